This is an optimization exercise on Yosys and OpenROAD, whose aim is small area and a short achievable clock period, not a production implementation.
Where RTL was checked, it was by simulation tests only, not by an equivalence proof against the original.
Order is by start time. A run may have started before the one above it ended, and the first run may already hold edits.
Not every run is shown, and edits may drop behaviour that the tests do not exercise.
The RTL of runs 2 to 5, 17, 18, 22 and 23 was laid out without a check of its function.
No activity file was given, so power comes from the tool's default toggle rates.

<file path="config.mk">
export PLATFORM = sky130hd
export DESIGN_NAME = PE_Array
export DESIGN_NICKNAME = PE_Array
export VERILOG_FILES = /design/flow/design.v
export SDC_FILE = /design/flow/constraint.sdc
export NUM_CORES = 4
export LEC_CHECK = 0
export CAP_MARGIN = 20
export CORE_MARGIN = 2
export CORE_UTILIZATION = 40
export SETUP_SLACK_MARGIN = 0.2
export SLEW_MARGIN = 20
</file>
<file path="constraint.sdc">
create_clock -name core_clock -period 7.0 [get_ports {clk}]
set_input_delay 1.4000 -clock core_clock [delete_from_list [all_inputs] [get_ports {clk}]]
set_output_delay 1.4000 -clock core_clock [all_outputs]
set_load 0.01 [all_outputs]
</file>
<file path="design.v">
(*use_dsp="yes"*)module PE#(
    parameter DATA_WIDTH = 8,
    parameter SUM_WIDTH = 32
)(
    input [DATA_WIDTH-1:0] ifm_in,
    input [DATA_WIDTH-1:0] w_in,
    input clk,
    input rst_n,
    input done,
    output [DATA_WIDTH-1:0] ifm_pass,
    output [DATA_WIDTH-1:0] w_pass,
    output [SUM_WIDTH-1:0] psum_out
);
    reg [DATA_WIDTH-1:0] ifm_pass_r;
    reg [DATA_WIDTH-1:0] w_pass_r;
    wire [SUM_WIDTH-1:0] mul;
    reg [SUM_WIDTH-1:0] psum_out_r;
    assign ifm_pass = ifm_pass_r;
    assign w_pass = w_pass_r;
    assign psum_out = psum_out_r;
    assign mul =  w_in * ifm_in;
    always @(posedge clk or negedge rst_n) begin
        if(!rst_n) begin
            ifm_pass_r <= 0;
            w_pass_r <= 0;
            psum_out_r <= 0;
        end
        else begin
            ifm_pass_r <= ifm_in;
            w_pass_r <= w_in;
            case(done)
                1'b0 : psum_out_r <= psum_out_r + mul;
                1'b1 : psum_out_r <= mul;
                default : psum_out_r <= 0;
            endcase
        end
    end
endmodule
module PE_Array #(
    parameter DATA_WIDTH = 8,
    parameter ARRAY_SIZE = 4,
    parameter DIAG_NUM = 2 * ARRAY_SIZE - 1,
    parameter SUM_WIDTH = 32
)(
    input [ARRAY_SIZE*DATA_WIDTH-1:0] ifm_in,
    input [ARRAY_SIZE*DATA_WIDTH-1:0] w_in,
    input clk,
    input rst_n,
    input [DIAG_NUM-1:0] done,
    output [ARRAY_SIZE*DATA_WIDTH-1:0] ifm_pass,
    output [ARRAY_SIZE*DATA_WIDTH-1:0] w_pass,
    output [ARRAY_SIZE*ARRAY_SIZE*SUM_WIDTH-1:0] psum_out
);
    wire [DATA_WIDTH-1:0] ifm_wire [0:ARRAY_SIZE-1][0:ARRAY_SIZE];
    wire [DATA_WIDTH-1:0] w_wire [0:ARRAY_SIZE][0:ARRAY_SIZE-1];
    generate
        for(genvar i=0; i<ARRAY_SIZE; i=i+1) begin : input_connections
            assign ifm_wire[i][0] = ifm_in[DATA_WIDTH*i +: DATA_WIDTH];
            assign w_wire[0][i] = w_in[DATA_WIDTH*i +: DATA_WIDTH];
        end
    endgenerate
    generate
        for(genvar i=0; i<ARRAY_SIZE; i=i+1) begin : output_connections
            assign ifm_pass[DATA_WIDTH*i +: DATA_WIDTH] = ifm_wire[i][ARRAY_SIZE];
            assign w_pass[DATA_WIDTH*i +: DATA_WIDTH] = w_wire[ARRAY_SIZE][i];
        end
    endgenerate
    generate
        for(genvar i=0;i<ARRAY_SIZE;i=i+1) begin : row_gen
            for(genvar j=0;j<ARRAY_SIZE;j=j+1) begin : col_gen
                PE #(
                .DATA_WIDTH(DATA_WIDTH),
                .SUM_WIDTH(SUM_WIDTH)
                )Processing_Element(
                .ifm_in(ifm_wire[i][j]),
                .w_in(w_wire[i][j]),
                .clk(clk),
                .rst_n(rst_n),
                .done(done[i+j]),
                .ifm_pass(ifm_wire[i][j+1]),
                .w_pass(w_wire[i+1][j]),
                .psum_out(psum_out[SUM_WIDTH*(i*ARRAY_SIZE+j) +: SUM_WIDTH])
                );
            end
        end
    endgenerate
endmodule
</file>
<file path="run.sh">
#!/bin/bash
# synth_recipe.tcl (not shown) runs the flow's synth.tcl, then flattens the netlist and writes it again
# the make line also repeats each setting of config.mk as NAME=value (left out here)
make -C /OpenROAD-flow-scripts/flow DESIGN_CONFIG=/design/flow/config.mk WORK_HOME=/design/flow/orfs CLKGATE_MAP_FILE= SYNTH_SCRIPT=/design/flow/synth_recipe.tcl finish
</file>
==> reports/metrics.cfg, run 1 <==
[logic_synthesis]
ys_types=97
synth_nets=9250
synth_most_common_cell=and2_1
yosys_warnings=2
synth_top_cell_by_area=dfrtp_1
ys_seq_area_share_pct=26.3
synth_area_leaders=dfrtp_1 26%, fa_1 16%, ha_1 15%
synthCells=7721
synth_ff_type=dfrtp_1
syn_avg_cell_area_um2=9.46
synth_top_area_share_pct=26.3
async_flop_share_pct=100
ys_ff_latch=768
synth-edff-count=0
synth_common_cells=909 x and2_1, 886 x inv_1, 864 x ha_1
synth_area_um2=73100

[place]
dp_hpwl_um=162000
portBuffers=648
detailedPlace.worstSlack_ns=-0.537
routabilityCongestion=0.899
place_inst=11100

[finish]
multi_input_area_um2=50200
final_cells=11300
finalNetCount=10300
fillers=16800
syn2layout_area_growth_pct=22.1
seqCellArea_um2=19200
drive_above_1_share_pct=8.73

[routing]
via_per_inst=5.17
m1WireLength_um=87900
drt_first_iter_violations=2683
antenna_left=0
vias=58300
drt_pass1_iterations=5
top_layer_used=met5
route.detailed.drc=0
routed_wl_um=204000
met3_length_um=10100
route.met2.wl_um=99400
wl_per_cell_um=18.1

[worst_setup_path]
ff2ff_setup_slack_ns=0.54
endpoint_kind=flip-flop
cp_max_fo=5
crit_type=input port to flip-flop
rr_worst_depth=24
worstSetupStartpointType=input port
critPathRequiredTime_ns=7.59
arrival_ns=7.15

[sta]
whs_ns=0.536
finalWorstSetupSlack_ns=0.435
fin_skew_ns=0.0224
finalCritPeriodShare_pct=93.8
worst_slew_margin_rel_pct=28.5
setup_viol=0
worst-slew-pin-transition_ns=1.07
rsz0062_at_grt=true
max_freq_mhz=152
slew_violations=0
fin_crit_ns=6.56
finalHoldViolCount=0

[die]
dieWidth_um=431
initial_utilization_pct=40.3
io-pin-count=649
die-area_um2=186000
rows=156
coreArea_um2=181000
die_y_um=431

[grt]
grt-ovfl-total=0
grt_max_degree=144
first_global_vias=60700
grt.total_usage_pct=22.0
grt_pass1_wl_um=331000
antenna_found_initial=24

[power]
power-per-cell-area_nw_per_um2=478
leakage_uw=0.0434
worst_ir_drop_vdd_mv=0.329
power_uw=42700

[clock_network]
clockBufferDepth=3
cts_made_buffers=101
cts_root_buf=clkbuf_16
cts_tree=done
cts.sinks=768
clk_latency_ns=0.74
clkTransAtPathRegs_ns=0.06
htreeDepth=3

[status]
status=timing/DRC/antenna clean

[min_path]
hp-class=flip-flop to flip-flop
holdPathStages=2

[flow_run]
drv_cap=0

==> power breakdown <==
| group | switching [µW] | internal, µW |
|---|---|---|
| sequential | 912 | 5410 |
| combinational | 16200 | 14500 |
| clock | 2230 | 3400 |
==> critical path, cell delays in order <==
cell	delay (ns)
clkdlybuf4s50_1	0.57
nand2_1	0.10
fa_1	0.49
fa_1	0.49
inv_1	0.05
fa_1	0.48
inv_1	0.05
fa_1	0.48
inv_1	0.04
ha_1	0.30
a21oi_1	0.17
o22ai_1	0.13
nor3_2	0.17
o21bai_2	0.12
a311oi_2	0.26
o21bai_1	0.12
xnor2_1	0.15
ha_1	0.34
nand2_1	0.08
o21ai_2	0.16
o21bai_1	0.13
o41a_1	0.22
or4b_1	0.46
xor2_1	0.14
nor2_1	0.05
==> metrics by stage <==
step / util, % / TNS (ns) / cell area [µm²]
finish: 49.3 / 0 / 89200
global route: 49.3 / 0 / 89200
CTS: 49.2 / 0 / 89100
detailed placement: 47.2 / -32.75 / 85500
global placement: 47.2 / -26.57 / 85500
floorplan: - / 0 / 73100
==> area by class of cell <==
| class | instances | area share, % |
|---|---|---|
| antenna | 8 | 0.0224 |
| clock buffer | 142 | 3.38 |
| clock inverter | 46 | 0.655 |
| inverter | 888 | 3.74 |
| multi-input combinational | 5956 | 56.2 |
| sequential | 768 | 21.5 |
| tap | 2370 | 3.32 |
| timing repair buffer | 1088 | 11.1 |
==> cell families (layout without fill, tap and decap cells) <==
| family | count (synthesis) | count (layout) | synth area share, % |
|---|---|---|---|
| AOI/OAI and AO/OA | 1405 | 1405 | 12.1 |
| xor gates and xnor gates | 576 | 576 | 6.91 |
| adders and majority gates | 1456 | 1456 | 31.0 |
| buffers and inverters | 997 | 2164 | 5.13 |
| DFF | 768 | 768 | 26.3 |
| muxes | 79 | 79 | 1.21 |
| other | 0 | 8 | 0 |
| and+or+nand+nor | 2440 | 2440 | 17.4 |
==> worst max path at each step <==
| stage | start | endpoint | slack (ns) | cells past startpoint |
|---|---|---|---|---|
| 6_report | w_in[25] | flip-flop | 0.44 | 25 |
| 5_1_grt | w_in[25] | flip-flop | 0.14 | 25 |
| 4_1_cts | w_in[27] | flip-flop | 0.26 | 25 |
| 3_5_place_dp | w_in[27] | flip-flop | -0.54 | 25 |
| 3_3_place_gp | w_in[28] | flip-flop | -0.50 | 25 |
| 2_1_floorplan | w_in[29] | flip-flop | 0.41 | 24 |
==> registers in the layout (all words and copies together) (netlist names) <==
signal and count:
row_gen.col_gen.Processing_Element.w_pass_r 128, row_gen.col_gen.Processing_Element.ifm_pass_r 128, row_gen.col_gen.Processing_Element.psum_out_r 512
==> per-layer routing <==
layer,global-route usage [%],vias up
met2,38.0,1163
met5,0,-
li1,-,28000
met3,3.62,303
met4,7.31,26
met1,27.9,28800
==> timing repair <==
action / 4_1_cts / 5_1_grt
resized for setup: 0 / 45
hold buffers: 0 / 0
endpoints found under the hold margin: 0 / 0
setup endpoints to repair: 0 / 113
buffers inserted: 0 / 2
==> cells in the final DEF, fill, tap and decap left out, types with 49 or more instances in the layout <==
master / count
or3_1: 49
ha_1: 864
nand4_1: 70
o21bai_1: 63
nand3_1: 148
o21ai_0: 343
xnor2_1: 302
clkbuf_16: 105
a21o_1: 188
mux2_2: 74
a21oi_1: 430
xor2_1: 272
nand2_1: 542
dfrtp_1: 763
o21a_1: 58
fa_1: 592
clkdlybuf4s50_1: 627
and3_1: 66
buf_4: 436
nor3_1: 62
and2_1: 909
inv_1: 886
nor2_1: 433
==> inputs of run 2 (changes only) <==
--- a/design.v
+++ b/design.v
@@ -1,38 +1,210 @@
-(*use_dsp="yes"*)module PE#(
-    parameter DATA_WIDTH = 8,
-    parameter SUM_WIDTH = 32
-)(
-    input [DATA_WIDTH-1:0] ifm_in,
-    input [DATA_WIDTH-1:0] w_in,
-    input clk,
-    input rst_n,
-    input done,
-    output [DATA_WIDTH-1:0] ifm_pass,
-    output [DATA_WIDTH-1:0] w_pass,
-    output [SUM_WIDTH-1:0] psum_out
+module PE (
+    input  [7:0]  ifm_in,
+    input  [7:0]  w_in,
+    input         clk,
+    input         rst_n,
+    input         done,
+    output [7:0]  ifm_pass,
+    output [7:0]  w_pass,
+    output [31:0] psum_out
 );
-    reg [DATA_WIDTH-1:0] ifm_pass_r;
-    reg [DATA_WIDTH-1:0] w_pass_r;
-    wire [SUM_WIDTH-1:0] mul;
-    reg [SUM_WIDTH-1:0] psum_out_r;
+    reg [7:0]  ifm_pass_r;
+    reg [7:0]  w_pass_r;
+    reg [31:0] psum_out_r;
     assign ifm_pass = ifm_pass_r;
     assign w_pass = w_pass_r;
     assign psum_out = psum_out_r;
-    assign mul =  w_in * ifm_in;
+    wire [15:0] acc = psum_out_r[15:0] & {16{~done}};
+    wire pp0_0 = w_in[0] & ifm_in[0];
+    wire pp0_1 = w_in[0] & ifm_in[1];
+    wire pp0_2 = w_in[0] & ifm_in[2];
+    wire pp0_3 = w_in[0] & ifm_in[3];
+    wire pp0_4 = w_in[0] & ifm_in[4];
+    wire pp0_5 = w_in[0] & ifm_in[5];
+    wire pp0_6 = w_in[0] & ifm_in[6];
+    wire pp0_7 = w_in[0] & ifm_in[7];
+    wire pp1_0 = w_in[1] & ifm_in[0];
+    wire pp1_1 = w_in[1] & ifm_in[1];
+    wire pp1_2 = w_in[1] & ifm_in[2];
+    wire pp1_3 = w_in[1] & ifm_in[3];
+    wire pp1_4 = w_in[1] & ifm_in[4];
+    wire pp1_5 = w_in[1] & ifm_in[5];
+    wire pp1_6 = w_in[1] & ifm_in[6];
+    wire pp1_7 = w_in[1] & ifm_in[7];
+    wire pp2_0 = w_in[2] & ifm_in[0];
+    wire pp2_1 = w_in[2] & ifm_in[1];
+    wire pp2_2 = w_in[2] & ifm_in[2];
+    wire pp2_3 = w_in[2] & ifm_in[3];
+    wire pp2_4 = w_in[2] & ifm_in[4];
+    wire pp2_5 = w_in[2] & ifm_in[5];
+    wire pp2_6 = w_in[2] & ifm_in[6];
+    wire pp2_7 = w_in[2] & ifm_in[7];
+    wire pp3_0 = w_in[3] & ifm_in[0];
+    wire pp3_1 = w_in[3] & ifm_in[1];
+    wire pp3_2 = w_in[3] & ifm_in[2];
+    wire pp3_3 = w_in[3] & ifm_in[3];
+    wire pp3_4 = w_in[3] & ifm_in[4];
+    wire pp3_5 = w_in[3] & ifm_in[5];
+    wire pp3_6 = w_in[3] & ifm_in[6];
+    wire pp3_7 = w_in[3] & ifm_in[7];
+    wire pp4_0 = w_in[4] & ifm_in[0];
+    wire pp4_1 = w_in[4] & ifm_in[1];
+    wire pp4_2 = w_in[4] & ifm_in[2];
+    wire pp4_3 = w_in[4] & ifm_in[3];
+    wire pp4_4 = w_in[4] & ifm_in[4];
+    wire pp4_5 = w_in[4] & ifm_in[5];
+    wire pp4_6 = w_in[4] & ifm_in[6];
+    wire pp4_7 = w_in[4] & ifm_in[7];
+    wire pp5_0 = w_in[5] & ifm_in[0];
+    wire pp5_1 = w_in[5] & ifm_in[1];
+    wire pp5_2 = w_in[5] & ifm_in[2];
+    wire pp5_3 = w_in[5] & ifm_in[3];
+    wire pp5_4 = w_in[5] & ifm_in[4];
+    wire pp5_5 = w_in[5] & ifm_in[5];
+    wire pp5_6 = w_in[5] & ifm_in[6];
+    wire pp5_7 = w_in[5] & ifm_in[7];
+    wire pp6_0 = w_in[6] & ifm_in[0];
+    wire pp6_1 = w_in[6] & ifm_in[1];
+    wire pp6_2 = w_in[6] & ifm_in[2];
+    wire pp6_3 = w_in[6] & ifm_in[3];
+    wire pp6_4 = w_in[6] & ifm_in[4];
+    wire pp6_5 = w_in[6] & ifm_in[5];
+    wire pp6_6 = w_in[6] & ifm_in[6];
+    wire pp6_7 = w_in[6] & ifm_in[7];
+    wire pp7_0 = w_in[7] & ifm_in[0];
+    wire pp7_1 = w_in[7] & ifm_in[1];
+    wire pp7_2 = w_in[7] & ifm_in[2];
+    wire pp7_3 = w_in[7] & ifm_in[3];
+    wire pp7_4 = w_in[7] & ifm_in[4];
+    wire pp7_5 = w_in[7] & ifm_in[5];
+    wire pp7_6 = w_in[7] & ifm_in[6];
+    wire pp7_7 = w_in[7] & ifm_in[7];
+    wire ts0 = pp0_5 ^ pp1_4;
+    wire tc0 = pp0_5 & pp1_4;
+    wire ts1 = pp0_6 ^ pp1_5 ^ pp2_4;
+    wire tc1 = (pp0_6 & pp1_5) | (pp0_6 & pp2_4) | (pp1_5 & pp2_4);
+    wire ts2 = pp3_3 ^ pp4_2;
+    wire tc2 = pp3_3 & pp4_2;
+    wire ts3 = pp0_7 ^ pp1_6 ^ pp2_5;
+    wire tc3 = (pp0_7 & pp1_6) | (pp0_7 & pp2_5) | (pp1_6 & pp2_5);
+    wire ts4 = pp3_4 ^ pp4_3 ^ pp5_2;
+    wire tc4 = (pp3_4 & pp4_3) | (pp3_4 & pp5_2) | (pp4_3 & pp5_2);
+    wire ts5 = pp6_1 ^ pp7_0;
+    wire tc5 = pp6_1 & pp7_0;
+    wire ts6 = pp1_7 ^ pp2_6 ^ pp3_5;
+    wire tc6 = (pp1_7 & pp2_6) | (pp1_7 & pp3_5) | (pp2_6 & pp3_5);
+    wire ts7 = pp4_4 ^ pp5_3 ^ pp6_2;
+    wire tc7 = (pp4_4 & pp5_3) | (pp4_4 & pp6_2) | (pp5_3 & pp6_2);
+    wire ts8 = pp7_1 ^ acc[8];
+    wire tc8 = pp7_1 & acc[8];
+    wire ts9 = pp2_7 ^ pp3_6 ^ pp4_5;
+    wire tc9 = (pp2_7 & pp3_6) | (pp2_7 & pp4_5) | (pp3_6 & pp4_5);
+    wire ts10 = pp5_4 ^ pp6_3 ^ pp7_2;
+    wire tc10 = (pp5_4 & pp6_3) | (pp5_4 & pp7_2) | (pp6_3 & pp7_2);
+    wire ts11 = pp3_7 ^ pp4_6 ^ pp5_5;
+    wire tc11 = (pp3_7 & pp4_6) | (pp3_7 & pp5_5) | (pp4_6 & pp5_5);
+    wire ts12 = pp0_3 ^ pp1_2;
+    wire tc12 = pp0_3 & pp1_2;
+    wire ts13 = pp0_4 ^ pp1_3 ^ pp2_2;
+    wire tc13 = (pp0_4 & pp1_3) | (pp0_4 & pp2_2) | (pp1_3 & pp2_2);
+    wire ts14 = pp3_1 ^ pp4_0;
+    wire tc14 = pp3_1 & pp4_0;
+    wire ts15 = ts0 ^ pp2_3 ^ pp3_2;
+    wire tc15 = (ts0 & pp2_3) | (ts0 & pp3_2) | (pp2_3 & pp3_2);
+    wire ts16 = pp4_1 ^ pp5_0 ^ acc[5];
+    wire tc16 = (pp4_1 & pp5_0) | (pp4_1 & acc[5]) | (pp5_0 & acc[5]);
+    wire ts17 = tc0 ^ ts1 ^ ts2;
+    wire tc17 = (tc0 & ts1) | (tc0 & ts2) | (ts1 & ts2);
+    wire ts18 = pp5_1 ^ pp6_0 ^ acc[6];
+    wire tc18 = (pp5_1 & pp6_0) | (pp5_1 & acc[6]) | (pp6_0 & acc[6]);
+    wire ts19 = tc1 ^ tc2 ^ ts3;
+    wire tc19 = (tc1 & tc2) | (tc1 & ts3) | (tc2 & ts3);
+    wire ts20 = ts4 ^ ts5 ^ acc[7];
+    wire tc20 = (ts4 & ts5) | (ts4 & acc[7]) | (ts5 & acc[7]);
+    wire ts21 = tc3 ^ tc4 ^ tc5;
+    wire tc21 = (tc3 & tc4) | (tc3 & tc5) | (tc4 & tc5);
+    wire ts22 = ts6 ^ ts7 ^ ts8;
+    wire tc22 = (ts6 & ts7) | (ts6 & ts8) | (ts7 & ts8);
+    wire ts23 = tc6 ^ tc7 ^ tc8;
+    wire tc23 = (tc6 & tc7) | (tc6 & tc8) | (tc7 & tc8);
+    wire ts24 = ts9 ^ ts10 ^ acc[9];
+    wire tc24 = (ts9 & ts10) | (ts9 & acc[9]) | (ts10 & acc[9]);
+    wire ts25 = tc9 ^ tc10 ^ ts11;
+    wire tc25 = (tc9 & tc10) | (tc9 & ts11) | (tc10 & ts11);
+    wire ts26 = pp6_4 ^ pp7_3 ^ acc[10];
+    wire tc26 = (pp6_4 & pp7_3) | (pp6_4 & acc[10]) | (pp7_3 & acc[10]);
+    wire ts27 = tc11 ^ pp4_7 ^ pp5_6;
+    wire tc27 = (tc11 & pp4_7) | (tc11 & pp5_6) | (pp4_7 & pp5_6);
+    wire ts28 = pp6_5 ^ pp7_4 ^ acc[11];
+    wire tc28 = (pp6_5 & pp7_4) | (pp6_5 & acc[11]) | (pp7_4 & acc[11]);
+    wire ts29 = pp5_7 ^ pp6_6 ^ pp7_5;
+    wire tc29 = (pp5_7 & pp6_6) | (pp5_7 & pp7_5) | (pp6_6 & pp7_5);
+    wire ts30 = pp0_2 ^ pp1_1;
+    wire tc30 = pp0_2 & pp1_1;
+    wire ts31 = ts12 ^ pp2_1 ^ pp3_0;
+    wire tc31 = (ts12 & pp2_1) | (ts12 & pp3_0) | (pp2_1 & pp3_0);
+    wire ts32 = tc12 ^ ts13 ^ ts14;
+    wire tc32 = (tc12 & ts13) | (tc12 & ts14) | (ts13 & ts14);
+    wire ts33 = tc13 ^ tc14 ^ ts15;
+    wire tc33 = (tc13 & tc14) | (tc13 & ts15) | (tc14 & ts15);
+    wire ts34 = tc15 ^ tc16 ^ ts17;
+    wire tc34 = (tc15 & tc16) | (tc15 & ts17) | (tc16 & ts17);
+    wire ts35 = tc17 ^ tc18 ^ ts19;
+    wire tc35 = (tc17 & tc18) | (tc17 & ts19) | (tc18 & ts19);
+    wire ts36 = tc19 ^ tc20 ^ ts21;
+    wire tc36 = (tc19 & tc20) | (tc19 & ts21) | (tc20 & ts21);
+    wire ts37 = tc21 ^ tc22 ^ ts23;
+    wire tc37 = (tc21 & tc22) | (tc21 & ts23) | (tc22 & ts23);
+    wire ts38 = tc23 ^ tc24 ^ ts25;
+    wire tc38 = (tc23 & tc24) | (tc23 & ts25) | (tc24 & ts25);
+    wire ts39 = tc25 ^ tc26 ^ ts27;
+    wire tc39 = (tc25 & tc26) | (tc25 & ts27) | (tc26 & ts27);
+    wire ts40 = tc27 ^ tc28 ^ ts29;
+    wire tc40 = (tc27 & tc28) | (tc27 & ts29) | (tc28 & ts29);
+    wire ts41 = tc29 ^ pp6_7 ^ pp7_6;
+    wire tc41 = (tc29 & pp6_7) | (tc29 & pp7_6) | (pp6_7 & pp7_6);
+    wire ts42 = pp0_1 ^ pp1_0;
+    wire tc42 = pp0_1 & pp1_0;
+    wire ts43 = ts30 ^ pp2_0 ^ acc[2];
+    wire tc43 = (ts30 & pp2_0) | (ts30 & acc[2]) | (pp2_0 & acc[2]);
+    wire ts44 = tc30 ^ ts31 ^ acc[3];
+    wire tc44 = (tc30 & ts31) | (tc30 & acc[3]) | (ts31 & acc[3]);
+    wire ts45 = tc31 ^ ts32 ^ acc[4];
+    wire tc45 = (tc31 & ts32) | (tc31 & acc[4]) | (ts32 & acc[4]);
+    wire ts46 = tc32 ^ ts33 ^ ts16;
+    wire tc46 = (tc32 & ts33) | (tc32 & ts16) | (ts33 & ts16);
+    wire ts47 = tc33 ^ ts34 ^ ts18;
+    wire tc47 = (tc33 & ts34) | (tc33 & ts18) | (ts34 & ts18);
+    wire ts48 = tc34 ^ ts35 ^ ts20;
+    wire tc48 = (tc34 & ts35) | (tc34 & ts20) | (ts35 & ts20);
+    wire ts49 = tc35 ^ ts36 ^ ts22;
+    wire tc49 = (tc35 & ts36) | (tc35 & ts22) | (ts36 & ts22);
+    wire ts50 = tc36 ^ ts37 ^ ts24;
+    wire tc50 = (tc36 & ts37) | (tc36 & ts24) | (ts37 & ts24);
+    wire ts51 = tc37 ^ ts38 ^ ts26;
+    wire tc51 = (tc37 & ts38) | (tc37 & ts26) | (ts38 & ts26);
+    wire ts52 = tc38 ^ ts39 ^ ts28;
+    wire tc52 = (tc38 & ts39) | (tc38 & ts28) | (ts39 & ts28);
+    wire ts53 = tc39 ^ ts40 ^ acc[12];
+    wire tc53 = (tc39 & ts40) | (tc39 & acc[12]) | (ts40 & acc[12]);
+    wire ts54 = tc40 ^ ts41 ^ acc[13];
+    wire tc54 = (tc40 & ts41) | (tc40 & acc[13]) | (ts41 & acc[13]);
+    wire ts55 = tc41 ^ pp7_7 ^ acc[14];
+    wire tc55 = (tc41 & pp7_7) | (tc41 & acc[14]) | (pp7_7 & acc[14]);
+    wire [15:0] ra = {tc55, tc54, tc53, tc52, tc51, tc50, tc49, tc48, tc47, tc46, tc45, tc44, tc43, tc42, ts42, pp0_0};
+    wire [15:0] rb = {acc[15], ts55, ts54, ts53, ts52, ts51, ts50, ts49, ts48, ts47, ts46, ts45, ts44, ts43, acc[1], acc[0]};
+    wire [16:0] lo = {1'b0, ra} + {1'b0, rb};
+    wire [15:0] hi_inc = psum_out_r[31:16] + 16'd1;
+    wire [15:0] hi = done ? 16'd0 : (lo[16] ? hi_inc : psum_out_r[31:16]);
     always @(posedge clk or negedge rst_n) begin
-        if(!rst_n) begin
-            ifm_pass_r <= 0;
-            w_pass_r <= 0;
-            psum_out_r <= 0;
-        end
-        else begin
+        if (!rst_n) begin
+            ifm_pass_r <= 8'd0;
+            w_pass_r <= 8'd0;
+            psum_out_r <= 32'd0;
+        end else begin
             ifm_pass_r <= ifm_in;
             w_pass_r <= w_in;
-            case(done)
-                1'b0 : psum_out_r <= psum_out_r + mul;
-                1'b1 : psum_out_r <= mul;
-                default : psum_out_r <= 0;
-            endcase
+            psum_out_r <= {hi, lo[15:0]};
         end
     end
 endmodule
@@ -68,10 +240,7 @@
     generate
         for(genvar i=0;i<ARRAY_SIZE;i=i+1) begin : row_gen
             for(genvar j=0;j<ARRAY_SIZE;j=j+1) begin : col_gen
-                PE #(
-                .DATA_WIDTH(DATA_WIDTH),
-                .SUM_WIDTH(SUM_WIDTH)
-                )Processing_Element(
+                PE Processing_Element(
                 .ifm_in(ifm_wire[i][j]),
                 .w_in(w_wire[i][j]),
                 .clk(clk),
==> reports/metrics.cfg, run 2 <==
[status]
status=timing/DRC/antenna clean  ; unchanged

[logic_synthesis]
synth_top_area_share_pct=30.1  ; was 26.3%
synth_ff_type=dfrtp_1  ; unchanged
syn_avg_cell_area_um2=9.97  ; was 9.46 µm²
synth_top_cell_by_area=dfrtp_1  ; unchanged
ys_seq_area_share_pct=30.1  ; was 26.3%
ys_ff_latch=768  ; unchanged
ys_types=90  ; was 97
synth_common_cells=906 x inv_1, 784 x fa_1, 768 x dfrtp_1  ; was 909 x and2_1, 886 x inv_1, 864 x ha_1
synth_area_leaders=dfrtp_1 30%, fa_1 25%, ha_1 7.8%  ; was dfrtp_1 26%, fa_1 16%, ha_1 15%
async_flop_share_pct=100  ; unchanged
synth_most_common_cell=inv_1  ; was and2_1
yosys_warnings=2  ; unchanged
synth-edff-count=0  ; unchanged
synth_nets=7655  ; was 9,250
synthCells=6398  ; was 7,721
synth_area_um2=63800  ; was 73,100 µm²

[routing]
via_per_inst=5.08  ; was 5.17
route.detailed.drc=0  ; unchanged
drt_pass1_iterations=7  ; was 5
vias=47100  ; was 58,300
drt_first_iter_violations=2487  ; was 2,683
wl_per_cell_um=19.4  ; was 18.1 µm
antenna_left=0  ; unchanged
routed_wl_um=180000  ; was 204,000 µm

[finish]
fillers=14700  ; was 16,800
drive_above_1_share_pct=4.50  ; was 8.73%
final_common_cell=inv_1  ; was and2_1
layout_common_cells=906 x inv_1, 784 x fa_1, 768 x dfrtp_1  ; was 909 x and2_1, 886 x inv_1, 864 x ha_1
largest_register_ffs=512  ; unchanged
finalNetCount=8370  ; was 10,300
regMostFlops=row_gen.col_gen.Processing_Element.psum_out_r  ; unchanged
syn2layout_area_growth_pct=19.8  ; was 22.1%
reg_top3=row_gen.col_gen.Processing_Element.psum_out_r: 512 flops, row_gen.col_gen.Processing_Element.ifm_pass_r: 128 flops, row_gen.col_gen.Processing_Element.w_pass_r: 128 flops  ; unchanged
final_cells=9270  ; was 11,300

[worst_setup_path]
crit_type=input port to flip-flop  ; unchanged
endpoint_kind=flip-flop  ; unchanged
critPathRequiredTime_ns=7.58  ; was 7.59 ns
arrival_ns=6.75  ; was 7.15 ns
worstSetupStartpointType=input port  ; unchanged
cp_max_fo=16  ; was 5

[grt]
antenna_found_initial=11  ; was 24
grt-ovfl-total=0  ; unchanged
grt.total_usage_pct=22.6  ; was 22.0%
grt_pass1_wl_um=290000  ; was 331,000 µm
grt_max_degree=162  ; was 144
first_global_vias=50400  ; was 60,700

[sta]
setup_viol=0  ; unchanged
slew_violations=0  ; unchanged
finalHoldViolCount=0  ; unchanged
fin_crit_ns=6.17  ; was 6.56 ns
setup_tns_ns=0  ; unchanged
fin_skew_ns=0.0321  ; was 0.0224 ns
rsz0062_at_grt=false  ; was true
worst_slew_margin_rel_pct=33.1  ; was 28.5%
worst-slew-pin-transition_ns=1.00  ; was 1.07 ns
finalCritPeriodShare_pct=88.2  ; was 93.8%
max_freq_mhz=162  ; was 152 MHz

[clock_network]
clockBufferDepth=3  ; unchanged
cts.sinks=768  ; unchanged
cts_tree=done  ; unchanged
cts_resized=0  ; unchanged
cts_made_buffers=98  ; was 101
cts_root_buf=clkbuf_16  ; unchanged
hold_buffers=0  ; unchanged
clk_latency_ns=0.72  ; was 0.74 ns
clkTransAtPathRegs_ns=0.06  ; about the same
htreeDepth=3  ; unchanged
cts_setup_buffers=0  ; unchanged

[power]
worst_ir_drop_vdd_mv=0.254  ; was 0.329 mV
power_uw=28600  ; was 42,700 µW
power-per-cell-area_nw_per_um2=374  ; was 478 nW/µm²
leakage_uw=0.0353  ; was 0.0434 µW

[place]
portBuffers=648  ; unchanged
place_inst=9085  ; was 11,100
dp_hpwl_um=140000  ; was 162,000 µm
routabilityCongestion=0.886  ; was 0.899

[flow_run]
drv_cap=0  ; unchanged

[die]
die-area_um2=163000  ; was 186,000 µm²
initial_utilization_pct=40.3  ; about the same
io-pin-count=649  ; unchanged
dieWidth_um=403  ; was 431 µm
die_y_um=403  ; was 431 µm
rows=146  ; was 156
coreArea_um2=158000  ; was 181,000 µm²

[min_path]
hp-class=flip-flop to flip-flop  ; unchanged

run 2: changes by cell type after synthesis, sizes merged, moves of 192 or more:
cell,change
fa,+192
and2,-323
nand2,+195
a21oi,-210
o21ai,-229
ha,-464
run 2: worst max-delay path: stages:
cell and delay (ns):
clkdlybuf4s50_1 0.60, and2_1 0.28, fa_1 0.50, inv_1 0.05
fa_1 0.48, fa_1 0.54, inv_1 0.05, fa_1 0.44
ha_1 0.23, nor3_1 0.32, o21ai_0 0.24, a311oi_1 0.54
o31ai_1 0.22, a31o_2 0.42, nand4_1 0.18, xor2_1 0.17
nor2_1 0.05
run 2: final cells by class:
type / count / area [µm²] / share of cell area [%]
Inverter: 907 / 3400 / 4.45
Clock buffer: 131 / 2770 / 3.62
Clock inverter: 50 / 576 / 0.753
Multi-Input combinational cell: 4619 / 40700 / 53.3
Sequential cell: 768 / 19200 / 25.1
Timing Repair Buffer: 719 / 7130 / 9.33
Tap cell: 2072 / 2590 / 3.39
Antenna cell: 4 / 10.0 / 0.0131
run 2: cell families after synthesis:
group	synth area share (%)
flops	30.1
mux	0.449
simple gates	18.7
fa+ha+maj	32.5
xor+xnor	4.67
buf+inv	6.06
compound gates	7.56
run 2: worst paths after layout:
path / startpoint / to / slack [ns] / cells past startpoint
hold / removal: flip-flop / flip-flop / 0.54 / 2
min in group asynchronous: rst_n / asynchronous set/reset pin / 0.74 / 1
max in group asynchronous: rst_n / asynchronous set/reset pin / 4.75 / 2
setup / recovery: ifm_in[13] / flip-flop / 0.83 / 17
hold reg to reg: flip-flop / flip-flop / 0.54 / 2
setup reg to reg: flip-flop / flip-flop / 1.43 / 17
run 2: stage by stage:
step / hold WS (ns) / util, % / setup WS [ns] / area, µm²
floorplan: 0.352 / - / 1.16 / 63800
global placement: 0.505 / 46.1 / 0.176 / 73100
detailed placement: 0.529 / 46.1 / 0.104 / 73100
CTS: 0.546 / 48.2 / 0.850 / 76400
global route: 0.568 / 48.2 / 0.513 / 76400
finish: 0.541 / 48.3 / 0.829 / 76400
run 2: routing by layer:
layer | vias up | part of all wire, % | global-route usage, %
met4 | 10 | 2.5 | 6.24
met1 | 24000 | 42 | 29.4
met5 | - | 0.037 | 0
met2 | 1078 | 48 | 37.5
met3 | 226 | 7.1 | 5.56
li1 | 21800 | - | -
run 2: power breakdown:
group          internal [µW]  switching, µW  total (µW)
sequential              5560            947        6510
clock                   3150           2150        5300
combinational           7640           9150       16800
==> inputs of run 3 (changes only) <==
--- a/design.v
+++ b/design.v
@@ -10,11 +10,8 @@
 );
     reg [7:0]  ifm_pass_r;
     reg [7:0]  w_pass_r;
-    reg [31:0] psum_out_r;
     assign ifm_pass = ifm_pass_r;
     assign w_pass = w_pass_r;
-    assign psum_out = psum_out_r;
-    wire [15:0] acc = psum_out_r[15:0] & {16{~done}};
     wire pp0_0 = w_in[0] & ifm_in[0];
     wire pp0_1 = w_in[0] & ifm_in[1];
     wire pp0_2 = w_in[0] & ifm_in[2];
@@ -79,6 +76,15 @@
     wire pp7_5 = w_in[7] & ifm_in[5];
     wire pp7_6 = w_in[7] & ifm_in[6];
     wire pp7_7 = w_in[7] & ifm_in[7];
+    reg [15:0] lo_a;
+    reg [15:0] lo_b;
+    reg [15:0] hi;
+    wire [16:0] lo = {1'b0, lo_a} + {1'b0, lo_b};
+    wire [15:0] hi_inc = hi + 16'd1;
+    wire [15:0] p_hi = lo[16] ? hi_inc : hi;
+    assign psum_out = {p_hi, lo[15:0]};
+    wire [15:0] acc = lo[15:0] & {16{~done}};
+    wire [15:0] acc_hi = p_hi & {16{~done}};
     wire ts0 = pp0_5 ^ pp1_4;
     wire tc0 = pp0_5 & pp1_4;
     wire ts1 = pp0_6 ^ pp1_5 ^ pp2_4;
@@ -109,102 +115,103 @@
     wire tc13 = (pp0_4 & pp1_3) | (pp0_4 & pp2_2) | (pp1_3 & pp2_2);
     wire ts14 = pp3_1 ^ pp4_0;
     wire tc14 = pp3_1 & pp4_0;
-    wire ts15 = ts0 ^ pp2_3 ^ pp3_2;
-    wire tc15 = (ts0 & pp2_3) | (ts0 & pp3_2) | (pp2_3 & pp3_2);
-    wire ts16 = pp4_1 ^ pp5_0 ^ acc[5];
-    wire tc16 = (pp4_1 & pp5_0) | (pp4_1 & acc[5]) | (pp5_0 & acc[5]);
-    wire ts17 = tc0 ^ ts1 ^ ts2;
-    wire tc17 = (tc0 & ts1) | (tc0 & ts2) | (ts1 & ts2);
-    wire ts18 = pp5_1 ^ pp6_0 ^ acc[6];
-    wire tc18 = (pp5_1 & pp6_0) | (pp5_1 & acc[6]) | (pp6_0 & acc[6]);
-    wire ts19 = tc1 ^ tc2 ^ ts3;
-    wire tc19 = (tc1 & tc2) | (tc1 & ts3) | (tc2 & ts3);
-    wire ts20 = ts4 ^ ts5 ^ acc[7];
-    wire tc20 = (ts4 & ts5) | (ts4 & acc[7]) | (ts5 & acc[7]);
-    wire ts21 = tc3 ^ tc4 ^ tc5;
-    wire tc21 = (tc3 & tc4) | (tc3 & tc5) | (tc4 & tc5);
+    wire ts15 = pp2_3 ^ pp3_2 ^ pp4_1;
+    wire tc15 = (pp2_3 & pp3_2) | (pp2_3 & pp4_1) | (pp3_2 & pp4_1);
+    wire ts16 = pp5_0 ^ ts0 ^ acc[5];
+    wire tc16 = (pp5_0 & ts0) | (pp5_0 & acc[5]) | (ts0 & acc[5]);
+    wire ts17 = pp5_1 ^ pp6_0 ^ tc0;
+    wire tc17 = (pp5_1 & pp6_0) | (pp5_1 & tc0) | (pp6_0 & tc0);
+    wire ts18 = ts2 ^ ts1 ^ acc[6];
+    wire tc18 = (ts2 & ts1) | (ts2 & acc[6]) | (ts1 & acc[6]);
+    wire ts19 = tc2 ^ ts5 ^ tc1;
+    wire tc19 = (tc2 & ts5) | (tc2 & tc1) | (ts5 & tc1);
+    wire ts20 = ts3 ^ ts4 ^ acc[7];
+    wire tc20 = (ts3 & ts4) | (ts3 & acc[7]) | (ts4 & acc[7]);
+    wire ts21 = tc5 ^ tc3 ^ tc4;
+    wire tc21 = (tc5 & tc3) | (tc5 & tc4) | (tc3 & tc4);
     wire ts22 = ts6 ^ ts7 ^ ts8;
     wire tc22 = (ts6 & ts7) | (ts6 & ts8) | (ts7 & ts8);
-    wire ts23 = tc6 ^ tc7 ^ tc8;
-    wire tc23 = (tc6 & tc7) | (tc6 & tc8) | (tc7 & tc8);
-    wire ts24 = ts9 ^ ts10 ^ acc[9];
-    wire tc24 = (ts9 & ts10) | (ts9 & acc[9]) | (ts10 & acc[9]);
-    wire ts25 = tc9 ^ tc10 ^ ts11;
-    wire tc25 = (tc9 & tc10) | (tc9 & ts11) | (tc10 & ts11);
-    wire ts26 = pp6_4 ^ pp7_3 ^ acc[10];
-    wire tc26 = (pp6_4 & pp7_3) | (pp6_4 & acc[10]) | (pp7_3 & acc[10]);
-    wire ts27 = tc11 ^ pp4_7 ^ pp5_6;
-    wire tc27 = (tc11 & pp4_7) | (tc11 & pp5_6) | (pp4_7 & pp5_6);
-    wire ts28 = pp6_5 ^ pp7_4 ^ acc[11];
-    wire tc28 = (pp6_5 & pp7_4) | (pp6_5 & acc[11]) | (pp7_4 & acc[11]);
+    wire ts23 = tc6 ^ tc7 ^ ts10;
+    wire tc23 = (tc6 & tc7) | (tc6 & ts10) | (tc7 & ts10);
+    wire ts24 = ts9 ^ acc[9] ^ tc8;
+    wire tc24 = (ts9 & acc[9]) | (ts9 & tc8) | (acc[9] & tc8);
+    wire ts25 = pp6_4 ^ pp7_3 ^ tc10;
+    wire tc25 = (pp6_4 & pp7_3) | (pp6_4 & tc10) | (pp7_3 & tc10);
+    wire ts26 = tc9 ^ ts11 ^ acc[10];
+    wire tc26 = (tc9 & ts11) | (tc9 & acc[10]) | (ts11 & acc[10]);
+    wire ts27 = pp4_7 ^ pp5_6 ^ pp6_5;
+    wire tc27 = (pp4_7 & pp5_6) | (pp4_7 & pp6_5) | (pp5_6 & pp6_5);
+    wire ts28 = pp7_4 ^ tc11 ^ acc[11];
+    wire tc28 = (pp7_4 & tc11) | (pp7_4 & acc[11]) | (tc11 & acc[11]);
     wire ts29 = pp5_7 ^ pp6_6 ^ pp7_5;
     wire tc29 = (pp5_7 & pp6_6) | (pp5_7 & pp7_5) | (pp6_6 & pp7_5);
     wire ts30 = pp0_2 ^ pp1_1;
     wire tc30 = pp0_2 & pp1_1;
-    wire ts31 = ts12 ^ pp2_1 ^ pp3_0;
-    wire tc31 = (ts12 & pp2_1) | (ts12 & pp3_0) | (pp2_1 & pp3_0);
-    wire ts32 = tc12 ^ ts13 ^ ts14;
-    wire tc32 = (tc12 & ts13) | (tc12 & ts14) | (ts13 & ts14);
-    wire ts33 = tc13 ^ tc14 ^ ts15;
-    wire tc33 = (tc13 & tc14) | (tc13 & ts15) | (tc14 & ts15);
-    wire ts34 = tc15 ^ tc16 ^ ts17;
-    wire tc34 = (tc15 & tc16) | (tc15 & ts17) | (tc16 & ts17);
-    wire ts35 = tc17 ^ tc18 ^ ts19;
-    wire tc35 = (tc17 & tc18) | (tc17 & ts19) | (tc18 & ts19);
-    wire ts36 = tc19 ^ tc20 ^ ts21;
-    wire tc36 = (tc19 & tc20) | (tc19 & ts21) | (tc20 & ts21);
-    wire ts37 = tc21 ^ tc22 ^ ts23;
-    wire tc37 = (tc21 & tc22) | (tc21 & ts23) | (tc22 & ts23);
-    wire ts38 = tc23 ^ tc24 ^ ts25;
-    wire tc38 = (tc23 & tc24) | (tc23 & ts25) | (tc24 & ts25);
-    wire ts39 = tc25 ^ tc26 ^ ts27;
-    wire tc39 = (tc25 & tc26) | (tc25 & ts27) | (tc26 & ts27);
-    wire ts40 = tc27 ^ tc28 ^ ts29;
-    wire tc40 = (tc27 & tc28) | (tc27 & ts29) | (tc28 & ts29);
-    wire ts41 = tc29 ^ pp6_7 ^ pp7_6;
-    wire tc41 = (tc29 & pp6_7) | (tc29 & pp7_6) | (pp6_7 & pp7_6);
+    wire ts31 = pp2_1 ^ pp3_0 ^ ts12;
+    wire tc31 = (pp2_1 & pp3_0) | (pp2_1 & ts12) | (pp3_0 & ts12);
+    wire ts32 = tc12 ^ ts14 ^ ts13;
+    wire tc32 = (tc12 & ts14) | (tc12 & ts13) | (ts14 & ts13);
+    wire ts33 = tc14 ^ tc13 ^ ts15;
+    wire tc33 = (tc14 & tc13) | (tc14 & ts15) | (tc13 & ts15);
+    wire ts34 = tc15 ^ ts17 ^ tc16;
+    wire tc34 = (tc15 & ts17) | (tc15 & tc16) | (ts17 & tc16);
+    wire ts35 = tc17 ^ ts19 ^ tc18;
+    wire tc35 = (tc17 & ts19) | (tc17 & tc18) | (ts19 & tc18);
+    wire ts36 = tc19 ^ ts21 ^ tc20;
+    wire tc36 = (tc19 & ts21) | (tc19 & tc20) | (ts21 & tc20);
+    wire ts37 = tc21 ^ ts23 ^ ts24;
+    wire tc37 = (tc21 & ts23) | (tc21 & ts24) | (ts23 & ts24);
+    wire ts38 = tc23 ^ ts25 ^ ts26;
+    wire tc38 = (tc23 & ts25) | (tc23 & ts26) | (ts25 & ts26);
+    wire ts39 = ts27 ^ tc25 ^ tc26;
+    wire tc39 = (ts27 & tc25) | (ts27 & tc26) | (tc25 & tc26);
+    wire ts40 = tc27 ^ ts29 ^ acc[12];
+    wire tc40 = (tc27 & ts29) | (tc27 & acc[12]) | (ts29 & acc[12]);
+    wire ts41 = pp6_7 ^ pp7_6 ^ tc29;
+    wire tc41 = (pp6_7 & pp7_6) | (pp6_7 & tc29) | (pp7_6 & tc29);
     wire ts42 = pp0_1 ^ pp1_0;
     wire tc42 = pp0_1 & pp1_0;
-    wire ts43 = ts30 ^ pp2_0 ^ acc[2];
-    wire tc43 = (ts30 & pp2_0) | (ts30 & acc[2]) | (pp2_0 & acc[2]);
-    wire ts44 = tc30 ^ ts31 ^ acc[3];
-    wire tc44 = (tc30 & ts31) | (tc30 & acc[3]) | (ts31 & acc[3]);
-    wire ts45 = tc31 ^ ts32 ^ acc[4];
-    wire tc45 = (tc31 & ts32) | (tc31 & acc[4]) | (ts32 & acc[4]);
+    wire ts43 = pp2_0 ^ ts30 ^ acc[2];
+    wire tc43 = (pp2_0 & ts30) | (pp2_0 & acc[2]) | (ts30 & acc[2]);
+    wire ts44 = tc30 ^ acc[3] ^ ts31;
+    wire tc44 = (tc30 & acc[3]) | (tc30 & ts31) | (acc[3] & ts31);
+    wire ts45 = acc[4] ^ tc31 ^ ts32;
+    wire tc45 = (acc[4] & tc31) | (acc[4] & ts32) | (tc31 & ts32);
     wire ts46 = tc32 ^ ts33 ^ ts16;
     wire tc46 = (tc32 & ts33) | (tc32 & ts16) | (ts33 & ts16);
-    wire ts47 = tc33 ^ ts34 ^ ts18;
-    wire tc47 = (tc33 & ts34) | (tc33 & ts18) | (ts34 & ts18);
-    wire ts48 = tc34 ^ ts35 ^ ts20;
-    wire tc48 = (tc34 & ts35) | (tc34 & ts20) | (ts35 & ts20);
-    wire ts49 = tc35 ^ ts36 ^ ts22;
-    wire tc49 = (tc35 & ts36) | (tc35 & ts22) | (ts36 & ts22);
-    wire ts50 = tc36 ^ ts37 ^ ts24;
-    wire tc50 = (tc36 & ts37) | (tc36 & ts24) | (ts37 & ts24);
-    wire ts51 = tc37 ^ ts38 ^ ts26;
-    wire tc51 = (tc37 & ts38) | (tc37 & ts26) | (ts38 & ts26);
-    wire ts52 = tc38 ^ ts39 ^ ts28;
-    wire tc52 = (tc38 & ts39) | (tc38 & ts28) | (ts39 & ts28);
-    wire ts53 = tc39 ^ ts40 ^ acc[12];
-    wire tc53 = (tc39 & ts40) | (tc39 & acc[12]) | (ts40 & acc[12]);
-    wire ts54 = tc40 ^ ts41 ^ acc[13];
-    wire tc54 = (tc40 & ts41) | (tc40 & acc[13]) | (ts41 & acc[13]);
-    wire ts55 = tc41 ^ pp7_7 ^ acc[14];
-    wire tc55 = (tc41 & pp7_7) | (tc41 & acc[14]) | (pp7_7 & acc[14]);
-    wire [15:0] ra = {tc55, tc54, tc53, tc52, tc51, tc50, tc49, tc48, tc47, tc46, tc45, tc44, tc43, tc42, ts42, pp0_0};
-    wire [15:0] rb = {acc[15], ts55, ts54, ts53, ts52, ts51, ts50, ts49, ts48, ts47, ts46, ts45, ts44, ts43, acc[1], acc[0]};
-    wire [16:0] lo = {1'b0, ra} + {1'b0, rb};
-    wire [15:0] hi_inc = psum_out_r[31:16] + 16'd1;
-    wire [15:0] hi = done ? 16'd0 : (lo[16] ? hi_inc : psum_out_r[31:16]);
+    wire ts47 = tc33 ^ ts18 ^ ts34;
+    wire tc47 = (tc33 & ts18) | (tc33 & ts34) | (ts18 & ts34);
+    wire ts48 = ts20 ^ tc34 ^ ts35;
+    wire tc48 = (ts20 & tc34) | (ts20 & ts35) | (tc34 & ts35);
+    wire ts49 = ts22 ^ tc35 ^ ts36;
+    wire tc49 = (ts22 & tc35) | (ts22 & ts36) | (tc35 & ts36);
+    wire ts50 = tc22 ^ tc36 ^ ts37;
+    wire tc50 = (tc22 & tc36) | (tc22 & ts37) | (tc36 & ts37);
+    wire ts51 = tc24 ^ ts38 ^ tc37;
+    wire tc51 = (tc24 & ts38) | (tc24 & tc37) | (ts38 & tc37);
+    wire ts52 = ts28 ^ ts39 ^ tc38;
+    wire tc52 = (ts28 & ts39) | (ts28 & tc38) | (ts39 & tc38);
+    wire ts53 = tc28 ^ ts40 ^ tc39;
+    wire tc53 = (tc28 & ts40) | (tc28 & tc39) | (ts40 & tc39);
+    wire ts54 = acc[13] ^ ts41 ^ tc40;
+    wire tc54 = (acc[13] & ts41) | (acc[13] & tc40) | (ts41 & tc40);
+    wire ts55 = pp7_7 ^ acc[14] ^ tc41;
+    wire tc55 = (pp7_7 & acc[14]) | (pp7_7 & tc41) | (acc[14] & tc41);
+    wire [15:0] ta = {acc[15], ts55, ts54, ts53, ts52, ts51, ts50, ts49, ts48, ts47, ts46, ts45, ts44, ts43, acc[1], pp0_0};
+    wire [15:0] tb = {tc55, tc54, tc53, tc52, tc51, tc50, tc49, tc48, tc47, tc46, tc45, tc44, tc43, tc42, ts42, acc[0]};
     always @(posedge clk or negedge rst_n) begin
         if (!rst_n) begin
             ifm_pass_r <= 8'd0;
             w_pass_r <= 8'd0;
-            psum_out_r <= 32'd0;
+            lo_a <= 16'd0;
+            lo_b <= 16'd0;
+            hi <= 16'd0;
         end else begin
             ifm_pass_r <= ifm_in;
             w_pass_r <= w_in;
-            psum_out_r <= {hi, lo[15:0]};
+            lo_a <= ta;
+            lo_b <= tb;
+            hi <= acc_hi;
         end
     end
 endmodule
==> reports/metrics.cfg, run 3 <==
[status]
status=timing/DRC/antenna clean  ; unchanged

[logic_synthesis]
ys_seq_area_share_pct=35.9  ; was 30.1%
syn_avg_cell_area_um2=10.9  ; was 9.97 µm²
ys_ff_latch=1024  ; was 768
synth-edff-count=0  ; unchanged
synth_area_leaders=dfrtp_1 36%, fa_1 22%, and2_1 7.7%  ; was dfrtp_1 30%, fa_1 25%, ha_1 7.8%
async_flop_share_pct=100  ; unchanged
yosys_warnings=2  ; unchanged
synth_ff_type=dfrtp_1  ; unchanged
ys_types=91  ; was 90
synth_most_common_cell=dfrtp_1  ; was inv_1
synth_nets=7826  ; was 7,655
synth_area_um2=71400  ; was 63,800 µm²
synth_top_area_share_pct=35.9  ; was 30.1%
synth_top_cell_by_area=dfrtp_1  ; unchanged
synth_common_cells=1,024 x dfrtp_1, 883 x and2_1, 879 x inv_1  ; was 906 x inv_1, 784 x fa_1, 768 x dfrtp_1
synthCells=6569  ; was 6,398

[finish]
syn2layout_area_growth_pct=19.1  ; was 19.8%
layout_common_cells=1,024 x dfrtp_1, 883 x and2_1, 879 x inv_1  ; was 906 x inv_1, 784 x fa_1, 768 x dfrtp_1
drive_above_1_share_pct=4.54  ; was 4.50%
fillers=16300  ; was 14,700
final_common_cell=dfrtp_1  ; was inv_1
final_util_pct=47.8  ; was 48.3%
finalNetCount=8551  ; was 8,370
reg_top3=row_gen.col_gen.Processing_Element.hi: 256 flops, row_gen.col_gen.Processing_Element.lo_a: 256 flops, row_gen.col_gen.Processing_Element.lo_b: 256 flops  ; was row_gen.col_gen.Processing_Element.psum_out_r: 512 flops, row_gen.col_gen.Processing_Element.ifm_pass_r: 128 flops, row_gen.col_gen.Processing_Element.w_pass_r: 128 flops

[die]
dieWidth_um=426  ; was 403 µm
die-area_um2=182000  ; was 163,000 µm²
rows=155  ; was 146
initial_utilization_pct=40.1  ; was 40.3%
io-pin-count=649  ; unchanged
coreArea_um2=178000  ; was 158,000 µm²
die_y_um=426  ; was 403 µm

[sta]
worst_slew_margin_rel_pct=26.4  ; was 33.1%
whs_ns=0.533  ; was 0.541 ns
setup_tns_ns=0  ; unchanged
finalHoldViolCount=0  ; unchanged
fin_skew_ns=0.0340  ; was 0.0321 ns
fin_crit_ns=6.36  ; was 6.17 ns
max_freq_mhz=157  ; was 162 MHz
setup_viol=0  ; unchanged
slew_violations=0  ; unchanged
rsz0062_at_grt=false  ; unchanged
finalCritPeriodShare_pct=90.9  ; was 88.2%
worst-slew-pin-transition_ns=1.10  ; was 1.00 ns

[routing]
via_per_inst=4.94  ; was 5.08
routed_wl_um=185000  ; was 180,000 µm
drt_first_iter_violations=2280  ; was 2,487
route.detailed.drc=0  ; unchanged
antenna_left=0  ; unchanged
vias=48200  ; was 47,100
wl_per_cell_um=18.9  ; was 19.4 µm
drt_pass1_iterations=5  ; was 7

[worst_setup_path]
rr_endpoint=row_gen[2].col_gen[1].Processing_Element.lo_a[9]
rr_worst_depth=17  ; unchanged
arrival_ns=4.96  ; was 6.75 ns
timing.rr.start=row_gen[2].col_gen[1].Processing_Element.lo_b[0]
crit_type=flip-flop to output pin  ; was input port to flip-flop
critPathRequiredTime_ns=5.60  ; was 7.58 ns
endpoint_kind=output pin  ; was flip-flop
worstSetupStartpointType=flip-flop  ; was input port
cp_max_fo=9  ; was 16
ff2ff_setup_slack_ns=2.49  ; was 1.43 ns

[place]
portBuffers=648  ; unchanged
dp_hpwl_um=141000  ; was 140,000 µm
routabilityCongestion=0.861  ; was 0.886

[flow_run]
drv_cap=0  ; unchanged

[clock_network]
cts.sinks=1024  ; was 768
clkTransAtPathRegs_ns=0.06  ; about the same
clk_latency_ns=0.78  ; was 0.72 ns
cts_root_buf=clkbuf_16  ; unchanged
cts_made_buffers=130  ; was 98
htreeDepth=4  ; was 3
cts_tree=done  ; unchanged
clockBufferDepth=3  ; unchanged

[power]
worst_ir_drop_vdd_mv=0.429  ; was 0.254 mV
leakage_uw=0.0405  ; was 0.0353 µW
power-per-cell-area_nw_per_um2=409  ; was 374 nW/µm²

[grt]
grt_pass1_wl_um=297000  ; was 290,000 µm
first_global_vias=52800  ; was 50,400
grt_max_degree=143  ; was 162
grt-ovfl-total=0  ; unchanged
antenna_found_initial=7  ; was 11
grt.total_usage_pct=20.9  ; was 22.6%

[min_path]
holdPathStages=0  ; was 2
hp-class=flip-flop to flip-flop  ; unchanged

-- run 3: cell types whose count changed after synthesis, sizes merged, moves of 17 or more --
cell,before,now
a21o,63,82
a21oi,226,165
and2,586,883
buf,27,10
dfrtp,768,1024
inv,907,879
mux2,13,39
nand2,737,329
nand2b,154,72
nor2,324,185
nor2b,140,459
nor3,79,98
o21ai,147,85
xnor2,179,282
-- run 3: cell type report --
type                    count  area (µm²)  share of cell area (%)
multi-input cells        4579       42100                    49.6
flip-flops and latches   1024       25600                    30.1
repair buffers            680        6780                    7.97
clock buffers             184        3820                    4.50
inverters                 879        3300                    3.88
well taps                2355        2950                    3.47
clock inverters            47         415                   0.489
diodes                      3        7.51                 0.00883
-- run 3: worst max path at each step --
stage | from | endpoint | slack [ns] | cells after the start
2_1_floorplan | row_gen[0].col_gen[0].Processing_Element.lo_b[0] | psum_out[17] | 2.68 | 11
3_3_place_gp | row_gen[2].col_gen[1].Processing_Element.lo_b[0] | psum_out[316] | 1.14 | 13
3_5_place_dp | row_gen[2].col_gen[1].Processing_Element.lo_a[0] | psum_out[316] | 1.06 | 13
4_1_cts | row_gen[2].col_gen[1].Processing_Element.lo_a[0] | psum_out[316] | 0.46 | 13
5_1_grt | row_gen[2].col_gen[1].Processing_Element.lo_a[0] | psum_out[316] | 0.40 | 13
6_report | row_gen[2].col_gen[1].Processing_Element.lo_b[0] | psum_out[316] | 0.64 | 13
-- run 3: through the flow --
step	power, µW	cell area, µm²	setup slack [ns]	std cells
after floorplan	19800	71400	2.68	6569
after global placement	28200	80800	1.14	9517
after detailed placement	28500	80800	1.06	9517
after CTS	35400	85000	0.460	9748
after global routing	37800	85000	0.401	9749
final	34800	85000	0.638	9751
-- run 3: cells by family after synthesis --
| kind of cell | count (synthesis) | synth area share [%] |
|---|---|---|
| compound gates | 559 | 5.25 |
| fa+ha+maj | 1184 | 29.0 |
| mux | 44 | 0.685 |
| buf+inv | 966 | 5.10 |
| flops | 1024 | 35.9 |
| simple gates | 2360 | 18.8 |
| xor+xnor | 432 | 5.30 |
-- run 3: timing repair --
item,4_1_cts,5_1_grt
hold buffers,0,0
resized for setup,1,0
setup buffers,0,0
setup endpoints to repair,1,0
-- run 3: routing by layer --
| metal | part of all wire (%) | GRT usage [%] | vias to the layer above | wire [µm] |
|---|---|---|---|---|
| li1 | - | - | 22200 | - |
| met5 | 0.0070 | 0 | - | 13 |
| met2 | 49 | 35.7 | 936 | 90800 |
| met3 | 4.7 | 3.81 | 301 | 8750 |
| met4 | 4.0 | 8.00 | 2 | 7460 |
| met1 | 42 | 26.3 | 24700 | 77600 |
-- run 3: critical path: stages, from the launching register on --
cell and delay (ns):
dfrtp_1 0.32, ha_1 0.16, inv_1 0.06, fa_1 0.40, nor2b_1 0.12, o21ai_0 0.10, a21boi_0 0.37, o211ai_1 0.16
a21boi_0 0.32, o211ai_2 0.43, a21boi_4 0.64, nand3_1 0.23, xnor2_1 0.28, clkdlybuf4s50_1 0.59
-- run 3: power by group --
group | switching [µW] | internal, µW | leakage (µW) | total (µW)
Sequential | 608 | 7320 | 0.0130 | 7920
Combinational | 11100 | 9200 | 0.0255 | 20300
Clock | 2710 | 3920 | 0.00209 | 6630
==> inputs of run 4 (changes only) <==
==> design.v (replaced) <==
module PE (
    input  [7:0]  ifm_in,
    input  [7:0]  w_in,
    input         clk,
    input         rst_n,
    input         done,
    output [7:0]  ifm_pass,
    output [7:0]  w_pass,
    output [31:0] psum_out
);
    reg [7:0]  ifm_pass_r;
    reg [7:0]  w_pass_r;
    assign ifm_pass = ifm_pass_r;
    assign w_pass = w_pass_r;
    wire pp0_0 = w_in[0] & ifm_in[0];
    wire pp0_1 = w_in[0] & ifm_in[1];
    wire pp0_2 = w_in[0] & ifm_in[2];
    wire pp0_3 = w_in[0] & ifm_in[3];
    wire pp0_4 = w_in[0] & ifm_in[4];
    wire pp0_5 = w_in[0] & ifm_in[5];
    wire pp0_6 = w_in[0] & ifm_in[6];
    wire pp0_7 = w_in[0] & ifm_in[7];
    wire pp1_0 = w_in[1] & ifm_in[0];
    wire pp1_1 = w_in[1] & ifm_in[1];
    wire pp1_2 = w_in[1] & ifm_in[2];
    wire pp1_3 = w_in[1] & ifm_in[3];
    wire pp1_4 = w_in[1] & ifm_in[4];
    wire pp1_5 = w_in[1] & ifm_in[5];
    wire pp1_6 = w_in[1] & ifm_in[6];
    wire pp1_7 = w_in[1] & ifm_in[7];
    wire pp2_0 = w_in[2] & ifm_in[0];
    wire pp2_1 = w_in[2] & ifm_in[1];
    wire pp2_2 = w_in[2] & ifm_in[2];
    wire pp2_3 = w_in[2] & ifm_in[3];
    wire pp2_4 = w_in[2] & ifm_in[4];
    wire pp2_5 = w_in[2] & ifm_in[5];
    wire pp2_6 = w_in[2] & ifm_in[6];
    wire pp2_7 = w_in[2] & ifm_in[7];
    wire pp3_0 = w_in[3] & ifm_in[0];
    wire pp3_1 = w_in[3] & ifm_in[1];
    wire pp3_2 = w_in[3] & ifm_in[2];
    wire pp3_3 = w_in[3] & ifm_in[3];
    wire pp3_4 = w_in[3] & ifm_in[4];
    wire pp3_5 = w_in[3] & ifm_in[5];
    wire pp3_6 = w_in[3] & ifm_in[6];
    wire pp3_7 = w_in[3] & ifm_in[7];
    wire pp4_0 = w_in[4] & ifm_in[0];
    wire pp4_1 = w_in[4] & ifm_in[1];
    wire pp4_2 = w_in[4] & ifm_in[2];
    wire pp4_3 = w_in[4] & ifm_in[3];
    wire pp4_4 = w_in[4] & ifm_in[4];
    wire pp4_5 = w_in[4] & ifm_in[5];
    wire pp4_6 = w_in[4] & ifm_in[6];
    wire pp4_7 = w_in[4] & ifm_in[7];
    wire pp5_0 = w_in[5] & ifm_in[0];
    wire pp5_1 = w_in[5] & ifm_in[1];
    wire pp5_2 = w_in[5] & ifm_in[2];
    wire pp5_3 = w_in[5] & ifm_in[3];
    wire pp5_4 = w_in[5] & ifm_in[4];
    wire pp5_5 = w_in[5] & ifm_in[5];
    wire pp5_6 = w_in[5] & ifm_in[6];
    wire pp5_7 = w_in[5] & ifm_in[7];
    wire pp6_0 = w_in[6] & ifm_in[0];
    wire pp6_1 = w_in[6] & ifm_in[1];
    wire pp6_2 = w_in[6] & ifm_in[2];
    wire pp6_3 = w_in[6] & ifm_in[3];
    wire pp6_4 = w_in[6] & ifm_in[4];
    wire pp6_5 = w_in[6] & ifm_in[5];
    wire pp6_6 = w_in[6] & ifm_in[6];
    wire pp6_7 = w_in[6] & ifm_in[7];
    wire pp7_0 = w_in[7] & ifm_in[0];
    wire pp7_1 = w_in[7] & ifm_in[1];
    wire pp7_2 = w_in[7] & ifm_in[2];
    wire pp7_3 = w_in[7] & ifm_in[3];
    wire pp7_4 = w_in[7] & ifm_in[4];
    wire pp7_5 = w_in[7] & ifm_in[5];
    wire pp7_6 = w_in[7] & ifm_in[6];
    wire pp7_7 = w_in[7] & ifm_in[7];
    reg [15:0] lo_a;    
    reg [8:0] lo_b;    
    reg        lo_c;
    reg [15:0] hi;
    wire [15:0] ra = {lo_a[15], lo_a[14], lo_a[13], lo_a[12], lo_a[11], lo_a[10], lo_a[9], lo_a[8], lo_a[7], lo_a[6], lo_a[5], lo_a[4], lo_a[3], lo_a[2], lo_a[1], lo_a[0]};
    wire [15:0] rb = {1'b0, lo_b[8], lo_b[7], 1'b0, lo_b[6], lo_b[5], lo_b[4], lo_b[3], lo_b[2], 1'b0, lo_b[1], lo_b[0], 1'b0, 1'b0, 1'b0, 1'b0};
    wire [16:0] lo = {1'b0, ra} + {1'b0, rb};
    wire [15:0] hi_inc = hi + 16'd1;
    wire [15:0] p_hi = (lo[16] | lo_c) ? hi_inc : hi;
    assign psum_out = {p_hi, lo[15:0]};
    wire [15:0] acc = lo[15:0] & {16{~done}};
    wire [15:0] acc_hi = p_hi & {16{~done}};
    wire hs0 = pp0_0 ^ acc[0];
    wire hc0 = pp0_0 & acc[0];
    wire ts0 = pp0_1 ^ pp1_0 ^ acc[1];
    wire tc0 = (pp0_1 & pp1_0) | (pp0_1 & acc[1]) | (pp1_0 & acc[1]);
    wire hs1 = hc0 ^ ts0;
    wire hc1 = hc0 & ts0;
    wire ts1 = pp0_2 ^ pp1_1 ^ pp2_0;
    wire tc1 = (pp0_2 & pp1_1) | (pp0_2 & pp2_0) | (pp1_1 & pp2_0);
    wire ts2 = ts1 ^ acc[2] ^ tc0;
    wire tc2 = (ts1 & acc[2]) | (ts1 & tc0) | (acc[2] & tc0);
    wire hs2 = hc1 ^ ts2;
    wire hc2 = hc1 & ts2;
    wire ts3 = pp0_3 ^ pp1_2 ^ pp2_1;
    wire tc3 = (pp0_3 & pp1_2) | (pp0_3 & pp2_1) | (pp1_2 & pp2_1);
    wire ts4 = pp3_0 ^ tc1 ^ ts3;
    wire tc4 = (pp3_0 & tc1) | (pp3_0 & ts3) | (tc1 & ts3);
    wire ts5 = acc[3] ^ ts4 ^ tc2;
    wire tc5 = (acc[3] & ts4) | (acc[3] & tc2) | (ts4 & tc2);
    wire hs3 = hc2 ^ ts5;
    wire hc3 = hc2 & ts5;
    wire ts6 = pp0_4 ^ pp1_3 ^ pp2_2;
    wire tc6 = (pp0_4 & pp1_3) | (pp0_4 & pp2_2) | (pp1_3 & pp2_2);
    wire ts7 = pp3_1 ^ pp4_0 ^ tc3;
    wire tc7 = (pp3_1 & pp4_0) | (pp3_1 & tc3) | (pp4_0 & tc3);
    wire ts8 = ts6 ^ acc[4] ^ tc4;
    wire tc8 = (ts6 & acc[4]) | (ts6 & tc4) | (acc[4] & tc4);
    wire ts9 = ts7 ^ ts8 ^ tc5;
    wire tc9 = (ts7 & ts8) | (ts7 & tc5) | (ts8 & tc5);
    wire ts10 = pp0_5 ^ pp1_4 ^ pp2_3;
    wire tc10 = (pp0_5 & pp1_4) | (pp0_5 & pp2_3) | (pp1_4 & pp2_3);
    wire ts11 = pp3_2 ^ pp4_1 ^ pp5_0;
    wire tc11 = (pp3_2 & pp4_1) | (pp3_2 & pp5_0) | (pp4_1 & pp5_0);
    wire ts12 = tc6 ^ ts10 ^ ts11;
    wire tc12 = (tc6 & ts10) | (tc6 & ts11) | (ts10 & ts11);
    wire ts13 = acc[5] ^ tc7 ^ ts12;
    wire tc13 = (acc[5] & tc7) | (acc[5] & ts12) | (tc7 & ts12);
    wire hs4 = tc8 ^ ts13;
    wire hc4 = tc8 & ts13;
    wire ts14 = pp0_6 ^ pp1_5 ^ pp2_4;
    wire tc14 = (pp0_6 & pp1_5) | (pp0_6 & pp2_4) | (pp1_5 & pp2_4);
    wire ts15 = pp3_3 ^ pp4_2 ^ pp5_1;
    wire tc15 = (pp3_3 & pp4_2) | (pp3_3 & pp5_1) | (pp4_2 & pp5_1);
    wire ts16 = pp6_0 ^ tc10 ^ tc11;
    wire tc16 = (pp6_0 & tc10) | (pp6_0 & tc11) | (tc10 & tc11);
    wire ts17 = ts14 ^ ts15 ^ acc[6];
    wire tc17 = (ts14 & ts15) | (ts14 & acc[6]) | (ts15 & acc[6]);
    wire ts18 = tc12 ^ ts16 ^ ts17;
    wire tc18 = (tc12 & ts16) | (tc12 & ts17) | (ts16 & ts17);
    wire ts19 = tc13 ^ ts18 ^ hc4;
    wire tc19 = (tc13 & ts18) | (tc13 & hc4) | (ts18 & hc4);
    wire ts20 = pp0_7 ^ pp1_6 ^ pp2_5;
    wire tc20 = (pp0_7 & pp1_6) | (pp0_7 & pp2_5) | (pp1_6 & pp2_5);
    wire ts21 = pp3_4 ^ pp4_3 ^ pp5_2;
    wire tc21 = (pp3_4 & pp4_3) | (pp3_4 & pp5_2) | (pp4_3 & pp5_2);
    wire ts22 = pp6_1 ^ pp7_0 ^ tc14;
    wire tc22 = (pp6_1 & pp7_0) | (pp6_1 & tc14) | (pp7_0 & tc14);
    wire ts23 = tc15 ^ ts20 ^ ts21;
    wire tc23 = (tc15 & ts20) | (tc15 & ts21) | (ts20 & ts21);
    wire ts24 = acc[7] ^ tc16 ^ ts22;
    wire tc24 = (acc[7] & tc16) | (acc[7] & ts22) | (tc16 & ts22);
    wire ts25 = tc17 ^ ts23 ^ ts24;
    wire tc25 = (tc17 & ts23) | (tc17 & ts24) | (ts23 & ts24);
    wire hs5 = tc18 ^ ts25;
    wire hc5 = tc18 & ts25;
    wire ts26 = pp1_7 ^ pp2_6 ^ pp3_5;
    wire tc26 = (pp1_7 & pp2_6) | (pp1_7 & pp3_5) | (pp2_6 & pp3_5);
    wire ts27 = pp4_4 ^ pp5_3 ^ pp6_2;
    wire tc27 = (pp4_4 & pp5_3) | (pp4_4 & pp6_2) | (pp5_3 & pp6_2);
    wire ts28 = pp7_1 ^ tc20 ^ tc21;
    wire tc28 = (pp7_1 & tc20) | (pp7_1 & tc21) | (tc20 & tc21);
    wire ts29 = ts26 ^ ts27 ^ acc[8];
    wire tc29 = (ts26 & ts27) | (ts26 & acc[8]) | (ts27 & acc[8]);
    wire ts30 = tc22 ^ tc23 ^ ts28;
    wire tc30 = (tc22 & tc23) | (tc22 & ts28) | (tc23 & ts28);
    wire ts31 = ts29 ^ tc24 ^ ts30;
    wire tc31 = (ts29 & tc24) | (ts29 & ts30) | (tc24 & ts30);
    wire hs6 = tc25 ^ ts31;
    wire hc6 = tc25 & ts31;
    wire ts32 = pp2_7 ^ pp3_6 ^ pp4_5;
    wire tc32 = (pp2_7 & pp3_6) | (pp2_7 & pp4_5) | (pp3_6 & pp4_5);
    wire ts33 = pp5_4 ^ pp6_3 ^ pp7_2;
    wire tc33 = (pp5_4 & pp6_3) | (pp5_4 & pp7_2) | (pp6_3 & pp7_2);
    wire ts34 = tc26 ^ tc27 ^ ts32;
    wire tc34 = (tc26 & tc27) | (tc26 & ts32) | (tc27 & ts32);
    wire ts35 = ts33 ^ acc[9] ^ tc28;
    wire tc35 = (ts33 & acc[9]) | (ts33 & tc28) | (acc[9] & tc28);
    wire ts36 = tc29 ^ ts34 ^ tc30;
    wire tc36 = (tc29 & ts34) | (tc29 & tc30) | (ts34 & tc30);
    wire ts37 = ts35 ^ ts36 ^ tc31;
    wire tc37 = (ts35 & ts36) | (ts35 & tc31) | (ts36 & tc31);
    wire ts38 = pp3_7 ^ pp4_6 ^ pp5_5;
    wire tc38 = (pp3_7 & pp4_6) | (pp3_7 & pp5_5) | (pp4_6 & pp5_5);
    wire ts39 = pp6_4 ^ pp7_3 ^ tc32;
    wire tc39 = (pp6_4 & pp7_3) | (pp6_4 & tc32) | (pp7_3 & tc32);
    wire ts40 = tc33 ^ ts38 ^ acc[10];
    wire tc40 = (tc33 & ts38) | (tc33 & acc[10]) | (ts38 & acc[10]);
    wire ts41 = tc34 ^ ts39 ^ ts40;
    wire tc41 = (tc34 & ts39) | (tc34 & ts40) | (ts39 & ts40);
    wire ts42 = tc35 ^ ts41 ^ tc36;
    wire tc42 = (tc35 & ts41) | (tc35 & tc36) | (ts41 & tc36);
    wire ts43 = pp4_7 ^ pp5_6 ^ pp6_5;
    wire tc43 = (pp4_7 & pp5_6) | (pp4_7 & pp6_5) | (pp5_6 & pp6_5);
    wire ts44 = pp7_4 ^ tc38 ^ ts43;
    wire tc44 = (pp7_4 & tc38) | (pp7_4 & ts43) | (tc38 & ts43);
    wire ts45 = acc[11] ^ tc39 ^ tc40;
    wire tc45 = (acc[11] & tc39) | (acc[11] & tc40) | (tc39 & tc40);
    wire ts46 = ts44 ^ tc41 ^ ts45;
    wire tc46 = (ts44 & tc41) | (ts44 & ts45) | (tc41 & ts45);
    wire ts47 = pp5_7 ^ pp6_6 ^ pp7_5;
    wire tc47 = (pp5_7 & pp6_6) | (pp5_7 & pp7_5) | (pp6_6 & pp7_5);
    wire ts48 = tc43 ^ ts47 ^ acc[12];
    wire tc48 = (tc43 & ts47) | (tc43 & acc[12]) | (ts47 & acc[12]);
    wire ts49 = tc44 ^ ts48 ^ tc45;
    wire tc49 = (tc44 & ts48) | (tc44 & tc45) | (ts48 & tc45);
    wire hs7 = tc46 ^ ts49;
    wire hc7 = tc46 & ts49;
    wire ts50 = pp6_7 ^ pp7_6 ^ tc47;
    wire tc50 = (pp6_7 & pp7_6) | (pp6_7 & tc47) | (pp7_6 & tc47);
    wire ts51 = acc[13] ^ ts50 ^ tc48;
    wire tc51 = (acc[13] & ts50) | (acc[13] & tc48) | (ts50 & tc48);
    wire hs8 = ts51 ^ tc49;
    wire hc8 = ts51 & tc49;
    wire ts52 = pp7_7 ^ acc[14] ^ tc50;
    wire tc52 = (pp7_7 & acc[14]) | (pp7_7 & tc50) | (acc[14] & tc50);
    wire hs9 = ts52 ^ tc51;
    wire hc9 = ts52 & tc51;
    wire ts53 = acc[15] ^ tc52 ^ hc9;
    wire tc53 = (acc[15] & tc52) | (acc[15] & hc9) | (tc52 & hc9);
    always @(posedge clk or negedge rst_n) begin
        if (!rst_n) begin
            ifm_pass_r <= 8'd0;
            w_pass_r <= 8'd0;
            lo_a <= 0;
            lo_b <= 0;
            lo_c <= 1'b0;
            hi <= 16'd0;
        end else begin
            ifm_pass_r <= ifm_in;
            w_pass_r <= w_in;
            lo_a <= {ts53, hs9, hc7, hs7, ts46, tc37, hc6, hc5, tc19, ts19, hs4, hc3, hs3, hs2, hs1, hs0};
            lo_b <= {hc8, hs8, tc42, ts42, ts37, hs6, hs5, tc9, ts9};
            lo_c <= tc53;
            hi <= acc_hi;
        end
    end
endmodule
module PE_Array #(
    parameter DATA_WIDTH = 8,
    parameter ARRAY_SIZE = 4,
    parameter DIAG_NUM = 2 * ARRAY_SIZE - 1,
    parameter SUM_WIDTH = 32
)(
    input [ARRAY_SIZE*DATA_WIDTH-1:0] ifm_in,
    input [ARRAY_SIZE*DATA_WIDTH-1:0] w_in,
    input clk,
    input rst_n,
    input [DIAG_NUM-1:0] done,
    output [ARRAY_SIZE*DATA_WIDTH-1:0] ifm_pass,
    output [ARRAY_SIZE*DATA_WIDTH-1:0] w_pass,
    output [ARRAY_SIZE*ARRAY_SIZE*SUM_WIDTH-1:0] psum_out
);
    wire [DATA_WIDTH-1:0] ifm_wire [0:ARRAY_SIZE-1][0:ARRAY_SIZE];
    wire [DATA_WIDTH-1:0] w_wire [0:ARRAY_SIZE][0:ARRAY_SIZE-1];
    generate
        for(genvar i=0; i<ARRAY_SIZE; i=i+1) begin : input_connections
            assign ifm_wire[i][0] = ifm_in[DATA_WIDTH*i +: DATA_WIDTH];
            assign w_wire[0][i] = w_in[DATA_WIDTH*i +: DATA_WIDTH];
        end
    endgenerate
    generate
        for(genvar i=0; i<ARRAY_SIZE; i=i+1) begin : output_connections
            assign ifm_pass[DATA_WIDTH*i +: DATA_WIDTH] = ifm_wire[i][ARRAY_SIZE];
            assign w_pass[DATA_WIDTH*i +: DATA_WIDTH] = w_wire[ARRAY_SIZE][i];
        end
    endgenerate
    generate
        for(genvar i=0;i<ARRAY_SIZE;i=i+1) begin : row_gen
            for(genvar j=0;j<ARRAY_SIZE;j=j+1) begin : col_gen
                PE Processing_Element(
                .ifm_in(ifm_wire[i][j]),
                .w_in(w_wire[i][j]),
                .clk(clk),
                .rst_n(rst_n),
                .done(done[i+j]),
                .ifm_pass(ifm_wire[i][j+1]),
                .w_pass(w_wire[i+1][j]),
                .psum_out(psum_out[SUM_WIDTH*(i*ARRAY_SIZE+j) +: SUM_WIDTH])
                );
            end
        end
    endgenerate
endmodule
==> flow/run.sh (new file) <==
#!/bin/bash
# Own layout flow: the standard synthesis unchanged, then the standard
# ORFS layout with the port buffers made from the smallest plain buffer
# (buffer_ports would otherwise pick the 10 um2 clkdlybuf4s50_1 delay cell).
set -euo pipefail
bash standard.sh synth > synth.log 2>&1
bash standard.sh "BUFFER_PORTS_ARGS=-buffer_cell sky130_fd_sc_hd__buf_1" finish > layout.log 2>&1
==> standard.sh (new file) <==
#!/bin/bash
# synth_recipe.tcl (not shown) runs the flow's synth.tcl, then flattens the netlist and writes it again
# the make line also repeats each setting of config.mk as NAME=value (left out here)
make -C /OpenROAD-flow-scripts/flow DESIGN_CONFIG=/design/flow/config.mk WORK_HOME=/design/flow/orfs CLKGATE_MAP_FILE= SYNTH_SCRIPT=/design/flow/synth_recipe.tcl "${@:-finish}"
--- a/config.mk
+++ b/config.mk
@@ -8,5 +8,6 @@
 export CAP_MARGIN = 20
 export CORE_MARGIN = 2
 export CORE_UTILIZATION = 40
+export CTS_BUF_LIST = sky130_fd_sc_hd__clkbuf_4 sky130_fd_sc_hd__clkbuf_8
 export SETUP_SLACK_MARGIN = 0.2
 export SLEW_MARGIN = 20
removed: run.sh
==> reports/metrics.cfg, run 4 <==
[worst_setup_path]
critPathRequiredTime_ns=5.60  ; about the same
slowest_delay_ns=0.79  ; was 0.64 ns
arrival_ns=4.04  ; was 4.96 ns
crit_family=compound AO/OA/AOI/OAI gates  ; unchanged
cp_max_fo=13  ; was 9
slowest_stage=a2111oi_4  ; was a21boi_4
path_cells=ha_1 -> fa_1 -> a31oi_1 -> a22oi_2 -> a2111oi_4 -> nor2_1 -> nor3b_1 -> xor2_1 -> buf_1  ; was ha_1 -> inv_1 -> fa_1 -> nor2b_1 -> o21ai_0 -> a21boi_0 -> o211ai_1 -> a21boi_0 -> o211ai_2 -> a21boi_4 -> nand3_1 -> xnor2_1 -> clkdlybuf4s50_1
timing.rr.start=row_gen[2].col_gen[1].Processing_Element.lo_b[0]  ; unchanged
rr_worst_depth=13  ; was 17
worstSetupStartpointType=flip-flop  ; unchanged
critPathCapture=psum_out[124]  ; was psum_out[316]
cp-startpoint=row_gen[0].col_gen[3].Processing_Element.lo_b[0]  ; was row_gen[2].col_gen[1].Processing_Element.lo_b[0]
endpoint_kind=output pin  ; unchanged
ff2ff_setup_slack_ns=2.92  ; was 2.49 ns
rr_endpoint=row_gen[2].col_gen[1].Processing_Element.lo_a[15]  ; was row_gen[2].col_gen[1].Processing_Element.lo_a[9]
critPathBufInv=1  ; was 2
cp_num_cells=9  ; was 13
crit_type=flip-flop to output pin  ; unchanged

[die]
rows=151  ; was 155
die-area_um2=173000  ; was 182,000 µm²
initial_utilization_pct=40.2  ; was 40.1%
io-pin-count=649  ; unchanged
die_y_um=416  ; was 426 µm
dieWidth_um=416  ; was 426 µm
coreArea_um2=169000  ; was 178,000 µm²

[routing]
via_per_inst=4.96  ; was 4.94
wl_per_cell_um=19.7  ; was 18.9 µm
vias=45800  ; was 48,200
m1WireLength_um=73200  ; was 77,600 µm
top_layer_used=met5  ; unchanged
routed_wl_um=182000  ; was 185,000 µm
route.met2.wl_um=91300  ; was 90,800 µm
drt_pass1_iterations=5  ; unchanged
drt_first_iter_violations=2229  ; was 2,280
antenna_left=0  ; unchanged
route.detailed.drc=0  ; unchanged
met3_length_um=9080  ; was 8750 µm

[sta]
fin_crit_ns=5.44  ; was 6.36 ns
slew_violations=0  ; unchanged
worst-slew-pin-transition_ns=1.18  ; was 1.10 ns
finalHoldViolCount=0  ; unchanged
setup_viol=0  ; unchanged
setup_tns_ns=0  ; unchanged
finalCritPeriodShare_pct=77.7  ; was 90.9%
fin_skew_ns=0.0520  ; was 0.0340 ns
worst_slew_margin_rel_pct=21.6  ; was 26.4%
rsz0062_at_grt=false  ; unchanged
max_freq_mhz=184  ; was 157 MHz

[clock_network]
cts_made_buffers=178  ; was 130
cts_resized=0  ; was 1
hold_buffers=0  ; unchanged
cts_root_buf=clkbuf_8  ; was clkbuf_16
clk_latency_ns=0.94  ; was 0.78 ns
htreeDepth=4  ; unchanged
cts.sinks=928  ; was 1,024
clkTransAtPathRegs_ns=0.06  ; about the same
cts_tree=done  ; unchanged
clockBufferDepth=3  ; unchanged
cts_setup_buffers=0  ; unchanged

[grt]
grt_max_degree=142  ; was 143
first_global_vias=49600  ; was 52,800
grt_pass1_wl_um=289000  ; was 297,000 µm
grt-ovfl-total=0  ; unchanged
grt.total_usage_pct=21.6  ; was 20.9%
antenna_found_initial=7  ; unchanged

[finish]
syn2layout_area_growth_pct=13.0  ; was 19.1%
drive_above_1_share_pct=6.96  ; was 4.54%
final_area_um2=76900  ; was 85,000 µm²
fillers=15900  ; was 16,300
reg_top3=row_gen.col_gen.Processing_Element.hi: 256 flops, row_gen.col_gen.Processing_Element.lo_a: 256 flops, row_gen.col_gen.Processing_Element.lo_b: 144 flops  ; was row_gen.col_gen.Processing_Element.hi: 256 flops, row_gen.col_gen.Processing_Element.lo_a: 256 flops, row_gen.col_gen.Processing_Element.lo_b: 256 flops
final_common_cell=and2_1  ; was dfrtp_1
layout_common_cells=937 x and2_1, 928 x dfrtp_1, 880 x fa_1  ; was 1,024 x dfrtp_1, 883 x and2_1, 879 x inv_1
multi_input_area_um2=40900  ; was 42,100 µm²
seqCellArea_um2=23200  ; was 25,600 µm²
finalNetCount=8137  ; was 8,551

[power]
power-per-cell-area_nw_per_um2=360  ; was 409 nW/µm²
worst_ir_drop_vdd_mv=0.322  ; was 0.429 mV
leakage_uw=0.0369  ; was 0.0405 µW

[logic_synthesis]
yosys.area_share.simple_pct=18.5  ; was 18.8%
synth_adder_area_share_pct=31.8  ; was 29.0%
synth_top_area_share_pct=34.1  ; was 35.9%
synth_nets=7414  ; was 7,826
synth-edff-count=0  ; unchanged
synth_most_common_cell=and2_1  ; was dfrtp_1
synth_compound_area_share_pct=4.15  ; was 5.25%
synth_area_leaders=dfrtp_1 34%, fa_1 26%, and2_1 8.6%  ; was dfrtp_1 36%, fa_1 22%, and2_1 7.7%
ys_ff_latch=928  ; was 1,024
yosys_warnings=2  ; unchanged
async_flop_share_pct=100  ; unchanged
syn_avg_cell_area_um2=11.1  ; was 10.9 µm²
synthMuxAreaShare_pct=0.977  ; was 0.685%
ys_types=91  ; unchanged
ys_seq_area_share_pct=34.1  ; was 35.9%
synth_common_cells=937 x and2_1, 928 x dfrtp_1, 880 x fa_1  ; was 1,024 x dfrtp_1, 883 x and2_1, 879 x inv_1
synth_xor_xnor_area_share_pct=4.75  ; was 5.30%
synth_top_family_by_area=adder cells  ; unchanged
synth_area_um2=68000  ; was 71,400 µm²
synthCells=6141  ; was 6,569
synth_top_cell_by_area=dfrtp_1  ; unchanged
synth_ff_type=dfrtp_1  ; unchanged

[place]
dp_hpwl_um=142000  ; was 141,000 µm
portBuffers=648  ; unchanged
placed_area_um2=72800  ; was 80,800 µm²
routabilityCongestion=0.886  ; was 0.861

[status]
status=timing/DRC/antenna clean  ; unchanged

[flow_run]
drv_cap=0  ; unchanged

[min_path]
holdPathStages=0  ; unchanged
hp-class=flip-flop to flip-flop  ; unchanged

## run 4: cell count changes after synthesis, sizes merged, moves of 47 or more
cell | previous run | this run
nor2b | 459 | 281
nand2 | 329 | 460
xnor2 | 282 | 177
dfrtp | 1024 | 928
fa | 784 | 880
ha | 400 | 320
buf | 10 | 82
inv | 879 | 819
and2 | 883 | 938
nor2 | 185 | 131
nor3 | 98 | 51
## run 4: layout make-up
type / count / share of cell area (%)
inverters: 819 / 4.00
multi-input cells: 4253 / 53.3
clock buffers: 290 / 4.75
repair buffers: 684 / 3.64
flip-flops and latches: 928 / 30.2
diodes: 7 / 0.0228
well taps: 2218 / 3.61
clock inverters: 37 / 0.501
## run 4: routing by layer
| metal | vias up | track usage, % |
|---|---|---|
| li1 | 20700 | - |
| met1 | 23600 | 26.4 |
| met2 | 1122 | 37.1 |
| met3 | 339 | 4.04 |
| met4 | 4 | 9.42 |
| met5 | - | 0 |
## run 4: cell families after synthesis
| group | Yosys count |
|---|---|
| AOI/OAI and AO/OA | 399 |
| xor gates and xnor gates | 369 |
| adders and majority gates | 1200 |
| buffers and inverters | 960 |
| DFF | 928 |
| muxes | 59 |
| and+or+nand+nor | 2226 |
## run 4: stage by stage
| stage | power, µW | setup WS [ns] | util, % | hold WS [ns] | instances |
|---|---|---|---|---|---|
| after floorplan | 17000 | 2.75 | - | 0.438 | 6141 |
| after global placement | 21500 | 2.32 | 43.0 | 0.547 | 8901 |
| after detailed placement | 21900 | 2.45 | 43.1 | 0.541 | 8902 |
| after CTS | 28200 | 1.45 | 45.4 | 0.537 | 9229 |
| after global routing | 30400 | 1.25 | 45.5 | 0.562 | 9234 |
| final | 27700 | 1.56 | 45.5 | 0.544 | 9236 |
## run 4: report_power, final
part	switching [µW]	total (µW)	internal [µW]
logic	8830	14200	5380
clock network	2520	6040	3520
registers	773	7410	6640
## run 4: worst min path at each step
stage	slack (ns)	end
final	0.54	flip-flop
after global routing	0.56	flip-flop
after CTS	0.54	flip-flop
after detailed placement	0.54	flip-flop
after global placement	0.55	flip-flop
after floorplan	0.44	flip-flop
==> inputs of run 5 (changes only) <==
--- a/config.mk
+++ b/config.mk
@@ -9,5 +9,5 @@
 export CORE_MARGIN = 2
 export CORE_UTILIZATION = 40
 export CTS_BUF_LIST = sky130_fd_sc_hd__clkbuf_4 sky130_fd_sc_hd__clkbuf_8
-export SETUP_SLACK_MARGIN = 0.2
+export SETUP_SLACK_MARGIN = 2.5
 export SLEW_MARGIN = 20
==> reports/metrics.cfg, run 5 <==
[sta]
slew_violations=0  ; unchanged
finalCritPeriodShare_pct=70.8  ; was 77.7%
fin_skew_ns=0.0523  ; was 0.0520 ns
setup_tns_ns=0  ; unchanged
setup_viol=0  ; unchanged
finalHoldViolCount=0  ; unchanged
worst_slew_margin_rel_pct=10.3  ; was 21.6%
worst-slew-pin-transition_ns=1.34  ; was 1.18 ns
max_freq_mhz=202  ; was 184 MHz
rsz0062_at_grt=true  ; was false
fin_crit_ns=4.96  ; was 5.44 ns

[finish]
finalNetCount=8502  ; was 8,137
reg_top3=row_gen.col_gen.Processing_Element.hi: 256 flops, row_gen.col_gen.Processing_Element.lo_a: 256 flops, row_gen.col_gen.Processing_Element.lo_b: 144 flops  ; unchanged
final_cells=9599  ; was 9,236
final_util_pct=50.2  ; was 45.5%
multi_input_area_um2=45100  ; was 40,900 µm²
final_common_cell=and2_1  ; unchanged
fillers=15000  ; was 15,900
layout_common_cells=933 x and2_1, 928 x dfrtp_1, 864 x fa_1  ; was 937 x and2_1, 928 x dfrtp_1, 880 x fa_1
syn2layout_area_growth_pct=24.8  ; was 13.0%
drive_above_1_share_pct=22.2  ; was 6.96%
seqCellArea_um2=23200  ; unchanged

[die]
coreArea_um2=169000  ; unchanged
io-pin-count=649  ; unchanged
die_y_um=416  ; unchanged
initial_utilization_pct=40.2  ; unchanged
rows=151  ; unchanged
die-area_um2=173000  ; unchanged
dieWidth_um=416  ; unchanged

[worst_setup_path]
crit_family=simple AND/OR/NAND/NOR gates  ; was compound AO/OA/AOI/OAI gates
endpoint_kind=output pin  ; unchanged
crit_type=flip-flop to output pin  ; unchanged
timing.rr.start=row_gen[2].col_gen[1].Processing_Element.lo_b[0]  ; unchanged
cp_max_fo=5  ; was 13
arrival_ns=3.56  ; was 4.04 ns
cp-startpoint=row_gen[3].col_gen[0].Processing_Element.lo_b[0]  ; was row_gen[0].col_gen[3].Processing_Element.lo_b[0]
path_cells=ha_4 -> inv_2 -> fa_2 -> nand4b_1 -> a211oi_4 -> nor2_4 -> buf_4 -> a21oi_4 -> nand4_1 -> xnor2_1 -> clkbuf_2  ; was ha_1 -> fa_1 -> a31oi_1 -> a22oi_2 -> a2111oi_4 -> nor2_1 -> nor3b_1 -> xor2_1 -> buf_1
slowest_stage=dfrtp_1  ; was a2111oi_4
critPathBufInv=3  ; was 1
critPathRequiredTime_ns=5.60  ; about the same
slowest_delay_ns=0.37  ; was 0.79 ns
worstSetupStartpointType=flip-flop  ; unchanged

[logic_synthesis]
synth_area_leaders=dfrtp_1 34%, fa_1 26%, and2_1 8.6%  ; unchanged
ys_ff_latch=928  ; unchanged
synth_area_um2=68000  ; unchanged
synth_top_cell_by_area=dfrtp_1  ; unchanged
synthCells=6141  ; unchanged
ys_seq_area_share_pct=34.1  ; unchanged
synth_most_common_cell=and2_1  ; unchanged
yosys_warnings=2  ; unchanged
ys_types=91  ; unchanged
synth_top_area_share_pct=34.1  ; unchanged
synth_nets=7414  ; unchanged
synth_ff_type=dfrtp_1  ; unchanged
synth_common_cells=937 x and2_1, 928 x dfrtp_1, 880 x fa_1  ; unchanged
async_flop_share_pct=100  ; unchanged
synth-edff-count=0  ; unchanged
syn_avg_cell_area_um2=11.1  ; unchanged

[routing]
top_layer_used=met5  ; unchanged
met3_length_um=9360  ; was 9080 µm
route.detailed.drc=0  ; unchanged
vias=47900  ; was 45,800
drt_first_iter_violations=2279  ; was 2,229
m1WireLength_um=76100  ; was 73,200 µm
via_per_inst=4.99  ; was 4.96
drt_pass1_iterations=5  ; unchanged
routed_wl_um=195000  ; was 182,000 µm
wl_per_cell_um=20.3  ; was 19.7 µm
route.met2.wl_um=98700  ; was 91,300 µm
antenna_left=0  ; unchanged

[min_path]
hp-class=flip-flop to flip-flop  ; unchanged

[clock_network]
clkTransAtPathRegs_ns=0.06  ; about the same
clk_latency_ns=0.93  ; was 0.94 ns
cts.sinks=928  ; unchanged
htreeDepth=4  ; unchanged
cts_root_buf=clkbuf_8  ; unchanged
cts_made_buffers=178  ; unchanged
cts_tree=done  ; unchanged
clockBufferDepth=3  ; unchanged

[place]
place_inst=8902  ; unchanged
routabilityCongestion=0.886  ; unchanged
portBuffers=648  ; unchanged
dp_hpwl_um=142000  ; unchanged

[grt]
grt_max_degree=142  ; unchanged
first_global_vias=52000  ; was 49,600
antenna_found_initial=7  ; unchanged
grt_pass1_wl_um=303000  ; was 289,000 µm
grt.total_usage_pct=22.6  ; was 21.6%
grt-ovfl-total=0  ; unchanged

[flow_run]
drv_cap=0  ; unchanged

[power]
worst_ir_drop_vdd_mv=0.324  ; was 0.322 mV
power-per-cell-area_nw_per_um2=359  ; was 360 nW/µm²
leakage_uw=0.0418  ; was 0.0369 µW

[status]
status=timing/DRC/antenna clean  ; unchanged

-- run 5: changes by cell type in the layout (fill, tap and decap cells not counted), sizes merged --
cell     change
buf        +342
and2         +1
nor2         +1
o2111ai      +1
clkbuf      +17
diode        -2
o2111a       +2
and3         +1
-- run 5: worst reg2reg max path, stage by stage, from the launching register on --
cell and delay (ns):
dfrtp_1 0.37, ha_2 0.20, inv_2 0.05, fa_2 0.19, and3b_1 0.19, or4_4 0.47, a31o_4 0.26, a21o_1 0.20
xor2_2 0.17, buf_4 0.15, nor2b_1 0.14, fa_1 0.47, fa_1 0.45, ha_1 0.23, fa_1 0.53
-- run 5: metrics by stage --
step	hold WS, ns	instance area (µm²)	total power (µW)	worst slack, ns
finish	0.547	84900	30500	2.04
global route	0.561	84900	33200	1.88
CTS	0.537	81800	29900	1.87
detailed placement	0.541	72800	21900	2.45
global placement	0.547	72800	21500	2.32
floorplan	0.438	68000	17000	2.75
-- run 5: final timing paths --
| kind | to | slack [ns] | cells past startpoint |
|---|---|---|---|
| setup / recovery | psum_out[412] | 2.04 | 11 |
| hold / removal | flip-flop | 0.55 | 0 |
| setup reg to reg | row_gen[2].col_gen[1].Processing_Element.lo_a[15] | 2.86 | 14 |
| hold reg to reg | flip-flop | 0.55 | 0 |
| max in group asynchronous | asynchronous set/reset pin | 4.96 | 2 |
| min in group asynchronous | row_gen[3].col_gen[2].Processing_Element.hi[7] | 0.66 | 1 |
-- run 5: where the power goes --
group          switching [µW]  leakage [µW]  total [µW]  internal (µW)
Clock                    2530       0.00212        6050           3520
Sequential                862        0.0117        7500           6640
Combinational            9960        0.0280       16900           6980
Total                   13400        0.0418       30500          17100
-- run 5: metal layers --
metal | up-vias | track usage (%)
met3 | 386 | 4.17
met2 | 1183 | 39.0
met4 | 4 | 10.9
met1 | 24900 | 27.2
met5 | - | 0
li1 | 21400 | -
-- run 5: layout make-up --
cell class | count | area share (%)
Inverter | 819 | 3.62
Tap cell | 2218 | 3.27
Multi-Input combinational cell | 4259 | 53.1
Antenna cell | 5 | 0.0147
Clock buffer | 290 | 4.30
Sequential cell | 928 | 27.3
Clock inverter | 37 | 0.454
Timing Repair Buffer | 1043 | 7.90
-- run 5: cells by family (layout without fill, tap and decap cells) --
family	Yosys count	count (layout)	synth area share (%)
buffers and inverters	960	2189	5.70
xor gates and xnor gates	369	369	4.75
muxes	59	59	0.977
AOI/OAI and AO/OA	399	402	4.15
DFF	928	928	34.1
other	0	5	0
and+or+nand+nor	2226	2229	18.5
adders and majority gates	1200	1200	31.8
-- run 5: timing repair --
action	in CTS	in global routing
hold buffers	0	0
buffers inserted	205	151
hold endpoints to repair	0	0
endpoints found under the setup margin	311	320
resized for setup	876	376
cloned	8	0
pin swaps	377	283
==> inputs of run 6 (changes only) <==
==> design.v (replaced) <==
module PE (
    input  [7:0]  ifm_in,
    input  [7:0]  w_in,
    input         clk,
    input         rst_n,
    input         done,
    output [7:0]  ifm_pass,
    output [7:0]  w_pass,
    output [31:0] psum_out
);
    reg [7:0]  ifm_pass_r;
    reg [7:0]  w_pass_r;
    assign ifm_pass = ifm_pass_r;
    assign w_pass = w_pass_r;
    reg [15:0] lo_a;    
    reg [9:0] lo_b;    
    reg [0:0] cy;    
    reg [15:0] hi;
    wire [15:0] ra = {lo_a[15], lo_a[14], lo_a[13], lo_a[12], lo_a[11], lo_a[10], lo_a[9], lo_a[8], lo_a[7], lo_a[6], lo_a[5], lo_a[4], lo_a[3], lo_a[2], lo_a[1], lo_a[0]};
    wire [15:0] rb = {lo_b[9], 1'b0, 1'b0, lo_b[8], lo_b[7], lo_b[6], lo_b[5], lo_b[4], lo_b[3], lo_b[2], 1'b0, lo_b[1], lo_b[0], 1'b0, 1'b0, 1'b0};
    wire [15:0] lo0 = ra[15:0] + rb[15:0];
    wire [15:0] lo = {lo0};
    wire [15:0] hi_inc = hi + 16'd1;
    wire [15:0] p_hi = cy[0] ? hi_inc : hi;
    assign psum_out = {p_hi, lo};
    wire [15:0] acc = lo & {16{~done}};
    wire [15:0] acc_hi = p_hi & {16{~done}};
    wire pp0_0 = w_in[0] & ifm_in[0];
    wire pp0_1 = w_in[0] & ifm_in[1];
    wire pp0_2 = w_in[0] & ifm_in[2];
    wire pp0_3 = w_in[0] & ifm_in[3];
    wire pp0_4 = w_in[0] & ifm_in[4];
    wire pp0_5 = w_in[0] & ifm_in[5];
    wire pp0_6 = w_in[0] & ifm_in[6];
    wire pp0_7 = w_in[0] & ifm_in[7];
    wire pp1_0 = w_in[1] & ifm_in[0];
    wire pp1_1 = w_in[1] & ifm_in[1];
    wire pp1_2 = w_in[1] & ifm_in[2];
    wire pp1_3 = w_in[1] & ifm_in[3];
    wire pp1_4 = w_in[1] & ifm_in[4];
    wire pp1_5 = w_in[1] & ifm_in[5];
    wire pp1_6 = w_in[1] & ifm_in[6];
    wire pp1_7 = w_in[1] & ifm_in[7];
    wire pp2_0 = w_in[2] & ifm_in[0];
    wire pp2_1 = w_in[2] & ifm_in[1];
    wire pp2_2 = w_in[2] & ifm_in[2];
    wire pp2_3 = w_in[2] & ifm_in[3];
    wire pp2_4 = w_in[2] & ifm_in[4];
    wire pp2_5 = w_in[2] & ifm_in[5];
    wire pp2_6 = w_in[2] & ifm_in[6];
    wire pp2_7 = w_in[2] & ifm_in[7];
    wire pp3_0 = w_in[3] & ifm_in[0];
    wire pp3_1 = w_in[3] & ifm_in[1];
    wire pp3_2 = w_in[3] & ifm_in[2];
    wire pp3_3 = w_in[3] & ifm_in[3];
    wire pp3_4 = w_in[3] & ifm_in[4];
    wire pp3_5 = w_in[3] & ifm_in[5];
    wire pp3_6 = w_in[3] & ifm_in[6];
    wire pp3_7 = w_in[3] & ifm_in[7];
    wire pp4_0 = w_in[4] & ifm_in[0];
    wire pp4_1 = w_in[4] & ifm_in[1];
    wire pp4_2 = w_in[4] & ifm_in[2];
    wire pp4_3 = w_in[4] & ifm_in[3];
    wire pp4_4 = w_in[4] & ifm_in[4];
    wire pp4_5 = w_in[4] & ifm_in[5];
    wire pp4_6 = w_in[4] & ifm_in[6];
    wire pp4_7 = w_in[4] & ifm_in[7];
    wire pp5_0 = w_in[5] & ifm_in[0];
    wire pp5_1 = w_in[5] & ifm_in[1];
    wire pp5_2 = w_in[5] & ifm_in[2];
    wire pp5_3 = w_in[5] & ifm_in[3];
    wire pp5_4 = w_in[5] & ifm_in[4];
    wire pp5_5 = w_in[5] & ifm_in[5];
    wire pp5_6 = w_in[5] & ifm_in[6];
    wire pp5_7 = w_in[5] & ifm_in[7];
    wire pp6_0 = w_in[6] & ifm_in[0];
    wire pp6_1 = w_in[6] & ifm_in[1];
    wire pp6_2 = w_in[6] & ifm_in[2];
    wire pp6_3 = w_in[6] & ifm_in[3];
    wire pp6_4 = w_in[6] & ifm_in[4];
    wire pp6_5 = w_in[6] & ifm_in[5];
    wire pp6_6 = w_in[6] & ifm_in[6];
    wire pp6_7 = w_in[6] & ifm_in[7];
    wire pp7_0 = w_in[7] & ifm_in[0];
    wire pp7_1 = w_in[7] & ifm_in[1];
    wire pp7_2 = w_in[7] & ifm_in[2];
    wire pp7_3 = w_in[7] & ifm_in[3];
    wire pp7_4 = w_in[7] & ifm_in[4];
    wire pp7_5 = w_in[7] & ifm_in[5];
    wire pp7_6 = w_in[7] & ifm_in[6];
    wire pp7_7 = w_in[7] & ifm_in[7];
    wire hs0 = pp0_0 ^ acc[0];
    wire hc0 = pp0_0 & acc[0];
    wire ts0 = pp0_1 ^ pp1_0 ^ acc[1];
    wire tc0 = (pp0_1 & pp1_0) | (pp0_1 & acc[1]) | (pp1_0 & acc[1]);
    wire hs1 = hc0 ^ ts0;
    wire hc1 = hc0 & ts0;
    wire ts1 = pp0_2 ^ pp1_1 ^ pp2_0;
    wire tc1 = (pp0_2 & pp1_1) | (pp0_2 & pp2_0) | (pp1_1 & pp2_0);
    wire ts2 = ts1 ^ acc[2] ^ tc0;
    wire tc2 = (ts1 & acc[2]) | (ts1 & tc0) | (acc[2] & tc0);
    wire hs2 = hc1 ^ ts2;
    wire hc2 = hc1 & ts2;
    wire ts3 = pp0_3 ^ pp1_2 ^ pp2_1;
    wire tc3 = (pp0_3 & pp1_2) | (pp0_3 & pp2_1) | (pp1_2 & pp2_1);
    wire ts4 = pp3_0 ^ tc1 ^ ts3;
    wire tc4 = (pp3_0 & tc1) | (pp3_0 & ts3) | (tc1 & ts3);
    wire ts5 = ts4 ^ acc[3] ^ tc2;
    wire tc5 = (ts4 & acc[3]) | (ts4 & tc2) | (acc[3] & tc2);
    wire ts6 = pp0_4 ^ pp1_3 ^ pp2_2;
    wire tc6 = (pp0_4 & pp1_3) | (pp0_4 & pp2_2) | (pp1_3 & pp2_2);
    wire ts7 = pp3_1 ^ pp4_0 ^ tc3;
    wire tc7 = (pp3_1 & pp4_0) | (pp3_1 & tc3) | (pp4_0 & tc3);
    wire ts8 = ts6 ^ tc4 ^ ts7;
    wire tc8 = (ts6 & tc4) | (ts6 & ts7) | (tc4 & ts7);
    wire hs3 = acc[4] ^ ts8;
    wire hc3 = acc[4] & ts8;
    wire ts9 = pp0_5 ^ pp1_4 ^ pp2_3;
    wire tc9 = (pp0_5 & pp1_4) | (pp0_5 & pp2_3) | (pp1_4 & pp2_3);
    wire ts10 = pp3_2 ^ pp4_1 ^ pp5_0;
    wire tc10 = (pp3_2 & pp4_1) | (pp3_2 & pp5_0) | (pp4_1 & pp5_0);
    wire ts11 = tc6 ^ ts10 ^ ts9;
    wire tc11 = (tc6 & ts10) | (tc6 & ts9) | (ts10 & ts9);
    wire ts12 = tc7 ^ ts11 ^ acc[5];
    wire tc12 = (tc7 & ts11) | (tc7 & acc[5]) | (ts11 & acc[5]);
    wire ts13 = tc8 ^ ts12 ^ hc3;
    wire tc13 = (tc8 & ts12) | (tc8 & hc3) | (ts12 & hc3);
    wire ts14 = pp0_6 ^ pp1_5 ^ pp2_4;
    wire tc14 = (pp0_6 & pp1_5) | (pp0_6 & pp2_4) | (pp1_5 & pp2_4);
    wire ts15 = pp3_3 ^ pp4_2 ^ pp5_1;
    wire tc15 = (pp3_3 & pp4_2) | (pp3_3 & pp5_1) | (pp4_2 & pp5_1);
    wire ts16 = pp6_0 ^ tc10 ^ tc9;
    wire tc16 = (pp6_0 & tc10) | (pp6_0 & tc9) | (tc10 & tc9);
    wire ts17 = ts14 ^ ts15 ^ tc11;
    wire tc17 = (ts14 & ts15) | (ts14 & tc11) | (ts15 & tc11);
    wire ts18 = ts16 ^ acc[6] ^ ts17;
    wire tc18 = (ts16 & acc[6]) | (ts16 & ts17) | (acc[6] & ts17);
    wire hs4 = tc12 ^ ts18;
    wire hc4 = tc12 & ts18;
    wire ts19 = pp0_7 ^ pp1_6 ^ pp2_5;
    wire tc19 = (pp0_7 & pp1_6) | (pp0_7 & pp2_5) | (pp1_6 & pp2_5);
    wire ts20 = pp3_4 ^ pp4_3 ^ pp5_2;
    wire tc20 = (pp3_4 & pp4_3) | (pp3_4 & pp5_2) | (pp4_3 & pp5_2);
    wire ts21 = pp6_1 ^ pp7_0 ^ tc14;
    wire tc21 = (pp6_1 & pp7_0) | (pp6_1 & tc14) | (pp7_0 & tc14);
    wire ts22 = tc15 ^ ts19 ^ ts20;
    wire tc22 = (tc15 & ts19) | (tc15 & ts20) | (ts19 & ts20);
    wire ts23 = tc16 ^ ts21 ^ ts22;
    wire tc23 = (tc16 & ts21) | (tc16 & ts22) | (ts21 & ts22);
    wire ts24 = acc[7] ^ tc17 ^ ts23;
    wire tc24 = (acc[7] & tc17) | (acc[7] & ts23) | (tc17 & ts23);
    wire hs5 = tc18 ^ ts24;
    wire hc5 = tc18 & ts24;
    wire ts25 = pp1_7 ^ pp2_6 ^ pp3_5;
    wire tc25 = (pp1_7 & pp2_6) | (pp1_7 & pp3_5) | (pp2_6 & pp3_5);
    wire ts26 = pp4_4 ^ pp5_3 ^ pp6_2;
    wire tc26 = (pp4_4 & pp5_3) | (pp4_4 & pp6_2) | (pp5_3 & pp6_2);
    wire ts27 = pp7_1 ^ tc19 ^ tc20;
    wire tc27 = (pp7_1 & tc19) | (pp7_1 & tc20) | (tc19 & tc20);
    wire ts28 = ts25 ^ ts26 ^ tc21;
    wire tc28 = (ts25 & ts26) | (ts25 & tc21) | (ts26 & tc21);
    wire ts29 = tc22 ^ ts27 ^ acc[8];
    wire tc29 = (tc22 & ts27) | (tc22 & acc[8]) | (ts27 & acc[8]);
    wire ts30 = ts28 ^ tc23 ^ ts29;
    wire tc30 = (ts28 & tc23) | (ts28 & ts29) | (tc23 & ts29);
    wire hs6 = tc24 ^ ts30;
    wire hc6 = tc24 & ts30;
    wire ts31 = pp2_7 ^ pp3_6 ^ pp4_5;
    wire tc31 = (pp2_7 & pp3_6) | (pp2_7 & pp4_5) | (pp3_6 & pp4_5);
    wire ts32 = pp5_4 ^ pp6_3 ^ pp7_2;
    wire tc32 = (pp5_4 & pp6_3) | (pp5_4 & pp7_2) | (pp6_3 & pp7_2);
    wire ts33 = tc25 ^ tc26 ^ ts31;
    wire tc33 = (tc25 & tc26) | (tc25 & ts31) | (tc26 & ts31);
    wire ts34 = ts32 ^ tc27 ^ ts33;
    wire tc34 = (ts32 & tc27) | (ts32 & ts33) | (tc27 & ts33);
    wire ts35 = acc[9] ^ tc28 ^ ts34;
    wire tc35 = (acc[9] & tc28) | (acc[9] & ts34) | (tc28 & ts34);
    wire ts36 = tc29 ^ ts35 ^ tc30;
    wire tc36 = (tc29 & ts35) | (tc29 & tc30) | (ts35 & tc30);
    wire ts37 = pp3_7 ^ pp4_6 ^ pp5_5;
    wire tc37 = (pp3_7 & pp4_6) | (pp3_7 & pp5_5) | (pp4_6 & pp5_5);
    wire ts38 = pp6_4 ^ pp7_3 ^ tc31;
    wire tc38 = (pp6_4 & pp7_3) | (pp6_4 & tc31) | (pp7_3 & tc31);
    wire ts39 = tc32 ^ ts37 ^ tc33;
    wire tc39 = (tc32 & ts37) | (tc32 & tc33) | (ts37 & tc33);
    wire ts40 = ts38 ^ acc[10] ^ tc34;
    wire tc40 = (ts38 & acc[10]) | (ts38 & tc34) | (acc[10] & tc34);
    wire ts41 = ts39 ^ tc35 ^ ts40;
    wire tc41 = (ts39 & tc35) | (ts39 & ts40) | (tc35 & ts40);
    wire ts42 = pp4_7 ^ pp5_6 ^ pp6_5;
    wire tc42 = (pp4_7 & pp5_6) | (pp4_7 & pp6_5) | (pp5_6 & pp6_5);
    wire ts43 = pp7_4 ^ tc37 ^ ts42;
    wire tc43 = (pp7_4 & tc37) | (pp7_4 & ts42) | (tc37 & ts42);
    wire ts44 = tc38 ^ ts43 ^ acc[11];
    wire tc44 = (tc38 & ts43) | (tc38 & acc[11]) | (ts43 & acc[11]);
    wire ts45 = tc39 ^ ts44 ^ tc40;
    wire tc45 = (tc39 & ts44) | (tc39 & tc40) | (ts44 & tc40);
    wire ts46 = pp5_7 ^ pp6_6 ^ pp7_5;
    wire tc46 = (pp5_7 & pp6_6) | (pp5_7 & pp7_5) | (pp6_6 & pp7_5);
    wire ts47 = tc42 ^ ts46 ^ tc43;
    wire tc47 = (tc42 & ts46) | (tc42 & tc43) | (ts46 & tc43);
    wire ts48 = acc[12] ^ ts47 ^ tc44;
    wire tc48 = (acc[12] & ts47) | (acc[12] & tc44) | (ts47 & tc44);
    wire ts49 = pp6_7 ^ pp7_6 ^ tc46;
    wire tc49 = (pp6_7 & pp7_6) | (pp6_7 & tc46) | (pp7_6 & tc46);
    wire ts50 = ts49 ^ acc[13] ^ tc47;
    wire tc50 = (ts49 & acc[13]) | (ts49 & tc47) | (acc[13] & tc47);
    wire hs7 = ts50 ^ tc48;
    wire hc7 = ts50 & tc48;
    wire ts51 = pp7_7 ^ tc49 ^ acc[14];
    wire tc51 = (pp7_7 & tc49) | (pp7_7 & acc[14]) | (tc49 & acc[14]);
    wire hs8 = ts51 ^ tc50;
    wire hc8 = ts51 & tc50;
    wire hs9 = hs8 ^ hc7;
    wire hc9 = hs8 & hc7;
    wire ts52 = acc[15] ^ tc51 ^ hc8;
    wire tc52 = (acc[15] & tc51) | (acc[15] & hc8) | (tc51 & hc8);
    wire [15:0] ta = {hc9, hs9, hs7, ts48, tc41, ts41, hc6, hc5, hc4, tc13, ts13, hs3, hc2, hs2, hs1, hs0};
    wire [15:0] tb = {ts52, 1'b0, 1'b0, tc45, ts45, tc36, ts36, hs6, hs5, hs4, 1'b0, tc5, ts5, 1'b0, 1'b0, 1'b0};
    wire [16:0] tsum16 = {1'b0, ta[15:0]} + {1'b0, tb[15:0]};
    always @(posedge clk or negedge rst_n) begin
        if (!rst_n) begin
            ifm_pass_r <= 8'd0;
            w_pass_r <= 8'd0;
            lo_a <= 0;
            lo_b <= 0;
            cy <= 0;
            hi <= 16'd0;
        end else begin
            ifm_pass_r <= ifm_in;
            w_pass_r <= w_in;
            lo_a <= {hc9, hs9, hs7, ts48, tc41, ts41, hc6, hc5, hc4, tc13, ts13, hs3, hc2, hs2, hs1, hs0};
            lo_b <= {ts52, tc45, ts45, tc36, ts36, hs6, hs5, hs4, tc5, ts5};
            cy <= {(tsum16[16] | tc52)};
            hi <= acc_hi;
        end
    end
endmodule
module PE_Array #(
    parameter DATA_WIDTH = 8,
    parameter ARRAY_SIZE = 4,
    parameter DIAG_NUM = 2 * ARRAY_SIZE - 1,
    parameter SUM_WIDTH = 32
)(
    input [ARRAY_SIZE*DATA_WIDTH-1:0] ifm_in,
    input [ARRAY_SIZE*DATA_WIDTH-1:0] w_in,
    input clk,
    input rst_n,
    input [DIAG_NUM-1:0] done,
    output [ARRAY_SIZE*DATA_WIDTH-1:0] ifm_pass,
    output [ARRAY_SIZE*DATA_WIDTH-1:0] w_pass,
    output [ARRAY_SIZE*ARRAY_SIZE*SUM_WIDTH-1:0] psum_out
);
    wire [DATA_WIDTH-1:0] ifm_wire [0:ARRAY_SIZE-1][0:ARRAY_SIZE];
    wire [DATA_WIDTH-1:0] w_wire [0:ARRAY_SIZE][0:ARRAY_SIZE-1];
    generate
        for(genvar i=0; i<ARRAY_SIZE; i=i+1) begin : input_connections
            assign ifm_wire[i][0] = ifm_in[DATA_WIDTH*i +: DATA_WIDTH];
            assign w_wire[0][i] = w_in[DATA_WIDTH*i +: DATA_WIDTH];
        end
    endgenerate
    generate
        for(genvar i=0; i<ARRAY_SIZE; i=i+1) begin : output_connections
            assign ifm_pass[DATA_WIDTH*i +: DATA_WIDTH] = ifm_wire[i][ARRAY_SIZE];
            assign w_pass[DATA_WIDTH*i +: DATA_WIDTH] = w_wire[ARRAY_SIZE][i];
        end
    endgenerate
    generate
        for(genvar i=0;i<ARRAY_SIZE;i=i+1) begin : row_gen
            for(genvar j=0;j<ARRAY_SIZE;j=j+1) begin : col_gen
                PE Processing_Element(
                .ifm_in(ifm_wire[i][j]),
                .w_in(w_wire[i][j]),
                .clk(clk),
                .rst_n(rst_n),
                .done(done[i+j]),
                .ifm_pass(ifm_wire[i][j+1]),
                .w_pass(w_wire[i+1][j]),
                .psum_out(psum_out[SUM_WIDTH*(i*ARRAY_SIZE+j) +: SUM_WIDTH])
                );
            end
        end
    endgenerate
endmodule
--- a/config.mk
+++ b/config.mk
@@ -9,5 +9,5 @@
 export CORE_MARGIN = 2
 export CORE_UTILIZATION = 40
 export CTS_BUF_LIST = sky130_fd_sc_hd__clkbuf_4 sky130_fd_sc_hd__clkbuf_8
-export SETUP_SLACK_MARGIN = 2.5
+export SETUP_SLACK_MARGIN = 0.2
 export SLEW_MARGIN = 20
==> reports/metrics.cfg, run 6 <==
[power]
leakage_uw=0.0378  ; was 0.0418 µW
power-per-cell-area_nw_per_um2=391  ; was 359 nW/µm²
intPower_uw=17000  ; was 17,100 µW
clkPwrFrac_pct=20.0  ; was 19.8%
worst_ir_drop_vdd_mv=0.305  ; was 0.324 mV
p_sw_uw=13600  ; was 13,400 µW
seqPwrFrac_pct=24.2  ; was 24.6%
switching_share_pct=44.4  ; was 43.8%
pwr-share-comb_pct=55.8  ; was 55.6%

[logic_synthesis]
syn_avg_cell_area_um2=11.1  ; about the same
synth-edff-count=0  ; unchanged
synth_area_leaders=dfrtp_1 34%, fa_1 25%, ha_1 8.4%  ; was dfrtp_1 34%, fa_1 26%, and2_1 8.6%
synth_ff_type=dfrtp_1  ; unchanged
synth_common_cells=944 x dfrtp_1, 864 x fa_1, 834 x inv_1  ; was 937 x and2_1, 928 x dfrtp_1, 880 x fa_1
ys_types=79  ; was 91
synth_most_common_cell=dfrtp_1  ; was and2_1
yosys_warnings=2  ; unchanged
synth_area_um2=69200  ; was 68,000 µm²
async_flop_share_pct=100  ; unchanged
synth_top_area_share_pct=34.1  ; about the same
synth_top_cell_by_area=dfrtp_1  ; unchanged
ys_ff_latch=944  ; was 928
synth_nets=7639  ; was 7,414
ys_seq_area_share_pct=34.1  ; about the same
synthCells=6238  ; was 6,141

[clock_network]
clkTransAtPathRegs_ns=0.06  ; about the same
cts_root_buf=clkbuf_8  ; unchanged
clockBufferDepth=3  ; unchanged
cts_setup_buffers=0  ; was 205
hold_buffers=0  ; unchanged
cts_resized=0  ; was 876
clk_latency_ns=0.95  ; was 0.93 ns
htreeDepth=4  ; unchanged
cts.sinks=944  ; was 928
cts_made_buffers=180  ; was 178
cts_tree=done  ; unchanged

[finish]
fillers=16200  ; was 15,000
reg_top3=row_gen.col_gen.Processing_Element.hi: 256 flops, row_gen.col_gen.Processing_Element.lo_a: 256 flops, row_gen.col_gen.Processing_Element.lo_b: 160 flops  ; was row_gen.col_gen.Processing_Element.hi: 256 flops, row_gen.col_gen.Processing_Element.lo_a: 256 flops, row_gen.col_gen.Processing_Element.lo_b: 144 flops
multi_input_area_um2=41900  ; was 45,100 µm²
finalNetCount=8392  ; was 8,502
final_common_cell=dfrtp_1  ; was and2_1
drive_above_1_share_pct=6.06  ; was 22.2%
layout_common_cells=944 x dfrtp_1, 864 x fa_1, 834 x inv_1  ; was 933 x and2_1, 928 x dfrtp_1, 864 x fa_1
syn2layout_area_growth_pct=13.2  ; was 24.8%
seqCellArea_um2=23600  ; was 23,200 µm²
final_cells=9449  ; was 9,599

[grt]
grt-ovfl-total=0  ; unchanged
antenna_found_initial=3  ; was 7
grt.total_usage_pct=20.4  ; was 22.6%
grt_pass1_wl_um=282000  ; was 303,000 µm
grt_max_degree=162  ; was 142
first_global_vias=50600  ; was 52,000

[sta]
finalCritPeriodShare_pct=71.7  ; was 70.8%
max_freq_mhz=199  ; was 202 MHz
slew_violations=0  ; unchanged
finalWorstSetupSlack_ns=1.98  ; was 2.04 ns
setup_viol=0  ; unchanged
fin_crit_ns=5.02  ; was 4.96 ns
rsz0062_at_grt=false  ; was true
finalHoldViolCount=0  ; unchanged
worst_slew_margin_rel_pct=36.4  ; was 10.3%
fin_skew_ns=0.0542  ; was 0.0523 ns
worst-slew-pin-transition_ns=0.954  ; was 1.34 ns
setup_tns_ns=0  ; unchanged

[die]
die-area_um2=176000  ; was 173,000 µm²
initial_utilization_pct=40.3  ; was 40.2%
io-pin-count=649  ; unchanged
dieWidth_um=420  ; was 416 µm
die_y_um=420  ; was 416 µm
coreArea_um2=172000  ; was 169,000 µm²
rows=152  ; was 151

[worst_setup_path]
worstSetupStartpointType=flip-flop  ; unchanged
arrival_ns=5.73  ; was 3.56 ns
critPathRequiredTime_ns=7.70  ; was 5.60 ns
cp_max_fo=3  ; was 5
cp-startpoint=row_gen[1].col_gen[2].Processing_Element.lo_b[0]  ; was row_gen[3].col_gen[0].Processing_Element.lo_b[0]
endpoint_kind=flip-flop  ; was output pin
crit_type=flip-flop to flip-flop  ; was flip-flop to output pin
timing.rr.start=row_gen[1].col_gen[2].Processing_Element.lo_b[0]  ; was row_gen[2].col_gen[1].Processing_Element.lo_b[0]

[place]
dp_hpwl_um=139000  ; was 142,000 µm
portBuffers=648  ; unchanged
place_inst=9119  ; was 8,902
detailedPlace.worstSlack_ns=1.31  ; was 2.45 ns
routabilityCongestion=0.871  ; was 0.886

[routing]
drt_first_iter_violations=2312  ; was 2,279
vias=45800  ; was 47,900
antenna_left=0  ; unchanged
routed_wl_um=175000  ; was 195,000 µm
wl_per_cell_um=18.5  ; was 20.3 µm
route.detailed.drc=0  ; unchanged
via_per_inst=4.84  ; was 4.99
drt_pass1_iterations=5  ; unchanged

[min_path]
hp-class=flip-flop to flip-flop  ; unchanged

[status]
status=timing/DRC/antenna clean  ; unchanged

[flow_run]
drv_cap=0  ; unchanged

[run 6: cell type report]
type | count | share of cell area (%)
sequential | 944 | 30.1
timing repair buffer | 672 | 3.44
inverter | 834 | 4.00
antenna | 5 | 0.0160
multi-input combinational | 4359 | 53.5
clock buffer | 274 | 4.44
tap | 2310 | 3.69
clock inverter | 51 | 0.789
[run 6: metal layers]
| layer | track usage, % | up-vias | part of all wire, % |
|---|---|---|---|
| li1 | - | 21000 | - |
| met1 | 24.8 | 23600 | 41 |
| met2 | 35.5 | 886 | 50 |
| met3 | 4.54 | 284 | 5.3 |
| met4 | 7.41 | 2 | 3.5 |
| met5 | 0 | - | 0.0074 |
[run 6: path summary, 6_finish.rpt]
path	endpoint	slack (ns)	depth (start not counted)
max	row_gen[1].col_gen[2].Processing_Element.cy	1.98	15
min	flip-flop	0.54	0
max reg2reg	row_gen[1].col_gen[2].Processing_Element.cy	1.98	15
min reg2reg	flip-flop	0.54	0
max in group asynchronous	row_gen[2].col_gen[2].Processing_Element.hi[9]	4.82	2
min in group asynchronous	asynchronous set/reset pin	0.61	1
[run 6: cell families after synthesis]
kind of cell / synth area share (%)
muxes: 0.338
adders and majority gates: 33.4
DFF: 34.1
buffers and inverters: 5.33
xor gates and xnor gates: 5.39
AOI/OAI and AO/OA: 3.86
and+or+nand+nor: 17.6
[run 6: stage by stage]
stage / instance area (µm²) / hold WS (ns) / util (%) / power [µW]
after floorplan: 69200 / 0.432 / - / 19100
after global placement: 74200 / 0.541 / 43.2 / 24400
after detailed placement: 74200 / 0.535 / 43.2 / 24800
after CTS: 78300 / 0.497 / 45.6 / 31200
after global routing: 78400 / 0.553 / 45.6 / 33800
final: 78400 / 0.538 / 45.6 / 30600
[run 6: worst max-delay path, stage by stage, from the launching register on]
cell and delay (ns):
dfrtp_1 0.36, ha_1 0.23, fa_1 0.44, a311o_1 0.36
a21oi_2 0.18, o21ai_1 0.15, xor2_1 0.19, nor2b_1 0.20
fa_1 0.49, fa_1 0.45, ha_1 0.21, ha_1 0.22
ha_1 0.30, and4_1 0.19, a2111oi_0 0.50, o21ai_0 0.32
[run 6: power groups by stage]
stage / Sequential (µW) / Clock (µW) / Combinational [µW]
after floorplan: 7280 / 0 / 11800
after detailed placement: 7520 / 0 / 17300
after global routing: 7550 / 6620 / 19700
final: 7420 / 6130 / 17100
after CTS: 7430 / 6350 / 17400
after global placement: 7500 / 0 / 16900
==> inputs of run 7 (changes only) <==
==> flow/run.sh (replaced) <==
#!/bin/bash
# Own layout flow: the standard synthesis unchanged, then the standard
# ORFS layout with two changes: the port buffers are the smallest plain
# buffer (buffer_ports would otherwise pick the 10 um2 clkdlybuf4s50_1 delay
# cell), and clock tree synthesis uses larger sink clusters and no dummy loads.
set -euo pipefail
bash standard.sh synth > synth.log 2>&1
bash standard.sh "BUFFER_PORTS_ARGS=-buffer_cell sky130_fd_sc_hd__buf_1" \
  "CTS_ARGS=-sink_clustering_enable -repair_clock_nets -sink_clustering_size 30 -sink_clustering_max_diameter 80 -buf_list {sky130_fd_sc_hd__clkbuf_8 sky130_fd_sc_hd__clkbuf_16} -dont_use_dummy_load" \
  finish > layout.log 2>&1
==> reports/metrics.cfg, run 7 <==
[routing]
antenna_left=0  ; unchanged
via_per_inst=4.88  ; was 4.84
vias=44900  ; was 45,800
drt_pass1_iterations=5  ; unchanged
routed_wl_um=172000  ; was 175,000 µm
wl_per_cell_um=18.7  ; was 18.5 µm
route.detailed.drc=0  ; unchanged
drt_first_iter_violations=2138  ; was 2,312

[logic_synthesis]
synth-edff-count=0  ; unchanged
synth_ff_type=dfrtp_1  ; unchanged
ys_ff_latch=944  ; unchanged
synth_nets=7639  ; unchanged
syn_avg_cell_area_um2=11.1  ; unchanged
synth_common_cells=944 x dfrtp_1, 864 x fa_1, 834 x inv_1  ; unchanged
synth_most_common_cell=dfrtp_1  ; unchanged
synthCells=6238  ; unchanged
async_flop_share_pct=100  ; unchanged
synth_top_cell_by_area=dfrtp_1  ; unchanged
ys_types=79  ; unchanged
ys_seq_area_share_pct=34.1  ; unchanged
yosys_warnings=2  ; unchanged
synth_area_leaders=dfrtp_1 34%, fa_1 25%, ha_1 8.4%  ; unchanged
synth_top_area_share_pct=34.1  ; unchanged
synth_area_um2=69200  ; unchanged

[flow_run]
drv_cap=0  ; unchanged

[worst_setup_path]
critPathRequiredTime_ns=7.45  ; was 7.70 ns
crit_family=adder cells  ; unchanged
endpoint_kind=flip-flop  ; unchanged
crit_top_cell=ha_1  ; unchanged
critPathBufInv=0  ; unchanged
crit_type=flip-flop to flip-flop  ; unchanged
cp_max_fo=3  ; unchanged
slowest_delay_ns=0.50  ; about the same
path_cells=ha_1 -> fa_1 -> a311o_1 -> a21oi_2 -> o21ai_1 -> xor2_1 -> nor2b_1 -> fa_1 -> fa_1 -> ha_1 -> ha_1 -> ha_1 -> and4_1 -> a2111oi_0 -> o21ai_0  ; unchanged
ff2ff_setup_slack_ns=1.97  ; was 1.98 ns
worstSetupStartpointType=flip-flop  ; unchanged
slowest_stage=a2111oi_0  ; unchanged
arrival_ns=5.47  ; was 5.73 ns

[finish]
final_common_cell=dfrtp_1  ; unchanged
final_area_um2=76200  ; was 78,400 µm²
reg_top3=row_gen.col_gen.Processing_Element.hi: 256 flops, row_gen.col_gen.Processing_Element.lo_a: 256 flops, row_gen.col_gen.Processing_Element.lo_b: 160 flops  ; unchanged
syn2layout_area_growth_pct=10.1  ; was 13.2%
final_util_pct=44.4  ; was 45.6%
drive_above_1_share_pct=2.70  ; was 6.06%
layout_common_cells=944 x dfrtp_1, 864 x fa_1, 834 x inv_1  ; unchanged
final_cells=9199  ; was 9,449
finalNetCount=8291  ; was 8,392
fillers=16300  ; was 16,200

[clock_network]
cts_setup_buffers=0  ; unchanged
clkTransAtPathRegs_ns=0.08  ; was 0.06 ns
clk_latency_ns=0.74  ; was 0.95 ns
cts_made_buffers=79  ; was 180
htreeDepth=3  ; was 4
hold_buffers=0  ; unchanged
clockBufferDepth=3  ; unchanged
cts.sinks=944  ; unchanged
cts_resized=0  ; unchanged
cts_root_buf=clkbuf_16  ; was clkbuf_8
cts_tree=done  ; unchanged

[min_path]
hp-class=flip-flop to flip-flop  ; unchanged

[grt]
grt_max_degree=162  ; unchanged
grt_pass1_wl_um=279000  ; was 282,000 µm
first_global_vias=49500  ; was 50,600
grt-ovfl-total=0  ; unchanged
antenna_found_initial=2  ; was 3
grt.total_usage_pct=20.1  ; was 20.4%

[power]
worst_ir_drop_vdd_mv=0.215  ; was 0.305 mV
power_uw=28500  ; was 30,600 µW
leakage_uw=0.0366  ; was 0.0378 µW
power-per-cell-area_nw_per_um2=373  ; was 391 nW/µm²

[status]
status=timing/DRC/antenna clean  ; unchanged

[sta]
rsz0062_at_grt=false  ; unchanged
worst-slew-pin-transition_ns=0.998  ; was 0.954 ns
worst_slew_margin_rel_pct=33.5  ; was 36.4%
setup_viol=0  ; unchanged
max_freq_mhz=199  ; about the same
finalCritPeriodShare_pct=71.8  ; was 71.7%
fin_crit_ns=5.03  ; was 5.02 ns
slew_violations=0  ; unchanged
fin_skew_ns=0.0790  ; was 0.0542 ns
finalHoldViolCount=0  ; unchanged
setup_tns_ns=0  ; unchanged

[die]
coreArea_um2=172000  ; unchanged
dieWidth_um=420  ; unchanged
io-pin-count=649  ; unchanged
rows=152  ; unchanged
die-area_um2=176000  ; unchanged
die_y_um=420  ; unchanged
initial_utilization_pct=40.3  ; unchanged

[place]
placed_area_um2=74200  ; unchanged
portBuffers=648  ; unchanged
place_inst=9119  ; unchanged
routabilityCongestion=0.871  ; unchanged
dp_hpwl_um=139000  ; unchanged

==> run 7: cell counts after synthesis <==
Identical to the previous run, type by type.
==> run 7: layout make-up <==
type / instances / area, µm² / share of cell area (%)
multi-input cells: 4359 / 41900 / 55.0
flip-flops and latches: 944 / 23600 / 31.0
inverters: 834 / 3130 / 4.11
well taps: 2310 / 2890 / 3.79
repair buffers: 672 / 2690 / 3.53
clock buffers: 79 / 1980 / 2.59
diodes: 1 / 2.50 / 0.00328
==> run 7: stage by stage <==
step                      hold WS, ns  setup WS (ns)
after floorplan                 0.432           1.90
after global placement          0.541           1.37
after detailed placement        0.535           1.31
after CTS                       0.507           1.84
after global routing            0.541           1.64
final                           0.499           1.97
==> run 7: kinds of logic (layout without fill, tap and decap cells) <==
kind of cell	Yosys count	after routing	synth area share, %
mux	21	21	0.338
other cells	0	1	0
compound gates	408	408	3.86
buf+inv	935	1585	5.33
flops	944	944	34.1
fa+ha+maj	1328	1328	33.4
simple gates	2181	2181	17.6
xor+xnor	421	421	5.39
==> run 7: where the power goes <==
part | switching, µW | internal (µW) | leakage, µW
clock network | 2000 | 1980 | 0.000974
registers | 695 | 6710 | 0.0119
logic | 10300 | 6760 | 0.0237
==> run 7: per-layer routing <==
layer | vias to the layer above | global-route usage [%] | part of all wire (%)
li1 | 20700 | - | -
met1 | 23200 | 24.8 | 41
met2 | 774 | 35.4 | 51
met3 | 221 | 3.75 | 4.8
met4 | 2 | 6.66 | 3.5
met5 | - | 0 | 0.0075
==> run 7: worst register-to-register path, stage by stage (launching register included) <==
cell       delay [ns]
dfrtp_1          0.37
ha_1             0.23
fa_1             0.44
a311o_1          0.36
a21oi_2          0.18
o21ai_1          0.14
xor2_1           0.19
nor2b_1          0.19
fa_1             0.49
fa_1             0.44
ha_1             0.21
ha_1             0.22
ha_1             0.30
and4_1           0.19
a2111oi_0        0.50
o21ai_0          0.32
==> run 7: final timing paths <==
| check | start | end | depth (start not counted) |
|---|---|---|---|
| min in group asynchronous | rst_n | asynchronous set/reset pin | 1 |
| worst min register to register | flip-flop | flip-flop | 0 |
| worst min-delay path | flip-flop | flip-flop | 0 |
| worst max-delay path | row_gen[1].col_gen[2].Processing_Element.lo_b[0] | row_gen[1].col_gen[2].Processing_Element.cy | 15 |
| worst max register to register | row_gen[1].col_gen[2].Processing_Element.lo_b[0] | row_gen[1].col_gen[2].Processing_Element.cy | 15 |
| max in group asynchronous | rst_n | row_gen[3].col_gen[0].Processing_Element.cy | 3 |
==> inputs of run 8 (changes only) <==
--- a/config.mk
+++ b/config.mk
@@ -9,5 +9,5 @@
 export CORE_MARGIN = 2
 export CORE_UTILIZATION = 40
 export CTS_BUF_LIST = sky130_fd_sc_hd__clkbuf_4 sky130_fd_sc_hd__clkbuf_8
-export SETUP_SLACK_MARGIN = 0.2
+export SETUP_SLACK_MARGIN = 2.5
 export SLEW_MARGIN = 20
==> reports/metrics.cfg, run 8 <==
[status]
status=timing/DRC/antenna clean  ; unchanged

[grt]
grt_max_degree=168  ; was 162
use_met3_pct=4.06  ; was 3.75%
grt.busiest_layer=met2  ; unchanged
first_global_vias=49600  ; was 49,500
grt_pass1_wl_um=279000  ; about the same
met1_usage_pct=24.8  ; about the same
antenna_found_initial=5  ; was 2
grt.total_usage_pct=20.2  ; was 20.1%
grt-ovfl-total=0  ; unchanged
met2_usage_pct=34.9  ; was 35.4%

[clock_network]
clockBufferDepth=3  ; unchanged
cts_tree=done  ; unchanged
htreeDepth=3  ; unchanged
cts_root_buf=clkbuf_16  ; unchanged
clkTransAtPathRegs_ns=0.07  ; was 0.08 ns
cts_made_buffers=83  ; was 79
hold_buffers=0  ; unchanged
clk_latency_ns=0.72  ; was 0.74 ns
cts.sinks=944  ; unchanged

[routing]
drt_first_iter_violations=2016  ; was 2,138
wl_per_cell_um=18.9  ; was 18.7 µm
route.detailed.drc=0  ; unchanged
drt_pass1_iterations=5  ; unchanged
routed_wl_um=176000  ; was 172,000 µm
vias=45400  ; was 44,900
antenna_left=0  ; unchanged
via_per_inst=4.89  ; was 4.88

[sta]
whs_ns=0.440  ; was 0.499 ns
worst_slew_margin_rel_pct=28.5  ; was 33.5%
finalCritPeriodShare_pct=65.6  ; was 71.8%
finalHoldViolCount=0  ; unchanged
worst-slew-pin-transition_ns=1.07  ; was 0.998 ns
max_freq_mhz=218  ; was 199 MHz
rsz0062_at_grt=true  ; was false
slew_violations=0  ; unchanged
setup_tns_ns=0  ; unchanged
fin_crit_ns=4.59  ; was 5.03 ns
setup_viol=0  ; unchanged
fin_skew_ns=0.0858  ; was 0.0790 ns

[logic_synthesis]
syn_avg_cell_area_um2=11.1  ; unchanged
synth_ff_type=dfrtp_1  ; unchanged
async_flop_share_pct=100  ; unchanged
ys_seq_area_share_pct=34.1  ; unchanged
ys_ff_latch=944  ; unchanged
ys_types=79  ; unchanged
synth_top_area_share_pct=34.1  ; unchanged
synth_most_common_cell=dfrtp_1  ; unchanged
synthCells=6238  ; unchanged
yosys_warnings=2  ; unchanged
synth_area_leaders=dfrtp_1 34%, fa_1 25%, ha_1 8.4%  ; unchanged
synth_nets=7639  ; unchanged
synth_top_cell_by_area=dfrtp_1  ; unchanged
synth-edff-count=0  ; unchanged
synth_common_cells=944 x dfrtp_1, 864 x fa_1, 834 x inv_1  ; unchanged
synth_area_um2=69200  ; unchanged

[power]
worst_ir_drop_vdd_mv=0.275  ; was 0.215 mV
clkPwrFrac_pct=14.0  ; about the same
leakage_uw=0.0374  ; was 0.0366 µW
power-per-cell-area_nw_per_um2=378  ; was 373 nW/µm²
seqPwrFrac_pct=25.1  ; was 26.0%
p_sw_uw=13500  ; was 13,000 µW
switching_share_pct=45.5  ; was 45.7%
intPower_uw=16100  ; was 15,500 µW
pwr-share-comb_pct=60.9  ; was 60.0%

[finish]
syn2layout_area_growth_pct=13.2  ; was 10.1%
reg_top3=row_gen.col_gen.Processing_Element.hi: 256 flops, row_gen.col_gen.Processing_Element.lo_a: 256 flops, row_gen.col_gen.Processing_Element.lo_b: 160 flops  ; unchanged
layout_common_cells=848 x dfrtp_1, 823 x inv_1, 812 x fa_1  ; was 944 x dfrtp_1, 864 x fa_1, 834 x inv_1
drive_above_1_share_pct=8.96  ; was 2.70%
finalNetCount=8393  ; was 8,291
final_common_cell=dfrtp_1  ; unchanged

[die]
die_y_um=420  ; unchanged
dieWidth_um=420  ; unchanged
io-pin-count=649  ; unchanged
initial_utilization_pct=40.3  ; unchanged
die-area_um2=176000  ; unchanged
rows=152  ; unchanged
coreArea_um2=172000  ; unchanged

[worst_setup_path]
critPathRequiredTime_ns=7.52  ; was 7.45 ns
arrival_ns=5.11  ; was 5.47 ns
worstSetupStartpointType=input port  ; was flip-flop
crit_type=input port to flip-flop  ; was flip-flop to flip-flop
cp_max_fo=8  ; was 3
endpoint_kind=flip-flop  ; unchanged

[flow_run]
drv_cap=0  ; unchanged

[place]
portBuffers=648  ; unchanged
routabilityCongestion=0.869  ; was 0.871
dp_hpwl_um=139000  ; about the same

[min_path]
hp-class=flip-flop to flip-flop  ; unchanged

[run 8: final cells by class]
type	instances	area [µm²]
fillers	16200	93400
flip-flops and latches	944	23700
diodes	2	5.00
well taps	2310	2890
inverters	834	3130
multi-input cells	4359	42700
repair buffers	770	3760
clock buffers	83	2080
[run 8: per-stage QoR]
stage | cell area, µm² | utilization (%) | total power (µW) | setup WS [ns] | std cells
floorplan | 69300 | - | 19100 | 2.09 | 6238
global placement | 74300 | 43.3 | 24400 | 1.42 | 9117
detailed placement | 74300 | 43.3 | 24800 | 1.42 | 9117
CTS | 76900 | 44.8 | 29300 | 2.41 | 9233
global route | 78300 | 45.6 | 32600 | 2.32 | 9301
finish | 78300 | 45.6 | 29600 | 2.41 | 9302
[run 8: power by group through the flow]
| stage | sequential (µW) | clock [µW] | combinational [µW] |
|---|---|---|---|
| after floorplan | 7280 | 0 | 11900 |
| after global placement | 7510 | 0 | 16900 |
| after detailed placement | 7530 | 0 | 17200 |
| after CTS | 7440 | 4300 | 17500 |
| after global routing | 7560 | 4480 | 20600 |
| final | 7430 | 4130 | 18000 |
[run 8: cells by family after synthesis]
group | Yosys count | synth area share [%]
adders and majority gates | 1328 | 33.4
AOI/OAI and AO/OA | 408 | 3.86
xor gates and xnor gates | 421 | 5.39
muxes | 21 | 0.338
and+or+nand+nor | 2181 | 17.6
DFF | 944 | 34.1
buffers and inverters | 935 | 5.33
[run 8: path summary, 6_finish.rpt]
path	startpoint	slack, ns	endpoint	depth (start not counted)
hold reg to reg	flip-flop	0.44	flip-flop	0
max in group asynchronous	rst_n	4.62	row_gen[0].col_gen[0].Processing_Element.lo_b[9]	3
setup reg to reg	flip-flop	2.54	row_gen[1].col_gen[3].Processing_Element.cy	12
min in group asynchronous	rst_n	0.69	row_gen[2].col_gen[3].Processing_Element.lo_a[1]	1
hold / removal	flip-flop	0.44	flip-flop	0
setup / recovery	w_in[18]	2.41	row_gen[0].col_gen[2].Processing_Element.cy	13
[run 8: critical path, cell delays in order]
cell     delay, ns
buf_12        0.09
nand2_4       0.04
fa_1          0.56
inv_2         0.04
fa_1          0.52
fa_1          0.52
fa_1          0.52
fa_2          0.61
ha_4          0.22
a21o_1        0.18
a21oi_2       0.13
a21oi_2       0.06
a211o_1       0.22
[run 8: routing by layer]
layer	part of all wire, %	routed length, µm
met1	41	71500
met2	50	88000
met3	4.9	8600
met4	4.4	7690
met5	0.022	39
[run 8: what timing repair did]
| action | 4_1_cts | 5_1_grt |
|---|---|---|
| resized for setup | 142 | 273 |
| buffers inserted | 33 | 67 |
| pin swaps | 22 | 100 |
| endpoints found under the setup margin | 27 | 42 |
==> inputs of run 9 (changes only) <==
==> flow/run.sh (replaced) <==
#!/bin/bash
# Own layout flow:
#  1. the standard synthesis, unchanged;
#  2. flow/polarity.py removes inverters from the synthesised netlist by
#     flipping full adders (self-dual) and swapping gates for their
#     complementary twins; registers and ports are untouched;
#  3. the standard ORFS layout, with the port buffers made from the smallest
#     plain buffer (buffer_ports would otherwise pick the 10 um2
#     clkdlybuf4s50_1 delay cell) and clock tree synthesis with larger sink
#     clusters and no dummy loads.
set -euo pipefail
bash standard.sh synth > synth.log 2>&1
R=orfs/results/sky130hd/PE_Array/base
cp $R/1_2_yosys.v $R/1_2_yosys_standard.v
python3 flow/polarity.py $R/1_2_yosys_standard.v $R/1_2_yosys.v > polarity.log 2>&1
rm -f $R/1_synth.odb $R/1_synth.sdc
bash standard.sh "BUFFER_PORTS_ARGS=-buffer_cell sky130_fd_sc_hd__buf_1" \
  "CTS_ARGS=-sink_clustering_enable -repair_clock_nets -sink_clustering_size 30 -sink_clustering_max_diameter 80 -buf_list {sky130_fd_sc_hd__clkbuf_8 sky130_fd_sc_hd__clkbuf_16} -dont_use_dummy_load" \
  finish > layout.log 2>&1
==> flow/polarity.py (new file) <==
#!/usr/bin/env python3
"""Remove inverters from a flat Yosys netlist by choosing output polarities.

Usage: polarity.py IN.v OUT.v

A full adder is self-dual: complementing its three inputs complements its sum
and carry.  So each full adder may be "flipped" (same cell, inputs and
outputs read complemented), and each and2/nand2 (or2/nor2, xor2/xnor2) may be
swapped for its complement.  Given the inverters of the netlist, this picks
the flips that need the fewest inverters (by area) with a local search, then
rewrites the netlist: every driver feeds its loads directly or through one
new inverter.  Registers, ports and every other cell are left as they are;
a driver whose inverter chain reaches a port keeps its chain untouched.
"""
import re, sys, os, json, math, collections, random

src = open(sys.argv[1]).read()
mod_start = src.index("module ")
first = re.search(r"^\s*sky130_fd_sc_hd__\w+\s+\S+\s*\(", src, re.M)
header = src[:first.start()]
end = src.rindex("endmodule")
body = src[first.start():end]

inst = []
for m in re.finditer(r"^\s*(sky130_fd_sc_hd__\w+)\s+(\S+)\s*\((.*?)\);", body, re.S | re.M):
    pins = [(p, n.strip()) for p, n in re.findall(r"\.(\w+)\(([^()]*)\)", m.group(3))]
    inst.append([m.group(1), m.group(2), pins])

ports = set()
for m in re.finditer(r"^\s*(input|output)\s+(\[[^\]]*\]\s*)?(\S+);", header, re.M):
    ports.add(m.group(3))
def is_port(net):
    return re.sub(r"\s*\[\d+\]$", "", net) in ports

OUTP = {"X", "Y", "Q", "Q_N", "SUM", "COUT", "HI", "LO"}
drv = {}
loads = collections.defaultdict(list)
for i, (c, nm, pins) in enumerate(inst):
    for p, n in pins:
        if p in OUTP:
            drv[n] = (i, p)
        else:
            loads[n].append((i, p))

def isinv(i):
    return re.match(r"sky130_fd_sc_hd__(inv|clkinv)_\d+$", inst[i][0]) is not None
def isfa(i):
    return re.match(r"sky130_fd_sc_hd__fa_\d+$", inst[i][0]) is not None
# complementary cell pairs (same inputs, complemented output): cell -> [twin, out pin, twin's out pin, area change]
SWAP = json.load(open(os.path.join(os.path.dirname(os.path.abspath(__file__)), "swap.json")))
INV = 3.7536

# roots: nets driven by a non-inverter cell, or input ports feeding cells
roots = {}
for n, (i, p) in drv.items():
    if not isinv(i):
        roots[n] = (i, p)
for n in loads:
    if n not in drv:
        roots[n] = (None, None)      # input port or constant

sinks = {}        # root net -> [(inst, pin, parity)]
chain_to_port = set()
used_inv = set()
def walk(net, par, out, invs):
    if is_port(net) and par is not None and net not in roots:
        out.append(("PORT", net, par))
    for (j, p) in loads.get(net, []):
        if isinv(j):
            invs.append(j)
            ynet = dict(inst[j][2])["Y"]
            walk(ynet, par ^ 1, out, invs)
        else:
            out.append((j, p, par))
for n in roots:
    out, invs = [], []
    walk(n, 0, out, invs)
    if any(s[0] == "PORT" for s in out) or is_port(n):
        chain_to_port.add(n)
        continue
    sinks[n] = out
    used_inv.update(invs)

fixed_cells = set()
for n in chain_to_port:
    i, p = roots[n]
    if i is not None:
        fixed_cells.add(i)
cand = [i for i in range(len(inst))
        if i not in fixed_cells and (isfa(i) or inst[i][0] in SWAP)]
flip = collections.defaultdict(int)

def fin(j):
    """inversion a flipped cell applies to its inputs (full adders only)"""
    return flip[j] if (j != "PORT" and isfa(j)) else 0

def root_cost(n):
    i, p = roots[n]
    fd = flip[i] if i is not None else 0
    return INV if any((par ^ fd ^ fin(j)) for j, q, par in sinks[n]) else 0.0
def cell_cost(i):
    return SWAP[inst[i][0]][3] if (flip[i] and inst[i][0] in SWAP) else 0.0

touch = collections.defaultdict(set)
for n, lst in sinks.items():
    i, p = roots[n]
    if i is not None:
        touch[i].add(n)
    for j, q, par in lst:
        touch[j].add(n)

before = sum(root_cost(n) for n in sinks)
random.seed(1)
for rnd in range(20):
    changed = False
    order = cand[:]
    random.shuffle(order)
    for i in order:
        b = sum(root_cost(n) for n in touch[i]) + cell_cost(i)
        flip[i] ^= 1
        a = sum(root_cost(n) for n in touch[i]) + cell_cost(i)
        if a < b - 1e-9:
            changed = True
        else:
            flip[i] ^= 1
    if not changed:
        break
cur = sum(root_cost(n) for n in sinks) + sum(cell_cost(i) for i in cand)
best, best_flip = cur, dict(flip)
steps = int(os.environ.get("POL_STEPS", "400000"))
for k in range(steps):
    T = 3.0 * (0.01 / 3.0) ** (k / steps)
    i = cand[random.randrange(len(cand))]
    b = sum(root_cost(n) for n in touch[i]) + cell_cost(i)
    flip[i] ^= 1
    a = sum(root_cost(n) for n in touch[i]) + cell_cost(i)
    d = a - b
    if d <= 0 or random.random() < math.exp(-d / T):
        cur += d
        if cur < best - 1e-9:
            best, best_flip = cur, dict(flip)
    else:
        flip[i] ^= 1
flip = collections.defaultdict(int, best_flip)
after = sum(root_cost(n) for n in sinks) + sum(cell_cost(i) for i in cand)
ninv_before = len(used_inv)

# rewrite
drop = set(used_inv)
newwires = []
conn = {}          # (inst, pin) -> net
ninv_after = 0
newinst = []
for n, lst in sinks.items():
    i, p = roots[n]
    fd = flip[i] if i is not None else 0
    inv_net = None
    for j, q, par in lst:
        need = par ^ fd ^ fin(j)
        if need:
            if inv_net is None:
                inv_net = f"_pol{len(newwires)}_"
                newwires.append(inv_net)
                newinst.append(["sky130_fd_sc_hd__inv_1", f"_polinv{len(newwires)}_",
                                [("A", n), ("Y", inv_net)]])
                ninv_after += 1
            conn[(j, q)] = inv_net
        else:
            conn[(j, q)] = n

def fmt(n):
    return n + " " if n.startswith("\\") else n

out = [header]
for w in newwires:
    out.append(f"  wire {w};\n")
for i, (c, nm, pins) in enumerate(inst):
    if i in drop:
        continue
    if flip[i] and c in SWAP:
        nc, po, pn, _ = SWAP[c]
        pins = [(pn if p == po else p, n) for p, n in pins]
        c = nc
    pins = [(p, conn.get((i, p), n)) for p, n in pins]
    out.append(f"  {c} {nm} (\n" + ",\n".join(f"    .{p}({fmt(n)})" for p, n in pins) + "\n  );\n")
for c, nm, pins in newinst:
    out.append(f"  {c} {nm} (\n" + ",\n".join(f"    .{p}({fmt(n)})" for p, n in pins) + "\n  );\n")
out.append(src[end:])
open(sys.argv[2], "w").write("".join(out))
nfl = sum(1 for i in cand if flip[i])
print(f"polarity: inverters {ninv_before} -> {ninv_after}, flipped {nfl} of {len(cand)} cells, "
      f"model cost {before:.1f} -> {after:.1f} um2")
==> flow/swap.json (new file) <==
{
"sky130_fd_sc_hd__a2111o_1": [
"sky130_fd_sc_hd__a2111oi_1",
"X",
"Y",
-1.2512
],
"sky130_fd_sc_hd__a2111o_2": [
"sky130_fd_sc_hd__a2111oi_2",
"X",
"Y",
2.5024
],
"sky130_fd_sc_hd__a2111o_4": [
"sky130_fd_sc_hd__a2111oi_4",
"X",
"Y",
6.256
],
"sky130_fd_sc_hd__a2111oi_0": [
"sky130_fd_sc_hd__a2111o_1",
"Y",
"X",
2.5024
],
"sky130_fd_sc_hd__a2111oi_1": [
"sky130_fd_sc_hd__a2111o_1",
"Y",
"X",
1.2512
],
"sky130_fd_sc_hd__a2111oi_2": [
"sky130_fd_sc_hd__a2111o_2",
"Y",
"X",
-2.5024
],
"sky130_fd_sc_hd__a2111oi_4": [
"sky130_fd_sc_hd__a2111o_4",
"Y",
"X",
-6.256
],
"sky130_fd_sc_hd__a211o_1": [
"sky130_fd_sc_hd__a211oi_1",
"X",
"Y",
-1.2512
],
"sky130_fd_sc_hd__a211o_2": [
"sky130_fd_sc_hd__a211oi_2",
"X",
"Y",
2.5024
],
"sky130_fd_sc_hd__a211o_4": [
"sky130_fd_sc_hd__a211oi_4",
"X",
"Y",
2.5024
],
"sky130_fd_sc_hd__a211oi_1": [
"sky130_fd_sc_hd__a211o_1",
"Y",
"X",
1.2512
],
"sky130_fd_sc_hd__a211oi_2": [
"sky130_fd_sc_hd__a211o_2",
"Y",
"X",
-2.5024
],
"sky130_fd_sc_hd__a211oi_4": [
"sky130_fd_sc_hd__a211o_4",
"Y",
"X",
-2.5024
],
"sky130_fd_sc_hd__a21bo_1": [
"sky130_fd_sc_hd__a21boi_1",
"X",
"Y",
-2.5024
],
"sky130_fd_sc_hd__a21bo_2": [
"sky130_fd_sc_hd__a21boi_2",
"X",
"Y",
1.2512
],
"sky130_fd_sc_hd__a21bo_4": [
"sky130_fd_sc_hd__a21boi_4",
"X",
"Y",
2.5024
],
"sky130_fd_sc_hd__a21boi_0": [
"sky130_fd_sc_hd__a21bo_1",
"Y",
"X",
2.5024
],
"sky130_fd_sc_hd__a21boi_1": [
"sky130_fd_sc_hd__a21bo_1",
"Y",
"X",
2.5024
],
"sky130_fd_sc_hd__a21boi_2": [
"sky130_fd_sc_hd__a21bo_2",
"Y",
"X",
-1.2512
],
"sky130_fd_sc_hd__a21boi_4": [
"sky130_fd_sc_hd__a21bo_4",
"Y",
"X",
-2.5024
],
"sky130_fd_sc_hd__a21o_1": [
"sky130_fd_sc_hd__a21oi_1",
"X",
"Y",
-2.5024
],
"sky130_fd_sc_hd__a21o_2": [
"sky130_fd_sc_hd__a21oi_2",
"X",
"Y",
0.0
],
"sky130_fd_sc_hd__a21o_4": [
"sky130_fd_sc_hd__a21oi_4",
"X",
"Y",
1.2512
],
"sky130_fd_sc_hd__a21oi_1": [
"sky130_fd_sc_hd__a21o_1",
"Y",
"X",
2.5024
],
"sky130_fd_sc_hd__a21oi_2": [
"sky130_fd_sc_hd__a21o_2",
"Y",
"X",
0.0
],
"sky130_fd_sc_hd__a21oi_4": [
"sky130_fd_sc_hd__a21o_4",
"Y",
"X",
-1.2512
],
"sky130_fd_sc_hd__a221o_1": [
"sky130_fd_sc_hd__a221oi_1",
"X",
"Y",
-1.2512
],
"sky130_fd_sc_hd__a221o_2": [
"sky130_fd_sc_hd__a221oi_2",
"X",
"Y",
3.7536
],
"sky130_fd_sc_hd__a221o_4": [
"sky130_fd_sc_hd__a221oi_4",
"X",
"Y",
5.0048
],
"sky130_fd_sc_hd__a221oi_1": [
"sky130_fd_sc_hd__a221o_1",
"Y",
"X",
1.2512
],
"sky130_fd_sc_hd__a221oi_2": [
"sky130_fd_sc_hd__a221o_2",
"Y",
"X",
-3.7536
],
"sky130_fd_sc_hd__a221oi_4": [
"sky130_fd_sc_hd__a221o_4",
"Y",
"X",
-5.0048
],
"sky130_fd_sc_hd__a22o_1": [
"sky130_fd_sc_hd__a22oi_1",
"X",
"Y",
-1.2512
],
"sky130_fd_sc_hd__a22o_2": [
"sky130_fd_sc_hd__a22oi_2",
"X",
"Y",
2.5024
],
"sky130_fd_sc_hd__a22o_4": [
"sky130_fd_sc_hd__a22oi_4",
"X",
"Y",
3.7536
],
"sky130_fd_sc_hd__a22oi_1": [
"sky130_fd_sc_hd__a22o_1",
"Y",
"X",
1.2512
],
"sky130_fd_sc_hd__a22oi_2": [
"sky130_fd_sc_hd__a22o_2",
"Y",
"X",
-2.5024
],
"sky130_fd_sc_hd__a22oi_4": [
"sky130_fd_sc_hd__a22o_4",
"Y",
"X",
-3.7536
],
"sky130_fd_sc_hd__a2bb2o_1": [
"sky130_fd_sc_hd__a2bb2oi_1",
"X",
"Y",
-1.2512
],
"sky130_fd_sc_hd__a2bb2o_2": [
"sky130_fd_sc_hd__a2bb2oi_2",
"X",
"Y",
3.7536
],
"sky130_fd_sc_hd__a2bb2o_4": [
"sky130_fd_sc_hd__a2bb2oi_4",
"X",
"Y",
6.256
],
"sky130_fd_sc_hd__a2bb2oi_1": [
"sky130_fd_sc_hd__a2bb2o_1",
"Y",
"X",
1.2512
],
"sky130_fd_sc_hd__a2bb2oi_2": [
"sky130_fd_sc_hd__a2bb2o_2",
"Y",
"X",
-3.7536
],
"sky130_fd_sc_hd__a2bb2oi_4": [
"sky130_fd_sc_hd__a2bb2o_4",
"Y",
"X",
-6.256
],
"sky130_fd_sc_hd__a311o_1": [
"sky130_fd_sc_hd__a311oi_1",
"X",
"Y",
-1.2512
],
"sky130_fd_sc_hd__a311o_2": [
"sky130_fd_sc_hd__a311oi_2",
"X",
"Y",
3.7536
],
"sky130_fd_sc_hd__a311o_4": [
"sky130_fd_sc_hd__a311oi_4",
"X",
"Y",
6.256
],
"sky130_fd_sc_hd__a311oi_1": [
"sky130_fd_sc_hd__a311o_1",
"Y",
"X",
1.2512
],
"sky130_fd_sc_hd__a311oi_2": [
"sky130_fd_sc_hd__a311o_2",
"Y",
"X",
-3.7536
],
"sky130_fd_sc_hd__a311oi_4": [
"sky130_fd_sc_hd__a311o_4",
"Y",
"X",
-6.256
],
"sky130_fd_sc_hd__a31o_1": [
"sky130_fd_sc_hd__a31oi_1",
"X",
"Y",
-2.5024
],
"sky130_fd_sc_hd__a31o_2": [
"sky130_fd_sc_hd__a31oi_2",
"X",
"Y",
3.7536
],
"sky130_fd_sc_hd__a31o_4": [
"sky130_fd_sc_hd__a31oi_4",
"X",
"Y",
3.7536
],
"sky130_fd_sc_hd__a31oi_1": [
"sky130_fd_sc_hd__a31o_1",
"Y",
"X",
2.5024
],
"sky130_fd_sc_hd__a31oi_2": [
"sky130_fd_sc_hd__a31o_2",
"Y",
"X",
-3.7536
],
"sky130_fd_sc_hd__a31oi_4": [
"sky130_fd_sc_hd__a31o_4",
"Y",
"X",
-3.7536
],
"sky130_fd_sc_hd__a32o_1": [
"sky130_fd_sc_hd__a32oi_1",
"X",
"Y",
-1.2512
],
"sky130_fd_sc_hd__a32o_2": [
"sky130_fd_sc_hd__a32oi_2",
"X",
"Y",
5.0048
],
"sky130_fd_sc_hd__a32o_4": [
"sky130_fd_sc_hd__a32oi_4",
"X",
"Y",
6.256
],
"sky130_fd_sc_hd__a32oi_1": [
"sky130_fd_sc_hd__a32o_1",
"Y",
"X",
1.2512
],
"sky130_fd_sc_hd__a32oi_2": [
"sky130_fd_sc_hd__a32o_2",
"Y",
"X",
-5.0048
],
"sky130_fd_sc_hd__a32oi_4": [
"sky130_fd_sc_hd__a32o_4",
"Y",
"X",
-6.256
],
"sky130_fd_sc_hd__a41o_1": [
"sky130_fd_sc_hd__a41oi_1",
"X",
"Y",
-1.2512
],
"sky130_fd_sc_hd__a41o_2": [
"sky130_fd_sc_hd__a41oi_2",
"X",
"Y",
5.0048
],
"sky130_fd_sc_hd__a41o_4": [
"sky130_fd_sc_hd__a41oi_4",
"X",
"Y",
6.256
],
"sky130_fd_sc_hd__a41oi_1": [
"sky130_fd_sc_hd__a41o_1",
"Y",
"X",
1.2512
],
"sky130_fd_sc_hd__a41oi_2": [
"sky130_fd_sc_hd__a41o_2",
"Y",
"X",
-5.0048
],
"sky130_fd_sc_hd__a41oi_4": [
"sky130_fd_sc_hd__a41o_4",
"Y",
"X",
-6.256
],
"sky130_fd_sc_hd__and2_0": [
"sky130_fd_sc_hd__nand2_1",
"X",
"Y",
-2.5024
],
"sky130_fd_sc_hd__and2_1": [
"sky130_fd_sc_hd__nand2_1",
"X",
"Y",
-2.5024
],
"sky130_fd_sc_hd__and2_2": [
"sky130_fd_sc_hd__nand2_2",
"X",
"Y",
-1.2512
],
"sky130_fd_sc_hd__and2_4": [
"sky130_fd_sc_hd__nand2_4",
"X",
"Y",
2.5024
],
"sky130_fd_sc_hd__and2b_1": [
"sky130_fd_sc_hd__nand2b_1",
"X",
"Y",
-1.2512
],
"sky130_fd_sc_hd__and2b_2": [
"sky130_fd_sc_hd__nand2b_2",
"X",
"Y",
0.0
],
"sky130_fd_sc_hd__and2b_4": [
"sky130_fd_sc_hd__nand2b_4",
"X",
"Y",
3.7536
],
"sky130_fd_sc_hd__and3_1": [
"sky130_fd_sc_hd__nand3_1",
"X",
"Y",
-1.2512
],
"sky130_fd_sc_hd__and3_2": [
"sky130_fd_sc_hd__nand3_2",
"X",
"Y",
2.5024
],
"sky130_fd_sc_hd__and3_4": [
"sky130_fd_sc_hd__nand3_4",
"X",
"Y",
6.256
],
"sky130_fd_sc_hd__and3b_1": [
"sky130_fd_sc_hd__nand3b_1",
"X",
"Y",
-1.2512
],
"sky130_fd_sc_hd__and3b_2": [
"sky130_fd_sc_hd__nand3b_2",
"X",
"Y",
1.2512
],
"sky130_fd_sc_hd__and3b_4": [
"sky130_fd_sc_hd__nand3b_4",
"X",
"Y",
7.5072
],
"sky130_fd_sc_hd__and4_1": [
"sky130_fd_sc_hd__nand4_1",
"X",
"Y",
-2.5024
],
"sky130_fd_sc_hd__and4_2": [
"sky130_fd_sc_hd__nand4_2",
"X",
"Y",
2.5024
],
"sky130_fd_sc_hd__and4_4": [
"sky130_fd_sc_hd__nand4_4",
"X",
"Y",
10.0096
],
"sky130_fd_sc_hd__and4b_1": [
"sky130_fd_sc_hd__nand4b_1",
"X",
"Y",
-1.2512
],
"sky130_fd_sc_hd__and4b_2": [
"sky130_fd_sc_hd__nand4b_2",
"X",
"Y",
3.7536
],
"sky130_fd_sc_hd__and4b_4": [
"sky130_fd_sc_hd__nand4b_4",
"X",
"Y",
10.0096
],
"sky130_fd_sc_hd__and4bb_1": [
"sky130_fd_sc_hd__nand4bb_1",
"X",
"Y",
-1.2512
],
"sky130_fd_sc_hd__and4bb_2": [
"sky130_fd_sc_hd__nand4bb_2",
"X",
"Y",
3.7536
],
"sky130_fd_sc_hd__and4bb_4": [
"sky130_fd_sc_hd__nand4bb_4",
"X",
"Y",
11.2608
],
"sky130_fd_sc_hd__ebufn_1": [
"sky130_fd_sc_hd__einvn_1",
"Z",
"Z",
-3.7536
],
"sky130_fd_sc_hd__ebufn_2": [
"sky130_fd_sc_hd__einvn_2",
"Z",
"Z",
-2.5024
],
"sky130_fd_sc_hd__ebufn_4": [
"sky130_fd_sc_hd__einvn_4",
"Z",
"Z",
-2.5024
],
"sky130_fd_sc_hd__ebufn_8": [
"sky130_fd_sc_hd__einvn_8",
"Z",
"Z",
-3.7536
],
"sky130_fd_sc_hd__einvn_0": [
"sky130_fd_sc_hd__ebufn_1",
"Z",
"Z",
5.0048
],
"sky130_fd_sc_hd__einvn_1": [
"sky130_fd_sc_hd__ebufn_1",
"Z",
"Z",
3.7536
],
"sky130_fd_sc_hd__einvn_2": [
"sky130_fd_sc_hd__ebufn_2",
"Z",
"Z",
2.5024
],
"sky130_fd_sc_hd__einvn_4": [
"sky130_fd_sc_hd__ebufn_4",
"Z",
"Z",
2.5024
],
"sky130_fd_sc_hd__einvn_8": [
"sky130_fd_sc_hd__ebufn_8",
"Z",
"Z",
3.7536
],
"sky130_fd_sc_hd__mux2_1": [
"sky130_fd_sc_hd__mux2i_1",
"X",
"Y",
-1.2512
],
"sky130_fd_sc_hd__mux2_2": [
"sky130_fd_sc_hd__mux2i_2",
"X",
"Y",
2.5024
],
"sky130_fd_sc_hd__mux2_4": [
"sky130_fd_sc_hd__mux2i_4",
"X",
"Y",
7.5072
],
"sky130_fd_sc_hd__mux2_8": [
"sky130_fd_sc_hd__mux2i_1",
"X",
"Y",
-16.2656
],
"sky130_fd_sc_hd__mux2i_1": [
"sky130_fd_sc_hd__mux2_1",
"Y",
"X",
1.2512
],
"sky130_fd_sc_hd__mux2i_2": [
"sky130_fd_sc_hd__mux2_2",
"Y",
"X",
-2.5024
],
"sky130_fd_sc_hd__mux2i_4": [
"sky130_fd_sc_hd__mux2_4",
"Y",
"X",
-7.5072
],
"sky130_fd_sc_hd__nand2_1": [
"sky130_fd_sc_hd__and2_1",
"Y",
"X",
2.5024
],
"sky130_fd_sc_hd__nand2_2": [
"sky130_fd_sc_hd__and2_2",
"Y",
"X",
1.2512
],
"sky130_fd_sc_hd__nand2_4": [
"sky130_fd_sc_hd__and2_4",
"Y",
"X",
-2.5024
],
"sky130_fd_sc_hd__nand2_8": [
"sky130_fd_sc_hd__and2_0",
"Y",
"X",
-13.7632
],
"sky130_fd_sc_hd__nand2b_1": [
"sky130_fd_sc_hd__and2b_1",
"Y",
"X",
1.2512
],
"sky130_fd_sc_hd__nand2b_2": [
"sky130_fd_sc_hd__and2b_2",
"Y",
"X",
0.0
],
"sky130_fd_sc_hd__nand2b_4": [
"sky130_fd_sc_hd__and2b_4",
"Y",
"X",
-3.7536
],
"sky130_fd_sc_hd__nand3_1": [
"sky130_fd_sc_hd__and3_1",
"Y",
"X",
1.2512
],
"sky130_fd_sc_hd__nand3_2": [
"sky130_fd_sc_hd__and3_2",
"Y",
"X",
-2.5024
],
"sky130_fd_sc_hd__nand3_4": [
"sky130_fd_sc_hd__and3_4",
"Y",
"X",
-6.256
],
"sky130_fd_sc_hd__nand3b_1": [
"sky130_fd_sc_hd__and3b_1",
"Y",
"X",
1.2512
],
"sky130_fd_sc_hd__nand3b_2": [
"sky130_fd_sc_hd__and3b_2",
"Y",
"X",
-1.2512
],
"sky130_fd_sc_hd__nand3b_4": [
"sky130_fd_sc_hd__and3b_4",
"Y",
"X",
-7.5072
],
"sky130_fd_sc_hd__nand4_1": [
"sky130_fd_sc_hd__and4_1",
"Y",
"X",
2.5024
],
"sky130_fd_sc_hd__nand4_2": [
"sky130_fd_sc_hd__and4_2",
"Y",
"X",
-2.5024
],
"sky130_fd_sc_hd__nand4_4": [
"sky130_fd_sc_hd__and4_4",
"Y",
"X",
-10.0096
],
"sky130_fd_sc_hd__nand4b_1": [
"sky130_fd_sc_hd__and4b_1",
"Y",
"X",
1.2512
],
"sky130_fd_sc_hd__nand4b_2": [
"sky130_fd_sc_hd__and4b_2",
"Y",
"X",
-3.7536
],
"sky130_fd_sc_hd__nand4b_4": [
"sky130_fd_sc_hd__and4b_4",
"Y",
"X",
-10.0096
],
"sky130_fd_sc_hd__nand4bb_1": [
"sky130_fd_sc_hd__and4bb_1",
"Y",
"X",
1.2512
],
"sky130_fd_sc_hd__nand4bb_2": [
"sky130_fd_sc_hd__and4bb_2",
"Y",
"X",
-3.7536
],
"sky130_fd_sc_hd__nand4bb_4": [
"sky130_fd_sc_hd__and4bb_4",
"Y",
"X",
-11.2608
],
"sky130_fd_sc_hd__nor2_1": [
"sky130_fd_sc_hd__or2_1",
"Y",
"X",
2.5024
],
"sky130_fd_sc_hd__nor2_2": [
"sky130_fd_sc_hd__or2_2",
"Y",
"X",
0.0
],
"sky130_fd_sc_hd__nor2_4": [
"sky130_fd_sc_hd__or2_4",
"Y",
"X",
-2.5024
],
"sky130_fd_sc_hd__nor2_8": [
"sky130_fd_sc_hd__or2_0",
"Y",
"X",
-13.7632
],
"sky130_fd_sc_hd__nor2b_1": [
"sky130_fd_sc_hd__or2b_1",
"Y",
"X",
1.2512
],
"sky130_fd_sc_hd__nor2b_2": [
"sky130_fd_sc_hd__or2b_2",
"Y",
"X",
0.0
],
"sky130_fd_sc_hd__nor2b_4": [
"sky130_fd_sc_hd__or2b_4",
"Y",
"X",
-2.5024
],
"sky130_fd_sc_hd__nor3_1": [
"sky130_fd_sc_hd__or3_1",
"Y",
"X",
1.2512
],
"sky130_fd_sc_hd__nor3_2": [
"sky130_fd_sc_hd__or3_2",
"Y",
"X",
-2.5024
],
"sky130_fd_sc_hd__nor3_4": [
"sky130_fd_sc_hd__or3_4",
"Y",
"X",
-5.0048
],
"sky130_fd_sc_hd__nor3b_1": [
"sky130_fd_sc_hd__or3b_1",
"Y",
"X",
1.2512
],
"sky130_fd_sc_hd__nor3b_2": [
"sky130_fd_sc_hd__or3b_2",
"Y",
"X",
-3.7536
],
"sky130_fd_sc_hd__nor3b_4": [
"sky130_fd_sc_hd__or3b_4",
"Y",
"X",
-7.5072
],
"sky130_fd_sc_hd__nor4_1": [
"sky130_fd_sc_hd__or4_1",
"Y",
"X",
1.2512
],
"sky130_fd_sc_hd__nor4_2": [
"sky130_fd_sc_hd__or4_2",
"Y",
"X",
-3.7536
],
"sky130_fd_sc_hd__nor4_4": [
"sky130_fd_sc_hd__or4_4",
"Y",
"X",
-10.0096
],
"sky130_fd_sc_hd__nor4b_1": [
"sky130_fd_sc_hd__or4b_1",
"Y",
"X",
1.2512
],
"sky130_fd_sc_hd__nor4b_2": [
"sky130_fd_sc_hd__or4b_2",
"Y",
"X",
-5.0048
],
"sky130_fd_sc_hd__nor4b_4": [
"sky130_fd_sc_hd__or4b_4",
"Y",
"X",
-10.0096
],
"sky130_fd_sc_hd__nor4bb_1": [
"sky130_fd_sc_hd__or4bb_1",
"Y",
"X",
1.2512
],
"sky130_fd_sc_hd__nor4bb_2": [
"sky130_fd_sc_hd__or4bb_2",
"Y",
"X",
-3.7536
],
"sky130_fd_sc_hd__nor4bb_4": [
"sky130_fd_sc_hd__or4bb_4",
"Y",
"X",
-10.0096
],
"sky130_fd_sc_hd__o2111a_1": [
"sky130_fd_sc_hd__o2111ai_1",
"X",
"Y",
-2.5024
],
"sky130_fd_sc_hd__o2111a_2": [
"sky130_fd_sc_hd__o2111ai_2",
"X",
"Y",
2.5024
],
"sky130_fd_sc_hd__o2111a_4": [
"sky130_fd_sc_hd__o2111ai_4",
"X",
"Y",
6.256
],
"sky130_fd_sc_hd__o2111ai_1": [
"sky130_fd_sc_hd__o2111a_1",
"Y",
"X",
2.5024
],
"sky130_fd_sc_hd__o2111ai_2": [
"sky130_fd_sc_hd__o2111a_2",
"Y",
"X",
-2.5024
],
"sky130_fd_sc_hd__o2111ai_4": [
"sky130_fd_sc_hd__o2111a_4",
"Y",
"X",
-6.256
],
"sky130_fd_sc_hd__o211a_1": [
"sky130_fd_sc_hd__o211ai_1",
"X",
"Y",
-2.5024
],
"sky130_fd_sc_hd__o211a_2": [
"sky130_fd_sc_hd__o211ai_2",
"X",
"Y",
2.5024
],
"sky130_fd_sc_hd__o211a_4": [
"sky130_fd_sc_hd__o211ai_4",
"X",
"Y",
3.7536
],
"sky130_fd_sc_hd__o211ai_1": [
"sky130_fd_sc_hd__o211a_1",
"Y",
"X",
2.5024
],
"sky130_fd_sc_hd__o211ai_2": [
"sky130_fd_sc_hd__o211a_2",
"Y",
"X",
-2.5024
],
"sky130_fd_sc_hd__o211ai_4": [
"sky130_fd_sc_hd__o211a_4",
"Y",
"X",
-3.7536
],
"sky130_fd_sc_hd__o21a_1": [
"sky130_fd_sc_hd__o21ai_1",
"X",
"Y",
-2.5024
],
"sky130_fd_sc_hd__o21a_2": [
"sky130_fd_sc_hd__o21ai_2",
"X",
"Y",
0.0
],
"sky130_fd_sc_hd__o21a_4": [
"sky130_fd_sc_hd__o21ai_4",
"X",
"Y",
1.2512
],
"sky130_fd_sc_hd__o21ai_0": [
"sky130_fd_sc_hd__o21a_1",
"Y",
"X",
2.5024
],
"sky130_fd_sc_hd__o21ai_1": [
"sky130_fd_sc_hd__o21a_1",
"Y",
"X",
2.5024
],
"sky130_fd_sc_hd__o21ai_2": [
"sky130_fd_sc_hd__o21a_2",
"Y",
"X",
0.0
],
"sky130_fd_sc_hd__o21ai_4": [
"sky130_fd_sc_hd__o21a_4",
"Y",
"X",
-1.2512
],
"sky130_fd_sc_hd__o21ba_1": [
"sky130_fd_sc_hd__o21bai_1",
"X",
"Y",
-2.5024
],
"sky130_fd_sc_hd__o21ba_2": [
"sky130_fd_sc_hd__o21bai_2",
"X",
"Y",
1.2512
],
"sky130_fd_sc_hd__o21ba_4": [
"sky130_fd_sc_hd__o21bai_4",
"X",
"Y",
2.5024
],
"sky130_fd_sc_hd__o21bai_1": [
"sky130_fd_sc_hd__o21ba_1",
"Y",
"X",
2.5024
],
"sky130_fd_sc_hd__o21bai_2": [
"sky130_fd_sc_hd__o21ba_2",
"Y",
"X",
-1.2512
],
"sky130_fd_sc_hd__o21bai_4": [
"sky130_fd_sc_hd__o21ba_4",
"Y",
"X",
-2.5024
],
"sky130_fd_sc_hd__o221a_1": [
"sky130_fd_sc_hd__o221ai_1",
"X",
"Y",
-2.5024
],
"sky130_fd_sc_hd__o221a_2": [
"sky130_fd_sc_hd__o221ai_2",
"X",
"Y",
3.7536
],
"sky130_fd_sc_hd__o221a_4": [
"sky130_fd_sc_hd__o221ai_4",
"X",
"Y",
6.256
],
"sky130_fd_sc_hd__o221ai_1": [
"sky130_fd_sc_hd__o221a_1",
"Y",
"X",
2.5024
],
"sky130_fd_sc_hd__o221ai_2": [
"sky130_fd_sc_hd__o221a_2",
"Y",
"X",
-3.7536
],
"sky130_fd_sc_hd__o221ai_4": [
"sky130_fd_sc_hd__o221a_4",
"Y",
"X",
-6.256
],
"sky130_fd_sc_hd__o22a_1": [
"sky130_fd_sc_hd__o22ai_1",
"X",
"Y",
-2.5024
],
"sky130_fd_sc_hd__o22a_2": [
"sky130_fd_sc_hd__o22ai_2",
"X",
"Y",
2.5024
],
"sky130_fd_sc_hd__o22a_4": [
"sky130_fd_sc_hd__o22ai_4",
"X",
"Y",
2.5024
],
"sky130_fd_sc_hd__o22ai_1": [
"sky130_fd_sc_hd__o22a_1",
"Y",
"X",
2.5024
],
"sky130_fd_sc_hd__o22ai_2": [
"sky130_fd_sc_hd__o22a_2",
"Y",
"X",
-2.5024
],
"sky130_fd_sc_hd__o22ai_4": [
"sky130_fd_sc_hd__o22a_4",
"Y",
"X",
-2.5024
],
"sky130_fd_sc_hd__o2bb2a_1": [
"sky130_fd_sc_hd__o2bb2ai_1",
"X",
"Y",
-1.2512
],
"sky130_fd_sc_hd__o2bb2a_2": [
"sky130_fd_sc_hd__o2bb2ai_2",
"X",
"Y",
3.7536
],
"sky130_fd_sc_hd__o2bb2a_4": [
"sky130_fd_sc_hd__o2bb2ai_4",
"X",
"Y",
7.5072
],
"sky130_fd_sc_hd__o2bb2ai_1": [
"sky130_fd_sc_hd__o2bb2a_1",
"Y",
"X",
1.2512
],
"sky130_fd_sc_hd__o2bb2ai_2": [
"sky130_fd_sc_hd__o2bb2a_2",
"Y",
"X",
-3.7536
],
"sky130_fd_sc_hd__o2bb2ai_4": [
"sky130_fd_sc_hd__o2bb2a_4",
"Y",
"X",
-7.5072
],
"sky130_fd_sc_hd__o311a_1": [
"sky130_fd_sc_hd__o311ai_1",
"X",
"Y",
-1.2512
],
"sky130_fd_sc_hd__o311a_2": [
"sky130_fd_sc_hd__o311ai_2",
"X",
"Y",
5.0048
],
"sky130_fd_sc_hd__o311a_4": [
"sky130_fd_sc_hd__o311ai_4",
"X",
"Y",
5.0048
],
"sky130_fd_sc_hd__o311ai_0": [
"sky130_fd_sc_hd__o311a_1",
"Y",
"X",
1.2512
],
"sky130_fd_sc_hd__o311ai_1": [
"sky130_fd_sc_hd__o311a_1",
"Y",
"X",
1.2512
],
"sky130_fd_sc_hd__o311ai_2": [
"sky130_fd_sc_hd__o311a_2",
"Y",
"X",
-5.0048
],
"sky130_fd_sc_hd__o311ai_4": [
"sky130_fd_sc_hd__o311a_4",
"Y",
"X",
-5.0048
],
"sky130_fd_sc_hd__o31a_1": [
"sky130_fd_sc_hd__o31ai_1",
"X",
"Y",
-1.2512
],
"sky130_fd_sc_hd__o31a_2": [
"sky130_fd_sc_hd__o31ai_2",
"X",
"Y",
2.5024
],
"sky130_fd_sc_hd__o31a_4": [
"sky130_fd_sc_hd__o31ai_4",
"X",
"Y",
3.7536
],
"sky130_fd_sc_hd__o31ai_1": [
"sky130_fd_sc_hd__o31a_1",
"Y",
"X",
1.2512
],
"sky130_fd_sc_hd__o31ai_2": [
"sky130_fd_sc_hd__o31a_2",
"Y",
"X",
-2.5024
],
"sky130_fd_sc_hd__o31ai_4": [
"sky130_fd_sc_hd__o31a_4",
"Y",
"X",
-3.7536
],
"sky130_fd_sc_hd__o32a_1": [
"sky130_fd_sc_hd__o32ai_1",
"X",
"Y",
-1.2512
],
"sky130_fd_sc_hd__o32a_2": [
"sky130_fd_sc_hd__o32ai_2",
"X",
"Y",
5.0048
],
"sky130_fd_sc_hd__o32a_4": [
"sky130_fd_sc_hd__o32ai_4",
"X",
"Y",
5.0048
],
"sky130_fd_sc_hd__o32ai_1": [
"sky130_fd_sc_hd__o32a_1",
"Y",
"X",
1.2512
],
"sky130_fd_sc_hd__o32ai_2": [
"sky130_fd_sc_hd__o32a_2",
"Y",
"X",
-5.0048
],
"sky130_fd_sc_hd__o32ai_4": [
"sky130_fd_sc_hd__o32a_4",
"Y",
"X",
-5.0048
],
"sky130_fd_sc_hd__o41a_1": [
"sky130_fd_sc_hd__o41ai_1",
"X",
"Y",
-2.5024
],
"sky130_fd_sc_hd__o41a_2": [
"sky130_fd_sc_hd__o41ai_2",
"X",
"Y",
3.7536
],
"sky130_fd_sc_hd__o41a_4": [
"sky130_fd_sc_hd__o41ai_4",
"X",
"Y",
6.256
],
"sky130_fd_sc_hd__o41ai_1": [
"sky130_fd_sc_hd__o41a_1",
"Y",
"X",
2.5024
],
"sky130_fd_sc_hd__o41ai_2": [
"sky130_fd_sc_hd__o41a_2",
"Y",
"X",
-3.7536
],
"sky130_fd_sc_hd__o41ai_4": [
"sky130_fd_sc_hd__o41a_4",
"Y",
"X",
-6.256
],
"sky130_fd_sc_hd__or2_0": [
"sky130_fd_sc_hd__nor2_1",
"X",
"Y",
-2.5024
],
"sky130_fd_sc_hd__or2_1": [
"sky130_fd_sc_hd__nor2_1",
"X",
"Y",
-2.5024
],
"sky130_fd_sc_hd__or2_2": [
"sky130_fd_sc_hd__nor2_2",
"X",
"Y",
0.0
],
"sky130_fd_sc_hd__or2_4": [
"sky130_fd_sc_hd__nor2_4",
"X",
"Y",
2.5024
],
"sky130_fd_sc_hd__or2b_1": [
"sky130_fd_sc_hd__nor2b_1",
"X",
"Y",
-1.2512
],
"sky130_fd_sc_hd__or2b_2": [
"sky130_fd_sc_hd__nor2b_2",
"X",
"Y",
0.0
],
"sky130_fd_sc_hd__or2b_4": [
"sky130_fd_sc_hd__nor2b_4",
"X",
"Y",
2.5024
],
"sky130_fd_sc_hd__or3_1": [
"sky130_fd_sc_hd__nor3_1",
"X",
"Y",
-1.2512
],
"sky130_fd_sc_hd__or3_2": [
"sky130_fd_sc_hd__nor3_2",
"X",
"Y",
2.5024
],
"sky130_fd_sc_hd__or3_4": [
"sky130_fd_sc_hd__nor3_4",
"X",
"Y",
5.0048
],
"sky130_fd_sc_hd__or3b_1": [
"sky130_fd_sc_hd__nor3b_1",
"X",
"Y",
-1.2512
],
"sky130_fd_sc_hd__or3b_2": [
"sky130_fd_sc_hd__nor3b_2",
"X",
"Y",
3.7536
],
"sky130_fd_sc_hd__or3b_4": [
"sky130_fd_sc_hd__nor3b_4",
"X",
"Y",
7.5072
],
"sky130_fd_sc_hd__or4_1": [
"sky130_fd_sc_hd__nor4_1",
"X",
"Y",
-1.2512
],
"sky130_fd_sc_hd__or4_2": [
"sky130_fd_sc_hd__nor4_2",
"X",
"Y",
3.7536
],
"sky130_fd_sc_hd__or4_4": [
"sky130_fd_sc_hd__nor4_4",
"X",
"Y",
10.0096
],
"sky130_fd_sc_hd__or4b_1": [
"sky130_fd_sc_hd__nor4b_1",
"X",
"Y",
-1.2512
],
"sky130_fd_sc_hd__or4b_2": [
"sky130_fd_sc_hd__nor4b_2",
"X",
"Y",
5.0048
],
"sky130_fd_sc_hd__or4b_4": [
"sky130_fd_sc_hd__nor4b_4",
"X",
"Y",
10.0096
],
"sky130_fd_sc_hd__or4bb_1": [
"sky130_fd_sc_hd__nor4bb_1",
"X",
"Y",
-1.2512
],
"sky130_fd_sc_hd__or4bb_2": [
"sky130_fd_sc_hd__nor4bb_2",
"X",
"Y",
3.7536
],
"sky130_fd_sc_hd__or4bb_4": [
"sky130_fd_sc_hd__nor4bb_4",
"X",
"Y",
10.0096
],
"sky130_fd_sc_hd__xnor2_1": [
"sky130_fd_sc_hd__xor2_1",
"Y",
"X",
0.0
],
"sky130_fd_sc_hd__xnor2_2": [
"sky130_fd_sc_hd__xor2_2",
"Y",
"X",
0.0
],
"sky130_fd_sc_hd__xnor2_4": [
"sky130_fd_sc_hd__xor2_4",
"Y",
"X",
0.0
],
"sky130_fd_sc_hd__xnor3_1": [
"sky130_fd_sc_hd__xor3_1",
"X",
"X",
1.2512
],
"sky130_fd_sc_hd__xnor3_2": [
"sky130_fd_sc_hd__xor3_2",
"X",
"X",
1.2512
],
"sky130_fd_sc_hd__xnor3_4": [
"sky130_fd_sc_hd__xor3_4",
"X",
"X",
1.2512
],
"sky130_fd_sc_hd__xor2_1": [
"sky130_fd_sc_hd__xnor2_1",
"X",
"Y",
0.0
],
"sky130_fd_sc_hd__xor2_2": [
"sky130_fd_sc_hd__xnor2_2",
"X",
"Y",
0.0
],
"sky130_fd_sc_hd__xor2_4": [
"sky130_fd_sc_hd__xnor2_4",
"X",
"Y",
0.0
],
"sky130_fd_sc_hd__xor3_1": [
"sky130_fd_sc_hd__xnor3_1",
"X",
"X",
-1.2512
],
"sky130_fd_sc_hd__xor3_2": [
"sky130_fd_sc_hd__xnor3_2",
"X",
"X",
-1.2512
],
"sky130_fd_sc_hd__xor3_4": [
"sky130_fd_sc_hd__xnor3_4",
"X",
"X",
-1.2512
]
}
--- a/config.mk
+++ b/config.mk
@@ -9,5 +9,5 @@
 export CORE_MARGIN = 2
 export CORE_UTILIZATION = 40
 export CTS_BUF_LIST = sky130_fd_sc_hd__clkbuf_4 sky130_fd_sc_hd__clkbuf_8
-export SETUP_SLACK_MARGIN = 2.5
+export SETUP_SLACK_MARGIN = 0.2
 export SLEW_MARGIN = 20
==> reports/metrics.cfg, run 9 <==
[worst_setup_path]
worstSetupStartpointType=input port  ; unchanged
slowest_delay_ns=0.58  ; was 0.61 ns
cp_max_fo=9  ; was 8
arrival_ns=5.51  ; was 5.11 ns
critPathRequiredTime_ns=7.54  ; was 7.52 ns
slowest_stage=fa_1  ; was fa_2
crit_type=input port to flip-flop  ; unchanged
endpoint_kind=flip-flop  ; unchanged
crit_top_cell=fa_1  ; unchanged
path_cells=buf_1 -> nand2_1 -> fa_1 -> inv_1 -> fa_1 -> fa_1 -> fa_1 -> fa_1 -> ha_1 -> a21o_1 -> a21oi_1 -> a21oi_1 -> a211o_1  ; was buf_12 -> nand2_4 -> fa_1 -> inv_2 -> fa_1 -> fa_1 -> fa_1 -> fa_2 -> ha_4 -> a21o_1 -> a21oi_2 -> a21oi_2 -> a211o_1

[power]
clkPwrFrac_pct=13.9  ; was 14.0%
pwr-share-comb_pct=59.8  ; was 60.9%
switching_share_pct=45.1  ; was 45.5%
power-per-cell-area_nw_per_um2=383  ; was 378 nW/µm²
worst_ir_drop_vdd_mv=0.340  ; was 0.275 mV
p_sw_uw=12800  ; was 13,500 µW
power_uw=28300  ; was 29,600 µW
intPower_uw=15500  ; was 16,100 µW
seqPwrFrac_pct=26.3  ; was 25.1%
leakage_uw=0.0345  ; was 0.0374 µW

[die]
io-pin-count=649  ; unchanged
initial_utilization_pct=40.2  ; was 40.3%
coreArea_um2=167000  ; was 172,000 µm²
dieWidth_um=413  ; was 420 µm
rows=150  ; was 152
die_y_um=413  ; was 420 µm
die-area_um2=171000  ; was 176,000 µm²

[sta]
worst-slew-pin-transition_ns=1.13  ; was 1.07 ns
fin_crit_ns=4.98  ; was 4.59 ns
slew_violations=0  ; unchanged
finalCritPeriodShare_pct=71.1  ; was 65.6%
setup_tns_ns=0  ; unchanged
worst_slew_margin_rel_pct=23.9  ; was 28.5%
finalHoldViolCount=0  ; unchanged
rsz0062_at_grt=false  ; was true
setup_viol=0  ; unchanged
max_freq_mhz=201  ; was 218 MHz
fin_skew_ns=0.0695  ; was 0.0858 ns

[clock_network]
cts_resized=0  ; was 142
cts.sinks=944  ; unchanged
cts_made_buffers=78  ; was 83
cts_setup_buffers=0  ; was 33
clk_latency_ns=0.69  ; was 0.72 ns
clkTransAtPathRegs_ns=0.09  ; was 0.07 ns
cts_tree=done  ; unchanged
htreeDepth=3  ; unchanged
hold_buffers=0  ; unchanged
clockBufferDepth=3  ; unchanged
cts_root_buf=clkbuf_16  ; unchanged

[grt]
first_global_vias=47100  ; was 49,600
grt_pass1_wl_um=272000  ; was 279,000 µm
grt-ovfl-total=0  ; unchanged
antenna_found_initial=4  ; was 5
grt_max_degree=162  ; was 168
grt.total_usage_pct=20.5  ; was 20.2%

[finish]
finalNetCount=7748  ; was 8,393
reg_top3=row_gen.col_gen.Processing_Element.hi: 256 flops, row_gen.col_gen.Processing_Element.lo_a: 256 flops, row_gen.col_gen.Processing_Element.lo_b: 160 flops  ; unchanged
final_common_cell=dfrtp_1  ; unchanged
layout_common_cells=944 x dfrtp_1, 864 x fa_1, 684 x and2_1  ; was 848 x dfrtp_1, 823 x inv_1, 812 x fa_1
antenna_cells=0  ; was 2
drive_above_1_share_pct=2.99  ; was 8.96%
syn2layout_area_growth_pct=10.3  ; was 13.2%

[logic_synthesis]
yosys_warnings=2  ; unchanged
synthCells=5690  ; was 6,238
synth_nets=7091  ; was 7,639
syn_avg_cell_area_um2=11.8  ; was 11.1 µm²
synth_area_um2=67000  ; was 69,200 µm²

[routing]
via_per_inst=5.03  ; was 4.89
wl_per_cell_um=20.0  ; was 18.9 µm
route.detailed.drc=0  ; unchanged
drt_pass1_iterations=8  ; was 5
drt_first_iter_violations=2154  ; was 2,016
routed_wl_um=171000  ; was 176,000 µm
antenna_left=0  ; unchanged
vias=43000  ; was 45,400

[place]
portBuffers=648  ; unchanged
dp_hpwl_um=137000  ; was 139,000 µm
routabilityCongestion=0.863  ; was 0.869

[status]
status=timing/DRC/antenna clean  ; unchanged

[flow_run]
drv_cap=0  ; unchanged

[min_path]
hp-class=flip-flop to flip-flop  ; unchanged

## run 9: area by class of cell
class | count | area (µm²)
flip-flops and latches | 944 | 23600
well taps | 2204 | 2760
clock buffers | 78 | 1950
repair buffers | 678 | 2740
multi-input cells | 4359 | 41800
inverters | 286 | 1070
fillers | 15600 | 92900
## run 9: metrics by stage
step	util, %	setup slack (ns)	hold slack (ns)	std cells	cell area (µm²)
global placement	43.1	1.37	0.546	8471	72000
global route	44.3	1.74	0.536	8549	73900
CTS	44.3	2.03	0.528	8549	73900
detailed placement	43.1	1.32	0.553	8471	72000
floorplan	-	1.90	0.431	5690	67000
finish	44.3	2.02	0.528	8549	73900
## run 9: worst paths after layout
kind	startpoint	end	slack (ns)	cells past startpoint
max	w_in[20]	row_gen[0].col_gen[2].Processing_Element.cy	2.02	13
min	flip-flop	flip-flop	0.53	0
max reg2reg	row_gen[1].col_gen[2].Processing_Element.lo_b[0]	row_gen[1].col_gen[2].Processing_Element.cy	2.08	15
min reg2reg	flip-flop	flip-flop	0.53	0
max in group asynchronous	rst_n	row_gen[2].col_gen[1].Processing_Element.hi[13]	4.49	3
min in group asynchronous	rst_n	row_gen[3].col_gen[3].Processing_Element.lo_b[2]	0.81	1
## run 9: critical path, delay by kind of cell
family                     cells  cell delay, ns
adders and majority gates      6            2.95
AOI/OAI and AO/OA              4            0.67
and+or+nand+nor                1            0.14
buffers and inverters          2            0.37
## run 9: layer usage
metal  part of all wire [%]  track usage [%]  wire (µm)
met5                  0.015                0         25
met4                    3.3             6.21       5700
met3                    6.4             5.14      11000
met2                     48             34.1      82400
met1                     42             26.2      71800
## run 9: power groups by stage
stage / clock, µW / sequential [µW] / combinational, µW
2_1_floorplan: 0 / 7280 / 11600
3_3_place_gp: 0 / 7520 / 16700
6_report: 3930 / 7440 / 16900
4_1_cts: 4110 / 7450 / 17200
3_5_place_dp: 0 / 7540 / 17100
5_1_grt: 4300 / 7570 / 19400
==> inputs of run 10 (changes only) <==
==> flow/run.sh (replaced) <==
#!/bin/bash
# Own layout flow: the standard synthesis unchanged, then the standard
# ORFS layout with two changes: the port buffers are the smallest plain
# buffer (buffer_ports would otherwise pick the 10 um2 clkdlybuf4s50_1 delay
# cell), and clock tree synthesis uses larger sink clusters and no dummy loads.
set -euo pipefail
bash standard.sh synth > synth.log 2>&1
bash standard.sh "BUFFER_PORTS_ARGS=-buffer_cell sky130_fd_sc_hd__buf_1" \
  "CTS_ARGS=-sink_clustering_enable -repair_clock_nets -sink_clustering_size 30 -sink_clustering_max_diameter 80 -buf_list {sky130_fd_sc_hd__clkbuf_8 sky130_fd_sc_hd__clkbuf_16} -dont_use_dummy_load" \
  finish > layout.log 2>&1
--- a/config.mk
+++ b/config.mk
@@ -9,5 +9,5 @@
 export CORE_MARGIN = 2
 export CORE_UTILIZATION = 40
 export CTS_BUF_LIST = sky130_fd_sc_hd__clkbuf_4 sky130_fd_sc_hd__clkbuf_8
-export SETUP_SLACK_MARGIN = 0.2
+export SETUP_SLACK_MARGIN = 3.2
 export SLEW_MARGIN = 20
removed: flow/polarity.py
removed: flow/swap.json
==> reports/metrics.cfg, run 10 <==
[sta]
slew_violations=0  ; unchanged
fin_crit_ns=4.43  ; was 4.98 ns
whs_ns=0.456  ; was 0.528 ns
fin_skew_ns=0.0752  ; was 0.0695 ns
max_freq_mhz=226  ; was 201 MHz
rsz0062_at_grt=true  ; was false
worst_slew_margin_rel_pct=35.6  ; was 23.9%
finalHoldViolCount=0  ; unchanged
worst-slew-pin-transition_ns=0.966  ; was 1.13 ns
finalCritPeriodShare_pct=63.3  ; was 71.1%
setup_tns_ns=0  ; unchanged
setup_viol=0  ; unchanged

[routing]
route.detailed.drc=0  ; unchanged
routed_wl_um=184000  ; was 171,000 µm
antenna_left=0  ; unchanged
wl_per_cell_um=19.1  ; was 20.0 µm
via_per_inst=4.89  ; was 5.03
drt_pass1_iterations=7  ; was 8
drt_first_iter_violations=1851  ; was 2,154
vias=47100  ; was 43,000

[finish]
final_area_um2=86200  ; was 73,900 µm²
reg_top3=row_gen.col_gen.Processing_Element.hi: 256 flops, row_gen.col_gen.Processing_Element.lo_a: 256 flops, row_gen.col_gen.Processing_Element.lo_b: 160 flops  ; unchanged
syn2layout_area_growth_pct=24.6  ; was 10.3%
layout_common_cells=817 x dfrtp_1, 793 x inv_1, 697 x and2_1  ; was 944 x dfrtp_1, 864 x fa_1, 684 x and2_1
fillers=15300  ; was 15,600
final_common_cell=dfrtp_1  ; unchanged
finalNetCount=8725  ; was 7,748
drive_above_1_share_pct=25.3  ; was 2.99%

[place]
placed_area_um2=74900  ; was 72,000 µm²
routabilityCongestion=0.873  ; was 0.863
dp_hpwl_um=138000  ; was 137,000 µm
portBuffers=648  ; unchanged

[die]
initial_utilization_pct=40.3  ; was 40.2%
io-pin-count=649  ; unchanged
die-area_um2=176000  ; was 171,000 µm²
dieWidth_um=420  ; was 413 µm
rows=152  ; was 150
die_y_um=420  ; was 413 µm
coreArea_um2=172000  ; was 167,000 µm²

[logic_synthesis]
ys_ff_latch=944
ys_seq_area_share_pct=34.1
synth_common_cells=944 x dfrtp_1, 864 x fa_1, 834 x inv_1
synth_top_cell_by_area=dfrtp_1
synth_most_common_cell=dfrtp_1
synth_adder_area_share_pct=33.4
ys_types=79
synth_area_leaders=dfrtp_1 34%, fa_1 25%, ha_1 8.4%
synth_area_um2=69200  ; was 67,000 µm²
yosys.area_share.simple_pct=17.6
syn_avg_cell_area_um2=11.1  ; was 11.8 µm²
synth_xor_xnor_area_share_pct=5.39
async_flop_share_pct=100
yosys_warnings=2  ; unchanged
synth_compound_area_share_pct=3.86
synth-edff-count=0
synth_nets=7639  ; was 7,091
synth_ff_type=dfrtp_1
synth_top_area_share_pct=34.1
synthMuxAreaShare_pct=0.338
synthCells=6238  ; was 5,690
synth_top_family_by_area=adder cells

[clock_network]
clockBufferDepth=3  ; unchanged
clk_latency_ns=0.71  ; was 0.69 ns
cts_made_buffers=85  ; was 78
htreeDepth=3  ; unchanged
clkTransAtPathRegs_ns=0.10  ; was 0.09 ns
hold_buffers=0  ; unchanged
cts_tree=done  ; unchanged
cts_root_buf=clkbuf_16  ; unchanged
cts.sinks=944  ; unchanged

[worst_setup_path]
slowest_stage=fa_2  ; was fa_1
slowest_delay_ns=0.59  ; was 0.58 ns
path_cells=buf_12 -> and2_4 -> fa_1 -> inv_1 -> fa_1 -> fa_1 -> inv_1 -> fa_1 -> fa_2 -> ha_4 -> and3_1 -> a221oi_2 -> o21ai_1  ; was buf_1 -> nand2_1 -> fa_1 -> inv_1 -> fa_1 -> fa_1 -> fa_1 -> fa_1 -> ha_1 -> a21o_1 -> a21oi_1 -> a21oi_1 -> a211o_1
critPathBufInv=3  ; was 2
endpoint_kind=flip-flop  ; unchanged
crit_top_cell=fa_1  ; unchanged
cp_max_fo=7  ; was 9
crit_type=input port to flip-flop  ; unchanged
arrival_ns=5.02  ; was 5.51 ns
worstSetupStartpointType=input port  ; unchanged
critPathRequiredTime_ns=7.59  ; was 7.54 ns
crit_family=adder cells  ; unchanged

[grt]
grt.total_usage_pct=20.9  ; was 20.5%
grt_pass1_wl_um=288000  ; was 272,000 µm
grt-ovfl-total=0  ; unchanged
grt_max_degree=163  ; was 162
first_global_vias=51600  ; was 47,100
antenna_found_initial=5  ; was 4

[power]
power-per-cell-area_nw_per_um2=408  ; was 383 nW/µm²
leakage_uw=0.0407  ; was 0.0345 µW
worst_ir_drop_vdd_mv=0.335  ; was 0.340 mV
power_uw=35200  ; was 28,300 µW

[status]
status=timing/DRC/antenna clean  ; unchanged

[min_path]
hp-class=flip-flop to flip-flop  ; unchanged

[flow_run]
drv_cap=0  ; unchanged

## run 10: kinds of logic after synthesis
group / count (synthesis)
buf+inv: 935
xor+xnor: 421
simple gates: 2181
flops: 944
fa+ha+maj: 1328
compound gates: 408
mux: 21
## run 10: worst paths after layout
kind	from	to	slack, ns	cells after the start
setup / recovery	ifm_in[21]	row_gen[2].col_gen[0].Processing_Element.cy	2.57	13
hold / removal	flip-flop	flip-flop	0.46	0
setup reg to reg	flip-flop	row_gen[2].col_gen[1].Processing_Element.cy	2.72	13
hold reg to reg	flip-flop	flip-flop	0.46	0
max in group asynchronous	rst_n	asynchronous set/reset pin	4.79	2
min in group asynchronous	rst_n	row_gen[3].col_gen[3].Processing_Element.hi[7]	0.70	1
## run 10: power breakdown
part,switching (µW),internal (µW),leakage (µW),total (µW)
Sequential,880,6730,0.0118,7610
Clock,2040,2130,0.00105,4160
Combinational,12500,10900,0.0278,23400
Total,15400,19800,0.0407,35200
## run 10: routing by layer
metal	GRT usage, %	vias to the layer above	routed length [µm]
met5	0	-	11
met4	6.65	2	6190
met3	3.86	263	8450
met2	37.0	801	94600
met1	25.5	24500	75300
li1	-	21600	-
## run 10: layout make-up
type	count	area (µm²)	share of cell area, %
Multi-Input combinational cell	4359	47200	54.7
Tap cell	2310	2890	3.35
Inverter	834	3130	3.63
Clock buffer	85	2130	2.47
Antenna cell	3	7.51	0.00871
Timing Repair Buffer	1100	7110	8.24
Sequential cell	944	23800	27.6
## run 10: what timing repair did
item,in CTS,in global routing
pin swaps,453,333
setup buffers,274,150
gates resized for setup,1032,460
endpoints found under the setup margin,267,267
## run 10: stage by stage
step	instances	setup WS (ns)	util (%)
global route	9635	2.51	50.2
CTS	9482	2.55	48.3
floorplan	6238	2.11	-
global placement	9123	1.57	43.6
finish	9635	2.57	50.2
detailed placement	9123	1.49	43.6
## run 10: worst reg2reg max path, cell delays in order (launching register included)
cell and delay [ns]:
dfrtp_2 0.48, and2_4 0.17, fa_1 0.53, inv_1 0.05
fa_1 0.45, fa_1 0.50, inv_1 0.05, fa_1 0.46
fa_1 0.56, ha_4 0.23, a21oi_4 0.16, nor3_1 0.08
nor4_2 0.30, o41ai_2 0.13
==> inputs of run 11 (changes only) <==
==> flow/run.sh (replaced) <==
#!/bin/bash
# Own layout flow:
#  1. the standard synthesis, unchanged;
#  2. flow/polarity.py removes inverters from the synthesised netlist by
#     flipping full adders (self-dual) and swapping gates for their
#     complementary twins; registers and ports are untouched;
#  3. the standard ORFS layout, with the port buffers made from the smallest
#     plain buffer (buffer_ports would otherwise pick the 10 um2
#     clkdlybuf4s50_1 delay cell) and clock tree synthesis with larger sink
#     clusters and no dummy loads.
set -euo pipefail
bash standard.sh synth > synth.log 2>&1
R=orfs/results/sky130hd/PE_Array/base
cp $R/1_2_yosys.v $R/1_2_yosys_standard.v
python3 flow/polarity.py $R/1_2_yosys_standard.v $R/1_2_yosys.v > polarity.log 2>&1
rm -f $R/1_synth.odb $R/1_synth.sdc
bash standard.sh "BUFFER_PORTS_ARGS=-buffer_cell sky130_fd_sc_hd__buf_1" \
  "CTS_ARGS=-sink_clustering_enable -repair_clock_nets -sink_clustering_size 30 -sink_clustering_max_diameter 80 -buf_list {sky130_fd_sc_hd__clkbuf_8 sky130_fd_sc_hd__clkbuf_16} -dont_use_dummy_load" \
  finish > layout.log 2>&1
==> flow/polarity.py: back to that of run 9 <==
==> flow/swap.json: back to that of run 9 <==
--- a/config.mk
+++ b/config.mk
@@ -9,5 +9,5 @@
 export CORE_MARGIN = 2
 export CORE_UTILIZATION = 40
 export CTS_BUF_LIST = sky130_fd_sc_hd__clkbuf_4 sky130_fd_sc_hd__clkbuf_8
-export SETUP_SLACK_MARGIN = 3.2
+export SETUP_SLACK_MARGIN = 2.5
 export SLEW_MARGIN = 20
==> reports/metrics.cfg, run 11 <==
[routing]
route.detailed.drc=0  ; unchanged
antenna_left=0  ; unchanged
wl_per_cell_um=20.0  ; was 19.1 µm
drt_first_iter_violations=2186  ; was 1,851
via_per_inst=5.01  ; was 4.89
drt_pass1_iterations=5  ; was 7
routed_wl_um=172000  ; was 184,000 µm
vias=43200  ; was 47,100

[power]
leakage_uw=0.0350  ; was 0.0407 µW
switching_share_pct=44.9  ; was 43.8%
p_sw_uw=13000  ; was 15,400 µW
clkPwrFrac_pct=13.4  ; was 11.8%
power_uw=28900  ; was 35,200 µW
worst_ir_drop_vdd_mv=0.243  ; was 0.335 mV
pwr-share-comb_pct=60.9  ; was 66.6%
power-per-cell-area_nw_per_um2=383  ; was 408 nW/µm²
seqPwrFrac_pct=25.7  ; was 21.6%
intPower_uw=15900  ; was 19,800 µW

[die]
die-area_um2=171000  ; was 176,000 µm²
io-pin-count=649  ; unchanged
die_y_um=413  ; was 420 µm
initial_utilization_pct=40.2  ; was 40.3%
rows=150  ; was 152
dieWidth_um=413  ; was 420 µm
coreArea_um2=167000  ; was 172,000 µm²

[sta]
fin_skew_ns=0.0707  ; was 0.0752 ns
max_freq_mhz=221  ; was 226 MHz
fin_crit_ns=4.53  ; was 4.43 ns
worst-slew-pin-transition_ns=0.989  ; was 0.966 ns
finalCritPeriodShare_pct=64.8  ; was 63.3%
setup_tns_ns=0  ; unchanged
finalHoldViolCount=0  ; unchanged
setup_viol=0  ; unchanged
rsz0062_at_grt=true  ; unchanged
slew_violations=0  ; unchanged
worst_slew_margin_rel_pct=34.1  ; was 35.6%

[clock_network]
clockBufferDepth=3  ; unchanged
hold_buffers=0  ; unchanged
cts_root_buf=clkbuf_16  ; unchanged
cts.sinks=944  ; unchanged
cts_tree=done  ; unchanged
clk_latency_ns=0.71  ; about the same
clkTransAtPathRegs_ns=0.07  ; was 0.10 ns
htreeDepth=3  ; unchanged
cts_made_buffers=75  ; was 85

[logic_synthesis]
synth_area_um2=67000  ; was 69,200 µm²
synthCells=5690  ; was 6,238
synth_nets=7091  ; was 7,639
syn_avg_cell_area_um2=11.8  ; was 11.1 µm²
yosys_warnings=2  ; unchanged

[finish]
multi_input_area_um2=42400  ; was 47,200 µm²
seqCellArea_um2=23700  ; was 23,800 µm²
reg_top3=row_gen.col_gen.Processing_Element.hi: 256 flops, row_gen.col_gen.Processing_Element.lo_a: 256 flops, row_gen.col_gen.Processing_Element.lo_b: 160 flops  ; unchanged
syn2layout_area_growth_pct=12.5  ; was 24.6%
final_util_pct=45.2  ; was 50.2%
fillers=15500  ; was 15,300
layout_common_cells=851 x dfrtp_1, 811 x fa_1, 679 x and2_1  ; was 817 x dfrtp_1, 793 x inv_1, 697 x and2_1
drive_above_1_share_pct=8.87  ; was 25.3%
final_common_cell=dfrtp_1  ; unchanged
finalNetCount=7819  ; was 8,725

[place]
dp_hpwl_um=137000  ; was 138,000 µm
routabilityCongestion=0.858  ; was 0.873
portBuffers=648  ; unchanged

[grt]
grt_max_degree=171  ; was 163
antenna_found_initial=10  ; was 5
grt_pass1_wl_um=273000  ; was 288,000 µm
first_global_vias=47200  ; was 51,600
grt.total_usage_pct=20.5  ; was 20.9%
grt-ovfl-total=0  ; unchanged

[worst_setup_path]
slowest_delay_ns=0.61  ; was 0.59 ns
crit_top_cell=fa_1  ; unchanged
slowest_stage=fa_1  ; was fa_2
path_cells=buf_12 -> and2_4 -> fa_1 -> fa_1 -> fa_1 -> fa_1 -> fa_1 -> ha_1 -> a21o_1 -> a221oi_2 -> o21ai_1  ; was buf_12 -> and2_4 -> fa_1 -> inv_1 -> fa_1 -> fa_1 -> inv_1 -> fa_1 -> fa_2 -> ha_4 -> and3_1 -> a221oi_2 -> o21ai_1
endpoint_kind=flip-flop  ; unchanged
crit_type=input port to flip-flop  ; unchanged
arrival_ns=5.06  ; was 5.02 ns
cp_max_fo=5  ; was 7
critPathRequiredTime_ns=7.53  ; was 7.59 ns
worstSetupStartpointType=input port  ; unchanged

[flow_run]
drv_cap=0  ; unchanged

[min_path]
hp-class=flip-flop to flip-flop  ; unchanged

[status]
status=timing/DRC/antenna clean  ; unchanged

-- run 11: changes by cell type in the layout (fill, tap and decap cells not counted), moves of 90 or more --
cell / delta
nand2_1: +90
ha_1: +125
xnor2_1: +93
buf_1: +175
fa_1: +115
buf_6: -109
fa_2: -115
inv_1: -507
buf_4: -337
-- run 11: metal layers --
metal	vias up	GRT usage (%)	wire [µm]
met1	22400	26.7	73600
met3	206	4.79	9710
met2	793	34.6	84500
met4	12	4.85	4360
li1	19800	-	-
met5	-	0	86
-- run 11: final cells by class --
class / count / share of cell area [%]
tap: 2204 / 3.66
multi-input combinational: 4359 / 56.3
timing repair buffer: 752 / 4.68
clock buffer: 75 / 2.49
sequential: 944 / 31.5
antenna: 1 / 0.00332
inverter: 286 / 1.42
-- run 11: path summary, 6_finish.rpt --
path | from | endpoint | slack [ns] | cells past startpoint
hold reg to reg | flip-flop | flip-flop | 0.47 | 0
max in group asynchronous | rst_n | row_gen[2].col_gen[0].Processing_Element.lo_b[5] | 4.59 | 2
hold / removal | flip-flop | flip-flop | 0.47 | 0
min in group asynchronous | rst_n | row_gen[3].col_gen[3].Processing_Element.hi[5] | 0.84 | 1
setup reg to reg | flip-flop | row_gen[2].col_gen[2].Processing_Element.cy | 2.59 | 12
setup / recovery | ifm_in[23] | row_gen[2].col_gen[0].Processing_Element.cy | 2.47 | 11
-- run 11: through the flow --
step	std cells	instance area (µm²)	hold slack [ns]	worst slack, ns
after CTS	8557	74400	0.516	2.44
after global placement	8470	72200	0.552	1.56
after detailed placement	8470	72200	0.550	1.53
after global routing	8621	75400	0.479	2.35
after floorplan	5690	67200	0.431	2.14
final	8621	75400	0.472	2.47
-- run 11: critical path, delay by kind of cell --
family,cells,cell delay [ns]
AOI/OAI and AO/OA,3,0.54
and+or+nand+nor,1,0.13
buffers and inverters,1,0.11
adders and majority gates,6,2.88
-- run 11: repair_timing --
| action | CTS | global route |
|---|---|---|
| gates resized for setup | 107 | 215 |
| pin swaps | 6 | 79 |
| setup buffers | 12 | 63 |
| setup endpoints to repair | 28 | 45 |
-- run 11: power groups by stage --
stage | clock (µW) | sequential (µW) | combinational, µW
after floorplan | 0 | 7280 | 11700
after global placement | 0 | 7520 | 16700
after detailed placement | 0 | 7550 | 17100
after CTS | 4030 | 7450 | 17400
after global routing | 4210 | 7570 | 20200
final | 3860 | 7450 | 17600
==> inputs of run 12 (changes only) <==
--- a/design.v
+++ b/design.v
@@ -13,15 +13,25 @@
     assign ifm_pass = ifm_pass_r;
     assign w_pass = w_pass_r;
     reg [15:0] lo_a;    
-    reg [9:0] lo_b;    
-    reg [0:0] cy;    
+    reg [10:0] lo_b;    
+    reg [3:0] g;
+    reg [3:0] p;
     reg [15:0] hi;
     wire [15:0] ra = {lo_a[15], lo_a[14], lo_a[13], lo_a[12], lo_a[11], lo_a[10], lo_a[9], lo_a[8], lo_a[7], lo_a[6], lo_a[5], lo_a[4], lo_a[3], lo_a[2], lo_a[1], lo_a[0]};
-    wire [15:0] rb = {lo_b[9], 1'b0, 1'b0, lo_b[8], lo_b[7], lo_b[6], lo_b[5], lo_b[4], lo_b[3], lo_b[2], 1'b0, lo_b[1], lo_b[0], 1'b0, 1'b0, 1'b0};
-    wire [15:0] lo0 = ra[15:0] + rb[15:0];
-    wire [15:0] lo = {lo0};
+    wire [15:0] rb = {lo_b[10], lo_b[9], 1'b0, lo_b[8], lo_b[7], lo_b[6], lo_b[5], lo_b[4], lo_b[3], lo_b[2], 1'b0, lo_b[1], lo_b[0], 1'b0, 1'b0, 1'b0};
+    wire [4:0] c;
+    assign c[0] = 1'b0;
+    assign c[1] = g[0] | (p[0] & c[0]);
+    assign c[2] = g[1] | (p[1] & c[1]);
+    assign c[3] = g[2] | (p[2] & c[2]);
+    assign c[4] = g[3] | (p[3] & c[3]);
+    wire [3:0] lo0 = ra[3:0] + rb[3:0];
+    wire [3:0] lo1 = ra[7:4] + rb[7:4] + {3'd0, c[1]};
+    wire [3:0] lo2 = ra[11:8] + rb[11:8] + {3'd0, c[2]};
+    wire [3:0] lo3 = ra[15:12] + rb[15:12] + {3'd0, c[3]};
+    wire [15:0] lo = {lo3, lo2, lo1, lo0};
     wire [15:0] hi_inc = hi + 16'd1;
-    wire [15:0] p_hi = cy[0] ? hi_inc : hi;
+    wire [15:0] p_hi = c[4] ? hi_inc : hi;
     assign psum_out = {p_hi, lo};
     wire [15:0] acc = lo & {16{~done}};
     wire [15:0] acc_hi = p_hi & {16{~done}};
@@ -105,8 +115,8 @@
     wire tc3 = (pp0_3 & pp1_2) | (pp0_3 & pp2_1) | (pp1_2 & pp2_1);
     wire ts4 = pp3_0 ^ tc1 ^ ts3;
     wire tc4 = (pp3_0 & tc1) | (pp3_0 & ts3) | (tc1 & ts3);
-    wire ts5 = ts4 ^ acc[3] ^ tc2;
-    wire tc5 = (ts4 & acc[3]) | (ts4 & tc2) | (acc[3] & tc2);
+    wire ts5 = acc[3] ^ ts4 ^ tc2;
+    wire tc5 = (acc[3] & ts4) | (acc[3] & tc2) | (ts4 & tc2);
     wire ts6 = pp0_4 ^ pp1_3 ^ pp2_2;
     wire tc6 = (pp0_4 & pp1_3) | (pp0_4 & pp2_2) | (pp1_3 & pp2_2);
     wire ts7 = pp3_1 ^ pp4_0 ^ tc3;
@@ -121,8 +131,8 @@
     wire tc10 = (pp3_2 & pp4_1) | (pp3_2 & pp5_0) | (pp4_1 & pp5_0);
     wire ts11 = tc6 ^ ts10 ^ ts9;
     wire tc11 = (tc6 & ts10) | (tc6 & ts9) | (ts10 & ts9);
-    wire ts12 = tc7 ^ ts11 ^ acc[5];
-    wire tc12 = (tc7 & ts11) | (tc7 & acc[5]) | (ts11 & acc[5]);
+    wire ts12 = tc7 ^ acc[5] ^ ts11;
+    wire tc12 = (tc7 & acc[5]) | (tc7 & ts11) | (acc[5] & ts11);
     wire ts13 = tc8 ^ ts12 ^ hc3;
     wire tc13 = (tc8 & ts12) | (tc8 & hc3) | (ts12 & hc3);
     wire ts14 = pp0_6 ^ pp1_5 ^ pp2_4;
@@ -133,10 +143,10 @@
     wire tc16 = (pp6_0 & tc10) | (pp6_0 & tc9) | (tc10 & tc9);
     wire ts17 = ts14 ^ ts15 ^ tc11;
     wire tc17 = (ts14 & ts15) | (ts14 & tc11) | (ts15 & tc11);
-    wire ts18 = ts16 ^ acc[6] ^ ts17;
-    wire tc18 = (ts16 & acc[6]) | (ts16 & ts17) | (acc[6] & ts17);
-    wire hs4 = tc12 ^ ts18;
-    wire hc4 = tc12 & ts18;
+    wire ts18 = ts16 ^ acc[6] ^ tc12;
+    wire tc18 = (ts16 & acc[6]) | (ts16 & tc12) | (acc[6] & tc12);
+    wire hs4 = ts17 ^ ts18;
+    wire hc4 = ts17 & ts18;
     wire ts19 = pp0_7 ^ pp1_6 ^ pp2_5;
     wire tc19 = (pp0_7 & pp1_6) | (pp0_7 & pp2_5) | (pp1_6 & pp2_5);
     wire ts20 = pp3_4 ^ pp4_3 ^ pp5_2;
@@ -145,10 +155,10 @@
     wire tc21 = (pp6_1 & pp7_0) | (pp6_1 & tc14) | (pp7_0 & tc14);
     wire ts22 = tc15 ^ ts19 ^ ts20;
     wire tc22 = (tc15 & ts19) | (tc15 & ts20) | (ts19 & ts20);
-    wire ts23 = tc16 ^ ts21 ^ ts22;
-    wire tc23 = (tc16 & ts21) | (tc16 & ts22) | (ts21 & ts22);
-    wire ts24 = acc[7] ^ tc17 ^ ts23;
-    wire tc24 = (acc[7] & tc17) | (acc[7] & ts23) | (tc17 & ts23);
+    wire ts23 = tc16 ^ ts21 ^ acc[7];
+    wire tc23 = (tc16 & ts21) | (tc16 & acc[7]) | (ts21 & acc[7]);
+    wire ts24 = ts22 ^ tc17 ^ ts23;
+    wire tc24 = (ts22 & tc17) | (ts22 & ts23) | (tc17 & ts23);
     wire hs5 = tc18 ^ ts24;
     wire hc5 = tc18 & ts24;
     wire ts25 = pp1_7 ^ pp2_6 ^ pp3_5;
@@ -171,12 +181,12 @@
     wire tc32 = (pp5_4 & pp6_3) | (pp5_4 & pp7_2) | (pp6_3 & pp7_2);
     wire ts33 = tc25 ^ tc26 ^ ts31;
     wire tc33 = (tc25 & tc26) | (tc25 & ts31) | (tc26 & ts31);
-    wire ts34 = ts32 ^ tc27 ^ ts33;
-    wire tc34 = (ts32 & tc27) | (ts32 & ts33) | (tc27 & ts33);
-    wire ts35 = acc[9] ^ tc28 ^ ts34;
-    wire tc35 = (acc[9] & tc28) | (acc[9] & ts34) | (tc28 & ts34);
-    wire ts36 = tc29 ^ ts35 ^ tc30;
-    wire tc36 = (tc29 & ts35) | (tc29 & tc30) | (ts35 & tc30);
+    wire ts34 = ts32 ^ tc27 ^ acc[9];
+    wire tc34 = (ts32 & tc27) | (ts32 & acc[9]) | (tc27 & acc[9]);
+    wire ts35 = ts33 ^ tc28 ^ tc29;
+    wire tc35 = (ts33 & tc28) | (ts33 & tc29) | (tc28 & tc29);
+    wire ts36 = ts34 ^ tc30 ^ ts35;
+    wire tc36 = (ts34 & tc30) | (ts34 & ts35) | (tc30 & ts35);
     wire ts37 = pp3_7 ^ pp4_6 ^ pp5_5;
     wire tc37 = (pp3_7 & pp4_6) | (pp3_7 & pp5_5) | (pp4_6 & pp5_5);
     wire ts38 = pp6_4 ^ pp7_3 ^ tc31;
@@ -191,47 +201,50 @@
     wire tc42 = (pp4_7 & pp5_6) | (pp4_7 & pp6_5) | (pp5_6 & pp6_5);
     wire ts43 = pp7_4 ^ tc37 ^ ts42;
     wire tc43 = (pp7_4 & tc37) | (pp7_4 & ts42) | (tc37 & ts42);
-    wire ts44 = tc38 ^ ts43 ^ acc[11];
-    wire tc44 = (tc38 & ts43) | (tc38 & acc[11]) | (ts43 & acc[11]);
+    wire ts44 = tc38 ^ acc[11] ^ ts43;
+    wire tc44 = (tc38 & acc[11]) | (tc38 & ts43) | (acc[11] & ts43);
     wire ts45 = tc39 ^ ts44 ^ tc40;
     wire tc45 = (tc39 & ts44) | (tc39 & tc40) | (ts44 & tc40);
     wire ts46 = pp5_7 ^ pp6_6 ^ pp7_5;
     wire tc46 = (pp5_7 & pp6_6) | (pp5_7 & pp7_5) | (pp6_6 & pp7_5);
     wire ts47 = tc42 ^ ts46 ^ tc43;
     wire tc47 = (tc42 & ts46) | (tc42 & tc43) | (ts46 & tc43);
-    wire ts48 = acc[12] ^ ts47 ^ tc44;
-    wire tc48 = (acc[12] & ts47) | (acc[12] & tc44) | (ts47 & tc44);
+    wire ts48 = acc[12] ^ tc44 ^ ts47;
+    wire tc48 = (acc[12] & tc44) | (acc[12] & ts47) | (tc44 & ts47);
     wire ts49 = pp6_7 ^ pp7_6 ^ tc46;
     wire tc49 = (pp6_7 & pp7_6) | (pp6_7 & tc46) | (pp7_6 & tc46);
     wire ts50 = ts49 ^ acc[13] ^ tc47;
     wire tc50 = (ts49 & acc[13]) | (ts49 & tc47) | (acc[13] & tc47);
-    wire hs7 = ts50 ^ tc48;
-    wire hc7 = ts50 & tc48;
+    wire hs7 = tc48 ^ ts50;
+    wire hc7 = tc48 & ts50;
     wire ts51 = pp7_7 ^ tc49 ^ acc[14];
     wire tc51 = (pp7_7 & tc49) | (pp7_7 & acc[14]) | (tc49 & acc[14]);
     wire hs8 = ts51 ^ tc50;
     wire hc8 = ts51 & tc50;
-    wire hs9 = hs8 ^ hc7;
-    wire hc9 = hs8 & hc7;
-    wire ts52 = acc[15] ^ tc51 ^ hc8;
-    wire tc52 = (acc[15] & tc51) | (acc[15] & hc8) | (tc51 & hc8);
-    wire [15:0] ta = {hc9, hs9, hs7, ts48, tc41, ts41, hc6, hc5, hc4, tc13, ts13, hs3, hc2, hs2, hs1, hs0};
-    wire [15:0] tb = {ts52, 1'b0, 1'b0, tc45, ts45, tc36, ts36, hs6, hs5, hs4, 1'b0, tc5, ts5, 1'b0, 1'b0, 1'b0};
-    wire [16:0] tsum16 = {1'b0, ta[15:0]} + {1'b0, tb[15:0]};
+    wire hs9 = acc[15] ^ tc51;
+    wire hc9 = acc[15] & tc51;
+    wire [15:0] ta = {hs9, hs8, hs7, ts48, ts45, tc36, hc6, hc5, hc4, tc13, ts13, hs3, hc2, hs2, hs1, hs0};
+    wire [15:0] tb = {hc8, hc7, 1'b0, tc45, tc41, ts41, ts36, hs6, hs5, hs4, 1'b0, tc5, ts5, 1'b0, 1'b0, 1'b0};
+    wire [4:0] gsum0 = {1'b0, ta[3:0]} + {1'b0, tb[3:0]};
+    wire [4:0] gsum1 = {1'b0, ta[7:4]} + {1'b0, tb[7:4]};
+    wire [4:0] gsum2 = {1'b0, ta[11:8]} + {1'b0, tb[11:8]};
+    wire [4:0] gsum3 = {1'b0, ta[15:12]} + {1'b0, tb[15:12]};
     always @(posedge clk or negedge rst_n) begin
         if (!rst_n) begin
             ifm_pass_r <= 8'd0;
             w_pass_r <= 8'd0;
             lo_a <= 0;
             lo_b <= 0;
-            cy <= 0;
+            g <= 0;
+            p <= 0;
             hi <= 16'd0;
         end else begin
             ifm_pass_r <= ifm_in;
             w_pass_r <= w_in;
-            lo_a <= {hc9, hs9, hs7, ts48, tc41, ts41, hc6, hc5, hc4, tc13, ts13, hs3, hc2, hs2, hs1, hs0};
-            lo_b <= {ts52, tc45, ts45, tc36, ts36, hs6, hs5, hs4, tc5, ts5};
-            cy <= {(tsum16[16] | tc52)};
+            lo_a <= {hs9, hs8, hs7, ts48, ts45, tc36, hc6, hc5, hc4, tc13, ts13, hs3, hc2, hs2, hs1, hs0};
+            lo_b <= {hc8, hc7, tc45, tc41, ts41, ts36, hs6, hs5, hs4, tc5, ts5};
+            g <= {(gsum3[4] | hc9), gsum2[4], gsum1[4], gsum0[4]};
+            p <= {(&(ta[15:12] ^ tb[15:12])), (&(ta[11:8] ^ tb[11:8])), (&(ta[7:4] ^ tb[7:4])), (&(ta[3:0] ^ tb[3:0]))};
             hi <= acc_hi;
         end
     end
--- a/config.mk
+++ b/config.mk
@@ -9,5 +9,5 @@
 export CORE_MARGIN = 2
 export CORE_UTILIZATION = 40
 export CTS_BUF_LIST = sky130_fd_sc_hd__clkbuf_4 sky130_fd_sc_hd__clkbuf_8
-export SETUP_SLACK_MARGIN = 2.5
+export SETUP_SLACK_MARGIN = 2.9
 export SLEW_MARGIN = 20
==> reports/metrics.cfg, run 12 <==
[logic_synthesis]
synthCells=5711  ; was 5,690
synth_area_um2=69300  ; was 67,000 µm²
synth_nets=7112  ; was 7,091
yosys_warnings=2  ; unchanged
syn_avg_cell_area_um2=12.1  ; was 11.8 µm²

[finish]
seqCellArea_um2=26500  ; was 23,700 µm²
drive_above_1_share_pct=13.9  ; was 8.87%
layout_common_cells=972 x dfrtp_1, 770 x fa_1, 556 x and2_1  ; was 851 x dfrtp_1, 811 x fa_1, 679 x and2_1
syn2layout_area_growth_pct=14.9  ; was 12.5%
fillers=15800  ; was 15,500
final_common_cell=dfrtp_1  ; unchanged
multi_input_area_um2=42100  ; was 42,400 µm²
reg_top3=row_gen.col_gen.Processing_Element.hi: 256 flops, row_gen.col_gen.Processing_Element.lo_a: 256 flops, row_gen.col_gen.Processing_Element.lo_b: 176 flops  ; was row_gen.col_gen.Processing_Element.hi: 256 flops, row_gen.col_gen.Processing_Element.lo_a: 256 flops, row_gen.col_gen.Processing_Element.lo_b: 160 flops
finalNetCount=7897  ; was 7,819

[sta]
fin_crit_ns=4.07  ; was 4.53 ns
whs_ns=0.440  ; was 0.472 ns
rsz0062_at_grt=true  ; unchanged
finalCritPeriodShare_pct=58.1  ; was 64.8%
worst_slew_margin_rel_pct=35.6  ; was 34.1%
slew_violations=0  ; unchanged
worst-slew-pin-transition_ns=0.966  ; was 0.989 ns
setup_tns_ns=0  ; unchanged
setup_viol=0  ; unchanged
fin_skew_ns=0.117  ; was 0.0707 ns
finalHoldViolCount=0  ; unchanged
max_freq_mhz=246  ; was 221 MHz

[power]
power-per-cell-area_nw_per_um2=385  ; was 383 nW/µm²
leakage_uw=0.0380  ; was 0.0350 µW
worst_ir_drop_vdd_mv=0.387  ; was 0.243 mV

[grt]
grt.total_usage_pct=20.6  ; was 20.5%
first_global_vias=48000  ; was 47,200
grt-ovfl-total=0  ; unchanged
antenna_found_initial=9  ; was 10
grt_pass1_wl_um=280000  ; was 273,000 µm
grt_max_degree=174  ; was 171

[worst_setup_path]
path_cells=buf_2 -> and2_4 -> fa_2 -> fa_2 -> fa_2 -> fa_2 -> fa_1 -> ha_4 -> a21oi_2 -> nor2b_1 -> o21ai_1 -> nand2b_1  ; was buf_12 -> and2_4 -> fa_1 -> fa_1 -> fa_1 -> fa_1 -> fa_1 -> ha_1 -> a21o_1 -> a221oi_2 -> o21ai_1
endpoint_kind=flip-flop  ; unchanged
crit_top_cell=fa_2  ; was fa_1
ff2ff_setup_slack_ns=3.02  ; was 2.59 ns
crit_family=adder cells  ; unchanged
critPathBufInv=1  ; unchanged
cp_num_cells=12  ; was 11
critPathRequiredTime_ns=7.54  ; was 7.53 ns
rr_endpoint=row_gen[3].col_gen[1].Processing_Element.g[2]  ; was row_gen[2].col_gen[2].Processing_Element.cy
cp_max_fo=9  ; was 5
slowest_delay_ns=0.57  ; was 0.61 ns
worstSetupStartpointType=input port  ; unchanged
rr_worst_depth=11  ; was 12
arrival_ns=4.61  ; was 5.06 ns
slowest_stage=fa_2  ; was fa_1
crit_type=input port to flip-flop  ; unchanged

[routing]
top_layer_used=met5  ; unchanged
drt_pass1_iterations=7  ; was 5
m1WireLength_um=71700  ; was 73,600 µm
met3_length_um=8350  ; was 9710 µm
drt_first_iter_violations=1955  ; was 2,186
wl_per_cell_um=20.3  ; was 20.0 µm
via_per_inst=4.95  ; was 5.01
routed_wl_um=178000  ; was 172,000 µm
route.detailed.drc=0  ; unchanged
route.met2.wl_um=91700  ; was 84,500 µm
antenna_left=0  ; unchanged
vias=43600  ; was 43,200

[die]
die-area_um2=177000  ; was 171,000 µm²
die_y_um=420  ; was 413 µm
rows=152  ; was 150
io-pin-count=649  ; unchanged
coreArea_um2=172000  ; was 167,000 µm²
initial_utilization_pct=40.3  ; was 40.2%
dieWidth_um=420  ; was 413 µm

[clock_network]
cts_root_buf=clkbuf_16  ; unchanged
cts_made_buffers=90  ; was 75
cts.sinks=1056  ; was 944
clkTransAtPathRegs_ns=0.10  ; was 0.07 ns
clk_latency_ns=0.75  ; was 0.71 ns
cts_tree=done  ; unchanged
htreeDepth=3  ; unchanged
clockBufferDepth=3  ; unchanged
hold_buffers=0  ; unchanged

[status]
status=timing/DRC/antenna clean  ; unchanged

[flow_run]
drv_cap=0  ; unchanged

[min_path]
holdPathStages=0  ; unchanged
hp-class=flip-flop to flip-flop  ; unchanged

[place]
dp_hpwl_um=138000  ; was 137,000 µm
portBuffers=648  ; unchanged
routabilityCongestion=0.846  ; was 0.858

-- run 12: power by group --
part           internal (µW)  switching, µW  total, µW
logic                   7680          10000      17700
clock network           2250           2220       4470
registers               7670            844       8510
total                  17600          13100      30700
-- run 12: timing repair --
action	4_1_cts	5_1_grt
pin swaps	47	64
endpoints found under the setup margin	196	126
setup buffers	64	67
hold endpoints to repair	0	0
resized for setup	259	214
-- run 12: worst max-delay path by stage --
stage                                                  start                                             to  slack (ns)
4_1_cts        row_gen[0].col_gen[3].Processing_Element.g[0]                                  psum_out[125]        2.80
3_5_place_dp                                      ifm_in[17]  row_gen[2].col_gen[0].Processing_Element.g[2]        1.73
3_3_place_gp                                      ifm_in[17]  row_gen[2].col_gen[0].Processing_Element.g[2]        1.80
6_report                                          ifm_in[31]  row_gen[3].col_gen[0].Processing_Element.g[2]        2.93
5_1_grt        row_gen[0].col_gen[3].Processing_Element.g[0]                                  psum_out[125]        2.80
2_1_floorplan                                       w_in[21]  row_gen[0].col_gen[2].Processing_Element.g[2]        2.53
-- run 12: area by class of cell --
cell class / instances / share of cell area (%)
Clock buffer: 90 / 2.83
Inverter: 467 / 2.23
Multi-Input combinational cell: 4069 / 52.8
Timing Repair Buffer: 812 / 5.15
Tap cell: 2310 / 3.63
Sequential cell: 1056 / 33.3
Antenna cell: 3 / 0.00942
-- run 12: worst register-to-register path, delay by kind of cell, from the launching register on --
kind / cells / cell delay [ns]
DFF: 1 / 0.50
AOI/OAI and AO/OA: 2 / 0.30
adders and majority gates: 6 / 2.63
and+or+nand+nor: 3 / 0.37
-- run 12: per-stage QoR --
stage          power [µW]  utilization [%]  std cells  worst slack, ns  instance area, µm²
2_1_floorplan       19900                -       5711             2.53               70100
3_3_place_gp        25400             43.7       8582             1.80               75100
3_5_place_dp        25800             43.7       8582             1.73               75100
4_1_cts             30900             45.7       8736             2.80               78500
5_1_grt             33800             46.3       8807             2.80               79700
6_report            30700             46.3       8807             2.93               79700
-- run 12: metal layers --
layer  global-route usage, %  vias up
met5                       0        -
met4                    7.07        8
met3                    3.93      244
met2                    36.2      822
met1                    25.2    22900
li1                        -    19600
==> inputs of run 13 (changes only) <==
--- a/config.mk
+++ b/config.mk
@@ -9,5 +9,5 @@
 export CORE_MARGIN = 2
 export CORE_UTILIZATION = 40
 export CTS_BUF_LIST = sky130_fd_sc_hd__clkbuf_4 sky130_fd_sc_hd__clkbuf_8
-export SETUP_SLACK_MARGIN = 2.9
+export SETUP_SLACK_MARGIN = 3.3
 export SLEW_MARGIN = 20
==> reports/metrics.cfg, run 13 <==
[status]
status=timing/DRC/antenna clean  ; unchanged

[finish]
final_common_cell=dfrtp_1  ; unchanged
drive_above_1_share_pct=38.3  ; was 13.9%
finalNetCount=8374  ; was 7,897
final_area_um2=91300  ; was 79,700 µm²
final_util_pct=53.1  ; was 46.3%
antenna_cells=0  ; was 3
layout_common_cells=900 x dfrtp_1, 524 x fa_1, 520 x and2_1  ; was 972 x dfrtp_1, 770 x fa_1, 556 x and2_1
reg_top3=row_gen.col_gen.Processing_Element.hi: 256 flops, row_gen.col_gen.Processing_Element.lo_a: 256 flops, row_gen.col_gen.Processing_Element.lo_b: 176 flops  ; unchanged
fillers=14400  ; was 15,800
syn2layout_area_growth_pct=31.7  ; was 14.9%

[die]
die-area_um2=177000  ; unchanged
rows=152  ; unchanged
io-pin-count=649  ; unchanged
dieWidth_um=420  ; unchanged
die_y_um=420  ; unchanged
coreArea_um2=172000  ; unchanged
initial_utilization_pct=40.3  ; unchanged

[sta]
rsz0062_at_grt=true  ; unchanged
fin_skew_ns=0.0948  ; was 0.117 ns
worst_slew_margin_rel_pct=37.6  ; was 35.6%
fin_crit_ns=4.05  ; was 4.07 ns
finalCritPeriodShare_pct=57.8  ; was 58.1%
finalHoldViolCount=0  ; unchanged
setup_tns_ns=0  ; unchanged
whs_ns=0.455  ; was 0.440 ns
setup_viol=0  ; unchanged
max_freq_mhz=247  ; was 246 MHz
slew_violations=0  ; unchanged
finalWorstSetupSlack_ns=2.95  ; was 2.93 ns
worst-slew-pin-transition_ns=0.937  ; was 0.966 ns

[routing]
via_per_inst=4.99  ; was 4.95
drt_pass1_iterations=5  ; was 7
drt_first_iter_violations=1933  ; was 1,955
routed_wl_um=194000  ; was 178,000 µm
antenna_left=0  ; unchanged
route.detailed.drc=0  ; unchanged
wl_per_cell_um=20.9  ; was 20.3 µm
vias=46300  ; was 43,600

[worst_setup_path]
slowest_delay_ns=0.52  ; was 0.57 ns
crit_type=flip-flop to output pin  ; was input port to flip-flop
crit_family=simple AND/OR/NAND/NOR gates  ; was adder cells
worstSetupStartpointType=flip-flop  ; was input port
slowest_stage=or4_4  ; was fa_2
crit_top_cell=and4_4  ; was fa_2
critPathBufInv=3  ; was 1
critPathRequiredTime_ns=5.60  ; was 7.54 ns
endpoint_kind=output pin  ; was flip-flop
arrival_ns=2.65  ; was 4.61 ns
cp_max_fo=5  ; was 9
cp-startpoint=row_gen[3].col_gen[0].Processing_Element.hi[4]  ; was ifm_in[31]
path_cells=and4_4 -> and4_4 -> clkinvlp_4 -> or4_4 -> inv_2 -> xor2_2 -> buf_4  ; was buf_2 -> and2_4 -> fa_2 -> fa_2 -> fa_2 -> fa_2 -> fa_1 -> ha_4 -> a21oi_2 -> nor2b_1 -> o21ai_1 -> nand2b_1

[power]
power-per-cell-area_nw_per_um2=404  ; was 385 nW/µm²
intPower_uw=21700  ; was 17,600 µW
leakage_uw=0.0439  ; was 0.0380 µW
switching_share_pct=41.1  ; was 42.7%
seqPwrFrac_pct=23.4  ; was 27.7%
p_sw_uw=15100  ; was 13,100 µW
clkPwrFrac_pct=11.7  ; was 14.6%
worst_ir_drop_vdd_mv=0.408  ; was 0.387 mV
pwr-share-comb_pct=64.9  ; was 57.7%

[place]
detailedPlace.worstSlack_ns=1.85  ; was 1.73 ns
placed_area_um2=75400  ; was 75,100 µm²
routabilityCongestion=0.846  ; about the same
portBuffers=648  ; unchanged
dp_hpwl_um=139000  ; was 138,000 µm

[logic_synthesis]
synth_area_um2=69300  ; unchanged
yosys_warnings=2  ; unchanged
syn_avg_cell_area_um2=12.1  ; unchanged
synth_nets=7112  ; unchanged
synthCells=5711  ; unchanged

[grt]
grt_max_degree=162  ; was 174
grt-ovfl-total=0  ; unchanged
first_global_vias=50200  ; was 48,000
grt.total_usage_pct=21.7  ; was 20.6%
grt_pass1_wl_um=295000  ; was 280,000 µm
antenna_found_initial=1  ; was 9

[clock_network]
cts_tree=done  ; unchanged
cts_root_buf=clkbuf_16  ; unchanged
htreeDepth=3  ; unchanged
cts_made_buffers=84  ; was 90
cts.sinks=1056  ; unchanged
clockBufferDepth=3  ; unchanged
clkTransAtPathRegs_ns=0.08  ; was 0.10 ns
hold_buffers=0  ; unchanged
clk_latency_ns=0.75  ; about the same

[min_path]
hp-class=flip-flop to flip-flop  ; unchanged

[flow_run]
drv_cap=0  ; unchanged

-- run 13: cell count changes in the layout (fill, tap and decap cells not counted), sizes merged --
cell | before | now
a31o | 40 | 41
buf | 762 | 1273
clkbuf | 140 | 105
clkinvlp | 5 | 8
diode | 3 | 0
inv | 462 | 459
-- run 13: worst paths after layout --
path / cells past startpoint / end / slack [ns]
min in group asynchronous: 1 / row_gen[3].col_gen[3].Processing_Element.lo_b[0] / 0.79
max: 7 / psum_out[413] / 2.95
max reg2reg: 12 / row_gen[1].col_gen[0].Processing_Element.g[2] / 3.15
max in group asynchronous: 3 / asynchronous set/reset pin / 4.61
min reg2reg: 0 / flip-flop / 0.45
min: 0 / flip-flop / 0.45
-- run 13: what timing repair did --
item	in CTS	in global routing
setup buffers	425	181
setup endpoints to repair	477	437
gates resized for setup	1633	811
pin swaps	579	501
gates cloned	4	1
-- run 13: layout make-up --
class / instances / area [µm²] / share of cell area, %
Multi-Input combinational cell: 4070 / 47900 / 52.4
Tap cell: 2310 / 2890 / 3.17
Inverter: 467 / 1840 / 2.02
Sequential cell: 1056 / 26600 / 29.2
Clock buffer: 84 / 2100 / 2.30
Timing Repair Buffer: 1294 / 9970 / 10.9
-- run 13: metrics by stage --
stage	cells	power, µW
2_1_floorplan	5711	20200
3_3_place_gp	8586	25800
3_5_place_dp	8586	26100
4_1_cts	9099	34700
5_1_grt	9281	40000
6_report	9281	36800
-- run 13: power groups by stage --
stage          Combinational, µW  Clock (µW)  Sequential [µW]
4_1_cts                    21600        4470             8570
6_report                   23900        4300             8620
3_3_place_gp               17200           0             8550
3_5_place_dp               17500           0             8610
2_1_floorplan              11900           0             8320
5_1_grt                    26500        4700             8760
-- run 13: layer usage --
layer,up-vias,routed length (µm),global-route usage [%],share of wire [%]
li1,20600,-,-,-
met1,24500,75200,26.1,39
met2,933,102000,38.8,52
met3,301,7770,3.22,4.0
met4,2,9240,8.80,4.8
met5,-,13,0,0.0067
==> inputs of run 14 (changes only) <==
--- a/flow/polarity.py
+++ b/flow/polarity.py
@@ -127,7 +127,7 @@
         break
 cur = sum(root_cost(n) for n in sinks) + sum(cell_cost(i) for i in cand)
 best, best_flip = cur, dict(flip)
-steps = int(os.environ.get("POL_STEPS", "400000"))
+steps = int(os.environ.get("POL_STEPS", "2000000"))
 for k in range(steps):
     T = 3.0 * (0.01 / 3.0) ** (k / steps)
     i = cand[random.randrange(len(cand))]
--- a/config.mk
+++ b/config.mk
@@ -7,7 +7,7 @@
 export LEC_CHECK = 0
 export CAP_MARGIN = 20
 export CORE_MARGIN = 2
-export CORE_UTILIZATION = 40
+export CORE_UTILIZATION = 75
 export CTS_BUF_LIST = sky130_fd_sc_hd__clkbuf_4 sky130_fd_sc_hd__clkbuf_8
-export SETUP_SLACK_MARGIN = 3.3
+export SETUP_SLACK_MARGIN = 2.9
 export SLEW_MARGIN = 20
==> reports/metrics.cfg, run 14 <==
[routing]
top_layer_used=met5  ; unchanged
wl_per_cell_um=21.8  ; was 20.9 µm
m1WireLength_um=61500  ; was 75,200 µm
met3_length_um=12600  ; was 7770 µm
drt_first_iter_violations=3756  ; was 1,933
antenna_left=0  ; unchanged
route.detailed.drc=0  ; unchanged
route.met2.wl_um=83600  ; was 102,000 µm
drt_pass1_iterations=8  ; was 5
vias=45400  ; was 46,300
routed_wl_um=168000  ; was 194,000 µm
via_per_inst=5.90  ; was 4.99

[worst_setup_path]
endpoint_kind=output pin  ; unchanged
crit_type=flip-flop to output pin  ; unchanged
critPathRequiredTime_ns=5.60  ; about the same
slowest_stage=o21ai_1  ; was or4_4
slowest_delay_ns=0.56  ; was 0.52 ns
cp_max_fo=11  ; was 5
critPathBufInv=1  ; was 3
crit_top_cell=nand2_1  ; was and4_4
crit_family=simple AND/OR/NAND/NOR gates  ; unchanged
path_cells=a21oi_4 -> o21ai_1 -> nand2_1 -> or4_1 -> nand2_1 -> buf_1  ; was and4_4 -> and4_4 -> clkinvlp_4 -> or4_4 -> inv_2 -> xor2_2 -> buf_4
worstSetupStartpointType=flip-flop  ; unchanged
ff2ff_setup_slack_ns=2.98  ; was 3.15 ns
arrival_ns=2.74  ; was 2.65 ns

[place]
dp_hpwl_um=129000  ; was 139,000 µm
place_inst=7542  ; was 8,586
portBuffers=648  ; unchanged
routabilityCongestion=0.902  ; was 0.846

[die]
dieWidth_um=307  ; was 420 µm
die-area_um2=94400  ; was 177,000 µm²
rows=111  ; was 152
io-pin-count=649  ; unchanged
coreArea_um2=91400  ; was 172,000 µm²
initial_utilization_pct=75.5  ; was 40.3%
die_y_um=307  ; was 420 µm

[sta]
max_freq_mhz=241  ; was 247 MHz
setup_tns_ns=0  ; unchanged
worst_slew_margin_rel_pct=37.1  ; was 37.6%
fin_crit_ns=4.14  ; was 4.05 ns
fin_skew_ns=0.0639  ; was 0.0948 ns
worst-slew-pin-transition_ns=0.943  ; was 0.937 ns
setup_viol=0  ; unchanged
finalCritPeriodShare_pct=59.2  ; was 57.8%
rsz0062_at_grt=true  ; unchanged
slew_violations=0  ; unchanged
finalHoldViolCount=0  ; unchanged

[logic_synthesis]
yosys_warnings=2  ; unchanged
syn_avg_cell_area_um2=11.9  ; was 12.1 µm²
synth_nets=7200  ; was 7,112
synthCells=5799  ; was 5,711
synth_area_um2=69000  ; was 69,300 µm²

[grt]
grt_max_degree=170  ; was 162
grt-ovfl-total=0  ; unchanged
first_global_vias=49200  ; was 50,200
grt_pass1_wl_um=264000  ; was 295,000 µm
antenna_found_initial=5  ; was 1
grt.total_usage_pct=36.4  ; was 21.7%

[power]
leakage_uw=0.0368  ; was 0.0439 µW
worst_ir_drop_vdd_mv=0.353  ; was 0.408 mV
power-per-cell-area_nw_per_um2=391  ; was 404 nW/µm²

[clock_network]
htreeDepth=2  ; was 3
cts_root_buf=clkbuf_16  ; unchanged
clockBufferDepth=3  ; unchanged
cts_made_buffers=51  ; was 84
cts.sinks=1056  ; unchanged
hold_buffers=0  ; unchanged
clk_latency_ns=0.72  ; was 0.75 ns
clkTransAtPathRegs_ns=0.10  ; was 0.08 ns
cts_tree=done  ; unchanged

[status]
status=timing/DRC/antenna clean  ; unchanged

[finish]
finalNetCount=7909  ; was 8,374
fillers=5025  ; was 14,400
final_cells=7696  ; was 9,281
drive_above_1_share_pct=12.0  ; was 38.3%
final_common_cell=dfrtp_1  ; unchanged
reg_top3=row_gen.col_gen.Processing_Element.hi: 256 flops, row_gen.col_gen.Processing_Element.lo_a: 256 flops, row_gen.col_gen.Processing_Element.lo_b: 176 flops  ; unchanged
layout_common_cells=952 x dfrtp_1, 770 x fa_1, 765 x nand2_1  ; was 900 x dfrtp_1, 524 x fa_1, 520 x and2_1
syn2layout_area_growth_pct=10.9  ; was 31.7%

[flow_run]
drv_cap=0  ; unchanged

[min_path]
hp-class=flip-flop to flip-flop  ; unchanged

==> run 14: final timing paths <==
path | start | to | cells after the start
setup / recovery | row_gen[1].col_gen[1].Processing_Element.p[1] | psum_out[188] | 6
hold / removal | flip-flop | flip-flop | 0
setup reg to reg | row_gen[3].col_gen[0].Processing_Element.g[0] | row_gen[3].col_gen[0].Processing_Element.g[2] | 13
hold reg to reg | flip-flop | flip-flop | 0
max in group asynchronous | rst_n | row_gen[1].col_gen[2].Processing_Element.g[0] | 3
min in group asynchronous | rst_n | row_gen[3].col_gen[2].Processing_Element.hi[0] | 1
==> run 14: layer usage <==
metal | track usage, % | up-vias
li1 | - | 19700
met1 | 46.7 | 23600
met2 | 60.0 | 1684
met3 | 7.16 | 464
met4 | 18.8 | 6
met5 | 0 | -
==> run 14: report_power, final <==
part / switching (µW) / internal (µW)
logic: 10500 / 7600
clock network: 1940 / 1300
registers: 880 / 7660
==> run 14: area by class of cell <==
class | count | area, µm² | share of cell area [%]
Tap cell | 1186 | 1480 | 1.94
Multi-Input combinational cell | 4069 | 41200 | 53.8
Clock buffer | 51 | 1280 | 1.67
Inverter | 555 | 2090 | 2.74
Sequential cell | 1056 | 26600 | 34.7
Timing Repair Buffer | 775 | 3910 | 5.11
Antenna cell | 4 | 10.0 | 0.0131
==> run 14: metrics by stage <==
step / area, µm² / setup WS (ns) / utilization (%) / hold WS [ns] / power [µW]
after floorplan: 69800 / 2.58 / - / 0.442 / 19900
after global routing: 76500 / 2.70 / 83.7 / 0.527 / 32400
after global placement: 73300 / 2.02 / 80.2 / 0.536 / 24900
after CTS: 75100 / 2.79 / 82.2 / 0.523 / 29400
after detailed placement: 73300 / 1.83 / 80.2 / 0.543 / 25800
final: 76500 / 2.86 / 83.7 / 0.509 / 29900
==> run 14: repair_timing <==
| item | CTS | global route |
|---|---|---|
| gates resized for setup | 146 | 343 |
| setup endpoints to repair | 133 | 100 |
| buffers inserted | 22 | 77 |
| pin swaps | 10 | 80 |
==> inputs of run 15 (changes only) <==
--- a/config.mk
+++ b/config.mk
@@ -7,7 +7,7 @@
 export LEC_CHECK = 0
 export CAP_MARGIN = 20
 export CORE_MARGIN = 2
-export CORE_UTILIZATION = 75
+export CORE_UTILIZATION = 60
 export CTS_BUF_LIST = sky130_fd_sc_hd__clkbuf_4 sky130_fd_sc_hd__clkbuf_8
-export SETUP_SLACK_MARGIN = 2.9
+export SETUP_SLACK_MARGIN = 2.7
 export SLEW_MARGIN = 20
==> reports/metrics.cfg, run 15 <==
[worst_setup_path]
rr_worst_depth=13  ; unchanged
arrival_ns=4.78  ; was 2.74 ns
cp_max_fo=9  ; was 11
endpoint_kind=flip-flop  ; was output pin
worstSetupStartpointType=input port  ; was flip-flop
crit_type=input port to flip-flop  ; was flip-flop to output pin
critPathRequiredTime_ns=7.59  ; was 5.60 ns

[routing]
drt_pass1_iterations=5  ; was 8
top_layer_used=met5  ; unchanged
routed_wl_um=162000  ; was 168,000 µm
route.met2.wl_um=78200  ; was 83,600 µm
wl_per_cell_um=20.4  ; was 21.8 µm
antenna_left=0  ; unchanged
met3_length_um=11300  ; was 12,600 µm
drt_first_iter_violations=2223  ; was 3,756
route.detailed.drc=0  ; unchanged
via_per_inst=5.48  ; was 5.90
vias=43500  ; was 45,400
m1WireLength_um=66200  ; was 61,500 µm

[logic_synthesis]
yosys_warnings=2  ; unchanged
synth_area_um2=69000  ; unchanged
syn_avg_cell_area_um2=11.9  ; unchanged
synth_nets=7200  ; unchanged
synthCells=5799  ; unchanged

[grt]
grt-ovfl-total=0  ; unchanged
grt.total_usage_pct=28.7  ; was 36.4%
antenna_found_initial=17  ; was 5
grt_max_degree=147  ; was 170
grt_pass1_wl_um=262000  ; was 264,000 µm
first_global_vias=47000  ; was 49,200

[die]
io-pin-count=649  ; unchanged
die-area_um2=118000  ; was 94,400 µm²
rows=124  ; was 111
coreArea_um2=114000  ; was 91,400 µm²
initial_utilization_pct=60.4  ; was 75.5%
dieWidth_um=343  ; was 307 µm
die_y_um=343  ; was 307 µm

[clock_network]
hold_buffers=0  ; unchanged
clk_latency_ns=0.72  ; about the same
cts_root_buf=clkbuf_16  ; unchanged
cts_tree=done  ; unchanged
htreeDepth=2  ; unchanged
clkTransAtPathRegs_ns=0.10  ; about the same
cts_made_buffers=58  ; was 51
cts.sinks=1056  ; unchanged
clockBufferDepth=3  ; unchanged

[power]
pwr-share-comb_pct=58.4  ; was 60.6%
seqPwrFrac_pct=29.6  ; was 28.6%
clkPwrFrac_pct=12.0  ; was 10.9%
switching_share_pct=44.0  ; was 44.6%
intPower_uw=16100  ; was 16,600 µW
power-per-cell-area_nw_per_um2=382  ; was 391 nW/µm²
worst_ir_drop_vdd_mv=0.338  ; was 0.353 mV
p_sw_uw=12600  ; was 13,300 µW
leakage_uw=0.0362  ; was 0.0368 µW

[finish]
reg_top3=row_gen.col_gen.Processing_Element.hi: 256 flops, row_gen.col_gen.Processing_Element.lo_a: 256 flops, row_gen.col_gen.Processing_Element.lo_b: 176 flops  ; unchanged
finalNetCount=7827  ; was 7,909
drive_above_1_share_pct=6.15  ; was 12.0%
syn2layout_area_growth_pct=8.73  ; was 10.9%
final_common_cell=dfrtp_1  ; unchanged
layout_common_cells=1,042 x dfrtp_1, 822 x fa_1, 809 x nand2_1  ; was 952 x dfrtp_1, 770 x fa_1, 765 x nand2_1
fillers=9272  ; was 5,025

[sta]
finalHoldViolCount=0  ; unchanged
finalCritPeriodShare_pct=59.9  ; was 59.2%
worst_slew_margin_rel_pct=42.5  ; was 37.1%
setup_viol=0  ; unchanged
slew_violations=0  ; unchanged
max_freq_mhz=238  ; was 241 MHz
fin_skew_ns=0.0585  ; was 0.0639 ns
whs_ns=0.537  ; was 0.509 ns
rsz0062_at_grt=true  ; unchanged
setup_tns_ns=0  ; unchanged
finalWorstSetupSlack_ns=2.81  ; was 2.86 ns
fin_crit_ns=4.19  ; was 4.14 ns
worst-slew-pin-transition_ns=0.863  ; was 0.943 ns

[place]
detailedPlace.worstSlack_ns=1.86  ; was 1.83 ns
dp_hpwl_um=129000  ; about the same
routabilityCongestion=0.891  ; was 0.902
portBuffers=648  ; unchanged

[flow_run]
drv_cap=0  ; unchanged

[min_path]
hp-class=flip-flop to flip-flop  ; unchanged
holdPathStages=0  ; unchanged

[status]
status=timing/DRC/antenna clean  ; unchanged

[run 15: cell types whose count changed in the layout (fill, tap and decap cells not counted), moves of 21 or more]
cell      before   now
dfrtp_1      952  1042
nand2_2       30     5
nand2_1      765   809
buf_1        546   585
clkbuf_2      24    50
fa_1         770   822
dfrtp_2      104    14
inv_1        532   553
fa_2         126    74
buf_4        140    33
[run 15: power groups by stage]
stage	Combinational, µW	Clock [µW]	Sequential [µW]
global route	19200	3770	8640
finish	16700	3440	8490
detailed placement	16800	0	8600
CTS	17000	3580	8490
global placement	16400	0	8550
floorplan	11400	0	8330
[run 15: through the flow]
step / power (µW) / cell area [µm²] / cells / utilization [%]
finish: 28700 / 75000 / 7944 / 65.7
CTS: 29100 / 74800 / 7927 / 65.5
global route: 31600 / 75000 / 7940 / 65.7
detailed placement: 25400 / 73300 / 7868 / 64.2
floorplan: 19700 / 69300 / 5799 / -
global placement: 25000 / 73300 / 7868 / 64.2
[run 15: routing by layer]
layer | vias up | global-route usage (%)
li1 | 19500 | -
met1 | 22600 | 38.7
met2 | 1168 | 46.6
met3 | 255 | 5.82
met4 | 14 | 10.5
met5 | - | 0
[run 15: worst paths after layout]
kind,start,to,slack [ns]
hold / removal,flip-flop,flip-flop,0.54
min in group asynchronous,rst_n,asynchronous set/reset pin,0.71
setup / recovery,w_in[6],row_gen[0].col_gen[0].Processing_Element.g[3],2.81
setup reg to reg,row_gen[3].col_gen[0].Processing_Element.g[0],row_gen[3].col_gen[0].Processing_Element.g[2],2.83
max in group asynchronous,rst_n,row_gen[1].col_gen[1].Processing_Element.lo_b[3],4.65
hold reg to reg,flip-flop,flip-flop,0.54
[run 15: final cells by class]
cell class	count	area, µm²	share of cell area (%)
repair buffers	686	2890	3.85
multi-input cells	4069	40200	53.6
clock buffers	58	1450	1.93
well taps	1512	1890	2.52
diodes	8	20.0	0.0267
inverters	555	2090	2.78
flip-flops and latches	1056	26400	35.2
[run 15: timing repair]
action / 4_1_cts / 5_1_grt
resized for setup: 16 / 85
pin swaps: 1 / 6
setup endpoints to repair: 28 / 57
buffers inserted: 1 / 9
[run 15: critical path, stage by stage]
cell and delay (ns):
buf_1 0.43, nand2_1 0.14, fa_1 0.48, fa_2 0.36
fa_1 0.50, inv_1 0.05, fa_1 0.36, ha_1 0.22
ha_1 0.30, a31o_2 0.24, a211o_1 0.29
==> inputs of run 16 (changes only) <==
==> flow/run.sh (replaced) <==
#!/bin/bash
# Own layout flow:
#  1. the standard synthesis, unchanged;
#  2. flow/polarity.py removes inverters from the synthesised netlist by
#     flipping full adders (self-dual) and swapping gates for their
#     complementary twins; registers and ports are untouched;
#  3. flow/fa_split.py replaces each full-adder cell by two xor2 cells and a
#     maj3 cell, which are faster;
#  4. the standard ORFS layout, with the port buffers made from the smallest
#     plain buffer (buffer_ports would otherwise pick the 10 um2
#     clkdlybuf4s50_1 delay cell) and clock tree synthesis with larger sink
#     clusters and no dummy loads.
set -euo pipefail
bash standard.sh synth > synth.log 2>&1
R=orfs/results/sky130hd/PE_Array/base
cp $R/1_2_yosys.v $R/1_2_yosys_standard.v
python3 flow/polarity.py $R/1_2_yosys_standard.v $R/1_2_yosys_polarity.v > polarity.log 2>&1
python3 flow/fa_split.py $R/1_2_yosys_polarity.v $R/1_2_yosys.v > fa_split.log 2>&1
rm -f $R/1_synth.odb $R/1_synth.sdc
bash standard.sh "BUFFER_PORTS_ARGS=-buffer_cell sky130_fd_sc_hd__buf_1" \
  "CTS_ARGS=-sink_clustering_enable -repair_clock_nets -sink_clustering_size 30 -sink_clustering_max_diameter 80 -buf_list {sky130_fd_sc_hd__clkbuf_8 sky130_fd_sc_hd__clkbuf_16} -dont_use_dummy_load" \
  finish > layout.log 2>&1
==> flow/fa_split.py (new file) <==
#!/usr/bin/env python3
"""Replace each full-adder cell of a flat netlist by two xor2 cells (sum) and
a maj3 cell (carry), which are faster than the fa cell.

Usage: fa_split.py IN.v OUT.v
"""
import re, sys
src = open(sys.argv[1]).read()
first = re.search(r"^\s*sky130_fd_sc_hd__\w+\s+\S+\s*\(", src, re.M)
header, end = src[:first.start()], src.rindex("endmodule")
body = src[first.start():end]
out, wires, n = [], [], 0
def fmt(x):
    return x + " " if x.startswith("\\") else x
for m in re.finditer(r"^\s*(sky130_fd_sc_hd__\w+)\s+(\S+)\s*\((.*?)\);", body, re.S | re.M):
    cell, name, conns = m.group(1), m.group(2), m.group(3)
    pins = {p: x.strip() for p, x in re.findall(r"\.(\w+)\(([^()]*)\)", conns)}
    if re.match(r"sky130_fd_sc_hd__fa_\d+$", cell):
        w = f"_fasplit{n}_"; n += 1; wires.append(w)
        a, b, c = fmt(pins["A"]), fmt(pins["B"]), fmt(pins["CIN"])
        if "SUM" in pins:
            out.append(f"  sky130_fd_sc_hd__xor2_1 {name}_x1 (\n    .A({a}),\n    .B({b}),\n    .X({w})\n  );\n")
            out.append(f"  sky130_fd_sc_hd__xor2_1 {name}_x2 (\n    .A({w}),\n    .B({c}),\n    .X({fmt(pins['SUM'])})\n  );\n")
        if "COUT" in pins:
            out.append(f"  sky130_fd_sc_hd__maj3_1 {name}_m (\n    .A({a}),\n    .B({b}),\n    .C({c}),\n    .X({fmt(pins['COUT'])})\n  );\n")
        continue
    out.append(m.group(0).lstrip("\n") + "\n")
open(sys.argv[2], "w").write(header + "".join(f"  wire {w};\n" for w in wires) + "".join(out) + src[end:])
print(f"fa_split: {n} full adders split")
--- a/config.mk
+++ b/config.mk
@@ -9,5 +9,5 @@
 export CORE_MARGIN = 2
 export CORE_UTILIZATION = 60
 export CTS_BUF_LIST = sky130_fd_sc_hd__clkbuf_4 sky130_fd_sc_hd__clkbuf_8
-export SETUP_SLACK_MARGIN = 2.7
+export SETUP_SLACK_MARGIN = 3.3
 export SLEW_MARGIN = 20
==> reports/metrics.cfg, run 16 <==
[sta]
worst-slew-pin-transition_ns=0.904  ; was 0.863 ns
rsz0062_at_grt=true  ; unchanged
finalHoldViolCount=0  ; unchanged
worst_slew_margin_rel_pct=39.7  ; was 42.5%
fin_skew_ns=0.0819  ; was 0.0585 ns
max_freq_mhz=250  ; was 238 MHz
slew_violations=0  ; unchanged
setup_viol=0  ; unchanged
finalCritPeriodShare_pct=57.2  ; was 59.9%
setup_tns_ns=0  ; unchanged
fin_crit_ns=4.00  ; was 4.19 ns

[routing]
antenna_left=0  ; unchanged
via_per_inst=5.41  ; was 5.48
drt_pass1_iterations=5  ; unchanged
vias=56200  ; was 43,500
routed_wl_um=195000  ; was 162,000 µm
wl_per_cell_um=18.8  ; was 20.4 µm
route.detailed.drc=0  ; unchanged
drt_first_iter_violations=3015  ; was 2,223

[die]
die-area_um2=129000  ; was 118,000 µm²
dieWidth_um=359  ; was 343 µm
die_y_um=359  ; was 343 µm
coreArea_um2=125000  ; was 114,000 µm²
rows=130  ; was 124
initial_utilization_pct=60.4  ; about the same
io-pin-count=649  ; unchanged

[worst_setup_path]
slowest_delay_ns=0.39  ; was 0.50 ns
crit_type=flip-flop to output pin  ; was input port to flip-flop
arrival_ns=2.60  ; was 4.78 ns
critPathRequiredTime_ns=5.60  ; was 7.59 ns
cp_max_fo=2  ; was 9
worstSetupStartpointType=flip-flop  ; was input port
crit_top_cell=and4_4  ; was fa_1
path_cells=and4_4 -> and4_4 -> clkinvlp_4 -> nor3_4 -> nand4_1 -> xnor2_2 -> buf_4  ; was buf_1 -> nand2_1 -> fa_1 -> fa_2 -> fa_1 -> inv_1 -> fa_1 -> ha_1 -> ha_1 -> a31o_2 -> a211o_1
slowest_stage=dfrtp_1  ; was fa_1
endpoint_kind=output pin  ; was flip-flop

[logic_synthesis]
yosys_warnings=2  ; unchanged
synth_area_um2=75700  ; was 69,000 µm²
synth_nets=8096  ; was 7,200
synthCells=7591  ; was 5,799
syn_avg_cell_area_um2=9.98  ; was 11.9 µm²

[grt]
use_met3_pct=4.85  ; was 5.82%
grt_pass1_wl_um=299000  ; was 262,000 µm
grt.busiest_layer=met2  ; unchanged
first_global_vias=56600  ; was 47,000
antenna_found_initial=7  ; was 17
grt.total_usage_pct=28.6  ; was 28.7%
met1_usage_pct=35.9  ; was 38.7%
met2_usage_pct=49.9  ; was 46.6%
grt-ovfl-total=0  ; unchanged
grt_max_degree=154  ; was 147

[clock_network]
clk_latency_ns=0.70  ; was 0.72 ns
cts_made_buffers=66  ; was 58
cts_root_buf=clkbuf_16  ; unchanged
htreeDepth=3  ; was 2
cts_tree=done  ; unchanged
clockBufferDepth=3  ; unchanged
cts.sinks=1056  ; unchanged
clkTransAtPathRegs_ns=0.09  ; was 0.10 ns

[place]
place_inst=9800  ; was 7,868
portBuffers=648  ; unchanged
routabilityCongestion=0.871  ; was 0.891
dp_hpwl_um=140000  ; was 129,000 µm

[power]
intPower_uw=20400  ; was 16,100 µW
power-per-cell-area_nw_per_um2=390  ; was 382 nW/µm²
pwr-share-comb_pct=65.8  ; was 58.4%
worst_ir_drop_vdd_mv=0.347  ; was 0.338 mV
switching_share_pct=43.9  ; was 44.0%
clkPwrFrac_pct=10.3  ; was 12.0%
p_sw_uw=15900  ; was 12,600 µW
leakage_uw=0.0462  ; was 0.0362 µW
seqPwrFrac_pct=23.9  ; was 29.6%

[finish]
reg_top3=row_gen.col_gen.Processing_Element.hi: 256 flops, row_gen.col_gen.Processing_Element.lo_a: 256 flops, row_gen.col_gen.Processing_Element.lo_b: 176 flops  ; unchanged
layout_common_cells=1,879 x xor2_1, 928 x dfrtp_1, 717 x nand2_1  ; was 1,042 x dfrtp_1, 822 x fa_1, 809 x nand2_1
finalNetCount=9238  ; was 7,827
syn2layout_area_growth_pct=22.9  ; was 8.73%
final_cells=10400  ; was 7,944
final_common_cell=xor2_1  ; was dfrtp_1
drive_above_1_share_pct=25.3  ; was 6.15%

[flow_run]
drv_cap=0  ; unchanged

[status]
status=timing/DRC/antenna clean  ; unchanged

[min_path]
hp-class=flip-flop to flip-flop  ; unchanged

==> run 16: layout make-up <==
type | count | area, µm²
fill | 8859 | 32400
sequential | 1056 | 26600
tap | 1650 | 2060
timing repair buffer | 1191 | 8290
inverter | 555 | 2150
multi-input combinational | 5863 | 52300
antenna | 6 | 15.0
clock buffer | 66 | 1650
==> run 16: worst max-delay path, delay by kind of cell, from the launching register on <==
| family | cells | cell delay, ns |
|---|---|---|
| and+or+nand+nor | 4 | 0.87 |
| DFF | 1 | 0.39 |
| buffers and inverters | 2 | 0.33 |
| xor gates and xnor gates | 1 | 0.35 |
==> run 16: per-stage QoR <==
step	total power [µW]	util (%)	worst slack, ns	hold slack (ns)	cell area (µm²)
after floorplan	22300	-	3.09	0.442	76900
after global placement	27300	64.6	2.26	0.553	81000
after detailed placement	27700	64.6	2.24	0.556	81000
after CTS	34100	70.0	3.03	0.538	87700
after global routing	39100	74.2	2.90	0.511	93000
final	36300	74.2	3.00	0.507	93000
==> run 16: final timing paths <==
kind	from	end	slack (ns)	cells after the start
worst min-delay path	flip-flop	flip-flop	0.51	0
worst max-delay path	row_gen[3].col_gen[0].Processing_Element.hi[2]	psum_out[415]	3.00	7
worst max register to register	row_gen[0].col_gen[1].Processing_Element.hi[3]	row_gen[0].col_gen[1].Processing_Element.hi[15]	3.03	24
max in group asynchronous	rst_n	asynchronous set/reset pin	4.57	3
worst min register to register	flip-flop	flip-flop	0.51	0
min in group asynchronous	rst_n	row_gen[2].col_gen[1].Processing_Element.hi[7]	0.81	1
==> run 16: power by group through the flow <==
stage / Clock, µW / Sequential (µW) / Combinational, µW
after floorplan: 0 / 8360 / 13900
after global placement: 0 / 8590 / 18700
after detailed placement: 0 / 8640 / 19100
after CTS: 3840 / 8590 / 21700
after global routing: 4050 / 8810 / 26200
final: 3740 / 8670 / 23900
==> run 16: routing by layer <==
metal / wire length [µm] / up-vias / share of wire, %
met3: 9240 / 321 / 4.7
met2: 97500 / 1082 / 50
met4: 6730 / 0 / 3.4
li1: - / 26900 / -
met1: 81700 / 27800 / 42
met5: 0 / - / 0
==> run 16: timing repair <==
item	CTS	global route
hold buffers	0	0
cloned	1	3
buffers inserted	274	237
pin swaps	312	420
setup endpoints to repair	406	388
gates resized for setup	857	967
==> inputs of run 17 (changes only) <==
--- a/design.v
+++ b/design.v
@@ -15,10 +15,14 @@
     reg [15:0] lo_a;    
     reg [10:0] lo_b;    
     reg [3:0] g;
-    reg [3:0] p;
     reg [15:0] hi;
     wire [15:0] ra = {lo_a[15], lo_a[14], lo_a[13], lo_a[12], lo_a[11], lo_a[10], lo_a[9], lo_a[8], lo_a[7], lo_a[6], lo_a[5], lo_a[4], lo_a[3], lo_a[2], lo_a[1], lo_a[0]};
     wire [15:0] rb = {lo_b[10], lo_b[9], 1'b0, lo_b[8], lo_b[7], lo_b[6], lo_b[5], lo_b[4], lo_b[3], lo_b[2], 1'b0, lo_b[1], lo_b[0], 1'b0, 1'b0, 1'b0};
+    wire [3:0] p;    
+    assign p[0] = &(ra[3:0] ^ rb[3:0]);
+    assign p[1] = &(ra[7:4] ^ rb[7:4]);
+    assign p[2] = &(ra[11:8] ^ rb[11:8]);
+    assign p[3] = &(ra[15:12] ^ rb[15:12]);
     wire [4:0] c;
     assign c[0] = 1'b0;
     assign c[1] = g[0] | (p[0] & c[0]);
@@ -236,7 +240,6 @@
             lo_a <= 0;
             lo_b <= 0;
             g <= 0;
-            p <= 0;
             hi <= 16'd0;
         end else begin
             ifm_pass_r <= ifm_in;
@@ -244,7 +247,6 @@
             lo_a <= {hs9, hs8, hs7, ts48, ts45, tc36, hc6, hc5, hc4, tc13, ts13, hs3, hc2, hs2, hs1, hs0};
             lo_b <= {hc8, hc7, tc45, tc41, ts41, ts36, hs6, hs5, hs4, tc5, ts5};
             g <= {(gsum3[4] | hc9), gsum2[4], gsum1[4], gsum0[4]};
-            p <= {(&(ta[15:12] ^ tb[15:12])), (&(ta[11:8] ^ tb[11:8])), (&(ta[7:4] ^ tb[7:4])), (&(ta[3:0] ^ tb[3:0]))};
             hi <= acc_hi;
         end
     end
==> flow/run.sh (replaced) <==
#!/bin/bash
# Own layout flow:
#  1. the standard synthesis, unchanged;
#  2. flow/polarity.py removes inverters from the synthesised netlist by
#     flipping full adders (self-dual) and swapping gates for their
#     complementary twins; registers and ports are untouched;
#  3. the standard ORFS layout, with the port buffers made from the smallest
#     plain buffer (buffer_ports would otherwise pick the 10 um2
#     clkdlybuf4s50_1 delay cell) and clock tree synthesis with larger sink
#     clusters and no dummy loads.
set -euo pipefail
bash standard.sh synth > synth.log 2>&1
R=orfs/results/sky130hd/PE_Array/base
cp $R/1_2_yosys.v $R/1_2_yosys_standard.v
python3 flow/polarity.py $R/1_2_yosys_standard.v $R/1_2_yosys.v > polarity.log 2>&1
rm -f $R/1_synth.odb $R/1_synth.sdc
bash standard.sh "BUFFER_PORTS_ARGS=-buffer_cell sky130_fd_sc_hd__buf_1" \
  "CTS_ARGS=-sink_clustering_enable -repair_clock_nets -sink_clustering_size 30 -sink_clustering_max_diameter 80 -buf_list {sky130_fd_sc_hd__clkbuf_8 sky130_fd_sc_hd__clkbuf_16} -dont_use_dummy_load" \
  finish > layout.log 2>&1
--- a/config.mk
+++ b/config.mk
@@ -9,5 +9,5 @@
 export CORE_MARGIN = 2
 export CORE_UTILIZATION = 60
 export CTS_BUF_LIST = sky130_fd_sc_hd__clkbuf_4 sky130_fd_sc_hd__clkbuf_8
-export SETUP_SLACK_MARGIN = 3.3
+export SETUP_SLACK_MARGIN = 2.9
 export SLEW_MARGIN = 20
removed: flow/fa_split.py
==> reports/metrics.cfg, run 17 <==
[status]
status=timing/DRC/antenna clean  ; unchanged

[min_path]
hp-class=flip-flop to flip-flop  ; unchanged
holdPathStages=0  ; unchanged

[routing]
route.detailed.drc=0  ; unchanged
wl_per_cell_um=21.7  ; was 18.8 µm
drt_first_iter_violations=3053  ; was 3,015
via_per_inst=5.66  ; was 5.41
vias=50000  ; was 56,200
antenna_left=0  ; unchanged
routed_wl_um=192000  ; was 195,000 µm
drt_pass1_iterations=6  ; was 5

[grt]
grt-ovfl-total=0  ; unchanged
antenna_found_initial=7  ; unchanged
grt_max_degree=140  ; was 154
grt_pass1_wl_um=296000  ; was 299,000 µm
grt.total_usage_pct=31.6  ; was 28.6%
first_global_vias=53200  ; was 56,600

[worst_setup_path]
slowest_delay_ns=0.52  ; was 0.39 ns
timing.rr.start=row_gen[2].col_gen[3].Processing_Element.lo_a[6]  ; was row_gen[0].col_gen[1].Processing_Element.hi[3]
arrival_ns=3.11  ; was 2.60 ns
rr_endpoint=row_gen[2].col_gen[3].Processing_Element.g[2]  ; was row_gen[0].col_gen[1].Processing_Element.hi[15]
worstSetupStartpointType=flip-flop  ; unchanged
critPathRequiredTime_ns=5.60  ; about the same
endpoint_kind=output pin  ; unchanged
rr_worst_depth=16  ; was 24
crit_type=flip-flop to output pin  ; unchanged
cp_max_fo=5  ; was 2
ff2ff_setup_slack_ns=2.59  ; was 3.03 ns
slowest_stage=or4b_4  ; was dfrtp_1
path_cells=ha_4 -> and2_4 -> a41o_4 -> inv_4 -> o31a_1 -> buf_6 -> or4b_4 -> inv_2 -> xor2_1 -> buf_2  ; was and4_4 -> and4_4 -> clkinvlp_4 -> nor3_4 -> nand4_1 -> xnor2_2 -> buf_4

[sta]
fin_skew_ns=0.0739  ; was 0.0819 ns
worst-slew-pin-transition_ns=0.955  ; was 0.904 ns
setup_tns_ns=0  ; unchanged
finalCritPeriodShare_pct=64.4  ; was 57.2%
finalHoldViolCount=0  ; unchanged
slew_violations=0  ; unchanged
fin_crit_ns=4.51  ; was 4.00 ns
max_freq_mhz=222  ; was 250 MHz
worst_slew_margin_rel_pct=36.3  ; was 39.7%
setup_viol=0  ; unchanged
whs_ns=0.517  ; was 0.507 ns
rsz0062_at_grt=true  ; unchanged

[die]
io-pin-count=649  ; unchanged
coreArea_um2=116000  ; was 125,000 µm²
rows=125  ; was 130
die-area_um2=120000  ; was 129,000 µm²
initial_utilization_pct=60.5  ; was 60.4%
dieWidth_um=346  ; was 359 µm
die_y_um=346  ; was 359 µm

[finish]
fillers=7440  ; was 8,859
final_common_cell=dfrtp_1  ; was xor2_1
finalNetCount=8709  ; was 9,238
drive_above_1_share_pct=31.2  ; was 25.3%
layout_common_cells=993 x dfrtp_1, 855 x nand2_1, 715 x fa_1  ; was 1,879 x xor2_1, 928 x dfrtp_1, 717 x nand2_1
multi_input_area_um2=49200  ; was 52,300 µm²
syn2layout_area_growth_pct=26.8  ; was 22.9%
reg_top3=row_gen.col_gen.Processing_Element.hi: 256 flops, row_gen.col_gen.Processing_Element.lo_a: 256 flops, row_gen.col_gen.Processing_Element.lo_b: 176 flops  ; unchanged
seqCellArea_um2=25200  ; was 26,600 µm²

[clock_network]
cts.sinks=1008  ; was 1,056
cts_root_buf=clkbuf_16  ; unchanged
htreeDepth=2  ; was 3
clk_latency_ns=0.73  ; was 0.70 ns
clkTransAtPathRegs_ns=0.10  ; was 0.09 ns
cts_tree=done  ; unchanged
cts_made_buffers=58  ; was 66
clockBufferDepth=3  ; unchanged

[place]
portBuffers=648  ; unchanged
dp_hpwl_um=132000  ; was 140,000 µm
routabilityCongestion=0.876  ; was 0.871

[power]
leakage_uw=0.0432  ; was 0.0462 µW
power-per-cell-area_nw_per_um2=401  ; was 390 nW/µm²
worst_ir_drop_vdd_mv=0.320  ; was 0.347 mV

[flow_run]
drv_cap=0  ; unchanged

[logic_synthesis]
synth_nets=7621  ; was 8,096
synth_area_um2=70200  ; was 75,700 µm²
yosys_warnings=2  ; unchanged
synthCells=6220  ; was 7,591
syn_avg_cell_area_um2=11.3  ; was 9.98 µm²

-- run 17: power by group --
group | switching (µW) | total, µW | internal [µW]
Clock | 1960 | 3430 | 1460
Sequential | 1160 | 8450 | 7300
Combinational | 12300 | 23800 | 11500
-- run 17: area by class of cell --
cell class / count / share of cell area, %
repair buffers: 1165 / 10.1
multi-input cells: 4508 / 55.3
flip-flops and latches: 1008 / 28.4
clock buffers: 58 / 1.63
repair inverters: 2 / 0.0169
inverters: 565 / 2.44
well taps: 1524 / 2.14
diodes: 3 / 0.00844
-- run 17: per-layer routing --
layer | share of wire [%] | GRT usage, % | vias to the layer above
met3 | 5.7 | 5.60 | 392
met5 | 0.029 | 0 | -
li1 | - | - | 22000
met1 | 39 | 40.1 | 26200
met2 | 51 | 54.2 | 1408
met4 | 4.5 | 12.2 | 8
-- run 17: worst max-delay path by stage --
| stage | cells after the start | startpoint | to |
|---|---|---|---|
| 4_1_cts | 9 | row_gen[0].col_gen[1].Processing_Element.lo_a[6] | psum_out[63] |
| 6_report | 10 | row_gen[2].col_gen[3].Processing_Element.lo_a[6] | psum_out[379] |
| 2_1_floorplan | 10 | ifm_in[10] | row_gen[1].col_gen[0].Processing_Element.g[2] |
| 3_3_place_gp | 12 | w_in[13] | row_gen[0].col_gen[1].Processing_Element.g[2] |
| 3_5_place_dp | 12 | w_in[12] | row_gen[0].col_gen[1].Processing_Element.g[2] |
| 5_1_grt | 10 | row_gen[0].col_gen[1].Processing_Element.lo_b[2] | psum_out[59] |
-- run 17: what timing repair did --
item                                    4_1_cts  5_1_grt
endpoints found under the hold margin         0        0
pin swaps                                   433      366
resized for setup                          1463      667
setup buffers                               304      171
gates cloned                                 20        4
endpoints found under the setup margin      420      402
hold buffers                                  0        0
-- run 17: worst max-delay path: cells and delay by family, from the launching register on --
kind | cells | cell delay, ns
DFF | 1 | 0.41
and+or+nand+nor | 2 | 0.66
adders and majority gates | 1 | 0.28
AOI/OAI and AO/OA | 2 | 0.45
buffers and inverters | 4 | 0.46
xor gates and xnor gates | 1 | 0.15
-- run 17: metrics by stage --
step	instance area, µm²	instances	total power [µW]	util [%]	worst slack, ns
after floorplan	71000	6220	19400	-	2.38
after global placement	74700	8273	24600	64.4	1.86
after detailed placement	74700	8273	25100	64.4	1.81
after CTS	84700	8655	33300	73.0	2.54
after global routing	89000	8833	38500	76.7	2.43
final	89000	8833	35700	76.7	2.49
==> inputs of run 18 (changes only) <==
--- a/design.v
+++ b/design.v
@@ -14,21 +14,10 @@
     assign w_pass = w_pass_r;
     reg [15:0] lo_a;    
     reg [10:0] lo_b;    
-    reg [3:0] g;
+    reg [4:1] c;    
     reg [15:0] hi;
     wire [15:0] ra = {lo_a[15], lo_a[14], lo_a[13], lo_a[12], lo_a[11], lo_a[10], lo_a[9], lo_a[8], lo_a[7], lo_a[6], lo_a[5], lo_a[4], lo_a[3], lo_a[2], lo_a[1], lo_a[0]};
     wire [15:0] rb = {lo_b[10], lo_b[9], 1'b0, lo_b[8], lo_b[7], lo_b[6], lo_b[5], lo_b[4], lo_b[3], lo_b[2], 1'b0, lo_b[1], lo_b[0], 1'b0, 1'b0, 1'b0};
-    wire [3:0] p;    
-    assign p[0] = &(ra[3:0] ^ rb[3:0]);
-    assign p[1] = &(ra[7:4] ^ rb[7:4]);
-    assign p[2] = &(ra[11:8] ^ rb[11:8]);
-    assign p[3] = &(ra[15:12] ^ rb[15:12]);
-    wire [4:0] c;
-    assign c[0] = 1'b0;
-    assign c[1] = g[0] | (p[0] & c[0]);
-    assign c[2] = g[1] | (p[1] & c[1]);
-    assign c[3] = g[2] | (p[2] & c[2]);
-    assign c[4] = g[3] | (p[3] & c[3]);
     wire [3:0] lo0 = ra[3:0] + rb[3:0];
     wire [3:0] lo1 = ra[7:4] + rb[7:4] + {3'd0, c[1]};
     wire [3:0] lo2 = ra[11:8] + rb[11:8] + {3'd0, c[2]};
@@ -233,20 +222,26 @@
     wire [4:0] gsum1 = {1'b0, ta[7:4]} + {1'b0, tb[7:4]};
     wire [4:0] gsum2 = {1'b0, ta[11:8]} + {1'b0, tb[11:8]};
     wire [4:0] gsum3 = {1'b0, ta[15:12]} + {1'b0, tb[15:12]};
+    wire [4:0] tc;
+    assign tc[0] = 1'b0;
+    assign tc[1] = gsum0[4] | ((&(ta[3:0] ^ tb[3:0])) & tc[0]);
+    assign tc[2] = gsum1[4] | ((&(ta[7:4] ^ tb[7:4])) & tc[1]);
+    assign tc[3] = gsum2[4] | ((&(ta[11:8] ^ tb[11:8])) & tc[2]);
+    assign tc[4] = (gsum3[4] | hc9) | ((&(ta[15:12] ^ tb[15:12])) & tc[3]);
     always @(posedge clk or negedge rst_n) begin
         if (!rst_n) begin
             ifm_pass_r <= 8'd0;
             w_pass_r <= 8'd0;
             lo_a <= 0;
             lo_b <= 0;
-            g <= 0;
+            c <= 0;
             hi <= 16'd0;
         end else begin
             ifm_pass_r <= ifm_in;
             w_pass_r <= w_in;
             lo_a <= {hs9, hs8, hs7, ts48, ts45, tc36, hc6, hc5, hc4, tc13, ts13, hs3, hc2, hs2, hs1, hs0};
             lo_b <= {hc8, hc7, tc45, tc41, ts41, ts36, hs6, hs5, hs4, tc5, ts5};
-            g <= {(gsum3[4] | hc9), gsum2[4], gsum1[4], gsum0[4]};
+            c <= tc[4:1];
             hi <= acc_hi;
         end
     end
==> reports/metrics.cfg, run 18 <==
[status]
status=timing/DRC/antenna clean  ; unchanged

[worst_setup_path]
crit_top_cell=fa_1
cp-startpoint=row_gen[1].col_gen[3].Processing_Element.c[2]  ; was row_gen[2].col_gen[3].Processing_Element.lo_a[6]
slowest_stage=o211ai_1  ; was or4b_4
critPathRequiredTime_ns=7.52  ; was 5.60 ns
critPathBufInv=2  ; was 4
slowest_delay_ns=0.67  ; was 0.52 ns
arrival_ns=4.78  ; was 3.11 ns
worstSetupStartpointType=flip-flop  ; unchanged
path_cells=fa_2 -> inv_2 -> fa_1 -> or2_4 -> fa_2 -> inv_2 -> fa_1 -> fa_1 -> ha_1 -> nand2_1 -> nor2_2 -> a211oi_2 -> o211ai_1  ; was ha_4 -> and2_4 -> a41o_4 -> inv_4 -> o31a_1 -> buf_6 -> or4b_4 -> inv_2 -> xor2_1 -> buf_2
crit_family=adder cells  ; was simple AND/OR/NAND/NOR gates
endpoint_kind=flip-flop  ; was output pin
ff2ff_setup_slack_ns=2.74  ; was 2.59 ns
timing.rr.start=row_gen[1].col_gen[3].Processing_Element.c[2]  ; was row_gen[2].col_gen[3].Processing_Element.lo_a[6]
crit_type=flip-flop to flip-flop  ; was flip-flop to output pin
cp_max_fo=2  ; was 5

[sta]
worst_slew_margin_rel_pct=38.8  ; was 36.3%
slew_violations=0  ; unchanged
setup_tns_ns=0  ; unchanged
rsz0062_at_grt=true  ; unchanged
worst-slew-pin-transition_ns=0.919  ; was 0.955 ns
setup_viol=0  ; unchanged
finalHoldViolCount=0  ; unchanged
fin_crit_ns=4.26  ; was 4.51 ns
max_freq_mhz=235  ; was 222 MHz
finalCritPeriodShare_pct=60.8  ; was 64.4%
fin_skew_ns=0.0733  ; was 0.0739 ns
whs_ns=0.410  ; was 0.517 ns

[die]
rows=122  ; was 125
initial_utilization_pct=60.6  ; was 60.5%
io-pin-count=649  ; unchanged
die_y_um=339  ; was 346 µm
die-area_um2=115000  ; was 120,000 µm²
coreArea_um2=111000  ; was 116,000 µm²
dieWidth_um=339  ; was 346 µm

[clock_network]
cts_root_buf=clkbuf_16  ; unchanged
cts_tree=done  ; unchanged
clkTransAtPathRegs_ns=0.10  ; about the same
htreeDepth=2  ; unchanged
cts_made_buffers=52  ; was 58
clockBufferDepth=3  ; unchanged
cts.sinks=1008  ; unchanged
hold_buffers=0  ; unchanged
clk_latency_ns=0.70  ; was 0.73 ns

[routing]
drt_first_iter_violations=2445  ; was 3,053
wl_per_cell_um=20.2  ; was 21.7 µm
drt_pass1_iterations=6  ; unchanged
routed_wl_um=162000  ; was 192,000 µm
via_per_inst=5.44  ; was 5.66
vias=43800  ; was 50,000
antenna_left=0  ; unchanged
route.detailed.drc=0  ; unchanged

[finish]
final_util_pct=69.0  ; was 76.7%
reg_top3=row_gen.col_gen.Processing_Element.hi: 256 flops, row_gen.col_gen.Processing_Element.lo_a: 256 flops, row_gen.col_gen.Processing_Element.lo_b: 176 flops  ; unchanged
finalNetCount=7950  ; was 8,709
layout_common_cells=880 x nand2_1, 878 x dfrtp_1, 747 x fa_1  ; was 993 x dfrtp_1, 855 x nand2_1, 715 x fa_1
syn2layout_area_growth_pct=14.0  ; was 26.8%
drive_above_1_share_pct=14.5  ; was 31.2%
final_common_cell=nand2_1  ; was dfrtp_1
final_cells=8037  ; was 8,833

[grt]
grt-ovfl-total=0  ; unchanged
grt_max_degree=157  ; was 140
grt.total_usage_pct=28.9  ; was 31.6%
first_global_vias=47300  ; was 53,200
grt_pass1_wl_um=260000  ; was 296,000 µm
antenna_found_initial=1  ; was 7

[power]
worst_ir_drop_vdd_mv=0.421  ; was 0.320 mV
leakage_uw=0.0362  ; was 0.0432 µW
power-per-cell-area_nw_per_um2=389  ; was 401 nW/µm²

[logic_synthesis]
synth_nets=7108  ; was 7,621
yosys_warnings=2  ; unchanged
synthCells=5707  ; was 6,220
syn_avg_cell_area_um2=11.8  ; was 11.3 µm²
synth_area_um2=67200  ; was 70,200 µm²

[place]
routabilityCongestion=0.867  ; was 0.876
dp_hpwl_um=124000  ; was 132,000 µm
place_inst=7761  ; was 8,273
portBuffers=648  ; unchanged

[min_path]
hp-class=flip-flop to flip-flop  ; unchanged

[flow_run]
drv_cap=0  ; unchanged

-- run 18: cell types whose count changed in the layout (fill, tap and decap cells not counted), sizes merged, moves of 44 or more --
cell   change
nor2b     +85
mux2     -100
buf      -250
inv       -79
nor2     -127
a21oi     -63
or3       -44
o21ai     -60
-- run 18: area by class of cell --
class / count / area [µm²]
multi-input combinational: 4107 / 41200
tap: 1488 / 1860
fill: 8492 / 34300
antenna: 2 / 5.00
inverter: 483 / 1810
sequential: 1008 / 25400
timing repair buffer: 897 / 5070
clock buffer: 52 / 1300
-- run 18: layer usage --
metal | up-vias | global-route usage (%) | share of wire, %
met4 | 0 | 11.1 | 4.1
met3 | 263 | 5.10 | 6.0
met1 | 22600 | 37.5 | 40
met2 | 1138 | 48.7 | 50
met5 | - | 0 | 0
li1 | 19700 | - | -
-- run 18: final timing paths --
| kind | to | cells past startpoint |
|---|---|---|
| min in group asynchronous | row_gen[3].col_gen[3].Processing_Element.hi[0] | 1 |
| setup reg to reg | row_gen[1].col_gen[3].Processing_Element.c[4] | 13 |
| setup / recovery | row_gen[1].col_gen[3].Processing_Element.c[4] | 13 |
| hold / removal | flip-flop | 0 |
| max in group asynchronous | asynchronous set/reset pin | 3 |
| hold reg to reg | flip-flop | 0 |
-- run 18: repair_timing --
| item | in CTS | in global routing |
|---|---|---|
| cloned | 0 | 3 |
| buffers inserted | 116 | 103 |
| hold endpoints to repair | 0 | 0 |
| setup endpoints to repair | 46 | 40 |
| pin swaps | 78 | 139 |
| gates resized for setup | 323 | 275 |
-- run 18: power by group --
| part | total, µW | leakage (µW) | internal (µW) | switching, µW |
|---|---|---|---|---|
| combinational | 18600 | 0.0229 | 7940 | 10700 |
| sequential | 7960 | 0.0126 | 7240 | 717 |
| clock | 3210 | 0.000641 | 1320 | 1880 |
| total | 29800 | 0.0362 | 16500 | 13300 |
-- run 18: stage by stage --
stage	instance area (µm²)	setup slack, ns	total power [µW]
after floorplan	68000	2.42	19800
after global placement	71800	1.79	24800
after detailed placement	71800	1.71	25300
after CTS	74700	2.65	29100
after global routing	76600	2.64	32700
final	76600	2.74	29800
==> inputs of run 19 (changes only) <==
--- a/design.v
+++ b/design.v
@@ -14,10 +14,17 @@
     assign w_pass = w_pass_r;
     reg [15:0] lo_a;    
     reg [10:0] lo_b;    
-    reg [4:1] c;    
+    reg [3:0] g;
+    reg [3:0] p;
     reg [15:0] hi;
     wire [15:0] ra = {lo_a[15], lo_a[14], lo_a[13], lo_a[12], lo_a[11], lo_a[10], lo_a[9], lo_a[8], lo_a[7], lo_a[6], lo_a[5], lo_a[4], lo_a[3], lo_a[2], lo_a[1], lo_a[0]};
     wire [15:0] rb = {lo_b[10], lo_b[9], 1'b0, lo_b[8], lo_b[7], lo_b[6], lo_b[5], lo_b[4], lo_b[3], lo_b[2], 1'b0, lo_b[1], lo_b[0], 1'b0, 1'b0, 1'b0};
+    wire [4:0] c;
+    assign c[0] = 1'b0;
+    assign c[1] = g[0] | (p[0] & c[0]);
+    assign c[2] = g[1] | (p[1] & c[1]);
+    assign c[3] = g[2] | (p[2] & c[2]);
+    assign c[4] = g[3] | (p[3] & c[3]);
     wire [3:0] lo0 = ra[3:0] + rb[3:0];
     wire [3:0] lo1 = ra[7:4] + rb[7:4] + {3'd0, c[1]};
     wire [3:0] lo2 = ra[11:8] + rb[11:8] + {3'd0, c[2]};
@@ -222,26 +229,22 @@
     wire [4:0] gsum1 = {1'b0, ta[7:4]} + {1'b0, tb[7:4]};
     wire [4:0] gsum2 = {1'b0, ta[11:8]} + {1'b0, tb[11:8]};
     wire [4:0] gsum3 = {1'b0, ta[15:12]} + {1'b0, tb[15:12]};
-    wire [4:0] tc;
-    assign tc[0] = 1'b0;
-    assign tc[1] = gsum0[4] | ((&(ta[3:0] ^ tb[3:0])) & tc[0]);
-    assign tc[2] = gsum1[4] | ((&(ta[7:4] ^ tb[7:4])) & tc[1]);
-    assign tc[3] = gsum2[4] | ((&(ta[11:8] ^ tb[11:8])) & tc[2]);
-    assign tc[4] = (gsum3[4] | hc9) | ((&(ta[15:12] ^ tb[15:12])) & tc[3]);
     always @(posedge clk or negedge rst_n) begin
         if (!rst_n) begin
             ifm_pass_r <= 8'd0;
             w_pass_r <= 8'd0;
             lo_a <= 0;
             lo_b <= 0;
-            c <= 0;
+            g <= 0;
+            p <= 0;
             hi <= 16'd0;
         end else begin
             ifm_pass_r <= ifm_in;
             w_pass_r <= w_in;
             lo_a <= {hs9, hs8, hs7, ts48, ts45, tc36, hc6, hc5, hc4, tc13, ts13, hs3, hc2, hs2, hs1, hs0};
             lo_b <= {hc8, hc7, tc45, tc41, ts41, ts36, hs6, hs5, hs4, tc5, ts5};
-            c <= tc[4:1];
+            g <= {(gsum3[4] | hc9), gsum2[4], gsum1[4], gsum0[4]};
+            p <= {(&(ta[15:12] ^ tb[15:12])), (&(ta[11:8] ^ tb[11:8])), (&(ta[7:4] ^ tb[7:4])), (&(ta[3:0] ^ tb[3:0]))};
             hi <= acc_hi;
         end
     end
--- a/config.mk
+++ b/config.mk
@@ -7,7 +7,7 @@
 export LEC_CHECK = 0
 export CAP_MARGIN = 20
 export CORE_MARGIN = 2
-export CORE_UTILIZATION = 60
+export CORE_UTILIZATION = 50
 export CTS_BUF_LIST = sky130_fd_sc_hd__clkbuf_4 sky130_fd_sc_hd__clkbuf_8
 export SETUP_SLACK_MARGIN = 2.9
 export SLEW_MARGIN = 20
==> reports/metrics.cfg, run 19 <==
[status]
status=timing/DRC/antenna clean  ; unchanged

[clock_network]
cts_root_buf=clkbuf_16  ; unchanged
cts.sinks=1056  ; was 1,008
clkTransAtPathRegs_ns=0.11  ; was 0.10 ns
cts_tree=done  ; unchanged
clk_latency_ns=0.70  ; about the same
cts_made_buffers=74  ; was 52
clockBufferDepth=3  ; unchanged
htreeDepth=3  ; was 2

[sta]
max_freq_mhz=245  ; was 235 MHz
setup_viol=0  ; unchanged
finalCritPeriodShare_pct=58.2  ; was 60.8%
fin_crit_ns=4.08  ; was 4.26 ns
slew_violations=0  ; unchanged
worst-slew-pin-transition_ns=0.925  ; was 0.919 ns
finalWorstSetupSlack_ns=2.92  ; was 2.74 ns
worst_slew_margin_rel_pct=38.4  ; was 38.8%
finalHoldViolCount=0  ; unchanged
fin_skew_ns=0.0661  ; was 0.0733 ns
setup_tns_ns=0  ; unchanged
whs_ns=0.480  ; was 0.410 ns
rsz0062_at_grt=true  ; unchanged

[power]
power-per-cell-area_nw_per_um2=386  ; was 389 nW/µm²
leakage_uw=0.0372  ; was 0.0362 µW
worst_ir_drop_vdd_mv=0.293  ; was 0.421 mV

[grt]
grt_max_degree=143  ; was 157
grt_pass1_wl_um=269000  ; was 260,000 µm
first_global_vias=47200  ; was 47,300
grt.total_usage_pct=24.5  ; was 28.9%
antenna_found_initial=10  ; was 1
grt-ovfl-total=0  ; unchanged

[routing]
route.detailed.drc=0  ; unchanged
met3_length_um=10800  ; was 9810 µm
top_layer_used=met5  ; was met4
drt_first_iter_violations=2047  ; was 2,445
drt_pass1_iterations=6  ; unchanged
via_per_inst=5.23  ; was 5.44
route.met2.wl_um=80400  ; was 80,500 µm
vias=43600  ; was 43,800
m1WireLength_um=71700  ; was 65,200 µm
routed_wl_um=168000  ; was 162,000 µm
antenna_left=0  ; unchanged
wl_per_cell_um=20.1  ; was 20.2 µm

[finish]
final_util_pct=56.8  ; was 69.0%
final_cells=8349  ; was 8,037
multi_input_area_um2=41200  ; about the same
syn2layout_area_growth_pct=12.9  ; was 14.0%
layout_common_cells=958 x dfrtp_1, 776 x fa_1, 774 x nand2_1  ; was 880 x nand2_1, 878 x dfrtp_1, 747 x fa_1
finalNetCount=7955  ; was 7,950
seqCellArea_um2=26500  ; was 25,400 µm²
final_common_cell=dfrtp_1  ; was nand2_1
drive_above_1_share_pct=12.3  ; was 14.5%
reg_top3=row_gen.col_gen.Processing_Element.hi: 256 flops, row_gen.col_gen.Processing_Element.lo_a: 256 flops, row_gen.col_gen.Processing_Element.lo_b: 176 flops  ; unchanged
fillers=11700  ; was 8,492

[die]
die_y_um=375  ; was 339 µm
coreArea_um2=137000  ; was 111,000 µm²
initial_utilization_pct=50.3  ; was 60.6%
io-pin-count=649  ; unchanged
die-area_um2=141000  ; was 115,000 µm²
rows=136  ; was 122
dieWidth_um=375  ; was 339 µm

[min_path]
hp-class=flip-flop to flip-flop  ; unchanged
holdPathStages=0  ; unchanged

[worst_setup_path]
critPathRequiredTime_ns=5.60  ; was 7.52 ns
rr_worst_depth=13  ; unchanged
endpoint_kind=output pin  ; was flip-flop
arrival_ns=2.68  ; was 4.78 ns
crit_type=flip-flop to output pin  ; was flip-flop to flip-flop
rr_endpoint=row_gen[0].col_gen[0].Processing_Element.g[2]  ; was row_gen[1].col_gen[3].Processing_Element.c[4]
cp_max_fo=6  ; was 2
worstSetupStartpointType=flip-flop  ; unchanged
timing.rr.start=row_gen[0].col_gen[0].Processing_Element.g[0]  ; was row_gen[1].col_gen[3].Processing_Element.c[2]
ff2ff_setup_slack_ns=3.02  ; was 2.74 ns

[logic_synthesis]
synth_area_um2=69000  ; was 67,200 µm²
syn_avg_cell_area_um2=11.9  ; was 11.8 µm²
synthCells=5799  ; was 5,707
synth_nets=7200  ; was 7,108
yosys_warnings=2  ; unchanged

[place]
detailedPlace.worstSlack_ns=1.88  ; was 1.71 ns
routabilityCongestion=0.859  ; was 0.867
place_inst=8156  ; was 7,761
dp_hpwl_um=132000  ; was 124,000 µm
portBuffers=648  ; unchanged

[flow_run]
drv_cap=0  ; unchanged

==> run 19: cell types whose count changed in the layout (fill, tap and decap cells not counted), sizes merged, moves of 50 or more <==
cell / previous run / this run
and4: 11 / 71
nand2: 935 / 816
buf: 883 / 755
and2: 225 / 302
inv: 483 / 553
clkbuf: 66 / 116
==> run 19: layout make-up <==
type                            count  share of cell area (%)
Timing Repair Buffer              797                    5.13
Multi-Input combinational cell   4070                    52.8
Clock buffer                       74                    2.38
Tap cell                         1794                    2.88
Antenna cell                        3                 0.00964
Sequential cell                  1056                    34.1
Inverter                          555                    2.69
==> run 19: power breakdown <==
| part | internal, µW | switching (µW) | leakage [µW] |
|---|---|---|---|
| sequential | 7660 | 847 | 0.0133 |
| combinational | 7500 | 10100 | 0.0229 |
| clock | 1870 | 2100 | 0.000912 |
| total | 17000 | 13100 | 0.0372 |
==> run 19: per-stage QoR <==
step / cell area [µm²] / total power, µW
6_report: 77900 / 30100
5_1_grt: 77900 / 33200
4_1_cts: 76600 / 30200
3_5_place_dp: 74100 / 25800
3_3_place_gp: 74100 / 25400
2_1_floorplan: 69800 / 19900
==> run 19: worst max-delay path: stages (launching register included) <==
cell     delay, ns
dfrtp_1       0.42
and4_1        0.28
and4_4        0.23
inv_1         0.10
nor3_2        0.19
nand4_1       0.11
buf_4         0.19
xnor2_4       0.26
buf_1         0.20
==> run 19: per-layer routing <==
| layer | up-vias | GRT usage, % |
|---|---|---|
| met3 | 207 | 5.67 |
| met2 | 965 | 40.1 |
| met4 | 10 | 6.59 |
| li1 | 19700 | - |
| met1 | 22700 | 33.0 |
| met5 | - | 0 |
==> run 19: how the worst max path moves through the flow <==
| stage | from | end | slack (ns) | cells after the start |
|---|---|---|---|---|
| final | row_gen[3].col_gen[0].Processing_Element.hi[2] | psum_out[415] | 2.92 | 8 |
| after global routing | row_gen[3].col_gen[0].Processing_Element.hi[2] | psum_out[415] | 2.72 | 8 |
| after CTS | row_gen[3].col_gen[0].Processing_Element.hi[2] | psum_out[415] | 2.83 | 8 |
| after detailed placement | ifm_in[10] | row_gen[1].col_gen[0].Processing_Element.g[2] | 1.88 | 13 |
| after global placement | w_in[0] | row_gen[0].col_gen[0].Processing_Element.g[2] | 1.95 | 13 |
| after floorplan | w_in[11] | row_gen[0].col_gen[1].Processing_Element.g[2] | 2.58 | 11 |
==> run 19: timing repair <==
item / in CTS / in global routing
buffers inserted: 38 / 77
endpoints found under the setup margin: 152 / 111
endpoints found under the hold margin: 0 / 0
gates resized for setup: 150 / 285
gates cloned: 0 / 1
hold buffers: 0 / 0
pin swaps: 24 / 55
==> inputs of run 20 (changes only) <==
--- a/config.mk
+++ b/config.mk
@@ -7,7 +7,7 @@
 export LEC_CHECK = 0
 export CAP_MARGIN = 20
 export CORE_MARGIN = 2
-export CORE_UTILIZATION = 50
+export CORE_UTILIZATION = 40
 export CTS_BUF_LIST = sky130_fd_sc_hd__clkbuf_4 sky130_fd_sc_hd__clkbuf_8
 export SETUP_SLACK_MARGIN = 2.9
 export SLEW_MARGIN = 20
==> reports/metrics.cfg, run 20 <==
[die]
initial_utilization_pct=40.2  ; was 50.3%
die_y_um=419  ; was 375 µm
io-pin-count=649  ; unchanged
coreArea_um2=172000  ; was 137,000 µm²
dieWidth_um=419  ; was 375 µm
rows=152  ; was 136
die-area_um2=176000  ; was 141,000 µm²

[routing]
drt_pass1_iterations=5  ; was 6
wl_per_cell_um=19.5  ; was 20.1 µm
routed_wl_um=172000  ; was 168,000 µm
m1WireLength_um=70300  ; was 71,700 µm
route.met2.wl_um=87500  ; was 80,400 µm
vias=43700  ; was 43,600
top_layer_used=met5  ; unchanged
route.detailed.drc=0  ; unchanged
antenna_left=0  ; unchanged
drt_first_iter_violations=1871  ; was 2,047
met3_length_um=8580  ; was 10,800 µm
via_per_inst=4.94  ; was 5.23

[finish]
finalNetCount=7936  ; was 7,955
syn2layout_area_growth_pct=14.0  ; was 12.9%
final_common_cell=dfrtp_1  ; unchanged
final_area_um2=78700  ; was 77,900 µm²
reg_top3=row_gen.col_gen.Processing_Element.hi: 256 flops, row_gen.col_gen.Processing_Element.lo_a: 256 flops, row_gen.col_gen.Processing_Element.lo_b: 176 flops  ; unchanged
drive_above_1_share_pct=12.7  ; was 12.3%
fillers=15900  ; was 11,700
layout_common_cells=949 x dfrtp_1, 770 x fa_1, 768 x nand2_1  ; was 958 x dfrtp_1, 776 x fa_1, 774 x nand2_1

[worst_setup_path]
crit_type=input port to flip-flop  ; was flip-flop to output pin
slowest_stage=fa_2  ; was dfrtp_1
path_cells=buf_6 -> nand2_2 -> fa_2 -> fa_2 -> fa_2 -> fa_1 -> inv_1 -> fa_2 -> ha_4 -> a21oi_2 -> nor2b_1 -> o21ai_1 -> nand2b_1  ; was and4_1 -> and4_4 -> inv_1 -> nor3_2 -> nand4_1 -> buf_4 -> xnor2_4 -> buf_1
cp_max_fo=9  ; was 6
slowest_delay_ns=0.57  ; was 0.42 ns
endpoint_kind=flip-flop  ; was output pin
critPathBufInv=2  ; was 3
crit_family=adder cells  ; was simple AND/OR/NAND/NOR gates
crit_top_cell=fa_2
arrival_ns=4.58  ; was 2.68 ns
critPathRequiredTime_ns=7.54  ; was 5.60 ns
worstSetupStartpointType=input port  ; was flip-flop

[power]
switching_share_pct=43.2  ; was 43.4%
clkPwrFrac_pct=14.1  ; was 13.2%
power-per-cell-area_nw_per_um2=386  ; about the same
seqPwrFrac_pct=28.0  ; was 28.3%
p_sw_uw=13100  ; about the same
intPower_uw=17300  ; was 17,000 µW
leakage_uw=0.0372  ; about the same
worst_ir_drop_vdd_mv=0.251  ; was 0.293 mV
pwr-share-comb_pct=57.9  ; was 58.5%

[sta]
whs_ns=0.471  ; was 0.480 ns
rsz0062_at_grt=true  ; unchanged
slew_violations=0  ; unchanged
finalHoldViolCount=0  ; unchanged
max_freq_mhz=248  ; was 245 MHz
setup_viol=0  ; unchanged
worst_slew_margin_rel_pct=37.9  ; was 38.4%
fin_skew_ns=0.0870  ; was 0.0661 ns
fin_crit_ns=4.04  ; was 4.08 ns
finalCritPeriodShare_pct=57.7  ; was 58.2%
setup_tns_ns=0  ; unchanged
worst-slew-pin-transition_ns=0.932  ; was 0.925 ns

[clock_network]
clkTransAtPathRegs_ns=0.10  ; was 0.11 ns
htreeDepth=3  ; unchanged
cts_tree=done  ; unchanged
cts.sinks=1056  ; unchanged
cts_root_buf=clkbuf_16  ; unchanged
clockBufferDepth=3  ; unchanged
clk_latency_ns=0.72  ; was 0.70 ns
cts_made_buffers=84  ; was 74

[logic_synthesis]
synthCells=5799  ; unchanged
yosys_warnings=2  ; unchanged
synth_nets=7200  ; unchanged
synth_area_um2=69000  ; unchanged
syn_avg_cell_area_um2=11.9  ; unchanged

[grt]
grt_pass1_wl_um=275000  ; was 269,000 µm
first_global_vias=48400  ; was 47,200
grt-ovfl-total=0  ; unchanged
grt.total_usage_pct=20.1  ; was 24.5%
antenna_found_initial=12  ; was 10
grt_max_degree=144  ; was 143

[min_path]
hp-class=flip-flop to flip-flop  ; unchanged

[place]
placed_area_um2=74700  ; was 74,100 µm²
portBuffers=648  ; unchanged
routabilityCongestion=0.845  ; was 0.859
dp_hpwl_um=135000  ; was 132,000 µm

[flow_run]
drv_cap=0  ; unchanged

[status]
status=timing/DRC/antenna clean  ; unchanged

[run 20: final cells by class]
type	instances	area, µm²	share of cell area, %
inverter	555	2090	2.66
multi-input combinational	4069	41200	52.4
sequential	1056	26600	33.8
clock buffer	84	2100	2.67
antenna	1	2.50	0.00318
tap	2310	2890	3.67
timing repair buffer	769	3820	4.86
[run 20: power by group through the flow]
stage / clock (µW) / combinational [µW] / sequential [µW]
final: 4270 / 17600 / 8520
after global routing: 4700 / 20200 / 8690
after detailed placement: 0 / 17200 / 8620
after CTS: 4480 / 17700 / 8520
after floorplan: 0 / 11600 / 8330
after global placement: 0 / 16900 / 8560
[run 20: per-stage QoR]
step / cells / total power [µW] / util (%) / worst slack, ns
2_1_floorplan: 5799 / 19900 / - / 2.58
3_3_place_gp: 8667 / 25500 / 43.6 / 1.81
3_5_place_dp: 8667 / 25800 / 43.6 / 1.77
4_1_cts: 8798 / 30700 / 45.3 / 2.77
5_1_grt: 8844 / 33600 / 45.9 / 2.78
6_report: 8844 / 30400 / 45.9 / 2.96
[run 20: routing by layer]
layer	track usage, %	up-vias
met2	34.9	844
met1	25.2	22900
li1	-	19700
met3	3.57	225
met5	0	-
met4	6.85	14
[run 20: timing repair]
action                     4_1_cts  5_1_grt
setup endpoints to repair      186       90
hold buffers                     0        0
buffers inserted                47       45
pin swaps                       26       62
gates resized for setup        180      313
gates cloned                     0        0
[run 20: worst paths after layout]
check                                                                   end  cells after the start  slack, ns  startpoint
min reg2reg                                                       flip-flop                      0       0.47   flip-flop
min                                                               flip-flop                      0       0.47   flip-flop
max in group asynchronous  row_gen[1].col_gen[0].Processing_Element.lo_b[4]                      3       4.53       rst_n
max reg2reg                   row_gen[2].col_gen[3].Processing_Element.g[2]                     11       3.04   flip-flop
min in group asynchronous   row_gen[3].col_gen[3].Processing_Element.hi[13]                      1       0.78       rst_n
max                           row_gen[2].col_gen[0].Processing_Element.g[2]                     13       2.96  ifm_in[20]
==> inputs of run 21 (changes only) <==
--- a/config.mk
+++ b/config.mk
@@ -9,5 +9,5 @@
 export CORE_MARGIN = 2
 export CORE_UTILIZATION = 40
 export CTS_BUF_LIST = sky130_fd_sc_hd__clkbuf_4 sky130_fd_sc_hd__clkbuf_8
-export SETUP_SLACK_MARGIN = 2.9
+export SETUP_SLACK_MARGIN = 3.05
 export SLEW_MARGIN = 20
==> reports/metrics.cfg, run 21 <==
[worst_setup_path]
timing.rr.start=row_gen[0].col_gen[0].Processing_Element.g[0]
path_cells=a21o_1 -> buf_12 -> a31o_4 -> clkinvlp_4 -> buf_6 -> or4_4 -> inv_2 -> xor2_1 -> buf_2  ; was buf_6 -> nand2_2 -> fa_2 -> fa_2 -> fa_2 -> fa_1 -> inv_1 -> fa_2 -> ha_4 -> a21oi_2 -> nor2b_1 -> o21ai_1 -> nand2b_1
critPathBufInv=5  ; was 2
cp_max_fo=2  ; was 9
rr_endpoint=row_gen[0].col_gen[0].Processing_Element.g[2]  ; was row_gen[2].col_gen[3].Processing_Element.g[2]
crit_type=flip-flop to output pin  ; was input port to flip-flop
crit_family=buffers and inverters  ; was adder cells
endpoint_kind=output pin  ; was flip-flop
worstSetupStartpointType=flip-flop  ; was input port
ff2ff_setup_slack_ns=3.03  ; was 3.04 ns
slowest_stage=or4_4  ; was fa_2
slowest_delay_ns=0.41  ; was 0.57 ns
arrival_ns=2.63  ; was 4.58 ns
critPathRequiredTime_ns=5.60  ; was 7.54 ns
cp_num_cells=9  ; was 13
rr_worst_depth=14  ; was 11

[sta]
finalWorstSetupSlack_ns=2.97  ; was 2.96 ns
setup_tns_ns=0  ; unchanged
whs_ns=0.476  ; was 0.471 ns
max_freq_mhz=248  ; about the same
worst-slew-pin-transition_ns=1.04  ; was 0.932 ns
worst_slew_margin_rel_pct=30.5  ; was 37.9%
finalHoldViolCount=0  ; unchanged
slew_violations=0  ; unchanged
setup_viol=0  ; unchanged
fin_skew_ns=0.0764  ; was 0.0870 ns
fin_crit_ns=4.03  ; was 4.04 ns
rsz0062_at_grt=true  ; unchanged
finalCritPeriodShare_pct=57.6  ; was 57.7%

[clock_network]
cts_root_buf=clkbuf_16  ; unchanged
clk_latency_ns=0.75  ; was 0.72 ns
clockBufferDepth=3  ; unchanged
cts.sinks=1056  ; unchanged
cts_tree=done  ; unchanged
clkTransAtPathRegs_ns=0.07  ; was 0.10 ns
cts_made_buffers=85  ; was 84
htreeDepth=3  ; unchanged

[finish]
layout_common_cells=918 x dfrtp_1, 753 x nand2_1, 711 x fa_1  ; was 949 x dfrtp_1, 770 x fa_1, 768 x nand2_1
fillers=15500  ; was 15,900
drive_above_1_share_pct=21.5  ; was 12.7%
final_common_cell=dfrtp_1  ; unchanged
reg_top3=row_gen.col_gen.Processing_Element.hi: 256 flops, row_gen.col_gen.Processing_Element.lo_a: 256 flops, row_gen.col_gen.Processing_Element.lo_b: 176 flops  ; unchanged
syn2layout_area_growth_pct=20.1  ; was 14.0%
final_util_pct=48.3  ; was 45.9%
finalNetCount=8142  ; was 7,936

[die]
rows=152  ; unchanged
dieWidth_um=419  ; unchanged
initial_utilization_pct=40.2  ; unchanged
die-area_um2=176000  ; unchanged
die_y_um=419  ; unchanged
coreArea_um2=172000  ; unchanged
io-pin-count=649  ; unchanged

[flow_run]
drv_cap=0  ; unchanged

[power]
power_uw=32300  ; was 30,400 µW
worst_ir_drop_vdd_mv=0.325  ; was 0.251 mV
power-per-cell-area_nw_per_um2=390  ; was 386 nW/µm²
leakage_uw=0.0394  ; was 0.0372 µW

[status]
status=timing/DRC/antenna clean  ; unchanged

[logic_synthesis]
yosys_warnings=2  ; unchanged
synth_nets=7200  ; unchanged
synth_area_um2=69000  ; unchanged
synthCells=5799  ; unchanged
syn_avg_cell_area_um2=11.9  ; unchanged

[grt]
antenna_found_initial=7  ; was 12
grt_max_degree=157  ; was 144
grt_pass1_wl_um=280000  ; was 275,000 µm
first_global_vias=48800  ; was 48,400
grt-ovfl-total=0  ; unchanged
grt.total_usage_pct=20.4  ; was 20.1%

[routing]
route.detailed.drc=0  ; unchanged
wl_per_cell_um=19.7  ; was 19.5 µm
via_per_inst=4.95  ; was 4.94
drt_first_iter_violations=2339  ; was 1,871
vias=44800  ; was 43,700
antenna_left=0  ; unchanged
routed_wl_um=179000  ; was 172,000 µm
drt_pass1_iterations=5  ; unchanged

[place]
portBuffers=648  ; unchanged
detailedPlace.worstSlack_ns=1.81  ; was 1.77 ns
dp_hpwl_um=137000  ; was 135,000 µm
routabilityCongestion=0.861  ; was 0.845

[min_path]
hp-class=flip-flop to flip-flop  ; unchanged
holdPathStages=0  ; unchanged

==> run 21: changes by cell type in the layout (fill, tap and decap cells not counted), moves of 26 or more <==
cell     delta
buf_6      +63
buf_1      -97
dfrtp_1    -31
dfrtp_2    +26
inv_2      +32
buf_4     +170
buf_2      +55
inv_1      -45
xnor2_2    +37
fa_1       -59
xnor2_1    -44
fa_2       +59
==> run 21: worst max path at each step <==
stage | startpoint | end | slack (ns)
global placement | w_in[29] | row_gen[0].col_gen[3].Processing_Element.g[1] | 1.90
global route | row_gen[2].col_gen[0].Processing_Element.hi[3] | psum_out[285] | 2.82
finish | row_gen[0].col_gen[0].Processing_Element.g[0] | psum_out[31] | 2.97
detailed placement | w_in[29] | row_gen[0].col_gen[3].Processing_Element.g[2] | 1.81
floorplan | w_in[11] | row_gen[0].col_gen[1].Processing_Element.g[2] | 2.58
CTS | row_gen[2].col_gen[0].Processing_Element.g[0] | psum_out[266] | 2.84
==> run 21: area by class of cell <==
type	instances	area, µm²	area share (%)
Clock buffer	85	2130	2.57
Sequential cell	1056	26600	32.1
Tap cell	2310	2890	3.49
Timing Repair Buffer	974	6160	7.44
Inverter	555	2130	2.57
Multi-Input combinational cell	4069	42900	51.8
Antenna cell	4	10.0	0.0121
==> run 21: routing by layer <==
metal  GRT usage (%)  vias to the layer above  routed length (µm)
li1                -                    20100                   -
met1            25.5                    23500               71600
met2            35.7                      942               91500
met3            3.52                      243                8610
met4            7.16                        2                6760
met5               0                        -                  13
==> run 21: power by group <==
group / switching (µW) / internal, µW
Combinational: 10700 / 8730
Clock: 2210 / 2130
Sequential: 864 / 7670
==> run 21: worst reg2reg max path, stage by stage (launching register included) <==
cell and delay, ns:
dfrtp_1 0.41, a21o_1 0.24, buf_6 0.13, fa_2 0.34, inv_2 0.07, fa_2 0.45, or2_4 0.25, fa_2 0.33
fa_1 0.45, fa_1 0.49, inv_1 0.06, ha_1 0.30, nor2b_1 0.14, o21ai_1 0.12, nand2b_1 0.07
==> run 21: timing repair <==
action / CTS / global route
gates cloned: 2 / 1
resized for setup: 596 / 550
hold buffers: 0 / 0
pin swaps: 147 / 219
setup endpoints to repair: 317 / 210
setup buffers: 131 / 158
==> run 21: per-stage QoR <==
stage               std cells  cell area [µm²]
floorplan                5799            69900
global placement         8672            74800
detailed placement       8672            74800
CTS                      8890            79600
global route             9050            82900
finish                   9053            82900
==> inputs of run 22 (changes only) <==
--- a/design.v
+++ b/design.v
@@ -14,17 +14,10 @@
     assign w_pass = w_pass_r;
     reg [15:0] lo_a;    
     reg [10:0] lo_b;    
-    reg [3:0] g;
-    reg [3:0] p;
+    reg [4:1] c;    
     reg [15:0] hi;
     wire [15:0] ra = {lo_a[15], lo_a[14], lo_a[13], lo_a[12], lo_a[11], lo_a[10], lo_a[9], lo_a[8], lo_a[7], lo_a[6], lo_a[5], lo_a[4], lo_a[3], lo_a[2], lo_a[1], lo_a[0]};
     wire [15:0] rb = {lo_b[10], lo_b[9], 1'b0, lo_b[8], lo_b[7], lo_b[6], lo_b[5], lo_b[4], lo_b[3], lo_b[2], 1'b0, lo_b[1], lo_b[0], 1'b0, 1'b0, 1'b0};
-    wire [4:0] c;
-    assign c[0] = 1'b0;
-    assign c[1] = g[0] | (p[0] & c[0]);
-    assign c[2] = g[1] | (p[1] & c[1]);
-    assign c[3] = g[2] | (p[2] & c[2]);
-    assign c[4] = g[3] | (p[3] & c[3]);
     wire [3:0] lo0 = ra[3:0] + rb[3:0];
     wire [3:0] lo1 = ra[7:4] + rb[7:4] + {3'd0, c[1]};
     wire [3:0] lo2 = ra[11:8] + rb[11:8] + {3'd0, c[2]};
@@ -229,22 +222,26 @@
     wire [4:0] gsum1 = {1'b0, ta[7:4]} + {1'b0, tb[7:4]};
     wire [4:0] gsum2 = {1'b0, ta[11:8]} + {1'b0, tb[11:8]};
     wire [4:0] gsum3 = {1'b0, ta[15:12]} + {1'b0, tb[15:12]};
+    wire [4:0] tc;
+    assign tc[0] = 1'b0;
+    assign tc[1] = gsum0[4] | ((&(ta[3:0] ^ tb[3:0])) & tc[0]);
+    assign tc[2] = gsum1[4] | ((&(ta[7:4] ^ tb[7:4])) & tc[1]);
+    assign tc[3] = gsum2[4] | ((&(ta[11:8] ^ tb[11:8])) & tc[2]);
+    assign tc[4] = (gsum3[4] | hc9) | ((&(ta[15:12] ^ tb[15:12])) & tc[3]);
     always @(posedge clk or negedge rst_n) begin
         if (!rst_n) begin
             ifm_pass_r <= 8'd0;
             w_pass_r <= 8'd0;
             lo_a <= 0;
             lo_b <= 0;
-            g <= 0;
-            p <= 0;
+            c <= 0;
             hi <= 16'd0;
         end else begin
             ifm_pass_r <= ifm_in;
             w_pass_r <= w_in;
             lo_a <= {hs9, hs8, hs7, ts48, ts45, tc36, hc6, hc5, hc4, tc13, ts13, hs3, hc2, hs2, hs1, hs0};
             lo_b <= {hc8, hc7, tc45, tc41, ts41, ts36, hs6, hs5, hs4, tc5, ts5};
-            g <= {(gsum3[4] | hc9), gsum2[4], gsum1[4], gsum0[4]};
-            p <= {(&(ta[15:12] ^ tb[15:12])), (&(ta[11:8] ^ tb[11:8])), (&(ta[7:4] ^ tb[7:4])), (&(ta[3:0] ^ tb[3:0]))};
+            c <= tc[4:1];
             hi <= acc_hi;
         end
     end
--- a/config.mk
+++ b/config.mk
@@ -9,5 +9,5 @@
 export CORE_MARGIN = 2
 export CORE_UTILIZATION = 40
 export CTS_BUF_LIST = sky130_fd_sc_hd__clkbuf_4 sky130_fd_sc_hd__clkbuf_8
-export SETUP_SLACK_MARGIN = 3.05
+export SETUP_SLACK_MARGIN = 2.8
 export SLEW_MARGIN = 20
==> reports/metrics.cfg, run 22 <==
[status]
status=timing/DRC/antenna clean  ; unchanged

[clock_network]
clk_latency_ns=0.71  ; was 0.75 ns
htreeDepth=3  ; unchanged
clkTransAtPathRegs_ns=0.09  ; was 0.07 ns
cts_tree=done  ; unchanged
cts_made_buffers=77  ; was 85
clockBufferDepth=3  ; unchanged
cts_root_buf=clkbuf_16  ; unchanged
cts.sinks=1008  ; was 1,056
hold_buffers=0  ; unchanged

[worst_setup_path]
cp_max_fo=9  ; was 2
crit_type=input port to flip-flop  ; was flip-flop to output pin
crit_family=adder cells  ; was buffers and inverters
critPathBufInv=1  ; was 5
slowest_stage=fa_1  ; was or4_4
arrival_ns=4.79  ; was 2.63 ns
worstSetupStartpointType=input port  ; was flip-flop
cp-startpoint=w_in[21]  ; was row_gen[0].col_gen[0].Processing_Element.g[0]
ff2ff_setup_slack_ns=2.79  ; was 3.03 ns
critPathCapture=row_gen[0].col_gen[2].Processing_Element.c[4]  ; was psum_out[31]
slowest_delay_ns=0.59  ; was 0.41 ns
rr_endpoint=row_gen[1].col_gen[2].Processing_Element.c[4]  ; was row_gen[0].col_gen[0].Processing_Element.g[2]
rr_worst_depth=12  ; was 14
cp_num_cells=11  ; was 9
endpoint_kind=flip-flop  ; was output pin
critPathRequiredTime_ns=7.54  ; was 5.60 ns
crit_top_cell=fa_1
path_cells=buf_12 -> and2_4 -> fa_1 -> fa_1 -> fa_2 -> fa_1 -> ha_4 -> ha_4 -> a2111o_1 -> a31oi_4 -> o21ai_1  ; was a21o_1 -> buf_12 -> a31o_4 -> clkinvlp_4 -> buf_6 -> or4_4 -> inv_2 -> xor2_1 -> buf_2

[die]
initial_utilization_pct=40.3  ; was 40.2%
coreArea_um2=167000  ; was 172,000 µm²
rows=150  ; was 152
die-area_um2=171000  ; was 176,000 µm²
dieWidth_um=414  ; was 419 µm
io-pin-count=649  ; unchanged
die_y_um=414  ; was 419 µm

[sta]
finalCritPeriodShare_pct=60.7  ; was 57.6%
fin_crit_ns=4.25  ; was 4.03 ns
fin_skew_ns=0.0757  ; was 0.0764 ns
finalHoldViolCount=0  ; unchanged
setup_tns_ns=0  ; unchanged
worst-slew-pin-transition_ns=0.803  ; was 1.04 ns
slew_violations=0  ; unchanged
max_freq_mhz=235  ; was 248 MHz
setup_viol=0  ; unchanged
rsz0062_at_grt=true  ; unchanged
finalWorstSetupSlack_ns=2.75  ; was 2.97 ns
worst_slew_margin_rel_pct=46.5  ; was 30.5%

[power]
switching_share_pct=44.4  ; was 42.7%
power_uw=30300  ; was 32,300 µW
p_sw_uw=13400  ; was 13,800 µW
intPower_uw=16800  ; was 18,500 µW
clkPwrFrac_pct=13.3  ; was 13.4%
leakage_uw=0.0361  ; was 0.0394 µW
pwr-share-comb_pct=60.4  ; was 60.2%
worst_ir_drop_vdd_mv=0.302  ; was 0.325 mV
seqPwrFrac_pct=26.4  ; about the same
power-per-cell-area_nw_per_um2=392  ; was 390 nW/µm²

[routing]
via_per_inst=5.01  ; was 4.95
m1WireLength_um=69100  ; was 71,600 µm
route.detailed.drc=0  ; unchanged
drt_first_iter_violations=2229  ; was 2,339
routed_wl_um=172000  ; was 179,000 µm
wl_per_cell_um=19.7  ; about the same
drt_pass1_iterations=5  ; unchanged
vias=43700  ; was 44,800
antenna_left=0  ; unchanged
top_layer_used=met5  ; unchanged
met3_length_um=8060  ; was 8610 µm
route.met2.wl_um=87900  ; was 91,500 µm

[grt]
antenna_found_initial=3  ; was 7
grt.total_usage_pct=20.3  ; was 20.4%
grt_pass1_wl_um=271000  ; was 280,000 µm
grt_max_degree=130  ; was 157
first_global_vias=47700  ; was 48,800
grt-ovfl-total=0  ; unchanged

[finish]
final_util_pct=46.3  ; was 48.3%
layout_common_cells=901 x nand2_1, 874 x dfrtp_1, 775 x fa_1  ; was 918 x dfrtp_1, 753 x nand2_1, 711 x fa_1
antenna_cells=0  ; was 4
seqCellArea_um2=25400  ; was 26,600 µm²
final_common_cell=nand2_1  ; was dfrtp_1
reg_top3=row_gen.col_gen.Processing_Element.hi: 256 flops, row_gen.col_gen.Processing_Element.lo_a: 256 flops, row_gen.col_gen.Processing_Element.lo_b: 176 flops  ; unchanged
drive_above_1_share_pct=13.2  ; was 21.5%
fillers=15400  ; was 15,500
multi_input_area_um2=40900  ; was 42,900 µm²
syn2layout_area_growth_pct=14.9  ; was 20.1%
finalNetCount=7931  ; was 8,142

[logic_synthesis]
syn_avg_cell_area_um2=11.8  ; was 11.9 µm²
synth_area_um2=67200  ; was 69,000 µm²
yosys_warnings=2  ; unchanged
synth_nets=7108  ; was 7,200
synthCells=5707  ; was 5,799

[flow_run]
drv_cap=0  ; unchanged

[min_path]
hp-class=flip-flop to flip-flop  ; unchanged

[place]
portBuffers=648  ; unchanged
dp_hpwl_um=134000  ; was 137,000 µm
detailedPlace.worstSlack_ns=1.67  ; was 1.81 ns
routabilityCongestion=0.862  ; was 0.861

[run 22: through the flow]
step | hold WS (ns) | cells | area [µm²]
floorplan | 0.434 | 5707 | 67800
global placement | 0.529 | 8479 | 72700
detailed placement | 0.541 | 8479 | 72700
CTS | 0.444 | 8613 | 75400
global route | 0.419 | 8732 | 77300
finish | 0.418 | 8732 | 77300
[run 22: layout make-up]
cell class	instances	area share (%)
Multi-Input combinational cell	4107	52.9
Sequential cell	1008	32.9
Timing Repair Buffer	853	5.84
Tap cell	2204	3.57
Clock buffer	77	2.49
Inverter	483	2.35
[run 22: worst min path at each step]
| stage | depth (start not counted) | from | slack [ns] | endpoint |
|---|---|---|---|---|
| 6_report | 0 | flip-flop | 0.42 | flip-flop |
| 4_1_cts | 0 | flip-flop | 0.44 | flip-flop |
| 3_3_place_gp | 0 | flip-flop | 0.53 | flip-flop |
| 5_1_grt | 0 | flip-flop | 0.42 | flip-flop |
| 2_1_floorplan | 0 | flip-flop | 0.43 | flip-flop |
| 3_5_place_dp | 0 | flip-flop | 0.54 | flip-flop |
[run 22: per-layer routing]
layer / global-route usage, % / up-vias
li1: - / 19700
met1: 25.5 / 22800
met2: 35.5 / 1020
met3: 3.36 / 245
met4: 6.89 / 4
met5: 0 / -
[run 22: power by group through the flow]
stage | Clock (µW) | Sequential (µW) | Combinational (µW)
detailed placement | 0 | 8130 | 17200
global route | 4390 | 8120 | 20800
floorplan | 0 | 7870 | 11800
global placement | 0 | 8080 | 16800
CTS | 4200 | 8000 | 17600
finish | 4010 | 7980 | 18300
[run 22: what timing repair did]
item                                    in CTS  in global routing
endpoints found under the setup margin      46                 38
pin swaps                                   18                128
gates cloned                                 0                  0
setup buffers                               57                119
gates resized for setup                    222                285
[run 22: worst register-to-register path: stages (launching register included)]
cell	delay [ns]
dfrtp_2	0.51
nand2_2	0.11
fa_2	0.40
fa_1	0.51
fa_1	0.44
fa_1	0.54
inv_2	0.05
ha_4	0.22
ha_4	0.26
nor2b_4	0.14
nand4_1	0.22
a211o_1	0.35
o211ai_1	0.30
==> inputs of run 23 (changes only) <==
==> design.v (replaced) <==
module PE (
    input  [7:0]  ifm_in,
    input  [7:0]  w_in,
    input         clk,
    input         rst_n,
    input         done,
    output [7:0]  ifm_pass,
    output [7:0]  w_pass,
    output [31:0] psum_out
);
    reg [7:0]  ifm_pass_r;
    reg [7:0]  w_pass_r;
    assign ifm_pass = ifm_pass_r;
    assign w_pass = w_pass_r;
    reg [15:0] lo_a;    
    reg [11:0] lo_b;    
    reg [3:0] g;
    reg [3:0] p;
    reg [15:0] hi;
    wire [15:0] ra = {lo_a[15], lo_a[14], lo_a[13], lo_a[12], lo_a[11], lo_a[10], lo_a[9], lo_a[8], lo_a[7], lo_a[6], lo_a[5], lo_a[4], lo_a[3], lo_a[2], lo_a[1], lo_a[0]};
    wire [15:0] rb = {lo_b[11], 1'b0, lo_b[10], lo_b[9], lo_b[8], lo_b[7], lo_b[6], lo_b[5], lo_b[4], lo_b[3], lo_b[2], lo_b[1], lo_b[0], 1'b0, 1'b0, 1'b0};
    wire [4:0] c;
    assign c[0] = 1'b0;
    assign c[1] = g[0] | (p[0] & c[0]);
    assign c[2] = g[1] | (p[1] & c[1]);
    assign c[3] = g[2] | (p[2] & c[2]);
    assign c[4] = g[3] | (p[3] & c[3]);
    wire [3:0] lo0 = ra[3:0] + rb[3:0];
    wire [3:0] lo1 = ra[7:4] + rb[7:4] + {3'd0, c[1]};
    wire [3:0] lo2 = ra[11:8] + rb[11:8] + {3'd0, c[2]};
    wire [3:0] lo3 = ra[15:12] + rb[15:12] + {3'd0, c[3]};
    wire [15:0] lo = {lo3, lo2, lo1, lo0};
    wire [15:0] hi_inc = hi + 16'd1;
    wire [15:0] p_hi = c[4] ? hi_inc : hi;
    assign psum_out = {p_hi, lo};
    wire [15:0] acc = lo & {16{~done}};
    wire [15:0] acc_hi = p_hi & {16{~done}};
    wire pp0_0 = w_in[0] & ifm_in[0];
    wire pp0_1 = w_in[0] & ifm_in[1];
    wire pp0_2 = w_in[0] & ifm_in[2];
    wire pp0_3 = w_in[0] & ifm_in[3];
    wire pp0_4 = w_in[0] & ifm_in[4];
    wire pp0_5 = w_in[0] & ifm_in[5];
    wire pp0_6 = w_in[0] & ifm_in[6];
    wire pp0_7 = w_in[0] & ifm_in[7];
    wire pp1_0 = w_in[1] & ifm_in[0];
    wire pp1_1 = w_in[1] & ifm_in[1];
    wire pp1_2 = w_in[1] & ifm_in[2];
    wire pp1_3 = w_in[1] & ifm_in[3];
    wire pp1_4 = w_in[1] & ifm_in[4];
    wire pp1_5 = w_in[1] & ifm_in[5];
    wire pp1_6 = w_in[1] & ifm_in[6];
    wire pp1_7 = w_in[1] & ifm_in[7];
    wire pp2_0 = w_in[2] & ifm_in[0];
    wire pp2_1 = w_in[2] & ifm_in[1];
    wire pp2_2 = w_in[2] & ifm_in[2];
    wire pp2_3 = w_in[2] & ifm_in[3];
    wire pp2_4 = w_in[2] & ifm_in[4];
    wire pp2_5 = w_in[2] & ifm_in[5];
    wire pp2_6 = w_in[2] & ifm_in[6];
    wire pp2_7 = w_in[2] & ifm_in[7];
    wire pp3_0 = w_in[3] & ifm_in[0];
    wire pp3_1 = w_in[3] & ifm_in[1];
    wire pp3_2 = w_in[3] & ifm_in[2];
    wire pp3_3 = w_in[3] & ifm_in[3];
    wire pp3_4 = w_in[3] & ifm_in[4];
    wire pp3_5 = w_in[3] & ifm_in[5];
    wire pp3_6 = w_in[3] & ifm_in[6];
    wire pp3_7 = w_in[3] & ifm_in[7];
    wire pp4_0 = w_in[4] & ifm_in[0];
    wire pp4_1 = w_in[4] & ifm_in[1];
    wire pp4_2 = w_in[4] & ifm_in[2];
    wire pp4_3 = w_in[4] & ifm_in[3];
    wire pp4_4 = w_in[4] & ifm_in[4];
    wire pp4_5 = w_in[4] & ifm_in[5];
    wire pp4_6 = w_in[4] & ifm_in[6];
    wire pp4_7 = w_in[4] & ifm_in[7];
    wire pp5_0 = w_in[5] & ifm_in[0];
    wire pp5_1 = w_in[5] & ifm_in[1];
    wire pp5_2 = w_in[5] & ifm_in[2];
    wire pp5_3 = w_in[5] & ifm_in[3];
    wire pp5_4 = w_in[5] & ifm_in[4];
    wire pp5_5 = w_in[5] & ifm_in[5];
    wire pp5_6 = w_in[5] & ifm_in[6];
    wire pp5_7 = w_in[5] & ifm_in[7];
    wire pp6_0 = w_in[6] & ifm_in[0];
    wire pp6_1 = w_in[6] & ifm_in[1];
    wire pp6_2 = w_in[6] & ifm_in[2];
    wire pp6_3 = w_in[6] & ifm_in[3];
    wire pp6_4 = w_in[6] & ifm_in[4];
    wire pp6_5 = w_in[6] & ifm_in[5];
    wire pp6_6 = w_in[6] & ifm_in[6];
    wire pp6_7 = w_in[6] & ifm_in[7];
    wire pp7_0 = w_in[7] & ifm_in[0];
    wire pp7_1 = w_in[7] & ifm_in[1];
    wire pp7_2 = w_in[7] & ifm_in[2];
    wire pp7_3 = w_in[7] & ifm_in[3];
    wire pp7_4 = w_in[7] & ifm_in[4];
    wire pp7_5 = w_in[7] & ifm_in[5];
    wire pp7_6 = w_in[7] & ifm_in[6];
    wire pp7_7 = w_in[7] & ifm_in[7];
    wire hs0 = pp0_0 ^ acc[0];
    wire hc0 = pp0_0 & acc[0];
    wire ts0 = pp0_1 ^ pp1_0 ^ acc[1];
    wire tc0 = (pp0_1 & pp1_0) | (pp0_1 & acc[1]) | (pp1_0 & acc[1]);
    wire hs1 = hc0 ^ ts0;
    wire hc1 = hc0 & ts0;
    wire ts1 = pp0_2 ^ pp1_1 ^ pp2_0;
    wire tc1 = (pp0_2 & pp1_1) | (pp0_2 & pp2_0) | (pp1_1 & pp2_0);
    wire ts2 = ts1 ^ acc[2] ^ tc0;
    wire tc2 = (ts1 & acc[2]) | (ts1 & tc0) | (acc[2] & tc0);
    wire hs2 = hc1 ^ ts2;
    wire hc2 = hc1 & ts2;
    wire ts3 = pp0_3 ^ pp1_2 ^ pp2_1;
    wire tc3 = (pp0_3 & pp1_2) | (pp0_3 & pp2_1) | (pp1_2 & pp2_1);
    wire ts4 = pp3_0 ^ tc1 ^ ts3;
    wire tc4 = (pp3_0 & tc1) | (pp3_0 & ts3) | (tc1 & ts3);
    wire ts5 = acc[3] ^ ts4 ^ tc2;
    wire tc5 = (acc[3] & ts4) | (acc[3] & tc2) | (ts4 & tc2);
    wire ts6 = pp0_4 ^ pp1_3 ^ pp2_2;
    wire tc6 = (pp0_4 & pp1_3) | (pp0_4 & pp2_2) | (pp1_3 & pp2_2);
    wire ts7 = pp3_1 ^ pp4_0 ^ tc3;
    wire tc7 = (pp3_1 & pp4_0) | (pp3_1 & tc3) | (pp4_0 & tc3);
    wire ts8 = ts6 ^ acc[4] ^ tc4;
    wire tc8 = (ts6 & acc[4]) | (ts6 & tc4) | (acc[4] & tc4);
    wire hs3 = ts7 ^ ts8;
    wire hc3 = ts7 & ts8;
    wire ts9 = pp0_5 ^ pp1_4 ^ pp2_3;
    wire tc9 = (pp0_5 & pp1_4) | (pp0_5 & pp2_3) | (pp1_4 & pp2_3);
    wire ts10 = pp3_2 ^ pp4_1 ^ pp5_0;
    wire tc10 = (pp3_2 & pp4_1) | (pp3_2 & pp5_0) | (pp4_1 & pp5_0);
    wire ts11 = tc6 ^ ts10 ^ ts9;
    wire tc11 = (tc6 & ts10) | (tc6 & ts9) | (ts10 & ts9);
    wire ts12 = tc7 ^ acc[5] ^ ts11;
    wire tc12 = (tc7 & acc[5]) | (tc7 & ts11) | (acc[5] & ts11);
    wire hs4 = tc8 ^ ts12;
    wire hc4 = tc8 & ts12;
    wire ts13 = pp0_6 ^ pp1_5 ^ pp2_4;
    wire tc13 = (pp0_6 & pp1_5) | (pp0_6 & pp2_4) | (pp1_5 & pp2_4);
    wire ts14 = pp3_3 ^ pp4_2 ^ pp5_1;
    wire tc14 = (pp3_3 & pp4_2) | (pp3_3 & pp5_1) | (pp4_2 & pp5_1);
    wire ts15 = pp6_0 ^ tc10 ^ tc9;
    wire tc15 = (pp6_0 & tc10) | (pp6_0 & tc9) | (tc10 & tc9);
    wire ts16 = ts13 ^ ts14 ^ acc[6];
    wire tc16 = (ts13 & ts14) | (ts13 & acc[6]) | (ts14 & acc[6]);
    wire ts17 = tc11 ^ ts15 ^ ts16;
    wire tc17 = (tc11 & ts15) | (tc11 & ts16) | (ts15 & ts16);
    wire hs5 = tc12 ^ hc4;
    wire hc5 = tc12 & hc4;
    wire ts18 = pp0_7 ^ pp1_6 ^ pp2_5;
    wire tc18 = (pp0_7 & pp1_6) | (pp0_7 & pp2_5) | (pp1_6 & pp2_5);
    wire ts19 = pp3_4 ^ pp4_3 ^ pp5_2;
    wire tc19 = (pp3_4 & pp4_3) | (pp3_4 & pp5_2) | (pp4_3 & pp5_2);
    wire ts20 = pp6_1 ^ pp7_0 ^ tc13;
    wire tc20 = (pp6_1 & pp7_0) | (pp6_1 & tc13) | (pp7_0 & tc13);
    wire ts21 = tc14 ^ ts18 ^ ts19;
    wire tc21 = (tc14 & ts18) | (tc14 & ts19) | (ts18 & ts19);
    wire ts22 = tc15 ^ acc[7] ^ ts20;
    wire tc22 = (tc15 & acc[7]) | (tc15 & ts20) | (acc[7] & ts20);
    wire ts23 = ts21 ^ tc16 ^ ts22;
    wire tc23 = (ts21 & tc16) | (ts21 & ts22) | (tc16 & ts22);
    wire hs6 = tc17 ^ hc5;
    wire hc6 = tc17 & hc5;
    wire ts24 = pp1_7 ^ pp2_6 ^ pp3_5;
    wire tc24 = (pp1_7 & pp2_6) | (pp1_7 & pp3_5) | (pp2_6 & pp3_5);
    wire ts25 = pp4_4 ^ pp5_3 ^ pp6_2;
    wire tc25 = (pp4_4 & pp5_3) | (pp4_4 & pp6_2) | (pp5_3 & pp6_2);
    wire ts26 = pp7_1 ^ tc18 ^ tc19;
    wire tc26 = (pp7_1 & tc18) | (pp7_1 & tc19) | (tc18 & tc19);
    wire ts27 = ts24 ^ ts25 ^ tc20;
    wire tc27 = (ts24 & ts25) | (ts24 & tc20) | (ts25 & tc20);
    wire ts28 = acc[8] ^ tc21 ^ ts26;
    wire tc28 = (acc[8] & tc21) | (acc[8] & ts26) | (tc21 & ts26);
    wire ts29 = tc22 ^ ts27 ^ ts28;
    wire tc29 = (tc22 & ts27) | (tc22 & ts28) | (ts27 & ts28);
    wire hs7 = tc23 ^ ts29;
    wire hc7 = tc23 & ts29;
    wire ts30 = pp2_7 ^ pp3_6 ^ pp4_5;
    wire tc30 = (pp2_7 & pp3_6) | (pp2_7 & pp4_5) | (pp3_6 & pp4_5);
    wire ts31 = pp5_4 ^ pp6_3 ^ pp7_2;
    wire tc31 = (pp5_4 & pp6_3) | (pp5_4 & pp7_2) | (pp6_3 & pp7_2);
    wire ts32 = tc24 ^ tc25 ^ ts30;
    wire tc32 = (tc24 & tc25) | (tc24 & ts30) | (tc25 & ts30);
    wire ts33 = ts31 ^ tc26 ^ acc[9];
    wire tc33 = (ts31 & tc26) | (ts31 & acc[9]) | (tc26 & acc[9]);
    wire ts34 = ts32 ^ tc27 ^ tc28;
    wire tc34 = (ts32 & tc27) | (ts32 & tc28) | (tc27 & tc28);
    wire ts35 = ts33 ^ tc29 ^ ts34;
    wire tc35 = (ts33 & tc29) | (ts33 & ts34) | (tc29 & ts34);
    wire ts36 = pp3_7 ^ pp4_6 ^ pp5_5;
    wire tc36 = (pp3_7 & pp4_6) | (pp3_7 & pp5_5) | (pp4_6 & pp5_5);
    wire ts37 = pp6_4 ^ pp7_3 ^ tc30;
    wire tc37 = (pp6_4 & pp7_3) | (pp6_4 & tc30) | (pp7_3 & tc30);
    wire ts38 = tc31 ^ ts36 ^ acc[10];
    wire tc38 = (tc31 & ts36) | (tc31 & acc[10]) | (ts36 & acc[10]);
    wire ts39 = tc32 ^ ts37 ^ tc33;
    wire tc39 = (tc32 & ts37) | (tc32 & tc33) | (ts37 & tc33);
    wire ts40 = ts38 ^ tc34 ^ ts39;
    wire tc40 = (ts38 & tc34) | (ts38 & ts39) | (tc34 & ts39);
    wire ts41 = pp4_7 ^ pp5_6 ^ pp6_5;
    wire tc41 = (pp4_7 & pp5_6) | (pp4_7 & pp6_5) | (pp5_6 & pp6_5);
    wire ts42 = pp7_4 ^ tc36 ^ ts41;
    wire tc42 = (pp7_4 & tc36) | (pp7_4 & ts41) | (tc36 & ts41);
    wire ts43 = tc37 ^ acc[11] ^ ts42;
    wire tc43 = (tc37 & acc[11]) | (tc37 & ts42) | (acc[11] & ts42);
    wire ts44 = tc38 ^ ts43 ^ tc39;
    wire tc44 = (tc38 & ts43) | (tc38 & tc39) | (ts43 & tc39);
    wire ts45 = pp5_7 ^ pp6_6 ^ pp7_5;
    wire tc45 = (pp5_7 & pp6_6) | (pp5_7 & pp7_5) | (pp6_6 & pp7_5);
    wire ts46 = tc41 ^ ts45 ^ acc[12];
    wire tc46 = (tc41 & ts45) | (tc41 & acc[12]) | (ts45 & acc[12]);
    wire ts47 = tc42 ^ ts46 ^ tc43;
    wire tc47 = (tc42 & ts46) | (tc42 & tc43) | (ts46 & tc43);
    wire ts48 = pp6_7 ^ pp7_6 ^ tc45;
    wire tc48 = (pp6_7 & pp7_6) | (pp6_7 & tc45) | (pp7_6 & tc45);
    wire ts49 = acc[13] ^ ts48 ^ tc46;
    wire tc49 = (acc[13] & ts48) | (acc[13] & tc46) | (ts48 & tc46);
    wire ts50 = pp7_7 ^ tc48 ^ acc[14];
    wire tc50 = (pp7_7 & tc48) | (pp7_7 & acc[14]) | (tc48 & acc[14]);
    wire hs8 = ts50 ^ tc49;
    wire hc8 = ts50 & tc49;
    wire hs9 = acc[15] ^ tc50;
    wire hc9 = acc[15] & tc50;
    wire [15:0] ta = {hs9, hs8, ts49, ts47, tc40, tc35, hc7, hc6, ts23, ts17, hc3, hs3, hc2, hs2, hs1, hs0};
    wire [15:0] tb = {hc8, 1'b0, tc47, tc44, ts44, ts40, ts35, hs7, hs6, hs5, hs4, tc5, ts5, 1'b0, 1'b0, 1'b0};
    wire [4:0] gsum0 = {1'b0, ta[3:0]} + {1'b0, tb[3:0]};
    wire [4:0] gsum1 = {1'b0, ta[7:4]} + {1'b0, tb[7:4]};
    wire [4:0] gsum2 = {1'b0, ta[11:8]} + {1'b0, tb[11:8]};
    wire [4:0] gsum3 = {1'b0, ta[15:12]} + {1'b0, tb[15:12]};
    always @(posedge clk or negedge rst_n) begin
        if (!rst_n) begin
            ifm_pass_r <= 8'd0;
            w_pass_r <= 8'd0;
            lo_a <= 0;
            lo_b <= 0;
            g <= 0;
            p <= 0;
            hi <= 16'd0;
        end else begin
            ifm_pass_r <= ifm_in;
            w_pass_r <= w_in;
            lo_a <= {hs9, hs8, ts49, ts47, tc40, tc35, hc7, hc6, ts23, ts17, hc3, hs3, hc2, hs2, hs1, hs0};
            lo_b <= {hc8, tc47, tc44, ts44, ts40, ts35, hs7, hs6, hs5, hs4, tc5, ts5};
            g <= {(gsum3[4] | hc9), gsum2[4], gsum1[4], gsum0[4]};
            p <= {(&(ta[15:12] ^ tb[15:12])), (&(ta[11:8] ^ tb[11:8])), (&(ta[7:4] ^ tb[7:4])), (&(ta[3:0] ^ tb[3:0]))};
            hi <= acc_hi;
        end
    end
endmodule
module PE_Array #(
    parameter DATA_WIDTH = 8,
    parameter ARRAY_SIZE = 4,
    parameter DIAG_NUM = 2 * ARRAY_SIZE - 1,
    parameter SUM_WIDTH = 32
)(
    input [ARRAY_SIZE*DATA_WIDTH-1:0] ifm_in,
    input [ARRAY_SIZE*DATA_WIDTH-1:0] w_in,
    input clk,
    input rst_n,
    input [DIAG_NUM-1:0] done,
    output [ARRAY_SIZE*DATA_WIDTH-1:0] ifm_pass,
    output [ARRAY_SIZE*DATA_WIDTH-1:0] w_pass,
    output [ARRAY_SIZE*ARRAY_SIZE*SUM_WIDTH-1:0] psum_out
);
    wire [DATA_WIDTH-1:0] ifm_wire [0:ARRAY_SIZE-1][0:ARRAY_SIZE];
    wire [DATA_WIDTH-1:0] w_wire [0:ARRAY_SIZE][0:ARRAY_SIZE-1];
    generate
        for(genvar i=0; i<ARRAY_SIZE; i=i+1) begin : input_connections
            assign ifm_wire[i][0] = ifm_in[DATA_WIDTH*i +: DATA_WIDTH];
            assign w_wire[0][i] = w_in[DATA_WIDTH*i +: DATA_WIDTH];
        end
    endgenerate
    generate
        for(genvar i=0; i<ARRAY_SIZE; i=i+1) begin : output_connections
            assign ifm_pass[DATA_WIDTH*i +: DATA_WIDTH] = ifm_wire[i][ARRAY_SIZE];
            assign w_pass[DATA_WIDTH*i +: DATA_WIDTH] = w_wire[ARRAY_SIZE][i];
        end
    endgenerate
    generate
        for(genvar i=0;i<ARRAY_SIZE;i=i+1) begin : row_gen
            for(genvar j=0;j<ARRAY_SIZE;j=j+1) begin : col_gen
                PE Processing_Element(
                .ifm_in(ifm_wire[i][j]),
                .w_in(w_wire[i][j]),
                .clk(clk),
                .rst_n(rst_n),
                .done(done[i+j]),
                .ifm_pass(ifm_wire[i][j+1]),
                .w_pass(w_wire[i+1][j]),
                .psum_out(psum_out[SUM_WIDTH*(i*ARRAY_SIZE+j) +: SUM_WIDTH])
                );
            end
        end
    endgenerate
endmodule
--- a/config.mk
+++ b/config.mk
@@ -9,5 +9,5 @@
 export CORE_MARGIN = 2
 export CORE_UTILIZATION = 40
 export CTS_BUF_LIST = sky130_fd_sc_hd__clkbuf_4 sky130_fd_sc_hd__clkbuf_8
-export SETUP_SLACK_MARGIN = 2.8
+export SETUP_SLACK_MARGIN = 2.9
 export SLEW_MARGIN = 20
==> reports/metrics.cfg, run 23 <==
[routing]
wl_per_cell_um=20.3  ; was 19.7 µm
drt_pass1_iterations=5  ; unchanged
vias=48900  ; was 43,700
via_per_inst=5.14  ; was 5.01
route.detailed.drc=0  ; unchanged
antenna_left=0  ; unchanged
drt_first_iter_violations=2582  ; was 2,229
routed_wl_um=194000  ; was 172,000 µm

[sta]
worst-slew-pin-transition_ns=0.986  ; was 0.803 ns
setup_viol=0  ; unchanged
rsz0062_at_grt=true  ; unchanged
finalHoldViolCount=0  ; unchanged
worst_slew_margin_rel_pct=34.3  ; was 46.5%
fin_crit_ns=4.09  ; was 4.25 ns
finalWorstSetupSlack_ns=2.91  ; was 2.75 ns
setup_tns_ns=0  ; unchanged
fin_skew_ns=0.0732  ; was 0.0757 ns
max_freq_mhz=245  ; was 235 MHz
finalCritPeriodShare_pct=58.4  ; was 60.7%
slew_violations=0  ; unchanged

[die]
initial_utilization_pct=40.2  ; was 40.3%
rows=155  ; was 150
die-area_um2=183000  ; was 171,000 µm²
dieWidth_um=428  ; was 414 µm
die_y_um=428  ; was 414 µm
io-pin-count=649  ; unchanged
coreArea_um2=178000  ; was 167,000 µm²

[worst_setup_path]
ff2ff_setup_slack_ns=2.99  ; was 2.79 ns
arrival_ns=4.65  ; was 4.79 ns
endpoint_kind=flip-flop  ; unchanged
critPathRequiredTime_ns=7.56  ; was 7.54 ns
crit_type=input port to flip-flop  ; unchanged
worstSetupStartpointType=input port  ; unchanged
cp_max_fo=9  ; unchanged

[logic_synthesis]
synth_area_um2=71800  ; was 67,200 µm²
synthCells=6451  ; was 5,707
synth_nets=7868  ; was 7,108
yosys_warnings=2  ; unchanged
syn_avg_cell_area_um2=11.1  ; was 11.8 µm²

[place]
dp_hpwl_um=150000  ; was 134,000 µm
portBuffers=648  ; unchanged
routabilityCongestion=0.870  ; was 0.862
placed_area_um2=77100  ; was 72,700 µm²
detailedPlace.worstSlack_ns=1.95  ; was 1.67 ns
place_inst=9343  ; was 8,479

[power]
leakage_uw=0.0384  ; was 0.0361 µW
worst_ir_drop_vdd_mv=0.331  ; was 0.302 mV
power-per-cell-area_nw_per_um2=388  ; was 392 nW/µm²

[clock_network]
hold_buffers=0  ; unchanged
cts_tree=done  ; unchanged
clockBufferDepth=3  ; unchanged
cts.sinks=1072  ; was 1,008
cts_root_buf=clkbuf_16  ; unchanged
clk_latency_ns=0.73  ; was 0.71 ns
htreeDepth=3  ; unchanged
clkTransAtPathRegs_ns=0.11  ; was 0.09 ns
cts_made_buffers=87  ; was 77

[grt]
grt_pass1_wl_um=304000  ; was 271,000 µm
grt.total_usage_pct=21.5  ; was 20.3%
grt_max_degree=167  ; was 130
grt-ovfl-total=0  ; unchanged
antenna_found_initial=10  ; was 3
first_global_vias=52800  ; was 47,700

[status]
status=timing/DRC/antenna clean  ; unchanged

[finish]
final_area_um2=81700  ; was 77,300 µm²
syn2layout_area_growth_pct=13.8  ; was 14.9%
final_common_cell=nand2_1  ; unchanged
reg_top3=row_gen.col_gen.Processing_Element.hi: 256 flops, row_gen.col_gen.Processing_Element.lo_a: 256 flops, row_gen.col_gen.Processing_Element.lo_b: 192 flops  ; was row_gen.col_gen.Processing_Element.hi: 256 flops, row_gen.col_gen.Processing_Element.lo_a: 256 flops, row_gen.col_gen.Processing_Element.lo_b: 176 flops
layout_common_cells=1,047 x nand2_1, 971 x dfrtp_1, 814 x fa_1  ; was 901 x nand2_1, 874 x dfrtp_1, 775 x fa_1
finalNetCount=8590  ; was 7,931
final_util_pct=45.8  ; was 46.3%
final_cells=9527  ; was 8,732
drive_above_1_share_pct=11.9  ; was 13.2%

[flow_run]
drv_cap=0  ; unchanged

[min_path]
hp-class=flip-flop to flip-flop  ; unchanged

-- run 23: routing by layer --
metal,routed length [µm],GRT usage [%],vias to the layer above
met5,26,0,-
met4,10300,9.86,4
met3,10400,3.71,331
met2,96000,36.7,1234
met1,76900,26.7,25300
li1,-,-,22100
-- run 23: layout make-up --
cell class | instances | area (µm²)
inverters | 658 | 2480
repair buffers | 782 | 3990
well taps | 2355 | 2950
flip-flops and latches | 1072 | 27000
multi-input cells | 4572 | 43100
clock buffers | 87 | 2180
diodes | 1 | 2.50
fillers | 16700 | 96800
-- run 23: critical path: stages --
cell      delay [ns]
buf_4           0.14
and2_4          0.14
fa_2            0.38
fa_1            0.52
fa_2            0.48
fa_2            0.40
fa_1            0.48
ha_1            0.32
a21oi_1         0.13
nor2b_1         0.06
o21ai_1         0.12
nand2b_1        0.07
-- run 23: repair_timing --
| item | CTS | global route |
|---|---|---|
| pin swaps | 49 | 66 |
| gates resized for setup | 323 | 285 |
| buffers inserted | 46 | 47 |
| gates cloned | 3 | 0 |
| hold endpoints to repair | 0 | 0 |
| setup endpoints to repair | 305 | 124 |
-- run 23: power by group --
part | total, µW | switching, µW | internal (µW)
sequential | 8670 | 913 | 7750
combinational | 18600 | 10800 | 7760
clock | 4430 | 2240 | 2180
total | 31700 | 14000 | 17700
-- run 23: path summary, 6_finish.rpt --
| kind | from | cells past startpoint | end |
|---|---|---|---|
| hold reg to reg | flip-flop | 0 | flip-flop |
| max in group asynchronous | rst_n | 3 | asynchronous set/reset pin |
| hold / removal | flip-flop | 0 | flip-flop |
| setup reg to reg | row_gen[1].col_gen[3].Processing_Element.g[0] | 13 | row_gen[1].col_gen[3].Processing_Element.g[2] |
| setup / recovery | ifm_in[12] | 12 | row_gen[1].col_gen[0].Processing_Element.g[2] |
| min in group asynchronous | rst_n | 1 | row_gen[2].col_gen[3].Processing_Element.lo_b[9] |
-- run 23: through the flow --
stage | hold slack [ns] | power, µW
2_1_floorplan | 0.352 | 20000
3_5_place_dp | 0.547 | 26400
6_report | 0.484 | 31700
4_1_cts | 0.538 | 31800
5_1_grt | 0.491 | 34900
3_3_place_gp | 0.533 | 26000
==> inputs of run 24 (changes only) <==
==> design.v: back to that of run 12 <==
--- a/config.mk
+++ b/config.mk
@@ -9,5 +9,5 @@
 export CORE_MARGIN = 2
 export CORE_UTILIZATION = 40
 export CTS_BUF_LIST = sky130_fd_sc_hd__clkbuf_4 sky130_fd_sc_hd__clkbuf_8
-export SETUP_SLACK_MARGIN = 2.9
+export SETUP_SLACK_MARGIN = 2.8
 export SLEW_MARGIN = 20
==> reports/metrics.cfg, run 24 <==
[die]
die-area_um2=176000  ; was 183,000 µm²
dieWidth_um=419  ; was 428 µm
io-pin-count=649  ; unchanged
coreArea_um2=172000  ; was 178,000 µm²
die_y_um=419  ; was 428 µm
initial_utilization_pct=40.2  ; about the same
rows=152  ; was 155

[power]
leakage_uw=0.0369  ; was 0.0384 µW
worst_ir_drop_vdd_mv=0.326  ; was 0.331 mV
power-per-cell-area_nw_per_um2=386  ; was 388 nW/µm²

[finish]
seqCellArea_um2=26500  ; was 27,000 µm²
final_common_cell=dfrtp_1  ; was nand2_1
finalNetCount=7908  ; was 8,590
final_util_pct=45.3  ; was 45.8%
layout_common_cells=1,006 x dfrtp_1, 795 x fa_1, 789 x nand2_1  ; was 1,047 x nand2_1, 971 x dfrtp_1, 814 x fa_1
fillers=16000  ; was 16,700
drive_above_1_share_pct=9.78  ; was 11.9%
multi_input_area_um2=40800  ; was 43,100 µm²
syn2layout_area_growth_pct=12.7  ; was 13.8%
reg_top3=row_gen.col_gen.Processing_Element.hi: 256 flops, row_gen.col_gen.Processing_Element.lo_a: 256 flops, row_gen.col_gen.Processing_Element.lo_b: 176 flops  ; was row_gen.col_gen.Processing_Element.hi: 256 flops, row_gen.col_gen.Processing_Element.lo_a: 256 flops, row_gen.col_gen.Processing_Element.lo_b: 192 flops

[grt]
antenna_found_initial=15  ; was 10
grt.total_usage_pct=20.1  ; was 21.5%
grt_pass1_wl_um=275000  ; was 304,000 µm
grt_max_degree=154  ; was 167
use_met3_pct=4.14  ; was 3.71%
met2_usage_pct=34.4  ; was 36.7%
met1_usage_pct=25.0  ; was 26.7%
grt-ovfl-total=0  ; unchanged
first_global_vias=48000  ; was 52,800
grt.busiest_layer=met2  ; unchanged

[routing]
wl_per_cell_um=19.5  ; was 20.3 µm
route.detailed.drc=0  ; unchanged
drt_first_iter_violations=2000  ; was 2,582
routed_wl_um=172000  ; was 194,000 µm
vias=43700  ; was 48,900
via_per_inst=4.95  ; was 5.14
antenna_left=0  ; unchanged
drt_pass1_iterations=5  ; unchanged

[sta]
fin_skew_ns=0.0841  ; was 0.0732 ns
finalWorstSetupSlack_ns=2.86  ; was 2.91 ns
slew_violations=0  ; unchanged
finalCritPeriodShare_pct=59.1  ; was 58.4%
rsz0062_at_grt=true  ; unchanged
setup_tns_ns=0  ; unchanged
fin_crit_ns=4.14  ; was 4.09 ns
setup_viol=0  ; unchanged
finalHoldViolCount=0  ; unchanged
max_freq_mhz=242  ; was 245 MHz
worst_slew_margin_rel_pct=31.9  ; was 34.3%
worst-slew-pin-transition_ns=1.02  ; was 0.986 ns

[place]
dp_hpwl_um=137000  ; was 150,000 µm
detailedPlace.worstSlack_ns=1.87  ; was 1.95 ns
routabilityCongestion=0.876  ; was 0.870
portBuffers=648  ; unchanged

[min_path]
hp-class=flip-flop to flip-flop  ; unchanged
holdPathStages=0  ; unchanged

[flow_run]
drv_cap=0  ; unchanged

[clock_network]
clockBufferDepth=3  ; unchanged
cts_root_buf=clkbuf_16  ; unchanged
clkTransAtPathRegs_ns=0.07  ; was 0.11 ns
hold_buffers=0  ; unchanged
clk_latency_ns=0.75  ; was 0.73 ns
htreeDepth=3  ; unchanged
cts.sinks=1056  ; was 1,072
cts_tree=done  ; unchanged
cts_made_buffers=86  ; was 87

[worst_setup_path]
rr_endpoint=row_gen[3].col_gen[0].Processing_Element.g[2]  ; was row_gen[1].col_gen[3].Processing_Element.g[2]
worstSetupStartpointType=input port  ; unchanged
crit_type=input port to flip-flop  ; unchanged
timing.rr.start=row_gen[3].col_gen[0].Processing_Element.g[0]  ; was row_gen[1].col_gen[3].Processing_Element.g[0]
rr_worst_depth=13  ; unchanged
critPathRequiredTime_ns=7.60  ; was 7.56 ns
ff2ff_setup_slack_ns=2.87  ; was 2.99 ns
cp_max_fo=9  ; unchanged
arrival_ns=4.74  ; was 4.65 ns
endpoint_kind=flip-flop  ; unchanged

[logic_synthesis]
synth_area_um2=69000  ; was 71,800 µm²
synth_nets=7200  ; was 7,868
synthCells=5799  ; was 6,451
yosys_warnings=2  ; unchanged
syn_avg_cell_area_um2=11.9  ; was 11.1 µm²

[status]
status=timing/DRC/antenna clean  ; unchanged

## run 24: worst max-delay path, cell delays in order
cell and delay [ns]:
buf_1 0.35, nand2_1 0.13, fa_1 0.47, fa_1 0.52, fa_2 0.36, fa_1 0.49
inv_1 0.05, ha_1 0.29, ha_1 0.31, a31o_2 0.23, a21o_1 0.15
## run 24: metal layers
layer  share of wire (%)  wire (µm)
met2                  50      85300
met4                 4.4       7520
met1                  41      70000
met3                 5.2       9000
met5               0.084        144
## run 24: worst max path at each step
stage                                                         end                                           from  cells after the start  slack (ns)
global placement    row_gen[0].col_gen[2].Processing_Element.g[2]                                       w_in[21]                     13        1.95
floorplan           row_gen[0].col_gen[1].Processing_Element.g[2]                                       w_in[11]                     11        2.58
CTS                                                  psum_out[11]  row_gen[0].col_gen[0].Processing_Element.g[0]                      7        2.79
detailed placement  row_gen[0].col_gen[2].Processing_Element.g[2]                                       w_in[21]                     13        1.87
finish              row_gen[1].col_gen[0].Processing_Element.g[1]                                      ifm_in[8]                     11        2.86
global route        row_gen[3].col_gen[0].Processing_Element.g[2]  row_gen[3].col_gen[0].Processing_Element.g[0]                     13        2.70
## run 24: stage by stage
| stage | total power, µW | instances | hold slack [ns] | cell area (µm²) |
|---|---|---|---|---|
| floorplan | 19900 | 5799 | 0.442 | 69600 |
| global placement | 25500 | 8672 | 0.559 | 74700 |
| detailed placement | 25900 | 8672 | 0.561 | 74700 |
| CTS | 30700 | 8776 | 0.560 | 77200 |
| global route | 33200 | 8816 | 0.514 | 77800 |
| finish | 30000 | 8818 | 0.496 | 77800 |
## run 24: power breakdown
group	internal, µW	total, µW	leakage, µW	switching (µW)
Sequential	7660	8500	0.0134	834
Combinational	7190	17200	0.0224	10000
Clock	2160	4330	0.00106	2170
## run 24: repair_timing
item	in CTS	in global routing
setup endpoints to repair	94	84
gates resized for setup	79	141
setup buffers	18	39
pin swaps	10	16
## run 24: cell type report
type | instances | area share, %
timing repair buffer | 739 | 4.32
sequential | 1056 | 34.1
inverter | 555 | 2.68
tap | 2310 | 3.72
clock buffer | 86 | 2.77
antenna | 3 | 0.00965
multi-input combinational | 4069 | 52.4
==> inputs of run 25 (changes only) <==
==> flow/run.sh (replaced) <==
#!/bin/bash
# Own layout flow:
#  1. the standard synthesis, unchanged;
#  2. flow/polarity.py removes inverters from the synthesised netlist by
#     flipping full adders (self-dual) and swapping gates for their
#     complementary twins (not the gates that flow/crit_pick.sh finds on
#     near-critical paths); registers and ports are untouched;
#  3. the standard ORFS layout, with the port buffers made from the smallest
#     plain buffer (buffer_ports would otherwise pick the 10 um2
#     clkdlybuf4s50_1 delay cell) and clock tree synthesis with larger sink
#     clusters and no dummy loads.
set -euo pipefail
bash standard.sh synth > synth.log 2>&1
R=orfs/results/sky130hd/PE_Array/base
cp $R/1_2_yosys.v $R/1_2_yosys_standard.v
bash flow/crit_pick.sh $R/1_2_yosys_standard.v constraint.sdc critical_cells.txt 0.6 > crit_pick.log 2>&1
python3 flow/polarity.py $R/1_2_yosys_standard.v $R/1_2_yosys.v critical_cells.txt > polarity.log 2>&1
rm -f $R/1_synth.odb $R/1_synth.sdc
bash standard.sh "BUFFER_PORTS_ARGS=-buffer_cell sky130_fd_sc_hd__buf_1" \
  "CTS_ARGS=-sink_clustering_enable -repair_clock_nets -sink_clustering_size 30 -sink_clustering_max_diameter 80 -buf_list {sky130_fd_sc_hd__clkbuf_8 sky130_fd_sc_hd__clkbuf_16} -dont_use_dummy_load" \
  finish > layout.log 2>&1
==> flow/crit_pick.sh (new file) <==
#!/bin/bash
# usage: crit_pick.sh NETLIST.v SDC OUT.txt WINDOW
# Lists the cells (other than full adders) whose worst output slack, estimated
# with the clock latency and port buffers of a typical layout, is within
# WINDOW ns of the design's worst slack.
N=$1; SDC=$2; OUT=$3; W=$4
cat > crit_pick.tcl <<EOF
read_liberty $FLOW_HOME/platforms/sky130hd/lib/sky130_fd_sc_hd__tt_025C_1v80.lib
read_verilog $N
link_design PE_Array
read_sdc $SDC
set_clock_latency 0.65 [get_clocks core_clock]
set_input_delay 1.55 -clock core_clock [delete_from_list [all_inputs] [get_ports clk]]
set_output_delay 1.62 -clock core_clock [all_outputs]
set worst [expr {[sta::worst_slack_cmd max] * 1e9}]
set f [open $OUT w]
set n 0
foreach c [get_cells *] {
  set ref [get_property \$c ref_name]
  if {[string match "sky130_fd_sc_hd__fa_*" \$ref] || [string match "sky130_fd_sc_hd__df*" \$ref]} { continue }
  set s 1e9
  foreach pin [get_pins -of_objects \$c -filter "direction == output"] {
    set v [get_property \$pin slack_max]
    if {\$v ne "" && \$v < \$s} { set s \$v }
  }
  if {\$s < \$worst + $W} { puts \$f [get_full_name \$c]; incr n }
}
close \$f
puts "crit_pick: worst slack \$worst, \$n cells within $W ns"
EOF
STA=$(dirname "$(command -v openroad)")/sta
[ -x "$STA" ] || STA=sta
"$STA" -no_splash -exit crit_pick.tcl
--- a/flow/polarity.py
+++ b/flow/polarity.py
@@ -1,7 +1,7 @@
 #!/usr/bin/env python3
 """Remove inverters from a flat Yosys netlist by choosing output polarities.
 
-Usage: polarity.py IN.v OUT.v
+Usage: polarity.py IN.v OUT.v [KEEP]   (KEEP: names of cells not to swap)
 
 A full adder is self-dual: complementing its three inputs complements its sum
 and carry.  So each full adder may be "flipped" (same cell, inputs and
@@ -86,8 +86,9 @@
     i, p = roots[n]
     if i is not None:
         fixed_cells.add(i)
+keep = set(open(sys.argv[3]).read().split()) if len(sys.argv) > 3 else set()
 cand = [i for i in range(len(inst))
-        if i not in fixed_cells and (isfa(i) or inst[i][0] in SWAP)]
+        if i not in fixed_cells and (isfa(i) or (inst[i][0] in SWAP and inst[i][1] not in keep))]
 flip = collections.defaultdict(int)
 
 def fin(j):
--- a/config.mk
+++ b/config.mk
@@ -9,5 +9,5 @@
 export CORE_MARGIN = 2
 export CORE_UTILIZATION = 40
 export CTS_BUF_LIST = sky130_fd_sc_hd__clkbuf_4 sky130_fd_sc_hd__clkbuf_8
-export SETUP_SLACK_MARGIN = 2.8
+export SETUP_SLACK_MARGIN = 2.9
 export SLEW_MARGIN = 20
==> reports/metrics.cfg, run 25 <==
[status]
status=timing/DRC/antenna clean  ; unchanged

[sta]
setup_viol=0  ; unchanged
finalCritPeriodShare_pct=58.6  ; was 59.1%
fin_crit_ns=4.10  ; was 4.14 ns
worst_slew_margin_rel_pct=34.6  ; was 31.9%
finalHoldViolCount=0  ; unchanged
fin_skew_ns=0.0793  ; was 0.0841 ns
max_freq_mhz=244  ; was 242 MHz
slew_violations=0  ; unchanged
setup_tns_ns=0  ; unchanged
rsz0062_at_grt=true  ; unchanged
worst-slew-pin-transition_ns=0.980  ; was 1.02 ns
whs_ns=0.481  ; was 0.496 ns

[routing]
vias=43800  ; was 43,700
antenna_left=0  ; unchanged
via_per_inst=4.98  ; was 4.95
route.detailed.drc=0  ; unchanged
wl_per_cell_um=20.0  ; was 19.5 µm
drt_first_iter_violations=2305  ; was 2,000
drt_pass1_iterations=5  ; unchanged
routed_wl_um=176000  ; was 172,000 µm

[grt]
antenna_found_initial=5  ; was 15
grt.total_usage_pct=20.3  ; was 20.1%
first_global_vias=48100  ; was 48,000
grt_max_degree=160  ; was 154
grt-ovfl-total=0  ; unchanged
grt_pass1_wl_um=278000  ; was 275,000 µm

[worst_setup_path]
crit_top_cell=fa_1  ; unchanged
crit_family=adder cells  ; unchanged
crit_type=flip-flop to flip-flop  ; was input port to flip-flop
slowest_stage=dfrtp_1  ; was fa_1
worstSetupStartpointType=flip-flop  ; was input port
critPathBufInv=1  ; was 2
path_cells=nand2_1 -> fa_1 -> fa_1 -> inv_1 -> fa_1 -> fa_1 -> fa_1 -> ha_1 -> a21oi_1 -> nor2b_1 -> o21ai_0 -> nand2b_1  ; was buf_1 -> nand2_1 -> fa_1 -> fa_1 -> fa_2 -> fa_1 -> inv_1 -> ha_1 -> ha_1 -> a31o_2 -> a21o_1
arrival_ns=4.67  ; was 4.74 ns
endpoint_kind=flip-flop  ; unchanged
cp_max_fo=9  ; unchanged
critPathRequiredTime_ns=7.56  ; was 7.60 ns
slowest_delay_ns=0.64  ; was 0.52 ns

[clock_network]
clockBufferDepth=3  ; unchanged
cts_root_buf=clkbuf_16  ; unchanged
clk_latency_ns=0.74  ; was 0.75 ns
cts_tree=done  ; unchanged
htreeDepth=3  ; unchanged
cts_made_buffers=83  ; was 86
cts.sinks=1056  ; unchanged
clkTransAtPathRegs_ns=0.10  ; was 0.07 ns
hold_buffers=0  ; unchanged

[die]
die-area_um2=176000  ; about the same
dieWidth_um=420  ; was 419 µm
die_y_um=420  ; was 419 µm
initial_utilization_pct=40.3  ; was 40.2%
coreArea_um2=172000  ; about the same
io-pin-count=649  ; unchanged
rows=152  ; unchanged

[place]
portBuffers=648  ; unchanged
dp_hpwl_um=137000  ; about the same
routabilityCongestion=0.855  ; was 0.876

[logic_synthesis]
synth_nets=7109  ; was 7,200
synth_area_um2=69200  ; was 69,000 µm²
synthCells=5708  ; was 5,799
syn_avg_cell_area_um2=12.1  ; was 11.9 µm²
yosys_warnings=2  ; unchanged

[finish]
drive_above_1_share_pct=13.2  ; was 9.78%
reg_top3=row_gen.col_gen.Processing_Element.hi: 256 flops, row_gen.col_gen.Processing_Element.lo_a: 256 flops, row_gen.col_gen.Processing_Element.lo_b: 176 flops  ; unchanged
final_util_pct=46.0  ; was 45.3%
finalNetCount=7889  ; was 7,908
layout_common_cells=966 x dfrtp_1, 772 x fa_1, 579 x nand2_1  ; was 1,006 x dfrtp_1, 795 x fa_1, 789 x nand2_1
final_common_cell=dfrtp_1  ; unchanged
seqCellArea_um2=26500  ; about the same
syn2layout_area_growth_pct=14.2  ; was 12.7%
multi_input_area_um2=41700  ; was 40,800 µm²
fillers=15800  ; was 16,000

[min_path]
hp-class=flip-flop to flip-flop  ; unchanged

[power]
worst_ir_drop_vdd_mv=0.338  ; was 0.326 mV
leakage_uw=0.0374  ; was 0.0369 µW
power-per-cell-area_nw_per_um2=386  ; about the same

[flow_run]
drv_cap=0  ; unchanged

-- run 25: layer usage --
layer,track usage (%),up-vias,part of all wire [%]
li1,-,19600,-
met1,25.6,23100,41
met2,35.2,890,51
met3,3.18,230,4.4
met4,7.14,8,3.9
met5,0,-,0.026
-- run 25: final timing paths --
check | cells past startpoint | end | slack [ns]
min | 0 | flip-flop | 0.48
min in group asynchronous | 1 | row_gen[0].col_gen[3].Processing_Element.hi[4] | 0.84
max in group asynchronous | 2 | asynchronous set/reset pin | 4.55
max | 12 | row_gen[3].col_gen[1].Processing_Element.g[2] | 2.90
min reg2reg | 0 | flip-flop | 0.48
max reg2reg | 12 | row_gen[3].col_gen[1].Processing_Element.g[2] | 2.90
-- run 25: through the flow --
stage / instances / setup slack [ns] / total power, µW / area, µm²
6_report: 8798 / 2.90 / 30500 / 79100
5_1_grt: 8796 / 2.69 / 33500 / 79100
4_1_cts: 8724 / 2.73 / 30600 / 78000
3_5_place_dp: 8581 / 1.91 / 25800 / 74900
3_3_place_gp: 8581 / 1.97 / 25400 / 74900
2_1_floorplan: 5708 / 2.52 / 19900 / 69900
-- run 25: cell type report --
type / instances / share of cell area (%)
multi-input combinational: 4070 / 52.7
sequential: 1056 / 33.6
timing repair buffer: 813 / 5.18
tap: 2310 / 3.66
clock buffer: 83 / 2.63
inverter: 464 / 2.22
antenna: 2 / 0.00633
-- run 25: repair_timing --
action	CTS	global route
endpoints found under the setup margin	206	109
endpoints found under the hold margin	0	0
gates resized for setup	183	246
pin swaps	19	55
setup buffers	59	72
cloned	1	0
-- run 25: power breakdown --
group / internal, µW / switching, µW
combinational: 7590 / 10100
clock: 2080 / 2180
sequential: 7670 / 849
total: 17300 / 13100

==> static timing again, ports no longer ideal <==
No port has a modelled driver above. Below, the same layouts with a new extraction and two added sets of constraints.
Step 1 (the two cells are an assumption about what drives the block):
set clk [get_ports {clk}]
set_driving_cell -lib_cell sky130_fd_sc_hd__clkbuf_16 $clk
set_driving_cell -lib_cell sky130_fd_sc_hd__buf_2 [delete_from_list [all_inputs] $clk]
Step 2 times the ports against the registers' clock, not the clock port: input delays grow and output delays shrink by t, the midpoint of the rising clock arrivals with the driver on.
Slacks: ideal ports / drivers / drivers and shift; pairs: ideal ports / drivers.
run	t (ns)	setup slack, ns	worst setup path after step 2	worst register clock-pin slew, ns
run 1	0.814	0.435 / 0.454 / -0.360	input to register	0.07 / 0.07
run 2	0.786	0.829 / 0.846 / 0.060	input to register	0.07 / 0.07
run 3	0.845	0.638 / 0.556 / 1.402	register to output	0.06 / 0.06
run 4	0.986	1.564 / 1.487 / 2.417	input to register	0.07 / 0.07
run 5	0.984	2.043 / 1.963 / 2.407	input to register	0.07 / 0.07
run 6	0.996	1.978 / 1.926 / 1.179	input to register	0.07 / 0.07
run 7	0.777	1.973 / 1.973 / 1.245	input to register	0.11 / 0.11
run 8	0.753	2.409 / 2.411 / 1.658	input to register	0.10 / 0.10
run 9	0.750	2.024 / 2.080 / 1.331	input to register	0.10 / 0.10
run 10	0.766	2.569 / 2.582 / 1.816	input to register	0.11 / 0.11
run 11	0.765	2.467 / 2.486 / 1.721	input to register	0.11 / 0.11
run 12	0.775	2.931 / 2.877 / 2.149	input to register	0.11 / 0.11
run 13	0.781	2.951 / 2.872 / 2.247	input to register	0.10 / 0.10
run 14	0.758	2.856 / 2.780 / 2.198	input to register	0.12 / 0.12
run 15	0.756	2.805 / 2.742 / 2.053	input to register	0.12 / 0.12
run 16	0.739	2.998 / 2.916 / 2.546	input to register	0.11 / 0.11
run 17	0.772	2.491 / 2.408 / 2.042	input to register	0.12 / 0.12
run 18	0.733	2.742 / 2.742 / 2.044	input to register	0.11 / 0.11
run 19	0.745	2.925 / 2.843 / 2.213	input to register	0.11 / 0.11
run 20	0.754	2.960 / 2.909 / 2.193	input to register	0.11 / 0.11
run 21	0.796	2.966 / 2.885 / 2.183	input to register	0.11 / 0.11
run 22	0.752	2.752 / 2.765 / 2.012	input to register	0.11 / 0.11
run 23	0.772	2.914 / 2.892 / 2.164	input to register	0.11 / 0.11
run 24	0.778	2.863 / 2.847 / 2.094	input to register	0.10 / 0.10
run 25	0.781	2.897 / 2.866 / 2.159	input to register	0.11 / 0.11
Met with ideal ports but missed after step 2: setup timing in run 1. The setup slack of run 6, which loses most, moves by -0.052 ns with the drivers and by -0.799 ns with both steps.
